From an optimization exercise on the open Yosys and OpenROAD flow, aimed at small area, a short achievable clock period and few clock cycles; shortcuts taken in it are not production practice.
At most, simulation tests tie the RTL to the original design; equivalence was not proved.
The runs stand in the order in which they began. Some may have run side by side, so a run need not build on the results above it, and the first need not be the original design.
Not every run is shown, and edits may drop behaviour that the tests do not exercise.
For run 4, only the layout was checked, not whether the RTL still works.

--- design/flow/constraint.sdc ---
create_clock -name core_clock -period 9.0 [get_ports {i_clk}]
set_input_delay 1.8000 -clock core_clock [delete_from_list [all_inputs] [get_ports {i_clk}]]
set_output_delay 1.8000 -clock core_clock [all_outputs]
set_load 0.01 [all_outputs]
--- design/flow/run.sh ---
#!/bin/bash
# synth_recipe.tcl (not shown) runs the flow's synth.tcl, then flattens the netlist and writes it again
# the make line also repeats each setting of config.mk as NAME=value (left out here)
make -C /OpenROAD-flow-scripts/flow DESIGN_CONFIG=/design/flow/config.mk WORK_HOME=/design/flow/orfs CLKGATE_MAP_FILE= SYNTH_SCRIPT=/design/flow/synth_recipe.tcl finish
--- design/flow/design.v ---
module additional_alu(i_clk, i_arst_n, i_en, i_operation,
											i_data_a, i_data_b, o_busy, o_div_zero, o_dout);
	parameter DATA_WIDTH = 32;
	parameter OPERATION_WIDTH = 3;
	input i_clk;
	input i_arst_n;
	input i_en;
	input [OPERATION_WIDTH - 1 : 0] i_operation;
	input [DATA_WIDTH - 1 : 0] i_data_a;
	input [DATA_WIDTH - 1 : 0] i_data_b;
	output reg [DATA_WIDTH - 1 : 0] o_dout;
	output reg o_busy;
	output o_div_zero;
	reg [DATA_WIDTH - 1 : 0] data_b;
	reg [DATA_WIDTH - 1 : 0] high;
	reg [DATA_WIDTH - 1 : 0] low;
	wire [DATA_WIDTH - 1 : 0] data_b_nxt;
	reg [DATA_WIDTH - 1 : 0] high_nxt;
	reg [DATA_WIDTH - 1 : 0] low_nxt;
	reg high_en;
	reg low_en;
	wire state_en;
	wire div_en;
	wire sign;
	wire mult_en;
	wire lo_adr;
	wire hi_adr;
	reg div_en_ff;
	reg sign_data_a;
	reg sign_data_b;
	wire lo_read_sel;
	wire hi_read_sel;
	reg sub_true;
	wire carry;
	wire [DATA_WIDTH - 1 : 0] alu_result;
	reg low_shl;
	reg carry_nxt;
	reg carry_ff;
	wire [DATA_WIDTH - 1 : 0] data_a_after_sign;
	wire [DATA_WIDTH - 1 :0] high_after_sign;
	wire [DATA_WIDTH - 1 :0] low_after_sign;
	wire 										 carry_low;
	reg [6 : 0] counter;
	wire counter_end;
	reg counter_en;
	reg [2 : 0] state;
	parameter IDDLE 			= 3'h0,
						START_MULT 	= 3'h1,
						ADD 				= 3'h2,
						SUB					= 3'h3,
						SHL 				= 3'h4,
						SHR		 			= 3'h5;
	assign state_mashine_en = i_en & i_operation[2];
	assign state_en = state_mashine_en & ~o_div_zero;
	assign div_en = i_operation[1] & state_mashine_en;
	assign mult_en = ~i_operation[1] & state_mashine_en;
	assign sign = ~i_operation[0];
	assign {lo_adr, write} = i_operation[1 : 0];
	assign hi_adr = ~lo_adr;
	assign o_div_zero = (i_data_b == 0) & div_en;
	always @(posedge i_clk, negedge i_arst_n) begin
		if(!i_arst_n) 
			div_en_ff <= 1'b0;
		else if(state_en)
			div_en_ff <= div_en;
	end
	always @(posedge i_clk, negedge i_arst_n) begin
		if(!i_arst_n) begin
			sign_data_a <= 1'b0;
			sign_data_b <= 1'b0;
		end else if(state_en) begin
			sign_data_a <= i_data_a[DATA_WIDTH - 1] & sign;
			sign_data_b <= i_data_b[DATA_WIDTH - 1] & sign;
		end
	end
	assign lo_read_sel = sign_data_a ^ sign_data_b;
	assign hi_read_sel = (div_en_ff & sign_data_a) | (~div_en_ff & lo_read_sel);
	sign_unsign_mux u_sign_data_b(.i_sel(sign & i_data_b[DATA_WIDTH - 1]), .i_data(i_data_b), .o_dout(data_b_nxt));
	always @(posedge i_clk, negedge i_arst_n) begin
		if(!i_arst_n)
			data_b <= 0;
		else if(state_en)
			data_b <= data_b_nxt;
	end
	assign {carry, alu_result} = sub_true ?  high - data_b : high + data_b;
	always @(posedge i_clk, negedge i_arst_n) begin
		if(!i_arst_n)
			low_shl <= 1'b0;
		else
			low_shl <= ~carry;
	end
	always @(posedge i_clk, negedge i_arst_n) begin
		if(!i_arst_n)
			carry_ff <= 1'b0;
		else
			carry_ff <= carry_nxt;
	end
	always @(posedge i_clk, negedge i_arst_n) begin
		if(!i_arst_n)
			high <= 0;
		else if(state_en)
			high <= 0;
		else if(high_en)
			high <= high_nxt;
	end
	sign_unsign_mux u_sign_low(.i_sel(sign & i_data_a[DATA_WIDTH - 1]), .i_data(i_data_a), .o_dout(data_a_after_sign));
	always @(posedge i_clk, negedge i_arst_n) begin
		if(!i_arst_n)
			low <= 0;
		else if(low_en)
			low <= low_nxt;
	end
	assign {carry_low, low_after_sign} = (low ^ {DATA_WIDTH{lo_read_sel}}) + {{DATA_WIDTH - 1{1'b0}}, lo_read_sel};
	assign high_after_sign = (high ^ {DATA_WIDTH{hi_read_sel}}) + {{DATA_WIDTH - 1{1'b0}}, hi_read_sel & (div_en_ff | carry_low)};
	always @(lo_adr, high_after_sign, low_after_sign) begin
		if(lo_adr == 1'b1)
			o_dout = low_after_sign;
		else
			o_dout = high_after_sign;
	end
	always @(posedge i_clk, negedge i_arst_n) begin
		if(!i_arst_n)
			counter <= 6'h0;
		else if(counter_end & counter_en)
			counter <= 6'h0;
		else if(counter_en)
			counter <= counter + 6'h1;
	end
	assign counter_end = counter == 6'h20;
	always @(posedge i_clk, negedge i_arst_n) begin
		if(!i_arst_n)
			state <= IDDLE;
		else begin
			case(state)
				IDDLE:begin
					if(state_en) begin
						if(mult_en)
							state <= SHR;
						else if(div_en)
							state <= SUB;
					end
				end
				SUB: begin
					if(carry == 1'b1)
						state <= ADD;
					else
						state <= SHL;
				end
				ADD: begin
					if(div_en_ff)
						state <= SHL;
					else
						state <= SHR;
				end
				SHR: begin
					if(counter_end == 1'b1)
						state <= IDDLE;
					else if(low[0] == 1'b1)
						state <= ADD;
				end
				SHL: begin
					if(counter_end == 1'b1)
						state <= IDDLE;
					else
						state <= SUB;
				end
			endcase
		end
	end
	always @(state, high, low, carry, low_shl, state_en, alu_result, i_data_a, data_a_after_sign,
					 lo_adr, hi_adr, i_en, write) begin
		high_nxt = i_data_a;
		sub_true = 1'b0;
		low_nxt = data_a_after_sign;
		o_busy = 1'b0;
		low_en = 1'b0;
		high_en = 1'b0;
		counter_en = 1'b0;
		carry_nxt = 1'b0;
		case(state)
			SHR: begin
				high_nxt = {carry_ff, high[31 : 1]};
				low_nxt = {high[0], low[31 : 1]};
				o_busy = 1'b1;
				low_en = 1'b1;
				high_en = 1'b1;
				counter_en = 1'b1;
				carry_nxt = 1'b0;
			end
			SHL: begin
				high_nxt = {high[30 : 0], low[31]};
				low_nxt = {low[30 : 0], low_shl};
				o_busy = 1'b1;
				low_en = 1'b1;
				high_en = ~counter_end;
				counter_en = 1'b1;
			end
			ADD: begin
			 	high_nxt = alu_result;
				sub_true = 1'b0;
				o_busy = 1'b1;
				high_en = 1'b1;
				carry_nxt = carry;
			end
			SUB: begin
			 	high_nxt = alu_result;
				sub_true = 1'b1;
				o_busy = 1'b1;
				high_en = 1'b1;
			end
			IDDLE: begin
				high_nxt = i_data_a;
				low_nxt = data_a_after_sign;
				o_busy = 1'b0;
				low_en = lo_adr & i_en & write & ~i_operation[2] | state_en;
				high_en = hi_adr & i_en & write & ~i_operation[2];
			end
		endcase
	end
endmodule
module sign_unsign_mux(i_sel, i_data, o_dout);
	parameter DATA_WIDTH = 32;
	input i_sel;
	input [DATA_WIDTH - 1 : 0] i_data;
	output [DATA_WIDTH - 1 : 0] o_dout;
	assign o_dout = (i_data ^ {DATA_WIDTH{i_sel}}) + {31'b0, i_sel};
endmodule
`timescale 1ns/1ps
module alu_cu(i_function, i_opcode, o_alu_ctrl, o_wrong_instr);
	input  		  [5 : 0] 	i_function;
	input  		  [5 : 0] 	i_opcode;
	output reg 	[5 : 0] 	o_alu_ctrl;
	output reg 	          o_wrong_instr;     
localparam SHIFT_CONSTANT_OUT = 4'h0,
					SHIFT_OUT      	    = 4'h1,
        	LUI_OUT	        		= 4'h3,
					ADDER_OUT       		= 4'h8,
	        LOGIK_OUT 	      	= 4'h9,
					SLT_OUT 	        	= 4'ha;
localparam  SLT 	= 2'h2,
        		SLTU 	= 2'h3;
localparam	ADD 	= 2'h0,
        		ADDU 	= 2'h1,
        		SUB 	= 2'h2,
        		SUBU 	= 2'h3;
localparam 	AND 	= 2'h0,
        		OR  	= 2'h1,
	        	XOR 	= 2'h2,
	        	NOR 	= 2'h3;
localparam 	SLL 	= 2'h0,
        		ROR 	= 2'h1,
	        	SRL 	= 2'h2,
	        	SRA 	= 2'h3;
localparam  ZERO_EXT      = 1'b0,
            SIGN_EXT      = 1'b1;
localparam 	REG_PORT_B = 0,
            IMMEDIATE = 1;
localparam 	REG_A 				= 1'b0,
						INC_PC 				= 1'b1;
localparam 	RT_RB 				= 1'b0,
						ZERO_RB				= 1'b1;
localparam  ALU_OUT       = 2'b00,
            MEM_DATA_OUT  = 2'b01,
            COPR_OUT      = 2'b10;
localparam  RT    = 2'b00,
            RD    = 2'b01,
            R31   = 2'b10;
localparam BYTE 				= 3'b000,
					 BYTE_UNS 		= 3'b100,
					 HALFWORD 		= 3'b001,
					 HALFWORD_UNS = 3'b101,
					 WORD 				= 3'b011,
					 WORDLEFT 		= 3'b010,
					 WORDRIGHT		= 3'b110;
localparam 	ALU = 1'b0,
						SEC_ALU = 1'b1;
localparam READ_HI = 3'b000;
localparam 	R_TYPE 	= 6'b00_0000,
					BRANCHES 	= 6'b00_0001,
	        JMP   	= 6'b00_0010,
	        JAL   	= 6'b00_0011,
	        BEQ   	= 6'b00_0100,
	        BNE   	= 6'b00_0101,
	        BLEZ   	= 6'b00_0110,
	        BGTZ  	= 6'b00_0111,
            ADDI    = 6'b00_1000,
            ADDIU    = 6'b00_1001,
        		SLTI  	= 6'b00_1010,
        		SLTIU  	= 6'b00_1011,
						ANDI 		= 6'b00_1100,
						ORI 		= 6'b00_1101,
						XORI 		= 6'b00_1110,
            LUI   	= 6'b00_1111,
          LB      = 6'b10_0000,
          LH      = 6'b10_0001,
        	LW    	= 6'b10_0011,
          LBU     = 6'b10_0100,
          LHU     = 6'b10_0101,
					LWL 		= 6'b10_0010,
					LWR 		= 6'b10_0110,
          SB      = 6'b10_1000,
          SH      = 6'b10_1001,
	        SW     	= 6'b10_1011,
					SWL 		= 6'b10_1010,
					SWR 		= 6'b10_1110,
          COPR0   = 6'b01_0000;
localparam JR = 6'b001000,
				 JALR = 6'b001001,
				 BREAK= 6'b001101,
					MFHI = 6'b010000,
					MTHI = 6'b010001,
					MFLO = 6'b010010,
					MTLO = 6'b010011,
					MULT = 6'b011000,
					MULTU = 6'b011001,
					DIV 	= 6'b011010,
					DIVU 	= 6'b011011;
localparam  MFC0 = 5'b00000,
            MTC0 = 5'b00100,
            RFE  = 5'b10000;
localparam 	BGEZ 		= 5'b00001,
					 	BGEZAL	= 5'b10001,
						BLTZ 		= 5'b00000,
						BLTZAL 	= 5'b10000;
	always @* begin
		o_alu_ctrl = {i_opcode[3],2'b00, i_opcode[2:0]};
		o_wrong_instr = 1'b0;
		case(i_opcode)
			R_TYPE: begin
					o_alu_ctrl = i_function;
					o_wrong_instr = i_function != 6'hc &
													i_function != 6'hd &
													i_function != 6'h2a &
													i_function != 6'h2b &
													!((i_function >= 6'h18) & (i_function <= 6'h1b)) &
													!(i_function <= 6'h13) &
													!((i_function >= 6'h20) & (i_function <= 6'h27));
				end
			SLTI, SLTIU: 														o_alu_ctrl = {SLT_OUT, i_opcode[1 : 0]};
			LUI: 		  															o_alu_ctrl = {LUI_OUT, SLL};
			BEQ, BNE: 															o_alu_ctrl = {ADDER_OUT, SUBU};
			SB, SH, SW, LB, LH, LW, LBU, LHU, 
			LWR, LWL, SWR, SWL,
			JAL, BRANCHES, BGTZ, BLEZ:							o_alu_ctrl = {ADDER_OUT, ADDU};
		endcase
	end
endmodule 
`timescale 1ns/1ps
module alu(i_operation, i_data_a, i_data_b, i_sa,
		      	o_dout, o_zero_flag, o_ovf_flag);
	parameter DATA_WIDTH 		= 32;
function integer log;
	input [31 : 0] base, number;
	integer i;
	integer tmp;
begin
	tmp = 1;
	for (i = 0; (number > tmp) && (i < 32); i = i + 1) begin
		tmp = tmp * base;
	end
	log = i;
end
endfunction
	localparam AMOUNT_WIDTH = log(2, DATA_WIDTH);
	input 			[5 : 0]									 	i_operation;
	input 			[DATA_WIDTH - 1 : 0] 		  i_data_a;
	input 			[DATA_WIDTH - 1 : 0] 		  i_data_b;
	input 			[AMOUNT_WIDTH - 1 : 0] 		i_sa;           
	output reg 	[DATA_WIDTH - 1 : 0] 	   	o_dout;
	output 	                             	o_zero_flag;
	output                               	o_ovf_flag;     
	wire signed [DATA_WIDTH - 1 : 0]	  s_data_a;  
	wire signed [DATA_WIDTH - 1 : 0]	  s_data_b;
	wire 			  [DATA_WIDTH - 1 : 0] 	  adder_din_b;
	wire    		[DATA_WIDTH - 1 : 0]	  shifter_out;
	reg		    	[DATA_WIDTH - 1 : 0]	  logik_out;
	wire	    	[DATA_WIDTH : 0]		    adder_out;
	reg 		    						            slt_out;
	reg  			    					            sub_true;
	wire 	    	[DATA_WIDTH - 1 : 0] 	  sub_true_ext;
	wire 	    	[DATA_WIDTH - 1 : 0] 	  or_out;
	wire 	    	[5 : 2]							 	  alu_sel;
	wire 	    	[1 : 0]					        op_sel;
	reg 	    	[1 : 0] 				        srs_amount;
	reg 	    	[AMOUNT_WIDTH - 1 : 0]	amount;
localparam SHIFT_CONSTANT_OUT = 4'h0,
					SHIFT_OUT      	    = 4'h1,
        	LUI_OUT	        		= 4'h3,
					ADDER_OUT       		= 4'h8,
	        LOGIK_OUT 	      	= 4'h9,
					SLT_OUT 	        	= 4'ha;
localparam  SLT 	= 2'h2,
        		SLTU 	= 2'h3;
localparam	ADD 	= 2'h0,
        		ADDU 	= 2'h1,
        		SUB 	= 2'h2,
        		SUBU 	= 2'h3;
localparam 	AND 	= 2'h0,
        		OR  	= 2'h1,
	        	XOR 	= 2'h2,
	        	NOR 	= 2'h3;
localparam 	SLL 	= 2'h0,
        		ROR 	= 2'h1,
	        	SRL 	= 2'h2,
	        	SRA 	= 2'h3;
localparam  ZERO_EXT      = 1'b0,
            SIGN_EXT      = 1'b1;
localparam 	REG_PORT_B = 0,
            IMMEDIATE = 1;
localparam 	REG_A 				= 1'b0,
						INC_PC 				= 1'b1;
localparam 	RT_RB 				= 1'b0,
						ZERO_RB				= 1'b1;
localparam  ALU_OUT       = 2'b00,
            MEM_DATA_OUT  = 2'b01,
            COPR_OUT      = 2'b10;
localparam  RT    = 2'b00,
            RD    = 2'b01,
            R31   = 2'b10;
localparam BYTE 				= 3'b000,
					 BYTE_UNS 		= 3'b100,
					 HALFWORD 		= 3'b001,
					 HALFWORD_UNS = 3'b101,
					 WORD 				= 3'b011,
					 WORDLEFT 		= 3'b010,
					 WORDRIGHT		= 3'b110;
localparam 	ALU = 1'b0,
						SEC_ALU = 1'b1;
localparam READ_HI = 3'b000;
	assign o_zero_flag 	= !o_dout;
  assign o_ovf_flag = (alu_sel == ADDER_OUT) & 
                      ((op_sel == ADD) | (op_sel == SUB)) & 
											(adder_out[DATA_WIDTH] ^ adder_out[DATA_WIDTH - 1]);
	assign or_out 	= i_data_a | i_data_b;
	assign s_data_a = i_data_a;   
	assign s_data_b = i_data_b;
	assign {alu_sel, op_sel} = i_operation;
	assign sub_true_ext = { DATA_WIDTH { sub_true }};
	assign adder_din_b = i_data_b ^ sub_true_ext;        
	assign adder_out = {i_data_a[DATA_WIDTH - 1], i_data_a} + {adder_din_b[DATA_WIDTH - 1], adder_din_b} + sub_true;
	always @* begin 
		o_dout = adder_out;
		case(alu_sel)
			SHIFT_OUT, 
				SHIFT_CONSTANT_OUT, 
				LUI_OUT:        	o_dout = shifter_out;
			LOGIK_OUT:	        o_dout = logik_out;
			ADDER_OUT: 	        o_dout = adder_out;
			SLT_OUT: 	          o_dout = {31'b0, slt_out};
		endcase
	end
	always @* begin
		slt_out = 1'b0;
		case(op_sel)
			SLT: 	slt_out	= s_data_a < s_data_b;  
			SLTU:	slt_out	= i_data_a < i_data_b; 
		endcase
	end
	always @* begin
		sub_true = 1'b0;
 		case(op_sel) 
			SUBU:	sub_true = 1'b1;
 			SUB:	sub_true = 1'b1;
 		endcase
	end
	always @* begin
		logik_out = 0;
		case(op_sel)
			AND: 	logik_out = i_data_a & i_data_b;
			OR: 	logik_out = or_out;
			XOR: 	logik_out = i_data_a ^ i_data_b;
			NOR: 	logik_out = ~or_out;
		endcase
	end
	always @* begin
		amount = 'h0;
		case(alu_sel)
			SHIFT_OUT:	        	amount = i_data_a[AMOUNT_WIDTH - 1 : 0]; 
			SHIFT_CONSTANT_OUT: 	amount = i_sa;
			LUI_OUT:	            amount = 5'd16;
		endcase
	end
	shifter u_shifter(
		.i_operation	( op_sel 		  ),
		.i_amount 		( amount		  ),
		.i_din 			  ( i_data_b		),
		.o_dout 		  ( shifter_out ));
endmodule
`timescale 1ns/1ps
module coprocessor(i_clk, i_arst_n, i_en, i_address, i_din, i_rfe_en, 
                    i_interrupts, i_delay_slot, i_exceptions,
                    i_pc,
                    o_dout, o_ie_catch, o_int_only);
  parameter DATA_WIDTH = 32;
  parameter PC_WIDTH = 30;
  parameter REG_ADDR_WIDTH = 5;
	parameter	N_INTS = 9;
  input                           i_clk;
  input                           i_arst_n;
  input                           i_en;              
  input [REG_ADDR_WIDTH - 1 : 0]  i_address;
  input [DATA_WIDTH - 1 : 0]      i_din;
  input                           i_rfe_en;             
	input [4 : 0] 									i_exceptions;
	input 													i_delay_slot;
	input [N_INTS - 1 : 0]	 				i_interrupts;
  input [PC_WIDTH - 1 : 0]        i_pc;
  output reg [DATA_WIDTH - 1 : 0] o_dout;
  output                          o_ie_catch;
  output                          o_int_only;      
  localparam  QUANTITY_INT = 6 + N_INTS; 
  localparam  STATUS_ADDR = 5'd12,
              CAUSE_ADDR = 5'd13,
              EPC_ADDR = 5'd14;
	integer i;
  reg  [4 : 0] 								mask_exceptions;
  reg  [N_INTS - 1 : 0] 			mask_interrupts;
  reg                         int_all_en;
	reg  [N_INTS - 1 : 0] 			interrupts_ff;
  wire  [4 : 0] 							cause_exceptions;
  wire  [N_INTS - 1 : 0] 			cause_interrupts;
  reg  [N_INTS - 1 : 0] 			pending_interrupts;
  reg  [QUANTITY_INT - 1 : 0] cause;
  reg  [DATA_WIDTH - 1 : 0]   dout_nxt;
	reg [DATA_WIDTH - 1 : 0] 		o_epc;
  always @(posedge i_clk, negedge i_arst_n) begin
		if(!i_arst_n)
			interrupts_ff <= {N_INTS{1'b0}};
		else
			interrupts_ff <= i_interrupts;
	end
	assign cause_exceptions = mask_exceptions & i_exceptions & {5{int_all_en}};
	assign cause_interrupts = (mask_interrupts & i_interrupts & ~interrupts_ff) | pending_interrupts;
  assign o_int_only = (|cause_interrupts | (|pending_interrupts)) & int_all_en;
	assign o_ie_catch = o_int_only | (|cause_exceptions);     
  always @(posedge i_clk, negedge i_arst_n) begin
    if(!i_arst_n)
      int_all_en <= 1;
    else if(i_rfe_en)
      int_all_en <= 1;
    else if(o_ie_catch)
      int_all_en <= 0;     
  end
  always @(posedge i_clk, negedge i_arst_n) begin
    if(!i_arst_n) begin
      mask_interrupts <= {N_INTS{1'b1}};
      mask_exceptions <= 5'h1f;
    end else if(i_en & (i_address == STATUS_ADDR)) begin
      mask_interrupts <= i_din[QUANTITY_INT - 1 : 6];
      mask_exceptions <= i_din[4 : 0];
		end
  end
	always @(posedge i_clk, negedge i_arst_n) begin
		if(!i_arst_n)
			pending_interrupts <= {N_INTS{1'b0}};
		else begin
			if(~int_all_en) begin
				for(i = 0; i < N_INTS; i = i + 1)
					if(cause_interrupts[i])
      			pending_interrupts[i] <= 1'b1;
			end else if(o_ie_catch)
				pending_interrupts <= {N_INTS{1'b0}};
		end
	end
  always @(posedge i_clk, negedge i_arst_n) begin
    if(!i_arst_n)
      cause <= 0;
    else begin
			if(o_ie_catch)
				cause <= {cause_interrupts, i_delay_slot, cause_exceptions};
		 	else if(i_en & (i_address == CAUSE_ADDR))
				cause <= i_din[QUANTITY_INT - 1 : 0];
		end
  end
  always @(posedge i_clk, negedge i_arst_n) begin
    if(!i_arst_n)
      o_epc <= 0;
    else begin
			if(o_ie_catch)
      	o_epc <= i_pc;
		end		
  end
  always @* begin
    dout_nxt = 'h0;
    case(i_address)
      STATUS_ADDR:  dout_nxt = { {DATA_WIDTH - QUANTITY_INT - 1{1'b0}}, mask_interrupts, 1'b0, mask_exceptions};
      CAUSE_ADDR: 	dout_nxt = { {DATA_WIDTH - QUANTITY_INT{1'b0}}, cause};               
      EPC_ADDR:    	dout_nxt = {o_epc, 2'b00};                                                       
    endcase
  end
  always @(posedge i_clk, negedge i_arst_n) begin
    if(!i_arst_n)
      o_dout <= 0;
    else
      o_dout <= dout_nxt;
  end
endmodule
`timescale 1ns/1ps
module core(i_clk, i_arst_n, i_int_source,
						i_instr_mem, o_instr_adr,
						o_wb_cyc, o_wb_stb, o_wb_sel, o_wb_we, o_wb_adr, o_wb_dat,
						i_wb_dat, i_wb_ack	);
	parameter DATA_WIDTH        = 32;                   
	parameter INSTR_ADDR_WIDTH  = 32;                  
	parameter INSTR_WIDTH       = 32;
	parameter PC_WIDTH          = INSTR_ADDR_WIDTH - 2;  
	parameter REG_ADDR_WIDTH    = 5;
	parameter N_INTS 						= 9;
	input 									i_clk;
	input 									i_arst_n;
  input [N_INTS - 1 : 0] 	i_int_source;
	input [31 : 0] 					i_instr_mem;
	output [29 : 0] 				o_instr_adr;
	input	 							i_wb_ack;
	input [31 : 0] 			i_wb_dat;
	output 							o_wb_cyc;
	output 							o_wb_stb;
	output 							o_wb_we;
	output [3 : 0] 			o_wb_sel;
	output [31 : 0] 		o_wb_adr;
	output [31 : 0] 		o_wb_dat;
	wire                          stall_en;         
	wire [INSTR_WIDTH - 1 : 0]    instruction;      
  wire [PC_WIDTH - 1 : 0]       pc_fe;         
  wire [PC_WIDTH - 1 : 0]       inc_pc;        	  
	wire [PC_WIDTH - 1 : 0]       pc_jmp;           
	wire                          jmp_en;          
	wire                          beq_en;
  wire                          bne_en;
  wire                          sign_bit;
  wire                          nozero;
  wire                          branch_en;
	wire 	[INSTR_ADDR_WIDTH -1  : 0] pc_branch;
  wire [PC_WIDTH - 1 : 0]       pc_de;          
  wire [PC_WIDTH - 1 : 0]       pc_ex;
	wire [DATA_WIDTH - 1 : 0]     rdout_a;           
	wire [DATA_WIDTH - 1 : 0]     rdout_b;           
	wire [DATA_WIDTH - 1 : 0]     immediate;
	wire [REG_ADDR_WIDTH - 1 : 0] sa;                
	wire                          srs_alu_b;         
	wire [5 : 0] 									alu_ctrl;
	wire [DATA_WIDTH - 1 : 0]     alu_res;           
	wire [DATA_WIDTH - 1 : 0]     rdout_b_ex;        
	wire [DATA_WIDTH - 1 : 0]     dout_mem;          
	wire                          dw_en_de;
	wire                          dw_en_ex;
	wire                          dr_en_de;
	wire                          dr_en_ex;
	wire  [1 : 0]                 dsrs_out_de;
	wire  [1 : 0]                 dsrs_out_ex;
  wire  [2 : 0]                 dsel_width_de;
  wire  [2 : 0]                 dsel_width_ex;
	wire                          rw_en_de;	
	wire                          rw_en_ex;
	wire                          rw_en_ma;
	wire [REG_ADDR_WIDTH - 1 : 0] raddr_w_de;	
	wire [REG_ADDR_WIDTH - 1 : 0] raddr_w_ex;
	wire [REG_ADDR_WIDTH - 1 : 0] raddr_w_ma;
  wire                          wr_addr_data;          
  wire                          ovf_flag;              
  wire                          div_zero;              
  wire                          wr_instr;          
  wire                          wr_adr_instr;          
	wire 	[4 : 0] 								exceptions;
	wire 													delay_slot;				 
  wire                          ie_catch;             
  wire                          int_only; 					  
  wire [DATA_WIDTH - 1 : 0] copr_dout;
  wire [REG_ADDR_WIDTH - 1 : 0] copr_addr;
  wire                          rfe_en;
  wire                          copr_wen;
	wire 													stall_en_ex;
	wire 													sec_alu_en;
	wire [2 : 0]									sec_alu_op;
	wire 													sel_sec_alu;
	wire 													stall_en_ma;
	wire 													mem_data_we;
	wire 													mem_data_re;
	wire [3 : 0]									mem_data_sel;
	wire [29 : 0]									mem_data_adr;
	wire [31 : 0]									mem_data_din;
	wire [31 : 0]									mem_data_dout;
	wire 													mem_data_ack;
	assign exceptions = {div_zero, ovf_flag, wr_addr_data, wr_adr_instr, wr_instr};
	assign o_instr_adr = pc_fe;
	fetch #(
		.INSTR_ADDR_WIDTH ( INSTR_ADDR_WIDTH 	))
	 u_fetch(
		.i_clk						( i_clk 				), 
		.i_arst_n 				( i_arst_n			), 
		.i_jmp_en 			  ( jmp_en			  ),
		.i_pc_jmp 				( pc_jmp 				),
		.i_instr_mem 			( i_instr_mem 	),
		.i_ie_catch 			( ie_catch 			),
		.i_stall_en_de 		( stall_en 			),	
		.i_stall_en_ex 		( stall_en_ex	  ),	
		.i_stall_en_ma 		( stall_en_ma 	),	
		.o_inc_pc 		    ( inc_pc	    	),
    .o_pc_fe		      ( pc_fe      		), 
    .o_instruction 		( instruction 	));
	decode  #(
		.INSTR_ADDR_WIDTH	( INSTR_ADDR_WIDTH 	))
	 u_decode(
		.i_clk						( i_clk 				), 
		.i_arst_n 				( i_arst_n			), 
		.i_instruction  	( instruction 	),
  	.i_rw_en_wb 			( rw_en_ma 			), 
		.i_rdin 					( dout_mem 			),
		.i_raddr_w_wb 		( raddr_w_ma 		),
    .i_raddr_w_ma     ( raddr_w_ex    ),
    .i_rw_en_ex       ( rw_en_ex      ),
    .i_ie_catch      	( ie_catch     ),
    .o_wr_instr			  ( wr_instr 			),
    .o_wr_adr_instr		( wr_adr_instr	),
    .i_pc_fe       		( pc_fe      		),
    .o_copr_addr      ( copr_addr			),
    .o_copr_wen       ( copr_wen			),
    .o_rfe_en        	( rfe_en				),
    .i_branch_en      ( branch_en     ),
		.i_pc_branch 			( pc_branch 		),
    .o_beq_en         ( beq_en        ),
    .o_bne_en         ( bne_en        ),
    .o_nozero         ( nozero        ),
    .o_sign_bit       ( sign_bit      ),
    .o_pc_de       		( pc_de      		),
		.o_stall_en 			( stall_en			), 
		.o_rdout_a 				( rdout_a 			), 
		.o_rdout_b 				( rdout_b 			), 
		.o_ext_immediate	( immediate 		), 
		.o_sa 						( sa 						), 
		.o_srs_alu_b 			( srs_alu_b 		), 
		.o_alu_ctrl 			( alu_ctrl 			),
		.o_dw_en_de 			( dw_en_de 			), 
		.o_dr_en_de 			( dr_en_de 			), 
		.o_dsrs_out_de		( dsrs_out_de 	), 
    .o_dsel_width_de  ( dsel_width_de ),
		.o_pc_jmp 				( pc_jmp 				), 
		.o_jmp_en 			  ( jmp_en 				), 
		.o_raddr_w_de 		( raddr_w_de 		), 
		.o_rw_en_de 			( rw_en_de 			),
		.i_inc_pc 		    ( inc_pc	    	),
		.o_sec_alu_en			( sec_alu_en 		),
		.o_sec_alu_op			(	sec_alu_op		),
		.o_sel_sec_alu		( sel_sec_alu 	),
		.i_stall_en				( stall_en_ex | stall_en_ma 	));
	execute #(
		.INSTR_ADDR_WIDTH	( INSTR_ADDR_WIDTH   ))
	 u_execute(
		.i_clk						( i_clk 				), 
		.i_arst_n 				( i_arst_n			),
		.i_stall_en 			( stall_en_ma		), 
		.i_alu_ctrl 			( alu_ctrl 			), 
		.i_data_a 				( rdout_a 			), 
		.i_data_b 				( rdout_b 			), 
		.i_immediate 			( immediate 		),
		.i_sa 						( sa 						), 
		.i_srs_b 					( srs_alu_b 		),
		.o_alu_result 		( alu_res 			), 
		.o_dout_b 				( rdout_b_ex 		),
    .i_beq_en         ( beq_en        ),
    .i_bne_en         ( bne_en        ),
    .i_sign_bit       ( sign_bit      ),
    .i_nozero       	( nozero      ),
		.o_pc_branch 			( pc_branch 		),
    .o_branch_en      ( branch_en     ),
		.i_dw_en_de 			( dw_en_de 			), 
		.i_dr_en_de 			( dr_en_de 			), 
		.i_dsrs_out_de		( dsrs_out_de		), 
    .i_dsel_width_de  ( dsel_width_de ),
		.i_rw_en_de				( rw_en_de 			), 
		.i_raddr_w_de			( raddr_w_de 		),
		.o_dw_en_ex				( dw_en_ex 			), 
		.o_dr_en_ex				( dr_en_ex 			), 
		.o_dsrs_out_ex 		( dsrs_out_ex 	), 
    .o_dsel_width_ex  ( dsel_width_ex ),
		.o_rw_en_ex 			( rw_en_ex 			), 
		.o_raddr_w_ex 		( raddr_w_ex		),
    .i_pc_de       		( pc_de      		),
    .o_pc_ex       		( pc_ex      		),
		.i_sec_alu_en 		( sec_alu_en 		),
		.i_sec_alu_op 		(	sec_alu_op 		),
		.i_sel_sec_alu 		(	sel_sec_alu 	),
		.i_int_only 			( int_only 			),
		.o_delay_slot 		( delay_slot 		),
		.o_div_zero 			(	div_zero 			),
    .o_ovf_flag       ( ovf_flag      ),
    .o_wr_addr_data   ( wr_addr_data  ),
		.o_stall_en_ex		(	stall_en_ex		));
	mem_access #(
    .PC_WIDTH         ( PC_WIDTH           ))
	 u_mem_access(
		.i_clk						( i_clk 				), 
		.i_arst_n 				( i_arst_n			), 
		.i_dw_en 					( dw_en_ex 			),
		.i_dr_en 					( dr_en_ex 			),
		.i_daddr 					( alu_res 			), 
		.i_din 						( rdout_b_ex 		), 
    .i_copr_dout      ( copr_dout     ), 
		.i_dsrs_out 			( dsrs_out_ex 	),
    .i_dsel_width     ( dsel_width_ex ),
		.o_dout 					( dout_mem 			),
		.i_rw_en_ex 			( rw_en_ex 			),
		.i_raddr_w_ex			( raddr_w_ex 		),
		.o_rw_en_ma 			( rw_en_ma 			),
		.o_raddr_w_ma			( raddr_w_ma 		),
		.o_stall_en_ma 		( stall_en_ma 	),
		.o_adr						( mem_data_adr	),
		.o_sel						( mem_data_sel	),
		.o_we							( mem_data_we 	),
		.o_re							( mem_data_re		),
		.o_din						( mem_data_din 	),
		.i_dout						( mem_data_dout ),
		.i_ack						( mem_data_ack 	));
   coprocessor #( 
    .N_INTS         ( N_INTS           ))
    u_coprocessor(
    .i_clk            ( i_clk         ), 
    .i_arst_n         ( i_arst_n      ), 
    .i_en             ( copr_wen    	), 
    .i_address        ( copr_addr     ), 
    .i_din            ( rdout_b       ), 
		.i_rfe_en         ( rfe_en       	),
		.i_interrupts 		( i_int_source	),
		.i_delay_slot 		( delay_slot 		),
		.i_exceptions 		( exceptions 		),
    .i_pc		       		( pc_ex       	),    
    .o_dout           ( copr_dout     ), 
    .o_ie_catch 	    ( ie_catch     	),
    .o_int_only       ( int_only     	));
	 wishbone u_wishbone(
		.o_wb_cyc					( o_wb_cyc			), 
		.o_wb_stb					( o_wb_stb 			), 
		.o_wb_sel					( o_wb_sel 			), 
		.o_wb_we					( o_wb_we 			), 
		.o_wb_adr					( o_wb_adr 			), 
		.o_wb_dat					( o_wb_dat 			),
		.i_wb_dat					( i_wb_dat 			), 
		.i_wb_ack					( i_wb_ack 			),
		.i_clk						( i_clk					), 
		.i_arst_n					( i_arst_n			), 
		.i_adr						( mem_data_adr 	), 
		.i_we							( mem_data_we 	), 
		.i_re							( mem_data_re 	), 
		.i_din						( mem_data_din 	), 
		.i_sel						( mem_data_sel 	), 
		.o_dout						( mem_data_dout	), 
		.o_ack						( mem_data_ack 	));
endmodule
`timescale 1ns/1ps
module decode(i_clk, i_arst_n, i_instruction, i_pc_fe, i_rw_en_wb, i_rdin, 
			i_raddr_w_wb, i_raddr_w_ma, i_rw_en_ex,
     	i_branch_en, i_pc_branch, o_stall_en,
      i_ie_catch,
      o_copr_addr, o_copr_wen, o_rfe_en, 
			o_rdout_a, o_rdout_b, o_ext_immediate, o_sa, o_srs_alu_b, o_alu_ctrl, 
      o_pc_de, o_beq_en, o_bne_en, o_sign_bit, o_nozero,
			o_dw_en_de, o_dr_en_de, o_dsrs_out_de, o_dsel_width_de, 
			o_pc_jmp, o_jmp_en, o_raddr_w_de, o_rw_en_de,
      o_wr_instr, o_wr_adr_instr,
			i_inc_pc, 
			o_sec_alu_en, o_sec_alu_op, o_sel_sec_alu,
			i_stall_en);
	parameter DATA_WIDTH 	    	        = 32;                      
	parameter INSTR_ADDR_WIDTH 	        = 32;                      
	parameter INSTR_WIDTH 		          = 32;
	parameter PC_WIDTH 		              = INSTR_ADDR_WIDTH - 2;
	parameter JMP_IMM_WIDTH 	          = PC_WIDTH - 4;            
	parameter IMM_WIDTH 		            = 16;                      
	parameter EXT_IM_WIDTH 							= INSTR_ADDR_WIDTH - IMM_WIDTH;
	parameter REG_ADDR_WIDTH 		        = 5;                       
  parameter ADDR_TRANSITION_INTERRUPT = 'h2;                     
function integer log;
	input [31 : 0] base, number;
	integer i;
	integer tmp;
begin
	tmp = 1;
	for (i = 0; (number > tmp) && (i < 32); i = i + 1) begin
		tmp = tmp * base;
	end
	log = i;
end
endfunction
	localparam ADDR_DATA_WIDTH = log(2, DATA_WIDTH);
	input                                 i_clk;
	input                                 i_arst_n;
	input      [INSTR_WIDTH - 1 : 0]      i_instruction;
  input      [PC_WIDTH - 1 : 0]         i_pc_fe;      
	input                                 i_rw_en_wb;      
	input      [DATA_WIDTH - 1 : 0]       i_rdin;          
	input 																i_stall_en;			 
	input 																i_rw_en_ex; 		 
	input      [REG_ADDR_WIDTH - 1 : 0]   i_raddr_w_wb;    
	input      [REG_ADDR_WIDTH - 1 : 0]   i_raddr_w_ma;    
  input                                 i_branch_en;
  input                                 i_ie_catch;     
	input 		 [PC_WIDTH - 1 : 0]					i_inc_pc;				 
	input 		 [31 : 0] 									i_pc_branch;
  output reg                            o_beq_en;        
  output reg                            o_bne_en;        
  output reg                            o_sign_bit;      
  output reg                            o_nozero;     	 
  output reg [PC_WIDTH - 1 : 0]         o_pc_de;      	 
  output reg [DATA_WIDTH - 1 : 0]       o_rdout_a;         
	output reg [DATA_WIDTH - 1 : 0]       o_rdout_b;         
	output reg [DATA_WIDTH - 1 : 0]       o_ext_immediate;   
	output reg [ADDR_DATA_WIDTH - 1 : 0]  o_sa;              
	output reg                            o_srs_alu_b;
	output reg [5 : 0]   									o_alu_ctrl; 
	output reg [PC_WIDTH - 1 : 0]         o_pc_jmp;           
	output                                o_jmp_en;           
	output reg [REG_ADDR_WIDTH - 1 : 0]   o_raddr_w_de;       
	output reg                            o_rw_en_de;
	output reg                            o_dw_en_de;
	output reg                            o_dr_en_de;
	output reg [1 : 0]                    o_dsrs_out_de;
	output reg [2 : 0]                    o_dsel_width_de;
  output reg [REG_ADDR_WIDTH - 1 : 0]   o_copr_addr;
  output reg                            o_copr_wen;
  output reg                            o_rfe_en;
	output                                o_stall_en;      
  output reg                            o_wr_instr;
  output reg                            o_wr_adr_instr;
	output reg 														o_sec_alu_en;
	output reg [2 : 0]										o_sec_alu_op;
	output reg 														o_sel_sec_alu;
	wire [5 : 0]     								opcode;        
	wire [REG_ADDR_WIDTH - 1 : 0]   rs;            
	wire [REG_ADDR_WIDTH - 1 : 0]   rt;	           
  wire [REG_ADDR_WIDTH - 1 : 0] 	rd;                   
	wire [ADDR_DATA_WIDTH - 1 : 0] 	sa_nxt;                   
	wire [5 : 0] 										alu_func;
	wire [IMM_WIDTH - 1 : 0] 	      immediate;
	wire [JMP_IMM_WIDTH - 1 : 0] 	  imm_jmp;
  wire [PC_WIDTH - 1 : 0]         pc_jmp_nxt;
  wire                            jmp_en_nxt;
	wire [DATA_WIDTH - 1 : 0]       rdout_a_nxt;              
	wire [DATA_WIDTH - 1 : 0] 			rdout_a_comb; 					  
	wire [DATA_WIDTH - 1 : 0]       rdout_b_nxt;              
	wire [DATA_WIDTH - 1 : 0]       ext_immediate_nxt;
	wire                            srs_alu_b_nxt;
	wire                            extend_operation;
	wire [5 : 0]   									alu_ctrl_nxt;
	wire [1 : 0]                    dsrs_out_nxt;
	wire [1 : 0]                    raddr_dst;                
  reg  [REG_ADDR_WIDTH - 1 : 0]   raddr_w_de_nxt;
	wire                            rw_en_nxt;
	wire                            beq_en_nxt;
	wire                            bne_en_nxt;
	wire                            dw_en_nxt;                     
	wire                            dr_en_nxt;                     
	wire [2 : 0] 										dsel_width_nxt;
	wire                            wrong_instr_alu_cu;
  wire                            wrong_instr_mipc_cu;
	wire 														rfe_en_nxt;
  wire                            kill_decode;
  wire                            copr_wen_nxt;
	wire                            jregs_true;
  wire                            jregs_en;
	wire 														srs_rb;
	wire [REG_ADDR_WIDTH - 1 : 0]		addr_rb_nxt;
	wire 														srs_rdout_a;
	wire														sign_bit_nxt; 					 
	wire														nozero_nxt; 					 
	wire 														sign_one;
	wire 														sign_zero;
	wire 														sec_alu_en_nxt;
	wire [2 : 0]										sec_alu_op_nxt;
	wire 														sel_sec_alu_nxt;
	wire 														wr_instr_nxt;
	wire 														wr_adr_instr_nxt;
localparam SHIFT_CONSTANT_OUT = 4'h0,
					SHIFT_OUT      	    = 4'h1,
        	LUI_OUT	        		= 4'h3,
					ADDER_OUT       		= 4'h8,
	        LOGIK_OUT 	      	= 4'h9,
					SLT_OUT 	        	= 4'ha;
localparam  SLT 	= 2'h2,
        		SLTU 	= 2'h3;
localparam	ADD 	= 2'h0,
        		ADDU 	= 2'h1,
        		SUB 	= 2'h2,
        		SUBU 	= 2'h3;
localparam 	AND 	= 2'h0,
        		OR  	= 2'h1,
	        	XOR 	= 2'h2,
	        	NOR 	= 2'h3;
localparam 	SLL 	= 2'h0,
        		ROR 	= 2'h1,
	        	SRL 	= 2'h2,
	        	SRA 	= 2'h3;
localparam  ZERO_EXT      = 1'b0,
            SIGN_EXT      = 1'b1;
localparam 	REG_PORT_B = 0,
            IMMEDIATE = 1;
localparam 	REG_A 				= 1'b0,
						INC_PC 				= 1'b1;
localparam 	RT_RB 				= 1'b0,
						ZERO_RB				= 1'b1;
localparam  ALU_OUT       = 2'b00,
            MEM_DATA_OUT  = 2'b01,
            COPR_OUT      = 2'b10;
localparam  RT    = 2'b00,
            RD    = 2'b01,
            R31   = 2'b10;
localparam BYTE 				= 3'b000,
					 BYTE_UNS 		= 3'b100,
					 HALFWORD 		= 3'b001,
					 HALFWORD_UNS = 3'b101,
					 WORD 				= 3'b011,
					 WORDLEFT 		= 3'b010,
					 WORDRIGHT		= 3'b110;
localparam 	ALU = 1'b0,
						SEC_ALU = 1'b1;
localparam READ_HI = 3'b000;
	assign {opcode, rs, rt, rd, sa_nxt, alu_func} = i_instruction;
	assign immediate = i_instruction[IMM_WIDTH - 1 : 0];
	assign imm_jmp = i_instruction[JMP_IMM_WIDTH - 1 : 0];
	assign pc_jmp_nxt = {i_pc_fe[PC_WIDTH - 1 : JMP_IMM_WIDTH], imm_jmp};
	assign jregs_en = jregs_true & ~o_stall_en;
	assign o_jmp_en = jmp_en_nxt | i_branch_en | i_ie_catch | jregs_en;
  assign wr_instr_nxt = wrong_instr_mipc_cu | wrong_instr_alu_cu;
	assign wr_adr_instr_nxt = |rdout_a_nxt[1 : 0] & jregs_en;
	assign en_decode = ~i_stall_en;
  assign kill_decode = en_decode &(o_stall_en | i_ie_catch);
	assign addr_rb_nxt = srs_rb == ZERO_RB ? 5'h0 : rt;
	register_file u_register_file(
		.i_clk							( i_clk 					  	),
		.i_addr_ra					( rs 	  					  	),
		.i_addr_rb					( addr_rb_nxt  				),
		.i_w_en 						( i_rw_en_wb 			  	),
		.i_addr_w 					( i_raddr_w_wb		  	),
		.i_din    					( i_rdin 					  	),
		.o_dout_ra 					( rdout_a_nxt 		  	),
		.o_dout_rb 					( rdout_b_nxt 		  	));
	assign ext_immediate_nxt = {{EXT_IM_WIDTH{(extend_operation == SIGN_EXT) & immediate[15]}},
														  immediate};
	alu_cu u_alu_cu(
		.i_function					( alu_func 						),
		.i_opcode						( opcode 	  					),
		.o_alu_ctrl					( alu_ctrl_nxt 				),
		.o_wrong_instr		 	( wrong_instr_alu_cu	));               
	mips_cu u_mips_cu(
		.i_opcode 					( opcode   				  	),
		.i_function					( alu_func 						),
		.i_copr_code      	( rs            			),
		.i_branch_code      ( rt            			),
		.o_raddr_dst				( raddr_dst				  	),
		.o_dsrs_out 				( dsrs_out_nxt		  	),
		.o_rw_en						( rw_en_nxt 			  	),
		.o_dw_en 						( dw_en_nxt 					),
		.o_dr_en 						( dr_en_nxt 					),
		.o_extend_operation ( extend_operation 	  ),
		.o_srs_alu_b 				( srs_alu_b_nxt 		  ),
		.o_jmp_en 					( jmp_en_nxt 	 			  ),
		.o_beq_en 			    ( beq_en_nxt 	        ),
		.o_bne_en 			    ( bne_en_nxt 	        ),
		.o_nozero 			    ( nozero_nxt	        ),
		.o_sign_one 			    ( sign_one 	        ),
		.o_sign_zero 			    ( sign_zero	        ),
		.o_srs_rdout_a	    ( srs_rdout_a	        ),
		.o_srs_rb 			    ( srs_rb		 	        ),
		.o_dsel_width 			( dsel_width_nxt			),
		.o_jregs_true		    ( jregs_true 	        ),
		.o_rfe_en         	( rfe_en_nxt   	),
    .o_copr_we        	( copr_wen_nxt   ),
		.o_sec_alu_en 		( sec_alu_en_nxt 	),
		.o_sec_alu_op 		( sec_alu_op_nxt 	),
		.o_sel_sec_alu 		( sel_sec_alu_nxt ),
    .o_wrong_instruction( wrong_instr_mipc_cu ));
 	hazard_cu u_hazard_cu(
		.i_opcode 				( opcode 				),
    .i_branch_en      ( i_branch_en   ),
		.i_rs 						( rs 						), 
		.i_rt 						( rt 						), 
		.i_ws_ex					( o_raddr_w_de	), 
		.i_ws_ma					( i_raddr_w_ma	), 
		.i_ws_wb					( i_raddr_w_wb	),
		.i_wen_ex 				( o_rw_en_de 		),
		.i_wen_ma 				( i_rw_en_ex 		),
		.i_wen_wb 				( i_rw_en_wb 		),
		.o_stall_en 			( o_stall_en 		));
  always @* begin
    if(i_ie_catch)
        o_pc_jmp = ADDR_TRANSITION_INTERRUPT;
    else begin
      o_pc_jmp = pc_jmp_nxt;
      if(jregs_true)
        o_pc_jmp = rdout_a_nxt[PC_WIDTH + 1 : 2];        
      if(i_branch_en)                                               
        o_pc_jmp = i_pc_branch;
    end
  end 
 	assign rdout_a_comb = srs_rdout_a == INC_PC ? {i_inc_pc, 2'b00} : rdout_a_nxt;
	assign sign_bit_nxt = (sign_one & rdout_a_nxt[31]) | (sign_zero & ~rdout_a_nxt[31]);
	always @(posedge i_clk, negedge i_arst_n) begin
		if(!i_arst_n) begin
			o_rdout_a <= 0;
			o_rdout_b <= 0;
			o_ext_immediate <= 0;
			o_sa <= 0;
			o_alu_ctrl <= 0;
			o_srs_alu_b <= 0;
      o_pc_de	 <= 0;
      o_beq_en <= 1'b0;
      o_bne_en <= 1'b0;
			o_sign_bit <= 1'b0;
			o_nozero <= 1'b0;
			o_sec_alu_en <= 1'b0;
			o_sel_sec_alu <= 1'b0;
			o_sec_alu_op <= 3'b0;
			o_wr_instr <= 1'b0;
			o_wr_adr_instr <= 1'b0;
    end else if(kill_decode) begin
      o_beq_en <= 1'b0;
      o_bne_en <= 1'b0;
			o_sign_bit <= 0;
			o_nozero <= 0;
      o_alu_ctrl <= 0;
			o_sec_alu_en <= 1'b0;
			o_wr_instr <= 1'b0;
			o_wr_adr_instr <= 1'b0;
		end else if(en_decode) begin
     	o_beq_en <= beq_en_nxt;
     	o_bne_en <= bne_en_nxt;
			o_sign_bit <= sign_bit_nxt;
			o_nozero <= nozero_nxt;
			o_sec_alu_en <= sec_alu_en_nxt;
			o_sec_alu_op <= sec_alu_op_nxt;
			o_sel_sec_alu <= sel_sec_alu_nxt;
			o_alu_ctrl <= alu_ctrl_nxt;
			o_rdout_a <= rdout_a_comb;
			o_rdout_b <= rdout_b_nxt;
   		o_pc_de <= i_pc_fe;
			o_ext_immediate <= ext_immediate_nxt;
			o_sa <= sa_nxt;
			o_srs_alu_b <= srs_alu_b_nxt;
			o_wr_instr <= wr_instr_nxt;
			o_wr_adr_instr <= wr_adr_instr_nxt;
		end
	end
	always @(posedge i_clk, negedge i_arst_n) begin
	 	if(!i_arst_n) begin
	 		o_dw_en_de <= 0;
	 		o_dr_en_de <= 0;
			o_dsrs_out_de <= 0;
			o_dsel_width_de <= 0;
		end else if(kill_decode) begin
	 		o_dw_en_de <= 0;
	 		o_dr_en_de <= 0;
		end else if(en_decode) begin
	 		o_dw_en_de <= dw_en_nxt;
	 		o_dr_en_de <= dr_en_nxt;
	 		o_dsrs_out_de <= dsrs_out_nxt;
			o_dsel_width_de <= dsel_width_nxt;
	 	end
	 end
   always @* begin
	 	raddr_w_de_nxt = rt;
    case(raddr_dst)
    	RD: raddr_w_de_nxt = rd;
			R31: raddr_w_de_nxt = 5'h1f;
		endcase
   end
	always @(posedge i_clk, negedge i_arst_n) begin
	 	if(!i_arst_n) begin
	 		o_rw_en_de <= 0;
			o_raddr_w_de <= 0;
		end else if(kill_decode) begin
	 		o_rw_en_de <= 0;
	 	end else if(en_decode) begin
 			o_rw_en_de <= rw_en_nxt | (sign_bit_nxt & (raddr_dst == R31));
      o_raddr_w_de <= raddr_w_de_nxt;
		end
	 end
  always @(posedge i_clk, negedge i_arst_n) begin
    if(!i_arst_n) begin
      o_copr_wen <= 0;
      o_rfe_en <= 0;
      o_copr_addr <= 0;
    end else if(kill_decode) begin
      o_copr_wen <= 0;
      o_rfe_en <= 0;
	 	end else if(en_decode) begin
     	o_rfe_en <= rfe_en_nxt;
     	o_copr_wen <= copr_wen_nxt;
      o_copr_addr <= rd;
		end
  end
endmodule
`timescale 1ns/1ps
module execute(i_clk, i_arst_n, i_stall_en,
		i_alu_ctrl, i_data_a, i_data_b, i_immediate, i_sa, i_srs_b, 
    i_pc_de, i_beq_en, i_bne_en, i_sign_bit, i_nozero,
		o_alu_result, o_dout_b, o_branch_en, o_pc_branch,
		i_dw_en_de, i_dr_en_de, i_dsrs_out_de, i_dsel_width_de, 
		i_rw_en_de, i_raddr_w_de,
		o_dw_en_ex, o_dr_en_ex, o_dsrs_out_ex, o_dsel_width_ex, 
		o_rw_en_ex, o_raddr_w_ex,
    o_pc_ex,
		i_sec_alu_en, i_sel_sec_alu, i_sec_alu_op,
		i_int_only, o_delay_slot,
		o_div_zero, o_ovf_flag, o_wr_addr_data,
		o_stall_en_ex);
	parameter DATA_WIDTH        = 32;                            
  parameter INSTR_ADDR_WIDTH  = 30;
  parameter PC_WIDTH          = INSTR_ADDR_WIDTH - 2; 
	parameter REG_ADDR_WIDTH    = 5;                        
function integer log;
	input [31 : 0] base, number;
	integer i;
	integer tmp;
begin
	tmp = 1;
	for (i = 0; (number > tmp) && (i < 32); i = i + 1) begin
		tmp = tmp * base;
	end
	log = i;
end
endfunction
	localparam ADDR_WIDTH_DATA  = log(2, DATA_WIDTH);       
	input                          			  i_clk;
	input                          			  i_arst_n;
	input 																i_stall_en;
	input [5 : 0]									 			  i_alu_ctrl;
	input [DATA_WIDTH - 1 : 0]     			  i_data_a;
	input [DATA_WIDTH - 1 : 0]     			  i_data_b;
	input [DATA_WIDTH - 1 : 0]     			  i_immediate;
	input [ADDR_WIDTH_DATA - 1 : 0]			  i_sa;            
	input                          			  i_srs_b;         
  input                                 i_beq_en;
  input                                 i_bne_en;
  input                                 i_sign_bit;
  input                                 i_nozero;
 	input [PC_WIDTH - 1 : 0]       			  i_pc_de;      
	input 																i_sec_alu_en;
	input 																i_sel_sec_alu;
	input [2 : 0] 												i_sec_alu_op;  
	output reg [DATA_WIDTH - 1 : 0]       o_alu_result;
	output reg [DATA_WIDTH - 1 : 0]       o_dout_b;        
  output                                o_branch_en;
	output [31 : 0] 											o_pc_branch;
	input 																i_int_only;
	output reg														o_delay_slot;
	output                                o_ovf_flag;       
	output 																o_div_zero;			 
	output 																o_wr_addr_data;
	input                          			  i_dw_en_de;
	input                          			  i_dr_en_de;
	input [1 : 0]                  			  i_dsrs_out_de;
	input [2 : 0]                  			  i_dsel_width_de;
	input                           		  i_rw_en_de;
	input [REG_ADDR_WIDTH - 1 : 0]        i_raddr_w_de;
	output reg                            o_dw_en_ex;      
	output reg                            o_dr_en_ex;      
	output reg [1 : 0]                    o_dsrs_out_ex;   
	output reg [2 : 0]                    o_dsel_width_ex;
	output reg                            o_rw_en_ex;      
	output reg [REG_ADDR_WIDTH - 1 : 0]   o_raddr_w_ex;    
  output reg [PC_WIDTH - 1 : 0]	        o_pc_ex;
	output 																o_stall_en_ex;  
localparam SHIFT_CONSTANT_OUT = 4'h0,
					SHIFT_OUT      	    = 4'h1,
        	LUI_OUT	        		= 4'h3,
					ADDER_OUT       		= 4'h8,
	        LOGIK_OUT 	      	= 4'h9,
					SLT_OUT 	        	= 4'ha;
localparam  SLT 	= 2'h2,
        		SLTU 	= 2'h3;
localparam	ADD 	= 2'h0,
        		ADDU 	= 2'h1,
        		SUB 	= 2'h2,
        		SUBU 	= 2'h3;
localparam 	AND 	= 2'h0,
        		OR  	= 2'h1,
	        	XOR 	= 2'h2,
	        	NOR 	= 2'h3;
localparam 	SLL 	= 2'h0,
        		ROR 	= 2'h1,
	        	SRL 	= 2'h2,
	        	SRA 	= 2'h3;
localparam  ZERO_EXT      = 1'b0,
            SIGN_EXT      = 1'b1;
localparam 	REG_PORT_B = 0,
            IMMEDIATE = 1;
localparam 	REG_A 				= 1'b0,
						INC_PC 				= 1'b1;
localparam 	RT_RB 				= 1'b0,
						ZERO_RB				= 1'b1;
localparam  ALU_OUT       = 2'b00,
            MEM_DATA_OUT  = 2'b01,
            COPR_OUT      = 2'b10;
localparam  RT    = 2'b00,
            RD    = 2'b01,
            R31   = 2'b10;
localparam BYTE 				= 3'b000,
					 BYTE_UNS 		= 3'b100,
					 HALFWORD 		= 3'b001,
					 HALFWORD_UNS = 3'b101,
					 WORD 				= 3'b011,
					 WORDLEFT 		= 3'b010,
					 WORDRIGHT		= 3'b110;
localparam 	ALU = 1'b0,
						SEC_ALU = 1'b1;
localparam READ_HI = 3'b000;
	reg  [DATA_WIDTH - 1 : 0] alu_b;                 
	wire [DATA_WIDTH - 1 : 0] alu_result_nxt;        
	wire zero_flag;
	wire sec_alu_busy;
	wire [DATA_WIDTH - 1 : 0] sec_alu_out;
	wire en_execute;
	wire kill_execute;
	reg delay_slot_first;
	assign en_execute = ~i_stall_en;
	assign kill_execute = en_execute & (i_int_only | o_stall_en_ex | o_wr_addr_data | o_ovf_flag | o_div_zero);
  assign o_branch_en = (i_beq_en & zero_flag) | (i_bne_en & ~zero_flag) | (i_sign_bit & ~(i_nozero & zero_flag));
	assign o_pc_branch = i_immediate + i_pc_de;
	assign o_stall_en_ex = sec_alu_busy & i_sec_alu_en;
	always @* begin
    alu_b = 0;
    case(i_srs_b)
      REG_PORT_B:   alu_b = i_data_b;
      IMMEDIATE:    alu_b = i_immediate;
    endcase
	end
	alu u_alu( 
		.i_operation 		( i_alu_ctrl     	),
		.i_data_a 			( i_data_a	    	),
		.i_data_b 			( alu_b			    	),
		.i_sa						( i_sa 			    	),
		.o_dout 				( alu_result_nxt  ),
		.o_zero_flag		( zero_flag	    	),
		.o_ovf_flag 		( o_ovf_flag     	));
	additional_alu u_alu_mult_div(
		.i_clk					(i_clk),
		.i_arst_n				(i_arst_n),
		.i_en						(i_sec_alu_en),
		.i_operation		(i_sec_alu_op),
		.i_data_a				(i_data_a),		
		.i_data_b				(i_data_b),
		.o_dout					(sec_alu_out),
		.o_busy					(sec_alu_busy),
		.o_div_zero			(o_div_zero));
	always @(posedge i_clk, negedge i_arst_n) begin
		if(!i_arst_n) begin
			o_alu_result <= 0;
			o_dout_b <= 0;
		end else if(en_execute) begin
			o_alu_result <= i_sel_sec_alu == SEC_ALU ? sec_alu_out : alu_result_nxt;
			o_dout_b <= i_data_b;
		end
	end
	always @(posedge i_clk, negedge i_arst_n) begin
		if(!i_arst_n) begin
			o_dw_en_ex <= 0;
			o_dr_en_ex <= 0;
			o_dsrs_out_ex <= 0;
			o_dsel_width_ex <= 0;
			o_rw_en_ex <= 0;
			o_raddr_w_ex <= 0;   
    end else if(kill_execute) begin
      o_dw_en_ex <= 0;
      o_dr_en_ex <= 0;
      o_rw_en_ex <= 0;
		end else if(en_execute) begin
			o_dw_en_ex <= i_dw_en_de;
			o_dr_en_ex <= i_dr_en_de;
			o_rw_en_ex <= i_rw_en_de;
			o_dsrs_out_ex <= i_dsrs_out_de;
			o_dsel_width_ex <= i_dsel_width_de;
			o_raddr_w_ex <= i_raddr_w_de;
		end
	end
  assign o_wr_addr_data = (i_dw_en_de | i_dr_en_de) & ((|alu_result_nxt[1:0] & (i_dsel_width_de == WORD)) | alu_result_nxt[0] & (i_dsel_width_de == HALFWORD));
	always @(posedge i_clk, negedge i_arst_n) begin
		if(!i_arst_n) begin
      o_pc_ex <= 0;    
      delay_slot_first <= 0;                 
			o_delay_slot <= 0;
    end else if(en_execute) begin
    	delay_slot_first <= o_branch_en;
			o_delay_slot <= delay_slot_first;
      o_pc_ex <= i_pc_de;
		end
 end
endmodule
`timescale 1ns/1ps
module fetch(i_clk, i_arst_n, i_ie_catch, i_jmp_en, i_pc_jmp, 
						i_stall_en_de, i_stall_en_ex, i_stall_en_ma,
						i_instr_mem,
						o_pc_fe, o_inc_pc, o_instruction);
	parameter INSTR_ADDR_WIDTH 	= 32;
	parameter INSTR_WIDTH 			= 32;
	localparam PC_WIDTH 				= INSTR_ADDR_WIDTH - 2;
	input 														i_clk;
	input 														i_arst_n;
	input 														i_jmp_en; 
	input 		  [PC_WIDTH - 1 : 0] 		i_pc_jmp;        
	input 		 	[INSTR_WIDTH - 1 : 0] i_instr_mem;
	input 														i_stall_en_de;	     
	input 														i_stall_en_ex;	     
	input 														i_stall_en_ma;	     
  input                             i_ie_catch;
	output reg 	[INSTR_WIDTH - 1 : 0] o_instruction;
	output reg  [PC_WIDTH - 1 : 0] 		o_pc_fe;         
	output 			[PC_WIDTH - 1 : 0]	  o_inc_pc;        
	wire [INSTR_WIDTH - 1 : 0] 			instruction_nxt;     
	assign o_inc_pc = o_pc_fe + 1;
	always @(posedge i_clk, negedge i_arst_n) begin
		if(!i_arst_n)
			o_pc_fe <= 0;
		else begin
			if(i_ie_catch)
				o_pc_fe <= i_pc_jmp;
			else if(~(i_stall_en_ex | i_stall_en_ma)) begin 
				if(i_jmp_en)
					o_pc_fe <= i_pc_jmp;
				else if(~i_stall_en_de)
					o_pc_fe <= o_inc_pc;
			end
		end
	end
	assign instruction_nxt = i_instr_mem;
	always @(posedge i_clk, negedge i_arst_n) begin
		if(!i_arst_n)
			o_instruction <= 0;
    else if(i_ie_catch)    
      o_instruction <= 0;
		else if(~(i_stall_en_de | i_stall_en_ex | i_stall_en_ma))
			o_instruction <= instruction_nxt;
	end
endmodule
`timescale 1ns/1ps
module hazard_cu(i_opcode, i_branch_en, i_rs, i_rt, 
									i_ws_ex, i_ws_ma, i_ws_wb, i_wen_ex, i_wen_ma, i_wen_wb,
									o_stall_en);
	parameter OPCODE_WIDTH = 6;
	parameter ADDR_REG = 5;
	input [OPCODE_WIDTH - 1 : 0] 	i_opcode;
  input                         i_branch_en;     
	input [ADDR_REG - 1 : 0] 	  	i_rs;
	input [ADDR_REG - 1 : 0] 	  	i_rt;
	input [ADDR_REG - 1 : 0] 	  	i_ws_ex; 				 
	input [ADDR_REG - 1 : 0] 	  	i_ws_ma;
	input [ADDR_REG - 1 : 0] 	  	i_ws_wb;
	input 												i_wen_ex;
	input 												i_wen_ma;
	input 												i_wen_wb;
	output 							          o_stall_en;
	wire re1;
	wire re2;
	wire we_ex;
	wire we_ma;
	wire we_wb;
localparam 	R_TYPE 	= 6'b00_0000,
					BRANCHES 	= 6'b00_0001,
	        JMP   	= 6'b00_0010,
	        JAL   	= 6'b00_0011,
	        BEQ   	= 6'b00_0100,
	        BNE   	= 6'b00_0101,
	        BLEZ   	= 6'b00_0110,
	        BGTZ  	= 6'b00_0111,
            ADDI    = 6'b00_1000,
            ADDIU    = 6'b00_1001,
        		SLTI  	= 6'b00_1010,
        		SLTIU  	= 6'b00_1011,
						ANDI 		= 6'b00_1100,
						ORI 		= 6'b00_1101,
						XORI 		= 6'b00_1110,
            LUI   	= 6'b00_1111,
          LB      = 6'b10_0000,
          LH      = 6'b10_0001,
        	LW    	= 6'b10_0011,
          LBU     = 6'b10_0100,
          LHU     = 6'b10_0101,
					LWL 		= 6'b10_0010,
					LWR 		= 6'b10_0110,
          SB      = 6'b10_1000,
          SH      = 6'b10_1001,
	        SW     	= 6'b10_1011,
					SWL 		= 6'b10_1010,
					SWR 		= 6'b10_1110,
          COPR0   = 6'b01_0000;
localparam JR = 6'b001000,
				 JALR = 6'b001001,
				 BREAK= 6'b001101,
					MFHI = 6'b010000,
					MTHI = 6'b010001,
					MFLO = 6'b010010,
					MTLO = 6'b010011,
					MULT = 6'b011000,
					MULTU = 6'b011001,
					DIV 	= 6'b011010,
					DIVU 	= 6'b011011;
localparam  MFC0 = 5'b00000,
            MTC0 = 5'b00100,
            RFE  = 5'b10000;
localparam 	BGEZ 		= 5'b00001,
					 	BGEZAL	= 5'b10001,
						BLTZ 		= 5'b00000,
						BLTZAL 	= 5'b10000;
	assign re1 = !(i_opcode == JMP) | !(i_opcode == COPR0) | !(i_opcode == JAL);
	assign re2 = (i_opcode == R_TYPE) |
							 (i_opcode == SW) | (i_opcode == SH) | (i_opcode == SB) | (i_opcode == SWR) | (i_opcode == SWL) |
				 			 (i_opcode == COPR0) | (i_opcode == BNE) | (i_opcode == BEQ) | (i_opcode == LWL) | (i_opcode == LWR);
	assign we_ex = i_ws_ex != 0 & i_wen_ex;
	assign we_ma = i_ws_ma != 0 & i_wen_ma;
	assign we_wb = i_ws_wb != 0 & i_wen_wb;
	assign o_stall_en = (	(i_rs == i_ws_ex) & we_ex |
							(i_rs == i_ws_ma) & we_ma |
							(i_rs == i_ws_wb) & we_wb	) & re1 |
						( 	(i_rt == i_ws_ex) & we_ex |
							(i_rt == i_ws_ma) & we_ma |
							(i_rt == i_ws_wb) & we_wb	) & re2 |
              i_branch_en;
endmodule
`timescale 1ns/1ps
module mem_access(i_clk, i_arst_n, i_dw_en, i_dr_en, i_dsrs_out, i_dsel_width, 
			i_daddr, i_din, o_dout,
			i_rw_en_ex, i_raddr_w_ex, o_rw_en_ma, o_raddr_w_ma,
      i_copr_dout,
			o_adr, o_sel, o_we, o_re, o_din, i_dout, i_ack,
			o_stall_en_ma);
	parameter ADDR_REG = 5;                
  parameter PC_WIDTH = 30;
	input             i_clk;
	input             i_arst_n;
	input             i_dw_en;          
	input             i_dr_en;          
	input [1 : 0]     i_dsrs_out;       
	input [2 : 0] 		i_dsel_width;
	input [31 : 0]    i_daddr;          
	input [31 : 0]    i_din;
  input [31 : 0]    i_copr_dout;
	output reg [31 : 0] o_dout;
	input                           i_rw_en_ex;
	input [ADDR_REG - 1 : 0]        i_raddr_w_ex;
	output reg                      o_rw_en_ma;        
	output reg [ADDR_REG - 1 : 0]   o_raddr_w_ma;      
	output [29 : 0] 		o_adr;
	output [3 : 0] 			o_sel;
	output  						o_we;
	output  						o_re;
	output [31 : 0] 		o_din;
	input [31 : 0] 			i_dout;
	input 							i_ack;
	output 							o_stall_en_ma;
	wire [31 :0] 						 dout;
	reg  [3 : 0] 						 sel_width;
	reg	 [31 : 0] 					 din_nxt;
	reg	 [31 : 0] 					 dout_nxt;
	wire 											kill_mem_access;
localparam SHIFT_CONSTANT_OUT = 4'h0,
					SHIFT_OUT      	    = 4'h1,
        	LUI_OUT	        		= 4'h3,
					ADDER_OUT       		= 4'h8,
	        LOGIK_OUT 	      	= 4'h9,
					SLT_OUT 	        	= 4'ha;
localparam  SLT 	= 2'h2,
        		SLTU 	= 2'h3;
localparam	ADD 	= 2'h0,
        		ADDU 	= 2'h1,
        		SUB 	= 2'h2,
        		SUBU 	= 2'h3;
localparam 	AND 	= 2'h0,
        		OR  	= 2'h1,
	        	XOR 	= 2'h2,
	        	NOR 	= 2'h3;
localparam 	SLL 	= 2'h0,
        		ROR 	= 2'h1,
	        	SRL 	= 2'h2,
	        	SRA 	= 2'h3;
localparam  ZERO_EXT      = 1'b0,
            SIGN_EXT      = 1'b1;
localparam 	REG_PORT_B = 0,
            IMMEDIATE = 1;
localparam 	REG_A 				= 1'b0,
						INC_PC 				= 1'b1;
localparam 	RT_RB 				= 1'b0,
						ZERO_RB				= 1'b1;
localparam  ALU_OUT       = 2'b00,
            MEM_DATA_OUT  = 2'b01,
            COPR_OUT      = 2'b10;
localparam  RT    = 2'b00,
            RD    = 2'b01,
            R31   = 2'b10;
localparam BYTE 				= 3'b000,
					 BYTE_UNS 		= 3'b100,
					 HALFWORD 		= 3'b001,
					 HALFWORD_UNS = 3'b101,
					 WORD 				= 3'b011,
					 WORDLEFT 		= 3'b010,
					 WORDRIGHT		= 3'b110;
localparam 	ALU = 1'b0,
						SEC_ALU = 1'b1;
localparam READ_HI = 3'b000;
	assign o_stall_en_ma = (i_dw_en | i_dr_en) & ~i_ack;
	assign kill_mem_access = o_stall_en_ma;
  always @(i_daddr[1:0], i_dsel_width) begin
  	sel_width = 4'h0;
  	case(i_dsel_width)
  		BYTE, BYTE_UNS: 
  			case(i_daddr[1:0])
  				2'b00: sel_width = 4'b0001;
  				2'b01: sel_width = 4'b0010;
 			 		2'b10: sel_width = 4'b0100;
  				2'b11: sel_width = 4'b1000;
  		endcase
  		HALFWORD, HALFWORD_UNS: 
  			case(i_daddr[1])
  				1'b0: sel_width = 4'b0011;
 			 		1'b1: sel_width = 4'b1100;
  		endcase
  		WORD:
  			sel_width = 4'b1111;
			WORDLEFT: begin
				case(i_daddr[1 : 0])
					2'b00: sel_width = 4'b0001;
					2'b01: sel_width = 4'b0011;
					2'b10: sel_width = 4'b0111;
					2'b11: sel_width = 4'b1111;
				endcase
			end
			WORDRIGHT: begin
				case(i_daddr[1 : 0])
					2'b00: sel_width = 4'b1111;
					2'b01: sel_width = 4'b1110;
					2'b10: sel_width = 4'b1100;
					2'b11: sel_width = 4'b1000;
				endcase
			end
  	endcase
  end
	always @(i_din, i_dsel_width, i_daddr) begin
		din_nxt = i_din;
		case(i_dsel_width)
			BYTE:			din_nxt = {4{i_din[7 : 0]}};
			HALFWORD: din_nxt = {2{i_din[15 : 0]}};
			WORD:			din_nxt = i_din;
			WORDLEFT:	begin
				case(i_daddr[1 : 0])
					2'b00:din_nxt = {24'h0, i_din[31 : 24]};
					2'b01:din_nxt = {16'h0, i_din[31 : 16]};
					2'b10:din_nxt = {8'h0, i_din[31 : 8]};
					2'b11:din_nxt = i_din;
				endcase
			end
			WORDRIGHT:	begin
				case(i_daddr[1 : 0])
					2'b00:din_nxt = i_din; 
					2'b01:din_nxt = {i_din[23 : 0], 8'b0};
					2'b10:din_nxt = {i_din[15 : 0], 16'b0};
					2'b11:din_nxt = {i_din[7 : 0], 24'b0};
				endcase
			end
		endcase
	end
	assign o_adr = i_daddr[31 : 2];
	assign o_sel = sel_width;
	assign o_we = i_dw_en;
	assign o_re = i_dr_en;
	assign o_din = din_nxt;
	assign dout = i_dout;
	always @(dout, i_din, i_dsel_width, i_daddr) begin
		dout_nxt = dout;
		case(i_dsel_width)
			BYTE:			begin
				case(i_daddr[1 : 0])
 					2'b00: dout_nxt = {{24{dout[7]}}, dout[7 : 0]};
 					2'b01: dout_nxt = {{24{dout[15]}}, dout[15 : 8]};
					2'b10: dout_nxt = {{24{dout[23]}}, dout[23 : 16]};
					2'b11: dout_nxt = {{24{dout[31]}}, dout[31 : 24]};
				endcase
		 	end
			BYTE_UNS:			begin
				case(i_daddr[1 : 0])
 					2'b00: dout_nxt = {24'h0, dout[7 : 0]};
 					2'b01: dout_nxt = {24'h0, dout[15 : 8]};
					2'b10: dout_nxt = {24'h0, dout[23 : 16]};
					2'b11: dout_nxt = {24'h0, dout[31 : 24]};
				endcase
		 	end
		 	HALFWORD:	begin
				case(i_daddr[1])
					1'b0: dout_nxt = {{16{dout[15]}}, dout[15 : 0]};
					1'b1: dout_nxt = {{16{dout[31]}}, dout[31 : 16]};
				endcase
		 	end
		 	HALFWORD_UNS:	begin
				case(i_daddr[1])
					1'b0: dout_nxt = {16'h0, dout[15 : 0]};
					1'b1: dout_nxt = {16'h0, dout[31 : 16]};
				endcase
		 	end
		 	WORD: 		dout_nxt = dout;
		 	WORDLEFT: begin
				case(i_daddr[1 : 0])
					2'b00: dout_nxt = {dout[7 : 0], i_din[23 : 0]};
					2'b01: dout_nxt = {dout[15 : 0], i_din[15 : 0]};
					2'b10: dout_nxt = {dout[23 : 0], i_din[7 : 0]};
					2'b11: dout_nxt = dout;
				endcase
		 	end
			WORDRIGHT:begin
				case(i_daddr[1 : 0])
					2'b00: dout_nxt = dout;
					2'b01: dout_nxt = {i_din[31 : 24], dout[31 : 8]};
					2'b10: dout_nxt = {i_din[31 : 16], dout[31 : 16]};
					2'b11: dout_nxt = {i_din[31 : 8], dout[31 : 24]};
				endcase
			end
		endcase
	end
	 always @(posedge i_clk, negedge i_arst_n) begin
	 	if(!i_arst_n)
	 		o_dout <= 0;
	 	else begin
      case(i_dsrs_out)
	 			ALU_OUT:o_dout <= i_daddr;
	 			MEM_DATA_OUT:o_dout <= dout_nxt;
        COPR_OUT: o_dout <= i_copr_dout;
      endcase
	 	end
	 end
	 always @(posedge i_clk, negedge i_arst_n) begin
	 	if(!i_arst_n) begin
	 		o_rw_en_ma <= 0;
	 		o_raddr_w_ma <= 0;
    end else begin
			if( kill_mem_access )
      	o_rw_en_ma <= 0;
	 		else begin
	 			o_rw_en_ma <= i_rw_en_ex;
	 			o_raddr_w_ma <= i_raddr_w_ex;
	 		end
		end
	 end
endmodule
`timescale 1ns/1ps
module mips_cu(i_opcode, i_function, i_copr_code, i_branch_code,
	o_raddr_dst, o_dsrs_out, o_rw_en,
	o_dw_en, o_dr_en, o_extend_operation, o_srs_alu_b, 
  o_jmp_en, o_beq_en, o_bne_en, o_sign_one, o_sign_zero, o_nozero, o_jregs_true,
	o_srs_rdout_a, o_srs_rb, o_dsel_width, 
	o_rfe_en, o_copr_we,
	o_sec_alu_en, o_sec_alu_op, o_sel_sec_alu,
  o_wrong_instruction);
	input  			[5 : 0] 						i_opcode;                
	input  			[5 : 0] 						i_function;
	input 			[4 : 0] 						i_copr_code;
	input 			[4 : 0] 						i_branch_code;
	output reg 				          		o_jmp_en;
	output reg 				           		o_rw_en;                 
	output reg	[1 : 0]	         		o_raddr_dst;             
	output reg 				          		o_extend_operation;     
	output reg        	          	o_srs_alu_b;
	output reg 	[1 : 0]           	o_dsrs_out;              
	output reg 					          	o_dw_en;                 
	output reg 					          	o_dr_en;                 
	output reg           						o_beq_en;
  output reg 						          o_bne_en;
  output reg 						          o_nozero;								 
  output reg 						          o_sign_one;
  output reg 						          o_sign_zero;
	output reg 											o_jregs_true;
	output reg 											o_srs_rdout_a;
	output reg 											o_srs_rb;
	output reg 	[2 : 0] 						o_dsel_width;
	output reg 											o_rfe_en;
  output reg 											o_copr_we;
	output reg 											o_sec_alu_en;
	output reg [2 : 0]							o_sec_alu_op;
	output reg 											o_sel_sec_alu;
	output reg                      o_wrong_instruction;
localparam SHIFT_CONSTANT_OUT = 4'h0,
					SHIFT_OUT      	    = 4'h1,
        	LUI_OUT	        		= 4'h3,
					ADDER_OUT       		= 4'h8,
	        LOGIK_OUT 	      	= 4'h9,
					SLT_OUT 	        	= 4'ha;
localparam  SLT 	= 2'h2,
        		SLTU 	= 2'h3;
localparam	ADD 	= 2'h0,
        		ADDU 	= 2'h1,
        		SUB 	= 2'h2,
        		SUBU 	= 2'h3;
localparam 	AND 	= 2'h0,
        		OR  	= 2'h1,
	        	XOR 	= 2'h2,
	        	NOR 	= 2'h3;
localparam 	SLL 	= 2'h0,
        		ROR 	= 2'h1,
	        	SRL 	= 2'h2,
	        	SRA 	= 2'h3;
localparam  ZERO_EXT      = 1'b0,
            SIGN_EXT      = 1'b1;
localparam 	REG_PORT_B = 0,
            IMMEDIATE = 1;
localparam 	REG_A 				= 1'b0,
						INC_PC 				= 1'b1;
localparam 	RT_RB 				= 1'b0,
						ZERO_RB				= 1'b1;
localparam  ALU_OUT       = 2'b00,
            MEM_DATA_OUT  = 2'b01,
            COPR_OUT      = 2'b10;
localparam  RT    = 2'b00,
            RD    = 2'b01,
            R31   = 2'b10;
localparam BYTE 				= 3'b000,
					 BYTE_UNS 		= 3'b100,
					 HALFWORD 		= 3'b001,
					 HALFWORD_UNS = 3'b101,
					 WORD 				= 3'b011,
					 WORDLEFT 		= 3'b010,
					 WORDRIGHT		= 3'b110;
localparam 	ALU = 1'b0,
						SEC_ALU = 1'b1;
localparam READ_HI = 3'b000;
localparam 	R_TYPE 	= 6'b00_0000,
					BRANCHES 	= 6'b00_0001,
	        JMP   	= 6'b00_0010,
	        JAL   	= 6'b00_0011,
	        BEQ   	= 6'b00_0100,
	        BNE   	= 6'b00_0101,
	        BLEZ   	= 6'b00_0110,
	        BGTZ  	= 6'b00_0111,
            ADDI    = 6'b00_1000,
            ADDIU    = 6'b00_1001,
        		SLTI  	= 6'b00_1010,
        		SLTIU  	= 6'b00_1011,
						ANDI 		= 6'b00_1100,
						ORI 		= 6'b00_1101,
						XORI 		= 6'b00_1110,
            LUI   	= 6'b00_1111,
          LB      = 6'b10_0000,
          LH      = 6'b10_0001,
        	LW    	= 6'b10_0011,
          LBU     = 6'b10_0100,
          LHU     = 6'b10_0101,
					LWL 		= 6'b10_0010,
					LWR 		= 6'b10_0110,
          SB      = 6'b10_1000,
          SH      = 6'b10_1001,
	        SW     	= 6'b10_1011,
					SWL 		= 6'b10_1010,
					SWR 		= 6'b10_1110,
          COPR0   = 6'b01_0000;
localparam JR = 6'b001000,
				 JALR = 6'b001001,
				 BREAK= 6'b001101,
					MFHI = 6'b010000,
					MTHI = 6'b010001,
					MFLO = 6'b010010,
					MTLO = 6'b010011,
					MULT = 6'b011000,
					MULTU = 6'b011001,
					DIV 	= 6'b011010,
					DIVU 	= 6'b011011;
localparam  MFC0 = 5'b00000,
            MTC0 = 5'b00100,
            RFE  = 5'b10000;
localparam 	BGEZ 		= 5'b00001,
					 	BGEZAL	= 5'b10001,
						BLTZ 		= 5'b00000,
						BLTZAL 	= 5'b10000;
	always @* begin
		o_raddr_dst = RT;
		o_dsrs_out = 2'b00;
		o_rw_en = 1'b0;
		o_dw_en = 1'b0;
		o_dr_en = 1'b0;
		o_extend_operation = ZERO_EXT;
		o_srs_alu_b = 1'b0;
		o_jmp_en = 1'b0;
		o_beq_en = 1'b0;
		o_bne_en = 1'b0;
		o_nozero = 1'b0;
		o_sign_one = 1'b0;
		o_sign_zero = 1'b0;
		o_jregs_true = 1'b0;
		o_srs_rdout_a = REG_A;
		o_srs_rb	= RT_RB;
		o_dsel_width = WORD;
		o_copr_we = 1'b0;
		o_rfe_en = 1'b0;
		o_sec_alu_en = 1'b0;
		o_sec_alu_op = READ_HI;
		o_sel_sec_alu = ALU;
    o_wrong_instruction = 1'b0;
		case(i_opcode)
			R_TYPE: begin
				o_dsrs_out = ALU_OUT;
        o_srs_alu_b = REG_PORT_B;
				o_rw_en = 1'b1;
        o_raddr_dst = RD;
				case(i_function)
						JR: o_jregs_true = 1'b1;
					JALR: begin
						o_jregs_true = 1'b1;
						o_srs_rb = ZERO_RB;
						o_srs_rdout_a = INC_PC;
					end
					BREAK: o_rw_en = 1'b0;
					MULT, MULTU, DIV,DIVU, MTHI, MTLO: begin
						o_sec_alu_en = 1'b1;
						o_sec_alu_op = {i_function[3], i_function[1 : 0]};
						o_rw_en = 1'b0;
					end
					MFHI, MFLO: begin
						o_sec_alu_en = 1'b1;
						o_sel_sec_alu = SEC_ALU;
						o_sec_alu_op = {i_function[3], i_function[1 : 0]};
					end
				endcase
			end
			BRANCHES: begin
				o_extend_operation = SIGN_EXT;
				case(i_branch_code)
					BGEZ, BGEZAL: o_sign_zero  = 1'b1;
					BLTZ, BLTZAL: o_sign_one = 1'b1;
				endcase
				case(i_branch_code)
					BGEZAL, BLTZAL: begin
						o_raddr_dst = R31;
						o_dsrs_out = ALU_OUT;
						o_srs_alu_b = REG_PORT_B;
						o_srs_rb = ZERO_RB;
						o_srs_rdout_a = INC_PC;
					end
				endcase
			end
      ADDI, ADDIU, SLTI, SLTIU: begin
				o_rw_en = 1'b1;
				o_extend_operation = SIGN_EXT;
				o_srs_alu_b = IMMEDIATE;
				o_dsrs_out = ALU_OUT;
			end
      ANDI, ORI, XORI, LUI: begin
				o_rw_en = 1'b1;
				o_extend_operation = ZERO_EXT;
				o_srs_alu_b = IMMEDIATE;
				o_dsrs_out = ALU_OUT;
			end
			JMP: o_jmp_en = 1'b1;
			JAL: begin
				o_jmp_en = 1'b1;
				o_rw_en = 1'b1;
				o_raddr_dst = R31;
				o_dsrs_out = ALU_OUT;
        o_srs_alu_b = REG_PORT_B;
				o_srs_rb = ZERO_RB;
				o_srs_rdout_a = INC_PC;
			end
      BEQ: begin 
        o_beq_en = 1'b1;
        o_srs_alu_b = REG_PORT_B;
				o_extend_operation = SIGN_EXT;
      end
			BNE: begin 
        o_bne_en = 1'b1;
        o_srs_alu_b = REG_PORT_B;
				o_extend_operation = SIGN_EXT;
      end
			BLEZ: begin
				o_extend_operation = SIGN_EXT;
				o_sign_one = 1'b1;
				o_srs_alu_b = REG_PORT_B;
				o_beq_en = 1'b1;
			end
			BGTZ: begin
				o_extend_operation = SIGN_EXT;
				o_sign_zero = 1'b1;
				o_srs_alu_b = REG_PORT_B;
				o_nozero = 1'b1;
			end
			LW, LB, LH, LBU, LHU, LWR, LWL: begin
				o_dsrs_out = MEM_DATA_OUT;
				o_rw_en = 1'b1;
				o_dr_en = 1'b1;
				o_srs_alu_b = IMMEDIATE;
				o_extend_operation = SIGN_EXT;
				o_dsel_width = i_opcode[2 : 0];
			end
			SW, SH, SB, SWL, SWR: begin
				o_extend_operation = SIGN_EXT;
				o_srs_alu_b = IMMEDIATE;
				o_dw_en = 1'b1;
				o_dsel_width = i_opcode[2 : 0];
			end
      COPR0: begin
			 	case(i_copr_code)
       	 MFC0:o_rw_en 	= 1'b1;
      	 MTC0:o_copr_we = 1'b1;
       	 RFE: o_rfe_en 	= 1'b1;
       	 default: o_wrong_instruction = 1'b1;
      	endcase
        o_dsrs_out = COPR_OUT;
      end
      default: o_wrong_instruction = 1'b1;
		endcase
	end
endmodule
`timescale 1ns/1ps
module register_file(i_clk, i_addr_ra, i_addr_rb, i_w_en, i_addr_w, i_din,
						o_dout_ra, o_dout_rb);
	parameter DATA_WIDTH = 32;
	parameter REG_ADDR_WIDTH = 5;
	input 				            		i_clk;
	input     	[REG_ADDR_WIDTH - 1 : 0] 	i_addr_ra;
	input     	[REG_ADDR_WIDTH - 1 : 0] 	i_addr_rb;
	input						            i_w_en;
	input     	[REG_ADDR_WIDTH - 1 : 0] 	i_addr_w;
	input     	[DATA_WIDTH - 1 : 0] 	   	i_din;
	output reg	[DATA_WIDTH - 1 : 0]    	o_dout_ra;
	output reg	[DATA_WIDTH - 1 : 0]     	o_dout_rb;
	reg [DATA_WIDTH - 1 : 0] registers [2**REG_ADDR_WIDTH - 1 : 1];
	always @* begin
		if(!i_addr_ra)
			o_dout_ra = 0;
		else
			o_dout_ra = registers[i_addr_ra];
	end
	always @* begin
		if(!i_addr_rb)
			o_dout_rb = 0;
		else
			o_dout_rb = registers[i_addr_rb];
	end
	always @(posedge i_clk) begin
		if(i_w_en)
			registers[i_addr_w] <= i_din;
	end
endmodule
`timescale 1ns/1ps
module shifter(i_operation, i_amount, i_din, o_dout);
	parameter DATA_WIDTH = 32;
function integer log;
	input [31 : 0] base, number;
	integer i;
	integer tmp;
begin
	tmp = 1;
	for (i = 0; (number > tmp) && (i < 32); i = i + 1) begin
		tmp = tmp * base;
	end
	log = i;
end
endfunction
	localparam ADDR_WIDTH 		= log(2, DATA_WIDTH);    
	localparam DATA_EXT_WIDTH 	= 2 * DATA_WIDTH;      
	input 	[1 : 0]					i_operation;
	input 	[ADDR_WIDTH - 1 : 0]	i_amount;
	input 	[DATA_WIDTH - 1 : 0] 	i_din;
	output	[DATA_WIDTH - 1 : 0] 	o_dout;
	wire 	[DATA_WIDTH - 2 : 0]		zero_ext;
	wire 	[DATA_WIDTH - 2 : 0]		sign_ext;
	wire	[ADDR_WIDTH - 1 : 0]		sll_true_ext;
	reg		[DATA_EXT_WIDTH - 2 : 0]	din_ext;
	wire 	[DATA_EXT_WIDTH - 2 : 0] 	dout_ext;
localparam SHIFT_CONSTANT_OUT = 4'h0,
					SHIFT_OUT      	    = 4'h1,
        	LUI_OUT	        		= 4'h3,
					ADDER_OUT       		= 4'h8,
	        LOGIK_OUT 	      	= 4'h9,
					SLT_OUT 	        	= 4'ha;
localparam  SLT 	= 2'h2,
        		SLTU 	= 2'h3;
localparam	ADD 	= 2'h0,
        		ADDU 	= 2'h1,
        		SUB 	= 2'h2,
        		SUBU 	= 2'h3;
localparam 	AND 	= 2'h0,
        		OR  	= 2'h1,
	        	XOR 	= 2'h2,
	        	NOR 	= 2'h3;
localparam 	SLL 	= 2'h0,
        		ROR 	= 2'h1,
	        	SRL 	= 2'h2,
	        	SRA 	= 2'h3;
localparam  ZERO_EXT      = 1'b0,
            SIGN_EXT      = 1'b1;
localparam 	REG_PORT_B = 0,
            IMMEDIATE = 1;
localparam 	REG_A 				= 1'b0,
						INC_PC 				= 1'b1;
localparam 	RT_RB 				= 1'b0,
						ZERO_RB				= 1'b1;
localparam  ALU_OUT       = 2'b00,
            MEM_DATA_OUT  = 2'b01,
            COPR_OUT      = 2'b10;
localparam  RT    = 2'b00,
            RD    = 2'b01,
            R31   = 2'b10;
localparam BYTE 				= 3'b000,
					 BYTE_UNS 		= 3'b100,
					 HALFWORD 		= 3'b001,
					 HALFWORD_UNS = 3'b101,
					 WORD 				= 3'b011,
					 WORDLEFT 		= 3'b010,
					 WORDRIGHT		= 3'b110;
localparam 	ALU = 1'b0,
						SEC_ALU = 1'b1;
localparam READ_HI = 3'b000;
	assign zero_ext 	= { DATA_WIDTH - 1 { 1'b0 				   }};
	assign sign_ext 	= { DATA_WIDTH - 1 { i_din[DATA_WIDTH - 1] }};
	assign sll_true_ext = { ADDR_WIDTH 	 { SLL == i_operation    }};
	assign dout_ext 	= din_ext >> (i_amount ^ sll_true_ext);    
	assign o_dout 		= dout_ext[DATA_WIDTH - 1 : 0];
	always @* begin	
		din_ext = 0;		
		case(i_operation)
			SLL: din_ext = {i_din, zero_ext};
			ROR: din_ext = {i_din[DATA_WIDTH - 2 : 0], i_din};
			SRL: din_ext = {zero_ext, i_din};
			SRA: din_ext = {sign_ext, i_din};
		endcase
	end
endmodule
module wishbone(o_wb_cyc, o_wb_stb, o_wb_sel, o_wb_we, o_wb_adr, o_wb_dat,
								i_wb_dat, i_wb_ack,
								i_clk, i_arst_n, i_adr, i_we, i_re, i_din, i_sel, o_dout, o_ack);
input 							i_clk;
input 							i_arst_n;
input 							i_we;
input 							i_re;
input [3 : 0] 			i_sel;
input [29 : 0] 			i_adr;
input [31 : 0] 			i_din;
output [31 : 0] 		o_dout;
output 							o_ack;
input	 							i_wb_ack;
input [31 : 0] 			i_wb_dat;
output 							o_wb_cyc;
output 							o_wb_stb;
output 							o_wb_we;
output [3 : 0] 			o_wb_sel;
output [31 : 0] 		o_wb_adr;
output [31 : 0] 		o_wb_dat;
assign o_wb_cyc = i_we | i_re;
assign o_wb_stb = o_wb_cyc;
assign o_wb_we = i_we;
assign o_wb_sel = i_sel;
assign o_wb_adr = {2'b00, i_adr};
assign o_wb_dat = i_din;
assign o_dout = i_wb_dat;
assign o_ack = i_wb_ack;
endmodule
--- design/flow/config.mk ---
export PLATFORM = sky130hd
export DESIGN_NAME = core
export DESIGN_NICKNAME = core
export VERILOG_FILES = /design/flow/design.v
export SDC_FILE = /design/flow/constraint.sdc
export NUM_CORES = 8
export LEC_CHECK = 0
export CAP_MARGIN = 20
export CORE_MARGIN = 2
export CORE_UTILIZATION = 40
export SLEW_MARGIN = 20
==> metrics.md, run 1 <==
| Metric | Value |
|---|---|
| Die width | 496 µm |
| Clk sinks | 1,566 |
| Post-Synthesis Cell Area | 0.0966 mm² |
| Fin nets | 9,226 |
| CP arrival | 8650 ps |
| CTS tree | yes |
| Period utilization | 87.9% |
| First-pass GRT wire length | 590,000 µm |
| Filler instances | 22,245 |
| Worst-path clk slew | 60 ps |
| DR pass1 iterations | 9 |
| Tightest Hold Check Type | reg2reg |
| Dpl hpwl | 296,000 µm |
| Largest family of logic cells by synthesized area | multiplexers |
| Mux share of post-synthesis cell area | 16.3% |
| Die Y | 496 µm |
| Max cap viols | 0 |
| Clk Latency, worst-skew pair | 860 ps |
| Yosys reg bits | 1,566 |
| Simple-Gate Fraction of Synth Area | 11.8% |
| GR Overflow Total | 0 |
| Final min period | 7910 ps |
| Port Buffers | 174 |
| Gpl congestion | 1.00 |
| Critical path endpoint category | flip-flop |
| Unrepaired setup endpoints after global routing | false |
| Most common cell in the synthesized netlist | edfxtp_1 |
| Area contributors post-synth | edfxtp_1, dfrtp_1, mux4_2 |
| All-layer global routing usage | 33.6% |
| Clock Tree Root | clkbuf_16 |
| Detailed-route DRC error count | 0 |
| Final Hold Viols | 0 |
| Pin count of the biggest net entering global routing | 159 |
| Mapped Cells | 9,121 |
| Sequential fraction of the synthesis area | 45.7% |
| Antenna violations before repair | 35 |
| Post-synthesis async set-or-reset flop share | 36.7% |
| Synth-to-Final Area Change | 11.3% |
| Core area | 0.240 mm² |
| Critical path class | reg2reg |
| Layout cell share with drive strength beyond 1 | 14.2% |
| Post-Synth XOR/XNOR Area | 3.37% |
| H-tree Lvls | 4 |
| Largest area contributor in the netlist | edfxtp_1 |
| Final setup skew | 52.8 ps |
| Adder-Cell Fraction of Synth Area | 2.70% |
| Post-synth EDFFs | 992 |
| Vias in the first global route | 76,217 |
| Vias post-DR | 80,528 |
| Vias/cell | 6.56 |
| Post-CTS sizing | 0 |
| DR iter-0 viols | 10,635 |
| # hold bufs at CTS | 0 |
| Compound-Gate Fraction of Synth Area | 16.0% |
| Postcts setup bufs | 0 |
| Row Count | 180 |
| Fin Setup TNS | 0 ps |
| Num ports | 177 |
| Top cell type's share of synthesized area | 30.8% |
| Peak fanout along the critical path | 100 |
| Slew Limit Fails | 0 |
| Die ar. | 0.246 mm² |
| Synth warn | 14 |
| Fmax | 126 MHz |
| CTS buffer count | 170 |
| Ys flop type | edfxtp_1 |
| Worst Tran Pin Value | 1260 ps |
| Clock Path Buffers | 3 |
| Crit-path cells | inv_1 > a21oi_1 > inv_1 > xnor2_1 > ha_1 > a21oi_1 > nand2_1 > a21o_1 > a21o_1 > a21oi_1 > a21oi_1 > a31o_2 > a2111o_1 > or4b_1 > nand4bb_1 > buf_4 > or2_1 > nor3_4 > or4b_4 > buf_12 > mux2_1 |
| Final setup violation count | 0 |
| Wire per inst | 34.4 µm |
| Unique masters post-synth | 109 |
| CP peak stage delay | 1010 ps |
| Top post-synthesis cells by count | edfxtp_1, nand2_1, nor2_1 |
| Starting Density | 40.2% |
| CP most frequent cell | a21oi_1 |
| Mean Syn Cell Area | 10.6 µm² |
| Antenna-violating nets left | 0 |
| Delay-heaviest family, CP | compound AO/OA/AOI/OAI gates |
| Final wirelength | 422,000 µm |
| Required @ worst endpoint | 9730 ps |
| Crit path buf inv count | 4 |
| Slowest CP cell | dfrtp_2 |
| Slew HR | 15.8% |
| CP startpoint kind | flip-flop |
| Outcome | complete, no violations |
-- area by class of cell --
class	instances	area [µm²]	share of cell area, %
antenna	8	20.0	0.0186
clock buffer	228	4710	4.38
timing repair buffer	456	4100	3.81
clock inverter	83	948	0.882
multi-input combinational	6585	48900	45.5
sequential	1566	44200	41.1
inverter	164	621	0.577
tap	3185	3990	3.71
-- through the flow --
stage	instances	utilization (%)	area, µm²	hold slack (ps)	setup slack [ps]
2_1_floorplan	9122	-	96600	429	1950
3_5_place_dp	11951	42.4	102000	452	1360
3_3_place_gp	11950	42.3	102000	447	1420
5_1_grt	12267	44.7	108000	476	779
4_1_cts	12262	44.7	107000	465	1330
6_report	12275	44.8	108000	464	1090
-- worst reg2reg max path: stages (launching register included) --
cell       delay (ps)
dfrtp_2          1010
inv_1             430
a21oi_1           410
inv_1             290
xnor2_1           420
ha_1              380
a21oi_1           460
nand2_1           100
a21o_1            220
a21o_1            170
a21oi_1           270
a21oi_1           120
a31o_2            230
a2111o_1          420
or4b_1            580
nand4bb_1         300
buf_4             220
or2_1             330
nor3_4            380
or4b_4            280
buf_12            400
mux2_1            430
-- state kept, by name (all words and copies together), names as in the netlist, 30 cells and up --
register,count
u_decode.u_register_file.registers,992
u_coprocessor.o_dout,32
u_decode.o_rdout_a,32
u_decode.o_rdout_b,32
u_execute.o_alu_result,32
u_execute.o_dout_b,32
u_execute.u_alu_mult_div.data_b,32
u_execute.u_alu_mult_div.high,32
u_execute.u_alu_mult_div.low,32
u_fetch.o_instruction,32
u_mem_access.o_dout,32
u_coprocessor.o_epc,30
u_decode.o_pc_de,30
u_execute.o_pc_ex,30
u_fetch.o_pc_fe,30
-- cell usage in the layout, fill, tap and decap left out, types with 186 or more instances in the layout --
cell | Yosys | routed
edfxtp_1 | 992 | 992
nand2_1 | 947 | 940
nor2_1 | 745 | 710
a21oi_1 | 634 | 631
o21ai_0 | 575 | 570
mux2i_1 | 538 | 537
dfrtp_1 | 559 | 535
mux4_2 | 355 | 355
buf_4 | 44 | 263
xnor2_1 | 265 | 262
o211ai_1 | 237 | 237
ha_1 | 204 | 203
nor3_1 | 186 | 186
-- cells by family after synthesis --
logic type,after synthesis
and+or+nand+nor,2511
AOI/OAI and AO/OA,2413
DFF,1566
muxes,1081
buffers and inverters,971
xor gates and xnor gates,371
adders and majority gates,207
other,1
-- layer usage --
metal  part of all wire, %  up-vias  global-route usage [%]
met4                   7.1       34                    20.0
li1                      -    34059                       -
met3                   9.8     1148                    8.22
met1                    38    40589                    42.3
met5                 0.058        -                       0
met2                    45     4698                    52.3
-- final timing paths --
| kind | depth (start not counted) | startpoint | to | slack [ps] |
|---|---|---|---|---|
| min in group asynchronous | 1 | i_arst_n | u_execute.u_alu_mult_div.counter[2]$_DFFE_PN0P_ | 900 |
| hold / removal | 2 | u_execute.o_pc_ex[10]$_DFFE_PN0N_ | u_execute.o_pc_ex[10]$_DFFE_PN0N_ | 460 |
| max in group asynchronous | 3 | i_arst_n | u_coprocessor.o_epc[5]$_DFFE_PN0P_ | 6060 |
| setup / recovery | 21 | u_decode.o_srs_alu_b$_DFFE_PN0P_ | u_decode.o_sa[3]$_DFFE_PN0P_ | 1090 |
| setup reg to reg | 21 | u_decode.o_srs_alu_b$_DFFE_PN0P_ | u_decode.o_sa[3]$_DFFE_PN0P_ | 1090 |
| hold reg to reg | 2 | u_execute.o_pc_ex[10]$_DFFE_PN0N_ | u_execute.o_pc_ex[10]$_DFFE_PN0N_ | 460 |
Testbench counts, summed over its fixed seeds: cycles 59,135.
Power of run 1 is not shown: the default activity estimate is doubtful for this run.
==> inputs of run 2 (changes only) <==
==> design/flow/design.v (replaced) <==
`timescale 1ns/1ps
module core(i_clk, i_arst_n, i_int_source,
            i_instr_mem, o_instr_adr,
            o_wb_cyc, o_wb_stb, o_wb_sel, o_wb_we, o_wb_adr, o_wb_dat,
            i_wb_dat, i_wb_ack);
  input         i_clk;
  input         i_arst_n;
  input  [8:0]  i_int_source;
  input  [31:0] i_instr_mem;
  output [29:0] o_instr_adr;
  input         i_wb_ack;
  input  [31:0] i_wb_dat;
  output        o_wb_cyc;
  output        o_wb_stb;
  output        o_wb_we;
  output [3:0]  o_wb_sel;
  output [31:0] o_wb_adr;
  output [31:0] o_wb_dat;
  reg  [29:0] pc;
  reg         ex_v;
  reg  [31:0] ex_a, ex_b;
  reg  [15:0] ex_imm;
  reg  [4:0]  ex_dest;
  reg         ex_wen, ex_lnkc;
  reg  [2:0]  ex_rsel;
  reg         ex_sub, ex_sgn, ex_ovfc;
  reg  [1:0]  ex_lop, ex_sop;
  reg         ex_svar;
  reg         ex_useimm, ex_sext, ex_lui;
  reg         ex_ld, ex_st;
  reg  [2:0]  ex_mt;
  reg         ex_beq, ex_bne, ex_blez, ex_bgtz, ex_bltz, ex_bgez, ex_cz;
  reg         ex_jmp, ex_jrc;
  reg         ex_mul, ex_div, ex_mdsgn, ex_mthi, ex_mtlo, ex_mdany, ex_hisel;
  reg         ex_mtc0, ex_rfe, ex_resv, ex_ds;
  reg  [29:0] ex_pc;
  reg         mw_req, mw_we, mw_wen, mw_ld;
  reg  [3:0]  mw_sel;
  reg  [31:0] mw_res, mw_dat;
  reg  [4:0]  mw_dest;
  reg  [2:0]  mw_mt;
  reg         mw_take;
  reg  [4:0]  st_exc;
  reg  [8:0]  st_int;
  reg  [14:0] cause;
  reg  [29:0] epc;
  reg         ie;
  reg  [8:0]  int_q, int_q2, pend;
  reg  [31:0] rf [1:31];
  wire freeze = mw_req & ~i_wb_ack;
  wire [31:0] ins = i_instr_mem;
  wire [5:0]  op  = ins[31:26];
  wire [4:0]  rs  = ins[25:21];
  wire [4:0]  rt  = ins[20:16];
  wire [4:0]  rd  = ins[15:11];
  wire [5:0]  fn  = ins[5:0];
  wire [29:0] pc_inc = pc + 30'd1;
  wire op_r     = op == 6'h00;
  wire op_regim = op == 6'h01;
  wire op_j     = op == 6'h02;
  wire op_jal   = op == 6'h03;
  wire op_beq   = op == 6'h04;
  wire op_bne   = op == 6'h05;
  wire op_blez  = op == 6'h06;
  wire op_bgtz  = op == 6'h07;
  wire op_addi  = op == 6'h08;
  wire op_addiu = op == 6'h09;
  wire op_slti  = op == 6'h0a;
  wire op_sltiu = op == 6'h0b;
  wire op_logi  = (op == 6'h0c) | (op == 6'h0d) | (op == 6'h0e);
  wire op_lui   = op == 6'h0f;
  wire op_cop0  = op == 6'h10;
  wire op_ld    = (op[5:3] == 3'b100) & (op[2:0] != 3'b111);
  wire op_st    = (op[5:3] == 3'b101) & ((op[2] == 1'b0) | (op[1:0] == 2'b10));
  wire f_sll  = fn == 6'h00, f_rotr = fn == 6'h01, f_srl = fn == 6'h02, f_sra = fn == 6'h03;
  wire f_sllv = fn == 6'h04, f_rotrv= fn == 6'h05, f_srlv= fn == 6'h06, f_srav= fn == 6'h07;
  wire f_shift = fn[5:3] == 3'b000;
  wire f_jr   = fn == 6'h08, f_jalr = fn == 6'h09;
  wire f_mfhi = fn == 6'h10, f_mthi = fn == 6'h11, f_mflo = fn == 6'h12, f_mtlo = fn == 6'h13;
  wire f_md   = fn[5:2] == 4'b0110;                        
  wire f_add  = fn[5:2] == 4'b1000;                        
  wire f_log  = fn[5:2] == 4'b1001;                        
  wire f_slt  = (fn == 6'h2a) | (fn == 6'h2b);
  wire c_mfc0 = op_cop0 & (rs == 5'd0);
  wire c_mtc0 = op_cop0 & (rs == 5'd4);
  wire c_rfe  = op_cop0 & (rs == 5'd16);
  wire rg_link = op_regim & rt[4];
  reg  [4:0] d_dest;
  reg        d_wen;
  always @* begin
    d_dest = rt;
    d_wen  = 1'b0;
    if (op_r) begin
      d_dest = rd;
      d_wen  = f_shift | f_jalr | f_mfhi | f_mflo | f_add | f_log | f_slt;
    end else if (op_jal | rg_link) begin
      d_dest = 5'd31;
      d_wen  = op_jal;
    end else
      d_wen = op_addi | op_addiu | op_slti | op_sltiu | op_logi | op_lui | op_ld | c_mfc0;
  end
  wire d_wen_nz = d_wen & (d_dest != 5'd0);
  wire d_lnkc   = rg_link;
  reg [2:0] d_rsel;
  always @* begin
    d_rsel = 3'd0;
    if (op_r) begin
      if (f_shift)               d_rsel = 3'd3;
      else if (f_log)            d_rsel = 3'd2;
      else if (f_slt)            d_rsel = 3'd1;
      else if (f_jalr)           d_rsel = 3'd5;
      else if (f_mfhi | f_mflo)  d_rsel = 3'd6;
    end else if (op_slti | op_sltiu) d_rsel = 3'd1;
    else if (op_logi)            d_rsel = 3'd2;
    else if (op_lui)             d_rsel = 3'd4;
    else if (op_jal | op_regim)  d_rsel = 3'd5;
    else if (op_cop0)            d_rsel = 3'd7;
  end
  wire d_sub   = (op_r & (f_add & fn[1] | f_slt)) | op_slti | op_sltiu;
  wire d_sgn   = (op_r & ((f_add & ~fn[0]) | (fn == 6'h2a))) | op_addi | op_slti;
  wire d_ovfc  = (op_r & f_add & ~fn[0]) | op_addi;
  wire [1:0] d_lop = op_r ? fn[1:0] : op[1:0];
  wire [1:0] d_sop = fn[1:0];
  wire d_svar  = fn[2];
  wire d_useimm = ~op_r & ~op_beq & ~op_bne & ~op_blez & ~op_bgtz & ~op_regim;
  wire d_sext  = ~op_logi;
  wire d_lui   = op_lui;
  wire d_cz    = op_blez | op_bgtz | op_regim;
  wire d_jmp   = op_j | op_jal | (op_r & (f_jr | f_jalr));
  wire d_jrc   = op_r & (f_jr | f_jalr);
  wire d_mul   = op_r & f_md & ~fn[1];
  wire d_div   = op_r & f_md & fn[1];
  wire d_mdany = op_r & (f_md | f_mfhi | f_mthi | f_mflo | f_mtlo);
  wire d_resv  = ~(op_r | op_regim | op_j | op_jal | op_beq | op_bne | op_blez | op_bgtz |
                   op_addi | op_addiu | op_slti | op_sltiu | op_logi | op_lui |
                   c_mfc0 | c_mtc0 | c_rfe | op_ld | op_st);
  wire d_uses_rt = op_r | op_beq | op_bne | op_st | (op_ld & (op[1:0] == 2'b10)) | op_cop0;
  wire d_bj    = d_jmp | op_beq | op_bne | op_blez | op_bgtz | op_regim;
  wire        ex_wfin;          
  wire [31:0] ex_res;
  wire [31:0] mw_wdata;
  wire [31:0] rf_a = (rs == 5'd0) ? 32'd0 : rf[rs];
  wire [31:0] rf_b = (rt == 5'd0) ? 32'd0 : rf[rt];
  wire fa_ex = ex_wfin & (rs == ex_dest);
  wire fb_ex = ex_wfin & (rt == ex_dest);
  wire fa_mw = mw_wen & (rs == mw_dest);
  wire fb_mw = mw_wen & (rt == mw_dest);
  wire [31:0] byp_a = fa_ex ? ex_res : fa_mw ? mw_wdata : rf_a;
  wire [31:0] byp_b = fb_ex ? ex_res : fb_mw ? mw_wdata : rf_b;
  wire [31:0] d_a   = (op_j | op_jal) ? {pc_inc[29:26], ins[25:0], 2'b00} : byp_a;
  wire ld_stall = ex_v & ex_ld & ex_wen & ((rs == ex_dest) | (d_uses_rt & (rt == ex_dest)));
  wire [31:0] immx = ex_lui ? {ex_imm, 16'd0} : {{16{ex_sext & ex_imm[15]}}, ex_imm};
  wire [31:0] opb  = ex_useimm ? immx : ex_b;
  wire [32:0] add_x = {ex_sgn & ex_a[31], ex_a};
  wire [32:0] add_y = {ex_sgn & opb[31], opb} ^ {33{ex_sub}};
  wire [32:0] sum   = add_x + add_y + {32'd0, ex_sub};
  wire        ovf   = sum[32] ^ sum[31];
  reg [31:0] logic_r;
  always @* begin
    case (ex_lop)
      2'd0: logic_r = ex_a & opb;
      2'd1: logic_r = ex_a | opb;
      2'd2: logic_r = ex_a ^ opb;
      default: logic_r = ~(ex_a | opb);
    endcase
  end
  wire [4:0]  samt = ex_svar ? ex_a[4:0] : ex_imm[10:6];
  wire        s_left = ex_sop == 2'd0;
  reg  [31:0] sh_hi;
  always @* begin
    case (ex_sop)
      2'd0: sh_hi = ex_b;                        
      2'd1: sh_hi = ex_b;                        
      2'd2: sh_hi = 32'd0;                       
      default: sh_hi = {32{ex_b[31]}};           
    endcase
  end
  wire [62:0] sh_in  = s_left ? {ex_b, 31'd0} : {sh_hi[30:0], ex_b};
  wire [4:0]  sh_n   = s_left ? ~samt : samt;
  wire [62:0] sh_out = sh_in >> sh_n;
  wire [31:0] md_out;
  reg [31:0] cp0_r;
  always @* begin
    case (ex_imm[15:11])
      5'd12: cp0_r = {17'd0, st_int, 1'b0, st_exc};
      5'd13: cp0_r = {17'd0, cause};
      5'd14: cp0_r = {epc, 2'b00};
      default: cp0_r = 32'd0;
    endcase
  end
  wire [31:0] link = {pc_inc, 2'b00};
  reg [31:0] res;
  always @* begin
    case (ex_rsel)
      3'd0: res = sum[31:0];
      3'd1: res = {31'd0, sum[32]};
      3'd2: res = logic_r;
      3'd3: res = sh_out[31:0];
      3'd4: res = opb;
      3'd5: res = link;
      3'd6: res = md_out;
      default: res = cp0_r;
    endcase
  end
  assign ex_res = res;
  wire [31:0] cmp_b = ex_b & {32{~ex_cz}};
  wire        eq    = (ex_a == cmp_b);
  wire        taken = ex_beq & eq | ex_bne & ~eq | ex_blez & (ex_a[31] | eq) |
                      ex_bgtz & ~ex_a[31] & ~eq | ex_bltz & ex_a[31] | ex_bgez & ~ex_a[31];
  wire        redirect = ex_v & (taken | ex_jmp);
  wire [29:0] br_tgt = pc + {{14{ex_imm[15]}}, ex_imm};
  wire [29:0] tgt    = ex_jmp ? ex_a[31:2] : br_tgt;
  wire        md_busy;
  wire        a_lo_bad = (ex_mt == 3'b001) & sum[0] | (ex_mt == 3'b011) & (sum[1] | sum[0]);
  wire        b_zero   = ex_b == 32'd0;
  wire [4:0]  exc = {ex_div & b_zero, ex_ovfc & ovf, (ex_ld | ex_st) & a_lo_bad,
                     ex_jrc & (ex_a[1] | ex_a[0]), ex_resv};
  wire        fault    = |exc;
  wire        ex_stall = ex_v & ex_mdany & md_busy;
  wire        take_exc = ex_v & ~mw_take & ie & |(exc & st_exc);
  wire        take_int = ex_v & ~mw_take & ie & |pend;
  wire        take     = (take_exc | take_int) & ~freeze;
  wire        ex_ok    = ex_v & ~mw_take & ~take_int;      
  assign ex_wfin = ex_v & (ex_wen | ex_lnkc & taken) & ~fault;
  wire md_go   = ex_ok & ~fault & ~freeze & ~md_busy;
  wire md_start = md_go & (ex_mul | ex_div);
  wire md_wrhi  = md_go & ex_mthi;
  wire md_wrlo  = md_go & ex_mtlo;
  wire [1:0] a_lo  = sum[1:0];
  wire [1:0] rot   = a_lo + {1'b0, ex_mt == 3'b010};        
  reg  [31:0] st_d;
  always @* begin
    case (rot)
      2'd0: st_d = ex_b;
      2'd1: st_d = {ex_b[23:0], ex_b[31:24]};
      2'd2: st_d = {ex_b[15:0], ex_b[31:16]};
      default: st_d = {ex_b[7:0], ex_b[31:8]};
    endcase
  end
  reg [3:0] sel;
  always @* begin
    case (ex_mt)
      3'b000, 3'b100: sel = 4'b0001 << a_lo;
      3'b001, 3'b101: sel = a_lo[1] ? 4'b1100 : 4'b0011;
      3'b010:         sel = (a_lo == 2'd0) ? 4'b0001 : (a_lo == 2'd1) ? 4'b0011 :
                            (a_lo == 2'd2) ? 4'b0111 : 4'b1111;
      3'b110:         sel = (a_lo == 2'd0) ? 4'b1111 : (a_lo == 2'd1) ? 4'b1110 :
                            (a_lo == 2'd2) ? 4'b1100 : 4'b1000;
      default:        sel = 4'b1111;
    endcase
  end
  wire [1:0] m_a   = mw_res[1:0];
  wire [1:0] m_rot = (mw_mt[1:0] == 2'b01) ? {m_a[1], 1'b0} : m_a + {1'b0, mw_mt == 3'b010};
  reg  [31:0] m_r;
  always @* begin
    case (m_rot)
      2'd0: m_r = i_wb_dat;
      2'd1: m_r = {i_wb_dat[7:0], i_wb_dat[31:8]};
      2'd2: m_r = {i_wb_dat[15:0], i_wb_dat[31:16]};
      default: m_r = {i_wb_dat[23:0], i_wb_dat[31:24]};
    endcase
  end
  reg [31:0] ld_v;
  always @* begin
    case (mw_mt)
      3'b000: ld_v = {{24{m_r[7]}}, m_r[7:0]};
      3'b100: ld_v = {24'd0, m_r[7:0]};
      3'b001: ld_v = {{16{m_r[15]}}, m_r[15:0]};
      3'b101: ld_v = {16'd0, m_r[15:0]};
      3'b010: ld_v = (m_a == 2'd0) ? {m_r[31:24], mw_dat[23:0]} :
                     (m_a == 2'd1) ? {m_r[31:16], mw_dat[15:0]} :
                     (m_a == 2'd2) ? {m_r[31:8],  mw_dat[7:0]}  : m_r;
      3'b110: ld_v = (m_a == 2'd0) ? m_r :
                     (m_a == 2'd1) ? {mw_dat[31:24], m_r[23:0]} :
                     (m_a == 2'd2) ? {mw_dat[31:16], m_r[15:0]} : {mw_dat[31:8], m_r[7:0]};
      default: ld_v = m_r;
    endcase
  end
  assign mw_wdata = mw_ld ? ld_v : mw_res;
  assign o_wb_cyc = mw_req;
  assign o_wb_stb = mw_req;
  assign o_wb_we  = mw_we;
  assign o_wb_sel = mw_sel;
  assign o_wb_adr = {2'b00, mw_res[31:2]};
  assign o_wb_dat = mw_dat;
  assign o_instr_adr = pc;
  always @(posedge i_clk)
    if (mw_wen) rf[mw_dest] <= mw_wdata;
  wire fd_go = ~freeze & ~mw_take & ~ex_stall & ~ld_stall;
  always @(posedge i_clk, negedge i_arst_n) begin
    if (!i_arst_n) begin
      pc <= 30'd0;
      ex_v <= 1'b0;
      mw_req <= 1'b0;
      mw_wen <= 1'b0;
      mw_take <= 1'b0;
    end else begin
      if (mw_take)    pc <= 30'd2;
      else if (fd_go) pc <= redirect ? tgt : pc_inc;
      if (mw_take) ex_v <= 1'b0;
      else if (~freeze & ~ex_stall) ex_v <= ~ld_stall;
      if (mw_take) begin
        mw_req <= 1'b0;
        mw_wen <= 1'b0;
      end else if (~freeze) begin
        mw_req <= ex_ok & ~fault & (ex_ld | ex_st);
        mw_wen <= ex_ok & ~ex_stall & ex_wfin;
      end
      mw_take <= take;
    end
  end
  always @(posedge i_clk) begin
    if (fd_go) begin
      ex_a <= d_a;
      ex_b <= byp_b;
      ex_imm <= ins[15:0];
      ex_dest <= d_dest;
      ex_wen <= d_wen_nz;
      ex_lnkc <= d_lnkc;
      ex_rsel <= d_rsel;
      ex_sub <= d_sub;
      ex_sgn <= d_sgn;
      ex_ovfc <= d_ovfc;
      ex_lop <= d_lop;
      ex_sop <= d_sop;
      ex_svar <= d_svar;
      ex_useimm <= d_useimm;
      ex_sext <= d_sext;
      ex_lui <= d_lui;
      ex_ld <= op_ld;
      ex_st <= op_st;
      ex_mt <= op[2:0];
      ex_beq <= op_beq;
      ex_bne <= op_bne;
      ex_blez <= op_blez;
      ex_bgtz <= op_bgtz;
      ex_bltz <= op_regim & ~rt[0];
      ex_bgez <= op_regim & rt[0];
      ex_cz <= d_cz;
      ex_jmp <= d_jmp;
      ex_jrc <= d_jrc;
      ex_mul <= d_mul;
      ex_div <= d_div;
      ex_mdsgn <= ~fn[0];
      ex_mthi <= op_r & f_mthi;
      ex_mtlo <= op_r & f_mtlo;
      ex_mdany <= d_mdany;
      ex_hisel <= ~fn[1];
      ex_mtc0 <= c_mtc0;
      ex_rfe <= c_rfe;
      ex_resv <= d_resv;
      ex_ds <= ex_v & ex_jmp | ex_v & (ex_beq | ex_bne | ex_blez | ex_bgtz | ex_bltz | ex_bgez);
      ex_pc <= pc;
    end
  end
  always @(posedge i_clk) begin
    if (~freeze) begin
      mw_we <= ex_st;
      mw_ld <= ex_ld;
      mw_sel <= sel;
      mw_res <= res;
      mw_dat <= (ex_st ? st_d : ex_b);
      mw_dest <= ex_dest;
      mw_mt <= ex_mt;
    end
  end
  wire cp_go = ex_ok & ~freeze;
  always @(posedge i_clk, negedge i_arst_n) begin
    if (!i_arst_n) begin
      st_exc <= 5'h1f;
      st_int <= 9'h1ff;
      cause <= 15'd0;
      epc <= 30'd0;
      ie <= 1'b1;
      int_q <= 9'd0;
      int_q2 <= 9'd0;
      pend <= 9'd0;
    end else begin
      int_q <= i_int_source;
      int_q2 <= int_q;
      if (take_int) pend <= int_q & ~int_q2 & st_int;
      else          pend <= pend | (int_q & ~int_q2 & st_int);
      if (take) begin
        ie <= 1'b0;
        epc <= ex_pc;
        cause <= {take_int ? pend : 9'd0, ex_ds, exc & st_exc & {5{ie}}};
      end else begin
        if (cp_go & ex_rfe) ie <= 1'b1;
        if (cp_go & ex_mtc0 & (ex_imm[15:11] == 5'd12)) begin
          st_int <= ex_b[14:6];
          st_exc <= ex_b[4:0];
        end
        if (cp_go & ex_mtc0 & (ex_imm[15:11] == 5'd13))
          cause <= ex_b[14:0];
      end
    end
  end
  reg         md_bsy;
  reg  [5:0]  md_cnt;
  reg         md_isdiv, md_lead;
  reg  [31:0] hi, lo, bm;
  reg         f_sa, f_sb, f_d;
  assign md_busy = md_bsy;
  wire        s_a = ex_mdsgn & ex_a[31];
  wire        s_b = ex_mdsgn & ex_b[31];
  wire [31:0] mag_a = (ex_a ^ {32{s_a}}) + {31'd0, s_a};
  wire [31:0] mag_b = (ex_b ^ {32{s_b}}) + {31'd0, s_b};
  wire [32:0] md_x  = md_isdiv ? {hi, lo[31]} : {1'b0, hi};
  wire [32:0] md_y  = md_isdiv ? ~{1'b0, bm} : (lo[0] ? {1'b0, bm} : 33'd0);
  wire [33:0] md_s  = {1'b0, md_x} + {1'b0, md_y} + {33'd0, md_isdiv};
  wire        md_ge = md_s[33];                            
  wire skip8 = md_lead & (lo[31:24] == 8'd0) & (md_cnt[5:3] != 3'd0);
  wire skip4 = md_lead & (lo[31:28] == 4'd0);
  always @(posedge i_clk, negedge i_arst_n) begin
    if (!i_arst_n) begin
      md_bsy <= 1'b0;
      md_cnt <= 6'd0;
      md_isdiv <= 1'b0;
      md_lead <= 1'b0;
      hi <= 32'd0;
      lo <= 32'd0;
      bm <= 32'd0;
      f_sa <= 1'b0;
      f_sb <= 1'b0;
      f_d <= 1'b0;
    end else if (md_start) begin
      md_bsy <= 1'b1;
      md_cnt <= 6'd32;
      md_isdiv <= ex_div;
      md_lead <= ex_div;
      hi <= 32'd0;
      lo <= mag_a;
      bm <= mag_b;
      f_sa <= s_a;
      f_sb <= s_b;
      f_d <= ex_div;
    end else if (md_bsy) begin
      if (md_isdiv) begin
        if (skip8) begin
          lo <= {lo[23:0], 8'd0};
          md_cnt <= md_cnt - 6'd8;
          md_bsy <= md_cnt != 6'd8;
        end else if (skip4) begin
          lo <= {lo[27:0], 4'd0};
          md_cnt <= md_cnt - 6'd4;
          md_bsy <= md_cnt != 6'd4;
        end else begin
          md_lead <= 1'b0;
          hi <= md_ge ? md_s[31:0] : {hi[30:0], lo[31]};
          lo <= {lo[30:0], md_ge};
          md_cnt <= md_cnt - 6'd1;
          md_bsy <= md_cnt != 6'd1;
        end
      end else begin
        hi <= md_s[32:1];
        lo <= {md_s[0], lo[31:1]};
        md_cnt <= md_cnt - 6'd1;
        md_bsy <= md_cnt != 6'd1;
      end
    end else begin
      if (md_wrhi) hi <= ex_a;
      if (md_wrlo) lo <= ex_a;
    end
  end
  wire        lo_zero = lo == 32'd0;
  wire        md_neg  = ex_hisel ? (f_d ? f_sa : f_sa ^ f_sb) : (f_sa ^ f_sb);
  wire        md_cin  = md_neg & (~ex_hisel | f_d | lo_zero);
  wire [31:0] md_x2   = ex_hisel ? hi : lo;
  assign md_out = (md_x2 ^ {32{md_neg}}) + {31'd0, md_cin};
endmodule
==> metrics.md, run 2 <==
| Metric | Value |
|---|---|
| Met1 WL | 131,000 µm (-18%) |
| Worst-path clk slew | 70 ps (about the same) |
| Clk sinks | 1,451 (-7.3%) |
| Die width | 476 µm (-4.0%) |
| Outcome | complete, no violations |
| Most flop-heavy register | rf |
| Postcts setup bufs | 0 (unchanged) |
| Max FFs per register | 992 (unchanged) |
| Peak fanout along the critical path | 40 (-60%) |
| Clock Tree Root | clkbuf_16 |
| Post-CTS sizing | 0 (unchanged) |
| Layout cell share with drive strength beyond 1 | 17.4% (+3.3 points) |
| Area after DPL | 0.0944 mm² (-7.3%) |
| Critical register-to-register path startpoint | ex_useimm$_DFFE_PP_ |
| Delay-heaviest family, CP | compound AO/OA/AOI/OAI gates |
| Placed cell count | 10,309 (-14%) |
| Sequential fraction of the synthesis area | 47.7% (+2.0 points) |
| Row Count | 173 (-3.9%) |
| Largest area contributor in the netlist | edfxtp_1 |
| Die ar. | 0.226 mm² (-7.8%) |
| # hold bufs at CTS | 0 (unchanged) |
| Antenna violations before repair | 17 (-51%) |
| Tightest Hold Check Type | reg2reg |
| CP Depth | 17 (-19%) |
| Critical path class | reg2reg |
| Top post-synthesis cells by count | edfxtp_1, nor2_1, a21oi_1 |
| Yosys reg bits | 1,451 (-7.3%) |
| Critical path endpoint category | flip-flop |
| CP arrival | 7800 ps (-850 ps) |
| Final Util | 45.0% (+0.26 points) |
| Dpl hpwl | 242,000 µm (-18%) |
| Mapped Cells | 7,562 (-17%) |
| Final setup violation count | 0 (unchanged) |
| H-tree Lvls | 4 (unchanged) |
| Critical Path Sink | ex_b[5]$_DFFE_PP_ |
| First-pass GRT wire length | 496,000 µm (-16%) |
| WL met3 | 31,500 µm (-24%) |
| Fin Setup TNS | 0 ps (unchanged) |
| Hold wc startpoint | int_q[3]$_DFF_PN0_ |
| Period utilization | 80.5% (-7.4 points) |
| Area contributors post-synth | edfxtp_1, mux4_2, dfrtp_1 |
| Slowest CP cell | edfxtp_1 |
| Fmax | 138 MHz (+9.2%) |
| Vias post-DR | 68,337 (-15%) |
| Met2 Wirelength | 165,000 µm (-14%) |
| CP peak stage delay | 870 ps (-140 ps) |
| Final setup skew | 70.6 ps (+17.8 ps) |
| Vias/cell | 6.45 (-1.7%) |
| Slew HR | 13.1% (-2.6 points) |
| Final Hold Viols | 0 (unchanged) |
| Detailed-route DRC error count | 0 (unchanged) |
| Final min period | 7250 ps (-667 ps) |
| Post-synth EDFFs | 1,223 (+23%) |
| Top cell type's share of synthesized area | 41.3% (+10 points) |
| CTS buffer count | 157 (-7.6%) |
| Gpl congestion | 1.06 (+5.8%) |
| Final wirelength | 356,000 µm (-16%) |
| Synth-to-Final Area Change | 12.1% |
| Die Y | 476 µm (-4.0%) |
| Clock Path Buffers | 3 (unchanged) |
| Wire per inst | 33.6 µm (-2.3%) |
| Reg2reg path depth | 17 (-19%) |
| Slew Limit Fails | 0 (unchanged) |
| CTS tree | yes |
| All-layer global routing usage | 30.9% (-2.7 points) |
| Mean Syn Cell Area | 11.8 µm² (+11%) |
| Number of non-filler instances in the completed layout | 10,598 (-14%) |
| Unique masters post-synth | 107 (-1.8%) |
| CP startpoint kind | flip-flop |
| GR Overflow Total | 0 (unchanged) |
| Ys flop type | edfxtp_1 |
| Starting Density | 40.2% (-0.060 points) |
| Most common cell in the synthesized netlist | edfxtp_1 |
| Unrepaired setup endpoints after global routing | false |
| Fin area | 0.0998 mm² (-7.2%) |
| Post-synthesis async set-or-reset flop share | 15.7% (-21 points) |
| Crit-path cells | clkinv_1 > buf_4 > or3_1 > o21ai_0 > xor2_1 > fa_1 > a211oi_2 > o211ai_1 > a221oi_4 > a31oi_4 > a31oi_4 > o31ai_1 > xnor2_1 > xnor3_2 > a211oi_2 > and2_2 > mux2_2 |
| Port Buffers | 174 (unchanged) |
| Required @ worst endpoint | 9550 ps (-180 ps) |
| Leading cell type in the layout, fill and taps excluded | edfxtp_1 |
| DR iter-0 viols | 8,819 (-17%) |
| Reg-to-reg slack, setup | 1750 ps (+670 ps) |
| Synth warn | 1 (-13) |
| Fin nets | 7,747 (-16%) |
| Worst Tran Pin Value | 1300 ps (+34.0 ps) |
| Crit path buf inv count | 2 (-2) |
| Num ports | 177 (unchanged) |
| Most frequent cells in the layout | edfxtp_1, nor2_1, a21oi_1, mux4_2, nand2_1 |
| Core area | 0.222 mm² (-7.8%) |
| Launch point of the worst path | ex_useimm$_DFFE_PP_ |
| Vias in the first global route | 65,911 (-14%) |
| FF-to-FF End | ex_b[5]$_DFFE_PP_ |
| Top routing layer in use | met5 |
| Clk Latency, worst-skew pair | 870 ps (about the same) |
| DR pass1 iterations | 9 (unchanged) |
| Pin count of the biggest net entering global routing | 143 (-10%) |
| Post-Synthesis Cell Area | 0.0890 mm² (-7.9%) |
| Antenna-violating nets left | 0 (unchanged) |
| Max cap viols | 0 (unchanged) |
## run 2: cell types whose count changed after synthesis, sizes merged, moves of 145 or more
cell / change
mux2i: -145
nand2: -393
edfxtp: +231
o211ai: -149
mux4: +213
dfrtp: -346
## run 2: metal layers
layer  track usage [%]  vias to the layer above
met5                 0                        -
met4              20.8                       18
met3              6.28                      961
met2              48.9                     3742
met1              38.2                    34699
li1                  -                    28917
## run 2: worst register-to-register path: stages, from the launching register on
cell and delay [ps]:
edfxtp_1 870, clkinv_1 210, buf_4 250, or3_1 320
o21ai_0 270, xor2_1 220, fa_1 490, a211oi_2 300
o211ai_1 220, a221oi_4 390, a31oi_4 220, a31oi_4 320
o31ai_1 150, xnor2_1 290, xnor3_2 680, a211oi_2 470
and2_2 820, mux2_2 460
## run 2: worst min-delay path by stage
stage	to	slack, ps	cells after the start
detailed placement	int_q2[3]$_DFF_PN0_	360	0
floorplan	int_q2[0]$_DFF_PN0_	350	0
finish	int_q2[3]$_DFF_PN0_	380	0
CTS	int_q2[3]$_DFF_PN0_	380	0
global placement	int_q2[3]$_DFF_PN0_	370	0
global route	int_q2[3]$_DFF_PN0_	390	0
## run 2: final cells by class
class                      count  area (µm²)
clock inverter                86        1220
tap                         2975        3720
inverter                     242         911
clock buffer                 197        4160
sequential                  1451       42500
fill                       20186      122000
timing repair buffer         413        3620
multi-input combinational   5228       43700
antenna                        6        15.0
## run 2: through the flow
| stage | hold slack [ps] | setup slack, ps |
|---|---|---|
| global route | 390 | 1560 |
| finish | 376 | 1750 |
| floorplan | 354 | 1060 |
| global placement | 368 | 2140 |
| detailed placement | 361 | 2020 |
| CTS | 379 | 1950 |
## run 2: cells by family (layout without fill, tap and decap cells)
family | count (synthesis) | count (layout) | share of synthesized area [%]
xor+xnor | 371 | 371 | 3.70
compound gates | 1867 | 1867 | 13.0
simple gates | 1699 | 1699 | 8.59
buf+inv | 884 | 938 | 3.85
flops | 1451 | 1451 | 47.7
mux | 1111 | 1111 | 20.7
other cells | 1 | 8 | 0.00421
fa+ha+maj | 178 | 178 | 2.54
Testbench counts for the RTL of run 2, summed over its fixed seeds: cycles 25,834.
Power of run 2 is not shown: the default activity estimate is doubtful for this run.
==> inputs of run 3 (changes only) <==
--- a/design/flow/design.v
+++ b/design/flow/design.v
@@ -32,7 +32,7 @@
   reg         ex_beq, ex_bne, ex_blez, ex_bgtz, ex_bltz, ex_bgez, ex_cz;
   reg         ex_jmp, ex_jrc;
   reg         ex_mul, ex_div, ex_mdsgn, ex_mthi, ex_mtlo, ex_mdany, ex_hisel;
-  reg         ex_mtc0, ex_rfe, ex_resv, ex_ds;
+  reg         ex_mtc0, ex_rfe, ex_resv, ex_ds, ex_nofwd;
   reg  [29:0] ex_pc;
   reg         mw_req, mw_we, mw_wen, mw_ld;
   reg  [3:0]  mw_sel;
@@ -139,16 +139,25 @@
   wire        ex_wfin;          
   wire [31:0] ex_res;
   wire [31:0] mw_wdata;
-  wire [31:0] rf_a = (rs == 5'd0) ? 32'd0 : rf[rs];
-  wire [31:0] rf_b = (rt == 5'd0) ? 32'd0 : rf[rt];
-  wire fa_ex = ex_wfin & (rs == ex_dest);
-  wire fb_ex = ex_wfin & (rt == ex_dest);
+  reg [31:0] rf_a, rf_b;
+  integer k;
+  always @* begin
+    rf_a = 32'd0;
+    rf_b = 32'd0;
+    for (k = 1; k < 32; k = k + 1) begin
+      rf_a = rf_a | (rf[k] & {32{rs == k}});
+      rf_b = rf_b | (rf[k] & {32{rt == k}});
+    end
+  end
+  wire ex_fwd = ex_v & (ex_wen | ex_lnkc & (ex_a[31] ^ ex_bgez)) & ~ex_nofwd;
+  wire fa_ex = ex_fwd & (rs == ex_dest);
+  wire fb_ex = ex_fwd & (rt == ex_dest);
   wire fa_mw = mw_wen & (rs == mw_dest);
   wire fb_mw = mw_wen & (rt == mw_dest);
   wire [31:0] byp_a = fa_ex ? ex_res : fa_mw ? mw_wdata : rf_a;
   wire [31:0] byp_b = fb_ex ? ex_res : fb_mw ? mw_wdata : rf_b;
   wire [31:0] d_a   = (op_j | op_jal) ? {pc_inc[29:26], ins[25:0], 2'b00} : byp_a;
-  wire ld_stall = ex_v & ex_ld & ex_wen & ((rs == ex_dest) | (d_uses_rt & (rt == ex_dest)));
+  wire ld_stall = ex_v & ex_nofwd & ex_wen & ((rs == ex_dest) | (d_uses_rt & (rt == ex_dest)));
   wire [31:0] immx = ex_lui ? {ex_imm, 16'd0} : {{16{ex_sext & ex_imm[15]}}, ex_imm};
   wire [31:0] opb  = ex_useimm ? immx : ex_b;
   wire [32:0] add_x = {ex_sgn & ex_a[31], ex_a};
@@ -328,6 +337,7 @@
       ex_sext <= d_sext;
       ex_lui <= d_lui;
       ex_ld <= op_ld;
+      ex_nofwd <= op_ld | d_ovfc;
       ex_st <= op_st;
       ex_mt <= op[2:0];
       ex_beq <= op_beq;
@@ -411,6 +421,8 @@
   wire        md_ge = md_s[33];                            
   wire skip8 = md_lead & (lo[31:24] == 8'd0) & (md_cnt[5:3] != 3'd0);
   wire skip4 = md_lead & (lo[31:28] == 4'd0);
+  always @(posedge i_clk)
+    if (md_start) bm <= mag_b;
   always @(posedge i_clk, negedge i_arst_n) begin
     if (!i_arst_n) begin
       md_bsy <= 1'b0;
@@ -419,7 +431,6 @@
       md_lead <= 1'b0;
       hi <= 32'd0;
       lo <= 32'd0;
-      bm <= 32'd0;
       f_sa <= 1'b0;
       f_sb <= 1'b0;
       f_d <= 1'b0;
@@ -430,7 +441,6 @@
       md_lead <= ex_div;
       hi <= 32'd0;
       lo <= mag_a;
-      bm <= mag_b;
       f_sa <= s_a;
       f_sb <= s_b;
       f_d <= ex_div;
==> metrics.md, run 3 <==
| Metric | Value |
|---|---|
| Unique masters post-synth | 111 (+3.7%) |
| Multi-input gate area | 0.0391 mm² (-10%) |
| FF-to-FF End | epc[16]$_DFFE_PN0P_ |
| Tightest Hold Check Type | reg2reg |
| Clk sinks | 1,452 (+0.069%) |
| Antenna-violating nets left | 0 (unchanged) |
| Critical Path Sink | epc[16]$_DFFE_PN0P_ |
| Synth-to-Final Area Change | 14.2% |
| Critical path class | reg2reg |
| Placed cell count | 10,554 (+2.4%) |
| Vias post-DR | 78,842 (+15%) |
| Max cap viols | 0 (unchanged) |
| GR Util met2 | 56.6% (+7.7 points) |
| Hold depth | 0 (unchanged) |
| CTS buffer count | 157 (unchanged) |
| Final Hold Viols | 0 (unchanged) |
| Vias in the first global route | 72,705 (+10%) |
| Worst Tran Pin Value | 1290 ps (-2.71 ps) |
| Layout cell share with drive strength beyond 1 | 11.4% (-6.0 points) |
| Slew Limit Fails | 0 (unchanged) |
| Hold wc startpoint | int_q[3]$_DFF_PN0_ |
| Wire per inst | 39.9 µm (+19%) |
| Ys flop type | edfxtp_1 |
| Top post-synthesis cells by count | edfxtp_1, nor2_1, clkbuf_1 |
| H-tree Lvls | 4 (unchanged) |
| Post-CTS sizing | 0 (unchanged) |
| Leading cell type in the layout, fill and taps excluded | edfxtp_1 |
| Die width | 463 µm (-2.7%) |
| DR iter-0 viols | 16,712 (+89%) |
| Post-synthesis async set-or-reset flop share | 13.5% (-2.2 points) |
| Fin Setup TNS | 0 ps (unchanged) |
| Required @ worst endpoint | 9730 ps (+180 ps) |
| Slew HR | 13.0% (-0.10 points) |
| Filler instances | 19,296 (-4.4%) |
| Antenna violations before repair | 31 (+14) |
| Vias/cell | 7.26 (+13%) |
| Mapped Cells | 7,904 (+4.5%) |
| Fmax | 148 MHz (+7.4%) |
| Mean Syn Cell Area | 10.6 µm² (-9.6%) |
| Detailed-route DRC error count | 0 (unchanged) |
| Final min period | 6750 ps (-499 ps) |
| Reg2reg path depth | 17 (unchanged) |
| Unrepaired setup endpoints after global routing | false |
| Critical path endpoint category | flip-flop |
| Row Count | 168 (-2.9%) |
| DR pass1 iterations | 14 (+5) |
| Post-route setup slack | 2250 ps (+499 ps) |
| Die ar. | 0.214 mm² (-5.4%) |
| Most flop-heavy register | rf |
| Worst-path clk slew | 60 ps (about the same) |
| Period utilization | 75.0% (-5.5 points) |
| Critical register-to-register path startpoint | ex_useimm$_DFFE_PP_ |
| # hold bufs at CTS | 0 (unchanged) |
| Core area | 0.209 mm² (-5.5%) |
| Clock Tree Root | clkbuf_16 |
| Met3 Use GR | 14.7% (+8.4 points) |
| GR Overflow Total | 0 (unchanged) |
| Post-Synthesis Cell Area | 0.0841 mm² (-5.5%) |
| Postcts setup bufs | 0 (unchanged) |
| Yosys reg bits | 1,452 (+0.069%) |
| Starting Density | 40.2% (about the same) |
| All-layer global routing usage | 38.7% (+7.8 points) |
| CP arrival | 7470 ps (-330 ps) |
| Clock Path Buffers | 3 (unchanged) |
| Peak fanout along the critical path | 45 (+13%) |
| Pin count of the biggest net entering global routing | 153 (+7.0%) |
| Most common cell in the synthesized netlist | edfxtp_1 |
| Area contributors post-synth | edfxtp_1, dfrtp_1, a22oi_1 |
| First-pass GRT wire length | 585,000 µm (+18%) |
| Final setup skew | 80.3 ps (+9.67 ps) |
| GR Util met1 | 45.1% (+7.0 points) |
| Number of non-filler instances in the completed layout | 10,864 (+2.5%) |
| Clk Latency, worst-skew pair | 880 ps (about the same) |
| Max FFs per register | 992 (unchanged) |
| Most frequent cells in the layout | edfxtp_1, nand2_1, nor2_1, a22oi_1, a21oi_1 |
| Largest area contributor in the netlist | edfxtp_1 |
| Outcome | complete, no violations |
| Reg-to-reg slack, setup | 2250 ps (+500 ps) |
| Die Y | 463 µm (-2.7%) |
| Fin nets | 8,165 (+5.4%) |
| Pre-CTS setup slack | 2520 ps (+492 ps) |
| Top cell type's share of synthesized area | 44.8% (+3.6 points) |
| Sequential fraction of the synthesis area | 50.7% (+3.0 points) |
| Launch point of the worst path | ex_useimm$_DFFE_PP_ |
| CTS tree | yes |
| GR peak layer | met2 |
| Final setup violation count | 0 (unchanged) |
| Port Buffers | 174 (unchanged) |
| Num ports | 177 (unchanged) |
| Post-synth EDFFs | 1,256 (+2.7%) |
| Register area | 0.0426 mm² (+0.45%) |
| Gpl congestion | 1.02 (-3.7%) |
| Synth warn | 1 (unchanged) |
| Dpl hpwl | 279,000 µm (+15%) |
| CP startpoint kind | flip-flop |
| Final wirelength | 433,000 µm (+22%) |
run 3: how the worst min path moves through the flow:
stage / slack, ps / endpoint
final: 390 / int_q2[3]$_DFF_PN0_
after global routing: 400 / int_q2[3]$_DFF_PN0_
after CTS: 390 / int_q2[3]$_DFF_PN0_
after detailed placement: 370 / int_q2[7]$_DFF_PN0_
after global placement: 370 / int_q2[3]$_DFF_PN0_
after floorplan: 350 / int_q2[1]$_DFF_PN0_
run 3: logic make-up after synthesis:
logic type / count (synthesis) / synth area share (%)
AOI/OAI and AO/OA: 2651 / 22.2
and+or+nand+nor: 1998 / 11.4
DFF: 1452 / 50.7
buffers and inverters: 895 / 4.19
muxes: 407 / 5.41
xor gates and xnor gates: 321 / 3.40
adders and majority gates: 179 / 2.70
other: 1 / 0.00446
run 3: per-layer routing:
| metal | vias up | share of wire (%) |
|---|---|---|
| met2 | 7579 | 42 |
| met3 | 2379 | 14 |
| met1 | 37902 | 33 |
| li1 | 30952 | - |
| met4 | 30 | 10 |
| met5 | - | 0.083 |
run 3: area by class of cell:
cell class / count / area share [%]
inverters: 234 / 0.922
multi-input cells: 5558 / 40.7
well taps: 2805 / 3.65
clock inverters: 111 / 1.39
flip-flops and latches: 1452 / 44.4
diodes: 15 / 0.0391
clock buffers: 182 / 4.28
repair buffers: 507 / 4.64
run 3: worst max-delay path, stage by stage (launching register included):
cell	delay, ps
edfxtp_1	560
inv_1	820
or3_1	200
a21boi_0	390
xnor2_1	200
inv_1	80
fa_1	380
nand2b_1	200
a21oi_1	250
o31a_1	310
nand3_1	180
nand2_1	240
a221oi_1	150
o211ai_1	570
a21boi_1	210
o21ai_2	680
inv_2	630
mux2_1	500
run 3: through the flow:
stage | hold WS [ps] | utilization (%) | instance area (µm²)
2_1_floorplan | 354 | - | 84100
3_3_place_gp | 375 | 43.2 | 90500
3_5_place_dp | 369 | 43.2 | 90500
4_1_cts | 388 | 45.8 | 96000
5_1_grt | 403 | 45.9 | 96000
6_report | 388 | 45.9 | 96100
Testbench counts for the RTL of run 3, summed over its fixed seeds: cycles 25,834.
Power of run 3 is not shown: the default activity estimate is doubtful for this run.
==> inputs of run 4 (changes only) <==
--- a/design/flow/design.v
+++ b/design/flow/design.v
@@ -1,4 +1,182 @@
 `timescale 1ns/1ps
+module muldiv(i_clk, i_arst_n, i_start, i_div, i_sgn, i_a, i_b, i_wrhi, i_wrlo,
+              i_hisel, o_busy, o_dout);
+  input         i_clk, i_arst_n;
+  input         i_start, i_div, i_sgn;
+  input  [31:0] i_a, i_b;
+  input         i_wrhi, i_wrlo;
+  input         i_hisel;
+  output        o_busy;
+  output [31:0] o_dout;
+  localparam RUN = 2'd0, NEGA = 2'd1, NEGB = 2'd2;
+  reg         bsy;
+  reg  [1:0]  ph;
+  reg  [5:0]  cnt;
+  reg         isdiv, lead;
+  reg  [31:0] hi, lo, bm;
+  reg         f_sa, f_sb, f_d;
+  assign o_busy = bsy;
+  wire        lo_zero = lo == 32'd0;
+  wire        rneg    = i_hisel ? (f_d ? f_sa : f_sa ^ f_sb) : (f_sa ^ f_sb);
+  wire        rcin    = rneg & (~i_hisel | f_d | lo_zero);
+  wire [31:0] rx      = (i_hisel ? hi : lo) ^ {32{rneg}};
+  pf_inc #(32) u_rd(.a(rx), .ci(rcin), .s(o_dout));
+  wire        run = bsy & (ph == RUN);
+  reg  [32:0] x, y;
+  reg         c;
+  always @* begin
+    if (run & isdiv) begin
+      x = {hi, lo[31]};  y = ~{1'b0, bm};  c = 1'b1;            
+    end else if (run) begin
+      x = {1'b0, hi};    y = lo[0] ? {1'b0, bm} : 33'd0;  c = 1'b0;    
+    end else if (ph == NEGA) begin
+      x = 33'd0;         y = ~{1'b0, lo};  c = 1'b1;            
+    end else begin
+      x = 33'd0;         y = ~{1'b0, bm};  c = 1'b1;            
+    end
+  end
+  wire [32:0] s;
+  wire        k;
+  ks_add #(33) u_add(.a(x), .b(y), .ci(c), .s(s), .co(k));
+  wire        ge = k;                                       
+  wire skip8 = isdiv ? lead & (lo[31:24] == 8'd0) : (lo[7:0] == 8'd0);
+  wire skip4 = isdiv ? lead & (lo[31:28] == 4'd0) : (lo[3:0] == 4'd0);
+  wire can8  = cnt[5:3] != 3'd0;
+  wire can4  = cnt[5:2] != 4'd0;
+  always @(posedge i_clk)
+    if (i_start) bm <= i_b;
+    else if (bsy & (ph == NEGB)) bm <= s[31:0];
+  always @(posedge i_clk, negedge i_arst_n) begin
+    if (!i_arst_n) begin
+      bsy <= 1'b0;
+      ph <= RUN;
+      cnt <= 6'd0;
+      isdiv <= 1'b0;
+      lead <= 1'b0;
+      hi <= 32'd0;
+      lo <= 32'd0;
+      f_sa <= 1'b0;
+      f_sb <= 1'b0;
+      f_d <= 1'b0;
+    end else if (i_start) begin
+      bsy <= 1'b1;
+      ph <= (i_sgn & i_a[31]) ? NEGA : (i_sgn & i_b[31]) ? NEGB : RUN;
+      cnt <= 6'd32;
+      isdiv <= i_div;
+      lead <= i_div;
+      hi <= 32'd0;
+      lo <= i_a;
+      f_sa <= i_sgn & i_a[31];
+      f_sb <= i_sgn & i_b[31];
+      f_d <= i_div;
+    end else if (bsy) begin
+      if (ph == NEGA) begin
+        lo <= s[31:0];
+        ph <= f_sb ? NEGB : RUN;
+      end else if (ph == NEGB) begin
+        ph <= RUN;
+      end else if (skip8 & can8 | skip4 & can4) begin
+        if (skip8 & can8) begin
+          if (isdiv) lo <= {lo[23:0], 8'd0};
+          else begin
+            hi <= {8'd0, hi[31:8]};
+            lo <= {hi[7:0], lo[31:8]};
+          end
+          cnt <= cnt - 6'd8;
+          bsy <= cnt != 6'd8;
+        end else begin
+          if (isdiv) lo <= {lo[27:0], 4'd0};
+          else begin
+            hi <= {4'd0, hi[31:4]};
+            lo <= {hi[3:0], lo[31:4]};
+          end
+          cnt <= cnt - 6'd4;
+          bsy <= cnt != 6'd4;
+        end
+      end else begin
+        lead <= 1'b0;
+        if (isdiv) begin
+          hi <= ge ? s[31:0] : {hi[30:0], lo[31]};
+          lo <= {lo[30:0], ge};
+        end else begin
+          hi <= s[32:1];
+          lo <= {s[0], lo[31:1]};
+        end
+        cnt <= cnt - 6'd1;
+        bsy <= cnt != 6'd1;
+      end
+    end else begin
+      if (i_wrhi) hi <= i_a;
+      if (i_wrlo) lo <= i_a;
+    end
+  end
+endmodule
+`timescale 1ns/1ps
+module ks_add #(parameter W = 32) (a, b, ci, s, co);
+  input  [W-1:0] a, b;
+  input          ci;
+  output [W-1:0] s;
+  output         co;
+  function integer clg;
+    input integer n;
+    integer t;
+    begin
+      clg = 0;
+      for (t = 1; t < n; t = t * 2) clg = clg + 1;
+    end
+  endfunction
+  localparam L = clg(W + 1);
+  wire [W:0] g [0:L];
+  wire [W:0] p [0:L];
+  assign g[0] = {a & b, ci};
+  assign p[0] = {a ^ b, 1'b0};
+  genvar l, i;
+  generate
+    for (l = 0; l < L; l = l + 1) begin : lv
+      for (i = 0; i <= W; i = i + 1) begin : bt
+        if (i >= (1 << l)) begin : c
+          assign g[l+1][i] = g[l][i] | (p[l][i] & g[l][i - (1 << l)]);
+          assign p[l+1][i] = p[l][i] & p[l][i - (1 << l)];
+        end else begin : n
+          assign g[l+1][i] = g[l][i];
+          assign p[l+1][i] = p[l][i];
+        end
+      end
+    end
+  endgenerate
+  assign s  = p[0][W:1] ^ g[L][W-1:0];
+  assign co = g[L][W];
+endmodule
+module pf_inc #(parameter W = 32) (a, ci, s);
+  input  [W-1:0] a;
+  input          ci;
+  output [W-1:0] s;
+  function integer clg;
+    input integer n;
+    integer t;
+    begin
+      clg = 0;
+      for (t = 1; t < n; t = t * 2) clg = clg + 1;
+    end
+  endfunction
+  localparam L = clg(W + 1);
+  wire [W:0] p [0:L];
+  assign p[0] = {a, ci};
+  genvar l, i;
+  generate
+    for (l = 0; l < L; l = l + 1) begin : lv
+      for (i = 0; i <= W; i = i + 1) begin : bt
+        if (i >= (1 << l)) begin : c
+          assign p[l+1][i] = p[l][i] & p[l][i - (1 << l)];
+        end else begin : n
+          assign p[l+1][i] = p[l][i];
+        end
+      end
+    end
+  endgenerate
+  assign s = a ^ p[L][W-1:0];
+endmodule
+`timescale 1ns/1ps
 module core(i_clk, i_arst_n, i_int_source,
             i_instr_mem, o_instr_adr,
             o_wb_cyc, o_wb_stb, o_wb_sel, o_wb_we, o_wb_adr, o_wb_dat,
@@ -18,7 +196,7 @@
   output [31:0] o_wb_dat;
   reg  [29:0] pc;
   reg         ex_v;
-  reg  [31:0] ex_a, ex_b;
+  reg  [31:0] ex_a, ex_b, ex_opb;
   reg  [15:0] ex_imm;
   reg  [4:0]  ex_dest;
   reg         ex_wen, ex_lnkc;
@@ -26,26 +204,25 @@
   reg         ex_sub, ex_sgn, ex_ovfc;
   reg  [1:0]  ex_lop, ex_sop;
   reg         ex_svar;
-  reg         ex_useimm, ex_sext, ex_lui;
   reg         ex_ld, ex_st;
   reg  [2:0]  ex_mt;
   reg         ex_beq, ex_bne, ex_blez, ex_bgtz, ex_bltz, ex_bgez, ex_cz;
   reg         ex_jmp, ex_jrc;
   reg         ex_mul, ex_div, ex_mdsgn, ex_mthi, ex_mtlo, ex_mdany, ex_hisel;
-  reg         ex_mtc0, ex_rfe, ex_resv, ex_ds, ex_nofwd;
+  reg         ex_mtc0, ex_rfe, ex_resv, ex_ds, ex_nofwd, ex_mds;
   reg  [29:0] ex_pc;
   reg         mw_req, mw_we, mw_wen, mw_ld;
   reg  [3:0]  mw_sel;
   reg  [31:0] mw_res, mw_dat;
   reg  [4:0]  mw_dest;
   reg  [2:0]  mw_mt;
-  reg         mw_take;
+  reg         mw_take, mw_ovf;
   reg  [4:0]  st_exc;
   reg  [8:0]  st_int;
   reg  [14:0] cause;
   reg  [29:0] epc;
   reg         ie;
-  reg  [8:0]  int_q, int_q2, pend;
+  reg  [8:0]  int_q, pend;
   reg  [31:0] rf [1:31];
   wire freeze = mw_req & ~i_wb_ack;
   wire [31:0] ins = i_instr_mem;
@@ -54,7 +231,8 @@
   wire [4:0]  rt  = ins[20:16];
   wire [4:0]  rd  = ins[15:11];
   wire [5:0]  fn  = ins[5:0];
-  wire [29:0] pc_inc = pc + 30'd1;
+  wire [29:0] pc_inc;
+  pf_inc #(30) u_pcinc(.a(pc), .ci(1'b1), .s(pc_inc));
   wire op_r     = op == 6'h00;
   wire op_regim = op == 6'h01;
   wire op_j     = op == 6'h02;
@@ -157,12 +335,14 @@
   wire [31:0] byp_a = fa_ex ? ex_res : fa_mw ? mw_wdata : rf_a;
   wire [31:0] byp_b = fb_ex ? ex_res : fb_mw ? mw_wdata : rf_b;
   wire [31:0] d_a   = (op_j | op_jal) ? {pc_inc[29:26], ins[25:0], 2'b00} : byp_a;
-  wire ld_stall = ex_v & ex_nofwd & ex_wen & ((rs == ex_dest) | (d_uses_rt & (rt == ex_dest)));
-  wire [31:0] immx = ex_lui ? {ex_imm, 16'd0} : {{16{ex_sext & ex_imm[15]}}, ex_imm};
-  wire [31:0] opb  = ex_useimm ? immx : ex_b;
+  wire [31:0] d_immx = op_lui ? {ins[15:0], 16'd0} : {{16{d_sext & ins[15]}}, ins[15:0]};
+  wire [31:0] d_opb  = d_useimm ? d_immx : byp_b;
+  wire ld_stall = ex_v & ex_ovfc | ex_v & ex_nofwd & ex_wen & ((rs == ex_dest) | (d_uses_rt & (rt == ex_dest)));
+  wire [31:0] opb  = ex_opb;
   wire [32:0] add_x = {ex_sgn & ex_a[31], ex_a};
   wire [32:0] add_y = {ex_sgn & opb[31], opb} ^ {33{ex_sub}};
-  wire [32:0] sum   = add_x + add_y + {32'd0, ex_sub};
+  wire [32:0] sum;
+  ks_add #(33) u_add(.a(add_x), .b(add_y), .ci(ex_sub), .s(sum), .co());
   wire        ovf   = sum[32] ^ sum[31];
   reg [31:0] logic_r;
   always @* begin
@@ -173,20 +353,20 @@
       default: logic_r = ~(ex_a | opb);
     endcase
   end
-  wire [4:0]  samt = ex_svar ? ex_a[4:0] : ex_imm[10:6];
+  wire [4:0]  samt   = ex_svar ? ex_a[4:0] : ex_imm[10:6];
   wire        s_left = ex_sop == 2'd0;
-  reg  [31:0] sh_hi;
-  always @* begin
-    case (ex_sop)
-      2'd0: sh_hi = ex_b;                        
-      2'd1: sh_hi = ex_b;                        
-      2'd2: sh_hi = 32'd0;                       
-      default: sh_hi = {32{ex_b[31]}};           
-    endcase
-  end
-  wire [62:0] sh_in  = s_left ? {ex_b, 31'd0} : {sh_hi[30:0], ex_b};
-  wire [4:0]  sh_n   = s_left ? ~samt : samt;
-  wire [62:0] sh_out = sh_in >> sh_n;
+  wire [4:0]  rot_n  = s_left ? 5'd0 - samt : samt;
+  wire [63:0] rot_w  = {ex_b, ex_b} >> rot_n;
+  wire [31:0] rot_r  = rot_w[31:0];
+  reg  [31:0] sh_th;                            
+  integer ti;
+  always @* for (ti = 0; ti < 32; ti = ti + 1) sh_th[ti] = ti < samt;
+  reg  [31:0] sh_mask;
+  integer mi;
+  always @* for (mi = 0; mi < 32; mi = mi + 1)
+    sh_mask[mi] = (ex_sop == 2'd1) ? 1'b0 : s_left ? sh_th[mi] : sh_th[31 - mi];
+  wire        sh_fill = (ex_sop == 2'd3) & ex_b[31];
+  wire [31:0] sh_out = (rot_r & ~sh_mask) | ({32{sh_fill}} & sh_mask);
   wire [31:0] md_out;
   reg [31:0] cp0_r;
   always @* begin
@@ -225,14 +405,16 @@
   wire [4:0]  exc = {ex_div & b_zero, ex_ovfc & ovf, (ex_ld | ex_st) & a_lo_bad,
                      ex_jrc & (ex_a[1] | ex_a[0]), ex_resv};
   wire        fault    = |exc;
-  wire        ex_stall = ex_v & ex_mdany & md_busy;
-  wire        take_exc = ex_v & ~mw_take & ie & |(exc & st_exc);
-  wire        take_int = ex_v & ~mw_take & ie & |pend;
-  wire        take     = (take_exc | take_int) & ~freeze;
-  wire        ex_ok    = ex_v & ~mw_take & ~take_int;      
+  wire        ex_stall = ex_v & ex_mdany & md_busy & ~ex_mds;
+  wire        ovf_take = mw_ovf & ie & st_exc[3];
+  wire        squash   = mw_take | ovf_take;
+  wire        int_now  = ex_v & ~squash & ~ex_mds & ie & |pend;
+  wire [4:0]  exc_f    = {exc[4], 1'b0, exc[2:0]};
+  wire        take     = (int_now | ex_v & ~squash & ie & |(exc_f & st_exc)) & ~freeze;
+  wire        ex_ok    = ex_v & ~squash & ~int_now;        
   assign ex_wfin = ex_v & (ex_wen | ex_lnkc & taken) & ~fault;
-  wire md_go   = ex_ok & ~fault & ~freeze & ~md_busy;
-  wire md_start = md_go & (ex_mul | ex_div);
+  wire md_go   = ex_ok & ~(ex_div & b_zero) & ~md_busy;    
+  wire md_start = md_go & (ex_mul | ex_div) & ~ex_mds;
   wire md_wrhi  = md_go & ex_mthi;
   wire md_wrlo  = md_go & ex_mtlo;
   wire [1:0] a_lo  = sum[1:0];
@@ -295,7 +477,7 @@
   assign o_instr_adr = pc;
   always @(posedge i_clk)
     if (mw_wen) rf[mw_dest] <= mw_wdata;
-  wire fd_go = ~freeze & ~mw_take & ~ex_stall & ~ld_stall;
+  wire fd_go = ~freeze & ~squash & ~ex_stall & ~ld_stall;
   always @(posedge i_clk, negedge i_arst_n) begin
     if (!i_arst_n) begin
       pc <= 30'd0;
@@ -303,17 +485,18 @@
       mw_req <= 1'b0;
       mw_wen <= 1'b0;
       mw_take <= 1'b0;
+      mw_ovf <= 1'b0;
+      ex_mds <= 1'b0;
     end else begin
-      if (mw_take)    pc <= 30'd2;
+      ex_mds <= freeze & (ex_mds | md_start);
+      if (squash)     pc <= 30'd2;
       else if (fd_go) pc <= redirect ? tgt : pc_inc;
-      if (mw_take) ex_v <= 1'b0;
+      if (squash) ex_v <= 1'b0;
       else if (~freeze & ~ex_stall) ex_v <= ~ld_stall;
-      if (mw_take) begin
-        mw_req <= 1'b0;
-        mw_wen <= 1'b0;
-      end else if (~freeze) begin
+      if (~freeze) begin
         mw_req <= ex_ok & ~fault & (ex_ld | ex_st);
         mw_wen <= ex_ok & ~ex_stall & ex_wfin;
+        mw_ovf <= ex_ok & exc[3];
       end
       mw_take <= take;
     end
@@ -322,6 +505,7 @@
     if (fd_go) begin
       ex_a <= d_a;
       ex_b <= byp_b;
+      ex_opb <= d_opb;
       ex_imm <= ins[15:0];
       ex_dest <= d_dest;
       ex_wen <= d_wen_nz;
@@ -333,9 +517,6 @@
       ex_lop <= d_lop;
       ex_sop <= d_sop;
       ex_svar <= d_svar;
-      ex_useimm <= d_useimm;
-      ex_sext <= d_sext;
-      ex_lui <= d_lui;
       ex_ld <= op_ld;
       ex_nofwd <= op_ld | d_ovfc;
       ex_st <= op_st;
@@ -374,7 +555,7 @@
       mw_mt <= ex_mt;
     end
   end
-  wire cp_go = ex_ok & ~freeze;
+  wire cp_go = ex_ok & ~freeze;    
   always @(posedge i_clk, negedge i_arst_n) begin
     if (!i_arst_n) begin
       st_exc <= 5'h1f;
@@ -383,17 +564,15 @@
       epc <= 30'd0;
       ie <= 1'b1;
       int_q <= 9'd0;
-      int_q2 <= 9'd0;
       pend <= 9'd0;
     end else begin
       int_q <= i_int_source;
-      int_q2 <= int_q;
-      if (take_int) pend <= int_q & ~int_q2 & st_int;
-      else          pend <= pend | (int_q & ~int_q2 & st_int);
-      if (take) begin
+      if (take & int_now) pend <= i_int_source & ~int_q & st_int;
+      else                pend <= pend | (i_int_source & ~int_q & st_int);
+      if (take | ovf_take) begin
         ie <= 1'b0;
         epc <= ex_pc;
-        cause <= {take_int ? pend : 9'd0, ex_ds, exc & st_exc & {5{ie}}};
+        cause <= {int_now ? pend : 9'd0, ex_ds, ovf_take ? 5'b01000 : exc_f & st_exc};
       end else begin
         if (cp_go & ex_rfe) ie <= 1'b1;
         if (cp_go & ex_mtc0 & (ex_imm[15:11] == 5'd12)) begin
@@ -405,76 +584,7 @@
       end
     end
   end
-  reg         md_bsy;
-  reg  [5:0]  md_cnt;
-  reg         md_isdiv, md_lead;
-  reg  [31:0] hi, lo, bm;
-  reg         f_sa, f_sb, f_d;
-  assign md_busy = md_bsy;
-  wire        s_a = ex_mdsgn & ex_a[31];
-  wire        s_b = ex_mdsgn & ex_b[31];
-  wire [31:0] mag_a = (ex_a ^ {32{s_a}}) + {31'd0, s_a};
-  wire [31:0] mag_b = (ex_b ^ {32{s_b}}) + {31'd0, s_b};
-  wire [32:0] md_x  = md_isdiv ? {hi, lo[31]} : {1'b0, hi};
-  wire [32:0] md_y  = md_isdiv ? ~{1'b0, bm} : (lo[0] ? {1'b0, bm} : 33'd0);
-  wire [33:0] md_s  = {1'b0, md_x} + {1'b0, md_y} + {33'd0, md_isdiv};
-  wire        md_ge = md_s[33];                            
-  wire skip8 = md_lead & (lo[31:24] == 8'd0) & (md_cnt[5:3] != 3'd0);
-  wire skip4 = md_lead & (lo[31:28] == 4'd0);
-  always @(posedge i_clk)
-    if (md_start) bm <= mag_b;
-  always @(posedge i_clk, negedge i_arst_n) begin
-    if (!i_arst_n) begin
-      md_bsy <= 1'b0;
-      md_cnt <= 6'd0;
-      md_isdiv <= 1'b0;
-      md_lead <= 1'b0;
-      hi <= 32'd0;
-      lo <= 32'd0;
-      f_sa <= 1'b0;
-      f_sb <= 1'b0;
-      f_d <= 1'b0;
-    end else if (md_start) begin
-      md_bsy <= 1'b1;
-      md_cnt <= 6'd32;
-      md_isdiv <= ex_div;
-      md_lead <= ex_div;
-      hi <= 32'd0;
-      lo <= mag_a;
-      f_sa <= s_a;
-      f_sb <= s_b;
-      f_d <= ex_div;
-    end else if (md_bsy) begin
-      if (md_isdiv) begin
-        if (skip8) begin
-          lo <= {lo[23:0], 8'd0};
-          md_cnt <= md_cnt - 6'd8;
-          md_bsy <= md_cnt != 6'd8;
-        end else if (skip4) begin
-          lo <= {lo[27:0], 4'd0};
-          md_cnt <= md_cnt - 6'd4;
-          md_bsy <= md_cnt != 6'd4;
-        end else begin
-          md_lead <= 1'b0;
-          hi <= md_ge ? md_s[31:0] : {hi[30:0], lo[31]};
-          lo <= {lo[30:0], md_ge};
-          md_cnt <= md_cnt - 6'd1;
-          md_bsy <= md_cnt != 6'd1;
-        end
-      end else begin
-        hi <= md_s[32:1];
-        lo <= {md_s[0], lo[31:1]};
-        md_cnt <= md_cnt - 6'd1;
-        md_bsy <= md_cnt != 6'd1;
-      end
-    end else begin
-      if (md_wrhi) hi <= ex_a;
-      if (md_wrlo) lo <= ex_a;
-    end
-  end
-  wire        lo_zero = lo == 32'd0;
-  wire        md_neg  = ex_hisel ? (f_d ? f_sa : f_sa ^ f_sb) : (f_sa ^ f_sb);
-  wire        md_cin  = md_neg & (~ex_hisel | f_d | lo_zero);
-  wire [31:0] md_x2   = ex_hisel ? hi : lo;
-  assign md_out = (md_x2 ^ {32{md_neg}}) + {31'd0, md_cin};
+  muldiv u_md(.i_clk(i_clk), .i_arst_n(i_arst_n), .i_start(md_start), .i_div(ex_div),
+              .i_sgn(ex_mdsgn), .i_a(ex_a), .i_b(ex_b), .i_wrhi(md_wrhi), .i_wrlo(md_wrlo),
+              .i_hisel(ex_hisel), .o_busy(md_busy), .o_dout(md_out));
 endmodule
--- a/design/flow/config.mk
+++ b/design/flow/config.mk
@@ -7,5 +7,6 @@
 export LEC_CHECK = 0
 export CAP_MARGIN = 20
 export CORE_MARGIN = 2
-export CORE_UTILIZATION = 40
+export CORE_UTILIZATION = 45
+export SETUP_SLACK_MARGIN = 5
 export SLEW_MARGIN = 20
==> metrics.md, run 4 <==
| Metric | Value |
|---|---|
| Period utilization | 49.1% (-26 points) |
| Die ar. | 0.192 mm² (-10%) |
| Layout cell share with drive strength beyond 1 | 26.2% (+15 points) |
| Final Util | 58.1% (+12 points) |
| Final min period | 4420 ps (-2330 ps) |
| Top cell type's share of synthesized area | 45.6% (+0.76 points) |
| Area after DPL | 0.0913 mm² (+0.81%) |
| Synth-to-Final Area Change | 28.5% |
| Unrepaired setup endpoints after global routing | true |
| First-pass GRT wire length | 687,000 µm (+17%) |
| Top post-synthesis cells by count | edfxtp_1, a22oi_1, nand2_1 |
| Fin nets | 8,832 (+8.2%) |
| Sequential fraction of the synthesis area | 51.2% (+0.57 points) |
| Vias/cell | 7.76 (+7.0%) |
| Post-synth EDFFs | 1,285 (+2.3%) |
| Die width | 438 µm (-5.4%) |
| GR Overflow Total | 0 (unchanged) |
| Pin count of the biggest net entering global routing | 76 (-50%) |
| Starting Density | 45.2% (+5.0 points) |
| Post-Synthesis Cell Area | 0.0847 mm² (+0.61%) |
| Synth warn | 5 (+4) |
| Gpl congestion | 1.10 (+7.7%) |
| Final setup skew | 52.3 ps (-28.0 ps) |
| DR pass1 iterations | 17 (+3) |
| Dpl hpwl | 330,000 µm (+18%) |
| Most flop-heavy register | rf |
| Mapped Cells | 7,899 (-0.063%) |
| Num ports | 177 (unchanged) |
| Yosys reg bits | 1,476 (+1.7%) |
| Core area | 0.187 mm² (-10%) |
| H-tree Lvls | 4 (unchanged) |
| Critical path class | in2reg |
| CTS buffer count | 163 (+3.8%) |
| All-layer global routing usage | 52.4% (+14 points) |
| Worst-path clk slew | 60 ps (about the same) |
| CP startpoint kind | primary input |
| Required @ worst endpoint | 9600 ps (-130 ps) |
| Vias in the first global route | 79,854 (+9.8%) |
| Wire per inst | 46.6 µm (+17%) |
| Antenna violations before repair | 43 (+39%) |
| Detailed-route DRC error count | 0 (unchanged) |
| Max FFs per register | 992 (unchanged) |
| Clk sinks | 1,476 (+1.7%) |
| Final wirelength | 524,000 µm (+21%) |
| CP arrival | 5020 ps (-2450 ps) |
| Largest area contributor in the netlist | edfxtp_1 |
| Area contributors post-synth | edfxtp_1, a22oi_1, dfrtp_1 |
| Fmax | 226 MHz (+53%) |
| Outcome | complete, no violations |
| Most common cell in the synthesized netlist | edfxtp_1 |
| Final setup violation count | 0 (unchanged) |
| Worst Tran Pin Value | 1450 ps (+160 ps) |
| CTS tree | yes |
| Slew HR | 3.00% (-10 points) |
| Fin area | 0.109 mm² (+13%) |
| DR iter-0 viols | 19,002 (+14%) |
| Mean Syn Cell Area | 10.7 µm² (+0.68%) |
| Slew Limit Fails | 0 (unchanged) |
| Clk Latency, worst-skew pair | 900 ps (+20 ps) |
| Leading cell type in the layout, fill and taps excluded | edfxtp_1 |
| Hold wc startpoint | int_q[2]$_DFF_PN0_ |
| Unique masters post-synth | 105 (-5.4%) |
| Die Y | 438 µm (-5.4%) |
| Row Count | 159 (-5.4%) |
| Clock Tree Root | clkbuf_16 |
| Launch point of the worst path | i_wb_dat[15] |
| Peak fanout along the critical path | 7 (-84%) |
| Final Hold Viols | 0 (unchanged) |
| Antenna-violating nets left | 0 (unchanged) |
| Critical path endpoint category | flip-flop |
| Port Buffers | 174 (unchanged) |
| Ys flop type | edfxtp_1 |
| Post-Route Hold Slack | 425 ps (+36.7 ps) |
| Clock Path Buffers | 3 (unchanged) |
| Max cap viols | 0 (unchanged) |
| Post-synthesis async set-or-reset flop share | 12.9% (-0.56 points) |
| Tightest Hold Check Type | reg2reg |
| Fin Setup TNS | 0 ps (unchanged) |
| Critical register-to-register path startpoint | u_md.isdiv$_DFFE_PN0P_ |
| Vias post-DR | 87,333 (+11%) |
| Most frequent cells in the layout | edfxtp_1, a22oi_1, nand2_1, buf_4, a21oi_1 |
==> run 4: cell types whose count changed after synthesis, sizes merged, moves of 42 or more <==
cell / before / now
a221oi: 322 / 97
a22o: 261 / 95
a22oi: 441 / 870
inv: 232 / 167
mux2i: 275 / 185
nand2: 516 / 746
nor2: 588 / 443
o211ai: 42 / 132
o21ai: 458 / 395
o22ai: 89 / 39
xnor2: 237 / 143
xor2: 84 / 126
==> run 4: cells by family after synthesis <==
kind of cell	synth area share [%]
multiplexers	5.22
other	0.00443
adder cells (fa/ha/maj)	2.57
AO/OA/AOI/OAI	22.6
flip-flops	51.2
AND/OR/NAND/NOR	11.8
buffers and inverters	3.74
XOR/XNOR	2.80
==> run 4: layer usage <==
| metal | share of wire [%] | track usage, % | up-vias |
|---|---|---|---|
| li1 | - | - | 32560 |
| met1 | 32 | 60.7 | 42114 |
| met2 | 40 | 73.7 | 9342 |
| met3 | 16 | 22.1 | 3283 |
| met4 | 12 | 46.4 | 34 |
| met5 | 0.094 | 1.19 | - |
==> run 4: path summary, 6_finish.rpt <==
kind,end,slack (ps),cells after the start
worst max-delay path,ex_opb[17]$_DFFE_PP_,4580,9
min in group asynchronous,pend[2]$_DFF_PN0_,930,1
worst max register to register,u_md.hi[27]$_DFFE_PN0P_,4590,20
max in group asynchronous,u_md.lo[2]$_DFFE_PN0P_,5990,3
worst min register to register,pend[2]$_DFF_PN0_,420,1
worst min-delay path,pend[2]$_DFF_PN0_,420,1
==> run 4: cell type report <==
cell class	instances	area, µm²
inverter	172	759
antenna	39	97.6
clock inverter	101	1150
tap	2495	3120
fill	15571	78600
clock buffer	197	4320
timing repair buffer	1140	11500
timing repair inverter	3	30.0
sequential	1476	43400
multi-input combinational	5627	44400
==> run 4: critical path, cell delays in order <==
cell,delay (ps)
clkdlybuf4s50_1,520
and3_1,210
o21ai_0,340
a21oi_4,160
or3_4,420
a22o_4,330
o211ai_1,750
o31ai_2,230
o21ba_1,230
==> run 4: repair_timing <==
action	4_1_cts	5_1_grt
pin swaps	245	251
gates resized for setup	813	493
hold buffers	0	0
cloned	32	7
setup endpoints to repair	1418	272
buffers inserted	393	171
==> run 4: through the flow <==
| stage | setup WS [ps] | cells |
|---|---|---|
| final | 4580 | 11250 |
| after global routing | 4540 | 11223 |
| after CTS | 4650 | 11031 |
| after detailed placement | 2930 | 10308 |
| after global placement | 2590 | 10305 |
| after floorplan | 4120 | 7900 |
Power of run 4 is not shown: the default activity estimate is doubtful for this run.
==> inputs of run 5 (changes only) <==
--- a/design/flow/design.v
+++ b/design/flow/design.v
@@ -93,6 +93,11 @@
           cnt <= cnt - 6'd4;
           bsy <= cnt != 6'd4;
         end
+      end else if (lead & (bm[31:3] != 29'd0)) begin
+        lead <= 1'b0;
+        hi <= {29'd0, lo[31:29]};
+        lo <= {lo[28:0], 3'd0};
+        cnt <= cnt - 6'd3;
       end else begin
         lead <= 1'b0;
         if (isdiv) begin
@@ -211,9 +216,11 @@
   reg         ex_mul, ex_div, ex_mdsgn, ex_mthi, ex_mtlo, ex_mdany, ex_hisel;
   reg         ex_mtc0, ex_rfe, ex_resv, ex_ds, ex_nofwd, ex_mds;
   reg  [29:0] ex_pc;
-  reg         mw_req, mw_we, mw_wen, mw_ld;
-  reg  [3:0]  mw_sel;
-  reg  [31:0] mw_res, mw_dat;
+  reg         mw_wen, mw_ld;
+  reg  [31:0] mw_res;
+  reg         b_req, b_we;
+  reg  [3:0]  b_sel;
+  reg  [31:0] b_adr, b_dat;
   reg  [4:0]  mw_dest;
   reg  [2:0]  mw_mt;
   reg         mw_take, mw_ovf;
@@ -224,7 +231,8 @@
   reg         ie;
   reg  [8:0]  int_q, pend;
   reg  [31:0] rf [1:31];
-  wire freeze = mw_req & ~i_wb_ack;
+  wire bus_hold = b_req & ~i_wb_ack;           
+  wire freeze   = mw_ld & bus_hold;            
   wire [31:0] ins = i_instr_mem;
   wire [5:0]  op  = ins[31:26];
   wire [4:0]  rs  = ins[25:21];
@@ -405,7 +413,8 @@
   wire [4:0]  exc = {ex_div & b_zero, ex_ovfc & ovf, (ex_ld | ex_st) & a_lo_bad,
                      ex_jrc & (ex_a[1] | ex_a[0]), ex_resv};
   wire        fault    = |exc;
-  wire        ex_stall = ex_v & ex_mdany & md_busy & ~ex_mds;
+  wire        ex_stall = ex_v & ex_mdany & md_busy & ~ex_mds |
+                         ex_v & (ex_ld | ex_st) & bus_hold;    
   wire        ovf_take = mw_ovf & ie & st_exc[3];
   wire        squash   = mw_take | ovf_take;
   wire        int_now  = ex_v & ~squash & ~ex_mds & ie & |pend;
@@ -440,7 +449,7 @@
       default:        sel = 4'b1111;
     endcase
   end
-  wire [1:0] m_a   = mw_res[1:0];
+  wire [1:0] m_a   = b_adr[1:0];
   wire [1:0] m_rot = (mw_mt[1:0] == 2'b01) ? {m_a[1], 1'b0} : m_a + {1'b0, mw_mt == 3'b010};
   reg  [31:0] m_r;
   always @* begin
@@ -458,22 +467,22 @@
       3'b100: ld_v = {24'd0, m_r[7:0]};
       3'b001: ld_v = {{16{m_r[15]}}, m_r[15:0]};
       3'b101: ld_v = {16'd0, m_r[15:0]};
-      3'b010: ld_v = (m_a == 2'd0) ? {m_r[31:24], mw_dat[23:0]} :
-                     (m_a == 2'd1) ? {m_r[31:16], mw_dat[15:0]} :
-                     (m_a == 2'd2) ? {m_r[31:8],  mw_dat[7:0]}  : m_r;
+      3'b010: ld_v = (m_a == 2'd0) ? {m_r[31:24], b_dat[23:0]} :
+                     (m_a == 2'd1) ? {m_r[31:16], b_dat[15:0]} :
+                     (m_a == 2'd2) ? {m_r[31:8],  b_dat[7:0]}  : m_r;
       3'b110: ld_v = (m_a == 2'd0) ? m_r :
-                     (m_a == 2'd1) ? {mw_dat[31:24], m_r[23:0]} :
-                     (m_a == 2'd2) ? {mw_dat[31:16], m_r[15:0]} : {mw_dat[31:8], m_r[7:0]};
+                     (m_a == 2'd1) ? {b_dat[31:24], m_r[23:0]} :
+                     (m_a == 2'd2) ? {b_dat[31:16], m_r[15:0]} : {b_dat[31:8], m_r[7:0]};
       default: ld_v = m_r;
     endcase
   end
   assign mw_wdata = mw_ld ? ld_v : mw_res;
-  assign o_wb_cyc = mw_req;
-  assign o_wb_stb = mw_req;
-  assign o_wb_we  = mw_we;
-  assign o_wb_sel = mw_sel;
-  assign o_wb_adr = {2'b00, mw_res[31:2]};
-  assign o_wb_dat = mw_dat;
+  assign o_wb_cyc = b_req;
+  assign o_wb_stb = b_req;
+  assign o_wb_we  = b_we;
+  assign o_wb_sel = b_sel;
+  assign o_wb_adr = {2'b00, b_adr[31:2]};
+  assign o_wb_dat = b_dat;
   assign o_instr_adr = pc;
   always @(posedge i_clk)
     if (mw_wen) rf[mw_dest] <= mw_wdata;
@@ -482,7 +491,8 @@
     if (!i_arst_n) begin
       pc <= 30'd0;
       ex_v <= 1'b0;
-      mw_req <= 1'b0;
+      b_req <= 1'b0;
+      mw_ld <= 1'b0;
       mw_wen <= 1'b0;
       mw_take <= 1'b0;
       mw_ovf <= 1'b0;
@@ -493,8 +503,10 @@
       else if (fd_go) pc <= redirect ? tgt : pc_inc;
       if (squash) ex_v <= 1'b0;
       else if (~freeze & ~ex_stall) ex_v <= ~ld_stall;
+      if (~bus_hold)
+        b_req <= ex_ok & ~ex_stall & ~fault & (ex_ld | ex_st);
       if (~freeze) begin
-        mw_req <= ex_ok & ~fault & (ex_ld | ex_st);
+        mw_ld <= ex_ok & ~ex_stall & ~fault & ex_ld;
         mw_wen <= ex_ok & ~ex_stall & ex_wfin;
         mw_ovf <= ex_ok & exc[3];
       end
@@ -545,12 +557,16 @@
     end
   end
   always @(posedge i_clk) begin
+    if (~bus_hold) begin
+      b_we <= ex_st;
+      b_sel <= sel;
+      b_adr <= sum[31:0];
+      b_dat <= (ex_st ? st_d : ex_b);
+    end
+  end
+  always @(posedge i_clk) begin
     if (~freeze) begin
-      mw_we <= ex_st;
-      mw_ld <= ex_ld;
-      mw_sel <= sel;
       mw_res <= res;
-      mw_dat <= (ex_st ? st_d : ex_b);
       mw_dest <= ex_dest;
       mw_mt <= ex_mt;
     end
==> metrics.md, run 5 <==
| Metric | Value |
|---|---|
| Outcome | complete, no violations |
| Post-synth EDFFs | 1,316 (+2.4%) |
| Yosys reg bits | 1,508 (+2.2%) |
| Final Util | 56.4% (-1.7 points) |
| Placed cell count | 10,346 (+0.37%) |
| Core area | 0.190 mm² (+1.6%) |
| CP Depth | 17 (+8) |
| Critical Path Sink | u_md.hi[2]$_DFFE_PN0P_ |
| Final Hold Viols | 0 (unchanged) |
| Largest area contributor in the netlist | edfxtp_1 |
| Worst Tran Pin Value | 1280 ps (-176 ps) |
| Tightest Hold Check Type | reg2reg |
| CP startpoint kind | flip-flop |
| Row Count | 160 (+0.63%) |
| Die width | 442 µm (+0.99%) |
| Unique masters post-synth | 120 (+14%) |
| Starting Density | 45.4% (+0.19 points) |
| Vias post-DR | 84,162 (-3.6%) |
| Antenna violations before repair | 38 (-12%) |
| Critical path endpoint category | flip-flop |
| CP most frequent cell | buf_12 |
| Gpl congestion | 1.03 (-6.3%) |
| Crit-path cells | buf_12 > clkinv_8 > buf_12 > nor2_4 > o21ai_4 > buf_4 > bufbuf_16 > a221oi_1 > ha_1 > nand2_1 > o21a_1 > o31ai_4 > a31o_4 > a31oi_4 > o2bb2ai_2 > a211oi_1 > a2111oi_0 |
| CP peak stage delay | 460 ps (-290 ps) |
| Clk sinks | 1,508 (+2.2%) |
| Die Y | 442 µm (+0.99%) |
| Final wirelength | 471,000 µm (-10%) |
| GR Overflow Total | 0 (unchanged) |
| Antenna-violating nets left | 0 (unchanged) |
| Max cap viols | 0 (unchanged) |
| Crit path buf inv count | 5 (+4) |
| Met1 WL | 157,000 µm (-6.9%) |
| Fin nets | 8,769 (-0.71%) |
| Peak fanout along the critical path | 16 (+9) |
| Top routing layer in use | met5 |
| All-layer global routing usage | 46.0% (-6.4 points) |
| Num ports | 177 (unchanged) |
| Launch point of the worst path | u_md.bsy$_DFF_PN0_ |
| Sequential fraction of the synthesis area | 51.3% (+0.096 points) |
| Period utilization | 49.1% (-0.051 points) |
| Most flop-heavy register | rf |
| WL met3 | 67,800 µm (-18%) |
| Worst-path clk slew | 60 ps (about the same) |
| Reg2reg path depth | 17 (-15%) |
| First-pass GRT wire length | 631,000 µm (-8.2%) |
| Critical path class | reg2reg |
| Mapped Cells | 8,037 (+1.7%) |
| Delay-heaviest family, CP | compound AO/OA/AOI/OAI gates |
| Max FFs per register | 992 (unchanged) |
| Top cell type's share of synthesized area | 45.8% (+0.18 points) |
| Pin count of the biggest net entering global routing | 131 (+72%) |
| H-tree Lvls | 4 (unchanged) |
| Ys flop type | edfxtp_1 |
| Most common cell in the synthesized netlist | edfxtp_1 |
| Fmax | 226 MHz (+0.10%) |
| CP arrival | 5120 ps (+100 ps) |
| Reg-to-reg slack, setup | 4580 ps (about the same) |
| Mean Syn Cell Area | 10.7 µm² (+0.26%) |
| Number of non-filler instances in the completed layout | 11,185 (-0.58%) |
| Clk Latency, worst-skew pair | 890 ps (about the same) |
| Post-Synthesis Cell Area | 0.0864 mm² (+2.0%) |
| DR iter-0 viols | 17,406 (-8.4%) |
| Critical register-to-register path startpoint | u_md.bsy$_DFF_PN0_ |
| Slowest CP cell | a31oi_4 |
| Die ar. | 0.195 mm² (+2.0%) |
| Wire per inst | 42.1 µm (-9.7%) |
| Met2 Wirelength | 194,000 µm (-7.0%) |
| Leading cell type in the layout, fill and taps excluded | edfxtp_1 |
| FF-to-FF End | u_md.hi[2]$_DFFE_PN0P_ |
| Synth warn | 5 (unchanged) |
| Dpl hpwl | 289,000 µm (-13%) |
| Port Buffers | 174 (unchanged) |
| CTS tree | yes |
| Detailed-route DRC error count | 0 (unchanged) |
| Clock Path Buffers | 3 (unchanged) |
| Clock Tree Root | clkbuf_16 |
| Most frequent cells in the layout | edfxtp_1, a22oi_1, nand2_1, buf_4, nor2_1 |
| Final setup violation count | 0 (unchanged) |
| Slew HR | 13.8% (+11 points) |
| Top post-synthesis cells by count | edfxtp_1, a22oi_1, nand2_1 |
| Vias/cell | 7.52 (-3.1%) |
| Area contributors post-synth | edfxtp_1, a22oi_1, dfrtp_1 |
| Synth-to-Final Area Change | 24.2% |
| Final min period | 4420 ps (-4.61 ps) |
| Layout cell share with drive strength beyond 1 | 23.4% (-2.8 points) |
| CTS buffer count | 163 (unchanged) |
| Unrepaired setup endpoints after global routing | true |
| Final setup skew | 75.1 ps (+22.8 ps) |
| Required @ worst endpoint | 9710 ps (+110 ps) |
| Post-synthesis async set-or-reset flop share | 12.7% (-0.21 points) |
| Vias in the first global route | 77,286 (-3.2%) |
| Fin Setup TNS | 0 ps (unchanged) |
| DR pass1 iterations | 14 (-3) |
| # hold bufs at CTS | 0 (unchanged) |
| Slew Limit Fails | 0 (unchanged) |
## run 5: cell types whose count changed after synthesis, sizes merged, moves of 26 or more
cell | previous run | this run
edfxtp | 1285 | 1316
a22o | 95 | 24
mux2i | 185 | 264
o211ai | 132 | 97
nand4 | 137 | 107
inv | 167 | 202
a31oi | 63 | 104
a22oi | 870 | 942
buf | 102 | 175
o21ai | 395 | 347
nor2 | 443 | 525
a21oi | 433 | 407
clkbuf | 530 | 501
## run 5: cell families after synthesis
kind of cell | count (synthesis) | synth area share, %
AND/OR/NAND/NOR | 2186 | 11.9
AO/OA/AOI/OAI | 2619 | 21.5
adder cells (fa/ha/maj) | 174 | 2.54
multiplexers | 417 | 5.77
XOR/XNOR | 252 | 2.63
flip-flops | 1508 | 51.3
other | 1 | 0.00434
buffers and inverters | 880 | 4.29
## run 5: timing repair
| item | 4_1_cts | 5_1_grt |
|---|---|---|
| gates cloned | 30 | 12 |
| resized for setup | 664 | 426 |
| buffers inserted | 319 | 158 |
| pin swaps | 238 | 216 |
| endpoints found under the setup margin | 1104 | 542 |
## run 5: worst min path at each step
| stage | startpoint | end | slack, ps | depth (start not counted) |
|---|---|---|---|---|
| floorplan | int_q[0]$_DFF_PN0_ | pend[0]$_DFF_PN0_ | 410 | 1 |
| detailed placement | int_q[7]$_DFF_PN0_ | pend[7]$_DFF_PN0_ | 420 | 1 |
| global placement | int_q[2]$_DFF_PN0_ | pend[2]$_DFF_PN0_ | 430 | 1 |
| finish | int_q[7]$_DFF_PN0_ | pend[7]$_DFF_PN0_ | 430 | 1 |
| global route | int_q[4]$_DFF_PN0_ | pend[4]$_DFF_PN0_ | 460 | 1 |
| CTS | int_q[7]$_DFF_PN0_ | pend[7]$_DFF_PN0_ | 430 | 1 |
## run 5: area by class of cell
type                    instances  area [µm²]
diodes                         22        55.1
clock buffers                 197        4300
clock inverters               101        1170
fillers                     15835       83100
inverters                     204         822
multi-input cells            5666       43800
flip-flops and latches       1508       44400
well taps                    2511        3140
repair buffers                974        9640
repair inverters                2        12.5
## run 5: metal layers
metal | up-vias | track usage, %
met5 | - | 1.39
met4 | 30 | 36.4
met3 | 2658 | 16.7
met2 | 8143 | 66.9
met1 | 40890 | 54.9
li1 | 32441 | -
## run 5: metrics by stage
step                      area [µm²]  hold WS (ps)  setup slack, ps
final                         107000           430             4580
after detailed placement       91800           423             2400
after global routing          107000           456             4520
after floorplan                86700           410             1120
after global placement         91800           428             2510
after CTS                     104000           432             4730
Testbench counts for the RTL of run 5, summed over its fixed seeds: cycles 23,591.
Power of run 5 is not shown: the default activity estimate is doubtful for this run.
==> inputs of run 6 (changes only) <==
--- a/design/flow/design.v
+++ b/design/flow/design.v
@@ -395,11 +395,11 @@
       3'd3: res = sh_out[31:0];
       3'd4: res = opb;
       3'd5: res = link;
-      3'd6: res = md_out;
       default: res = cp0_r;
     endcase
   end
   assign ex_res = res;
+  wire [31:0] mw_res_d = (ex_rsel == 3'd6) ? md_out : res;
   wire [31:0] cmp_b = ex_b & {32{~ex_cz}};
   wire        eq    = (ex_a == cmp_b);
   wire        taken = ex_beq & eq | ex_bne & ~eq | ex_blez & (ex_a[31] | eq) |
@@ -530,7 +530,7 @@
       ex_sop <= d_sop;
       ex_svar <= d_svar;
       ex_ld <= op_ld;
-      ex_nofwd <= op_ld | d_ovfc;
+      ex_nofwd <= op_ld | d_ovfc | op_r & (f_mfhi | f_mflo);
       ex_st <= op_st;
       ex_mt <= op[2:0];
       ex_beq <= op_beq;
@@ -566,7 +566,7 @@
   end
   always @(posedge i_clk) begin
     if (~freeze) begin
-      mw_res <= res;
+      mw_res <= mw_res_d;
       mw_dest <= ex_dest;
       mw_mt <= ex_mt;
     end
==> design/flow/config.mk (replaced) <==
export PLATFORM = sky130hd
export DESIGN_NAME = core
export DESIGN_NICKNAME = core
export VERILOG_FILES = /design/flow/design.v
export SDC_FILE = /design/flow/constraint.sdc
export NUM_CORES = 8
export LEC_CHECK = 0
export CAP_MARGIN = 5
export CORE_MARGIN = 2
export CORE_UTILIZATION = 45
export CTS_CLUSTER_DIAMETER = 100
export CTS_CLUSTER_SIZE = 20
export SETUP_SLACK_MARGIN = 5
export SLEW_MARGIN = 5
==> metrics.md, run 6 <==
| Metric | Value |
|---|---|
| Yosys reg bits | 1,508 (unchanged) |
| FF-to-FF End | ex_b[13]$_DFFE_PP_ |
| CTS buffer count | 90 (-45%) |
| Slowest CP cell | nor2_4 |
| H-tree Lvls | 3 (-1) |
| Vias post-DR | 81,434 (-3.2%) |
| Die ar. | 0.192 mm² (-1.5%) |
| Fmax | 225 MHz (-0.59%) |
| Largest area contributor in the netlist | edfxtp_1 |
| GR Overflow Total | 0 (unchanged) |
| Clk Latency, worst-skew pair | 840 ps (-50 ps) |
| Unique masters post-synth | 104 (-13%) |
| Final setup violation count | 0 (unchanged) |
| Slew Limit Fails | 0 (unchanged) |
| Top cell type's share of synthesized area | 46.5% (+0.71 points) |
| Synth-to-Final Area Change | 18.2% |
| Final wirelength | 452,000 µm (-4.1%) |
| Post-Synthesis Cell Area | 0.0850 mm² (-1.5%) |
| Starting Density | 45.3% (-0.078 points) |
| Met1 WL | 149,000 µm (-4.7%) |
| Met2 Wirelength | 181,000 µm (-6.5%) |
| Final min period | 4440 ps (+26.1 ps) |
| Unrepaired setup endpoints after global routing | true |
| Vias/cell | 7.64 (+1.6%) |
| Critical register-to-register path startpoint | ex_imm[2]$_DFFE_PP_ |
| DR iter-0 viols | 17,740 (+1.9%) |
| Area contributors post-synth | edfxtp_1, a22oi_1, dfrtp_1 |
| Final Util | 53.5% (-2.9 points) |
| Hold depth | 1 (unchanged) |
| Die Y | 439 µm (-0.76%) |
| Num ports | 177 (unchanged) |
| Clk sinks | 1,508 (unchanged) |
| Leading cell type in the layout, fill and taps excluded | edfxtp_1 |
| Outcome | complete, no violations |
| Ys flop type | edfxtp_1 |
| Max FFs per register | 992 (unchanged) |
| Post-synth EDFFs | 1,316 (unchanged) |
| Slew HR | 5.35% (-8.5 points) |
| All-layer global routing usage | 45.3% (-0.70 points) |
| WL met3 | 72,500 µm (+6.9%) |
| Most common cell in the synthesized netlist | edfxtp_1 |
| Tightest Hold Check Type | reg2reg |
| Final Hold Viols | 0 (unchanged) |
| Dpl hpwl | 278,000 µm (-3.5%) |
| Fin nets | 8,349 (-4.8%) |
| Max cap viols | 0 (unchanged) |
| Reg-to-reg slack, setup | 4610 ps (+30 ps) |
| Reg2reg path depth | 16 (-1) |
| Die width | 439 µm (-0.76%) |
| First-pass GRT wire length | 608,000 µm (-3.6%) |
| Period utilization | 49.3% (+0.29 points) |
| Hold wc startpoint | int_q[6]$_DFF_PN0_ |
| CTS tree | yes |
| Antenna-violating nets left | 0 (unchanged) |
| Vias in the first global route | 74,236 (-3.9%) |
| Top routing layer in use | met5 |
| CP startpoint kind | primary input |
| CP arrival | 5060 ps (-60 ps) |
| Critical path endpoint category | flip-flop |
| Core area | 0.188 mm² (-1.4%) |
| Crit path buf inv count | 2 (-3) |
| Critical path class | in2reg |
| Final setup skew | 63.6 ps (-11.6 ps) |
| Sequential fraction of the synthesis area | 52.1% (+0.80 points) |
| # hold bufs at CTS | 0 (unchanged) |
| Top post-synthesis cells by count | edfxtp_1, nand2_1, a22oi_1 |
| Row Count | 159 (-0.63%) |
| CP peak stage delay | 520 ps (+60 ps) |
| Hold EP | pend[6]$_DFF_PN0_ |
| Mean Syn Cell Area | 10.9 µm² (+1.4%) |
| Required @ worst endpoint | 9620 ps (-90 ps) |
| Clock Path Buffers | 3 (unchanged) |
| Antenna violations before repair | 29 (-24%) |
| Fin Setup TNS | 0 ps (unchanged) |
| Post-synthesis async set-or-reset flop share | 12.7% (unchanged) |
| Wire per inst | 42.4 µm (+0.70%) |
| Delay-heaviest family, CP | simple AND/OR/NAND/NOR gates |
| Most frequent cells in the layout | edfxtp_1, nand2_1, a22oi_1, buf_4, nor2_1 |
| Crit-path cells | clkdlybuf4s15_2 > nor2_1 > nand2_1 > nor2_4 > buf_6 > a221oi_1 > nand4_1 > nor3_1 > a21oi_1 > o21ai_0 > o211ai_1 |
| Layout cell share with drive strength beyond 1 | 19.6% (-3.8 points) |
| DR pass1 iterations | 30 (+16) |
| Peak fanout along the critical path | 24 (+8) |
| Worst-path clk slew | 90 ps (+30 ps) |
| Clock Tree Root | clkbuf_16 |
| Pin count of the biggest net entering global routing | 111 (-15%) |
| Port Buffers | 174 (unchanged) |
| Worst Tran Pin Value | 1420 ps (+139 ps) |
| Detailed-route DRC error count | 0 (unchanged) |
| Mapped Cells | 7,804 (-2.9%) |
| Synth warn | 5 (unchanged) |
| Most flop-heavy register | rf |
| Gpl congestion | 1.03 (+0.34%) |
[run 6: routing by layer]
metal	up-vias	track usage, %
met5	-	0.596
met4	24	35.5
met3	2543	18.6
met2	8438	63.6
met1	39290	54.8
li1	31139	-
[run 6: kinds of logic (layout without fill, tap and decap cells)]
group	after synthesis	count (layout)	share of synthesized area, %
other cells	1	32	0.00441
compound gates	2529	2533	21.0
xor+xnor	274	274	2.82
mux	447	447	6.41
flops	1508	1508	52.1
simple gates	2029	2037	11.0
buf+inv	842	1156	3.98
fa+ha+maj	174	174	2.58
[run 6: worst max path at each step]
stage                   startpoint  slack (ps)  cells after the start                 endpoint
6_report           i_instr_mem[24]        4560                     11       ex_a[22]$_DFFE_PP_
3_5_place_dp              i_wb_ack        2320                     10    st_exc[4]$_DFFE_PN1P_
4_1_cts        ex_imm[2]$_DFFE_PP_        4750                     16     mw_res[13]$_DFFE_PN_
2_1_floorplan             i_wb_ack        4210                     10    st_exc[0]$_DFFE_PN1P_
3_3_place_gp              i_wb_ack        2470                     10    st_int[4]$_DFFE_PN1P_
5_1_grt         u_md.bsy$_DFF_PN0_        4560                     19  u_md.hi[23]$_DFFE_PN0P_
[run 6: timing repair]
item / 4_1_cts / 5_1_grt
pin swaps: 149 / 102
resized for setup: 512 / 242
buffers inserted: 263 / 88
gates cloned: 22 / 6
endpoints found under the setup margin: 844 / 485
[run 6: cell type report]
class	count	area, µm²
flip-flops and latches	1508	44400
fillers	16184	87300
clock inverters	19	299
clock buffers	105	2350
repair buffers	843	8110
well taps	2495	3120
multi-input cells	5467	41400
inverters	182	752
diodes	30	75.1
repair inverters	7	53.8
[run 6: metrics by stage]
step                      hold WS, ps  instances  instance area (µm²)  setup WS [ps]
after floorplan                   410       7805                85600           4210
after global placement            420      10122                91000           2470
after detailed placement          421      10122                91000           2320
after CTS                         451      10531                98400           4750
after global routing              462      10635               100000           4560
final                             451      10656               100000           4560
[run 6: worst register-to-register path: stages, from the launching register on]
cell	delay, ps
edfxtp_1	450
buf_12	180
buf_8	130
mux2i_4	200
ha_4	310
nor3_4	40
a21oi_4	200
buf_12	180
buf_16	140
mux4_2	560
mux2_4	300
mux4_2	500
o211ai_1	360
nand2_1	170
a21oi_4	160
buf_12	170
mux2i_1	100
Testbench counts for the RTL of run 6, summed over its fixed seeds: cycles 23,591.
Power of run 6 is not shown: the default activity estimate is doubtful for this run.
==> inputs of run 7 (changes only) <==
--- a/design/flow/design.v
+++ b/design/flow/design.v
@@ -1,55 +1,83 @@
 `timescale 1ns/1ps
-module muldiv(i_clk, i_arst_n, i_start, i_div, i_sgn, i_a, i_b, i_wrhi, i_wrlo,
+module muldiv(i_clk, i_arst_n, i_start, i_div, i_sgn, i_a, i_b, i_sum, i_wrhi, i_wrlo,
               i_hisel, o_busy, o_dout);
   input         i_clk, i_arst_n;
   input         i_start, i_div, i_sgn;
   input  [31:0] i_a, i_b;
+  input  [31:0] i_sum;                   
   input         i_wrhi, i_wrlo;
   input         i_hisel;
   output        o_busy;
   output [31:0] o_dout;
-  localparam RUN = 2'd0, NEGA = 2'd1, NEGB = 2'd2;
-  reg         bsy;
-  reg  [1:0]  ph;
+  reg         bsy, nega, fix, hs, inv;
   reg  [5:0]  cnt;
   reg         isdiv, lead;
   reg  [31:0] hi, lo, bm;
   reg         f_sa, f_sb, f_d;
   assign o_busy = bsy;
   wire        lo_zero = lo == 32'd0;
-  wire        rneg    = i_hisel ? (f_d ? f_sa : f_sa ^ f_sb) : (f_sa ^ f_sb);
-  wire        rcin    = rneg & (~i_hisel | f_d | lo_zero);
-  wire [31:0] rx      = (i_hisel ? hi : lo) ^ {32{rneg}};
+  wire        rhi     = i_hisel & ~nega;
+  wire        rneg    = nega | (rhi ? (f_d ? f_sa : f_sa ^ f_sb) : (f_sa ^ f_sb));
+  wire        rcin    = nega | rneg & (~rhi | f_d | lo_zero);
+  wire [31:0] rx      = (rhi ? hi : lo) ^ {32{rneg}};
   pf_inc #(32) u_rd(.a(rx), .ci(rcin), .s(o_dout));
-  wire        run = bsy & (ph == RUN);
-  reg  [32:0] x, y;
-  reg         c;
-  always @* begin
-    if (run & isdiv) begin
-      x = {hi, lo[31]};  y = ~{1'b0, bm};  c = 1'b1;            
-    end else if (run) begin
-      x = {1'b0, hi};    y = lo[0] ? {1'b0, bm} : 33'd0;  c = 1'b0;    
-    end else if (ph == NEGA) begin
-      x = 33'd0;         y = ~{1'b0, lo};  c = 1'b1;            
+  wire [33:0] x = fix ? {hs, hs, hi} : isdiv ? {hs, hi, lo[31]} : {2'b00, hi};
+  wire [33:0] y = isdiv ? {{2{f_sb}}, bm} ^ {34{inv}} : (lo[0] ? {2'b00, bm} : 34'd0);
+  wire        c = isdiv & inv;
+  wire [33:0] s;
+  ks_add #(34) u_add(.a(x), .b(y), .ci(c), .s(s), .co());
+  wire        q = ~s[32];                                 
+  wire can8  = cnt[5:3] != 3'd0;
+  wire can4  = cnt[5:2] != 4'd0;
+  wire sk8   = can8 & (isdiv ? lead & (lo[31:24] == 8'd0) : (lo[7:0] == 8'd0));
+  wire sk4   = can4 & isdiv & lead & (lo[31:28] == 4'd0);
+  wire sk3   = isdiv & lead & ((bm[31:3] ^ {29{f_sb}}) != 29'd0);
+  wire run   = bsy & ~nega & ~fix;
+  wire step  = run & ~sk8 & ~sk4 & ~sk3;
+  wire [31:0] hi_step = isdiv ? s[31:0] : s[32:1];
+  wire [31:0] lo_step = isdiv ? {lo[30:0], q} : {s[0], lo[31:1]};
+  wire        sa0 = i_sgn & i_a[31];
+  wire        sb0 = i_sgn & i_b[31];
+  wire [31:0] hi0 = (sa0 & sb0) ? ~i_sum : sa0 ? i_b : sb0 ? i_a : 32'd0;
+  reg  [31:0] hi_o, lo_o;
+  always @* begin
+    hi_o = hi;
+    lo_o = lo;
+    if (i_start) begin
+      hi_o = i_div ? 32'd0 : hi0;
+      lo_o = i_div ? i_a : i_a ^ {32{sa0}};
+    end else if (nega) begin
+      lo_o = o_dout;
+    end else if (fix) begin
+      hi_o = s[31:0];
+    end else if (bsy) begin
+      if (sk8) begin
+        if (isdiv) lo_o = {lo[23:0], 8'd0};
+        else begin
+          hi_o = {8'd0, hi[31:8]};
+          lo_o = {hi[7:0], lo[31:8]};
+        end
+      end else if (sk4) begin
+        lo_o = {lo[27:0], 4'd0};
+      end else begin
+        hi_o = {29'd0, lo[31:29]};
+        lo_o = {lo[28:0], 3'd0};
+      end
     end else begin
-      x = 33'd0;         y = ~{1'b0, bm};  c = 1'b1;            
+      if (i_wrhi) hi_o = i_a;
+      if (i_wrlo) lo_o = i_a;
     end
   end
-  wire [32:0] s;
-  wire        k;
-  ks_add #(33) u_add(.a(x), .b(y), .ci(c), .s(s), .co(k));
-  wire        ge = k;                                       
-  wire skip8 = isdiv ? lead & (lo[31:24] == 8'd0) : (lo[7:0] == 8'd0);
-  wire skip4 = isdiv ? lead & (lo[31:28] == 4'd0) : (lo[3:0] == 4'd0);
-  wire can8  = cnt[5:3] != 3'd0;
-  wire can4  = cnt[5:2] != 4'd0;
+  wire do_step = step & ~i_start;
   always @(posedge i_clk)
-    if (i_start) bm <= i_b;
-    else if (bsy & (ph == NEGB)) bm <= s[31:0];
+    if (i_start) bm <= i_div ? i_b : i_b ^ {32{sb0}};
   always @(posedge i_clk, negedge i_arst_n) begin
     if (!i_arst_n) begin
       bsy <= 1'b0;
-      ph <= RUN;
+      nega <= 1'b0;
+      fix <= 1'b0;
+      hs <= 1'b0;
+      inv <= 1'b0;
       cnt <= 6'd0;
       isdiv <= 1'b0;
       lead <= 1'b0;
@@ -58,61 +86,50 @@
       f_sa <= 1'b0;
       f_sb <= 1'b0;
       f_d <= 1'b0;
-    end else if (i_start) begin
-      bsy <= 1'b1;
-      ph <= (i_sgn & i_a[31]) ? NEGA : (i_sgn & i_b[31]) ? NEGB : RUN;
-      cnt <= 6'd32;
-      isdiv <= i_div;
-      lead <= i_div;
-      hi <= 32'd0;
-      lo <= i_a;
-      f_sa <= i_sgn & i_a[31];
-      f_sb <= i_sgn & i_b[31];
-      f_d <= i_div;
-    end else if (bsy) begin
-      if (ph == NEGA) begin
-        lo <= s[31:0];
-        ph <= f_sb ? NEGB : RUN;
-      end else if (ph == NEGB) begin
-        ph <= RUN;
-      end else if (skip8 & can8 | skip4 & can4) begin
-        if (skip8 & can8) begin
-          if (isdiv) lo <= {lo[23:0], 8'd0};
-          else begin
-            hi <= {8'd0, hi[31:8]};
-            lo <= {hi[7:0], lo[31:8]};
-          end
+    end else begin
+      hi <= do_step ? hi_step : hi_o;
+      lo <= do_step ? lo_step : lo_o;
+      if (i_start) begin
+        bsy <= 1'b1;
+        nega <= i_div & sa0;
+        hs <= 1'b0;
+        inv <= ~sb0;                          
+        cnt <= 6'd32;
+        isdiv <= i_div;
+        lead <= i_div;
+        f_sa <= sa0;
+        f_sb <= sb0;
+        f_d <= i_div;
+      end else if (nega) begin
+        nega <= 1'b0;
+      end else if (fix) begin
+        fix <= 1'b0;
+        bsy <= 1'b0;
+        hs <= 1'b0;
+      end else if (bsy) begin
+        if (sk8) begin
           cnt <= cnt - 6'd8;
           bsy <= cnt != 6'd8;
-        end else begin
-          if (isdiv) lo <= {lo[27:0], 4'd0};
-          else begin
-            hi <= {4'd0, hi[31:4]};
-            lo <= {hi[3:0], lo[31:4]};
-          end
+        end else if (sk4) begin
           cnt <= cnt - 6'd4;
           bsy <= cnt != 6'd4;
-        end
-      end else if (lead & (bm[31:3] != 29'd0)) begin
-        lead <= 1'b0;
-        hi <= {29'd0, lo[31:29]};
-        lo <= {lo[28:0], 3'd0};
-        cnt <= cnt - 6'd3;
-      end else begin
-        lead <= 1'b0;
-        if (isdiv) begin
-          hi <= ge ? s[31:0] : {hi[30:0], lo[31]};
-          lo <= {lo[30:0], ge};
+        end else if (sk3) begin
+          lead <= 1'b0;
+          cnt <= cnt - 6'd3;
         end else begin
-          hi <= s[32:1];
-          lo <= {s[0], lo[31:1]};
+          lead <= 1'b0;
+          cnt <= cnt - 6'd1;
+          if (isdiv) begin
+            hs <= s[32];
+            inv <= s[32] ? f_sb : ~f_sb;        
+          end
+          if (cnt == 6'd1) begin
+            bsy <= isdiv & s[32];               
+            fix <= isdiv & s[32];
+            inv <= f_sb;                        
+          end
         end
-        cnt <= cnt - 6'd1;
-        bsy <= cnt != 6'd1;
       end
-    end else begin
-      if (i_wrhi) hi <= i_a;
-      if (i_wrlo) lo <= i_a;
     end
   end
 endmodule
@@ -340,11 +357,14 @@
   wire fb_ex = ex_fwd & (rt == ex_dest);
   wire fa_mw = mw_wen & (rs == mw_dest);
   wire fb_mw = mw_wen & (rt == mw_dest);
-  wire [31:0] byp_a = fa_ex ? ex_res : fa_mw ? mw_wdata : rf_a;
-  wire [31:0] byp_b = fb_ex ? ex_res : fb_mw ? mw_wdata : rf_b;
-  wire [31:0] d_a   = (op_j | op_jal) ? {pc_inc[29:26], ins[25:0], 2'b00} : byp_a;
+  wire        op_jj = op_j | op_jal;
   wire [31:0] d_immx = op_lui ? {ins[15:0], 16'd0} : {{16{d_sext & ins[15]}}, ins[15:0]};
-  wire [31:0] d_opb  = d_useimm ? d_immx : byp_b;
+  wire [31:0] e_a   = op_jj ? {pc_inc[29:26], ins[25:0], 2'b00} : fa_mw ? mw_wdata : rf_a;
+  wire [31:0] e_b   = fb_mw ? mw_wdata : rf_b;
+  wire [31:0] e_opb = d_useimm ? d_immx : e_b;
+  wire [31:0] d_a   = (fa_ex & ~op_jj) ? ex_res : e_a;
+  wire [31:0] byp_b = fb_ex ? ex_res : e_b;
+  wire [31:0] d_opb = (fb_ex & ~d_useimm) ? ex_res : e_opb;
   wire ld_stall = ex_v & ex_ovfc | ex_v & ex_nofwd & ex_wen & ((rs == ex_dest) | (d_uses_rt & (rt == ex_dest)));
   wire [31:0] opb  = ex_opb;
   wire [32:0] add_x = {ex_sgn & ex_a[31], ex_a};
@@ -386,18 +406,18 @@
     endcase
   end
   wire [31:0] link = {pc_inc, 2'b00};
-  reg [31:0] res;
+  reg [31:0] res_e;
   always @* begin
     case (ex_rsel)
-      3'd0: res = sum[31:0];
-      3'd1: res = {31'd0, sum[32]};
-      3'd2: res = logic_r;
-      3'd3: res = sh_out[31:0];
-      3'd4: res = opb;
-      3'd5: res = link;
-      default: res = cp0_r;
+      3'd2: res_e = logic_r;
+      3'd4: res_e = opb;
+      3'd5: res_e = link;
+      default: res_e = cp0_r;
     endcase
   end
+  wire [31:0] res = (ex_rsel == 3'd0) ? sum[31:0] :
+                    (ex_rsel == 3'd1) ? {31'd0, sum[32]} :
+                    (ex_rsel == 3'd3) ? sh_out[31:0] : res_e;
   assign ex_res = res;
   wire [31:0] mw_res_d = (ex_rsel == 3'd6) ? md_out : res;
   wire [31:0] cmp_b = ex_b & {32{~ex_cz}};
@@ -601,6 +621,6 @@
     end
   end
   muldiv u_md(.i_clk(i_clk), .i_arst_n(i_arst_n), .i_start(md_start), .i_div(ex_div),
-              .i_sgn(ex_mdsgn), .i_a(ex_a), .i_b(ex_b), .i_wrhi(md_wrhi), .i_wrlo(md_wrlo),
+              .i_sgn(ex_mdsgn), .i_a(ex_a), .i_b(ex_b), .i_sum(sum[31:0]), .i_wrhi(md_wrhi), .i_wrlo(md_wrlo),
               .i_hisel(ex_hisel), .o_busy(md_busy), .o_dout(md_out));
 endmodule
==> metrics.md, run 7 <==
| Metric | Value |
|---|---|
| Outcome | complete, no violations |
| Row Count | 162 (+1.9%) |
| Sequential fraction of the synthesis area | 50.4% (-1.7 points) |
| Clock Path Buffers | 3 (unchanged) |
| Mapped Cells | 8,292 (+6.3%) |
| All-layer global routing usage | 47.0% (+1.8 points) |
| CP startpoint kind | flip-flop |
| Core area | 0.195 mm² (+3.6%) |
| Final min period | 4160 ps (-282 ps) |
| Slowest CP cell | edfxtp_1 |
| Slew Limit Fails | 0 (unchanged) |
| Worst Tran Pin Value | 1360 ps (-63.2 ps) |
| Final Util | 52.8% (-0.68 points) |
| Critical path endpoint category | flip-flop |
| Top cell type's share of synthesized area | 44.9% (-1.6 points) |
| Post-synth EDFFs | 1,316 (unchanged) |
| # hold bufs at CTS | 0 (unchanged) |
| Critical path class | reg2reg |
| Clock Tree Root | clkbuf_16 |
| Period utilization | 46.2% (-3.1 points) |
| First-pass GRT wire length | 648,000 µm (+6.6%) |
| Max FFs per register | 992 (unchanged) |
| Unrepaired setup endpoints after global routing | true |
| Final setup violation count | 0 (unchanged) |
| Most flop-heavy register | rf |
| Pin count of the biggest net entering global routing | 97 (-13%) |
| GR Util met2 | 66.7% (+3.1 points) |
| Vias post-DR | 85,063 (+4.5%) |
| Adder-Cell Fraction of Synth Area | 2.49% (-0.091 points) |
| Layout cell share with drive strength beyond 1 | 18.4% (-1.2 points) |
| Post-Synth XOR/XNOR Area | 2.92% (+0.10 points) |
| Vias/cell | 7.66 (+0.18%) |
| Peak fanout along the critical path | 41 (+71%) |
| Post-Route Hold Slack | 432 ps (-19.0 ps) |
| Detailed-route DRC error count | 0 (unchanged) |
| Simple-Gate Fraction of Synth Area | 12.2% (+1.1 points) |
| Post-Synthesis Cell Area | 0.0881 mm² (+3.5%) |
| CTS tree | yes |
| Compound-Gate Fraction of Synth Area | 21.6% (+0.54 points) |
| Dpl hpwl | 304,000 µm (+9.4%) |
| Clk Latency, worst-skew pair | 840 ps (about the same) |
| Area contributors post-synth | edfxtp_1, a22oi_1, dfrtp_1 |
| Antenna-violating nets left | 0 (unchanged) |
| Slew HR | 9.66% (+4.3 points) |
| Top post-synthesis cells by count | edfxtp_1, a22oi_1, nand2_1 |
| Fin Setup TNS | 0 ps (unchanged) |
| Die Y | 446 µm (+1.7%) |
| Most frequent cells in the layout | edfxtp_1, a22oi_1, nand2_1, buf_4, nor2_1 |
| Final Hold Viols | 0 (unchanged) |
| Max cap viols | 0 (unchanged) |
| Num ports | 177 (unchanged) |
| Synth-to-Final Area Change | 16.7% |
| Met3 Use GR | 18.2% (-0.37 points) |
| Gpl congestion | 1.06 (+2.8%) |
| Unique masters post-synth | 117 (+13%) |
| Clk sinks | 1,510 (+0.13%) |
| Most common cell in the synthesized netlist | edfxtp_1 |
| Largest family of logic cells by synthesized area | compound AO/OA/AOI/OAI gates |
| Die width | 446 µm (+1.7%) |
| Port Buffers | 174 (unchanged) |
| Tightest Hold Check Type | reg2reg |
| Wire per inst | 43.8 µm (+3.3%) |
| Crit-path cells | o21ai_0 > a2111o_1 > nand2b_2 > clkbuf_8 > inv_8 > buf_6 > o22ai_2 > a211oi_2 > a21oi_1 |
| Post-synthesis async set-or-reset flop share | 12.8% (+0.12 points) |
| Worst-path clk slew | 90 ps (about the same) |
| DR pass1 iterations | 14 (-53%) |
| Final setup skew | 94.7 ps (+31.2 ps) |
| Die ar. | 0.199 mm² (+3.5%) |
| GR Overflow Total | 0 (unchanged) |
| Required @ worst endpoint | 9650 ps (+30 ps) |
| Mean Syn Cell Area | 10.6 µm² (-2.6%) |
| H-tree Lvls | 3 (unchanged) |
| CTS buffer count | 92 (+2.2%) |
| CP arrival | 4810 ps (-250 ps) |
| Yosys reg bits | 1,510 (+0.13%) |
| Fin nets | 8,758 (+4.9%) |
| DR iter-0 viols | 17,917 (+1.0%) |
| Fmax | 240 MHz (+6.8%) |
| Largest area contributor in the netlist | edfxtp_1 |
| Vias in the first global route | 77,452 (+4.3%) |
| Mux share of post-synthesis cell area | 6.43% (+0.012 points) |
| Final wirelength | 487,000 µm (+7.7%) |
| Antenna violations before repair | 30 (+3.4%) |
| Leading cell type in the layout, fill and taps excluded | edfxtp_1 |
| Starting Density | 45.3% (about the same) |
| Ys flop type | edfxtp_1 |
| GR Util met1 | 55.8% (+1.1 points) |
| Synth warn | 6 (+1) |
| CP peak stage delay | 990 ps (+470 ps) |
| GR peak layer | met2 |
==> run 7: critical path: cells and delay by family, from the launching register on <==
family                 cells  cell delay (ps)
buffers and inverters      3              970
flip-flops                 1              990
AND/OR/NAND/NOR            1              260
AO/OA/AOI/OAI              5             1790
==> run 7: area by class of cell <==
class                   count  area [µm²]
diodes                     22        55.1
clock buffers             110        2370
clock inverters            22         329
fillers                 16975       91800
inverters                 177         722
multi-input cells        5929       43900
flip-flops and latches   1510       44400
well taps                2542        3180
repair buffers            798        7800
repair inverters            1        8.76
==> run 7: layer usage <==
| layer | vias to the layer above | routed length, µm | share of wire, % |
|---|---|---|---|
| li1 | 32778 | - | - |
| met1 | 41167 | 162000 | 33 |
| met2 | 8332 | 197000 | 41 |
| met3 | 2764 | 72000 | 15 |
| met4 | 22 | 54600 | 11 |
| met5 | - | 249 | 0.051 |
==> run 7: logic make-up after synthesis <==
family / count (synthesis)
AND/OR/NAND/NOR: 2304
multiplexers: 458
AO/OA/AOI/OAI: 2688
XOR/XNOR: 294
flip-flops: 1510
adder cells (fa/ha/maj): 174
other: 1
buffers and inverters: 863
==> run 7: repair_timing <==
action / in CTS / in global routing
resized for setup: 512 / 267
setup endpoints to repair: 1533 / 346
setup buffers: 199 / 86
pin swaps: 110 / 91
cloned: 22 / 5
==> run 7: stage by stage <==
| stage | setup WS (ps) | instance area, µm² | instances |
|---|---|---|---|
| after floorplan | 4220 | 88100 | 8293 |
| after global placement | 2560 | 93600 | 10645 |
| after detailed placement | 2490 | 93600 | 10645 |
| after CTS | 4900 | 101000 | 10998 |
| after global routing | 4830 | 103000 | 11094 |
| final | 4840 | 103000 | 11111 |
==> run 7: final timing paths <==
kind | from | endpoint | slack (ps) | cells past startpoint
min in group asynchronous | i_arst_n | pc[10]$_DFFE_PN0P_ | 1030 | 1
min | int_q[4]$_DFF_PN0_ | pend[4]$_DFF_PN0_ | 430 | 1
max | ex_div$_DFFE_PP_ | u_md.hi[3]$_DFFE_PN0P_ | 4840 | 9
max in group asynchronous | i_arst_n | u_md.f_d$_DFFE_PN0P_ | 6440 | 2
min reg2reg | int_q[4]$_DFF_PN0_ | pend[4]$_DFF_PN0_ | 430 | 1
max reg2reg | ex_div$_DFFE_PP_ | u_md.hi[3]$_DFFE_PN0P_ | 4840 | 9
Testbench counts for the RTL of run 7, summed over its fixed seeds: cycles 23,739.
Power of run 7 is not shown: the default activity estimate is doubtful for this run.
==> inputs of run 8 (changes only) <==
--- a/design/flow/design.v
+++ b/design/flow/design.v
@@ -9,10 +9,11 @@
   input         i_hisel;
   output        o_busy;
   output [31:0] o_dout;
-  reg         bsy, nega, fix, hs, inv;
+  reg         bsy, nega, pre;
   reg  [5:0]  cnt;
   reg         isdiv, lead;
   reg  [31:0] hi, lo, bm;
+  reg  [34:0] b3;
   reg         f_sa, f_sb, f_d;
   assign o_busy = bsy;
   wire        lo_zero = lo == 32'd0;
@@ -21,21 +22,35 @@
   wire        rcin    = nega | rneg & (~rhi | f_d | lo_zero);
   wire [31:0] rx      = (rhi ? hi : lo) ^ {32{rneg}};
   pf_inc #(32) u_rd(.a(rx), .ci(rcin), .s(o_dout));
-  wire [33:0] x = fix ? {hs, hs, hi} : isdiv ? {hs, hi, lo[31]} : {2'b00, hi};
-  wire [33:0] y = isdiv ? {{2{f_sb}}, bm} ^ {34{inv}} : (lo[0] ? {2'b00, bm} : 34'd0);
-  wire        c = isdiv & inv;
-  wire [33:0] s;
-  ks_add #(34) u_add(.a(x), .b(y), .ci(c), .s(s), .co());
-  wire        q = ~s[32];                                 
+  wire [34:0] b1  = {{3{isdiv & f_sb}}, bm};
+  wire [34:0] b2  = {b1[33:0], 1'b0};
+  wire        nb  = isdiv & ~f_sb;           
+  wire [34:0] r4  = {1'b0, hi, lo[31:30]};
+  reg  [34:0] mm;
+  always @* begin
+    case (lo[1:0])
+      2'd0: mm = 35'd0;
+      2'd1: mm = b1;
+      2'd2: mm = b2;
+      default: mm = b3;
+    endcase
+  end
+  wire [34:0] x1 = pre ? b2 : isdiv ? r4 : {3'd0, hi};
+  wire [34:0] y1 = pre ? b1 : isdiv ? b1 ^ {35{nb}} : mm;
+  wire [34:0] s1, s2, s3;
+  ks_add #(35) u_a1(.a(x1), .b(y1), .ci(~pre & nb), .s(s1), .co());
+  ks_add #(35) u_a2(.a(r4), .b(b2 ^ {35{nb}}), .ci(nb), .s(s2), .co());
+  ks_add #(35) u_a3(.a(r4), .b(b3 ^ {35{nb}}), .ci(nb), .s(s3), .co());
+  wire        k1 = ~s1[34], k2 = ~s2[34], k3 = ~s3[34];
   wire can8  = cnt[5:3] != 3'd0;
   wire can4  = cnt[5:2] != 4'd0;
   wire sk8   = can8 & (isdiv ? lead & (lo[31:24] == 8'd0) : (lo[7:0] == 8'd0));
   wire sk4   = can4 & isdiv & lead & (lo[31:28] == 4'd0);
-  wire sk3   = isdiv & lead & ((bm[31:3] ^ {29{f_sb}}) != 29'd0);
-  wire run   = bsy & ~nega & ~fix;
-  wire step  = run & ~sk8 & ~sk4 & ~sk3;
-  wire [31:0] hi_step = isdiv ? s[31:0] : s[32:1];
-  wire [31:0] lo_step = isdiv ? {lo[30:0], q} : {s[0], lo[31:1]};
+  wire sk2   = ~pre & isdiv & lead & ((bm[31:2] ^ {30{f_sb}}) != 30'd0);
+  wire step  = bsy & ~nega & ~pre & ~sk8 & ~sk4 & ~sk2;
+  wire [31:0] hi_div  = k3 ? s3[31:0] : k2 ? s2[31:0] : k1 ? s1[31:0] : r4[31:0];
+  wire [31:0] hi_step = isdiv ? hi_div : s1[33:2];
+  wire [31:0] lo_step = isdiv ? {lo[29:0], k3 | k2, k3 | k1 & ~k2} : {s1[1:0], lo[31:2]};
   wire        sa0 = i_sgn & i_a[31];
   wire        sb0 = i_sgn & i_b[31];
   wire [31:0] hi0 = (sa0 & sb0) ? ~i_sum : sa0 ? i_b : sb0 ? i_a : 32'd0;
@@ -48,8 +63,6 @@
       lo_o = i_div ? i_a : i_a ^ {32{sa0}};
     end else if (nega) begin
       lo_o = o_dout;
-    end else if (fix) begin
-      hi_o = s[31:0];
     end else if (bsy) begin
       if (sk8) begin
         if (isdiv) lo_o = {lo[23:0], 8'd0};
@@ -59,9 +72,9 @@
         end
       end else if (sk4) begin
         lo_o = {lo[27:0], 4'd0};
-      end else begin
-        hi_o = {29'd0, lo[31:29]};
-        lo_o = {lo[28:0], 3'd0};
+      end else if (sk2) begin
+        hi_o = {30'd0, lo[31:30]};
+        lo_o = {lo[29:0], 2'd0};
       end
     end else begin
       if (i_wrhi) hi_o = i_a;
@@ -69,15 +82,15 @@
     end
   end
   wire do_step = step & ~i_start;
-  always @(posedge i_clk)
+  always @(posedge i_clk) begin
     if (i_start) bm <= i_div ? i_b : i_b ^ {32{sb0}};
+    if (pre) b3 <= s1;
+  end
   always @(posedge i_clk, negedge i_arst_n) begin
     if (!i_arst_n) begin
       bsy <= 1'b0;
       nega <= 1'b0;
-      fix <= 1'b0;
-      hs <= 1'b0;
-      inv <= 1'b0;
+      pre <= 1'b0;
       cnt <= 6'd0;
       isdiv <= 1'b0;
       lead <= 1'b0;
@@ -92,42 +105,29 @@
       if (i_start) begin
         bsy <= 1'b1;
         nega <= i_div & sa0;
-        hs <= 1'b0;
-        inv <= ~sb0;                          
+        pre <= 1'b1;
         cnt <= 6'd32;
         isdiv <= i_div;
         lead <= i_div;
         f_sa <= sa0;
         f_sb <= sb0;
         f_d <= i_div;
-      end else if (nega) begin
-        nega <= 1'b0;
-      end else if (fix) begin
-        fix <= 1'b0;
-        bsy <= 1'b0;
-        hs <= 1'b0;
       end else if (bsy) begin
-        if (sk8) begin
+        nega <= 1'b0;
+        pre <= 1'b0;
+        if (~nega & sk8) begin
           cnt <= cnt - 6'd8;
           bsy <= cnt != 6'd8;
-        end else if (sk4) begin
+        end else if (~nega & sk4) begin
           cnt <= cnt - 6'd4;
           bsy <= cnt != 6'd4;
-        end else if (sk3) begin
+        end else if (sk2) begin
           lead <= 1'b0;
-          cnt <= cnt - 6'd3;
-        end else begin
+          cnt <= cnt - 6'd2;
+        end else if (step) begin
           lead <= 1'b0;
-          cnt <= cnt - 6'd1;
-          if (isdiv) begin
-            hs <= s[32];
-            inv <= s[32] ? f_sb : ~f_sb;        
-          end
-          if (cnt == 6'd1) begin
-            bsy <= isdiv & s[32];               
-            fix <= isdiv & s[32];
-            inv <= f_sb;                        
-          end
+          cnt <= cnt - 6'd2;
+          bsy <= cnt != 6'd2;
         end
       end
     end
==> metrics.md, run 8 <==
| Metric | Value |
|---|---|
| Top cell type's share of synthesized area | 43.6% (-1.3 points) |
| Largest regs | rf (992), u_md.b3 (35) |
| Mean Syn Cell Area | 10.4 µm² (-2.5%) |
| Mux share of post-synthesis cell area | 5.52% (-0.91 points) |
| Sequential fraction of the synthesis area | 48.7% (-1.7 points) |
| Period utilization | 50.4% (+4.2 points) |
| Clock Path Buffers | 3 (unchanged) |
| Pin count of the biggest net entering global routing | 125 (+29%) |
| Number of non-filler instances in the completed layout | 12,160 (+9.4%) |
| Compound-Gate Fraction of Synth Area | 22.4% (+0.86 points) |
| Layout cell share with drive strength beyond 1 | 20.6% (+2.2 points) |
| Slew Limit Fails | 0 (unchanged) |
| Fin area | 0.112 mm² (+9.2%) |
| Final wirelength | 505,000 µm (+3.7%) |
| CP arrival | 5280 ps (+470 ps) |
| Crit-path cells | buf_12 > nand2_8 > buf_8 > xnor2_1 > ha_1 > o21a_1 > o221a_2 > a41oi_2 > a21bo_2 > nand2_1 > a31oi_2 > a31oi_1 > o21ai_0 > mux2i_1 > a311oi_2 > o31ai_1 |
| Worst Tran Pin Value | 1350 ps (-2.73 ps) |
| Antenna violations before repair | 42 (+40%) |
| CTS buffer count | 92 (unchanged) |
| Unique masters post-synth | 111 (-5.1%) |
| Clk Latency, worst-skew pair | 870 ps (+30 ps) |
| Gpl congestion | 1.08 (+1.4%) |
| Fmax | 220 MHz (-8.4%) |
| Largest area contributor in the netlist | edfxtp_1 |
| Synth-to-Final Area Change | 20.5% |
| CP startpoint kind | flip-flop |
| Delay-heaviest family, CP | compound AO/OA/AOI/OAI gates |
| Unrepaired setup endpoints after global routing | true |
| Fin Setup TNS | 0 ps (unchanged) |
| Vias/cell | 7.62 (-0.47%) |
| Synth warn | 6 (unchanged) |
| Mapped Cells | 8,996 (+8.5%) |
| Antenna-violating nets left | 0 (unchanged) |
| Vias in the first global route | 84,430 (+9.0%) |
| CTS tree | yes |
| Final setup violation count | 0 (unchanged) |
| Starting Density | 45.4% (+0.13 points) |
| Most flop-heavy register | rf |
| Area contributors post-synth | edfxtp_1, a22oi_1, dfrtp_1 |
| Max FFs per register | 992 (unchanged) |
| Wire per inst | 41.5 µm (-5.2%) |
| Worst-path clk slew | 90 ps (about the same) |
| Post-synthesis async set-or-reset flop share | 12.4% (-0.46 points) |
| Peak fanout along the critical path | 7 (-83%) |
| Simple-Gate Fraction of Synth Area | 12.1% (-0.11 points) |
| Outcome | complete, no violations |
| DR pass1 iterations | 13 (-1) |
| First-pass GRT wire length | 679,000 µm (+4.8%) |
| All-layer global routing usage | 45.9% (-1.2 points) |
| Slew HR | 9.20% (-0.47 points) |
| Port Buffers | 174 (unchanged) |
| Critical path class | reg2reg |
| CP peak stage delay | 580 ps (-410 ps) |
| Top post-synthesis cells by count | edfxtp_1, nand2_1, a22oi_1 |
| Final min period | 4540 ps (+379 ps) |
| Slowest CP cell | dfrtp_4 |
| Filler instances | 17,601 (+3.7%) |
| Die ar. | 0.211 mm² (+5.7%) |
| Area after DPL | 0.0992 mm² (+5.9%) |
| Clock Tree Root | clkbuf_16 |
| Num ports | 177 (unchanged) |
| Dpl hpwl | 308,000 µm (+1.3%) |
| Post-Synthesis Cell Area | 0.0931 mm² (+5.8%) |
| Most common cell in the synthesized netlist | edfxtp_1 |
| Vias post-DR | 92,657 (+8.9%) |
| Die Y | 459 µm (+2.8%) |
| H-tree Lvls | 3 (unchanged) |
| Tightest Hold Check Type | reg2reg |
| Largest family of logic cells by synthesized area | compound AO/OA/AOI/OAI gates |
| Final Hold Viols | 0 (unchanged) |
| Clk sinks | 1,542 (+2.1%) |
| Detailed-route DRC error count | 0 (unchanged) |
| DR iter-0 viols | 19,923 (+11%) |
| Crit path buf inv count | 2 (-1) |
| Most frequent cells in the layout | edfxtp_1, nand2_1, a22oi_1, buf_4, nor2_1 |
| Yosys reg bits | 1,542 (+2.1%) |
| Fin nets | 9,724 (+11%) |
| Post-Synth XOR/XNOR Area | 3.97% (+1.0 points) |
| Post-synth EDFFs | 1,351 (+2.7%) |
| Final setup skew | 81.8 ps (-12.9 ps) |
| Max cap viols | 0 (unchanged) |
| Die width | 459 µm (+2.8%) |
| Leading cell type in the layout, fill and taps excluded | edfxtp_1 |
| GR Overflow Total | 0 (unchanged) |
| Row Count | 166 (+2.5%) |
| Placed cell count | 11,478 (+7.8%) |
| Ys flop type | edfxtp_1 |
| Critical path endpoint category | flip-flop |
| Core area | 0.205 mm² (+5.5%) |
| Required @ worst endpoint | 9740 ps (+90 ps) |
| Adder-Cell Fraction of Synth Area | 3.27% (+0.78 points) |
run 8: changes by cell type in the layout (fill, tap and decap cells not counted), sizes merged, moves of 44 or more:
cell and change:
xor2 +44, xnor2 +84, o21ai +126, nor2 +50, a221oi +155, a22oi -253, nand2 +54, a22o +129
ha +69, buf +224, a21oi +137, mux2 -66
run 8: logic make-up (layout without fill, tap and decap cells):
family | after synthesis | in the layout
muxes | 422 | 422
other | 1 | 31
buffers and inverters | 940 | 1372
AOI/OAI and AO/OA | 2998 | 2999
DFF | 1542 | 1542
and+or+nand+nor | 2430 | 2442
adders and majority gates | 242 | 242
xor gates and xnor gates | 421 | 422
run 8: area by class of cell:
class                   instances  area [µm²]  area share (%)
multi-input cells            6529       49300            43.9
flip-flops and latches       1542       45400            40.5
repair buffers               1029       10500            9.34
well taps                    2688        3360            3.00
clock buffers                 109        2390            2.13
inverters                     208         860           0.766
clock inverters                22         383           0.341
diodes                         29        72.6          0.0647
repair inverters                4        30.0          0.0268
run 8: routing by layer:
| metal | share of wire, % | vias up | GRT usage (%) |
|---|---|---|---|
| li1 | - | 35731 | - |
| met1 | 33 | 44431 | 54.3 |
| met2 | 40 | 9386 | 64.5 |
| met3 | 16 | 3057 | 20.3 |
| met4 | 11 | 52 | 35.8 |
| met5 | 0.21 | - | 2.78 |
run 8: worst paths after layout:
kind,cells past startpoint,start,slack [ps],end
setup / recovery,16,u_md.f_d$_DFFE_PN0P_,4460,u_md.hi[31]$_DFFE_PN0P_
hold / removal,1,int_q[6]$_DFF_PN0_,440,pend[6]$_DFF_PN0_
setup reg to reg,16,u_md.f_d$_DFFE_PN0P_,4460,u_md.hi[31]$_DFFE_PN0P_
hold reg to reg,1,int_q[6]$_DFF_PN0_,440,pend[6]$_DFF_PN0_
max in group asynchronous,2,i_arst_n,6700,b_req$_DFFE_PN0N_
min in group asynchronous,1,i_arst_n,940,u_md.hi[24]$_DFFE_PN0P_
run 8: worst register-to-register path, cell delays in order, from the launching register on:
cell	delay, ps
dfrtp_4	580
buf_12	190
nand2_8	140
buf_8	160
xnor2_1	130
ha_1	310
o21a_1	230
o221a_2	300
a41oi_2	330
a21bo_2	210
nand2_1	150
a31oi_2	400
a31oi_1	310
o21ai_0	290
mux2i_1	370
a311oi_2	90
o31ai_1	260
run 8: stage by stage:
step | utilization, % | setup WS, ps | hold WS, ps
4_1_cts | 53.3 | 4690 | 440
3_5_place_dp | 48.3 | 2120 | 427
3_3_place_gp | 48.3 | 2320 | 416
2_1_floorplan | - | 4150 | 410
6_report | 54.7 | 4460 | 436
5_1_grt | 54.7 | 4320 | 453
run 8: what timing repair did:
action	4_1_cts	5_1_grt
cloned	34	8
endpoints found under the setup margin	1168	483
buffers inserted	348	132
gates resized for setup	783	384
pin swaps	209	187
hold buffers	0	0
Testbench counts for the RTL of run 8, summed over its fixed seeds: cycles 21,597.
Power of run 8 is not shown: the default activity estimate is doubtful for this run.
==> inputs of run 9 (changes only) <==
--- a/design/flow/design.v
+++ b/design/flow/design.v
@@ -9,11 +9,10 @@
   input         i_hisel;
   output        o_busy;
   output [31:0] o_dout;
-  reg         bsy, nega, pre;
+  reg         bsy, nega, fix, hs, inv;
   reg  [5:0]  cnt;
   reg         isdiv, lead;
   reg  [31:0] hi, lo, bm;
-  reg  [34:0] b3;
   reg         f_sa, f_sb, f_d;
   assign o_busy = bsy;
   wire        lo_zero = lo == 32'd0;
@@ -22,36 +21,24 @@
   wire        rcin    = nega | rneg & (~rhi | f_d | lo_zero);
   wire [31:0] rx      = (rhi ? hi : lo) ^ {32{rneg}};
   pf_inc #(32) u_rd(.a(rx), .ci(rcin), .s(o_dout));
-  wire [34:0] b1  = {{3{isdiv & f_sb}}, bm};
-  wire [34:0] b2  = {b1[33:0], 1'b0};
-  wire        nb  = isdiv & ~f_sb;           
-  wire [34:0] r4  = {1'b0, hi, lo[31:30]};
-  reg  [34:0] mm;
-  always @* begin
-    case (lo[1:0])
-      2'd0: mm = 35'd0;
-      2'd1: mm = b1;
-      2'd2: mm = b2;
-      default: mm = b3;
-    endcase
-  end
-  wire [34:0] x1 = pre ? b2 : isdiv ? r4 : {3'd0, hi};
-  wire [34:0] y1 = pre ? b1 : isdiv ? b1 ^ {35{nb}} : mm;
-  wire [34:0] s1, s2, s3;
-  ks_add #(35) u_a1(.a(x1), .b(y1), .ci(~pre & nb), .s(s1), .co());
-  ks_add #(35) u_a2(.a(r4), .b(b2 ^ {35{nb}}), .ci(nb), .s(s2), .co());
-  ks_add #(35) u_a3(.a(r4), .b(b3 ^ {35{nb}}), .ci(nb), .s(s3), .co());
-  wire        k1 = ~s1[34], k2 = ~s2[34], k3 = ~s3[34];
+  wire [33:0] x = fix ? {hs, hs, hi} : isdiv ? {hs, hi, lo[31]} : {2'b00, hi};
+  wire [33:0] y = isdiv ? {{2{f_sb}}, bm} ^ {34{inv}} : (lo[0] ? {2'b00, bm} : 34'd0);
+  wire        c = isdiv & inv;
+  wire [33:0] s;
+  ks_add #(34) u_add(.a(x), .b(y), .ci(c), .s(s), .co());
+  wire        q = ~s[32];                                 
   wire can8  = cnt[5:3] != 3'd0;
   wire can4  = cnt[5:2] != 4'd0;
   wire sk8   = can8 & (isdiv ? lead & (lo[31:24] == 8'd0) : (lo[7:0] == 8'd0));
   wire sk4   = can4 & isdiv & lead & (lo[31:28] == 4'd0);
-  wire sk2   = ~pre & isdiv & lead & ((bm[31:2] ^ {30{f_sb}}) != 30'd0);
-  wire step  = bsy & ~nega & ~pre & ~sk8 & ~sk4 & ~sk2;
-  wire [31:0] hi_div  = k3 ? s3[31:0] : k2 ? s2[31:0] : k1 ? s1[31:0] : r4[31:0];
-  wire [31:0] hi_step = isdiv ? hi_div : s1[33:2];
-  wire [31:0] lo_step = isdiv ? {lo[29:0], k3 | k2, k3 | k1 & ~k2} : {s1[1:0], lo[31:2]};
+  wire sk3   = isdiv & lead & ((bm[31:3] ^ {29{f_sb}}) != 29'd0);
+  wire run   = bsy & ~nega & ~fix;
+  wire step  = run & ~sk8 & ~sk4 & ~sk3;
+  wire [31:0] hi_step = isdiv ? s[31:0] : s[32:1];
+  wire [31:0] lo_step = isdiv ? {lo[30:0], q} : {s[0], lo[31:1]};
   wire        sa0 = i_sgn & i_a[31];
+  wire        st8 = i_div & ~sa0 & (i_a[31:24] == 8'd0);
+  wire        st4 = i_div & ~sa0 & (i_a[31:28] == 4'd0);
   wire        sb0 = i_sgn & i_b[31];
   wire [31:0] hi0 = (sa0 & sb0) ? ~i_sum : sa0 ? i_b : sb0 ? i_a : 32'd0;
   reg  [31:0] hi_o, lo_o;
@@ -60,9 +47,11 @@
     lo_o = lo;
     if (i_start) begin
       hi_o = i_div ? 32'd0 : hi0;
-      lo_o = i_div ? i_a : i_a ^ {32{sa0}};
+      lo_o = ~i_div ? i_a ^ {32{sa0}} : st8 ? {i_a[23:0], 8'd0} : st4 ? {i_a[27:0], 4'd0} : i_a;
     end else if (nega) begin
       lo_o = o_dout;
+    end else if (fix) begin
+      hi_o = s[31:0];
     end else if (bsy) begin
       if (sk8) begin
         if (isdiv) lo_o = {lo[23:0], 8'd0};
@@ -72,9 +61,9 @@
         end
       end else if (sk4) begin
         lo_o = {lo[27:0], 4'd0};
-      end else if (sk2) begin
-        hi_o = {30'd0, lo[31:30]};
-        lo_o = {lo[29:0], 2'd0};
+      end else begin
+        hi_o = {29'd0, lo[31:29]};
+        lo_o = {lo[28:0], 3'd0};
       end
     end else begin
       if (i_wrhi) hi_o = i_a;
@@ -82,15 +71,15 @@
     end
   end
   wire do_step = step & ~i_start;
-  always @(posedge i_clk) begin
+  always @(posedge i_clk)
     if (i_start) bm <= i_div ? i_b : i_b ^ {32{sb0}};
-    if (pre) b3 <= s1;
-  end
   always @(posedge i_clk, negedge i_arst_n) begin
     if (!i_arst_n) begin
       bsy <= 1'b0;
       nega <= 1'b0;
-      pre <= 1'b0;
+      fix <= 1'b0;
+      hs <= 1'b0;
+      inv <= 1'b0;
       cnt <= 6'd0;
       isdiv <= 1'b0;
       lead <= 1'b0;
@@ -105,29 +94,42 @@
       if (i_start) begin
         bsy <= 1'b1;
         nega <= i_div & sa0;
-        pre <= 1'b1;
-        cnt <= 6'd32;
+        hs <= 1'b0;
+        inv <= ~sb0;                          
+        cnt <= st8 ? 6'd24 : st4 ? 6'd28 : 6'd32;
         isdiv <= i_div;
         lead <= i_div;
         f_sa <= sa0;
         f_sb <= sb0;
         f_d <= i_div;
-      end else if (bsy) begin
+      end else if (nega) begin
         nega <= 1'b0;
-        pre <= 1'b0;
-        if (~nega & sk8) begin
+      end else if (fix) begin
+        fix <= 1'b0;
+        bsy <= 1'b0;
+        hs <= 1'b0;
+      end else if (bsy) begin
+        if (sk8) begin
           cnt <= cnt - 6'd8;
           bsy <= cnt != 6'd8;
-        end else if (~nega & sk4) begin
+        end else if (sk4) begin
           cnt <= cnt - 6'd4;
           bsy <= cnt != 6'd4;
-        end else if (sk2) begin
+        end else if (sk3) begin
           lead <= 1'b0;
-          cnt <= cnt - 6'd2;
-        end else if (step) begin
+          cnt <= cnt - 6'd3;
+        end else begin
           lead <= 1'b0;
-          cnt <= cnt - 6'd2;
-          bsy <= cnt != 6'd2;
+          cnt <= cnt - 6'd1;
+          if (isdiv) begin
+            hs <= s[32];
+            inv <= s[32] ? f_sb : ~f_sb;        
+          end
+          if (cnt == 6'd1) begin
+            bsy <= isdiv & s[32];               
+            fix <= isdiv & s[32];
+            inv <= f_sb;                        
+          end
         end
       end
     end
==> metrics.md, run 9 <==
| Metric | Value |
|---|---|
| Mapped Cells | 8,251 (-8.3%) |
| Max cap viols | 0 (unchanged) |
| Critical path endpoint category | flip-flop |
| Clk sinks | 1,510 (-2.1%) |
| Synth warn | 6 (unchanged) |
| Clock Tree Root | clkbuf_16 |
| Outcome | complete, no violations |
| Die width | 445 µm (-3.0%) |
| Pin count of the biggest net entering global routing | 101 (-19%) |
| Die Y | 445 µm (-3.0%) |
| Filler instances | 16,801 (-4.5%) |
| Top cell type's share of synthesized area | 45.2% (+1.6 points) |
| Sequential fraction of the synthesis area | 50.7% (+2.0 points) |
| Core area | 0.193 mm² (-6.0%) |
| H-tree Lvls | 3 (unchanged) |
| Fmax | 241 MHz (+9.4%) |
| Clock Path Buffers | 3 (unchanged) |
| Required @ worst endpoint | 9680 ps (-60 ps) |
| Num ports | 177 (unchanged) |
| Mean Syn Cell Area | 10.6 µm² (+2.5%) |
| Slew Limit Fails | 0 (unchanged) |
| Row Count | 161 (-3.0%) |
| Die ar. | 0.198 mm² (-6.0%) |
| Slew HR | 13.4% (+4.2 points) |
| Antenna violations before repair | 43 (+2.4%) |
| Detailed-route DRC error count | 0 (unchanged) |
| Leading cell type in the layout, fill and taps excluded | edfxtp_1 |
| Post-synthesis async set-or-reset flop share | 12.8% (+0.46 points) |
| Final min period | 4150 ps (-390 ps) |
| Gpl congestion | 1.06 (-1.6%) |
| Synth-to-Final Area Change | 17.2% |
| CP startpoint kind | flip-flop |
| Multi-input gate area | 0.0434 mm² (-12%) |
| Unrepaired setup endpoints after global routing | true |
| Fin nets | 8,750 (-10%) |
| Post-Synthesis Cell Area | 0.0875 mm² (-6.0%) |
| Most frequent cells in the layout | edfxtp_1, nand2_1, a22oi_1, buf_4, nor2_1 |
| Antenna-violating nets left | 0 (unchanged) |
| Final setup skew | 52.9 ps (-28.9 ps) |
| DR pass1 iterations | 15 (+2) |
| Vias in the first global route | 78,227 (-7.3%) |
| Tightest Hold Check Type | reg2reg |
| First-pass GRT wire length | 650,000 µm (-4.2%) |
| Dpl hpwl | 302,000 µm (-2.0%) |
| Register area | 0.0444 mm² (-2.2%) |
| All-layer global routing usage | 47.4% (+1.5 points) |
| Critical path class | reg2reg |
| Most flop-heavy register | rf |
| Final wirelength | 487,000 µm (-3.5%) |
| DR iter-0 viols | 18,754 (-5.9%) |
| # hold bufs at CTS | 0 (unchanged) |
| Starting Density | 45.4% (about the same) |
| Largest area contributor in the netlist | edfxtp_1 |
| CP arrival | 4830 ps (-450 ps) |
| Final setup violation count | 0 (unchanged) |
| Vias/cell | 7.71 (+1.1%) |
| Port Buffers | 174 (unchanged) |
| Max FFs per register | 992 (unchanged) |
| Period utilization | 46.1% (-4.3 points) |
| CTS buffer count | 91 (-1.1%) |
| Worst-path clk slew | 100 ps (about the same) |
| Yosys reg bits | 1,510 (-2.1%) |
| Worst Tran Pin Value | 1290 ps (-63.8 ps) |
| Ys flop type | edfxtp_1 |
| Peak fanout along the critical path | 6 (-1) |
| Area contributors post-synth | edfxtp_1, a22oi_1, dfrtp_1 |
| Wire per inst | 43.9 µm (+5.8%) |
| Vias post-DR | 85,482 (-7.7%) |
| Top post-synthesis cells by count | edfxtp_1, nand2_1, a22oi_1 |
| Most common cell in the synthesized netlist | edfxtp_1 |
| Unique masters post-synth | 107 (-3.6%) |
| Final Hold Viols | 0 (unchanged) |
| Fin Setup TNS | 0 ps (unchanged) |
| Clk Latency, worst-skew pair | 820 ps (-50 ps) |
| Layout cell share with drive strength beyond 1 | 18.8% (-1.8 points) |
| GR Overflow Total | 0 (unchanged) |
| CTS tree | yes |
| Post-synth EDFFs | 1,316 (-2.6%) |
==> run 9: repair_timing <==
| action | 4_1_cts | 5_1_grt |
|---|---|---|
| setup buffers | 239 | 87 |
| pin swaps | 104 | 87 |
| cloned | 20 | 6 |
| endpoints found under the setup margin | 1495 | 326 |
| gates resized for setup | 380 | 260 |
==> run 9: worst max-delay path: stages, from the launching register on <==
cell and delay [ps]:
edfxtp_1 430, buf_6 150, mux2i_4 180, buf_12 150, ha_4 260, nor3_4 30
a21o_4 230, buf_12 130, buf_16 130, buf_12 120, mux4_2 360, mux2i_4 90
mux4_2 500, mux2_4 300, a221oi_4 440, a21oi_4 150, o21ai_2 200, a21o_1 130
==> run 9: final timing paths <==
kind / from / to / slack [ps] / cells after the start
setup / recovery: ex_imm[2]$_DFFE_PP_ / ex_opb[2]$_DFFE_PP_ / 4850 / 17
hold reg to reg: int_q[0]$_DFF_PN0_ / pend[0]$_DFF_PN0_ / 440 / 1
max in group asynchronous: i_arst_n / u_md.nega$_DFF_PN0_ / 6560 / 2
min in group asynchronous: i_arst_n / int_q[7]$_DFF_PN0_ / 1030 / 1
hold / removal: int_q[0]$_DFF_PN0_ / pend[0]$_DFF_PN0_ / 440 / 1
setup reg to reg: ex_imm[2]$_DFFE_PP_ / ex_opb[2]$_DFFE_PP_ / 4850 / 17
==> run 9: cells by family (layout without fill, tap and decap cells) <==
group                    count (synthesis)  count (layout)  synth area share [%]
AND/OR/NAND/NOR                       2196            2201                  11.7
AO/OA/AOI/OAI                         2694            2700                  21.5
multiplexers                           461             461                  6.21
adder cells (fa/ha/maj)                174             174                  2.50
flip-flops                            1510            1510                  50.7
other                                    1              21               0.00428
XOR/XNOR                               332             332                  3.34
buffers and inverters                  883            1168                  4.07
==> run 9: metal layers <==
metal	track usage (%)	up-vias	part of all wire (%)
met1	55.8	40944	33
met5	1.59	-	0.13
met2	66.7	8963	40
met3	20.3	2960	16
met4	38.8	40	11
li1	-	32575	-
==> run 9: final cells by class <==
| cell class | instances | area share (%) |
|---|---|---|
| Sequential cell | 1510 | 43.3 |
| Multi-Input combinational cell | 5870 | 42.3 |
| Timing Repair Buffer | 845 | 7.85 |
| Tap cell | 2526 | 3.08 |
| Clock buffer | 121 | 2.39 |
| Inverter | 182 | 0.722 |
| Clock inverter | 19 | 0.262 |
| Antenna cell | 19 | 0.0463 |
| Timing Repair inverter | 1 | 0.0159 |
==> run 9: per-stage QoR <==
stage               instance area (µm²)  utilization (%)  instances  hold WS, ps  setup WS, ps
floorplan                         88100                -       8252          410          3440
global placement                  93500             48.5      10582          419          2620
detailed placement                93500             48.5      10582          435          2620
CTS                              101000             52.1      10981          447          4930
global route                     103000             53.1      11078          464          4780
finish                           103000             53.2      11093          443          4850
Testbench counts for the RTL of run 9, summed over its fixed seeds: cycles 23,537.
Power of run 9 is not shown: the default activity estimate is doubtful for this run.
==> inputs of run 10 (changes only) <==
--- a/design/flow/design.v
+++ b/design/flow/design.v
@@ -32,6 +32,7 @@
   wire sk8   = can8 & (isdiv ? lead & (lo[31:24] == 8'd0) : (lo[7:0] == 8'd0));
   wire sk4   = can4 & isdiv & lead & (lo[31:28] == 4'd0);
   wire sk3   = isdiv & lead & ((bm[31:3] ^ {29{f_sb}}) != 29'd0);
+  wire [1:0] z3 = ~can8 ? 2'd0 : lo[31] ? 2'd0 : lo[30] ? 2'd1 : lo[29] ? 2'd2 : 2'd3;
   wire run   = bsy & ~nega & ~fix;
   wire step  = run & ~sk8 & ~sk4 & ~sk3;
   wire [31:0] hi_step = isdiv ? s[31:0] : s[32:1];
@@ -62,8 +63,12 @@
       end else if (sk4) begin
         lo_o = {lo[27:0], 4'd0};
       end else begin
-        hi_o = {29'd0, lo[31:29]};
-        lo_o = {lo[28:0], 3'd0};
+        case (z3)
+          2'd0: begin hi_o = {29'd0, lo[31:29]}; lo_o = {lo[28:0], 3'd0}; end
+          2'd1: begin hi_o = {28'd0, lo[31:28]}; lo_o = {lo[27:0], 4'd0}; end
+          2'd2: begin hi_o = {27'd0, lo[31:27]}; lo_o = {lo[26:0], 5'd0}; end
+          default: begin hi_o = {26'd0, lo[31:26]}; lo_o = {lo[25:0], 6'd0}; end
+        endcase
       end
     end else begin
       if (i_wrhi) hi_o = i_a;
@@ -117,7 +122,7 @@
           bsy <= cnt != 6'd4;
         end else if (sk3) begin
           lead <= 1'b0;
-          cnt <= cnt - 6'd3;
+          cnt <= cnt - 6'd3 - {4'd0, z3};
         end else begin
           lead <= 1'b0;
           cnt <= cnt - 6'd1;
==> metrics.md, run 10 <==
| Metric | Value |
|---|---|
| Die width | 450 µm (+1.2%) |
| Hold EP | pend[6]$_DFF_PN0_ |
| Pin count of the biggest net entering global routing | 121 (+20%) |
| Wire per inst | 43.1 µm (-1.9%) |
| Top post-synthesis cells by count | edfxtp_1, a22oi_1, nand2_1 |
| DR pass1 iterations | 13 (-2) |
| Post-synth EDFFs | 1,316 (unchanged) |
| Antenna violations before repair | 34 (-21%) |
| Worst-path clk slew | 100 ps (about the same) |
| Unique masters post-synth | 107 (unchanged) |
| Gpl congestion | 1.04 (-1.6%) |
| Clock Path Buffers | 3 (unchanged) |
| Vias/cell | 7.54 (-2.1%) |
| Final min period | 4150 ps (-2.63 ps) |
| Clk sinks | 1,510 (unchanged) |
| Required @ worst endpoint | 9490 ps (-190 ps) |
| Ys flop type | edfxtp_1 |
| Detailed-route DRC error count | 0 (unchanged) |
| Largest area contributor in the netlist | edfxtp_1 |
| Worst Tran Pin Value | 1210 ps (-81.4 ps) |
| First-pass GRT wire length | 660,000 µm (+1.5%) |
| Slew HR | 19.2% (+5.8 points) |
| Post-Synthesis Cell Area | 0.0896 mm² (+2.4%) |
| Layout cell share with drive strength beyond 1 | 17.7% (-1.1 points) |
| Mean Syn Cell Area | 10.4 µm² (-1.6%) |
| Most flop-heavy register | rf |
| DR iter-0 viols | 18,082 (-3.6%) |
| Critical path endpoint category | flip-flop |
| Tightest Hold Check Type | reg2reg |
| All-layer global routing usage | 46.7% (-0.70 points) |
| Top cell type's share of synthesized area | 44.1% (-1.1 points) |
| Clk Latency, worst-skew pair | 820 ps (about the same) |
| Dpl hpwl | 313,000 µm (+3.4%) |
| Mapped Cells | 8,584 (+4.0%) |
| # hold bufs at CTS | 0 (unchanged) |
| Synth warn | 6 (unchanged) |
| Most common cell in the synthesized netlist | edfxtp_1 |
| Die ar. | 0.203 mm² (+2.4%) |
| CTS tree | yes |
| Reg-to-reg slack, setup | 4850 ps (about the same) |
| CTS buffer count | 91 (unchanged) |
| CP arrival | 4630 ps (-200 ps) |
| Synth-to-Final Area Change | 16.1% |
| Port Buffers | 174 (unchanged) |
| Max FFs per register | 992 (unchanged) |
| GR Overflow Total | 0 (unchanged) |
| Row Count | 163 (+1.2%) |
| Clock Tree Root | clkbuf_16 |
| Yosys reg bits | 1,510 (unchanged) |
| Max cap viols | 0 (unchanged) |
| Starting Density | 45.3% (about the same) |
| Unrepaired setup endpoints after global routing | true |
| H-tree Lvls | 3 (unchanged) |
| Hold wc startpoint | int_q[6]$_DFF_PN0_ |
| Area contributors post-synth | edfxtp_1, a22oi_1, dfrtp_1 |
| Fin Setup TNS | 0 ps (unchanged) |
| Hold depth | 1 (unchanged) |
| Fin nets | 9,022 (+3.1%) |
| Outcome | complete, no violations |
| Final setup violation count | 0 (unchanged) |
| Critical path class | reg2reg |
| Sequential fraction of the synthesis area | 49.5% (-1.2 points) |
| Post-synthesis async set-or-reset flop share | 12.8% (unchanged) |
| Most frequent cells in the layout | edfxtp_1, a22oi_1, nand2_1, buf_4, nor2_1 |
| Vias in the first global route | 79,225 (+1.3%) |
| Reg2reg path depth | 12 (-5) |
| Period utilization | 46.1% (about the same) |
| Register area | 0.0444 mm² (about the same) |
| Fmax | 241 MHz (about the same) |
| Leading cell type in the layout, fill and taps excluded | edfxtp_1 |
| Final setup skew | 71.7 ps (+18.8 ps) |
| Final Hold Viols | 0 (unchanged) |
| Critical register-to-register path startpoint | mw_mt[2]$_DFFE_PN_ |
| CP startpoint kind | flip-flop |
| Die Y | 450 µm (+1.2%) |
| FF-to-FF End | ex_a[31]$_DFFE_PP_ |
| Multi-input gate area | 0.0452 mm² (+4.1%) |
| Final wirelength | 494,000 µm (+1.4%) |
| Antenna-violating nets left | 0 (unchanged) |
| Peak fanout along the critical path | 5 (-1) |
| Filler instances | 17,240 (+2.6%) |
| Vias post-DR | 86,513 (+1.2%) |
| Slew Limit Fails | 0 (unchanged) |
| Core area | 0.198 mm² (+2.4%) |
| Num ports | 177 (unchanged) |
run 10: routing by layer:
metal  share of wire (%)  GRT usage, %  routed length [µm]  vias up
met1                  33          55.8              165000    41896
met3                  14          16.5               70200     2591
met4                  11          38.8               53800       29
met5               0.091         0.450                 452        -
met2                  41          67.4              205000     8305
li1                    -             -                   -    33692
run 10: repair_timing:
item                                    4_1_cts  5_1_grt
endpoints found under the setup margin     1378      405
gates cloned                                 22        8
setup buffers                               173       84
resized for setup                           425      285
pin swaps                                    92       80
run 10: how the worst max path moves through the flow:
stage,slack (ps),end,start,cells past startpoint
global placement,2590,ex_a[16]$_DFFE_PP_,i_wb_dat[23],10
floorplan,4470,st_exc[0]$_DFFE_PN1P_,i_wb_ack,9
CTS,4800,ex_opb[8]$_DFFE_PP_,ex_rsel[1]$_DFFE_PP_,11
global route,4860,mw_wen$_DFFE_PN0N_,ex_sub$_DFFE_PP_,13
detailed placement,2510,ex_a[16]$_DFFE_PP_,i_wb_dat[23],10
finish,4850,ex_a[31]$_DFFE_PP_,mw_mt[2]$_DFFE_PN_,12
run 10: area by class of cell:
type	count	share of cell area [%]
inverters	175	0.672
clock buffers	111	2.32
repair buffers	796	7.31
diodes	24	0.0577
clock inverters	22	0.310
flip-flops and latches	1510	42.7
well taps	2640	3.18
multi-input cells	6195	43.4
run 10: through the flow:
step / worst slack [ps] / instance area [µm²] / hold slack [ps] / utilization, % / instances
3_3_place_gp: 2590 / 95500 / 427 / 48.3 / 11029
6_report: 4850 / 104000 / 429 / 52.6 / 11473
3_5_place_dp: 2510 / 95500 / 434 / 48.3 / 11029
4_1_cts: 4800 / 102000 / 434 / 51.5 / 11357
5_1_grt: 4860 / 104000 / 454 / 52.6 / 11451
2_1_floorplan: 4470 / 89800 / 410 / - / 8585
run 10: critical path, cell delays in order, from the launching register on:
cell and delay [ps]:
edfxtp_1 490, or3b_4 450, clkinvlp_4 110, ha_4 180
nand2_4 80, xnor2_4 190, buf_12 140, mux2_4 290
o211ai_1 660, a41oi_4 260, buf_12 230, o211ai_1 480
o221ai_1 230
run 10: kinds of logic after synthesis:
group / count (synthesis) / share of synthesized area, %
buf+inv: 896 / 4.06
mux: 502 / 6.79
flops: 1510 / 49.5
fa+ha+maj: 177 / 2.50
other cells: 1 / 0.00418
compound gates: 2736 / 21.3
xor+xnor: 325 / 3.21
simple gates: 2437 / 12.6
Testbench counts for the RTL of run 10, summed over its fixed seeds: cycles 23,237.
Power of run 10 is not shown: the default activity estimate is doubtful for this run.
==> inputs of run 11 (changes only) <==
--- a/design/flow/design.v
+++ b/design/flow/design.v
@@ -9,7 +9,8 @@
   input         i_hisel;
   output        o_busy;
   output [31:0] o_dout;
-  reg         bsy, nega, fix, hs, inv;
+  reg         bsy, nega, fix, hs, inv, bc;
+  reg         m_neg, m_two, m_one;           
   reg  [5:0]  cnt;
   reg         isdiv, lead;
   reg  [31:0] hi, lo, bm;
@@ -21,22 +22,28 @@
   wire        rcin    = nega | rneg & (~rhi | f_d | lo_zero);
   wire [31:0] rx      = (rhi ? hi : lo) ^ {32{rneg}};
   pf_inc #(32) u_rd(.a(rx), .ci(rcin), .s(o_dout));
-  wire [33:0] x = fix ? {hs, hs, hi} : isdiv ? {hs, hi, lo[31]} : {2'b00, hi};
-  wire [33:0] y = isdiv ? {{2{f_sb}}, bm} ^ {34{inv}} : (lo[0] ? {2'b00, bm} : 34'd0);
-  wire        c = isdiv & inv;
+  wire [33:0] m_y   = (m_two ? {1'b0, bm, 1'b0} : m_one ? {2'b00, bm} : 34'd0) ^ {34{m_neg}};
+  wire [33:0] x = (fix | ~isdiv) ? {hs, hs, hi} : {hs, hi, lo[31]};
+  wire [33:0] y = isdiv ? {{2{f_sb}}, bm} ^ {34{inv}} : fix ? {2'b00, bm} : m_y;
+  wire        c = isdiv ? inv : ~fix & m_neg;
   wire [33:0] s;
   ks_add #(34) u_add(.a(x), .b(y), .ci(c), .s(s), .co());
   wire        q = ~s[32];                                 
   wire can8  = cnt[5:3] != 3'd0;
   wire can4  = cnt[5:2] != 4'd0;
-  wire sk8   = can8 & (isdiv ? lead & (lo[31:24] == 8'd0) : (lo[7:0] == 8'd0));
+  wire sk8   = can8 & (isdiv ? lead & (lo[31:24] == 8'd0) :
+                              (lo[7:0] == 8'd0) & ~bc | (lo[7:0] == 8'hff) & bc);
   wire sk4   = can4 & isdiv & lead & (lo[31:28] == 4'd0);
   wire sk3   = isdiv & lead & ((bm[31:3] ^ {29{f_sb}}) != 29'd0);
   wire [1:0] z3 = ~can8 ? 2'd0 : lo[31] ? 2'd0 : lo[30] ? 2'd1 : lo[29] ? 2'd2 : 2'd3;
   wire run   = bsy & ~nega & ~fix;
   wire step  = run & ~sk8 & ~sk4 & ~sk3;
-  wire [31:0] hi_step = isdiv ? s[31:0] : s[32:1];
-  wire [31:0] lo_step = isdiv ? {lo[30:0], q} : {s[0], lo[31:1]};
+  function [2:0] booth;                      
+    input [2:0] t;
+    booth = {t[2] & ~(t[1] & t[0]), ~t[2] & t[1] & t[0] | t[2] & ~t[1] & ~t[0], t[1] ^ t[0]};
+  endfunction
+  wire [31:0] hi_step = isdiv ? s[31:0] : s[33:2];
+  wire [31:0] lo_step = isdiv ? {lo[30:0], q} : {s[1:0], lo[31:2]};
   wire        sa0 = i_sgn & i_a[31];
   wire        st8 = i_div & ~sa0 & (i_a[31:24] == 8'd0);
   wire        st4 = i_div & ~sa0 & (i_a[31:28] == 4'd0);
@@ -57,7 +64,7 @@
       if (sk8) begin
         if (isdiv) lo_o = {lo[23:0], 8'd0};
         else begin
-          hi_o = {8'd0, hi[31:8]};
+          hi_o = {{8{hs}}, hi[31:8]};
           lo_o = {hi[7:0], lo[31:8]};
         end
       end else if (sk4) begin
@@ -85,6 +92,8 @@
       fix <= 1'b0;
       hs <= 1'b0;
       inv <= 1'b0;
+      bc <= 1'b0;
+      {m_neg, m_two, m_one} <= 3'd0;
       cnt <= 6'd0;
       isdiv <= 1'b0;
       lead <= 1'b0;
@@ -100,6 +109,8 @@
         bsy <= 1'b1;
         nega <= i_div & sa0;
         hs <= 1'b0;
+        bc <= 1'b0;
+        {m_neg, m_two, m_one} <= booth({i_a[1] ^ sa0, i_a[0] ^ sa0, 1'b0});
         inv <= ~sb0;                          
         cnt <= st8 ? 6'd24 : st4 ? 6'd28 : 6'd32;
         isdiv <= i_div;
@@ -117,24 +128,39 @@
         if (sk8) begin
           cnt <= cnt - 6'd8;
           bsy <= cnt != 6'd8;
+          if (~isdiv) begin
+            bc <= lo[7];
+            {m_neg, m_two, m_one} <= booth({lo[9:8], lo[7]});
+            if (cnt == 6'd8) begin
+              bsy <= lo[7];                     
+              fix <= lo[7];
+            end
+          end
         end else if (sk4) begin
           cnt <= cnt - 6'd4;
           bsy <= cnt != 6'd4;
         end else if (sk3) begin
           lead <= 1'b0;
           cnt <= cnt - 6'd3 - {4'd0, z3};
-        end else begin
+        end else if (isdiv) begin
           lead <= 1'b0;
           cnt <= cnt - 6'd1;
-          if (isdiv) begin
-            hs <= s[32];
-            inv <= s[32] ? f_sb : ~f_sb;        
-          end
+          hs <= s[32];
+          inv <= s[32] ? f_sb : ~f_sb;          
           if (cnt == 6'd1) begin
-            bsy <= isdiv & s[32];               
-            fix <= isdiv & s[32];
+            bsy <= s[32];                       
+            fix <= s[32];
             inv <= f_sb;                        
           end
+        end else begin
+          cnt <= cnt - 6'd2;
+          hs <= s[33];
+          bc <= lo[1];
+          {m_neg, m_two, m_one} <= booth({lo[3:2], lo[1]});
+          if (cnt == 6'd2) begin
+            bsy <= lo[1];                       
+            fix <= lo[1];
+          end
         end
       end
     end
==> metrics.md, run 11 <==
| Metric | Value |
|---|---|
| Final wirelength | 515,000 µm (+4.3%) |
| DR pass1 iterations | 12 (-1) |
| Synth warn | 6 (unchanged) |
| Critical path endpoint category | flip-flop |
| Die width | 451 µm (about the same) |
| Final setup skew | 81.3 ps (+9.56 ps) |
| Most frequent cells in the layout | edfxtp_1, a22oi_1, nand2_1, buf_4, o21ai_0 |
| Ys flop type | edfxtp_1 |
| Peak fanout along the critical path | 6 (+1) |
| Fmax | 231 MHz (-4.1%) |
| Crit-path cells | buf_12 > nor2_4 > buf_12 > buf_16 > a211oi_2 > a211o_1 > o21ai_1 > o21ai_1 > ha_1 > nor2b_4 > o31a_1 > o31a_1 > buf_6 > a21oi_4 > o21bai_4 > o41ai_2 > xor2_1 > buf_4 > nor2_1 > a2111oi_2 > nor2_1 |
| Final min period | 4320 ps (+177 ps) |
| Hold wc startpoint | int_q[3]$_DFF_PN0_ |
| Filler instances | 17,077 (-0.95%) |
| Most flop-heavy register | rf |
| Required @ worst endpoint | 9680 ps (+190 ps) |
| Synth-to-Final Area Change | 19.8% |
| Detailed-route DRC error count | 0 (unchanged) |
| Clock Path Buffers | 3 (unchanged) |
| Starting Density | 45.4% (about the same) |
| Most common cell in the synthesized netlist | edfxtp_1 |
| Final setup violation count | 0 (unchanged) |
| Crit path buf inv count | 5 (+2) |
| CP peak stage delay | 450 ps (-210 ps) |
| CP startpoint kind | flip-flop |
| Fin nets | 9,172 (+1.7%) |
| Post-Route Hold Slack | 443 ps (+13.6 ps) |
| Post-synth EDFFs | 1,316 (unchanged) |
| All-layer global routing usage | 48.7% (+2.1 points) |
| Max cap viols | 0 (unchanged) |
| Core area | 0.198 mm² (+0.10%) |
| DR iter-0 viols | 18,254 (+0.95%) |
| Unique masters post-synth | 102 (-4.7%) |
| Top post-synthesis cells by count | edfxtp_1, nand2_1, a22oi_1 |
| Final Hold Viols | 0 (unchanged) |
| Worst-path clk slew | 100 ps (about the same) |
| Die Y | 451 µm (about the same) |
| Launch point of the worst path | u_md.m_neg$_DFFE_PN0P_ |
| First-pass GRT wire length | 687,000 µm (+4.0%) |
| Leading cell type in the layout, fill and taps excluded | edfxtp_1 |
| Row Count | 163 (unchanged) |
| Num ports | 177 (unchanged) |
| Clock Tree Root | clkbuf_16 |
| Post-synthesis async set-or-reset flop share | 13.1% (+0.23 points) |
| Tightest Hold Check Type | reg2reg |
| Slew HR | 16.8% (-2.4 points) |
| Die ar. | 0.203 mm² (+0.15%) |
| Pin count of the biggest net entering global routing | 90 (-26%) |
| Critical path class | reg2reg |
| Outcome | complete, no violations |
| Vias in the first global route | 81,303 (+2.6%) |
| Fin Setup TNS | 0 ps (unchanged) |
| Wire per inst | 44.3 µm (+2.9%) |
| Port Buffers | 174 (unchanged) |
| Gpl congestion | 1.03 (-0.92%) |
| GR Overflow Total | 0 (unchanged) |
| Worst Tran Pin Value | 1240 ps (+34.9 ps) |
| Critical register-to-register path startpoint | u_md.m_neg$_DFFE_PN0P_ |
| Slowest CP cell | dfrtp_2 |
| Clk Latency, worst-skew pair | 840 ps (+20 ps) |
| Clk sinks | 1,514 (+0.26%) |
| Antenna-violating nets left | 0 (unchanged) |
| Area contributors post-synth | edfxtp_1, a22oi_1, dfrtp_1 |
| Max FFs per register | 992 (unchanged) |
| Layout cell share with drive strength beyond 1 | 21.5% (+3.8 points) |
| Vias/cell | 7.60 (+0.80%) |
| Post-Synthesis Cell Area | 0.0897 mm² (+0.15%) |
| Top cell type's share of synthesized area | 44.0% (-0.066 points) |
| H-tree Lvls | 3 (unchanged) |
| Delay-heaviest family, CP | compound AO/OA/AOI/OAI gates |
| Unrepaired setup endpoints after global routing | true |
| Yosys reg bits | 1,514 (+0.26%) |
| Antenna violations before repair | 34 (unchanged) |
| CTS buffer count | 94 (+3.3%) |
| Slew Limit Fails | 0 (unchanged) |
| Vias post-DR | 88,357 (+2.1%) |
| Mapped Cells | 8,556 (-0.33%) |
| Period utilization | 48.0% (+2.0 points) |
| Largest area contributor in the netlist | edfxtp_1 |
| CP arrival | 5000 ps (+370 ps) |
| Dpl hpwl | 323,000 µm (+3.3%) |
| Mean Syn Cell Area | 10.5 µm² (+0.48%) |
| CTS tree | yes |
| Sequential fraction of the synthesis area | 49.6% (about the same) |
## run 11: per-stage QoR
stage               util, %  worst slack (ps)  area (µm²)  instances
floorplan                 -              4210       89900       8557
global placement       48.4              2480       95800      11001
detailed placement     48.4              2500       95800      11001
CTS                    52.9              4690      105000      11472
global route           54.3              4530      107000      11596
finish                 54.4              4680      108000      11625
## run 11: repair_timing
| item | 4_1_cts | 5_1_grt |
|---|---|---|
| endpoints found under the setup margin | 1043 | 510 |
| hold buffers | 0 | 0 |
| pin swaps | 206 | 108 |
| setup buffers | 314 | 113 |
| resized for setup | 669 | 397 |
| gates cloned | 22 | 8 |
## run 11: cell families after synthesis
logic type,count (synthesis),synth area share (%)
other,1,0.00418
and+or+nand+nor,2154,11.3
muxes,484,6.15
DFF,1514,49.6
buffers and inverters,927,4.15
AOI/OAI and AO/OA,2924,22.6
adders and majority gates,182,2.56
xor gates and xnor gates,370,3.62
## run 11: area by class of cell
| class | instances | area [µm²] | area share (%) |
|---|---|---|---|
| multi-input combinational | 6124 | 46300 | 43.1 |
| sequential | 1514 | 44500 | 41.4 |
| timing repair buffer | 996 | 9680 | 9.00 |
| tap | 2640 | 3300 | 3.07 |
| clock buffer | 109 | 2430 | 2.26 |
| inverter | 179 | 744 | 0.692 |
| clock inverter | 26 | 413 | 0.384 |
| antenna | 32 | 80.1 | 0.0745 |
| timing repair inverter | 5 | 37.5 | 0.0349 |
## run 11: routing by layer
metal / track usage (%) / vias up / routed length [µm]
met4: 42.9 / 20 / 59400
met3: 18.3 / 2793 / 74900
li1: - / 34071 / -
met1: 58.0 / 42765 / 172000
met2: 68.7 / 8708 / 209000
met5: 0.0947 / - / 117
## run 11: final timing paths
check                                     endpoint  slack [ps]  depth (start not counted)
setup / recovery           u_md.hi[17]$_DFFE_PN0P_        4680                         21
hold / removal                   pend[3]$_DFF_PN0_         440                          1
setup reg to reg           u_md.hi[17]$_DFFE_PN0P_        4680                         21
hold reg to reg                  pend[3]$_DFF_PN0_         440                          1
max in group asynchronous        mw_ld$_DFFE_PN0N_        6430                          2
min in group asynchronous        pend[5]$_DFF_PN0_        1020                          1
Testbench counts for the RTL of run 11, summed over its fixed seeds: cycles 22,729.
Power of run 11 is not shown: the default activity estimate is doubtful for this run.
==> inputs of run 12 (changes only) <==
--- a/design/flow/design.v
+++ b/design/flow/design.v
@@ -35,7 +35,6 @@
                               (lo[7:0] == 8'd0) & ~bc | (lo[7:0] == 8'hff) & bc);
   wire sk4   = can4 & isdiv & lead & (lo[31:28] == 4'd0);
   wire sk3   = isdiv & lead & ((bm[31:3] ^ {29{f_sb}}) != 29'd0);
-  wire [1:0] z3 = ~can8 ? 2'd0 : lo[31] ? 2'd0 : lo[30] ? 2'd1 : lo[29] ? 2'd2 : 2'd3;
   wire run   = bsy & ~nega & ~fix;
   wire step  = run & ~sk8 & ~sk4 & ~sk3;
   function [2:0] booth;                      
@@ -70,12 +69,8 @@
       end else if (sk4) begin
         lo_o = {lo[27:0], 4'd0};
       end else begin
-        case (z3)
-          2'd0: begin hi_o = {29'd0, lo[31:29]}; lo_o = {lo[28:0], 3'd0}; end
-          2'd1: begin hi_o = {28'd0, lo[31:28]}; lo_o = {lo[27:0], 4'd0}; end
-          2'd2: begin hi_o = {27'd0, lo[31:27]}; lo_o = {lo[26:0], 5'd0}; end
-          default: begin hi_o = {26'd0, lo[31:26]}; lo_o = {lo[25:0], 6'd0}; end
-        endcase
+        hi_o = {29'd0, lo[31:29]};
+        lo_o = {lo[28:0], 3'd0};
       end
     end else begin
       if (i_wrhi) hi_o = i_a;
@@ -141,7 +136,7 @@
           bsy <= cnt != 6'd4;
         end else if (sk3) begin
           lead <= 1'b0;
-          cnt <= cnt - 6'd3 - {4'd0, z3};
+          cnt <= cnt - 6'd3;
         end else if (isdiv) begin
           lead <= 1'b0;
           cnt <= cnt - 6'd1;
==> metrics.md, run 12 <==
| Metric | Value |
|---|---|
| Multi-input gate area | 0.0462 mm² (-0.19%) |
| Most flop-heavy register | rf |
| Final wirelength | 523,000 µm (+1.5%) |
| Detailed-route DRC error count | 0 (unchanged) |
| Worst Tran Pin Value | 1250 ps (+3.18 ps) |
| Port Buffers | 174 (unchanged) |
| Most common cell in the synthesized netlist | edfxtp_1 |
| Die Y | 450 µm (-0.22%) |
| Post-Synthesis Cell Area | 0.0893 mm² (-0.45%) |
| Clock Tree Root | clkbuf_16 |
| Die width | 450 µm (-0.22%) |
| Final Util | 54.7% (+0.32 points) |
| Synth-to-Final Area Change | 20.8% |
| Largest family of logic cells by synthesized area | compound AO/OA/AOI/OAI gates |
| H-tree Lvls | 3 (unchanged) |
| DR iter-0 viols | 19,021 (+4.2%) |
| Antenna-violating nets left | 0 (unchanged) |
| Max cap viols | 0 (unchanged) |
| Antenna violations before repair | 39 (+15%) |
| GR Overflow Total | 0 (unchanged) |
| Peak fanout along the critical path | 39 (+33) |
| Final setup skew | 110 ps (+28.3 ps) |
| Mapped Cells | 8,499 (-0.67%) |
| CP Depth | 10 (-52%) |
| Adder-Cell Fraction of Synth Area | 2.54% (-0.025 points) |
| Mean Syn Cell Area | 10.5 µm² (+0.22%) |
| Required @ worst endpoint | 9540 ps (-140 ps) |
| Fin area | 0.108 mm² (+0.38%) |
| Vias in the first global route | 80,300 (-1.2%) |
| Number of non-filler instances in the completed layout | 11,585 (-0.34%) |
| FF-to-FF End | mw_res[21]$_DFFE_PN_ |
| Gpl congestion | 1.06 (+2.2%) |
| Wire per inst | 45.1 µm (+1.8%) |
| Delay-heaviest family, CP | buffers and inverters |
| DR pass1 iterations | 13 (+1) |
| Final min period | 4190 ps (-136 ps) |
| Critical register-to-register path startpoint | ex_rsel[0]$_DFFE_PP_ |
| Slew HR | 17.0% (+0.15 points) |
| Row Count | 163 (unchanged) |
| Largest area contributor in the netlist | edfxtp_1 |
| Clk sinks | 1,514 (unchanged) |
| CP most frequent cell | buf_4 |
| Critical path class | reg2reg |
| Starting Density | 45.3% (-0.11 points) |
| First-pass GRT wire length | 689,000 µm (+0.39%) |
| Clock Path Buffers | 3 (unchanged) |
| Layout cell share with drive strength beyond 1 | 21.8% (+0.29 points) |
| CP startpoint kind | flip-flop |
| Reg-to-reg slack, setup | 4810 ps (+140 ps) |
| Post-synth EDFFs | 1,316 (unchanged) |
| Compound-Gate Fraction of Synth Area | 21.9% (-0.67 points) |
| Leading cell type in the layout, fill and taps excluded | edfxtp_1 |
| Clk Latency, worst-skew pair | 860 ps (+20 ps) |
| Register area | 0.0445 mm² (about the same) |
| Launch point of the worst path | ex_rsel[0]$_DFFE_PP_ |
| Max FFs per register | 992 (unchanged) |
| Unrepaired setup endpoints after global routing | true |
| CTS buffer count | 94 (unchanged) |
| Fin nets | 9,137 (-0.38%) |
| Dpl hpwl | 324,000 µm (+0.43%) |
| CP arrival | 4730 ps (-270 ps) |
| Unique masters post-synth | 108 (+5.9%) |
| Vias post-DR | 88,806 (+0.51%) |
| Outcome | complete, no violations |
| Post-synthesis async set-or-reset flop share | 13.1% (unchanged) |
| Synth warn | 6 (unchanged) |
| Crit path buf inv count | 4 (-1) |
| Num ports | 177 (unchanged) |
| Vias/cell | 7.67 (+0.86%) |
| Ys flop type | edfxtp_1 |
| Crit-path cells | buf_4 > inv_1 > nor2_1 > buf_4 > nand2_1 > o21ai_0 > a31oi_1 > a22oi_2 > buf_12 > mux2i_1 |
| Simple-Gate Fraction of Synth Area | 11.9% (+0.54 points) |
| Slew Limit Fails | 0 (unchanged) |
| Slowest CP cell | o21ai_0 |
| # hold bufs at CTS | 0 (unchanged) |
| Reg2reg path depth | 10 (-52%) |
| Top post-synthesis cells by count | edfxtp_1, a22oi_1, nand2_1 |
| Sequential fraction of the synthesis area | 49.8% (+0.22 points) |
| Critical path endpoint category | flip-flop |
| Yosys reg bits | 1,514 (unchanged) |
| Worst-path clk slew | 90 ps (about the same) |
| Critical Path Sink | mw_res[21]$_DFFE_PN_ |
| All-layer global routing usage | 49.3% (+0.57 points) |
| Core area | 0.197 mm² (-0.21%) |
| Die ar. | 0.202 mm² (-0.45%) |
| Area after DPL | 0.0954 mm² (-0.39%) |
| Area contributors post-synth | edfxtp_1, a22oi_1, dfrtp_1 |
| Fmax | 239 MHz (+3.3%) |
| Tightest Hold Check Type | reg2reg |
| Most frequent cells in the layout | edfxtp_1, a22oi_1, nand2_1, buf_4, nor2_1 |
| Final setup violation count | 0 (unchanged) |
| Post-Synth XOR/XNOR Area | 3.69% (+0.068 points) |
| Pin count of the biggest net entering global routing | 105 (+17%) |
| CP peak stage delay | 620 ps (+170 ps) |
| Mux share of post-synthesis cell area | 5.97% (-0.18 points) |
| Fin Setup TNS | 0 ps (unchanged) |
| Filler instances | 17,027 (-0.29%) |
| Placed cell count | 10,942 (-0.54%) |
| Period utilization | 46.5% (-1.5 points) |
| Final Hold Viols | 0 (unchanged) |
| Top cell type's share of synthesized area | 44.2% (+0.20 points) |
| CTS tree | yes |
-- run 12: cell count changes after synthesis, sizes merged, moves of 58 or more --
cell and delta:
a22oi +106, a221oi -58, o21ai -107, nand2 +72, a22o -58, mux2i -69
-- run 12: metrics by stage --
step | hold slack (ps) | setup slack (ps)
3_3_place_gp | 417 | 2430
6_report | 433 | 4810
2_1_floorplan | 410 | 4250
3_5_place_dp | 424 | 2380
5_1_grt | 448 | 4730
4_1_cts | 436 | 4910
-- run 12: routing by layer --
layer | up-vias | part of all wire, % | track usage, %
li1 | 33845 | - | -
met1 | 42970 | 33 | 58.5
met2 | 8888 | 40 | 69.1
met3 | 3069 | 15 | 19.2
met4 | 34 | 12 | 43.2
met5 | - | 0.15 | 1.78
-- run 12: how the worst min path moves through the flow --
stage,endpoint,cells after the start,from
floorplan,pend[0]$_DFF_PN0_,1,int_q[0]$_DFF_PN0_
global placement,pend[6]$_DFF_PN0_,1,int_q[6]$_DFF_PN0_
detailed placement,pend[1]$_DFF_PN0_,1,int_q[1]$_DFF_PN0_
CTS,pend[1]$_DFF_PN0_,1,int_q[1]$_DFF_PN0_
global route,pend[2]$_DFF_PN0_,1,int_q[2]$_DFF_PN0_
finish,pend[2]$_DFF_PN0_,1,int_q[2]$_DFF_PN0_
-- run 12: area by class of cell --
class,count,share of cell area (%)
multi-input combinational,6100,42.8
sequential,1514,41.2
timing repair buffer,1000,9.51
tap,2640,3.06
clock buffer,109,2.27
inverter,170,0.651
clock inverter,24,0.378
antenna,27,0.0626
timing repair inverter,1,0.00811
-- run 12: logic make-up (layout without fill, tap and decap cells) --
family,Yosys count,in the layout
AOI/OAI and AO/OA,2831,2835
other,1,29
muxes,429,429
DFF,1514,1514
buffers and inverters,902,1304
xor gates and xnor gates,372,372
and+or+nand+nor,2270,2282
adders and majority gates,180,180
-- run 12: what timing repair did --
action                                  in CTS  in global routing
endpoints found under the setup margin    1478                353
pin swaps                                  193                188
setup buffers                              294                134
gates resized for setup                    679                441
cloned                                      33                 22
Testbench counts for the RTL of run 12, summed over its fixed seeds: cycles 23,029.
Power of run 12 is not shown: the default activity estimate is doubtful for this run.
==> inputs of run 13 (changes only) <==
--- a/design/flow/design.v
+++ b/design/flow/design.v
@@ -9,8 +9,7 @@
   input         i_hisel;
   output        o_busy;
   output [31:0] o_dout;
-  reg         bsy, nega, fix, hs, inv, bc;
-  reg         m_neg, m_two, m_one;           
+  reg         bsy, nega, fix, hs, inv;
   reg  [5:0]  cnt;
   reg         isdiv, lead;
   reg  [31:0] hi, lo, bm;
@@ -22,27 +21,21 @@
   wire        rcin    = nega | rneg & (~rhi | f_d | lo_zero);
   wire [31:0] rx      = (rhi ? hi : lo) ^ {32{rneg}};
   pf_inc #(32) u_rd(.a(rx), .ci(rcin), .s(o_dout));
-  wire [33:0] m_y   = (m_two ? {1'b0, bm, 1'b0} : m_one ? {2'b00, bm} : 34'd0) ^ {34{m_neg}};
-  wire [33:0] x = (fix | ~isdiv) ? {hs, hs, hi} : {hs, hi, lo[31]};
-  wire [33:0] y = isdiv ? {{2{f_sb}}, bm} ^ {34{inv}} : fix ? {2'b00, bm} : m_y;
-  wire        c = isdiv ? inv : ~fix & m_neg;
+  wire [33:0] x = fix ? {hs, hs, hi} : isdiv ? {hs, hi, lo[31]} : {2'b00, hi};
+  wire [33:0] y = isdiv ? {{2{f_sb}}, bm} ^ {34{inv}} : (lo[0] ? {2'b00, bm} : 34'd0);
+  wire        c = isdiv & inv;
   wire [33:0] s;
   ks_add #(34) u_add(.a(x), .b(y), .ci(c), .s(s), .co());
   wire        q = ~s[32];                                 
   wire can8  = cnt[5:3] != 3'd0;
   wire can4  = cnt[5:2] != 4'd0;
-  wire sk8   = can8 & (isdiv ? lead & (lo[31:24] == 8'd0) :
-                              (lo[7:0] == 8'd0) & ~bc | (lo[7:0] == 8'hff) & bc);
+  wire sk8   = can8 & (isdiv ? lead & (lo[31:24] == 8'd0) : (lo[7:0] == 8'd0));
   wire sk4   = can4 & isdiv & lead & (lo[31:28] == 4'd0);
   wire sk3   = isdiv & lead & ((bm[31:3] ^ {29{f_sb}}) != 29'd0);
   wire run   = bsy & ~nega & ~fix;
   wire step  = run & ~sk8 & ~sk4 & ~sk3;
-  function [2:0] booth;                      
-    input [2:0] t;
-    booth = {t[2] & ~(t[1] & t[0]), ~t[2] & t[1] & t[0] | t[2] & ~t[1] & ~t[0], t[1] ^ t[0]};
-  endfunction
-  wire [31:0] hi_step = isdiv ? s[31:0] : s[33:2];
-  wire [31:0] lo_step = isdiv ? {lo[30:0], q} : {s[1:0], lo[31:2]};
+  wire [31:0] hi_step = isdiv ? s[31:0] : s[32:1];
+  wire [31:0] lo_step = isdiv ? {lo[30:0], q} : {s[0], lo[31:1]};
   wire        sa0 = i_sgn & i_a[31];
   wire        st8 = i_div & ~sa0 & (i_a[31:24] == 8'd0);
   wire        st4 = i_div & ~sa0 & (i_a[31:28] == 4'd0);
@@ -63,7 +56,7 @@
       if (sk8) begin
         if (isdiv) lo_o = {lo[23:0], 8'd0};
         else begin
-          hi_o = {{8{hs}}, hi[31:8]};
+          hi_o = {8'd0, hi[31:8]};
           lo_o = {hi[7:0], lo[31:8]};
         end
       end else if (sk4) begin
@@ -87,8 +80,6 @@
       fix <= 1'b0;
       hs <= 1'b0;
       inv <= 1'b0;
-      bc <= 1'b0;
-      {m_neg, m_two, m_one} <= 3'd0;
       cnt <= 6'd0;
       isdiv <= 1'b0;
       lead <= 1'b0;
@@ -104,8 +95,6 @@
         bsy <= 1'b1;
         nega <= i_div & sa0;
         hs <= 1'b0;
-        bc <= 1'b0;
-        {m_neg, m_two, m_one} <= booth({i_a[1] ^ sa0, i_a[0] ^ sa0, 1'b0});
         inv <= ~sb0;                          
         cnt <= st8 ? 6'd24 : st4 ? 6'd28 : 6'd32;
         isdiv <= i_div;
@@ -123,39 +112,24 @@
         if (sk8) begin
           cnt <= cnt - 6'd8;
           bsy <= cnt != 6'd8;
-          if (~isdiv) begin
-            bc <= lo[7];
-            {m_neg, m_two, m_one} <= booth({lo[9:8], lo[7]});
-            if (cnt == 6'd8) begin
-              bsy <= lo[7];                     
-              fix <= lo[7];
-            end
-          end
         end else if (sk4) begin
           cnt <= cnt - 6'd4;
           bsy <= cnt != 6'd4;
         end else if (sk3) begin
           lead <= 1'b0;
           cnt <= cnt - 6'd3;
-        end else if (isdiv) begin
+        end else begin
           lead <= 1'b0;
           cnt <= cnt - 6'd1;
-          hs <= s[32];
-          inv <= s[32] ? f_sb : ~f_sb;          
+          if (isdiv) begin
+            hs <= s[32];
+            inv <= s[32] ? f_sb : ~f_sb;        
+          end
           if (cnt == 6'd1) begin
-            bsy <= s[32];                       
-            fix <= s[32];
+            bsy <= isdiv & s[32];               
+            fix <= isdiv & s[32];
             inv <= f_sb;                        
           end
-        end else begin
-          cnt <= cnt - 6'd2;
-          hs <= s[33];
-          bc <= lo[1];
-          {m_neg, m_two, m_one} <= booth({lo[3:2], lo[1]});
-          if (cnt == 6'd2) begin
-            bsy <= lo[1];                       
-            fix <= lo[1];
-          end
         end
       end
     end
@@ -246,8 +220,9 @@
   output [31:0] o_wb_dat;
   reg  [29:0] pc;
   reg         ex_v;
-  reg  [31:0] ex_a, ex_b, ex_opb;
+  reg  [31:0] ex_a, ex_b;
   reg  [15:0] ex_imm;
+  reg         ex_useimm, ex_sext, ex_lui;
   reg  [4:0]  ex_dest;
   reg         ex_wen, ex_lnkc;
   reg  [2:0]  ex_rsel;
@@ -389,12 +364,11 @@
   wire [31:0] d_immx = op_lui ? {ins[15:0], 16'd0} : {{16{d_sext & ins[15]}}, ins[15:0]};
   wire [31:0] e_a   = op_jj ? {pc_inc[29:26], ins[25:0], 2'b00} : fa_mw ? mw_wdata : rf_a;
   wire [31:0] e_b   = fb_mw ? mw_wdata : rf_b;
-  wire [31:0] e_opb = d_useimm ? d_immx : e_b;
   wire [31:0] d_a   = (fa_ex & ~op_jj) ? ex_res : e_a;
   wire [31:0] byp_b = fb_ex ? ex_res : e_b;
-  wire [31:0] d_opb = (fb_ex & ~d_useimm) ? ex_res : e_opb;
   wire ld_stall = ex_v & ex_ovfc | ex_v & ex_nofwd & ex_wen & ((rs == ex_dest) | (d_uses_rt & (rt == ex_dest)));
-  wire [31:0] opb  = ex_opb;
+  wire [31:0] immx = ex_lui ? {ex_imm, 16'd0} : {{16{ex_sext & ex_imm[15]}}, ex_imm};
+  wire [31:0] opb  = ex_useimm ? immx : ex_b;
   wire [32:0] add_x = {ex_sgn & ex_a[31], ex_a};
   wire [32:0] add_y = {ex_sgn & opb[31], opb} ^ {33{ex_sub}};
   wire [32:0] sum;
@@ -565,8 +539,10 @@
     if (fd_go) begin
       ex_a <= d_a;
       ex_b <= byp_b;
-      ex_opb <= d_opb;
       ex_imm <= ins[15:0];
+      ex_useimm <= d_useimm;
+      ex_sext <= d_sext;
+      ex_lui <= d_lui;
       ex_dest <= d_dest;
       ex_wen <= d_wen_nz;
       ex_lnkc <= d_lnkc;
==> metrics.md, run 13 <==
| Metric | Value |
|---|---|
| Period utilization | 48.9% (+2.4 points) |
| H-tree Lvls | 3 (unchanged) |
| Critical path class | reg2reg |
| Max FFs per register | 992 (unchanged) |
| Leading cell type in the layout, fill and taps excluded | edfxtp_1 |
| Vias/cell | 7.66 (-0.13%) |
| All-layer global routing usage | 46.4% (-2.9 points) |
| Reg-to-reg slack, setup | 4600 ps (-220 ps) |
| Die width | 441 µm (-2.0%) |
| Top cell type's share of synthesized area | 45.1% (+0.83 points) |
| Outcome | complete, no violations |
| Post-synthesis async set-or-reset flop share | 13.1% (+0.021 points) |
| Vias post-DR | 82,469 (-7.1%) |
| Reg2reg path depth | 16 (+6) |
| Critical path endpoint category | flip-flop |
| Most frequent cells in the layout | edfxtp_1, nand2_1, buf_4, a22oi_1, nor2_1 |
| Yosys reg bits | 1,481 (-2.2%) |
| Post-Synthesis Cell Area | 0.0858 mm² (-4.0%) |
| Unique masters post-synth | 107 (-0.93%) |
| Largest area contributor in the netlist | edfxtp_1 |
| Clk sinks | 1,481 (-2.2%) |
| Detailed-route DRC error count | 0 (unchanged) |
| DR pass1 iterations | 14 (+1) |
| Top post-synthesis cells by count | edfxtp_1, nor2_1, clkbuf_1 |
| Antenna violations before repair | 31 (-21%) |
| Synth-to-Final Area Change | 18.9% |
| CP arrival | 4970 ps (+240 ps) |
| Most common cell in the synthesized netlist | edfxtp_1 |
| Post-synth EDFFs | 1,287 (-2.2%) |
| Synth warn | 6 (unchanged) |
| CTS buffer count | 89 (-5.3%) |
| GR Overflow Total | 0 (unchanged) |
| Unrepaired setup endpoints after global routing | true |
| Mapped Cells | 7,954 (-6.4%) |
| Peak fanout along the critical path | 14 (-64%) |
| Hold wc startpoint | int_q[7]$_DFF_PN0_ |
| Port Buffers | 174 (unchanged) |
| Tightest Hold Check Type | reg2reg |
| Ys flop type | edfxtp_1 |
| Slew Limit Fails | 0 (unchanged) |
| Fin nets | 8,462 (-7.4%) |
| Die Y | 441 µm (-2.0%) |
| Most flop-heavy register | rf |
| Core area | 0.190 mm² (-3.9%) |
| CP startpoint kind | flip-flop |
| Pin count of the biggest net entering global routing | 132 (+26%) |
| Final min period | 4400 ps (+217 ps) |
| Final setup skew | 46.0 ps (-63.6 ps) |
| Max cap viols | 0 (unchanged) |
| Register area | 0.0435 mm² (-2.2%) |
| Worst Tran Pin Value | 1430 ps (+181 ps) |
| DR iter-0 viols | 17,373 (-8.7%) |
| Num ports | 177 (unchanged) |
| Antenna-violating nets left | 0 (unchanged) |
| Filler instances | 16,293 (-4.3%) |
| FF-to-FF End | ex_a[0]$_DFFE_PP_ |
| CTS tree | yes |
| First-pass GRT wire length | 623,000 µm (-9.6%) |
| Area contributors post-synth | edfxtp_1, dfrtp_1, a22oi_1 |
| Launch point of the worst path | ex_b[0]$_DFFE_PP_ |
| Final Hold Viols | 0 (unchanged) |
| Gpl congestion | 1.09 (+3.0%) |
| Fin Setup TNS | 0 ps (unchanged) |
| Sequential fraction of the synthesis area | 50.7% (+0.94 points) |
| Mean Syn Cell Area | 10.8 µm² (+2.6%) |
| Layout cell share with drive strength beyond 1 | 20.5% (-1.2 points) |
| Row Count | 160 (-1.8%) |
| Clk Latency, worst-skew pair | 810 ps (-50 ps) |
| Final setup violation count | 0 (unchanged) |
| Slew HR | 4.94% (-12 points) |
| Multi-input gate area | 0.0437 mm² (-5.6%) |
| Wire per inst | 43.6 µm (-3.5%) |
| Clock Tree Root | clkbuf_16 |
| Required @ worst endpoint | 9570 ps (+30 ps) |
| Vias in the first global route | 75,235 (-6.3%) |
| Worst-path clk slew | 90 ps (about the same) |
| Fmax | 227 MHz (-4.9%) |
| Die ar. | 0.194 mm² (-4.0%) |
| Critical register-to-register path startpoint | ex_b[0]$_DFFE_PP_ |
| Final wirelength | 469,000 µm (-10%) |
| Dpl hpwl | 288,000 µm (-11%) |
| Critical Path Sink | ex_a[0]$_DFFE_PP_ |
| Starting Density | 45.2% (-0.063 points) |
| Clock Path Buffers | 3 (unchanged) |
run 13: kinds of logic after synthesis:
kind of cell / synth area share, %
compound gates: 21.4
simple gates: 11.0
flops: 50.7
buf+inv: 4.15
mux: 6.60
xor+xnor: 3.57
fa+ha+maj: 2.55
other cells: 0.00437
run 13: through the flow:
stage,setup WS [ps],cells,hold WS [ps],area [µm²],util [%]
finish,4600,10772,438,102000,53.7
CTS,4860,10650,440,99400,52.4
global route,4580,10760,453,102000,53.7
detailed placement,2720,10249,426,91500,48.2
global placement,2720,10249,425,91500,48.2
floorplan,4220,7955,410,86500,-
run 13: metal layers:
| layer | share of wire [%] | GRT usage (%) | up-vias |
|---|---|---|---|
| met5 | 0.062 | 0.149 | - |
| met4 | 11 | 37.7 | 24 |
| met3 | 15 | 17.2 | 2649 |
| met2 | 41 | 66.3 | 8026 |
| met1 | 33 | 55.7 | 40118 |
| li1 | - | - | 31652 |
run 13: cell type report:
type / instances / share of cell area, %
Clock inverter: 15 / 0.220
Timing Repair inverter: 4 / 0.0294
Inverter: 177 / 0.740
Clock buffer: 107 / 2.26
Timing Repair Buffer: 852 / 8.14
Tap cell: 2511 / 3.08
Antenna cell: 17 / 0.0417
Sequential cell: 1481 / 42.7
Multi-Input combinational cell: 5608 / 42.8
run 13: worst min-delay path by stage:
stage	to	slack [ps]	cells after the start
CTS	pend[7]$_DFF_PN0_	440	1
finish	pend[7]$_DFF_PN0_	440	1
floorplan	pend[0]$_DFF_PN0_	410	1
global route	pend[5]$_DFF_PN0_	450	1
global placement	pend[7]$_DFF_PN0_	430	1
detailed placement	pend[1]$_DFF_PN0_	430	1
run 13: worst max-delay path, stage by stage (launching register included):
cell      delay [ps]
edfxtp_1         370
buf_8            280
nand2b_1         130
and2_2           240
xnor2_1          140
ha_1             320
a211o_1          310
a211oi_2         300
o31a_1           340
a211oi_4         120
o21a_1           250
or4_4            440
a32oi_4          260
buf_12           170
o21ai_4           80
buf_6            170
o21ai_4          250
run 13: timing repair:
action / in CTS / in global routing
hold endpoints to repair: 0 / 0
setup endpoints to repair: 835 / 312
gates cloned: 18 / 12
pin swaps: 140 / 138
setup buffers: 261 / 93
hold buffers: 0 / 0
gates resized for setup: 585 / 330
Testbench counts for the RTL of run 13, summed over its fixed seeds: cycles 23,537.
Power of run 13 is not shown: the default activity estimate is doubtful for this run.
==> inputs of run 14 (changes only) <==
--- a/design/flow/design.v
+++ b/design/flow/design.v
@@ -220,9 +220,8 @@
   output [31:0] o_wb_dat;
   reg  [29:0] pc;
   reg         ex_v;
-  reg  [31:0] ex_a, ex_b;
+  reg  [31:0] ex_a, ex_b, ex_opb;
   reg  [15:0] ex_imm;
-  reg         ex_useimm, ex_sext, ex_lui;
   reg  [4:0]  ex_dest;
   reg         ex_wen, ex_lnkc;
   reg  [2:0]  ex_rsel;
@@ -364,11 +363,12 @@
   wire [31:0] d_immx = op_lui ? {ins[15:0], 16'd0} : {{16{d_sext & ins[15]}}, ins[15:0]};
   wire [31:0] e_a   = op_jj ? {pc_inc[29:26], ins[25:0], 2'b00} : fa_mw ? mw_wdata : rf_a;
   wire [31:0] e_b   = fb_mw ? mw_wdata : rf_b;
+  wire [31:0] e_opb = d_useimm ? d_immx : e_b;
   wire [31:0] d_a   = (fa_ex & ~op_jj) ? ex_res : e_a;
   wire [31:0] byp_b = fb_ex ? ex_res : e_b;
+  wire [31:0] d_opb = (fb_ex & ~d_useimm) ? ex_res : e_opb;
   wire ld_stall = ex_v & ex_ovfc | ex_v & ex_nofwd & ex_wen & ((rs == ex_dest) | (d_uses_rt & (rt == ex_dest)));
-  wire [31:0] immx = ex_lui ? {ex_imm, 16'd0} : {{16{ex_sext & ex_imm[15]}}, ex_imm};
-  wire [31:0] opb  = ex_useimm ? immx : ex_b;
+  wire [31:0] opb  = ex_opb;
   wire [32:0] add_x = {ex_sgn & ex_a[31], ex_a};
   wire [32:0] add_y = {ex_sgn & opb[31], opb} ^ {33{ex_sub}};
   wire [32:0] sum;
@@ -539,10 +539,8 @@
     if (fd_go) begin
       ex_a <= d_a;
       ex_b <= byp_b;
+      ex_opb <= d_opb;
       ex_imm <= ins[15:0];
-      ex_useimm <= d_useimm;
-      ex_sext <= d_sext;
-      ex_lui <= d_lui;
       ex_dest <= d_dest;
       ex_wen <= d_wen_nz;
       ex_lnkc <= d_lnkc;
--- a/design/flow/config.mk
+++ b/design/flow/config.mk
@@ -7,7 +7,7 @@
 export LEC_CHECK = 0
 export CAP_MARGIN = 5
 export CORE_MARGIN = 2
-export CORE_UTILIZATION = 45
+export CORE_UTILIZATION = 50
 export CTS_CLUSTER_DIAMETER = 100
 export CTS_CLUSTER_SIZE = 20
 export SETUP_SLACK_MARGIN = 5
==> metrics.md, run 14 <==
| Metric | Value |
|---|---|
| Synth-to-Final Area Change | 18.2% |
| Fmax | 237 MHz (+4.2%) |
| Crit-path cells | buf_12 > mux2i_4 > ha_4 > nor3_4 > a21o_4 > buf_4 > mux4_2 > mux2i_4 > mux2i_2 > mux2_4 > nand2_1 > o211ai_1 > a32oi_4 > buf_12 > o22ai_1 |
| Final setup skew | 99.1 ps (+53.2 ps) |
| Detailed-route DRC error count | 0 (unchanged) |
| Most common cell in the synthesized netlist | edfxtp_1 |
| Slew HR | 8.79% (+3.8 points) |
| Slowest CP cell | mux4_2 |
| Critical path class | reg2reg |
| Peak fanout along the critical path | 6 (-8) |
| Worst-path clk slew | 90 ps (about the same) |
| Post-Route Hold Slack | 433 ps (-4.65 ps) |
| First-pass GRT wire length | 655,000 µm (+5.0%) |
| Max cap viols | 0 (unchanged) |
| Final min period | 4220 ps (-179 ps) |
| DR iter-0 viols | 20,665 (+19%) |
| Fin nets | 8,765 (+3.6%) |
| Unique masters post-synth | 107 (unchanged) |
| Antenna-violating nets left | 0 (unchanged) |
| Antenna violations before repair | 47 (+52%) |
| CP startpoint kind | flip-flop |
| Gpl congestion | 1.10 (+0.86%) |
| GR Overflow Total | 0 (unchanged) |
| Core area | 0.174 mm² (-8.4%) |
| Outcome | complete, no violations |
| Worst Tran Pin Value | 1350 ps (-72.0 ps) |
| Final Hold Viols | 0 (unchanged) |
| GR peak layer | met2 |
| Die width | 422 µm (-4.1%) |
| Mapped Cells | 8,251 (+3.7%) |
| Required @ worst endpoint | 9560 ps (about the same) |
| Reg-to-reg slack, setup | 4780 ps (+180 ps) |
| Port Buffers | 174 (unchanged) |
| CP arrival | 4780 ps (-190 ps) |
| Most frequent cells in the layout | edfxtp_1, nand2_1, a22oi_1, buf_4, nor2_1 |
| Die Y | 422 µm (-4.1%) |
| Final setup violation count | 0 (unchanged) |
| Clock Path Buffers | 3 (unchanged) |
| Filler instances | 14,375 (-12%) |
| Fin Setup TNS | 0 ps (unchanged) |
| Post-route setup slack | 4780 ps (+179 ps) |
| Post-Synthesis Cell Area | 0.0875 mm² (+2.0%) |
| Clk sinks | 1,510 (+2.0%) |
| Delay-heaviest family, CP | multiplexers |
| Dpl hpwl | 306,000 µm (+6.3%) |
| Period utilization | 46.9% (-2.0 points) |
| Vias post-DR | 87,015 (+5.5%) |
| CTS buffer count | 90 (+1.1%) |
| Largest area contributor in the netlist | edfxtp_1 |
| Area contributors post-synth | edfxtp_1, a22oi_1, dfrtp_1 |
| Pre-CTS setup slack | 2690 ps (-27.6 ps) |
| Met3 Use GR | 24.3% (+7.1 points) |
| Top post-synthesis cells by count | edfxtp_1, nand2_1, a22oi_1 |
| Slew Limit Fails | 0 (unchanged) |
| Post-synth EDFFs | 1,316 (+2.3%) |
| Final wirelength | 492,000 µm (+4.9%) |
| Die ar. | 0.178 mm² (-8.1%) |
| Unrepaired setup endpoints after global routing | true |
| Starting Density | 50.3% (+5.2 points) |
| GR Util met1 | 61.7% (+6.0 points) |
| Pin count of the biggest net entering global routing | 104 (-21%) |
| Wire per inst | 45.1 µm (+3.5%) |
| All-layer global routing usage | 53.0% (+6.6 points) |
| Most flop-heavy register | rf |
| H-tree Lvls | 3 (unchanged) |
| Post-synthesis async set-or-reset flop share | 12.8% (-0.25 points) |
| Sequential fraction of the synthesis area | 50.7% (about the same) |
| Critical path endpoint category | flip-flop |
| Clk Latency, worst-skew pair | 880 ps (+70 ps) |
| DR pass1 iterations | 17 (+3) |
| Top cell type's share of synthesized area | 45.2% (+0.095 points) |
| Ys flop type | edfxtp_1 |
| GR Util met2 | 73.1% (+6.8 points) |
| Num ports | 177 (unchanged) |
| Layout cell share with drive strength beyond 1 | 19.6% (-0.90 points) |
| Row Count | 153 (-4.4%) |
| Tightest Hold Check Type | reg2reg |
| Yosys reg bits | 1,510 (+2.0%) |
| CP peak stage delay | 520 ps (+80 ps) |
| Mean Syn Cell Area | 10.6 µm² (-1.6%) |
| CTS tree | yes |
| Clock Tree Root | clkbuf_16 |
| Max FFs per register | 992 (unchanged) |
| Crit path buf inv count | 3 (unchanged) |
| Leading cell type in the layout, fill and taps excluded | edfxtp_1 |
| Synth warn | 6 (unchanged) |
| Vias/cell | 7.97 (+4.1%) |
| Vias in the first global route | 78,658 (+4.5%) |
## run 14: cell type report
class                           instances  area (µm²)  area share, %
Multi-Input combinational cell       5876       44200           42.7
Antenna cell                           40         100         0.0967
Tap cell                             2325        2910           2.81
Timing Repair inverter                  2        46.3         0.0447
Sequential cell                      1510       44400           42.9
Inverter                              182         747          0.722
Clock buffer                          116        2370           2.29
Clock inverter                         17         328          0.317
Timing Repair Buffer                  854        8390           8.10
## run 14: timing repair
| item | 4_1_cts | 5_1_grt |
|---|---|---|
| hold buffers | 0 | 0 |
| buffers inserted | 235 | 99 |
| pin swaps | 102 | 94 |
| gates cloned | 27 | 5 |
| gates resized for setup | 480 | 327 |
| setup endpoints to repair | 1501 | 316 |
## run 14: per-layer routing
layer,vias to the layer above,routed length [µm]
met2,9621,194000
li1,32624,-
met1,41481,157000
met4,38,59300
met3,3251,81600
met5,-,714
## run 14: logic make-up (layout without fill, tap and decap cells)
family	after synthesis	after routing	share of synthesized area, %
fa+ha+maj	174	174	2.50
xor+xnor	332	333	3.34
flops	1510	1510	50.7
mux	461	461	6.21
other cells	1	42	0.00428
compound gates	2694	2705	21.5
buf+inv	883	1171	4.07
simple gates	2196	2201	11.7
## run 14: path summary, 6_finish.rpt
kind / start / cells after the start / to
worst max-delay path: ex_a[1]$_DFFE_PP_ / 15 / ex_opb[20]$_DFFE_PP_
worst min-delay path: int_q[6]$_DFF_PN0_ / 1 / pend[6]$_DFF_PN0_
worst max register to register: ex_a[1]$_DFFE_PP_ / 15 / ex_opb[20]$_DFFE_PP_
worst min register to register: int_q[6]$_DFF_PN0_ / 1 / pend[6]$_DFF_PN0_
max in group asynchronous: i_arst_n / 2 / u_md.isdiv$_DFFE_PN0P_
min in group asynchronous: i_arst_n / 1 / int_q[2]$_DFF_PN0_
## run 14: through the flow
stage,instances,instance area (µm²),util (%)
after floorplan,8252,88100,-
after global placement,10383,93300,53.7
after detailed placement,10383,93300,53.7
after CTS,10778,101000,58.1
after global routing,10886,103000,59.5
final,10922,103000,59.5
Testbench counts for the RTL of run 14, summed over its fixed seeds: cycles 23,537.
Power of run 14 is not shown: the default activity estimate is doubtful for this run.

-- afterwards: timing with drivers on the ports --
No port has a modelled driver above. Below, the same layouts with a new extraction and two added sets of constraints. Step 1 sets driving cells, clkbuf_16 on the clock port and buf_2 on the other inputs (assumed; they add their load-dependent delay and slew). Step 2 moves the port delays by t, midway between the first and last clock arrival at a register: inputs arrive t later, outputs are due t later. That takes back most of the time a late clock gives input paths. Three values: ideal, step 1, step 2; two values: the first two.
run | t (ns) | slack for setup (ns) | clock arrival spread, ns | slew at the worst register clock pin (ns) | cell pins on the clock port's net
run 1 | 0.935 | 1.087 / 1.087 / 1.087 | 0.056 / 0.056 | 0.07 / 0.07 | 1
run 2 | 0.932 | 1.755 / 1.755 / 1.755 | 0.072 / 0.072 | 0.07 / 0.07 | 1
run 3 | 0.939 | 2.254 / 2.254 / 2.107 | 0.081 / 0.081 | 0.07 / 0.07 | 1
run 4 | 0.956 | 4.580 / 4.586 / 3.660 | 0.058 / 0.058 | 0.08 / 0.08 | 1
run 5 | 0.937 | 4.585 / 4.585 / 3.832 | 0.076 / 0.076 | 0.07 / 0.07 | 1
run 6 | 0.899 | 4.559 / 4.544 / 3.646 | 0.065 / 0.065 | 0.10 / 0.10 | 1
run 7 | 0.906 | 4.841 / 4.841 / 4.097 | 0.096 / 0.096 | 0.10 / 0.10 | 1
run 8 | 0.916 | 4.462 / 4.462 / 3.702 | 0.083 / 0.082 | 0.11 / 0.11 | 1
run 9 | 0.887 | 4.852 / 4.852 / 4.084 | 0.053 / 0.053 | 0.11 / 0.11 | 1
run 10 | 0.881 | 4.855 / 4.855 / 4.092 | 0.077 / 0.077 | 0.10 / 0.10 | 1
run 11 | 0.911 | 4.678 / 4.678 / 4.012 | 0.091 / 0.091 | 0.10 / 0.10 | 1
run 12 | 0.898 | 4.814 / 4.814 / 4.033 | 0.118 / 0.117 | 0.10 / 0.10 | 1
run 13 | 0.879 | 4.597 / 4.597 / 4.071 | 0.047 / 0.047 | 0.10 / 0.10 | 1
run 14 | 0.914 | 4.776 / 4.776 / 3.951 | 0.099 / 0.099 | 0.10 / 0.10 | 1
After both steps every run listed still meets setup and hold. For run 4, which loses most, drivers alone change the setup slack by +0.006 ns; drivers and shift together by -0.920 ns.
